Background: an optimization exercise with open tools, aiming at small area, a short achievable clock period and few clock cycles. Do not read the settings as production practice.
At most, simulation tests tie the RTL to the original design; equivalence was not proved.
Runs are listed by start time; runs that overlapped did not see each other's results, and the first one shown may already differ from the original design.
Not every run is shown, and edits may drop behaviour that the tests do not exercise.
No functional check of the RTL was part of runs 2 to 8, 11, 18, 19, 21, 26 and 27.
Power figures rest on the tool's default switching activity, not on a simulated workload.

**run.sh**
```bash
#!/bin/bash
# synth_recipe.tcl (not shown) runs the flow's synth.tcl, then flattens the netlist and writes it again
# the make line also repeats each setting of config.mk as NAME=value (left out here)
make -C /OpenROAD-flow-scripts/flow DESIGN_CONFIG=/design/flow/config.mk WORK_HOME=/design/flow/orfs CLKGATE_MAP_FILE= SYNTH_SCRIPT=/design/flow/synth_recipe.tcl finish
```
**config.mk**
```make
export PLATFORM = sky130hd
export DESIGN_NAME = mul
export DESIGN_NICKNAME = mul
export VERILOG_FILES = /design/flow/design.v
export SDC_FILE = /design/flow/constraint.sdc
export NUM_CORES = 4
export LEC_CHECK = 0
export CAP_MARGIN = 20
export CORE_MARGIN = 2
export CORE_UTILIZATION = 40
export SLEW_MARGIN = 20
```
**constraint.sdc**
```tcl
create_clock -name core_clock -period 12.0 [get_ports {clk}]
set_input_delay 2.4000 -clock core_clock [delete_from_list [all_inputs] [get_ports {clk}]]
set_output_delay 2.4000 -clock core_clock [all_outputs]
set_load 0.01 [all_outputs]
```
**design.v**
```verilog
module mul
(
	input clk,
	input rst,
	input  [31:0] a,
	input  [31:0] b,
	input start,
	output [31:0] res_mul,
	output logic vld
);
logic znak;
logic [63:0] ab;
assign res_mul = ab[31:0];
assign znak = a[31] ^ b[31];
logic [31:0] a_abs;
logic [31:0] b_abs;
logic [31:0] a_norm;
logic [31:0] b_norm;
assign a_abs = (a[31]) ? (~a + 1) : a;
assign b_abs = (b[31]) ? (~b + 1) : b;
logic [63:0] ab_abs;
logic [4:0] cnt;
logic [31:0] max_abs;
logic [31:0] min_abs;
assign max_abs = (a_abs > b_abs) ? a_abs : b_abs;
assign min_abs = (a_abs > b_abs) ? b_abs : a_abs;
assign vld = (cnt == 5'd31);
assign ab = (znak) ? (~(ab_abs) + 1) : ab_abs;
always_ff @(posedge clk) begin
	if (rst || (~start)&&(cnt == 5'd0)) begin
		ab_abs <= '0;
		cnt <= '0;
	end
	else begin
		if (cnt == 5'd31) begin 
			cnt <= '0;
			ab_abs <= '0;
		end
		else begin
			ab_abs <= ab_abs + ((max_abs & {32{min_abs [cnt]}}) << cnt);	
			cnt <= cnt + 1;
		end
	end
end
endmodule
```
==> results.toml, run 1 <==
[synth]
syn_inst = 1073
yosysTopAreaCellShare_pct = 10.8
synth_edf_count = 0
yosysSeqAreaShare_pct = 9.12
avgSynthCellArea_um2 = 7.57
yosys-top-cells-area = "mux4_2, ha_1, dfxtp_1"
yosys_register_bits = 37
ys.flop_type = "dfxtp_1"
synth_area_leader_cell = "mux4_2"
syn-num-nets = 1210
synthArstFlopShare_pct = 0
yosys_warnings = 1
netlist_area_um2 = 8120
yosysUniqueCellTypes = 75

[power_and_ir_drop]
p_per_area_nw_per_um2 = 156
power.leakage_nw = 4.02
ir_drop_uv = 59.8

[sta]
rsz0062_at_grt = "no"
fmax_mhz = 89.6
post-route-period-util_pct = 93.0
relSlewSlack_pct = 37.4
worstMarginPinSlew_ns = 0.937
report.final.slew_viol_count = 0
final.min_clock_period_ns = 11.16
finClkSkew_ns = 0.00966
hold_viol_final = 0
setup_tns_ns = 0
setup_violations = 0

[global_route]
grt_max_degree = 36
grt_pass1_vias = 7762
antenna_found_initial = 0
grt_overflow = 0
grtUsageTotal_pct = 23.0
grt_pass1_wl_um = 40300

[clock_network]
ctsHtreeMaxLevel = 2
cts.sinks = 37
path_clk_slew_ns = 0.06
cts_hold_buf = 0
clk_latency_ns = 0.29
clk_path_buf_depth = 2
cts_tree = "yes"
cts_root_buffer = "clkbuf_16"
cts_buffers = 5

[place]
hpwl_um = 20700
io_buffer_count = 99
place_congestion = 0.913
dpl-instance-area_um2 = 9410

[detailed_routing]
vias_per_cell = 5.80
drt_first_pass_iters = 7
post_drt_wl_per_cell_um = 17.5
vias = 8234
wl_met1_um = 11600
routed_wl_um = 24800
route.met2.wl_um = 11300
top_layer = "met4"
ant_nets = 0
drt_iter0_drc = 470
post-route-drc-count = 0
met3RoutedLength_um = 1090

[worst_setup_path]
slowest_stage = "or4_1"
crit_type = "in -> reg"
cp_max_fo = 14
max_stage_delay_ns = 0.61
cp_common_cell = "buf_4"
cp-start-kind = "primary input"
endpoint_kind = "flop"
crit_arrival_ns = 11.38
crit_required_ns = 12.22

[floorplan]
die_area_um2 = 21500
die_y_um = 147
core_area_um2 = 20100
die_x_um = 147
num_rows = 52
initial_core_util_pct = 40.4
ios = 100

[hold_path]
holdCritPathClass = "reg -> reg"

[layout]
layout_commonest_cell = "nor2_1"
final_nets = 1285
drive_above_1_share_pct = 8.79
fin_area_um2 = 9560
n_antenna_cell = 0
area_delta_synth_final_pct = 17.6
mostFrequentLayoutCells = "nor2_1, clkdlybuf4s50_1, nand2_1"
final_core_util_pct = 47.5

[flow_run]
maxCapViolCount = 0

[status]
status = "finished clean"
final cells by class:
class / instances / area, um^2
Clock inverter: 2 / 10.0
Clock buffer: 6 / 129
Fill cell: 2028 / 10500
Sequential cell: 37 / 741
Multi-Input combinational cell: 913 / 6920
Tap cell: 270 / 338
Timing Repair Buffer: 119 / 1150
Inverter: 72 / 270
cell families (layout without fill, tap and decap cells):
logic type,after synthesis,in the layout,share of synthesized area (%)
simple gates,365,365,21.9
mux,94,94,18.0
buf+inv,123,199,5.84
xor+xnor,112,112,12.1
flops,37,37,9.12
compound gates,272,272,22.2
fa+ha+maj,70,70,10.9
synth_stat cells (4+ instances only):
library cell / n
nor2_1: 129
nand2_1: 87
xor2_1: 72
a21oi_1: 70
ha_1: 69
inv_1: 69
o21ai_0: 60
mux2i_1: 43
xnor2_1: 40
mux4_2: 39
dfxtp_1: 37
clkbuf_1: 34
nor3_1: 28
o31ai_1: 19
nand4_1: 17
nand3_1: 15
o211ai_1: 15
o2111ai_1: 14
a211oi_1: 13
nand2b_1: 13
and2_1: 11
buf_1: 11
mux2_2: 11
o41ai_1: 10
a21o_1: 9
and3_1: 9
or4_1: 9
a31oi_1: 8
o21bai_1: 8
or3_1: 8
o221ai_1: 7
nor4_1: 6
or2_2: 6
o21a_1: 5
a211o_1: 4
buf_2: 4
nor4b_1: 4
final timing paths:
kind          start         end  slack [ns]  depth (start not counted)
max           a[20]  ab_abs[31]        0.84                         35
min          cnt[0]      cnt[0]        0.69                          2
max reg2reg  cnt[1]  ab_abs[28]        6.15                         26
min reg2reg  cnt[0]      cnt[0]        0.69                          2
metrics by stage:
step	worst slack (ns)	instances	total power, W	hold slack, ns
after floorplan	1.73	1073	0.000982	0.549
after global placement	0.624	1411	0.00135	0.668
after detailed placement	0.487	1411	0.00136	0.677
after CTS	0.754	1419	0.00149	0.695
after global routing	0.0441	1419	0.00163	0.732
final	0.837	1419	0.00149	0.688
registers in the layout, summed over array words and instances, names as in the netlist:
| name | flops |
|---|---|
| ab_abs | 32 |
| cnt | 5 |
where the power goes:
group | internal (W) | total, W | switching, W
clock | 0.0000763 | 0.000128 | 0.0000513
sequential | 0.000158 | 0.000206 | 0.0000475
combinational | 0.000552 | 0.00116 | 0.000607
total | 0.000787 | 0.00149 | 0.000706
critical path: cells and delay by family:
family | cells | cell delay, ns
AO/OA/AOI/OAI | 12 | 2.52
XOR/XNOR | 1 | 0.29
adder cells (fa/ha/maj) | 2 | 0.60
buffers and inverters | 5 | 1.25
multiplexers | 1 | 0.53
AND/OR/NAND/NOR | 14 | 3.79
what timing repair did:
item	CTS	global route
setup endpoints to repair	0	3
setup buffers	0	0
gates resized for setup	0	1
routing by layer:
layer	global-route usage, %	vias to the layer above
li1	-	4129
met1	31.4	3811
met2	38.2	255
met3	2.00	39
met4	7.96	0
met5	0	-
Testbench counts, summed over its fixed seeds: cycles 51,200.
==> run 2, diff against run 1 <==
==> design.v (replaced) <==
module mul
(
	input clk,
	input rst,
	input  [31:0] a,
	input  [31:0] b,
	input start,
	output [31:0] res_mul,
	output logic vld
);
logic bo0, bt0, bn0;
logic pp1;
logic pp2;
logic pp3;
logic pp4;
logic pp5;
logic pp6;
logic pp7;
logic pp8;
logic pp9;
logic pp10;
logic pp11;
logic pp12;
logic pp13;
logic pp14;
logic pp15;
logic pp16;
logic pp17;
logic pp18;
logic pp19;
logic pp20;
logic pp21;
logic pp22;
logic pp23;
logic pp24;
logic pp25;
logic pp26;
logic pp27;
logic pp28;
logic pp29;
logic pp30;
logic pp31;
logic pp32;
logic bo1, bt1, bn1;
logic pp33;
logic pp34;
logic pp35;
logic pp36;
logic pp37;
logic pp38;
logic pp39;
logic pp40;
logic pp41;
logic pp42;
logic pp43;
logic pp44;
logic pp45;
logic pp46;
logic pp47;
logic pp48;
logic pp49;
logic pp50;
logic pp51;
logic pp52;
logic pp53;
logic pp54;
logic pp55;
logic pp56;
logic pp57;
logic pp58;
logic pp59;
logic pp60;
logic pp61;
logic pp62;
logic bo2, bt2, bn2;
logic pp63;
logic pp64;
logic pp65;
logic pp66;
logic pp67;
logic pp68;
logic pp69;
logic pp70;
logic pp71;
logic pp72;
logic pp73;
logic pp74;
logic pp75;
logic pp76;
logic pp77;
logic pp78;
logic pp79;
logic pp80;
logic pp81;
logic pp82;
logic pp83;
logic pp84;
logic pp85;
logic pp86;
logic pp87;
logic pp88;
logic pp89;
logic pp90;
logic bo3, bt3, bn3;
logic pp91;
logic pp92;
logic pp93;
logic pp94;
logic pp95;
logic pp96;
logic pp97;
logic pp98;
logic pp99;
logic pp100;
logic pp101;
logic pp102;
logic pp103;
logic pp104;
logic pp105;
logic pp106;
logic pp107;
logic pp108;
logic pp109;
logic pp110;
logic pp111;
logic pp112;
logic pp113;
logic pp114;
logic pp115;
logic pp116;
logic bo4, bt4, bn4;
logic pp117;
logic pp118;
logic pp119;
logic pp120;
logic pp121;
logic pp122;
logic pp123;
logic pp124;
logic pp125;
logic pp126;
logic pp127;
logic pp128;
logic pp129;
logic pp130;
logic pp131;
logic pp132;
logic pp133;
logic pp134;
logic pp135;
logic pp136;
logic pp137;
logic pp138;
logic pp139;
logic pp140;
logic bo5, bt5, bn5;
logic pp141;
logic pp142;
logic pp143;
logic pp144;
logic pp145;
logic pp146;
logic pp147;
logic pp148;
logic pp149;
logic pp150;
logic pp151;
logic pp152;
logic pp153;
logic pp154;
logic pp155;
logic pp156;
logic pp157;
logic pp158;
logic pp159;
logic pp160;
logic pp161;
logic pp162;
logic bo6, bt6, bn6;
logic pp163;
logic pp164;
logic pp165;
logic pp166;
logic pp167;
logic pp168;
logic pp169;
logic pp170;
logic pp171;
logic pp172;
logic pp173;
logic pp174;
logic pp175;
logic pp176;
logic pp177;
logic pp178;
logic pp179;
logic pp180;
logic pp181;
logic pp182;
logic bo7, bt7, bn7;
logic pp183;
logic pp184;
logic pp185;
logic pp186;
logic pp187;
logic pp188;
logic pp189;
logic pp190;
logic pp191;
logic pp192;
logic pp193;
logic pp194;
logic pp195;
logic pp196;
logic pp197;
logic pp198;
logic pp199;
logic pp200;
logic bo8, bt8, bn8;
logic pp201;
logic pp202;
logic pp203;
logic pp204;
logic pp205;
logic pp206;
logic pp207;
logic pp208;
logic pp209;
logic pp210;
logic pp211;
logic pp212;
logic pp213;
logic pp214;
logic pp215;
logic pp216;
logic bo9, bt9, bn9;
logic pp217;
logic pp218;
logic pp219;
logic pp220;
logic pp221;
logic pp222;
logic pp223;
logic pp224;
logic pp225;
logic pp226;
logic pp227;
logic pp228;
logic pp229;
logic pp230;
logic bo10, bt10, bn10;
logic pp231;
logic pp232;
logic pp233;
logic pp234;
logic pp235;
logic pp236;
logic pp237;
logic pp238;
logic pp239;
logic pp240;
logic pp241;
logic pp242;
logic bo11, bt11, bn11;
logic pp243;
logic pp244;
logic pp245;
logic pp246;
logic pp247;
logic pp248;
logic pp249;
logic pp250;
logic pp251;
logic pp252;
logic bo12, bt12, bn12;
logic pp253;
logic pp254;
logic pp255;
logic pp256;
logic pp257;
logic pp258;
logic pp259;
logic pp260;
logic bo13, bt13, bn13;
logic pp261;
logic pp262;
logic pp263;
logic pp264;
logic pp265;
logic pp266;
logic bo14, bt14, bn14;
logic pp267;
logic pp268;
logic pp269;
logic pp270;
logic bo15, bt15, bn15;
logic pp271;
logic pp272;
logic s273;
logic c274;
logic s275;
logic c276;
logic s277;
logic c278;
logic s279;
logic c280;
logic s281;
logic c282;
logic s283;
logic c284;
logic s285;
logic c286;
logic s287;
logic c288;
logic s289;
logic c290;
logic s291;
logic c292;
logic s293;
logic c294;
logic s295;
logic c296;
logic s297;
logic c298;
logic s299;
logic c300;
logic s301;
logic c302;
logic s303;
logic c304;
logic s305;
logic c306;
logic s307;
logic c308;
logic s309;
logic c310;
logic s311;
logic c312;
logic s313;
logic c314;
logic s315;
logic c316;
logic s317;
logic c318;
logic s319;
logic c320;
logic s321;
logic c322;
logic s323;
logic c324;
logic s325;
logic c326;
logic s327;
logic c328;
logic s329;
logic c330;
logic s331;
logic c332;
logic s333;
logic c334;
logic s335;
logic c336;
logic s337;
logic c338;
logic s339;
logic c340;
logic s341;
logic c342;
logic s343;
logic c344;
logic s345;
logic c346;
logic s347;
logic c348;
logic s349;
logic c350;
logic s351;
logic c352;
logic s353;
logic c354;
logic s355;
logic c356;
logic s357;
logic c358;
logic s359;
logic c360;
logic s361;
logic c362;
logic s363;
logic c364;
logic s365;
logic c366;
logic s367;
logic c368;
logic s369;
logic c370;
logic s371;
logic c372;
logic s373;
logic c374;
logic s375;
logic c376;
logic s377;
logic c378;
logic s379;
logic c380;
logic s381;
logic c382;
logic s383;
logic c384;
logic s385;
logic c386;
logic s387;
logic c388;
logic s389;
logic c390;
logic s391;
logic c392;
logic s393;
logic c394;
logic s395;
logic c396;
logic s397;
logic c398;
logic s399;
logic c400;
logic s401;
logic c402;
logic s403;
logic c404;
logic s405;
logic c406;
logic s407;
logic c408;
logic s409;
logic c410;
logic s411;
logic c412;
logic s413;
logic c414;
logic s415;
logic c416;
logic s417;
logic c418;
logic s419;
logic c420;
logic s421;
logic c422;
logic s423;
logic c424;
logic s425;
logic c426;
logic s427;
logic c428;
logic s429;
logic c430;
logic s431;
logic c432;
logic s433;
logic c434;
logic s435;
logic c436;
logic s437;
logic c438;
logic s439;
logic c440;
logic s441;
logic c442;
logic s443;
logic c444;
logic s445;
logic c446;
logic s447;
logic c448;
logic s449;
logic c450;
logic s451;
logic c452;
logic s453;
logic c454;
logic s455;
logic c456;
logic s457;
logic c458;
logic s459;
logic c460;
logic s461;
logic c462;
logic s463;
logic c464;
logic s465;
logic c466;
logic s467;
logic c468;
logic s469;
logic c470;
logic s471;
logic c472;
logic s473;
logic c474;
logic s475;
logic c476;
logic s477;
logic c478;
logic s479;
logic c480;
logic s481;
logic c482;
logic s483;
logic c484;
logic s485;
logic c486;
logic s487;
logic c488;
logic s489;
logic c490;
logic s491;
logic c492;
logic s493;
logic c494;
logic s495;
logic c496;
logic s497;
logic c498;
logic s499;
logic c500;
logic s501;
logic c502;
logic s503;
logic c504;
logic s505;
logic c506;
logic s507;
logic c508;
logic s509;
logic c510;
logic s511;
logic c512;
logic s513;
logic c514;
logic s515;
logic c516;
logic s517;
logic c518;
logic s519;
logic c520;
logic s521;
logic c522;
logic s523;
logic c524;
logic s525;
logic c526;
logic s527;
logic c528;
logic s529;
logic c530;
logic s531;
logic c532;
logic s533;
logic c534;
logic s535;
logic c536;
logic s537;
logic c538;
logic s539;
logic c540;
logic s541;
logic c542;
logic s543;
logic c544;
logic s545;
logic c546;
logic s547;
logic c548;
logic s549;
logic c550;
logic s551;
logic c552;
logic s553;
logic c554;
logic s555;
logic c556;
logic s557;
logic c558;
logic s559;
logic c560;
logic s561;
logic c562;
logic s563;
logic c564;
logic s565;
logic c566;
logic s567;
logic c568;
logic s569;
logic c570;
logic s571;
logic c572;
logic s573;
logic c574;
logic s575;
logic c576;
logic s577;
logic c578;
logic s579;
logic c580;
logic s581;
logic c582;
logic s583;
logic c584;
logic s585;
logic c586;
logic s587;
logic c588;
logic s589;
logic c590;
logic s591;
logic c592;
logic s593;
logic c594;
logic s595;
logic c596;
logic s597;
logic c598;
logic s599;
logic c600;
logic s601;
logic c602;
logic s603;
logic c604;
logic s605;
logic c606;
logic s607;
logic c608;
logic s609;
logic c610;
logic s611;
logic c612;
logic s613;
logic c614;
logic s615;
logic c616;
logic s617;
logic c618;
logic s619;
logic c620;
logic s621;
logic c622;
logic s623;
logic c624;
logic s625;
logic c626;
logic s627;
logic c628;
logic s629;
logic c630;
logic s631;
logic c632;
logic s633;
logic c634;
logic s635;
logic c636;
logic s637;
logic c638;
logic s639;
logic c640;
logic s641;
logic c642;
logic s643;
logic c644;
logic s645;
logic c646;
logic s647;
logic c648;
logic s649;
logic c650;
logic s651;
logic c652;
logic s653;
logic c654;
logic s655;
logic c656;
logic s657;
logic c658;
logic s659;
logic c660;
logic s661;
logic c662;
logic s663;
logic c664;
logic s665;
logic c666;
logic s667;
logic c668;
logic s669;
logic c670;
logic s671;
logic c672;
logic s673;
logic c674;
logic s675;
logic c676;
logic s677;
logic c678;
logic s679;
logic c680;
logic s681;
logic c682;
logic s683;
logic c684;
logic s685;
logic c686;
logic s687;
logic c688;
logic s689;
logic c690;
logic s691;
logic c692;
logic s693;
logic c694;
logic s695;
logic c696;
logic s697;
logic c698;
logic s699;
logic c700;
logic s701;
logic c702;
logic s703;
logic c704;
logic s705;
logic c706;
logic s707;
logic c708;
logic s709;
logic c710;
logic s711;
logic c712;
logic s713;
logic c714;
logic s715;
logic c716;
logic s717;
logic c718;
logic s719;
logic c720;
logic s721;
logic c722;
logic x723;
logic x724;
logic x725;
logic x726;
logic x727;
logic x728;
logic x729;
logic x730;
logic x731;
logic x732;
logic x733;
logic x734;
logic x735;
logic x736;
logic x737;
assign bo0 = b[0] ^ 1'b0;
assign bt0 = (b[1] & ~b[0] & ~1'b0) | (~b[1] & b[0] & 1'b0);
assign bn0 = b[1] & ~(b[0] & 1'b0);
assign pp1 = ((bo0 & a[0]) | (bt0 & 1'b0)) ^ bn0;
assign pp2 = ((bo0 & a[1]) | (bt0 & a[0])) ^ bn0;
assign pp3 = ((bo0 & a[2]) | (bt0 & a[1])) ^ bn0;
assign pp4 = ((bo0 & a[3]) | (bt0 & a[2])) ^ bn0;
assign pp5 = ((bo0 & a[4]) | (bt0 & a[3])) ^ bn0;
assign pp6 = ((bo0 & a[5]) | (bt0 & a[4])) ^ bn0;
assign pp7 = ((bo0 & a[6]) | (bt0 & a[5])) ^ bn0;
assign pp8 = ((bo0 & a[7]) | (bt0 & a[6])) ^ bn0;
assign pp9 = ((bo0 & a[8]) | (bt0 & a[7])) ^ bn0;
assign pp10 = ((bo0 & a[9]) | (bt0 & a[8])) ^ bn0;
assign pp11 = ((bo0 & a[10]) | (bt0 & a[9])) ^ bn0;
assign pp12 = ((bo0 & a[11]) | (bt0 & a[10])) ^ bn0;
assign pp13 = ((bo0 & a[12]) | (bt0 & a[11])) ^ bn0;
assign pp14 = ((bo0 & a[13]) | (bt0 & a[12])) ^ bn0;
assign pp15 = ((bo0 & a[14]) | (bt0 & a[13])) ^ bn0;
assign pp16 = ((bo0 & a[15]) | (bt0 & a[14])) ^ bn0;
assign pp17 = ((bo0 & a[16]) | (bt0 & a[15])) ^ bn0;
assign pp18 = ((bo0 & a[17]) | (bt0 & a[16])) ^ bn0;
assign pp19 = ((bo0 & a[18]) | (bt0 & a[17])) ^ bn0;
assign pp20 = ((bo0 & a[19]) | (bt0 & a[18])) ^ bn0;
assign pp21 = ((bo0 & a[20]) | (bt0 & a[19])) ^ bn0;
assign pp22 = ((bo0 & a[21]) | (bt0 & a[20])) ^ bn0;
assign pp23 = ((bo0 & a[22]) | (bt0 & a[21])) ^ bn0;
assign pp24 = ((bo0 & a[23]) | (bt0 & a[22])) ^ bn0;
assign pp25 = ((bo0 & a[24]) | (bt0 & a[23])) ^ bn0;
assign pp26 = ((bo0 & a[25]) | (bt0 & a[24])) ^ bn0;
assign pp27 = ((bo0 & a[26]) | (bt0 & a[25])) ^ bn0;
assign pp28 = ((bo0 & a[27]) | (bt0 & a[26])) ^ bn0;
assign pp29 = ((bo0 & a[28]) | (bt0 & a[27])) ^ bn0;
assign pp30 = ((bo0 & a[29]) | (bt0 & a[28])) ^ bn0;
assign pp31 = ((bo0 & a[30]) | (bt0 & a[29])) ^ bn0;
assign pp32 = ((bo0 & a[31]) | (bt0 & a[30])) ^ bn0;
assign bo1 = b[2] ^ b[1];
assign bt1 = (b[3] & ~b[2] & ~b[1]) | (~b[3] & b[2] & b[1]);
assign bn1 = b[3] & ~(b[2] & b[1]);
assign pp33 = ((bo1 & a[0]) | (bt1 & 1'b0)) ^ bn1;
assign pp34 = ((bo1 & a[1]) | (bt1 & a[0])) ^ bn1;
assign pp35 = ((bo1 & a[2]) | (bt1 & a[1])) ^ bn1;
assign pp36 = ((bo1 & a[3]) | (bt1 & a[2])) ^ bn1;
assign pp37 = ((bo1 & a[4]) | (bt1 & a[3])) ^ bn1;
assign pp38 = ((bo1 & a[5]) | (bt1 & a[4])) ^ bn1;
assign pp39 = ((bo1 & a[6]) | (bt1 & a[5])) ^ bn1;
assign pp40 = ((bo1 & a[7]) | (bt1 & a[6])) ^ bn1;
assign pp41 = ((bo1 & a[8]) | (bt1 & a[7])) ^ bn1;
assign pp42 = ((bo1 & a[9]) | (bt1 & a[8])) ^ bn1;
assign pp43 = ((bo1 & a[10]) | (bt1 & a[9])) ^ bn1;
assign pp44 = ((bo1 & a[11]) | (bt1 & a[10])) ^ bn1;
assign pp45 = ((bo1 & a[12]) | (bt1 & a[11])) ^ bn1;
assign pp46 = ((bo1 & a[13]) | (bt1 & a[12])) ^ bn1;
assign pp47 = ((bo1 & a[14]) | (bt1 & a[13])) ^ bn1;
assign pp48 = ((bo1 & a[15]) | (bt1 & a[14])) ^ bn1;
assign pp49 = ((bo1 & a[16]) | (bt1 & a[15])) ^ bn1;
assign pp50 = ((bo1 & a[17]) | (bt1 & a[16])) ^ bn1;
assign pp51 = ((bo1 & a[18]) | (bt1 & a[17])) ^ bn1;
assign pp52 = ((bo1 & a[19]) | (bt1 & a[18])) ^ bn1;
assign pp53 = ((bo1 & a[20]) | (bt1 & a[19])) ^ bn1;
assign pp54 = ((bo1 & a[21]) | (bt1 & a[20])) ^ bn1;
assign pp55 = ((bo1 & a[22]) | (bt1 & a[21])) ^ bn1;
assign pp56 = ((bo1 & a[23]) | (bt1 & a[22])) ^ bn1;
assign pp57 = ((bo1 & a[24]) | (bt1 & a[23])) ^ bn1;
assign pp58 = ((bo1 & a[25]) | (bt1 & a[24])) ^ bn1;
assign pp59 = ((bo1 & a[26]) | (bt1 & a[25])) ^ bn1;
assign pp60 = ((bo1 & a[27]) | (bt1 & a[26])) ^ bn1;
assign pp61 = ((bo1 & a[28]) | (bt1 & a[27])) ^ bn1;
assign pp62 = ((bo1 & a[29]) | (bt1 & a[28])) ^ bn1;
assign bo2 = b[4] ^ b[3];
assign bt2 = (b[5] & ~b[4] & ~b[3]) | (~b[5] & b[4] & b[3]);
assign bn2 = b[5] & ~(b[4] & b[3]);
assign pp63 = ((bo2 & a[0]) | (bt2 & 1'b0)) ^ bn2;
assign pp64 = ((bo2 & a[1]) | (bt2 & a[0])) ^ bn2;
assign pp65 = ((bo2 & a[2]) | (bt2 & a[1])) ^ bn2;
assign pp66 = ((bo2 & a[3]) | (bt2 & a[2])) ^ bn2;
assign pp67 = ((bo2 & a[4]) | (bt2 & a[3])) ^ bn2;
assign pp68 = ((bo2 & a[5]) | (bt2 & a[4])) ^ bn2;
assign pp69 = ((bo2 & a[6]) | (bt2 & a[5])) ^ bn2;
assign pp70 = ((bo2 & a[7]) | (bt2 & a[6])) ^ bn2;
assign pp71 = ((bo2 & a[8]) | (bt2 & a[7])) ^ bn2;
assign pp72 = ((bo2 & a[9]) | (bt2 & a[8])) ^ bn2;
assign pp73 = ((bo2 & a[10]) | (bt2 & a[9])) ^ bn2;
assign pp74 = ((bo2 & a[11]) | (bt2 & a[10])) ^ bn2;
assign pp75 = ((bo2 & a[12]) | (bt2 & a[11])) ^ bn2;
assign pp76 = ((bo2 & a[13]) | (bt2 & a[12])) ^ bn2;
assign pp77 = ((bo2 & a[14]) | (bt2 & a[13])) ^ bn2;
assign pp78 = ((bo2 & a[15]) | (bt2 & a[14])) ^ bn2;
assign pp79 = ((bo2 & a[16]) | (bt2 & a[15])) ^ bn2;
assign pp80 = ((bo2 & a[17]) | (bt2 & a[16])) ^ bn2;
assign pp81 = ((bo2 & a[18]) | (bt2 & a[17])) ^ bn2;
assign pp82 = ((bo2 & a[19]) | (bt2 & a[18])) ^ bn2;
assign pp83 = ((bo2 & a[20]) | (bt2 & a[19])) ^ bn2;
assign pp84 = ((bo2 & a[21]) | (bt2 & a[20])) ^ bn2;
assign pp85 = ((bo2 & a[22]) | (bt2 & a[21])) ^ bn2;
assign pp86 = ((bo2 & a[23]) | (bt2 & a[22])) ^ bn2;
assign pp87 = ((bo2 & a[24]) | (bt2 & a[23])) ^ bn2;
assign pp88 = ((bo2 & a[25]) | (bt2 & a[24])) ^ bn2;
assign pp89 = ((bo2 & a[26]) | (bt2 & a[25])) ^ bn2;
assign pp90 = ((bo2 & a[27]) | (bt2 & a[26])) ^ bn2;
assign bo3 = b[6] ^ b[5];
assign bt3 = (b[7] & ~b[6] & ~b[5]) | (~b[7] & b[6] & b[5]);
assign bn3 = b[7] & ~(b[6] & b[5]);
assign pp91 = ((bo3 & a[0]) | (bt3 & 1'b0)) ^ bn3;
assign pp92 = ((bo3 & a[1]) | (bt3 & a[0])) ^ bn3;
assign pp93 = ((bo3 & a[2]) | (bt3 & a[1])) ^ bn3;
assign pp94 = ((bo3 & a[3]) | (bt3 & a[2])) ^ bn3;
assign pp95 = ((bo3 & a[4]) | (bt3 & a[3])) ^ bn3;
assign pp96 = ((bo3 & a[5]) | (bt3 & a[4])) ^ bn3;
assign pp97 = ((bo3 & a[6]) | (bt3 & a[5])) ^ bn3;
assign pp98 = ((bo3 & a[7]) | (bt3 & a[6])) ^ bn3;
assign pp99 = ((bo3 & a[8]) | (bt3 & a[7])) ^ bn3;
assign pp100 = ((bo3 & a[9]) | (bt3 & a[8])) ^ bn3;
assign pp101 = ((bo3 & a[10]) | (bt3 & a[9])) ^ bn3;
assign pp102 = ((bo3 & a[11]) | (bt3 & a[10])) ^ bn3;
assign pp103 = ((bo3 & a[12]) | (bt3 & a[11])) ^ bn3;
assign pp104 = ((bo3 & a[13]) | (bt3 & a[12])) ^ bn3;
assign pp105 = ((bo3 & a[14]) | (bt3 & a[13])) ^ bn3;
assign pp106 = ((bo3 & a[15]) | (bt3 & a[14])) ^ bn3;
assign pp107 = ((bo3 & a[16]) | (bt3 & a[15])) ^ bn3;
assign pp108 = ((bo3 & a[17]) | (bt3 & a[16])) ^ bn3;
assign pp109 = ((bo3 & a[18]) | (bt3 & a[17])) ^ bn3;
assign pp110 = ((bo3 & a[19]) | (bt3 & a[18])) ^ bn3;
assign pp111 = ((bo3 & a[20]) | (bt3 & a[19])) ^ bn3;
assign pp112 = ((bo3 & a[21]) | (bt3 & a[20])) ^ bn3;
assign pp113 = ((bo3 & a[22]) | (bt3 & a[21])) ^ bn3;
assign pp114 = ((bo3 & a[23]) | (bt3 & a[22])) ^ bn3;
assign pp115 = ((bo3 & a[24]) | (bt3 & a[23])) ^ bn3;
assign pp116 = ((bo3 & a[25]) | (bt3 & a[24])) ^ bn3;
assign bo4 = b[8] ^ b[7];
assign bt4 = (b[9] & ~b[8] & ~b[7]) | (~b[9] & b[8] & b[7]);
assign bn4 = b[9] & ~(b[8] & b[7]);
assign pp117 = ((bo4 & a[0]) | (bt4 & 1'b0)) ^ bn4;
assign pp118 = ((bo4 & a[1]) | (bt4 & a[0])) ^ bn4;
assign pp119 = ((bo4 & a[2]) | (bt4 & a[1])) ^ bn4;
assign pp120 = ((bo4 & a[3]) | (bt4 & a[2])) ^ bn4;
assign pp121 = ((bo4 & a[4]) | (bt4 & a[3])) ^ bn4;
assign pp122 = ((bo4 & a[5]) | (bt4 & a[4])) ^ bn4;
assign pp123 = ((bo4 & a[6]) | (bt4 & a[5])) ^ bn4;
assign pp124 = ((bo4 & a[7]) | (bt4 & a[6])) ^ bn4;
assign pp125 = ((bo4 & a[8]) | (bt4 & a[7])) ^ bn4;
assign pp126 = ((bo4 & a[9]) | (bt4 & a[8])) ^ bn4;
assign pp127 = ((bo4 & a[10]) | (bt4 & a[9])) ^ bn4;
assign pp128 = ((bo4 & a[11]) | (bt4 & a[10])) ^ bn4;
assign pp129 = ((bo4 & a[12]) | (bt4 & a[11])) ^ bn4;
assign pp130 = ((bo4 & a[13]) | (bt4 & a[12])) ^ bn4;
assign pp131 = ((bo4 & a[14]) | (bt4 & a[13])) ^ bn4;
assign pp132 = ((bo4 & a[15]) | (bt4 & a[14])) ^ bn4;
assign pp133 = ((bo4 & a[16]) | (bt4 & a[15])) ^ bn4;
assign pp134 = ((bo4 & a[17]) | (bt4 & a[16])) ^ bn4;
assign pp135 = ((bo4 & a[18]) | (bt4 & a[17])) ^ bn4;
assign pp136 = ((bo4 & a[19]) | (bt4 & a[18])) ^ bn4;
assign pp137 = ((bo4 & a[20]) | (bt4 & a[19])) ^ bn4;
assign pp138 = ((bo4 & a[21]) | (bt4 & a[20])) ^ bn4;
assign pp139 = ((bo4 & a[22]) | (bt4 & a[21])) ^ bn4;
assign pp140 = ((bo4 & a[23]) | (bt4 & a[22])) ^ bn4;
assign bo5 = b[10] ^ b[9];
assign bt5 = (b[11] & ~b[10] & ~b[9]) | (~b[11] & b[10] & b[9]);
assign bn5 = b[11] & ~(b[10] & b[9]);
assign pp141 = ((bo5 & a[0]) | (bt5 & 1'b0)) ^ bn5;
assign pp142 = ((bo5 & a[1]) | (bt5 & a[0])) ^ bn5;
assign pp143 = ((bo5 & a[2]) | (bt5 & a[1])) ^ bn5;
assign pp144 = ((bo5 & a[3]) | (bt5 & a[2])) ^ bn5;
assign pp145 = ((bo5 & a[4]) | (bt5 & a[3])) ^ bn5;
assign pp146 = ((bo5 & a[5]) | (bt5 & a[4])) ^ bn5;
assign pp147 = ((bo5 & a[6]) | (bt5 & a[5])) ^ bn5;
assign pp148 = ((bo5 & a[7]) | (bt5 & a[6])) ^ bn5;
assign pp149 = ((bo5 & a[8]) | (bt5 & a[7])) ^ bn5;
assign pp150 = ((bo5 & a[9]) | (bt5 & a[8])) ^ bn5;
assign pp151 = ((bo5 & a[10]) | (bt5 & a[9])) ^ bn5;
assign pp152 = ((bo5 & a[11]) | (bt5 & a[10])) ^ bn5;
assign pp153 = ((bo5 & a[12]) | (bt5 & a[11])) ^ bn5;
assign pp154 = ((bo5 & a[13]) | (bt5 & a[12])) ^ bn5;
assign pp155 = ((bo5 & a[14]) | (bt5 & a[13])) ^ bn5;
assign pp156 = ((bo5 & a[15]) | (bt5 & a[14])) ^ bn5;
assign pp157 = ((bo5 & a[16]) | (bt5 & a[15])) ^ bn5;
assign pp158 = ((bo5 & a[17]) | (bt5 & a[16])) ^ bn5;
assign pp159 = ((bo5 & a[18]) | (bt5 & a[17])) ^ bn5;
assign pp160 = ((bo5 & a[19]) | (bt5 & a[18])) ^ bn5;
assign pp161 = ((bo5 & a[20]) | (bt5 & a[19])) ^ bn5;
assign pp162 = ((bo5 & a[21]) | (bt5 & a[20])) ^ bn5;
assign bo6 = b[12] ^ b[11];
assign bt6 = (b[13] & ~b[12] & ~b[11]) | (~b[13] & b[12] & b[11]);
assign bn6 = b[13] & ~(b[12] & b[11]);
assign pp163 = ((bo6 & a[0]) | (bt6 & 1'b0)) ^ bn6;
assign pp164 = ((bo6 & a[1]) | (bt6 & a[0])) ^ bn6;
assign pp165 = ((bo6 & a[2]) | (bt6 & a[1])) ^ bn6;
assign pp166 = ((bo6 & a[3]) | (bt6 & a[2])) ^ bn6;
assign pp167 = ((bo6 & a[4]) | (bt6 & a[3])) ^ bn6;
assign pp168 = ((bo6 & a[5]) | (bt6 & a[4])) ^ bn6;
assign pp169 = ((bo6 & a[6]) | (bt6 & a[5])) ^ bn6;
assign pp170 = ((bo6 & a[7]) | (bt6 & a[6])) ^ bn6;
assign pp171 = ((bo6 & a[8]) | (bt6 & a[7])) ^ bn6;
assign pp172 = ((bo6 & a[9]) | (bt6 & a[8])) ^ bn6;
assign pp173 = ((bo6 & a[10]) | (bt6 & a[9])) ^ bn6;
assign pp174 = ((bo6 & a[11]) | (bt6 & a[10])) ^ bn6;
assign pp175 = ((bo6 & a[12]) | (bt6 & a[11])) ^ bn6;
assign pp176 = ((bo6 & a[13]) | (bt6 & a[12])) ^ bn6;
assign pp177 = ((bo6 & a[14]) | (bt6 & a[13])) ^ bn6;
assign pp178 = ((bo6 & a[15]) | (bt6 & a[14])) ^ bn6;
assign pp179 = ((bo6 & a[16]) | (bt6 & a[15])) ^ bn6;
assign pp180 = ((bo6 & a[17]) | (bt6 & a[16])) ^ bn6;
assign pp181 = ((bo6 & a[18]) | (bt6 & a[17])) ^ bn6;
assign pp182 = ((bo6 & a[19]) | (bt6 & a[18])) ^ bn6;
assign bo7 = b[14] ^ b[13];
assign bt7 = (b[15] & ~b[14] & ~b[13]) | (~b[15] & b[14] & b[13]);
assign bn7 = b[15] & ~(b[14] & b[13]);
assign pp183 = ((bo7 & a[0]) | (bt7 & 1'b0)) ^ bn7;
assign pp184 = ((bo7 & a[1]) | (bt7 & a[0])) ^ bn7;
assign pp185 = ((bo7 & a[2]) | (bt7 & a[1])) ^ bn7;
assign pp186 = ((bo7 & a[3]) | (bt7 & a[2])) ^ bn7;
assign pp187 = ((bo7 & a[4]) | (bt7 & a[3])) ^ bn7;
assign pp188 = ((bo7 & a[5]) | (bt7 & a[4])) ^ bn7;
assign pp189 = ((bo7 & a[6]) | (bt7 & a[5])) ^ bn7;
assign pp190 = ((bo7 & a[7]) | (bt7 & a[6])) ^ bn7;
assign pp191 = ((bo7 & a[8]) | (bt7 & a[7])) ^ bn7;
assign pp192 = ((bo7 & a[9]) | (bt7 & a[8])) ^ bn7;
assign pp193 = ((bo7 & a[10]) | (bt7 & a[9])) ^ bn7;
assign pp194 = ((bo7 & a[11]) | (bt7 & a[10])) ^ bn7;
assign pp195 = ((bo7 & a[12]) | (bt7 & a[11])) ^ bn7;
assign pp196 = ((bo7 & a[13]) | (bt7 & a[12])) ^ bn7;
assign pp197 = ((bo7 & a[14]) | (bt7 & a[13])) ^ bn7;
assign pp198 = ((bo7 & a[15]) | (bt7 & a[14])) ^ bn7;
assign pp199 = ((bo7 & a[16]) | (bt7 & a[15])) ^ bn7;
assign pp200 = ((bo7 & a[17]) | (bt7 & a[16])) ^ bn7;
assign bo8 = b[16] ^ b[15];
assign bt8 = (b[17] & ~b[16] & ~b[15]) | (~b[17] & b[16] & b[15]);
assign bn8 = b[17] & ~(b[16] & b[15]);
assign pp201 = ((bo8 & a[0]) | (bt8 & 1'b0)) ^ bn8;
assign pp202 = ((bo8 & a[1]) | (bt8 & a[0])) ^ bn8;
assign pp203 = ((bo8 & a[2]) | (bt8 & a[1])) ^ bn8;
assign pp204 = ((bo8 & a[3]) | (bt8 & a[2])) ^ bn8;
assign pp205 = ((bo8 & a[4]) | (bt8 & a[3])) ^ bn8;
assign pp206 = ((bo8 & a[5]) | (bt8 & a[4])) ^ bn8;
assign pp207 = ((bo8 & a[6]) | (bt8 & a[5])) ^ bn8;
assign pp208 = ((bo8 & a[7]) | (bt8 & a[6])) ^ bn8;
assign pp209 = ((bo8 & a[8]) | (bt8 & a[7])) ^ bn8;
assign pp210 = ((bo8 & a[9]) | (bt8 & a[8])) ^ bn8;
assign pp211 = ((bo8 & a[10]) | (bt8 & a[9])) ^ bn8;
assign pp212 = ((bo8 & a[11]) | (bt8 & a[10])) ^ bn8;
assign pp213 = ((bo8 & a[12]) | (bt8 & a[11])) ^ bn8;
assign pp214 = ((bo8 & a[13]) | (bt8 & a[12])) ^ bn8;
assign pp215 = ((bo8 & a[14]) | (bt8 & a[13])) ^ bn8;
assign pp216 = ((bo8 & a[15]) | (bt8 & a[14])) ^ bn8;
assign bo9 = b[18] ^ b[17];
assign bt9 = (b[19] & ~b[18] & ~b[17]) | (~b[19] & b[18] & b[17]);
assign bn9 = b[19] & ~(b[18] & b[17]);
assign pp217 = ((bo9 & a[0]) | (bt9 & 1'b0)) ^ bn9;
assign pp218 = ((bo9 & a[1]) | (bt9 & a[0])) ^ bn9;
assign pp219 = ((bo9 & a[2]) | (bt9 & a[1])) ^ bn9;
assign pp220 = ((bo9 & a[3]) | (bt9 & a[2])) ^ bn9;
assign pp221 = ((bo9 & a[4]) | (bt9 & a[3])) ^ bn9;
assign pp222 = ((bo9 & a[5]) | (bt9 & a[4])) ^ bn9;
assign pp223 = ((bo9 & a[6]) | (bt9 & a[5])) ^ bn9;
assign pp224 = ((bo9 & a[7]) | (bt9 & a[6])) ^ bn9;
assign pp225 = ((bo9 & a[8]) | (bt9 & a[7])) ^ bn9;
assign pp226 = ((bo9 & a[9]) | (bt9 & a[8])) ^ bn9;
assign pp227 = ((bo9 & a[10]) | (bt9 & a[9])) ^ bn9;
assign pp228 = ((bo9 & a[11]) | (bt9 & a[10])) ^ bn9;
assign pp229 = ((bo9 & a[12]) | (bt9 & a[11])) ^ bn9;
assign pp230 = ((bo9 & a[13]) | (bt9 & a[12])) ^ bn9;
assign bo10 = b[20] ^ b[19];
assign bt10 = (b[21] & ~b[20] & ~b[19]) | (~b[21] & b[20] & b[19]);
assign bn10 = b[21] & ~(b[20] & b[19]);
assign pp231 = ((bo10 & a[0]) | (bt10 & 1'b0)) ^ bn10;
assign pp232 = ((bo10 & a[1]) | (bt10 & a[0])) ^ bn10;
assign pp233 = ((bo10 & a[2]) | (bt10 & a[1])) ^ bn10;
assign pp234 = ((bo10 & a[3]) | (bt10 & a[2])) ^ bn10;
assign pp235 = ((bo10 & a[4]) | (bt10 & a[3])) ^ bn10;
assign pp236 = ((bo10 & a[5]) | (bt10 & a[4])) ^ bn10;
assign pp237 = ((bo10 & a[6]) | (bt10 & a[5])) ^ bn10;
assign pp238 = ((bo10 & a[7]) | (bt10 & a[6])) ^ bn10;
assign pp239 = ((bo10 & a[8]) | (bt10 & a[7])) ^ bn10;
assign pp240 = ((bo10 & a[9]) | (bt10 & a[8])) ^ bn10;
assign pp241 = ((bo10 & a[10]) | (bt10 & a[9])) ^ bn10;
assign pp242 = ((bo10 & a[11]) | (bt10 & a[10])) ^ bn10;
assign bo11 = b[22] ^ b[21];
assign bt11 = (b[23] & ~b[22] & ~b[21]) | (~b[23] & b[22] & b[21]);
assign bn11 = b[23] & ~(b[22] & b[21]);
assign pp243 = ((bo11 & a[0]) | (bt11 & 1'b0)) ^ bn11;
assign pp244 = ((bo11 & a[1]) | (bt11 & a[0])) ^ bn11;
assign pp245 = ((bo11 & a[2]) | (bt11 & a[1])) ^ bn11;
assign pp246 = ((bo11 & a[3]) | (bt11 & a[2])) ^ bn11;
assign pp247 = ((bo11 & a[4]) | (bt11 & a[3])) ^ bn11;
assign pp248 = ((bo11 & a[5]) | (bt11 & a[4])) ^ bn11;
assign pp249 = ((bo11 & a[6]) | (bt11 & a[5])) ^ bn11;
assign pp250 = ((bo11 & a[7]) | (bt11 & a[6])) ^ bn11;
assign pp251 = ((bo11 & a[8]) | (bt11 & a[7])) ^ bn11;
assign pp252 = ((bo11 & a[9]) | (bt11 & a[8])) ^ bn11;
assign bo12 = b[24] ^ b[23];
assign bt12 = (b[25] & ~b[24] & ~b[23]) | (~b[25] & b[24] & b[23]);
assign bn12 = b[25] & ~(b[24] & b[23]);
assign pp253 = ((bo12 & a[0]) | (bt12 & 1'b0)) ^ bn12;
assign pp254 = ((bo12 & a[1]) | (bt12 & a[0])) ^ bn12;
assign pp255 = ((bo12 & a[2]) | (bt12 & a[1])) ^ bn12;
assign pp256 = ((bo12 & a[3]) | (bt12 & a[2])) ^ bn12;
assign pp257 = ((bo12 & a[4]) | (bt12 & a[3])) ^ bn12;
assign pp258 = ((bo12 & a[5]) | (bt12 & a[4])) ^ bn12;
assign pp259 = ((bo12 & a[6]) | (bt12 & a[5])) ^ bn12;
assign pp260 = ((bo12 & a[7]) | (bt12 & a[6])) ^ bn12;
assign bo13 = b[26] ^ b[25];
assign bt13 = (b[27] & ~b[26] & ~b[25]) | (~b[27] & b[26] & b[25]);
assign bn13 = b[27] & ~(b[26] & b[25]);
assign pp261 = ((bo13 & a[0]) | (bt13 & 1'b0)) ^ bn13;
assign pp262 = ((bo13 & a[1]) | (bt13 & a[0])) ^ bn13;
assign pp263 = ((bo13 & a[2]) | (bt13 & a[1])) ^ bn13;
assign pp264 = ((bo13 & a[3]) | (bt13 & a[2])) ^ bn13;
assign pp265 = ((bo13 & a[4]) | (bt13 & a[3])) ^ bn13;
assign pp266 = ((bo13 & a[5]) | (bt13 & a[4])) ^ bn13;
assign bo14 = b[28] ^ b[27];
assign bt14 = (b[29] & ~b[28] & ~b[27]) | (~b[29] & b[28] & b[27]);
assign bn14 = b[29] & ~(b[28] & b[27]);
assign pp267 = ((bo14 & a[0]) | (bt14 & 1'b0)) ^ bn14;
assign pp268 = ((bo14 & a[1]) | (bt14 & a[0])) ^ bn14;
assign pp269 = ((bo14 & a[2]) | (bt14 & a[1])) ^ bn14;
assign pp270 = ((bo14 & a[3]) | (bt14 & a[2])) ^ bn14;
assign bo15 = b[30] ^ b[29];
assign bt15 = (b[31] & ~b[30] & ~b[29]) | (~b[31] & b[30] & b[29]);
assign bn15 = b[31] & ~(b[30] & b[29]);
assign pp271 = ((bo15 & a[0]) | (bt15 & 1'b0)) ^ bn15;
assign pp272 = ((bo15 & a[1]) | (bt15 & a[0])) ^ bn15;
assign s273 = bn1 ^ pp3;
assign c274 = bn1 & pp3;
assign s275 = pp4 ^ pp34;
assign c276 = pp4 & pp34;
assign s277 = bn2 ^ pp5 ^ pp35;
assign c278 = (bn2 & pp5) | (pp35 & (bn2 ^ pp5));
assign s279 = pp63 ^ c276;
assign c280 = pp63 & c276;
assign s281 = pp6 ^ pp36 ^ pp64;
assign c282 = (pp6 & pp36) | (pp64 & (pp6 ^ pp36));
assign s283 = c278 ^ c280;
assign c284 = c278 & c280;
assign s285 = bn3 ^ pp7 ^ pp37;
assign c286 = (bn3 & pp7) | (pp37 & (bn3 ^ pp7));
assign s287 = pp65 ^ pp91 ^ c282;
assign c288 = (pp65 & pp91) | (c282 & (pp65 ^ pp91));
assign s289 = s285 ^ c284;
assign c290 = s285 & c284;
assign s291 = pp8 ^ pp38 ^ pp66;
assign c292 = (pp8 & pp38) | (pp66 & (pp8 ^ pp38));
assign s293 = pp92 ^ c286 ^ s291;
assign c294 = (pp92 & c286) | (s291 & (pp92 ^ c286));
assign s295 = c288 ^ c290;
assign c296 = c288 & c290;
assign s297 = bn4 ^ pp9 ^ pp39;
assign c298 = (bn4 & pp9) | (pp39 & (bn4 ^ pp9));
assign s299 = pp67 ^ pp93 ^ pp117;
assign c300 = (pp67 & pp93) | (pp117 & (pp67 ^ pp93));
assign s301 = c292 ^ s297 ^ s299;
assign c302 = (c292 & s297) | (s299 & (c292 ^ s297));
assign s303 = c294 ^ s301;
assign c304 = c294 & s301;
assign s305 = pp10 ^ pp40 ^ pp68;
assign c306 = (pp10 & pp40) | (pp68 & (pp10 ^ pp40));
assign s307 = pp94 ^ pp118 ^ c298;
assign c308 = (pp94 & pp118) | (c298 & (pp94 ^ pp118));
assign s309 = c300 ^ s305 ^ c302;
assign c310 = (c300 & s305) | (c302 & (c300 ^ s305));
assign s311 = s307 ^ c304;
assign c312 = s307 & c304;
assign s313 = bn5 ^ pp11 ^ pp41;
assign c314 = (bn5 & pp11) | (pp41 & (bn5 ^ pp11));
assign s315 = pp69 ^ pp95 ^ pp119;
assign c316 = (pp69 & pp95) | (pp119 & (pp69 ^ pp95));
assign s317 = pp141 ^ c306 ^ s313;
assign c318 = (pp141 & c306) | (s313 & (pp141 ^ c306));
assign s319 = s315 ^ c308 ^ s317;
assign c320 = (s315 & c308) | (s317 & (s315 ^ c308));
assign s321 = c310 ^ c312;
assign c322 = c310 & c312;
assign s323 = pp12 ^ pp42 ^ pp70;
assign c324 = (pp12 & pp42) | (pp70 & (pp12 ^ pp42));
assign s325 = pp96 ^ pp120 ^ pp142;
assign c326 = (pp96 & pp120) | (pp142 & (pp96 ^ pp120));
assign s327 = c314 ^ c316 ^ s323;
assign c328 = (c314 & c316) | (s323 & (c314 ^ c316));
assign s329 = s325 ^ c318 ^ s327;
assign c330 = (s325 & c318) | (s327 & (s325 ^ c318));
assign s331 = c320 ^ s329;
assign c332 = c320 & s329;
assign s333 = bn6 ^ pp13 ^ pp43;
assign c334 = (bn6 & pp13) | (pp43 & (bn6 ^ pp13));
assign s335 = pp71 ^ pp97 ^ pp121;
assign c336 = (pp71 & pp97) | (pp121 & (pp71 ^ pp97));
assign s337 = pp143 ^ pp163 ^ c324;
assign c338 = (pp143 & pp163) | (c324 & (pp143 ^ pp163));
assign s339 = c326 ^ s333 ^ s335;
assign c340 = (c326 & s333) | (s335 & (c326 ^ s333));
assign s341 = c328 ^ s337 ^ s339;
assign c342 = (c328 & s337) | (s339 & (c328 ^ s337));
assign s343 = c330 ^ s341;
assign c344 = c330 & s341;
assign s345 = pp14 ^ pp44 ^ pp72;
assign c346 = (pp14 & pp44) | (pp72 & (pp14 ^ pp44));
assign s347 = pp98 ^ pp122 ^ pp144;
assign c348 = (pp98 & pp122) | (pp144 & (pp98 ^ pp122));
assign s349 = pp164 ^ c334 ^ c336;
assign c350 = (pp164 & c334) | (c336 & (pp164 ^ c334));
assign s351 = s345 ^ s347 ^ c338;
assign c352 = (s345 & s347) | (c338 & (s345 ^ s347));
assign s353 = c340 ^ s349 ^ s351;
assign c354 = (c340 & s349) | (s351 & (c340 ^ s349));
assign s355 = c342 ^ c344;
assign c356 = c342 & c344;
assign s357 = bn7 ^ pp15 ^ pp45;
assign c358 = (bn7 & pp15) | (pp45 & (bn7 ^ pp15));
assign s359 = pp73 ^ pp99 ^ pp123;
assign c360 = (pp73 & pp99) | (pp123 & (pp73 ^ pp99));
assign s361 = pp145 ^ pp165 ^ pp183;
assign c362 = (pp145 & pp165) | (pp183 & (pp145 ^ pp165));
assign s363 = c346 ^ c348 ^ s357;
assign c364 = (c346 & c348) | (s357 & (c346 ^ c348));
assign s365 = s359 ^ s361 ^ c350;
assign c366 = (s359 & s361) | (c350 & (s359 ^ s361));
assign s367 = s363 ^ c352 ^ s365;
assign c368 = (s363 & c352) | (s365 & (s363 ^ c352));
assign s369 = c354 ^ s367;
assign c370 = c354 & s367;
assign s371 = pp16 ^ pp46 ^ pp74;
assign c372 = (pp16 & pp46) | (pp74 & (pp16 ^ pp46));
assign s373 = pp100 ^ pp124 ^ pp146;
assign c374 = (pp100 & pp124) | (pp146 & (pp100 ^ pp124));
assign s375 = pp166 ^ pp184 ^ c358;
assign c376 = (pp166 & pp184) | (c358 & (pp166 ^ pp184));
assign s377 = c360 ^ c362 ^ s371;
assign c378 = (c360 & c362) | (s371 & (c360 ^ c362));
assign s379 = s373 ^ c364 ^ s375;
assign c380 = (s373 & c364) | (s375 & (s373 ^ c364));
assign s381 = s377 ^ c366 ^ s379;
assign c382 = (s377 & c366) | (s379 & (s377 ^ c366));
assign s383 = c368 ^ s381;
assign c384 = c368 & s381;
assign s385 = bn8 ^ pp17 ^ pp47;
assign c386 = (bn8 & pp17) | (pp47 & (bn8 ^ pp17));
assign s387 = pp75 ^ pp101 ^ pp125;
assign c388 = (pp75 & pp101) | (pp125 & (pp75 ^ pp101));
assign s389 = pp147 ^ pp167 ^ pp185;
assign c390 = (pp147 & pp167) | (pp185 & (pp147 ^ pp167));
assign s391 = pp201 ^ c372 ^ c374;
assign c392 = (pp201 & c372) | (c374 & (pp201 ^ c372));
assign s393 = s385 ^ s387 ^ s389;
assign c394 = (s385 & s387) | (s389 & (s385 ^ s387));
assign s395 = c376 ^ c378 ^ s391;
assign c396 = (c376 & c378) | (s391 & (c376 ^ c378));
assign s397 = s393 ^ c380 ^ s395;
assign c398 = (s393 & c380) | (s395 & (s393 ^ c380));
assign s399 = c382 ^ s397;
assign c400 = c382 & s397;
assign s401 = pp18 ^ pp48 ^ pp76;
assign c402 = (pp18 & pp48) | (pp76 & (pp18 ^ pp48));
assign s403 = pp102 ^ pp126 ^ pp148;
assign c404 = (pp102 & pp126) | (pp148 & (pp102 ^ pp126));
assign s405 = pp168 ^ pp186 ^ pp202;
assign c406 = (pp168 & pp186) | (pp202 & (pp168 ^ pp186));
assign s407 = c386 ^ c388 ^ c390;
assign c408 = (c386 & c388) | (c390 & (c386 ^ c388));
assign s409 = s401 ^ s403 ^ s405;
assign c410 = (s401 & s403) | (s405 & (s401 ^ s403));
assign s411 = c392 ^ c394 ^ s407;
assign c412 = (c392 & c394) | (s407 & (c392 ^ c394));
assign s413 = s409 ^ c396 ^ s411;
assign c414 = (s409 & c396) | (s411 & (s409 ^ c396));
assign s415 = c398 ^ s413;
assign c416 = c398 & s413;
assign s417 = bn9 ^ pp19 ^ pp49;
assign c418 = (bn9 & pp19) | (pp49 & (bn9 ^ pp19));
assign s419 = pp77 ^ pp103 ^ pp127;
assign c420 = (pp77 & pp103) | (pp127 & (pp77 ^ pp103));
assign s421 = pp149 ^ pp169 ^ pp187;
assign c422 = (pp149 & pp169) | (pp187 & (pp149 ^ pp169));
assign s423 = pp203 ^ pp217 ^ c402;
assign c424 = (pp203 & pp217) | (c402 & (pp203 ^ pp217));
assign s425 = c404 ^ c406 ^ s417;
assign c426 = (c404 & c406) | (s417 & (c404 ^ c406));
assign s427 = s419 ^ s421 ^ c408;
assign c428 = (s419 & s421) | (c408 & (s419 ^ s421));
assign s429 = c410 ^ s423 ^ s425;
assign c430 = (c410 & s423) | (s425 & (c410 ^ s423));
assign s431 = s427 ^ c412 ^ s429;
assign c432 = (s427 & c412) | (s429 & (s427 ^ c412));
assign s433 = c414 ^ s431;
assign c434 = c414 & s431;
assign s435 = pp20 ^ pp50 ^ pp78;
assign c436 = (pp20 & pp50) | (pp78 & (pp20 ^ pp50));
assign s437 = pp104 ^ pp128 ^ pp150;
assign c438 = (pp104 & pp128) | (pp150 & (pp104 ^ pp128));
assign s439 = pp170 ^ pp188 ^ pp204;
assign c440 = (pp170 & pp188) | (pp204 & (pp170 ^ pp188));
assign s441 = pp218 ^ c418 ^ c420;
assign c442 = (pp218 & c418) | (c420 & (pp218 ^ c418));
assign s443 = c422 ^ s435 ^ s437;
assign c444 = (c422 & s435) | (s437 & (c422 ^ s435));
assign s445 = s439 ^ c424 ^ c426;
assign c446 = (s439 & c424) | (c426 & (s439 ^ c424));
assign s447 = s441 ^ s443 ^ c428;
assign c448 = (s441 & s443) | (c428 & (s441 ^ s443));
assign s449 = s445 ^ c430 ^ s447;
assign c450 = (s445 & c430) | (s447 & (s445 ^ c430));
assign s451 = c432 ^ s449;
assign c452 = c432 & s449;
assign s453 = bn10 ^ pp21 ^ pp51;
assign c454 = (bn10 & pp21) | (pp51 & (bn10 ^ pp21));
assign s455 = pp79 ^ pp105 ^ pp129;
assign c456 = (pp79 & pp105) | (pp129 & (pp79 ^ pp105));
assign s457 = pp151 ^ pp171 ^ pp189;
assign c458 = (pp151 & pp171) | (pp189 & (pp151 ^ pp171));
assign s459 = pp205 ^ pp219 ^ pp231;
assign c460 = (pp205 & pp219) | (pp231 & (pp205 ^ pp219));
assign s461 = c436 ^ c438 ^ c440;
assign c462 = (c436 & c438) | (c440 & (c436 ^ c438));
assign s463 = s453 ^ s455 ^ s457;
assign c464 = (s453 & s455) | (s457 & (s453 ^ s455));
assign s465 = s459 ^ c442 ^ c444;
assign c466 = (s459 & c442) | (c444 & (s459 ^ c442));
assign s467 = s461 ^ s463 ^ c446;
assign c468 = (s461 & s463) | (c446 & (s461 ^ s463));
assign s469 = s465 ^ c448 ^ s467;
assign c470 = (s465 & c448) | (s467 & (s465 ^ c448));
assign s471 = c450 ^ s469;
assign c472 = c450 & s469;
assign s473 = pp22 ^ pp52 ^ pp80;
assign c474 = (pp22 & pp52) | (pp80 & (pp22 ^ pp52));
assign s475 = pp106 ^ pp130 ^ pp152;
assign c476 = (pp106 & pp130) | (pp152 & (pp106 ^ pp130));
assign s477 = pp172 ^ pp190 ^ pp206;
assign c478 = (pp172 & pp190) | (pp206 & (pp172 ^ pp190));
assign s479 = pp220 ^ pp232 ^ c454;
assign c480 = (pp220 & pp232) | (c454 & (pp220 ^ pp232));
assign s481 = c456 ^ c458 ^ c460;
assign c482 = (c456 & c458) | (c460 & (c456 ^ c458));
assign s483 = s473 ^ s475 ^ s477;
assign c484 = (s473 & s475) | (s477 & (s473 ^ s475));
assign s485 = c462 ^ c464 ^ s479;
assign c486 = (c462 & c464) | (s479 & (c462 ^ c464));
assign s487 = s481 ^ s483 ^ c466;
assign c488 = (s481 & s483) | (c466 & (s481 ^ s483));
assign s489 = s485 ^ c468 ^ s487;
assign c490 = (s485 & c468) | (s487 & (s485 ^ c468));
assign s491 = c470 ^ s489;
assign c492 = c470 & s489;
assign s493 = bn11 ^ pp23 ^ pp53;
assign c494 = (bn11 & pp23) | (pp53 & (bn11 ^ pp23));
assign s495 = pp81 ^ pp107 ^ pp131;
assign c496 = (pp81 & pp107) | (pp131 & (pp81 ^ pp107));
assign s497 = pp153 ^ pp173 ^ pp191;
assign c498 = (pp153 & pp173) | (pp191 & (pp153 ^ pp173));
assign s499 = pp207 ^ pp221 ^ pp233;
assign c500 = (pp207 & pp221) | (pp233 & (pp207 ^ pp221));
assign s501 = pp243 ^ c474 ^ c476;
assign c502 = (pp243 & c474) | (c476 & (pp243 ^ c474));
assign s503 = c478 ^ s493 ^ s495;
assign c504 = (c478 & s493) | (s495 & (c478 ^ s493));
assign s505 = s497 ^ s499 ^ c480;
assign c506 = (s497 & s499) | (c480 & (s497 ^ s499));
assign s507 = c482 ^ c484 ^ s501;
assign c508 = (c482 & c484) | (s501 & (c482 ^ c484));
assign s509 = s503 ^ s505 ^ c486;
assign c510 = (s503 & s505) | (c486 & (s503 ^ s505));
assign s511 = s507 ^ c488 ^ s509;
assign c512 = (s507 & c488) | (s509 & (s507 ^ c488));
assign s513 = c490 ^ s511;
assign c514 = c490 & s511;
assign s515 = pp24 ^ pp54 ^ pp82;
assign c516 = (pp24 & pp54) | (pp82 & (pp24 ^ pp54));
assign s517 = pp108 ^ pp132 ^ pp154;
assign c518 = (pp108 & pp132) | (pp154 & (pp108 ^ pp132));
assign s519 = pp174 ^ pp192 ^ pp208;
assign c520 = (pp174 & pp192) | (pp208 & (pp174 ^ pp192));
assign s521 = pp222 ^ pp234 ^ pp244;
assign c522 = (pp222 & pp234) | (pp244 & (pp222 ^ pp234));
assign s523 = c494 ^ c496 ^ c498;
assign c524 = (c494 & c496) | (c498 & (c494 ^ c496));
assign s525 = c500 ^ s515 ^ s517;
assign c526 = (c500 & s515) | (s517 & (c500 ^ s515));
assign s527 = s519 ^ s521 ^ c502;
assign c528 = (s519 & s521) | (c502 & (s519 ^ s521));
assign s529 = c504 ^ s523 ^ s525;
assign c530 = (c504 & s523) | (s525 & (c504 ^ s523));
assign s531 = c506 ^ s527 ^ c508;
assign c532 = (c506 & s527) | (c508 & (c506 ^ s527));
assign s533 = s529 ^ c510 ^ s531;
assign c534 = (s529 & c510) | (s531 & (s529 ^ c510));
assign s535 = c512 ^ s533;
assign c536 = c512 & s533;
assign s537 = bn12 ^ pp25 ^ pp55;
assign c538 = (bn12 & pp25) | (pp55 & (bn12 ^ pp25));
assign s539 = pp83 ^ pp109 ^ pp133;
assign c540 = (pp83 & pp109) | (pp133 & (pp83 ^ pp109));
assign s541 = pp155 ^ pp175 ^ pp193;
assign c542 = (pp155 & pp175) | (pp193 & (pp155 ^ pp175));
assign s543 = pp209 ^ pp223 ^ pp235;
assign c544 = (pp209 & pp223) | (pp235 & (pp209 ^ pp223));
assign s545 = pp245 ^ pp253 ^ c516;
assign c546 = (pp245 & pp253) | (c516 & (pp245 ^ pp253));
assign s547 = c518 ^ c520 ^ c522;
assign c548 = (c518 & c520) | (c522 & (c518 ^ c520));
assign s549 = s537 ^ s539 ^ s541;
assign c550 = (s537 & s539) | (s541 & (s537 ^ s539));
assign s551 = s543 ^ c524 ^ c526;
assign c552 = (s543 & c524) | (c526 & (s543 ^ c524));
assign s553 = s545 ^ s547 ^ s549;
assign c554 = (s545 & s547) | (s549 & (s545 ^ s547));
assign s555 = c528 ^ s551 ^ c530;
assign c556 = (c528 & s551) | (c530 & (c528 ^ s551));
assign s557 = s553 ^ c532 ^ s555;
assign c558 = (s553 & c532) | (s555 & (s553 ^ c532));
assign s559 = c534 ^ s557;
assign c560 = c534 & s557;
assign s561 = pp26 ^ pp56 ^ pp84;
assign c562 = (pp26 & pp56) | (pp84 & (pp26 ^ pp56));
assign s563 = pp110 ^ pp134 ^ pp156;
assign c564 = (pp110 & pp134) | (pp156 & (pp110 ^ pp134));
assign s565 = pp176 ^ pp194 ^ pp210;
assign c566 = (pp176 & pp194) | (pp210 & (pp176 ^ pp194));
assign s567 = pp224 ^ pp236 ^ pp246;
assign c568 = (pp224 & pp236) | (pp246 & (pp224 ^ pp236));
assign s569 = pp254 ^ c538 ^ c540;
assign c570 = (pp254 & c538) | (c540 & (pp254 ^ c538));
assign s571 = c542 ^ c544 ^ s561;
assign c572 = (c542 & c544) | (s561 & (c542 ^ c544));
assign s573 = s563 ^ s565 ^ s567;
assign c574 = (s563 & s565) | (s567 & (s563 ^ s565));
assign s575 = c546 ^ c548 ^ c550;
assign c576 = (c546 & c548) | (c550 & (c546 ^ c548));
assign s577 = s569 ^ s571 ^ s573;
assign c578 = (s569 & s571) | (s573 & (s569 ^ s571));
assign s579 = c552 ^ s575 ^ c554;
assign c580 = (c552 & s575) | (c554 & (c552 ^ s575));
assign s581 = s577 ^ c556 ^ s579;
assign c582 = (s577 & c556) | (s579 & (s577 ^ c556));
assign s583 = c558 ^ s581;
assign c584 = c558 & s581;
assign s585 = bn13 ^ pp27 ^ pp57;
assign c586 = (bn13 & pp27) | (pp57 & (bn13 ^ pp27));
assign s587 = pp85 ^ pp111 ^ pp135;
assign c588 = (pp85 & pp111) | (pp135 & (pp85 ^ pp111));
assign s589 = pp157 ^ pp177 ^ pp195;
assign c590 = (pp157 & pp177) | (pp195 & (pp157 ^ pp177));
assign s591 = pp211 ^ pp225 ^ pp237;
assign c592 = (pp211 & pp225) | (pp237 & (pp211 ^ pp225));
assign s593 = pp247 ^ pp255 ^ pp261;
assign c594 = (pp247 & pp255) | (pp261 & (pp247 ^ pp255));
assign s595 = c562 ^ c564 ^ c566;
assign c596 = (c562 & c564) | (c566 & (c562 ^ c564));
assign s597 = c568 ^ s585 ^ s587;
assign c598 = (c568 & s585) | (s587 & (c568 ^ s585));
assign s599 = s589 ^ s591 ^ s593;
assign c600 = (s589 & s591) | (s593 & (s589 ^ s591));
assign s601 = c570 ^ c572 ^ c574;
assign c602 = (c570 & c572) | (c574 & (c570 ^ c572));
assign s603 = s595 ^ s597 ^ s599;
assign c604 = (s595 & s597) | (s599 & (s595 ^ s597));
assign s605 = c576 ^ s601 ^ c578;
assign c606 = (c576 & s601) | (c578 & (c576 ^ s601));
assign s607 = s603 ^ c580 ^ s605;
assign c608 = (s603 & c580) | (s605 & (s603 ^ c580));
assign s609 = c582 ^ s607;
assign c610 = c582 & s607;
assign s611 = pp28 ^ pp58 ^ pp86;
assign c612 = (pp28 & pp58) | (pp86 & (pp28 ^ pp58));
assign s613 = pp112 ^ pp136 ^ pp158;
assign c614 = (pp112 & pp136) | (pp158 & (pp112 ^ pp136));
assign s615 = pp178 ^ pp196 ^ pp212;
assign c616 = (pp178 & pp196) | (pp212 & (pp178 ^ pp196));
assign s617 = pp226 ^ pp238 ^ pp248;
assign c618 = (pp226 & pp238) | (pp248 & (pp226 ^ pp238));
assign s619 = pp256 ^ pp262 ^ c586;
assign c620 = (pp256 & pp262) | (c586 & (pp256 ^ pp262));
assign s621 = c588 ^ c590 ^ c592;
assign c622 = (c588 & c590) | (c592 & (c588 ^ c590));
assign s623 = c594 ^ s611 ^ s613;
assign c624 = (c594 & s611) | (s613 & (c594 ^ s611));
assign s625 = s615 ^ s617 ^ c596;
assign c626 = (s615 & s617) | (c596 & (s615 ^ s617));
assign s627 = c598 ^ c600 ^ s619;
assign c628 = (c598 & c600) | (s619 & (c598 ^ c600));
assign s629 = s621 ^ s623 ^ s625;
assign c630 = (s621 & s623) | (s625 & (s621 ^ s623));
assign s631 = c602 ^ s627 ^ c604;
assign c632 = (c602 & s627) | (c604 & (c602 ^ s627));
assign s633 = s629 ^ c606 ^ s631;
assign c634 = (s629 & c606) | (s631 & (s629 ^ c606));
assign s635 = c608 ^ s633;
assign c636 = c608 & s633;
assign s637 = bn14 ^ pp29 ^ pp59;
assign c638 = (bn14 & pp29) | (pp59 & (bn14 ^ pp29));
assign s639 = pp87 ^ pp113 ^ pp137;
assign c640 = (pp87 & pp113) | (pp137 & (pp87 ^ pp113));
assign s641 = pp159 ^ pp179 ^ pp197;
assign c642 = (pp159 & pp179) | (pp197 & (pp159 ^ pp179));
assign s643 = pp213 ^ pp227 ^ pp239;
assign c644 = (pp213 & pp227) | (pp239 & (pp213 ^ pp227));
assign s645 = pp249 ^ pp257 ^ pp263;
assign c646 = (pp249 & pp257) | (pp263 & (pp249 ^ pp257));
assign s647 = pp267 ^ c612 ^ c614;
assign c648 = (pp267 & c612) | (c614 & (pp267 ^ c612));
assign s649 = c616 ^ c618 ^ s637;
assign c650 = (c616 & c618) | (s637 & (c616 ^ c618));
assign s651 = s639 ^ s641 ^ s643;
assign c652 = (s639 & s641) | (s643 & (s639 ^ s641));
assign s653 = s645 ^ c620 ^ c622;
assign c654 = (s645 & c620) | (c622 & (s645 ^ c620));
assign s655 = c624 ^ s647 ^ s649;
assign c656 = (c624 & s647) | (s649 & (c624 ^ s647));
assign s657 = s651 ^ c626 ^ s653;
assign c658 = (s651 & c626) | (s653 & (s651 ^ c626));
assign s659 = c628 ^ s655 ^ c630;
assign c660 = (c628 & s655) | (c630 & (c628 ^ s655));
assign s661 = s657 ^ c632 ^ s659;
assign c662 = (s657 & c632) | (s659 & (s657 ^ c632));
assign s663 = c634 ^ c636;
assign c664 = c634 & c636;
assign s665 = pp30 ^ pp60 ^ pp88;
assign c666 = (pp30 & pp60) | (pp88 & (pp30 ^ pp60));
assign s667 = pp114 ^ pp138 ^ pp160;
assign c668 = (pp114 & pp138) | (pp160 & (pp114 ^ pp138));
assign s669 = pp180 ^ pp198 ^ pp214;
assign c670 = (pp180 & pp198) | (pp214 & (pp180 ^ pp198));
assign s671 = pp228 ^ pp240 ^ pp250;
assign c672 = (pp228 & pp240) | (pp250 & (pp228 ^ pp240));
assign s673 = pp258 ^ pp264 ^ pp268;
assign c674 = (pp258 & pp264) | (pp268 & (pp258 ^ pp264));
assign s675 = c638 ^ c640 ^ c642;
assign c676 = (c638 & c640) | (c642 & (c638 ^ c640));
assign s677 = c644 ^ c646 ^ s665;
assign c678 = (c644 & c646) | (s665 & (c644 ^ c646));
assign s679 = s667 ^ s669 ^ s671;
assign c680 = (s667 & s669) | (s671 & (s667 ^ s669));
assign s681 = s673 ^ c648 ^ c650;
assign c682 = (s673 & c648) | (c650 & (s673 ^ c648));
assign s683 = c652 ^ s675 ^ s677;
assign c684 = (c652 & s675) | (s677 & (c652 ^ s675));
assign s685 = s679 ^ c654 ^ s681;
assign c686 = (s679 & c654) | (s681 & (s679 ^ c654));
assign s687 = c656 ^ s683 ^ c658;
assign c688 = (c656 & s683) | (c658 & (c656 ^ s683));
assign s689 = s685 ^ c660 ^ s687;
assign c690 = (s685 & c660) | (s687 & (s685 ^ c660));
assign s691 = c662 ^ s689;
assign c692 = c662 & s689;
assign s693 = bn15 ^ pp31 ^ pp61;
assign c694 = (bn15 & pp31) | (pp61 & (bn15 ^ pp31));
assign s695 = pp89 ^ pp115 ^ pp139;
assign c696 = (pp89 & pp115) | (pp139 & (pp89 ^ pp115));
assign s697 = pp161 ^ pp181 ^ pp199;
assign c698 = (pp161 & pp181) | (pp199 & (pp161 ^ pp181));
assign s699 = pp215 ^ pp229 ^ pp241;
assign c700 = (pp215 & pp229) | (pp241 & (pp215 ^ pp229));
assign s701 = pp251 ^ pp259 ^ pp265;
assign c702 = (pp251 & pp259) | (pp265 & (pp251 ^ pp259));
assign s703 = pp269 ^ pp271 ^ c666;
assign c704 = (pp269 & pp271) | (c666 & (pp269 ^ pp271));
assign s705 = c668 ^ c670 ^ c672;
assign c706 = (c668 & c670) | (c672 & (c668 ^ c670));
assign s707 = c674 ^ s693 ^ s695;
assign c708 = (c674 & s693) | (s695 & (c674 ^ s693));
assign s709 = s697 ^ s699 ^ s701;
assign c710 = (s697 & s699) | (s701 & (s697 ^ s699));
assign s711 = c676 ^ c678 ^ c680;
assign c712 = (c676 & c678) | (c680 & (c676 ^ c678));
assign s713 = s703 ^ s705 ^ s707;
assign c714 = (s703 & s705) | (s707 & (s703 ^ s705));
assign s715 = s709 ^ c682 ^ s711;
assign c716 = (s709 & c682) | (s711 & (s709 ^ c682));
assign s717 = c684 ^ s713 ^ c686;
assign c718 = (c684 & s713) | (c686 & (c684 ^ s713));
assign s719 = s715 ^ c688 ^ s717;
assign c720 = (s715 & c688) | (s717 & (s715 ^ c688));
assign s721 = c690 ^ s719;
assign c722 = c690 & s719;
assign x723 = pp32 ^ pp62 ^ pp90;
assign x724 = pp116 ^ pp140 ^ pp162;
assign x725 = pp182 ^ pp200 ^ pp216;
assign x726 = pp230 ^ pp242 ^ pp252;
assign x727 = pp260 ^ pp266 ^ pp270;
assign x728 = pp272 ^ x723 ^ x724;
assign x729 = x725 ^ x726 ^ x727;
assign x730 = c694 ^ c696 ^ c698;
assign x731 = c700 ^ c702 ^ x728;
assign x732 = x729 ^ x730 ^ c704;
assign x733 = c706 ^ c708 ^ c710;
assign x734 = x731 ^ x732 ^ x733;
assign x735 = c712 ^ c714 ^ x734;
assign x736 = c716 ^ x735 ^ c718;
assign x737 = x736 ^ c720 ^ c722;
logic [31:0] r0, r1;
assign r0 = {x737, c692, c664, s661, c610, c584, c560, c536, c514, c492, c472, c452, c434, c416, c400, c384, c370, c356, s353, c332, c322, s319, s309, c296, s293, s287, s281, s277, c274, pp33, pp2, pp1};
assign r1 = {1'b0, s721, s691, s663, s635, s609, s583, s559, s535, s513, s491, s471, s451, s433, s415, s399, s383, s369, s355, s343, s331, s321, s311, s303, s295, s289, s283, s279, s275, s273, 1'b0, bn0};
logic [31:0] s_q, c_q;
always_ff @(posedge clk) begin
	s_q <= r0;
	c_q <= r1;
	vld <= start & ~rst;
end
assign res_mul = s_q + c_q;
endmodule
==> results.toml, run 2 <==
[layout]
mostFrequentLayoutCells = "a22oi_1, xor2_1, fa_1"
area_delta_synth_final_pct = 12.7
largest_reg_flops = 32
fin_area_um2 = 14800
multiInputGateArea_um2 = 11000
reg_top3 = "s_q x32, c_q x30, vld x1"
drive_above_1_share_pct = 5.23
final_nets = 1747
register_area_um2 = 1260
largest-register = "s_q"
layout_commonest_cell = "a22oi_1"
fillers = 3073
n_antenna_cell = 0

[detailed_routing]
drt_first_pass_iters = 6
vias = 10500
drt_iter0_drc = 895
vias_per_cell = 5.66
post-route-drc-count = 0
routed_wl_um = 38200
ant_nets = 0
post_drt_wl_per_cell_um = 20.6

[clock_network]
clk_path_buf_depth = 2
ctsHtreeMaxLevel = 3
path_clk_slew_ns = 0.07
cts_buffers = 9
cts.sinks = 63
cts_tree = "yes"
cts_hold_buf = 0
cts_root_buffer = "clkbuf_16"
cts-resized-gates = 0
postCtsSetupBuffers = 0

[floorplan]
num_rows = 66
ios = 100
die_area_um2 = 34300
die_x_um = 185
initial_core_util_pct = 40.5
die_y_um = 185
core_area_um2 = 32500

[synth]
ys.flop_type = "dfxtp_1"
yosysSeqAreaShare_pct = 9.60
synth_edf_count = 0
synth_area_leader_cell = "fa_1"
avgSynthCellArea_um2 = 9.42
ys_top_cells_by_count = "a22oi_1, xor2_1, fa_1, xnor2_1, clkbuf_1"
yosys-top-cells-area = "fa_1, xor2_1, a22oi_1"
netlist_area_um2 = 13100
syn-num-nets = 1733
yosysUniqueCellTypes = 47
yosys_warnings = 1
synth_most_common_cell = "a22oi_1"
synthArstFlopShare_pct = 0
syn_inst = 1395
yosysTopAreaCellShare_pct = 29.9
yosys_register_bits = 63

[sta]
hold_viol_final = 0
setup_slack_ns = 4.02
rsz0062_at_grt = "no"
report.final.slew_viol_count = 0
relSlewSlack_pct = 26.8
post-route-period-util_pct = 66.5
whs_ns = 2.58
setup_violations = 0
final.min_clock_period_ns = 7.98
fmax_mhz = 125
worstMarginPinSlew_ns = 1.09
setup_tns_ns = 0

[worst_setup_path]
crit_arrival_ns = 8.26
cp-start-kind = "primary input"
endpoint_kind = "flop"
cp_max_fo = 24
crit_path_start = "b[3]"
crit_required_ns = 12.28
crit_type = "in -> reg"

[global_route]
grtUsageTotal_pct = 22.9
grt_pass1_wl_um = 60200
grt_max_degree = 62
grt_overflow = 0
grt_pass1_vias = 10400
antenna_found_initial = 0

[power_and_ir_drop]
power.leakage_nw = 5.97
ir_drop_uv = 285
totalPowerFinal_w = 0.00484
p_per_area_nw_per_um2 = 327

[place]
hpwl_um = 28000
dpl-instance-area_um2 = 14500
place_congestion = 0.891
dp_worst_setup_slack_ns = 3.65
io_buffer_count = 99

[hold_path]
holdCritPathClass = "in -> reg"
worstHoldStart = "rst"

[status]
status = "finished clean"

[flow_run]
maxCapViolCount = 0
==> run 2: final cells by class <==
class | instances | area share [%]
multi-input cells | 1095 | 74.4
repair buffers | 137 | 8.55
flip-flops and latches | 63 | 8.51
well taps | 442 | 3.73
inverters | 103 | 2.61
clock buffers | 9 | 1.52
clock inverters | 7 | 0.710
==> run 2: cell families (layout without fill, tap and decap cells) <==
group	Yosys count	after routing	share of synthesized area, %
AOI/OAI and AO/OA	355	355	18.8
xor gates and xnor gates	331	331	22.1
adders and majority gates	271	271	37.0
buffers and inverters	237	256	6.81
DFF	63	63	9.60
and+or+nand+nor	138	138	5.73
==> run 2: per-stage QoR <==
step	cells	util, %
3_3_place_gp	1840	44.6
6_report	1856	45.6
5_1_grt	1856	45.6
4_1_cts	1856	45.6
2_1_floorplan	1395	-
3_5_place_dp	1840	44.6
==> run 2: metal layers <==
| layer | GRT usage (%) | share of wire (%) | vias to the layer above |
|---|---|---|---|
| li1 | - | - | 4723 |
| met1 | 32.0 | 44 | 5257 |
| met2 | 36.8 | 47 | 470 |
| met3 | 3.68 | 6.9 | 55 |
| met4 | 5.90 | 2.1 | 0 |
| met5 | 0 | 0 | - |
==> run 2: critical path, cell delays in order <==
cell             delay [ns]
clkdlybuf4s50_1        0.49
ha_1                   0.23
nor2b_1                0.49
inv_2                  0.46
xnor2_1                0.28
fa_1                   0.48
fa_1                   0.46
fa_1                   0.40
fa_1                   0.42
fa_1                   0.46
fa_1                   0.49
inv_1                  0.04
ha_1                   0.18
xor2_1                 0.15
xnor2_1                0.21
xnor2_1                0.15
xnor2_1                0.15
xnor2_1                0.15
xnor2_1                0.13
==> run 2: worst paths after layout <==
kind | end | depth (start not counted)
worst max-delay path | s_q[31] | 19
worst min-delay path | vld | 2
==> run 2: power by group <==
| part | leakage (nW) | internal [W] | switching [W] |
|---|---|---|---|
| Clock | 0.158 | 0.000185 | 0.000121 |
| Sequential | 0.528 | 0.000391 | 0.0000265 |
| Combinational | 5.29 | 0.00198 | 0.00214 |
==> run 3, diff against run 2 <==
--- a/config.mk
+++ b/config.mk
@@ -7,5 +7,6 @@
 export LEC_CHECK = 0
 export CAP_MARGIN = 20
 export CORE_MARGIN = 2
-export CORE_UTILIZATION = 40
+export CORE_UTILIZATION = 60
+export SETUP_SLACK_MARGIN = 5
 export SLEW_MARGIN = 20
==> results.toml, run 3 <==
[status]
status = "finished clean"

[sta]
rsz0062_at_grt = "no"
setup_violations = 0
setup_slack_ns = 5.16
worstMarginPinSlew_ns = 0.646
hold_viol_final = 0
setup_tns_ns = 0
final.min_clock_period_ns = 6.84
fmax_mhz = 146
report.final.slew_viol_count = 0
relSlewSlack_pct = 56.9
post-route-period-util_pct = 57.0

[detailed_routing]
drt_iter0_drc = 1430
routed_wl_um = 41200
drt_first_pass_iters = 6
vias_per_cell = 6.35
post_drt_wl_per_cell_um = 23.5
vias = 11100
post-route-drc-count = 0
ant_nets = 0

[clock_network]
cts.sinks = 63
cts_tree = "yes"
cts_buffers = 9
ctsHtreeMaxLevel = 3
clk_path_buf_depth = 2
path_clk_slew_ns = 0.07
cts_root_buffer = "clkbuf_16"

[place]
dp_worst_setup_slack_ns = 3.75
place_congestion = 0.911
io_buffer_count = 99
dpl-instance-area_um2 = 14300
hpwl_um = 27000

[layout]
largest-register = "s_q"
drive_above_1_share_pct = 15.5
n_antenna_cell = 0
final_core_util_pct = 73.3
area_delta_synth_final_pct = 21.0
largest_reg_flops = 32
layout_commonest_cell = "a22oi_1"
mostFrequentLayoutCells = "a22oi_1, xor2_1, fa_1"
final_nets = 1806
reg_top3 = "s_q x32, c_q x30, vld x1"
fin_area_um2 = 15900

[power_and_ir_drop]
power_frac_comb_pct = 85.1
ir_drop_uv = 376
p_switching_w = 0.00235
p_per_area_nw_per_um2 = 315
totalPowerFinal_w = 0.00500
power.leakage_nw = 6.65
seqPwrFrac_pct = 8.3
p_sw_share_pct = 47.0
clock_power_share_pct = 6.6
p_int_w = 0.00265

[floorplan]
ios = 100
die_y_um = 152
num_rows = 54
die_x_um = 152
core_area_um2 = 21700
die_area_um2 = 23100
initial_core_util_pct = 60.6

[global_route]
met3_usage_pct = 8.39
grt_overflow = 0
grtUsageTotal_pct = 35.1
grt_pass1_wl_um = 63500
top_usage_layer = "met2"
grt_max_degree = 62
met2_usage_pct = 55.5
grt_use_met1_pct = 47.8
antenna_found_initial = 1
grt_pass1_vias = 11100

[worst_setup_path]
slowest_stage = "clkdlybuf4s18_2"
endpoint_kind = "flop"
max_stage_delay_ns = 0.57
crit_type = "in -> reg"
crit_required_ns = 12.26
cp-start-kind = "primary input"
cp_common_cell = "xnor2_1"
cp_max_fo = 21
cp_top_family = "adder cells"
crit_chain = "clkdlybuf4s18_2 -> a22oi_1 -> xor2_1 -> fa_2 -> fa_2 -> fa_1 -> fa_2 -> fa_1 -> fa_1 -> inv_1 -> ha_1 -> xor2_1 -> xnor2_1 -> xnor2_1 -> xnor2_1 -> xnor2_1 -> xnor2_1"
crit_arrival_ns = 7.10
crit_buf_inv = 2

[synth]
syn_inst = 1395
netlist_area_um2 = 13100
ys_top_cells_by_count = "a22oi_1, xor2_1, fa_1, xnor2_1, clkbuf_1"
yosys_warnings = 1
ys.flop_type = "dfxtp_1"
synth_area_leader_cell = "fa_1"
yosys-top-cells-area = "fa_1, xor2_1, a22oi_1"
yosys_register_bits = 63
synth_edf_count = 0
synthArstFlopShare_pct = 0
yosysSeqAreaShare_pct = 9.60
synth_most_common_cell = "a22oi_1"
yosysUniqueCellTypes = 47
syn-num-nets = 1733
avgSynthCellArea_um2 = 9.42
yosysTopAreaCellShare_pct = 29.9

[hold_path]
worstHoldStart = "b[1]"
holdPathStages = 2
holdCritPathClass = "in -> reg"
holdPathEnd = "c_q[0]"

[flow_run]
maxCapViolCount = 0
==> run 3: power groups by stage <==
stage	Clock (W)	Combinational (W)	Sequential (W)
2_1_floorplan	0	0.00287	0.000415
3_3_place_gp	0	0.00409	0.000421
3_5_place_dp	0	0.00417	0.000422
4_1_cts	0.000332	0.00425	0.000417
5_1_grt	0.000338	0.00483	0.000423
6_report	0.000328	0.00426	0.000416
==> run 3: area by class of cell <==
type                       count  area [um^2]
fill                        1621         5790
clock inverter                 7          128
sequential                    63         1260
inverter                     103          393
tap                          280          350
multi-input combinational   1096        11500
timing repair buffer         195         2080
clock buffer                   9          225
==> run 3: through the flow <==
step,hold WS [ns],std cells
finish,2.56,1753
global route,2.56,1753
CTS,2.59,1735
detailed placement,2.95,1674
global placement,2.94,1674
floorplan,2.43,1395
==> run 3: worst max-delay path by stage <==
stage,startpoint,end,depth (start not counted)
5_1_grt,b[14],s_q[31],21
4_1_cts,b[1],s_q[31],18
6_report,a[11],s_q[31],17
2_1_floorplan,b[1],s_q[31],22
3_3_place_gp,b[3],s_q[31],19
3_5_place_dp,b[3],s_q[31],19
==> run 3: kinds of logic (layout without fill, tap and decap cells) <==
group                    count (synthesis)  after routing  synth area share [%]
AND/OR/NAND/NOR                        138            138                  5.73
flip-flops                              63             63                  9.60
XOR/XNOR                               331            331                  22.1
adder cells (fa/ha/maj)                271            271                  37.0
AO/OA/AOI/OAI                          355            356                  18.8
buffers and inverters                  237            314                  6.81
==> run 3: routing by layer <==
| metal | wire, um | up-vias |
|---|---|---|
| li1 | - | 4855 |
| met1 | 16300 | 5454 |
| met2 | 19100 | 692 |
| met3 | 4210 | 128 |
| met4 | 1520 | 2 |
| met5 | 13 | - |
==> run 3: what timing repair did <==
action | 4_1_cts | 5_1_grt
resized for setup | 145 | 118
pin swaps | 16 | 28
buffers inserted | 39 | 12
endpoints found under the setup margin | 12 | 1
gates cloned | 6 | 6
hold buffers | 0 | 0
--- run 4: outline of the changes from run 3 ---
design.v: 1559 -> 940 lines; modules unchanged: 0
  mul: edited, 1559 -> 940 lines, shown in part
==> module mul as of run 4, first 43 of 940 lines <==
module mul
(
	input clk,
	input rst,
	input  [31:0] a,
	input  [31:0] b,
	input start,
	output [31:0] res_mul,
	output logic vld
);
logic bo0, bt0, bn0;
assign bo0 = b[0] ^ 1'b0;
assign bt0 = (b[1] & ~b[0] & ~1'b0) | (~b[1] & b[0] & 1'b0);
assign bn0 = b[1] & ~(b[0] & 1'b0);
assign pp1 = ((bo0 & a[0]) | (bt0 & 1'b0)) ^ bn0;
assign pp2 = ((bo0 & a[1]) | (bt0 & a[0])) ^ bn0;
assign pp3 = ((bo0 & a[2]) | (bt0 & a[1])) ^ bn0;
assign pp4 = ((bo0 & a[3]) | (bt0 & a[2])) ^ bn0;
assign pp5 = ((bo0 & a[4]) | (bt0 & a[3])) ^ bn0;
assign pp6 = ((bo0 & a[5]) | (bt0 & a[4])) ^ bn0;
assign pp7 = ((bo0 & a[6]) | (bt0 & a[5])) ^ bn0;
assign pp8 = ((bo0 & a[7]) | (bt0 & a[6])) ^ bn0;
assign pp9 = ((bo0 & a[8]) | (bt0 & a[7])) ^ bn0;
assign pp10 = ((bo0 & a[9]) | (bt0 & a[8])) ^ bn0;
assign pp11 = ((bo0 & a[10]) | (bt0 & a[9])) ^ bn0;
assign pp12 = ((bo0 & a[11]) | (bt0 & a[10])) ^ bn0;
assign pp13 = ((bo0 & a[12]) | (bt0 & a[11])) ^ bn0;
assign pp14 = ((bo0 & a[13]) | (bt0 & a[12])) ^ bn0;
assign pp15 = ((bo0 & a[14]) | (bt0 & a[13])) ^ bn0;
assign pp16 = ((bo0 & a[15]) | (bt0 & a[14])) ^ bn0;
assign pp17 = ((bo0 & a[16]) | (bt0 & a[15])) ^ bn0;
assign pp18 = ((bo0 & a[17]) | (bt0 & a[16])) ^ bn0;
assign pp19 = ((bo0 & a[18]) | (bt0 & a[17])) ^ bn0;
assign pp20 = ((bo0 & a[19]) | (bt0 & a[18])) ^ bn0;
assign pp21 = ((bo0 & a[20]) | (bt0 & a[19])) ^ bn0;
assign pp22 = ((bo0 & a[21]) | (bt0 & a[20])) ^ bn0;
assign pp23 = ((bo0 & a[22]) | (bt0 & a[21])) ^ bn0;
assign pp24 = ((bo0 & a[23]) | (bt0 & a[22])) ^ bn0;
assign pp25 = ((bo0 & a[24]) | (bt0 & a[23])) ^ bn0;
assign pp26 = ((bo0 & a[25]) | (bt0 & a[24])) ^ bn0;
assign pp27 = ((bo0 & a[26]) | (bt0 & a[25])) ^ bn0;
assign pp28 = ((bo0 & a[27]) | (bt0 & a[26])) ^ bn0;
assign pp29 = ((bo0 & a[28]) | (bt0 & a[27])) ^ bn0;
--- a/config.mk
+++ b/config.mk
@@ -7,6 +7,5 @@
 export LEC_CHECK = 0
 export CAP_MARGIN = 20
 export CORE_MARGIN = 2
-export CORE_UTILIZATION = 60
-export SETUP_SLACK_MARGIN = 5
+export CORE_UTILIZATION = 40
 export SLEW_MARGIN = 20
==> results.toml, run 4 <==
[status]
status = "finished clean"

[global_route]
grt_max_degree = 68
antenna_found_initial = 0
grt_pass1_wl_um = 64400
grt_overflow = 0
grt_pass1_vias = 11400
grtUsageTotal_pct = 23.6

[flow_run]
maxCapViolCount = 0

[layout]
fin_area_um2 = 15200
layout_commonest_cell = "a22oi_1"
n_antenna_cell = 0
drive_above_1_share_pct = 5.36
final_nets = 1845
fin_cells = 1960
mostFrequentLayoutCells = "a22oi_1, fa_1, xnor2_1"
area_delta_synth_final_pct = 12.0

[synth]
ys_top_cells_by_count = "a22oi_1, fa_1, xnor2_1, inv_1, xor2_1"
synthArstFlopShare_pct = 0
synth_edf_count = 0
yosysUniqueCellTypes = 56
yosys-top-cells-area = "fa_1, a22oi_1, xnor2_1"
yosysTopAreaCellShare_pct = 28.9
yosys_register_bits = 70
yosys_warnings = 1
syn_inst = 1488
synth_area_leader_cell = "fa_1"
avgSynthCellArea_um2 = 9.14
yosysSeqAreaShare_pct = 10.3
synth_most_common_cell = "a22oi_1"
ys.flop_type = "dfxtp_1"
netlist_area_um2 = 13600
syn-num-nets = 1826

[power_and_ir_drop]
ir_drop_uv = 157
totalPowerFinal_w = 0.00429
power.leakage_nw = 6.34
p_per_area_nw_per_um2 = 282

[detailed_routing]
drt_first_pass_iters = 6
post_drt_wl_per_cell_um = 20.9
vias = 11100
post-route-drc-count = 0
routed_wl_um = 41000
drt_iter0_drc = 1094
vias_per_cell = 5.68
ant_nets = 0

[clock_network]
clk_path_buf_depth = 2
cts.sinks = 70
postCtsSetupBuffers = 0
cts_root_buffer = "clkbuf_16"
cts_buffers = 9
path_clk_slew_ns = 0.06
cts_tree = "yes"
cts_hold_buf = 0
ctsHtreeMaxLevel = 3
cts-resized-gates = 0

[worst_setup_path]
cp_max_fo = 22
crit_arrival_ns = 7.18
crit_required_ns = 12.25
cp-start-kind = "primary input"
crit_type = "in -> reg"
endpoint_kind = "flop"

[hold_path]
holdCritPathClass = "in -> reg"

[place]
dp_cells = 1944
dpl-instance-area_um2 = 15000
place_congestion = 0.868
io_buffer_count = 99
dp_worst_setup_slack_ns = 4.64
hpwl_um = 29300

[sta]
post-route-period-util_pct = 57.7
hold_viol_final = 0
final.min_clock_period_ns = 6.93
relSlewSlack_pct = 30.0
fmax_mhz = 144
rsz0062_at_grt = "no"
worstMarginPinSlew_ns = 1.05
setup_violations = 0
setup_tns_ns = 0
setup_slack_ns = 5.07
report.final.slew_viol_count = 0

[floorplan]
die_x_um = 188
die_y_um = 188
initial_core_util_pct = 40.5
ios = 100
num_rows = 67
core_area_um2 = 33500
die_area_um2 = 35500
## run 4: changes by cell type in the layout (fill, tap and decap cells not counted), moves of 18 or more
cell | previous run | this run
xor2_1 | 206 | 136
inv_1 | 101 | 152
nand2_1 | 35 | 68
nand3_1 | 4 | 22
nand2b_1 | 9 | 30
fa_1 | 174 | 196
clkdlybuf4s50_1 | 50 | 97
fa_2 | 22 | 0
a21oi_1 | 62 | 36
xnor2_1 | 124 | 163
## run 4: logic make-up after synthesis
group | after synthesis | synth area share (%)
AOI/OAI and AO/OA | 351 | 18.3
muxes | 16 | 1.18
and+or+nand+nor | 191 | 6.95
buffers and inverters | 290 | 8.21
xor gates and xnor gates | 299 | 19.3
adders and majority gates | 271 | 35.8
DFF | 70 | 10.3
## run 4: critical path, stage by stage
cell	delay, ns
clkdlybuf4s50_1	0.49
ha_1	0.24
nor2b_1	0.62
clkinv_1	0.15
buf_4	0.30
xnor2_1	0.21
fa_1	0.48
fa_1	0.54
inv_1	0.05
fa_1	0.48
fa_1	0.49
ha_1	0.21
ha_1	0.20
ha_1	0.28
## run 4: metrics by stage
stage | hold slack, ns | util [%]
floorplan | 2.43 | -
finish | 2.56 | 45.4
global route | 2.58 | 45.4
detailed placement | 2.94 | 44.6
global placement | 2.93 | 44.6
CTS | 2.55 | 45.4
## run 4: final cells by class
type | count | area, um^2
Timing Repair Buffer | 141 | 1300
Inverter | 157 | 589
Fill cell | 3287 | 18300
Multi-Input combinational cell | 1128 | 11100
Clock buffer | 9 | 225
Sequential cell | 70 | 1400
Tap cell | 448 | 561
Clock inverter | 7 | 47.5
## run 4: report_power, final
part	switching (W)	internal, W	total, W
combinational	0.00191	0.00169	0.00360
sequential	0.0000339	0.000404	0.000438
clock	0.000115	0.000140	0.000255
total	0.00206	0.00223	0.00429
## run 4: metal layers
metal,wire [um],global-route usage [%],vias up
met5,0,0.412,-
met1,17300,31.1,5518
met4,1350,10.1,0
met2,19300,38.0,532
li1,-,-,4980
met3,3120,4.10,95
## run 4: final timing paths
path / endpoint / startpoint / cells after the start / slack [ns]
max: s471_q / b[3] / 14 / 5.07
min: vld / rst / 2 / 2.56
==> run 5, diff against run 4 <==
==> flow/run.sh (new file) <==
#!/bin/bash
# The standard ORFS layout, with the port buffers that ORFS inserts before
# global placement made of sky130_fd_sc_hd__buf_4 instead of the delay
# buffer that buffer_ports picks by default.
set -euo pipefail
cd "$(dirname "$0")/.."
export BUFFER_PORTS_ARGS="-buffer_cell sky130_fd_sc_hd__buf_4"
bash standard.sh finish > standard.log 2>&1
==> standard.sh (new file) <==
#!/bin/bash
# synth_recipe.tcl (not shown) runs the flow's synth.tcl, then flattens the netlist and writes it again
# the make line also repeats each setting of config.mk as NAME=value (left out here)
make -C /OpenROAD-flow-scripts/flow DESIGN_CONFIG=/design/flow/config.mk WORK_HOME=/design/flow/orfs CLKGATE_MAP_FILE= SYNTH_SCRIPT=/design/flow/synth_recipe.tcl "${@:-finish}"
removed: run.sh
==> results.toml, run 5 <==
[status]
status = "finished clean"

[synth]
syn-num-nets = 1826
avgSynthCellArea_um2 = 9.14
yosys-top-cells-area = "fa_1, a22oi_1, xnor2_1"
synth_most_common_cell = "a22oi_1"
ys_top_cells_by_count = "a22oi_1, fa_1, xnor2_1, inv_1, xor2_1"
synth_edf_count = 0
yosys_register_bits = 70
yosys_warnings = 1
ys.flop_type = "dfxtp_1"
yosysSeqAreaShare_pct = 10.3
synth_area_leader_cell = "fa_1"
netlist_area_um2 = 13600
synthArstFlopShare_pct = 0
yosysTopAreaCellShare_pct = 28.9
syn_inst = 1488
yosysUniqueCellTypes = 56

[place]
io_buffer_count = 99
hpwl_um = 29100
place_congestion = 0.872
dp_worst_setup_slack_ns = 5.05

[sta]
setup_slack_ns = 5.41
relSlewSlack_pct = 42.9
final.min_clock_period_ns = 6.59
post-route-period-util_pct = 54.9
rsz0062_at_grt = "no"
worstMarginPinSlew_ns = 0.854
setup_violations = 0
report.final.slew_viol_count = 0
fmax_mhz = 152
hold_viol_final = 0
setup_tns_ns = 0

[layout]
mostFrequentLayoutCells = "a22oi_1, fa_1, xnor2_1"
area_delta_synth_final_pct = 9.42
final_core_util_pct = 44.4
layout_commonest_cell = "a22oi_1"
drive_above_1_share_pct = 10.9
n_antenna_cell = 0
final_nets = 1830

[worst_setup_path]
crit_arrival_ns = 6.84
cp-start-kind = "primary input"
cp_common_cell = "fa_1"
cp_max_fo = 22
crit_chain = "buf_4 -> ha_1 -> nor2b_1 -> clkinv_1 -> buf_4 -> xnor2_1 -> fa_1 -> fa_1 -> fa_1 -> fa_1 -> fa_1 -> inv_1 -> ha_1"
crit_type = "in -> reg"
crit_buf_inv = 4
max_stage_delay_ns = 0.66
endpoint_kind = "flop"
crit_required_ns = 12.24
slowest_stage = "nor2b_1"
cp_top_family = "adder cells"

[global_route]
grt_pass1_vias = 11300
antenna_found_initial = 0
grt_pass1_wl_um = 64900
grt_max_degree = 68
grt_overflow = 0
grtUsageTotal_pct = 23.6

[detailed_routing]
routed_wl_um = 40800
ant_nets = 0
vias_per_cell = 5.64
vias = 11000
post-route-drc-count = 0
post_drt_wl_per_cell_um = 21.0
drt_first_pass_iters = 8
drt_iter0_drc = 1043

[clock_network]
path_clk_slew_ns = 0.06
cts_hold_buf = 0
clk_path_buf_depth = 2
cts-resized-gates = 0
cts_buffers = 9
ctsHtreeMaxLevel = 3
postCtsSetupBuffers = 0
cts_tree = "yes"
cts_root_buffer = "clkbuf_16"
cts.sinks = 70

[floorplan]
initial_core_util_pct = 40.5
die_x_um = 188
die_area_um2 = 35500
num_rows = 67
core_area_um2 = 33500
die_y_um = 188
ios = 100

[hold_path]
worstHoldStart = "rst"
holdCritPathClass = "in -> reg"
holdPathEnd = "vld"
holdPathStages = 2

[power_and_ir_drop]
ir_drop_uv = 121
power.leakage_nw = 6.36
p_per_area_nw_per_um2 = 282
totalPowerFinal_w = 0.00419

[flow_run]
maxCapViolCount = 0
==> run 5: cell counts after synthesis <==
No cell type changed its count.
==> run 5: logic make-up (layout without fill, tap and decap cells) <==
group / after synthesis / count (layout) / share of synthesized area (%)
AO/OA/AOI/OAI: 351 / 351 / 18.3
XOR/XNOR: 299 / 299 / 19.3
buffers and inverters: 290 / 299 / 8.21
adder cells (fa/ha/maj): 271 / 271 / 35.8
AND/OR/NAND/NOR: 191 / 191 / 6.95
flip-flops: 70 / 70 / 10.3
multiplexers: 16 / 16 / 1.18
==> run 5: worst max path at each step <==
stage             end  cells after the start  from
6_report       s513_q                     13  b[3]
4_1_cts        s513_q                     13  b[3]
5_1_grt        s513_q                     13  b[3]
3_5_place_dp   s513_q                     13  b[3]
2_1_floorplan  s471_q                     15  b[1]
3_3_place_gp   s513_q                     13  b[3]
==> run 5: area by class of cell <==
| type | count | area, um^2 |
|---|---|---|
| fillers | 3307 | 18700 |
| multi-input cells | 1128 | 11100 |
| flip-flops and latches | 70 | 1400 |
| repair buffers | 126 | 946 |
| inverters | 157 | 589 |
| well taps | 448 | 561 |
| clock buffers | 9 | 225 |
| clock inverters | 7 | 50.0 |
==> run 5: per-layer routing <==
metal / vias up / track usage (%) / wire length [um]
li1: 4947 / - / -
met1: 5388 / 31.5 / 17100
met2: 528 / 38.8 / 19300
met3: 99 / 3.43 / 2940
met4: 0 / 9.19 / 1460
met5: - / 0 / 0
==> run 5: power breakdown <==
| part | internal [W] | total, W | leakage (nW) | switching [W] |
|---|---|---|---|---|
| clock | 0.000140 | 0.000256 | 0.128 | 0.000116 |
| sequential | 0.000404 | 0.000439 | 0.588 | 0.0000351 |
| combinational | 0.00159 | 0.00350 | 5.64 | 0.00191 |
| total | 0.00213 | 0.00419 | 6.36 | 0.00206 |
==> run 5: metrics by stage <==
step,instance area [um^2],instances,hold WS (ns)
after detailed placement,14600,1929,2.56
final,14900,1945,2.18
after CTS,14900,1945,2.17
after floorplan,13600,1488,2.43
after global routing,14900,1945,2.19
after global placement,14600,1929,2.56
==> run 6, diff against run 5 <==
--- a/design.v
+++ b/design.v
@@ -372,23 +372,21 @@
 logic s401, c402, s403, c404, s405, c406, s407, c408, s409, c410, s411, c412, s413, c414, s415, c416;
 logic s417, c418, s419, c420, s421, c422, s423, c424, s425, c426, s427, c428, s429, c430, s431, c432;
 logic s433, c434, s435, c436, s437, c438, s439, c440, s441, c442, s443, c444, s445, c446, s447, c448;
-logic s449, c450, s451, c452, s453, c454, s455, c456, s457, c458, s459, c460, s461, c462, s463, c464;
-logic s465, c466, s467, c468, s469, c470, s471, c472, s473, c474, s475, c476, s477, c478, s479, c480;
-logic s481, c482, s483, c484, s485, c486, s487, c488, s489, c490, s491, c492, s493, c494, s495, c496;
-logic s497, c498, s499, c500, s501, c502, s503, c504, s505, c506, s507, c508, s509, c510, s511, c512;
-logic s513, c514, s515, c516, s517, c518, s519, c520, s521, c522, s523, c524, s525, c526, s527, c528;
-logic s529, c530, s531, c532, s533, c534, s535, c536, s537, c538, s539, c540, s541, c542, s543, c544;
-logic s545, c546, s547, c548, s549, c550, s551, c552, s553, c554, s555, c556, s557, c558, s561, c562;
-logic s563, c564, s565, c566, s567, c568, s569, c570, s571, c572, s573, c574, s575, c576, s577, c578;
-logic s579, c580, s581, c582, s585, c586, s587, c588, s589, c590, s591, c592, s593, c594, s595, c596;
-logic s597, c598, s599, c600, s601, c602, s603, c604, s605, c606, s607, c608, s611, c612, s613, c614;
-logic s615, c616, s617, c618, s619, c620, s621, c622, s623, c624, s625, c626, s627, c628, s629, c630;
-logic s631, c632, s633, c634, s637, c638, s639, c640, s641, c642, s643, c644, s645, c646, s647, c648;
-logic s649, c650, s651, c652, s653, c654, s655, c656, s657, c658, s659, c660, s665, c666, s667, c668;
-logic s669, c670, s671, c672, s673, c674, s675, c676, s677, c678, s679, c680, s681, c682, s683, c684;
-logic s685, c686, s687, c688, s693, c694, s695, c696, s697, c698, s699, c700, s701, c702, s703, c704;
-logic s705, c706, s707, c708, s709, c710, s711, c712, s713, c714, s715, c716, s717, c718, s723, s724;
-logic s725, s726, s727, s728, s729, s730, s731, s732, s733, s734, s735;
+logic s453, c454, s455, c456, s457, c458, s459, c460, s461, c462, s463, c464, s465, c466, s467, c468;
+logic s473, c474, s475, c476, s477, c478, s479, c480, s481, c482, s483, c484, s485, c486, s487, c488;
+logic s493, c494, s495, c496, s497, c498, s499, c500, s501, c502, s503, c504, s505, c506, s507, c508;
+logic s509, c510, s515, c516, s517, c518, s519, c520, s521, c522, s523, c524, s525, c526, s527, c528;
+logic s529, c530, s531, c532, s537, c538, s539, c540, s541, c542, s543, c544, s545, c546, s547, c548;
+logic s549, c550, s551, c552, s553, c554, s555, c556, s561, c562, s563, c564, s565, c566, s567, c568;
+logic s569, c570, s571, c572, s573, c574, s575, c576, s577, c578, s579, c580, s585, c586, s587, c588;
+logic s589, c590, s591, c592, s593, c594, s595, c596, s597, c598, s599, c600, s601, c602, s603, c604;
+logic s605, c606, s611, c612, s613, c614, s615, c616, s617, c618, s619, c620, s621, c622, s623, c624;
+logic s625, c626, s627, c628, s629, c630, s631, c632, s637, c638, s639, c640, s641, c642, s643, c644;
+logic s645, c646, s647, c648, s649, c650, s651, c652, s653, c654, s655, c656, s657, c658, s665, c666;
+logic s667, c668, s669, c670, s671, c672, s673, c674, s675, c676, s677, c678, s679, c680, s681, c682;
+logic s683, c684, s685, c686, s693, c694, s695, c696, s697, c698, s699, c700, s701, c702, s703, c704;
+logic s705, c706, s707, c708, s709, c710, s711, c712, s713, c714, s715, c716, s723, s724, s725, s726;
+logic s727, s728, s729, s730, s731, s732, s733, s734, s735;
 assign s273 = bn1 ^ pp3;
 assign c274 = bn1 & pp3;
 assign s275 = pp4 ^ pp34;
@@ -565,10 +563,6 @@
 assign c446 = (s439 & c424) | (c426 & (s439 ^ c424));
 assign s447 = s441 ^ s443 ^ c428;
 assign c448 = (s441 & s443) | (c428 & (s441 ^ s443));
-assign s449 = s445 ^ c430 ^ s447;
-assign c450 = (s445 & c430) | (s447 & (s445 ^ c430));
-assign s451 = c432 ^ c434;
-assign c452 = c432 & c434;
 assign s453 = bn10 ^ pp21 ^ pp51;
 assign c454 = (bn10 & pp21) | (pp51 & (bn10 ^ pp21));
 assign s455 = pp79 ^ pp105 ^ pp129;
@@ -585,10 +579,6 @@
 assign c466 = (s459 & c442) | (c444 & (s459 ^ c442));
 assign s467 = s461 ^ s463 ^ c446;
 assign c468 = (s461 & s463) | (c446 & (s461 ^ s463));
-assign s469 = s465 ^ c448 ^ s467;
-assign c470 = (s465 & c448) | (s467 & (s465 ^ c448));
-assign s471 = c450 ^ c452;
-assign c472 = c450 & c452;
 assign s473 = pp22 ^ pp52 ^ pp80;
 assign c474 = (pp22 & pp52) | (pp80 & (pp22 ^ pp52));
 assign s475 = pp106 ^ pp130 ^ pp152;
@@ -605,10 +595,6 @@
 assign c486 = (c462 & c464) | (s479 & (c462 ^ c464));
 assign s487 = s481 ^ s483 ^ c466;
 assign c488 = (s481 & s483) | (c466 & (s481 ^ s483));
-assign s489 = s485 ^ c468 ^ s487;
-assign c490 = (s485 & c468) | (s487 & (s485 ^ c468));
-assign s491 = c470 ^ s489;
-assign c492 = c470 & s489;
 assign s493 = bn11 ^ pp23 ^ pp53;
 assign c494 = (bn11 & pp23) | (pp53 & (bn11 ^ pp23));
 assign s495 = pp81 ^ pp107 ^ pp131;
@@ -627,10 +613,6 @@
 assign c508 = (c482 & c484) | (s501 & (c482 ^ c484));
 assign s509 = s503 ^ c486 ^ s505;
 assign c510 = (s503 & c486) | (s505 & (s503 ^ c486));
-assign s511 = s507 ^ c488 ^ s509;
-assign c512 = (s507 & c488) | (s509 & (s507 ^ c488));
-assign s513 = c490 ^ s511;
-assign c514 = c490 & s511;
 assign s515 = pp24 ^ pp54 ^ pp82;
 assign c516 = (pp24 & pp54) | (pp82 & (pp24 ^ pp54));
 assign s517 = pp108 ^ pp132 ^ pp154;
@@ -649,10 +631,6 @@
 assign c530 = (c504 & s523) | (s525 & (c504 ^ s523));
 assign s531 = c506 ^ c508 ^ s527;
 assign c532 = (c506 & c508) | (s527 & (c506 ^ c508));
-assign s533 = s529 ^ c510 ^ s531;
-assign c534 = (s529 & c510) | (s531 & (s529 ^ c510));
-assign s535 = c512 ^ s533;
-assign c536 = c512 & s533;
 assign s537 = bn12 ^ pp25 ^ pp55;
 assign c538 = (bn12 & pp25) | (pp55 & (bn12 ^ pp25));
 assign s539 = pp83 ^ pp109 ^ pp133;
@@ -673,8 +651,6 @@
 assign c554 = (s545 & s547) | (s549 & (s545 ^ s547));
 assign s555 = c528 ^ s551 ^ c530;
 assign c556 = (c528 & s551) | (c530 & (c528 ^ s551));
-assign s557 = s553 ^ c532 ^ s555;
-assign c558 = (s553 & c532) | (s555 & (s553 ^ c532));
 assign s561 = pp26 ^ pp56 ^ pp84;
 assign c562 = (pp26 & pp56) | (pp84 & (pp26 ^ pp56));
 assign s563 = pp110 ^ pp134 ^ pp156;
@@ -695,8 +671,6 @@
 assign c578 = (s569 & s571) | (s573 & (s569 ^ s571));
 assign s579 = c552 ^ s575 ^ c554;
 assign c580 = (c552 & s575) | (c554 & (c552 ^ s575));
-assign s581 = s577 ^ c556 ^ s579;
-assign c582 = (s577 & c556) | (s579 & (s577 ^ c556));
 assign s585 = bn13 ^ pp27 ^ pp57;
 assign c586 = (bn13 & pp27) | (pp57 & (bn13 ^ pp27));
 assign s587 = pp85 ^ pp111 ^ pp135;
@@ -719,8 +693,6 @@
 assign c604 = (s595 & s597) | (s599 & (s595 ^ s597));
 assign s605 = c576 ^ s601 ^ c578;
 assign c606 = (c576 & s601) | (c578 & (c576 ^ s601));
-assign s607 = s603 ^ c580 ^ s605;
-assign c608 = (s603 & c580) | (s605 & (s603 ^ c580));
 assign s611 = pp28 ^ pp58 ^ pp86;
 assign c612 = (pp28 & pp58) | (pp86 & (pp28 ^ pp58));
 assign s613 = pp112 ^ pp136 ^ pp158;
@@ -743,8 +715,6 @@
 assign c630 = (s621 & s623) | (c602 & (s621 ^ s623));
 assign s631 = s625 ^ s627 ^ c604;
 assign c632 = (s625 & s627) | (c604 & (s625 ^ s627));
-assign s633 = s629 ^ c606 ^ s631;
-assign c634 = (s629 & c606) | (s631 & (s629 ^ c606));
 assign s637 = bn14 ^ pp29 ^ pp59;
 assign c638 = (bn14 & pp29) | (pp59 & (bn14 ^ pp29));
 assign s639 = pp87 ^ pp113 ^ pp137;
@@ -767,8 +737,6 @@
 assign c656 = (c624 & s647) | (s649 & (c624 ^ s647));
 assign s657 = s651 ^ c626 ^ c628;
 assign c658 = (s651 & c626) | (c628 & (s651 ^ c626));
-assign s659 = s653 ^ s655 ^ c630;
-assign c660 = (s653 & s655) | (c630 & (s653 ^ s655));
 assign s665 = pp30 ^ pp60 ^ pp88;
 assign c666 = (pp30 & pp60) | (pp88 & (pp30 ^ pp60));
 assign s667 = pp114 ^ pp138 ^ pp160;
@@ -791,8 +759,6 @@
 assign c684 = (c652 & s675) | (s677 & (c652 ^ s675));
 assign s685 = s679 ^ c654 ^ s681;
 assign c686 = (s679 & c654) | (s681 & (s679 ^ c654));
-assign s687 = c656 ^ s683 ^ c658;
-assign c688 = (c656 & s683) | (c658 & (c656 ^ s683));
 assign s693 = bn15 ^ pp31 ^ pp61;
 assign c694 = (bn15 & pp31) | (pp61 & (bn15 ^ pp31));
 assign s695 = pp89 ^ pp115 ^ pp139;
@@ -817,8 +783,6 @@
 assign c714 = (s703 & s705) | (s707 & (s703 ^ s705));
 assign s715 = s709 ^ c682 ^ s711;
 assign c716 = (s709 & c682) | (s711 & (s709 ^ c682));
-assign s717 = c684 ^ s713 ^ c686;
-assign c718 = (c684 & s713) | (c686 & (c684 ^ s713));
 assign s723 = pp32 ^ pp62 ^ pp90;
 assign s724 = pp116 ^ pp140 ^ pp162;
 assign s725 = pp182 ^ pp200 ^ pp216;
@@ -832,34 +796,58 @@
 assign s733 = c706 ^ s731 ^ c708;
 assign s734 = c710 ^ s732 ^ s733;
 assign s735 = c712 ^ c714 ^ s734;
-logic c534_q, s557_q, c558_q, s581_q, c582_q, s607_q, c608_q, s633_q, s657_q, c632_q, s659_q, c634_q, s685_q, c660_q, s687_q, s715_q;
-logic c688_q, s717_q, s735_q, c716_q, c718_q, pp1_q, pp2_q, pp33_q, c274_q, s277_q, s281_q, s287_q, s293_q, c296_q, s309_q, s319_q;
-logic c322_q, c332_q, s353_q, s367_q, c370_q, c384_q, c400_q, c416_q, s449_q, s469_q, c472_q, c492_q, c514_q, c536_q, bn0_q, s273_q;
-logic s275_q, s279_q, s283_q, s289_q, s295_q, s303_q, s311_q, s321_q, s331_q, s343_q, s355_q, s369_q, s383_q, s399_q, s415_q, s433_q;
-logic s451_q, s471_q, s491_q, s513_q, s535_q;
+logic s445_q, c430_q, s447_q, c432_q, c434_q, s465_q, c448_q, s467_q, s485_q, c468_q, s487_q, s507_q, c488_q, s509_q, s529_q, c510_q;
+logic s531_q, s553_q, c532_q, s555_q, s577_q, c556_q, s579_q, s603_q, c580_q, s605_q, s629_q, c606_q, s631_q, s653_q, s655_q, c630_q;
+logic s657_q, c632_q, c656_q, s683_q, c658_q, s685_q, c684_q, s713_q, c686_q, s715_q, s735_q, c716_q, pp1_q, pp2_q, pp33_q, c274_q;
+logic s277_q, s281_q, s287_q, s293_q, c296_q, s309_q, s319_q, c322_q, c332_q, s353_q, s367_q, c370_q, c384_q, c400_q, c416_q, bn0_q;
+logic s273_q, s275_q, s279_q, s283_q, s289_q, s295_q, s303_q, s311_q, s321_q, s331_q, s343_q, s355_q, s369_q, s383_q, s399_q, s415_q;
+logic s433_q;
 always_ff @(posedge clk) begin
 	vld <= start & ~rst;
-	c534_q <= c534;
-	s557_q <= s557;
-	c558_q <= c558;
-	s581_q <= s581;
-	c582_q <= c582;
-	s607_q <= s607;
-	c608_q <= c608;
-	s633_q <= s633;
+	s445_q <= s445;
+	c430_q <= c430;
+	s447_q <= s447;
+	c432_q <= c432;
+	c434_q <= c434;
+	s465_q <= s465;
+	c448_q <= c448;
+	s467_q <= s467;
+	s485_q <= s485;
+	c468_q <= c468;
+	s487_q <= s487;
+	s507_q <= s507;
+	c488_q <= c488;
+	s509_q <= s509;
+	s529_q <= s529;
+	c510_q <= c510;
+	s531_q <= s531;
+	s553_q <= s553;
+	c532_q <= c532;
+	s555_q <= s555;
+	s577_q <= s577;
+	c556_q <= c556;
+	s579_q <= s579;
+	s603_q <= s603;
+	c580_q <= c580;
+	s605_q <= s605;
+	s629_q <= s629;
+	c606_q <= c606;
+	s631_q <= s631;
+	s653_q <= s653;
+	s655_q <= s655;
+	c630_q <= c630;
 	s657_q <= s657;
 	c632_q <= c632;
-	s659_q <= s659;
-	c634_q <= c634;
+	c656_q <= c656;
+	s683_q <= s683;
+	c658_q <= c658;
 	s685_q <= s685;
-	c660_q <= c660;
-	s687_q <= s687;
+	c684_q <= c684;
+	s713_q <= s713;
+	c686_q <= c686;
 	s715_q <= s715;
-	c688_q <= c688;
-	s717_q <= s717;
 	s735_q <= s735;
 	c716_q <= c716;
-	c718_q <= c718;
 	pp1_q <= pp1;
 	pp2_q <= pp2;
 	pp33_q <= pp33;
@@ -879,12 +867,6 @@
 	c384_q <= c384;
 	c400_q <= c400;
 	c416_q <= c416;
-	s449_q <= s449;
-	s469_q <= s469;
-	c472_q <= c472;
-	c492_q <= c492;
-	c514_q <= c514;
-	c536_q <= c536;
 	bn0_q <= bn0;
 	s273_q <= s273;
 	s275_q <= s275;
@@ -903,38 +885,69 @@
 	s399_q <= s399;
 	s415_q <= s415;
 	s433_q <= s433;
-	s451_q <= s451;
-	s471_q <= s471;
-	s491_q <= s491;
-	s513_q <= s513;
-	s535_q <= s535;
 end
-logic s559, c560, s583, c584, s609, c610, s635, c636, s661, c662, s663, c664, s689, c690, s691, c692;
-logic s719, c720, s721, c722, s736, s737;
-assign s559 = c534_q ^ s557_q;
-assign c560 = c534_q & s557_q;
-assign s583 = c558_q ^ s581_q;
-assign c584 = c558_q & s581_q;
-assign s609 = c582_q ^ s607_q;
-assign c610 = c582_q & s607_q;
-assign s635 = c608_q ^ s633_q;
-assign c636 = c608_q & s633_q;
-assign s661 = s657_q ^ c632_q ^ s659_q;
-assign c662 = (s657_q & c632_q) | (s659_q & (s657_q ^ c632_q));
-assign s663 = c634_q ^ c636;
-assign c664 = c634_q & c636;
-assign s689 = s685_q ^ c660_q ^ s687_q;
-assign c690 = (s685_q & c660_q) | (s687_q & (s685_q ^ c660_q));
+logic s449, c450, s451, c452, s469, c470, s471, c472, s489, c490, s491, c492, s511, c512, s513, c514;
+logic s533, c534, s535, c536, s557, c558, s559, c560, s581, c582, s583, c584, s607, c608, s609, c610;
+logic s633, c634, s635, c636, s659, c660, s661, c662, s663, c664, s687, c688, s689, c690, s691, c692;
+logic s717, c718, s719, c720, s721, c722, s736, s737;
+assign s449 = s445_q ^ c430_q ^ s447_q;
+assign c450 = (s445_q & c430_q) | (s447_q & (s445_q ^ c430_q));
+assign s451 = c432_q ^ c434_q;
+assign c452 = c432_q & c434_q;
+assign s469 = s465_q ^ c448_q ^ s467_q;
+assign c470 = (s465_q & c448_q) | (s467_q & (s465_q ^ c448_q));
+assign s471 = c450 ^ c452;
+assign c472 = c450 & c452;
+assign s489 = s485_q ^ c468_q ^ s487_q;
+assign c490 = (s485_q & c468_q) | (s487_q & (s485_q ^ c468_q));
+assign s491 = c470 ^ s489;
+assign c492 = c470 & s489;
+assign s511 = s507_q ^ c488_q ^ s509_q;
+assign c512 = (s507_q & c488_q) | (s509_q & (s507_q ^ c488_q));
+assign s513 = c490 ^ s511;
+assign c514 = c490 & s511;
+assign s533 = s529_q ^ c510_q ^ s531_q;
+assign c534 = (s529_q & c510_q) | (s531_q & (s529_q ^ c510_q));
+assign s535 = c512 ^ s533;
+assign c536 = c512 & s533;
+assign s557 = s553_q ^ c532_q ^ s555_q;
+assign c558 = (s553_q & c532_q) | (s555_q & (s553_q ^ c532_q));
+assign s559 = c534 ^ s557;
+assign c560 = c534 & s557;
+assign s581 = s577_q ^ c556_q ^ s579_q;
+assign c582 = (s577_q & c556_q) | (s579_q & (s577_q ^ c556_q));
+assign s583 = c558 ^ s581;
+assign c584 = c558 & s581;
+assign s607 = s603_q ^ c580_q ^ s605_q;
+assign c608 = (s603_q & c580_q) | (s605_q & (s603_q ^ c580_q));
+assign s609 = c582 ^ s607;
+assign c610 = c582 & s607;
+assign s633 = s629_q ^ c606_q ^ s631_q;
+assign c634 = (s629_q & c606_q) | (s631_q & (s629_q ^ c606_q));
+assign s635 = c608 ^ s633;
+assign c636 = c608 & s633;
+assign s659 = s653_q ^ s655_q ^ c630_q;
+assign c660 = (s653_q & s655_q) | (c630_q & (s653_q ^ s655_q));
+assign s661 = s657_q ^ c632_q ^ s659;
+assign c662 = (s657_q & c632_q) | (s659 & (s657_q ^ c632_q));
+assign s663 = c634 ^ c636;
+assign c664 = c634 & c636;
+assign s687 = c656_q ^ s683_q ^ c658_q;
+assign c688 = (c656_q & s683_q) | (c658_q & (c656_q ^ s683_q));
+assign s689 = s685_q ^ c660 ^ s687;
+assign c690 = (s685_q & c660) | (s687 & (s685_q ^ c660));
 assign s691 = c662 ^ c664;
 assign c692 = c662 & c664;
-assign s719 = s715_q ^ c688_q ^ s717_q;
-assign c720 = (s715_q & c688_q) | (s717_q & (s715_q ^ c688_q));
+assign s717 = c684_q ^ s713_q ^ c686_q;
+assign c718 = (c684_q & s713_q) | (c686_q & (c684_q ^ s713_q));
+assign s719 = s715_q ^ c688 ^ s717;
+assign c720 = (s715_q & c688) | (s717 & (s715_q ^ c688));
 assign s721 = c690 ^ s719;
 assign c722 = c690 & s719;
-assign s736 = s735_q ^ c716_q ^ c718_q;
+assign s736 = s735_q ^ c716_q ^ c718;
 assign s737 = s736 ^ c720;
 logic [31:0] r0, r1;
-assign r0 = {c722, c692, s689, s661, c610, c584, c560, c536_q, c514_q, c492_q, c472_q, s469_q, s449_q, c416_q, c400_q, c384_q, c370_q, s367_q, s353_q, c332_q, c322_q, s319_q, s309_q, c296_q, s293_q, s287_q, s281_q, s277_q, c274_q, pp33_q, pp2_q, pp1_q};
-assign r1 = {s737, s721, s691, s663, s635, s609, s583, s559, s535_q, s513_q, s491_q, s471_q, s451_q, s433_q, s415_q, s399_q, s383_q, s369_q, s355_q, s343_q, s331_q, s321_q, s311_q, s303_q, s295_q, s289_q, s283_q, s279_q, s275_q, s273_q, 1'b0, bn0_q};
+assign r0 = {c722, c692, s689, s661, c610, c584, c560, c536, c514, c492, c472, s469, s449, c416_q, c400_q, c384_q, c370_q, s367_q, s353_q, c332_q, c322_q, s319_q, s309_q, c296_q, s293_q, s287_q, s281_q, s277_q, c274_q, pp33_q, pp2_q, pp1_q};
+assign r1 = {s737, s721, s691, s663, s635, s609, s583, s559, s535, s513, s491, s471, s451, s433_q, s415_q, s399_q, s383_q, s369_q, s355_q, s343_q, s331_q, s321_q, s311_q, s303_q, s295_q, s289_q, s283_q, s279_q, s275_q, s273_q, 1'b0, bn0_q};
 assign res_mul = r0 + r1;
 endmodule
--- a/config.mk
+++ b/config.mk
@@ -8,4 +8,5 @@
 export CAP_MARGIN = 20
 export CORE_MARGIN = 2
 export CORE_UTILIZATION = 40
+export SETUP_SLACK_MARGIN = 5
 export SLEW_MARGIN = 20
==> results.toml, run 6 <==
[floorplan]
die_x_um = 191
initial_core_util_pct = 40.7
core_area_um2 = 34500
ios = 100
die_y_um = 191
die_area_um2 = 36600
num_rows = 68

[layout]
area_delta_synth_final_pct = 9.27
n_antenna_cell = 0
layout_commonest_cell = "a22oi_1"
final_nets = 1899
mostFrequentLayoutCells = "a22oi_1, inv_1, fa_1"
final_core_util_pct = 44.5
drive_above_1_share_pct = 9.96

[detailed_routing]
vias_per_cell = 5.57
routed_wl_um = 40700
drt_first_pass_iters = 8
ant_nets = 0
vias = 11300
post-route-drc-count = 0
drt_iter0_drc = 992
post_drt_wl_per_cell_um = 20.1

[clock_network]
path_clk_slew_ns = 0.07
cts-resized-gates = 0
cts_buffers = 9
ctsHtreeMaxLevel = 3
cts_root_buffer = "clkbuf_16"
cts.sinks = 82
clk_path_buf_depth = 2
cts_tree = "yes"
postCtsSetupBuffers = 0
cts_hold_buf = 0

[worst_setup_path]
crit_arrival_ns = 6.65
crit_type = "in -> reg"
crit_required_ns = 12.26
cp-endpoint = "s735_q"
crit_path_start = "b[3]"
cp-start-kind = "primary input"
cp_max_fo = 24
endpoint_kind = "flop"

[sta]
rsz0062_at_grt = "no"
relSlewSlack_pct = 44.0
hold_viol_final = 0
worstMarginPinSlew_ns = 0.838
report.final.slew_viol_count = 0
setup_violations = 0
post-route-period-util_pct = 53.3
final.min_clock_period_ns = 6.39
setup_tns_ns = 0
setup_slack_ns = 5.61
fmax_mhz = 156

[global_route]
grt_pass1_wl_um = 64000
grt_overflow = 0
grt_use_met1_pct = 29.3
grt_max_degree = 68
met3_usage_pct = 4.66
grt_pass1_vias = 11400
top_usage_layer = "met2"
met2_usage_pct = 37.3
grtUsageTotal_pct = 22.9
antenna_found_initial = 0

[synth]
synthArstFlopShare_pct = 0
yosysTopAreaCellShare_pct = 27.9
syn_inst = 1563
synth_most_common_cell = "a22oi_1"
yosys_warnings = 1
yosysSeqAreaShare_pct = 11.7
synth_area_leader_cell = "fa_1"
ys.flop_type = "dfxtp_1"
netlist_area_um2 = 14100
synth_edf_count = 0
syn-num-nets = 1901
yosys-top-cells-area = "fa_1, a22oi_1, dfxtp_1"
ys_top_cells_by_count = "a22oi_1, inv_1, fa_1, xor2_1, xnor2_1"
avgSynthCellArea_um2 = 8.99
yosys_register_bits = 82
yosysUniqueCellTypes = 53

[hold_path]
holdCritPathClass = "in -> reg"

[place]
dp_worst_setup_slack_ns = 5.27
place_congestion = 0.876
io_buffer_count = 99
hpwl_um = 29900

[power_and_ir_drop]
ir_drop_uv = 411
p_per_area_nw_per_um2 = 323
power.leakage_nw = 6.80

[status]
status = "finished clean"

[flow_run]
maxCapViolCount = 0
[run 6: cell count changes in the layout (fill, tap and decap cells not counted), sizes merged, moves of 4 or more]
cell / before / now
and2b: 6 / 0
dfxtp: 70 / 82
inv: 156 / 206
nand2: 68 / 64
nand3: 22 / 26
nor2b: 10 / 16
o22ai: 1 / 5
xnor2: 163 / 141
xor2: 136 / 148
[run 6: cell families after synthesis]
kind of cell               Yosys count  synth area share, %
muxes                               15                 1.07
DFF                                 82                 11.7
xor gates and xnor gates           291                 18.3
adders and majority gates          271                 34.6
AOI/OAI and AO/OA                  362                 18.1
and+or+nand+nor                    202                 7.10
buffers and inverters              340                 9.15
[run 6: critical path, stage by stage]
cell and delay (ns):
buf_4 0.13, ha_1 0.19, nor2b_1 0.51, inv_2 0.48, xnor2_1 0.40, fa_1 0.49, fa_1 0.51, inv_1 0.05
fa_1 0.39, xor2_1 0.18, xnor2_1 0.19, xnor2_1 0.16, xnor2_1 0.16, xnor2_1 0.16, xnor3_1 0.23
[run 6: how the worst min path moves through the flow]
stage / from / end / slack [ns] / cells past startpoint
CTS: rst / vld / 2.16 / 2
floorplan: b[1] / bn0_q / 2.43 / 0
detailed placement: rst / vld / 2.56 / 2
global route: rst / vld / 2.16 / 2
global placement: rst / vld / 2.56 / 2
finish: rst / vld / 2.18 / 2
[run 6: metrics by stage]
stage / total power (W) / std cells / hold WS [ns] / instance area (um^2)
2_1_floorplan: 0.00328 / 1563 / 2.43 / 14100
3_3_place_gp: 0.00468 / 2005 / 2.56 / 15100
3_5_place_dp: 0.00476 / 2005 / 2.56 / 15100
4_1_cts: 0.00505 / 2021 / 2.16 / 15400
5_1_grt: 0.00554 / 2021 / 2.16 / 15400
6_report: 0.00496 / 2021 / 2.18 / 15400
[run 6: final cells by class]
type | instances | area, um^2
clock buffer | 9 | 225
multi-input combinational | 1141 | 11200
sequential | 82 | 1640
inverter | 202 | 758
fill | 3440 | 19200
timing repair buffer | 125 | 938
clock inverter | 7 | 60.1
tap | 455 | 569
[run 6: layer usage]
layer | routed length (um) | vias to the layer above
met5 | 0 | -
met4 | 1640 | 0
met3 | 3010 | 104
met2 | 19400 | 494
met1 | 16600 | 5510
li1 | - | 5154
[run 6: power breakdown]
group	internal (W)	switching, W	total, W
Combinational	0.00192	0.00228	0.00420
Clock	0.000144	0.000125	0.000269
Sequential	0.000445	0.0000463	0.000491
==> run 7, diff against run 6 <==
--- a/design.v
+++ b/design.v
@@ -435,8 +435,8 @@
 assign c318 = (pp141 & c306) | (s313 & (pp141 ^ c306));
 assign s319 = s315 ^ c308 ^ s317;
 assign c320 = (s315 & c308) | (s317 & (s315 ^ c308));
-assign s321 = c312 ^ c310;
-assign c322 = c312 & c310;
+assign s321 = c310 ^ c312;
+assign c322 = c310 & c312;
 assign s323 = pp12 ^ pp42 ^ pp70;
 assign c324 = (pp12 & pp42) | (pp70 & (pp12 ^ pp42));
 assign s325 = pp96 ^ pp120 ^ pp142;
@@ -649,8 +649,8 @@
 assign c552 = (s543 & c524) | (c526 & (s543 ^ c524));
 assign s553 = s545 ^ s547 ^ s549;
 assign c554 = (s545 & s547) | (s549 & (s545 ^ s547));
-assign s555 = c528 ^ s551 ^ c530;
-assign c556 = (c528 & s551) | (c530 & (c528 ^ s551));
+assign s555 = c528 ^ c530 ^ s551;
+assign c556 = (c528 & c530) | (s551 & (c528 ^ c530));
 assign s561 = pp26 ^ pp56 ^ pp84;
 assign c562 = (pp26 & pp56) | (pp84 & (pp26 ^ pp56));
 assign s563 = pp110 ^ pp134 ^ pp156;
@@ -669,8 +669,8 @@
 assign c576 = (c546 & c548) | (c550 & (c546 ^ c548));
 assign s577 = s569 ^ s571 ^ s573;
 assign c578 = (s569 & s571) | (s573 & (s569 ^ s571));
-assign s579 = c552 ^ s575 ^ c554;
-assign c580 = (c552 & s575) | (c554 & (c552 ^ s575));
+assign s579 = c552 ^ c554 ^ s575;
+assign c580 = (c552 & c554) | (s575 & (c552 ^ c554));
 assign s585 = bn13 ^ pp27 ^ pp57;
 assign c586 = (bn13 & pp27) | (pp57 & (bn13 ^ pp27));
 assign s587 = pp85 ^ pp111 ^ pp135;
@@ -691,8 +691,8 @@
 assign c602 = (c570 & c572) | (c574 & (c570 ^ c572));
 assign s603 = s595 ^ s597 ^ s599;
 assign c604 = (s595 & s597) | (s599 & (s595 ^ s597));
-assign s605 = c576 ^ s601 ^ c578;
-assign c606 = (c576 & s601) | (c578 & (c576 ^ s601));
+assign s605 = c576 ^ c578 ^ s601;
+assign c606 = (c576 & c578) | (s601 & (c576 ^ c578));
 assign s611 = pp28 ^ pp58 ^ pp86;
 assign c612 = (pp28 & pp58) | (pp86 & (pp28 ^ pp58));
 assign s613 = pp112 ^ pp136 ^ pp158;
@@ -713,8 +713,8 @@
 assign c628 = (c598 & c600) | (s619 & (c598 ^ c600));
 assign s629 = s621 ^ s623 ^ c602;
 assign c630 = (s621 & s623) | (c602 & (s621 ^ s623));
-assign s631 = s625 ^ s627 ^ c604;
-assign c632 = (s625 & s627) | (c604 & (s625 ^ s627));
+assign s631 = s625 ^ c604 ^ s627;
+assign c632 = (s625 & c604) | (s627 & (s625 ^ c604));
 assign s637 = bn14 ^ pp29 ^ pp59;
 assign c638 = (bn14 & pp29) | (pp59 & (bn14 ^ pp29));
 assign s639 = pp87 ^ pp113 ^ pp137;
@@ -757,8 +757,8 @@
 assign c682 = (s673 & c648) | (c650 & (s673 ^ c648));
 assign s683 = c652 ^ s675 ^ s677;
 assign c684 = (c652 & s675) | (s677 & (c652 ^ s675));
-assign s685 = s679 ^ c654 ^ s681;
-assign c686 = (s679 & c654) | (s681 & (s679 ^ c654));
+assign s685 = s679 ^ c654 ^ c656;
+assign c686 = (s679 & c654) | (c656 & (s679 ^ c654));
 assign s693 = bn15 ^ pp31 ^ pp61;
 assign c694 = (bn15 & pp31) | (pp61 & (bn15 ^ pp31));
 assign s695 = pp89 ^ pp115 ^ pp139;
@@ -781,8 +781,8 @@
 assign c712 = (c676 & c678) | (c680 & (c676 ^ c678));
 assign s713 = s703 ^ s705 ^ s707;
 assign c714 = (s703 & s705) | (s707 & (s703 ^ s705));
-assign s715 = s709 ^ c682 ^ s711;
-assign c716 = (s709 & c682) | (s711 & (s709 ^ c682));
+assign s715 = s709 ^ c682 ^ c684;
+assign c716 = (s709 & c682) | (c684 & (s709 ^ c682));
 assign s723 = pp32 ^ pp62 ^ pp90;
 assign s724 = pp116 ^ pp140 ^ pp162;
 assign s725 = pp182 ^ pp200 ^ pp216;
@@ -793,19 +793,19 @@
 assign s730 = c694 ^ c696 ^ c698;
 assign s731 = c700 ^ c702 ^ s728;
 assign s732 = s729 ^ s730 ^ c704;
-assign s733 = c706 ^ s731 ^ c708;
-assign s734 = c710 ^ s732 ^ s733;
+assign s733 = c706 ^ c708 ^ c710;
+assign s734 = s731 ^ s732 ^ s733;
 assign s735 = c712 ^ c714 ^ s734;
-logic s445_q, c430_q, s447_q, c432_q, c434_q, s465_q, c448_q, s467_q, s485_q, c468_q, s487_q, s507_q, c488_q, s509_q, s529_q, c510_q;
-logic s531_q, s553_q, c532_q, s555_q, s577_q, c556_q, s579_q, s603_q, c580_q, s605_q, s629_q, c606_q, s631_q, s653_q, s655_q, c630_q;
-logic s657_q, c632_q, c656_q, s683_q, c658_q, s685_q, c684_q, s713_q, c686_q, s715_q, s735_q, c716_q, pp1_q, pp2_q, pp33_q, c274_q;
+logic c430_q, s445_q, s447_q, c432_q, c434_q, s465_q, c448_q, s467_q, s485_q, c468_q, s487_q, s507_q, c488_q, s509_q, s529_q, c510_q;
+logic s531_q, s553_q, c532_q, s555_q, s577_q, c556_q, s579_q, s603_q, c580_q, s605_q, c606_q, s629_q, s631_q, s653_q, s655_q, c630_q;
+logic c632_q, s657_q, s681_q, s683_q, c658_q, s685_q, s711_q, s713_q, c686_q, s715_q, c716_q, s735_q, pp1_q, pp2_q, pp33_q, c274_q;
 logic s277_q, s281_q, s287_q, s293_q, c296_q, s309_q, s319_q, c322_q, c332_q, s353_q, s367_q, c370_q, c384_q, c400_q, c416_q, bn0_q;
 logic s273_q, s275_q, s279_q, s283_q, s289_q, s295_q, s303_q, s311_q, s321_q, s331_q, s343_q, s355_q, s369_q, s383_q, s399_q, s415_q;
 logic s433_q;
 always_ff @(posedge clk) begin
 	vld <= start & ~rst;
-	s445_q <= s445;
 	c430_q <= c430;
+	s445_q <= s445;
 	s447_q <= s447;
 	c432_q <= c432;
 	c434_q <= c434;
@@ -830,24 +830,24 @@
 	s603_q <= s603;
 	c580_q <= c580;
 	s605_q <= s605;
-	s629_q <= s629;
 	c606_q <= c606;
+	s629_q <= s629;
 	s631_q <= s631;
 	s653_q <= s653;
 	s655_q <= s655;
 	c630_q <= c630;
-	s657_q <= s657;
 	c632_q <= c632;
-	c656_q <= c656;
+	s657_q <= s657;
+	s681_q <= s681;
 	s683_q <= s683;
 	c658_q <= c658;
 	s685_q <= s685;
-	c684_q <= c684;
+	s711_q <= s711;
 	s713_q <= s713;
 	c686_q <= c686;
 	s715_q <= s715;
-	s735_q <= s735;
 	c716_q <= c716;
+	s735_q <= s735;
 	pp1_q <= pp1;
 	pp2_q <= pp2;
 	pp33_q <= pp33;
@@ -890,8 +890,8 @@
 logic s533, c534, s535, c536, s557, c558, s559, c560, s581, c582, s583, c584, s607, c608, s609, c610;
 logic s633, c634, s635, c636, s659, c660, s661, c662, s663, c664, s687, c688, s689, c690, s691, c692;
 logic s717, c718, s719, c720, s721, c722, s736, s737;
-assign s449 = s445_q ^ c430_q ^ s447_q;
-assign c450 = (s445_q & c430_q) | (s447_q & (s445_q ^ c430_q));
+assign s449 = c430_q ^ s445_q ^ s447_q;
+assign c450 = (c430_q & s445_q) | (s447_q & (c430_q ^ s445_q));
 assign s451 = c432_q ^ c434_q;
 assign c452 = c432_q & c434_q;
 assign s469 = s465_q ^ c448_q ^ s467_q;
@@ -922,29 +922,29 @@
 assign c608 = (s603_q & c580_q) | (s605_q & (s603_q ^ c580_q));
 assign s609 = c582 ^ s607;
 assign c610 = c582 & s607;
-assign s633 = s629_q ^ c606_q ^ s631_q;
-assign c634 = (s629_q & c606_q) | (s631_q & (s629_q ^ c606_q));
+assign s633 = c606_q ^ s629_q ^ s631_q;
+assign c634 = (c606_q & s629_q) | (s631_q & (c606_q ^ s629_q));
 assign s635 = c608 ^ s633;
 assign c636 = c608 & s633;
 assign s659 = s653_q ^ s655_q ^ c630_q;
 assign c660 = (s653_q & s655_q) | (c630_q & (s653_q ^ s655_q));
-assign s661 = s657_q ^ c632_q ^ s659;
-assign c662 = (s657_q & c632_q) | (s659 & (s657_q ^ c632_q));
+assign s661 = c632_q ^ s657_q ^ s659;
+assign c662 = (c632_q & s657_q) | (s659 & (c632_q ^ s657_q));
 assign s663 = c634 ^ c636;
 assign c664 = c634 & c636;
-assign s687 = c656_q ^ s683_q ^ c658_q;
-assign c688 = (c656_q & s683_q) | (c658_q & (c656_q ^ s683_q));
+assign s687 = s681_q ^ s683_q ^ c658_q;
+assign c688 = (s681_q & s683_q) | (c658_q & (s681_q ^ s683_q));
 assign s689 = s685_q ^ c660 ^ s687;
 assign c690 = (s685_q & c660) | (s687 & (s685_q ^ c660));
 assign s691 = c662 ^ c664;
 assign c692 = c662 & c664;
-assign s717 = c684_q ^ s713_q ^ c686_q;
-assign c718 = (c684_q & s713_q) | (c686_q & (c684_q ^ s713_q));
+assign s717 = s711_q ^ s713_q ^ c686_q;
+assign c718 = (s711_q & s713_q) | (c686_q & (s711_q ^ s713_q));
 assign s719 = s715_q ^ c688 ^ s717;
 assign c720 = (s715_q & c688) | (s717 & (s715_q ^ c688));
 assign s721 = c690 ^ s719;
 assign c722 = c690 & s719;
-assign s736 = s735_q ^ c716_q ^ c718;
+assign s736 = c716_q ^ s735_q ^ c718;
 assign s737 = s736 ^ c720;
 logic [31:0] r0, r1;
 assign r0 = {c722, c692, s689, s661, c610, c584, c560, c536, c514, c492, c472, s469, s449, c416_q, c400_q, c384_q, c370_q, s367_q, s353_q, c332_q, c322_q, s319_q, s309_q, c296_q, s293_q, s287_q, s281_q, s277_q, c274_q, pp33_q, pp2_q, pp1_q};
==> flow/run.sh (replaced) <==
#!/bin/bash
# The standard ORFS layout with three changes to how it is made:
#  - synthesis skips the generic ABC pass inside Yosys's synth command
#    (SYNTH_ARGS=-noabc), so extract_fa sees the adders as written and maps
#    them to full-adder cells without inverters between them; registers and
#    their names are the standard synthesis's;
#  - the port buffers are sky130_fd_sc_hd__buf_4 instead of a delay buffer;
#  - repair_timing aims for a larger setup margin.
set -euo pipefail
cd "$(dirname "$0")/.."
export SYNTH_ARGS="-noabc"
export BUFFER_PORTS_ARGS="-buffer_cell sky130_fd_sc_hd__buf_4"
export SETUP_SLACK_MARGIN=6.5
bash standard.sh finish > standard.log 2>&1
--- a/config.mk
+++ b/config.mk
@@ -7,6 +7,5 @@
 export LEC_CHECK = 0
 export CAP_MARGIN = 20
 export CORE_MARGIN = 2
-export CORE_UTILIZATION = 40
-export SETUP_SLACK_MARGIN = 5
+export CORE_UTILIZATION = 55
 export SLEW_MARGIN = 20
==> results.toml, run 7 <==
[sta]
post-route-period-util_pct = 47.0
setup_violations = 0
rsz0062_at_grt = "yes"
report.final.slew_viol_count = 0
whs_ns = 2.19
relSlewSlack_pct = 54.6
worstMarginPinSlew_ns = 0.676
setup_slack_ns = 6.36
hold_viol_final = 0
fmax_mhz = 177
final.min_clock_period_ns = 5.64
setup_tns_ns = 0

[layout]
final_nets = 1807
drive_above_1_share_pct = 25.8
layout_commonest_cell = "xnor2_1"
n_antenna_cell = 0
mostFrequentLayoutCells = "xnor2_1, a22oi_1, fa_1"
final_core_util_pct = 69.3
area_delta_synth_final_pct = 25.1

[detailed_routing]
drt_iter0_drc = 1411
drt_first_pass_iters = 7
vias_per_cell = 6.49
ant_nets = 0
post-route-drc-count = 0
vias = 11700
routed_wl_um = 47900
post_drt_wl_per_cell_um = 26.6

[synth]
synthAdderAreaFrac_pct = 36.4
yosysTopAreaCellShare_pct = 29.4
yosys_warnings = 1
netlist_area_um2 = 13400
avgSynthCellArea_um2 = 9.85
syn_inst = 1356
synthMuxAreaShare_pct = 0
yosys_register_bits = 82
yosysUniqueCellTypes = 59
synthArstFlopShare_pct = 0
yosys-top-cells-area = "fa_1, xnor2_1, a22oi_1"
syn-num-nets = 1694
ys_top_cells_by_count = "xnor2_1, a22oi_1, fa_1, clkbuf_1, dfxtp_1"
synth_xor_area_share_pct = 21.6
synthSimpleGateAreaFrac_pct = 4.42
ys.flop_type = "dfxtp_1"
synth_most_common_cell = "xnor2_1"
synth_area_leader_cell = "fa_1"
synth_edf_count = 0
synth_top_family_by_area = "adder cells"
synth_compound_area_share_pct = 20.4
yosysSeqAreaShare_pct = 12.3

[power_and_ir_drop]
p_int_w = 0.00317
power.leakage_nw = 6.50
totalPowerFinal_w = 0.00594
ir_drop_uv = 545
p_per_area_nw_per_um2 = 355
clock_power_share_pct = 5.6
p_sw_share_pct = 46.7
power_frac_comb_pct = 85.9
p_switching_w = 0.00277
seqPwrFrac_pct = 8.5

[worst_setup_path]
cp_max_fo = 4
crit_required_ns = 9.60
crit_type = "reg -> out"
cp-start-kind = "flop"
endpoint_kind = "output port"
crit_arrival_ns = 3.24

[clock_network]
cts_root_buffer = "clkbuf_16"
ctsHtreeMaxLevel = 3
clk_path_buf_depth = 2
cts.sinks = 82
cts_tree = "yes"
cts_buffers = 9
path_clk_slew_ns = 0.07

[hold_path]
holdPathStages = 2
holdPathEnd = "vld"
worstHoldStart = "rst"
holdCritPathClass = "in -> reg"

[place]
io_buffer_count = 99
dp_worst_setup_slack_ns = 5.21
hpwl_um = 29500
place_congestion = 0.882

[global_route]
antenna_found_initial = 0
grt_pass1_vias = 11400
grt_max_degree = 60
grtUsageTotal_pct = 36.8
grt_pass1_wl_um = 70600
grt_overflow = 0

[floorplan]
die_y_um = 160
num_rows = 57
initial_core_util_pct = 55.4
die_area_um2 = 25500
ios = 100
core_area_um2 = 24100
die_x_um = 160

[flow_run]
maxCapViolCount = 0

[status]
status = "finished clean"
==> run 7: cell count changes in the layout (fill, tap and decap cells not counted), sizes merged, moves of 9 or more <==
cell    delta
nand3b     -9
a21oi     +33
o21ai     -16
mux2i     -15
nand3     -20
xnor2    +146
buf       +91
inv      -168
nor2      -24
xor2     -108
nor2b     -13
==> run 7: layer usage <==
layer,track usage [%],vias up,wire length [um]
met3,9.06,203,5550
met5,0,-,0
met1,50.4,5676,18800
met4,14.2,0,2570
met2,56.6,852,21000
li1,-,4924,-
==> run 7: cell type report <==
type	count	area [um^2]
inverter	45	294
fill	1852	7400
timing repair inverter	2	17.5
clock inverter	5	104
timing repair buffer	222	2120
clock buffer	10	229
sequential	82	1650
tap	324	405
multi-input combinational	1107	11900
==> run 7: worst max path at each step <==
stage	slack, ns	cells after the start	startpoint	endpoint
final	6.36	13	c430_q	res_mul[27]
after global routing	6.25	13	c430_q	res_mul[27]
after CTS	6.34	11	s507_q	res_mul[29]
after detailed placement	5.21	11	b[1]	s433_q
after global placement	5.29	11	b[1]	s383_q
after floorplan	6.33	15	b[3]	s735_q
==> run 7: critical path: stages, from the launching register on <==
cell      delay [ns]
dfxtp_2         0.32
fa_2            0.41
ha_4            0.24
ha_4            0.29
nand4_1         0.11
buf_4           0.18
nor2_4          0.08
nand4_1         0.15
a211oi_4        0.35
nor3_4          0.07
or2_4           0.27
buf_4           0.14
xnor2_2         0.12
buf_4           0.15
==> run 7: repair_timing <==
| item | in CTS | in global routing |
|---|---|---|
| endpoints found under the setup margin | 64 | 27 |
| gates resized for setup | 142 | 94 |
| pin swaps | 52 | 75 |
| hold buffers | 0 | 0 |
| cloned | 7 | 3 |
| buffers inserted | 57 | 44 |
==> run 7: per-stage QoR <==
step                      cells  cell area [um^2]
after floorplan            1356             13500
after CTS                  1750             15800
after global placement     1671             14200
after detailed placement   1671             14200
final                      1797             16700
after global routing       1797             16700
==> run 7: power groups by stage <==
stage / registers (W) / logic, W / clock network (W)
3_5_place_dp: 0.000508 / 0.00425 / 0
4_1_cts: 0.000505 / 0.00472 / 0.000339
3_3_place_gp: 0.000505 / 0.00419 / 0
2_1_floorplan: 0.000495 / 0.00281 / 0
5_1_grt: 0.000519 / 0.00556 / 0.000348
6_report: 0.000505 / 0.00510 / 0.000333
==> run 7: kinds of logic after synthesis <==
kind of cell             after synthesis
buffers and inverters                167
AO/OA/AOI/OAI                        385
flip-flops                            82
XOR/XNOR                             328
AND/OR/NAND/NOR                      123
adder cells (fa/ha/maj)              271
==> run 8, diff against run 7 <==
--- a/design.v
+++ b/design.v
@@ -372,21 +372,23 @@
 logic s401, c402, s403, c404, s405, c406, s407, c408, s409, c410, s411, c412, s413, c414, s415, c416;
 logic s417, c418, s419, c420, s421, c422, s423, c424, s425, c426, s427, c428, s429, c430, s431, c432;
 logic s433, c434, s435, c436, s437, c438, s439, c440, s441, c442, s443, c444, s445, c446, s447, c448;
-logic s453, c454, s455, c456, s457, c458, s459, c460, s461, c462, s463, c464, s465, c466, s467, c468;
-logic s473, c474, s475, c476, s477, c478, s479, c480, s481, c482, s483, c484, s485, c486, s487, c488;
-logic s493, c494, s495, c496, s497, c498, s499, c500, s501, c502, s503, c504, s505, c506, s507, c508;
-logic s509, c510, s515, c516, s517, c518, s519, c520, s521, c522, s523, c524, s525, c526, s527, c528;
-logic s529, c530, s531, c532, s537, c538, s539, c540, s541, c542, s543, c544, s545, c546, s547, c548;
-logic s549, c550, s551, c552, s553, c554, s555, c556, s561, c562, s563, c564, s565, c566, s567, c568;
-logic s569, c570, s571, c572, s573, c574, s575, c576, s577, c578, s579, c580, s585, c586, s587, c588;
+logic s449, c450, s451, c452, s453, c454, s455, c456, s457, c458, s459, c460, s461, c462, s463, c464;
+logic s465, c466, s467, c468, s469, c470, s473, c474, s475, c476, s477, c478, s479, c480, s481, c482;
+logic s483, c484, s485, c486, s487, c488, s489, c490, s493, c494, s495, c496, s497, c498, s499, c500;
+logic s501, c502, s503, c504, s505, c506, s507, c508, s509, c510, s511, c512, s515, c516, s517, c518;
+logic s519, c520, s521, c522, s523, c524, s525, c526, s527, c528, s529, c530, s531, c532, s533, c534;
+logic s537, c538, s539, c540, s541, c542, s543, c544, s545, c546, s547, c548, s549, c550, s551, c552;
+logic s553, c554, s555, c556, s557, c558, s561, c562, s563, c564, s565, c566, s567, c568, s569, c570;
+logic s571, c572, s573, c574, s575, c576, s577, c578, s579, c580, s581, c582, s585, c586, s587, c588;
 logic s589, c590, s591, c592, s593, c594, s595, c596, s597, c598, s599, c600, s601, c602, s603, c604;
-logic s605, c606, s611, c612, s613, c614, s615, c616, s617, c618, s619, c620, s621, c622, s623, c624;
-logic s625, c626, s627, c628, s629, c630, s631, c632, s637, c638, s639, c640, s641, c642, s643, c644;
-logic s645, c646, s647, c648, s649, c650, s651, c652, s653, c654, s655, c656, s657, c658, s665, c666;
-logic s667, c668, s669, c670, s671, c672, s673, c674, s675, c676, s677, c678, s679, c680, s681, c682;
-logic s683, c684, s685, c686, s693, c694, s695, c696, s697, c698, s699, c700, s701, c702, s703, c704;
-logic s705, c706, s707, c708, s709, c710, s711, c712, s713, c714, s715, c716, s723, s724, s725, s726;
-logic s727, s728, s729, s730, s731, s732, s733, s734, s735;
+logic s605, c606, s607, c608, s611, c612, s613, c614, s615, c616, s617, c618, s619, c620, s621, c622;
+logic s623, c624, s625, c626, s627, c628, s629, c630, s631, c632, s633, c634, s637, c638, s639, c640;
+logic s641, c642, s643, c644, s645, c646, s647, c648, s649, c650, s651, c652, s653, c654, s655, c656;
+logic s657, c658, s659, c660, s665, c666, s667, c668, s669, c670, s671, c672, s673, c674, s675, c676;
+logic s677, c678, s679, c680, s681, c682, s683, c684, s685, c686, s687, c688, s693, c694, s695, c696;
+logic s697, c698, s699, c700, s701, c702, s703, c704, s705, c706, s707, c708, s709, c710, s711, c712;
+logic s713, c714, s715, c716, s717, c718, s723, s724, s725, s726, s727, s728, s729, s730, s731, s732;
+logic s733, s734, s735;
 assign s273 = bn1 ^ pp3;
 assign c274 = bn1 & pp3;
 assign s275 = pp4 ^ pp34;
@@ -563,6 +565,10 @@
 assign c446 = (s439 & c424) | (c426 & (s439 ^ c424));
 assign s447 = s441 ^ s443 ^ c428;
 assign c448 = (s441 & s443) | (c428 & (s441 ^ s443));
+assign s449 = c430 ^ s445 ^ s447;
+assign c450 = (c430 & s445) | (s447 & (c430 ^ s445));
+assign s451 = c432 ^ c434;
+assign c452 = c432 & c434;
 assign s453 = bn10 ^ pp21 ^ pp51;
 assign c454 = (bn10 & pp21) | (pp51 & (bn10 ^ pp21));
 assign s455 = pp79 ^ pp105 ^ pp129;
@@ -579,6 +585,8 @@
 assign c466 = (s459 & c442) | (c444 & (s459 ^ c442));
 assign s467 = s461 ^ s463 ^ c446;
 assign c468 = (s461 & s463) | (c446 & (s461 ^ s463));
+assign s469 = s465 ^ c448 ^ s467;
+assign c470 = (s465 & c448) | (s467 & (s465 ^ c448));
 assign s473 = pp22 ^ pp52 ^ pp80;
 assign c474 = (pp22 & pp52) | (pp80 & (pp22 ^ pp52));
 assign s475 = pp106 ^ pp130 ^ pp152;
@@ -595,6 +603,8 @@
 assign c486 = (c462 & c464) | (s479 & (c462 ^ c464));
 assign s487 = s481 ^ s483 ^ c466;
 assign c488 = (s481 & s483) | (c466 & (s481 ^ s483));
+assign s489 = s485 ^ c468 ^ s487;
+assign c490 = (s485 & c468) | (s487 & (s485 ^ c468));
 assign s493 = bn11 ^ pp23 ^ pp53;
 assign c494 = (bn11 & pp23) | (pp53 & (bn11 ^ pp23));
 assign s495 = pp81 ^ pp107 ^ pp131;
@@ -613,6 +623,8 @@
 assign c508 = (c482 & c484) | (s501 & (c482 ^ c484));
 assign s509 = s503 ^ c486 ^ s505;
 assign c510 = (s503 & c486) | (s505 & (s503 ^ c486));
+assign s511 = s507 ^ c488 ^ s509;
+assign c512 = (s507 & c488) | (s509 & (s507 ^ c488));
 assign s515 = pp24 ^ pp54 ^ pp82;
 assign c516 = (pp24 & pp54) | (pp82 & (pp24 ^ pp54));
 assign s517 = pp108 ^ pp132 ^ pp154;
@@ -631,6 +643,8 @@
 assign c530 = (c504 & s523) | (s525 & (c504 ^ s523));
 assign s531 = c506 ^ c508 ^ s527;
 assign c532 = (c506 & c508) | (s527 & (c506 ^ c508));
+assign s533 = s529 ^ c510 ^ s531;
+assign c534 = (s529 & c510) | (s531 & (s529 ^ c510));
 assign s537 = bn12 ^ pp25 ^ pp55;
 assign c538 = (bn12 & pp25) | (pp55 & (bn12 ^ pp25));
 assign s539 = pp83 ^ pp109 ^ pp133;
@@ -651,6 +665,8 @@
 assign c554 = (s545 & s547) | (s549 & (s545 ^ s547));
 assign s555 = c528 ^ c530 ^ s551;
 assign c556 = (c528 & c530) | (s551 & (c528 ^ c530));
+assign s557 = s553 ^ c532 ^ s555;
+assign c558 = (s553 & c532) | (s555 & (s553 ^ c532));
 assign s561 = pp26 ^ pp56 ^ pp84;
 assign c562 = (pp26 & pp56) | (pp84 & (pp26 ^ pp56));
 assign s563 = pp110 ^ pp134 ^ pp156;
@@ -671,6 +687,8 @@
 assign c578 = (s569 & s571) | (s573 & (s569 ^ s571));
 assign s579 = c552 ^ c554 ^ s575;
 assign c580 = (c552 & c554) | (s575 & (c552 ^ c554));
+assign s581 = s577 ^ c556 ^ s579;
+assign c582 = (s577 & c556) | (s579 & (s577 ^ c556));
 assign s585 = bn13 ^ pp27 ^ pp57;
 assign c586 = (bn13 & pp27) | (pp57 & (bn13 ^ pp27));
 assign s587 = pp85 ^ pp111 ^ pp135;
@@ -693,6 +711,8 @@
 assign c604 = (s595 & s597) | (s599 & (s595 ^ s597));
 assign s605 = c576 ^ c578 ^ s601;
 assign c606 = (c576 & c578) | (s601 & (c576 ^ c578));
+assign s607 = s603 ^ c580 ^ s605;
+assign c608 = (s603 & c580) | (s605 & (s603 ^ c580));
 assign s611 = pp28 ^ pp58 ^ pp86;
 assign c612 = (pp28 & pp58) | (pp86 & (pp28 ^ pp58));
 assign s613 = pp112 ^ pp136 ^ pp158;
@@ -715,6 +735,8 @@
 assign c630 = (s621 & s623) | (c602 & (s621 ^ s623));
 assign s631 = s625 ^ c604 ^ s627;
 assign c632 = (s625 & c604) | (s627 & (s625 ^ c604));
+assign s633 = c606 ^ s629 ^ s631;
+assign c634 = (c606 & s629) | (s631 & (c606 ^ s629));
 assign s637 = bn14 ^ pp29 ^ pp59;
 assign c638 = (bn14 & pp29) | (pp59 & (bn14 ^ pp29));
 assign s639 = pp87 ^ pp113 ^ pp137;
@@ -737,6 +759,8 @@
 assign c656 = (c624 & s647) | (s649 & (c624 ^ s647));
 assign s657 = s651 ^ c626 ^ c628;
 assign c658 = (s651 & c626) | (c628 & (s651 ^ c626));
+assign s659 = s653 ^ s655 ^ c630;
+assign c660 = (s653 & s655) | (c630 & (s653 ^ s655));
 assign s665 = pp30 ^ pp60 ^ pp88;
 assign c666 = (pp30 & pp60) | (pp88 & (pp30 ^ pp60));
 assign s667 = pp114 ^ pp138 ^ pp160;
@@ -759,6 +783,8 @@
 assign c684 = (c652 & s675) | (s677 & (c652 ^ s675));
 assign s685 = s679 ^ c654 ^ c656;
 assign c686 = (s679 & c654) | (c656 & (s679 ^ c654));
+assign s687 = s681 ^ s683 ^ c658;
+assign c688 = (s681 & s683) | (c658 & (s681 ^ s683));
 assign s693 = bn15 ^ pp31 ^ pp61;
 assign c694 = (bn15 & pp31) | (pp61 & (bn15 ^ pp31));
 assign s695 = pp89 ^ pp115 ^ pp139;
@@ -783,6 +809,8 @@
 assign c714 = (s703 & s705) | (s707 & (s703 ^ s705));
 assign s715 = s709 ^ c682 ^ c684;
 assign c716 = (s709 & c682) | (c684 & (s709 ^ c682));
+assign s717 = s711 ^ s713 ^ c686;
+assign c718 = (s711 & s713) | (c686 & (s711 ^ s713));
 assign s723 = pp32 ^ pp62 ^ pp90;
 assign s724 = pp116 ^ pp140 ^ pp162;
 assign s725 = pp182 ^ pp200 ^ pp216;
@@ -796,58 +824,42 @@
 assign s733 = c706 ^ c708 ^ c710;
 assign s734 = s731 ^ s732 ^ s733;
 assign s735 = c712 ^ c714 ^ s734;
-logic c430_q, s445_q, s447_q, c432_q, c434_q, s465_q, c448_q, s467_q, s485_q, c468_q, s487_q, s507_q, c488_q, s509_q, s529_q, c510_q;
-logic s531_q, s553_q, c532_q, s555_q, s577_q, c556_q, s579_q, s603_q, c580_q, s605_q, c606_q, s629_q, s631_q, s653_q, s655_q, c630_q;
-logic c632_q, s657_q, s681_q, s683_q, c658_q, s685_q, s711_q, s713_q, c686_q, s715_q, c716_q, s735_q, pp1_q, pp2_q, pp33_q, c274_q;
-logic s277_q, s281_q, s287_q, s293_q, c296_q, s309_q, s319_q, c322_q, c332_q, s353_q, s367_q, c370_q, c384_q, c400_q, c416_q, bn0_q;
-logic s273_q, s275_q, s279_q, s283_q, s289_q, s295_q, s303_q, s311_q, s321_q, s331_q, s343_q, s355_q, s369_q, s383_q, s399_q, s415_q;
-logic s433_q;
+logic c450_q, c452_q, c470_q, s489_q, c490_q, s511_q, c512_q, s533_q, c534_q, s557_q, c558_q, s581_q, c582_q, s607_q, c608_q, s633_q;
+logic c632_q, s657_q, s659_q, c634_q, s685_q, c660_q, s687_q, s715_q, c688_q, s717_q, c716_q, s735_q, c718_q, pp1_q, pp2_q, pp33_q;
+logic c274_q, s277_q, s281_q, s287_q, s293_q, c296_q, s309_q, s319_q, c322_q, c332_q, s353_q, s367_q, c370_q, c384_q, c400_q, c416_q;
+logic s449_q, s469_q, bn0_q, s273_q, s275_q, s279_q, s283_q, s289_q, s295_q, s303_q, s311_q, s321_q, s331_q, s343_q, s355_q, s369_q;
+logic s383_q, s399_q, s415_q, s433_q, s451_q;
 always_ff @(posedge clk) begin
 	vld <= start & ~rst;
-	c430_q <= c430;
-	s445_q <= s445;
-	s447_q <= s447;
-	c432_q <= c432;
-	c434_q <= c434;
-	s465_q <= s465;
-	c448_q <= c448;
-	s467_q <= s467;
-	s485_q <= s485;
-	c468_q <= c468;
-	s487_q <= s487;
-	s507_q <= s507;
-	c488_q <= c488;
-	s509_q <= s509;
-	s529_q <= s529;
-	c510_q <= c510;
-	s531_q <= s531;
-	s553_q <= s553;
-	c532_q <= c532;
-	s555_q <= s555;
-	s577_q <= s577;
-	c556_q <= c556;
-	s579_q <= s579;
-	s603_q <= s603;
-	c580_q <= c580;
-	s605_q <= s605;
-	c606_q <= c606;
-	s629_q <= s629;
-	s631_q <= s631;
-	s653_q <= s653;
-	s655_q <= s655;
-	c630_q <= c630;
+	c450_q <= c450;
+	c452_q <= c452;
+	c470_q <= c470;
+	s489_q <= s489;
+	c490_q <= c490;
+	s511_q <= s511;
+	c512_q <= c512;
+	s533_q <= s533;
+	c534_q <= c534;
+	s557_q <= s557;
+	c558_q <= c558;
+	s581_q <= s581;
+	c582_q <= c582;
+	s607_q <= s607;
+	c608_q <= c608;
+	s633_q <= s633;
 	c632_q <= c632;
 	s657_q <= s657;
-	s681_q <= s681;
-	s683_q <= s683;
-	c658_q <= c658;
+	s659_q <= s659;
+	c634_q <= c634;
 	s685_q <= s685;
-	s711_q <= s711;
-	s713_q <= s713;
-	c686_q <= c686;
+	c660_q <= c660;
+	s687_q <= s687;
 	s715_q <= s715;
+	c688_q <= c688;
+	s717_q <= s717;
 	c716_q <= c716;
 	s735_q <= s735;
+	c718_q <= c718;
 	pp1_q <= pp1;
 	pp2_q <= pp2;
 	pp33_q <= pp33;
@@ -867,6 +879,8 @@
 	c384_q <= c384;
 	c400_q <= c400;
 	c416_q <= c416;
+	s449_q <= s449;
+	s469_q <= s469;
 	bn0_q <= bn0;
 	s273_q <= s273;
 	s275_q <= s275;
@@ -885,69 +899,42 @@
 	s399_q <= s399;
 	s415_q <= s415;
 	s433_q <= s433;
+	s451_q <= s451;
 end
-logic s449, c450, s451, c452, s469, c470, s471, c472, s489, c490, s491, c492, s511, c512, s513, c514;
-logic s533, c534, s535, c536, s557, c558, s559, c560, s581, c582, s583, c584, s607, c608, s609, c610;
-logic s633, c634, s635, c636, s659, c660, s661, c662, s663, c664, s687, c688, s689, c690, s691, c692;
-logic s717, c718, s719, c720, s721, c722, s736, s737;
-assign s449 = c430_q ^ s445_q ^ s447_q;
-assign c450 = (c430_q & s445_q) | (s447_q & (c430_q ^ s445_q));
-assign s451 = c432_q ^ c434_q;
-assign c452 = c432_q & c434_q;
-assign s469 = s465_q ^ c448_q ^ s467_q;
-assign c470 = (s465_q & c448_q) | (s467_q & (s465_q ^ c448_q));
-assign s471 = c450 ^ c452;
-assign c472 = c450 & c452;
-assign s489 = s485_q ^ c468_q ^ s487_q;
-assign c490 = (s485_q & c468_q) | (s487_q & (s485_q ^ c468_q));
-assign s491 = c470 ^ s489;
-assign c492 = c470 & s489;
-assign s511 = s507_q ^ c488_q ^ s509_q;
-assign c512 = (s507_q & c488_q) | (s509_q & (s507_q ^ c488_q));
-assign s513 = c490 ^ s511;
-assign c514 = c490 & s511;
-assign s533 = s529_q ^ c510_q ^ s531_q;
-assign c534 = (s529_q & c510_q) | (s531_q & (s529_q ^ c510_q));
-assign s535 = c512 ^ s533;
-assign c536 = c512 & s533;
-assign s557 = s553_q ^ c532_q ^ s555_q;
-assign c558 = (s553_q & c532_q) | (s555_q & (s553_q ^ c532_q));
-assign s559 = c534 ^ s557;
-assign c560 = c534 & s557;
-assign s581 = s577_q ^ c556_q ^ s579_q;
-assign c582 = (s577_q & c556_q) | (s579_q & (s577_q ^ c556_q));
-assign s583 = c558 ^ s581;
-assign c584 = c558 & s581;
-assign s607 = s603_q ^ c580_q ^ s605_q;
-assign c608 = (s603_q & c580_q) | (s605_q & (s603_q ^ c580_q));
-assign s609 = c582 ^ s607;
-assign c610 = c582 & s607;
-assign s633 = c606_q ^ s629_q ^ s631_q;
-assign c634 = (c606_q & s629_q) | (s631_q & (c606_q ^ s629_q));
-assign s635 = c608 ^ s633;
-assign c636 = c608 & s633;
-assign s659 = s653_q ^ s655_q ^ c630_q;
-assign c660 = (s653_q & s655_q) | (c630_q & (s653_q ^ s655_q));
-assign s661 = c632_q ^ s657_q ^ s659;
-assign c662 = (c632_q & s657_q) | (s659 & (c632_q ^ s657_q));
-assign s663 = c634 ^ c636;
-assign c664 = c634 & c636;
-assign s687 = s681_q ^ s683_q ^ c658_q;
-assign c688 = (s681_q & s683_q) | (c658_q & (s681_q ^ s683_q));
-assign s689 = s685_q ^ c660 ^ s687;
-assign c690 = (s685_q & c660) | (s687 & (s685_q ^ c660));
+logic s471, c472, s491, c492, s513, c514, s535, c536, s559, c560, s583, c584, s609, c610, s635, c636;
+logic s661, c662, s663, c664, s689, c690, s691, c692, s719, c720, s721, c722, s736, s737;
+assign s471 = c450_q ^ c452_q;
+assign c472 = c450_q & c452_q;
+assign s491 = c470_q ^ s489_q;
+assign c492 = c470_q & s489_q;
+assign s513 = c490_q ^ s511_q;
+assign c514 = c490_q & s511_q;
+assign s535 = c512_q ^ s533_q;
+assign c536 = c512_q & s533_q;
+assign s559 = c534_q ^ s557_q;
+assign c560 = c534_q & s557_q;
+assign s583 = c558_q ^ s581_q;
+assign c584 = c558_q & s581_q;
+assign s609 = c582_q ^ s607_q;
+assign c610 = c582_q & s607_q;
+assign s635 = c608_q ^ s633_q;
+assign c636 = c608_q & s633_q;
+assign s661 = c632_q ^ s657_q ^ s659_q;
+assign c662 = (c632_q & s657_q) | (s659_q & (c632_q ^ s657_q));
+assign s663 = c634_q ^ c636;
+assign c664 = c634_q & c636;
+assign s689 = s685_q ^ c660_q ^ s687_q;
+assign c690 = (s685_q & c660_q) | (s687_q & (s685_q ^ c660_q));
 assign s691 = c662 ^ c664;
 assign c692 = c662 & c664;
-assign s717 = s711_q ^ s713_q ^ c686_q;
-assign c718 = (s711_q & s713_q) | (c686_q & (s711_q ^ s713_q));
-assign s719 = s715_q ^ c688 ^ s717;
-assign c720 = (s715_q & c688) | (s717 & (s715_q ^ c688));
+assign s719 = s715_q ^ c688_q ^ s717_q;
+assign c720 = (s715_q & c688_q) | (s717_q & (s715_q ^ c688_q));
 assign s721 = c690 ^ s719;
 assign c722 = c690 & s719;
-assign s736 = c716_q ^ s735_q ^ c718;
+assign s736 = c716_q ^ s735_q ^ c718_q;
 assign s737 = s736 ^ c720;
 logic [31:0] r0, r1;
-assign r0 = {c722, c692, s689, s661, c610, c584, c560, c536, c514, c492, c472, s469, s449, c416_q, c400_q, c384_q, c370_q, s367_q, s353_q, c332_q, c322_q, s319_q, s309_q, c296_q, s293_q, s287_q, s281_q, s277_q, c274_q, pp33_q, pp2_q, pp1_q};
-assign r1 = {s737, s721, s691, s663, s635, s609, s583, s559, s535, s513, s491, s471, s451, s433_q, s415_q, s399_q, s383_q, s369_q, s355_q, s343_q, s331_q, s321_q, s311_q, s303_q, s295_q, s289_q, s283_q, s279_q, s275_q, s273_q, 1'b0, bn0_q};
+assign r0 = {c722, c692, s689, s661, c610, c584, c560, c536, c514, c492, c472, s469_q, s449_q, c416_q, c400_q, c384_q, c370_q, s367_q, s353_q, c332_q, c322_q, s319_q, s309_q, c296_q, s293_q, s287_q, s281_q, s277_q, c274_q, pp33_q, pp2_q, pp1_q};
+assign r1 = {s737, s721, s691, s663, s635, s609, s583, s559, s535, s513, s491, s471, s451_q, s433_q, s415_q, s399_q, s383_q, s369_q, s355_q, s343_q, s331_q, s321_q, s311_q, s303_q, s295_q, s289_q, s283_q, s279_q, s275_q, s273_q, 1'b0, bn0_q};
 assign res_mul = r0 + r1;
 endmodule
==> results.toml, run 8 <==
[synth]
synthSimpleGateAreaFrac_pct = 5.24
synthAdderAreaFrac_pct = 37.1
yosys-top-cells-area = "fa_1, xnor2_1, a22oi_1"
synthArstFlopShare_pct = 0
yosysSeqAreaShare_pct = 10.7
ys_top_cells_by_count = "xnor2_1, a22oi_1, fa_1, clkbuf_1, ha_1"
synth_edf_count = 0
yosysUniqueCellTypes = 53
synth_area_leader_cell = "fa_1"
yosys_warnings = 1
synth_top_family_by_area = "adder cells"
synthMuxAreaShare_pct = 0
syn-num-nets = 1690
ys.flop_type = "dfxtp_1"
syn_inst = 1352
synth_xor_area_share_pct = 22.0
netlist_area_um2 = 13100
synth_compound_area_share_pct = 20.1
yosys_register_bits = 70
synth_most_common_cell = "xnor2_1"
avgSynthCellArea_um2 = 9.68
yosysTopAreaCellShare_pct = 30.0

[sta]
setup_slack_ns = 6.46
final.min_clock_period_ns = 5.54
post-route-period-util_pct = 46.2
rsz0062_at_grt = "yes"
worstMarginPinSlew_ns = 0.629
hold_viol_final = 0
setup_violations = 0
report.final.slew_viol_count = 0
setup_tns_ns = 0
relSlewSlack_pct = 58.1
fmax_mhz = 180

[worst_setup_path]
cp.depth = 12
crit_arrival_ns = 5.77
cp-endpoint = "s607_q"
crit_required_ns = 12.23
max_stage_delay_ns = 0.55
slowest_stage = "fa_2"
crit_chain = "buf_8 -> nand2b_4 -> o22ai_4 -> buf_12 -> buf_12 -> a22oi_2 -> xnor2_2 -> fa_2 -> fa_2 -> fa_2 -> fa_2 -> fa_1"
cp_top_family = "adder cells"
crit_buf_inv = 3
endpoint_kind = "flop"
cp-start-kind = "primary input"
crit_type = "in -> reg"
cp_max_fo = 6
cp_common_cell = "fa_2"
crit_path_start = "b[2]"

[power_and_ir_drop]
seqPwrFrac_pct = 10.1
p_sw_share_pct = 47.0
p_int_w = 0.00231
ir_drop_uv = 269
p_per_area_nw_per_um2 = 264
power_frac_comb_pct = 83.8
clock_power_share_pct = 6.1
p_switching_w = 0.00205
power.leakage_nw = 6.28

[floorplan]
core_area_um2 = 23400
die_x_um = 158
num_rows = 56
die_area_um2 = 25100
ios = 100
die_y_um = 158
initial_core_util_pct = 55.9

[global_route]
grt_pass1_wl_um = 66400
grtUsageTotal_pct = 36.0
grt_pass1_vias = 11200
antenna_found_initial = 1
grt_overflow = 0
grt_max_degree = 60

[clock_network]
cts.sinks = 70
clk_path_buf_depth = 2
cts_hold_buf = 0
cts_root_buffer = "clkbuf_16"
cts_tree = "yes"
ctsHtreeMaxLevel = 3
cts_buffers = 9
path_clk_slew_ns = 0.07

[detailed_routing]
drt_iter0_drc = 1440
drt_first_pass_iters = 7
routed_wl_um = 46200
ant_nets = 0
vias_per_cell = 6.47
post_drt_wl_per_cell_um = 26.0
post-route-drc-count = 0
vias = 11500

[layout]
fillers = 1840
final_nets = 1790
area_delta_synth_final_pct = 26.0
register_area_um2 = 1400
drive_above_1_share_pct = 28.3
multiInputGateArea_um2 = 12000
mostFrequentLayoutCells = "xnor2_1, a22oi_1, buf_4"
layout_commonest_cell = "xnor2_1"

[place]
hpwl_um = 28000
io_buffer_count = 99
dp_worst_setup_slack_ns = 5.37
place_congestion = 0.904

[status]
status = "finished clean"

[hold_path]
holdCritPathClass = "in -> reg"

[flow_run]
maxCapViolCount = 0
run 8: cells by family (layout without fill, tap and decap cells):
kind of cell / after synthesis / after routing
buffers and inverters: 168 / 272
AOI/OAI and AO/OA: 378 / 379
other: 0 / 1
adders and majority gates: 271 / 271
and+or+nand+nor: 138 / 138
DFF: 70 / 70
xor gates and xnor gates: 327 / 327
run 8: how the worst min path moves through the flow:
stage               start  cells after the start     to
finish                rst                      2    vld
detailed placement    rst                      2    vld
global route          rst                      2    vld
global placement      rst                      2    vld
floorplan            b[1]                      0  bn0_q
CTS                   rst                      2    vld
run 8: layout make-up:
type,instances,share of cell area [%]
Tap cell,319,2.42
Inverter,46,1.83
Timing Repair inverter,5,0.228
Clock buffer,9,1.37
Clock inverter,7,0.341
Multi-Input combinational cell,1115,72.7
Timing Repair Buffer,205,12.6
Antenna cell,1,0.0152
Sequential cell,70,8.50
run 8: layer usage:
metal | vias to the layer above | share of wire, % | track usage [%] | wire length, um
met5 | - | 0.026 | 0 | 12
met4 | 2 | 4.8 | 14.9 | 2230
met3 | 192 | 11 | 9.20 | 5220
met2 | 758 | 45 | 56.0 | 20700
met1 | 5665 | 39 | 48.1 | 18000
li1 | 4878 | - | - | -
run 8: timing repair:
action                                  4_1_cts  5_1_grt
resized for setup                            96       75
pin swaps                                    31       73
endpoints found under the setup margin       54       40
buffers inserted                             53       41
cloned                                        8        5
hold endpoints to repair                      0        0
run 8: power by group through the flow:
stage / registers (W) / clock network [W] / logic (W)
4_1_cts: 0.000439 / 0.000271 / 0.00353
3_5_place_dp: 0.000444 / 0 / 0.00344
5_1_grt: 0.000449 / 0.000280 / 0.00413
2_1_floorplan: 0.000432 / 0 / 0.00241
6_report: 0.000440 / 0.000266 / 0.00366
3_3_place_gp: 0.000443 / 0 / 0.00337
run 8: per-stage QoR:
stage	cells	util, %	area [um^2]	power, W	hold WS (ns)
after floorplan	1352	-	13900	0.00284	2.43
after global routing	1776	70.5	16500	0.00486	2.18
after global placement	1653	60.9	14300	0.00381	2.56
after detailed placement	1653	60.9	14300	0.00388	2.56
after CTS	1730	67.0	15700	0.00424	2.18
final	1777	70.5	16500	0.00436	2.19
==> run 9, diff against run 8 <==
--- a/design.v
+++ b/design.v
@@ -372,23 +372,24 @@
 logic s401, c402, s403, c404, s405, c406, s407, c408, s409, c410, s411, c412, s413, c414, s415, c416;
 logic s417, c418, s419, c420, s421, c422, s423, c424, s425, c426, s427, c428, s429, c430, s431, c432;
 logic s433, c434, s435, c436, s437, c438, s439, c440, s441, c442, s443, c444, s445, c446, s447, c448;
-logic s449, c450, s451, c452, s453, c454, s455, c456, s457, c458, s459, c460, s461, c462, s463, c464;
-logic s465, c466, s467, c468, s469, c470, s473, c474, s475, c476, s477, c478, s479, c480, s481, c482;
-logic s483, c484, s485, c486, s487, c488, s489, c490, s493, c494, s495, c496, s497, c498, s499, c500;
-logic s501, c502, s503, c504, s505, c506, s507, c508, s509, c510, s511, c512, s515, c516, s517, c518;
-logic s519, c520, s521, c522, s523, c524, s525, c526, s527, c528, s529, c530, s531, c532, s533, c534;
-logic s537, c538, s539, c540, s541, c542, s543, c544, s545, c546, s547, c548, s549, c550, s551, c552;
-logic s553, c554, s555, c556, s557, c558, s561, c562, s563, c564, s565, c566, s567, c568, s569, c570;
-logic s571, c572, s573, c574, s575, c576, s577, c578, s579, c580, s581, c582, s585, c586, s587, c588;
-logic s589, c590, s591, c592, s593, c594, s595, c596, s597, c598, s599, c600, s601, c602, s603, c604;
-logic s605, c606, s607, c608, s611, c612, s613, c614, s615, c616, s617, c618, s619, c620, s621, c622;
-logic s623, c624, s625, c626, s627, c628, s629, c630, s631, c632, s633, c634, s637, c638, s639, c640;
-logic s641, c642, s643, c644, s645, c646, s647, c648, s649, c650, s651, c652, s653, c654, s655, c656;
-logic s657, c658, s659, c660, s665, c666, s667, c668, s669, c670, s671, c672, s673, c674, s675, c676;
-logic s677, c678, s679, c680, s681, c682, s683, c684, s685, c686, s687, c688, s693, c694, s695, c696;
-logic s697, c698, s699, c700, s701, c702, s703, c704, s705, c706, s707, c708, s709, c710, s711, c712;
-logic s713, c714, s715, c716, s717, c718, s723, s724, s725, s726, s727, s728, s729, s730, s731, s732;
-logic s733, s734, s735;
+logic s449, c450, s453, c454, s455, c456, s457, c458, s459, c460, s461, c462, s463, c464, s465, c466;
+logic s467, c468, s469, c470, s473, c474, s475, c476, s477, c478, s479, c480, s481, c482, s483, c484;
+logic s485, c486, s487, c488, s489, c490, s493, c494, s495, c496, s497, c498, s499, c500, s501, c502;
+logic s503, c504, s505, c506, s507, c508, s509, c510, s511, c512, s515, c516, s517, c518, s519, c520;
+logic s521, c522, s523, c524, s525, c526, s527, c528, s529, c530, s531, c532, s533, c534, s537, c538;
+logic s539, c540, s541, c542, s543, c544, s545, c546, s547, c548, s549, c550, s551, c552, s553, c554;
+logic s555, c556, s561, c562, s563, c564, s565, c566, s567, c568, s569, c570, s571, c572, s573, c574;
+logic s575, c576, s577, c578, s579, c580, s585, c586, s587, c588, s589, c590, s591, c592, s593, c594;
+logic s595, c596, s597, c598, s599, c600, s601, c602, s603, c604, s605, c606, s611, c612, s613, c614;
+logic s615, c616, s617, c618, s619, c620, s621, c622, s623, c624, s625, c626, s627, c628, s629, c630;
+logic s631, c632, s637, c638, s639, c640, s641, c642, s643, c644, s645, c646, s647, c648, s649, c650;
+logic s651, c652, s653, c654, s655, c656, s657, c658, s659, c660, s665, c666, s667, c668, s669, c670;
+logic s671, c672, s673, c674, s675, c676, s677, c678, s679, c680, s681, c682, s683, c684, s685, c686;
+logic s687, c688, s693, c694, s695, c696, s697, c698, s699, c700, s701, c702, s703, c704, s705, c706;
+logic s707, c708, s709, c710, s711, c712, s713, c714, s715, c716, s717, c718, s723, s724, s725, s726;
+logic s727, s728, s729, s730, s731, s732, s733, s734, s735, s736, s737, s738, s739, s740, s741, s742;
+logic s743, s744, s745, s746, s747, s748, s749, s752, c753, s754, c755, s756, c757, s758, c759, s760;
+logic c761, s762, c763;
 assign s273 = bn1 ^ pp3;
 assign c274 = bn1 & pp3;
 assign s275 = pp4 ^ pp34;
@@ -485,8 +486,8 @@
 assign c366 = (s359 & s361) | (c350 & (s359 ^ s361));
 assign s367 = s363 ^ c352 ^ s365;
 assign c368 = (s363 & c352) | (s365 & (s363 ^ c352));
-assign s369 = c354 ^ c356;
-assign c370 = c354 & c356;
+assign s369 = c354 ^ s367;
+assign c370 = c354 & s367;
 assign s371 = pp16 ^ pp46 ^ pp74;
 assign c372 = (pp16 & pp46) | (pp74 & (pp16 ^ pp46));
 assign s373 = pp100 ^ pp124 ^ pp146;
@@ -567,8 +568,6 @@
 assign c448 = (s441 & s443) | (c428 & (s441 ^ s443));
 assign s449 = c430 ^ s445 ^ s447;
 assign c450 = (c430 & s445) | (s447 & (c430 ^ s445));
-assign s451 = c432 ^ c434;
-assign c452 = c432 & c434;
 assign s453 = bn10 ^ pp21 ^ pp51;
 assign c454 = (bn10 & pp21) | (pp51 & (bn10 ^ pp21));
 assign s455 = pp79 ^ pp105 ^ pp129;
@@ -665,8 +664,6 @@
 assign c554 = (s545 & s547) | (s549 & (s545 ^ s547));
 assign s555 = c528 ^ c530 ^ s551;
 assign c556 = (c528 & c530) | (s551 & (c528 ^ c530));
-assign s557 = s553 ^ c532 ^ s555;
-assign c558 = (s553 & c532) | (s555 & (s553 ^ c532));
 assign s561 = pp26 ^ pp56 ^ pp84;
 assign c562 = (pp26 & pp56) | (pp84 & (pp26 ^ pp56));
 assign s563 = pp110 ^ pp134 ^ pp156;
@@ -687,8 +684,6 @@
 assign c578 = (s569 & s571) | (s573 & (s569 ^ s571));
 assign s579 = c552 ^ c554 ^ s575;
 assign c580 = (c552 & c554) | (s575 & (c552 ^ c554));
-assign s581 = s577 ^ c556 ^ s579;
-assign c582 = (s577 & c556) | (s579 & (s577 ^ c556));
 assign s585 = bn13 ^ pp27 ^ pp57;
 assign c586 = (bn13 & pp27) | (pp57 & (bn13 ^ pp27));
 assign s587 = pp85 ^ pp111 ^ pp135;
@@ -711,8 +706,6 @@
 assign c604 = (s595 & s597) | (s599 & (s595 ^ s597));
 assign s605 = c576 ^ c578 ^ s601;
 assign c606 = (c576 & c578) | (s601 & (c576 ^ c578));
-assign s607 = s603 ^ c580 ^ s605;
-assign c608 = (s603 & c580) | (s605 & (s603 ^ c580));
 assign s611 = pp28 ^ pp58 ^ pp86;
 assign c612 = (pp28 & pp58) | (pp86 & (pp28 ^ pp58));
 assign s613 = pp112 ^ pp136 ^ pp158;
@@ -735,8 +728,6 @@
 assign c630 = (s621 & s623) | (c602 & (s621 ^ s623));
 assign s631 = s625 ^ c604 ^ s627;
 assign c632 = (s625 & c604) | (s627 & (s625 ^ c604));
-assign s633 = c606 ^ s629 ^ s631;
-assign c634 = (c606 & s629) | (s631 & (c606 ^ s629));
 assign s637 = bn14 ^ pp29 ^ pp59;
 assign c638 = (bn14 & pp29) | (pp59 & (bn14 ^ pp29));
 assign s639 = pp87 ^ pp113 ^ pp137;
@@ -811,61 +802,92 @@
 assign c716 = (s709 & c682) | (c684 & (s709 ^ c682));
 assign s717 = s711 ^ s713 ^ c686;
 assign c718 = (s711 & s713) | (c686 & (s711 ^ s713));
-assign s723 = pp32 ^ pp62 ^ pp90;
-assign s724 = pp116 ^ pp140 ^ pp162;
-assign s725 = pp182 ^ pp200 ^ pp216;
-assign s726 = pp230 ^ pp242 ^ pp252;
-assign s727 = pp260 ^ pp266 ^ pp270;
-assign s728 = pp272 ^ s723 ^ s724;
-assign s729 = s725 ^ s726 ^ s727;
-assign s730 = c694 ^ c696 ^ c698;
-assign s731 = c700 ^ c702 ^ s728;
-assign s732 = s729 ^ s730 ^ c704;
-assign s733 = c706 ^ c708 ^ c710;
-assign s734 = s731 ^ s732 ^ s733;
-assign s735 = c712 ^ c714 ^ s734;
-logic c450_q, c452_q, c470_q, s489_q, c490_q, s511_q, c512_q, s533_q, c534_q, s557_q, c558_q, s581_q, c582_q, s607_q, c608_q, s633_q;
-logic c632_q, s657_q, s659_q, c634_q, s685_q, c660_q, s687_q, s715_q, c688_q, s717_q, c716_q, s735_q, c718_q, pp1_q, pp2_q, pp33_q;
-logic c274_q, s277_q, s281_q, s287_q, s293_q, c296_q, s309_q, s319_q, c322_q, c332_q, s353_q, s367_q, c370_q, c384_q, c400_q, c416_q;
-logic s449_q, s469_q, bn0_q, s273_q, s275_q, s279_q, s283_q, s289_q, s295_q, s303_q, s311_q, s321_q, s331_q, s343_q, s355_q, s369_q;
-logic s383_q, s399_q, s415_q, s433_q, s451_q;
+assign s723 = pp32 ^ pp62;
+assign s724 = pp90 ^ pp116;
+assign s725 = pp140 ^ pp162;
+assign s726 = pp182 ^ pp200;
+assign s727 = pp216 ^ pp230;
+assign s728 = pp242 ^ pp252;
+assign s729 = pp260 ^ pp266;
+assign s730 = pp270 ^ pp272;
+assign s731 = s723 ^ s724;
+assign s732 = s725 ^ s726;
+assign s733 = s727 ^ s728;
+assign s734 = s729 ^ s730;
+assign s735 = s731 ^ s732;
+assign s736 = s733 ^ s734;
+assign s737 = c694 ^ c696;
+assign s738 = c698 ^ c700;
+assign s739 = c702 ^ s735;
+assign s740 = s736 ^ s737;
+assign s741 = s738 ^ s739;
+assign s742 = s740 ^ c704;
+assign s743 = c706 ^ c708;
+assign s744 = c710 ^ s741;
+assign s745 = s742 ^ s743;
+assign s746 = s744 ^ s745;
+assign s747 = c712 ^ c714;
+assign s748 = s746 ^ s747;
+assign s749 = s748 ^ c716;
+assign s752 = pp1 ^ bn0;
+assign c753 = pp1 & bn0;
+assign s754 = pp2 ^ c753;
+assign c755 = pp2 & c753;
+assign s756 = pp33 ^ s273 ^ c755;
+assign c757 = (pp33 & s273) | (c755 & (pp33 ^ s273));
+assign s758 = c274 ^ s275 ^ c757;
+assign c759 = (c274 & s275) | (c757 & (c274 ^ s275));
+assign s760 = s277 ^ s279 ^ c759;
+assign c761 = (s277 & s279) | (c759 & (s277 ^ s279));
+assign s762 = s281 ^ s283 ^ c761;
+assign c763 = (s281 & s283) | (c761 & (s281 ^ s283));
+logic c432_q, c434_q, c450_q, s469_q, c470_q, s489_q, c490_q, s511_q, c512_q, s533_q, s553_q, c532_q, s555_q, c534_q, s577_q, c556_q;
+logic s579_q, s603_q, c580_q, s605_q, c606_q, s629_q, s631_q, c632_q, s657_q, s659_q, s685_q, c660_q, s687_q, s715_q, c688_q, s717_q;
+logic s749_q, c718_q, s752_q, s754_q, s756_q, s758_q, s760_q, s762_q, s287_q, s293_q, c296_q, s309_q, s319_q, c322_q, c332_q, s353_q;
+logic c356_q, c370_q, c384_q, c400_q, c416_q, s449_q, s289_q, s295_q, s303_q, s311_q, s321_q, s331_q, s343_q, s355_q, s369_q, s383_q;
+logic s399_q, s415_q, s433_q, c763_q;
 always_ff @(posedge clk) begin
 	vld <= start & ~rst;
+	c432_q <= c432;
+	c434_q <= c434;
 	c450_q <= c450;
-	c452_q <= c452;
+	s469_q <= s469;
 	c470_q <= c470;
 	s489_q <= s489;
 	c490_q <= c490;
 	s511_q <= s511;
 	c512_q <= c512;
 	s533_q <= s533;
+	s553_q <= s553;
+	c532_q <= c532;
+	s555_q <= s555;
 	c534_q <= c534;
-	s557_q <= s557;
-	c558_q <= c558;
-	s581_q <= s581;
-	c582_q <= c582;
-	s607_q <= s607;
-	c608_q <= c608;
-	s633_q <= s633;
+	s577_q <= s577;
+	c556_q <= c556;
+	s579_q <= s579;
+	s603_q <= s603;
+	c580_q <= c580;
+	s605_q <= s605;
+	c606_q <= c606;
+	s629_q <= s629;
+	s631_q <= s631;
 	c632_q <= c632;
 	s657_q <= s657;
 	s659_q <= s659;
-	c634_q <= c634;
 	s685_q <= s685;
 	c660_q <= c660;
 	s687_q <= s687;
 	s715_q <= s715;
 	c688_q <= c688;
 	s717_q <= s717;
-	c716_q <= c716;
-	s735_q <= s735;
+	s749_q <= s749;
 	c718_q <= c718;
-	pp1_q <= pp1;
-	pp2_q <= pp2;
-	pp33_q <= pp33;
-	c274_q <= c274;
-	s277_q <= s277;
-	s281_q <= s281;
+	s752_q <= s752;
+	s754_q <= s754;
+	s756_q <= s756;
+	s758_q <= s758;
+	s760_q <= s760;
+	s762_q <= s762;
 	s287_q <= s287;
 	s293_q <= s293;
 	c296_q <= c296;
@@ -874,18 +896,12 @@
 	c322_q <= c322;
 	c332_q <= c332;
 	s353_q <= s353;
-	s367_q <= s367;
+	c356_q <= c356;
 	c370_q <= c370;
 	c384_q <= c384;
 	c400_q <= c400;
 	c416_q <= c416;
 	s449_q <= s449;
-	s469_q <= s469;
-	bn0_q <= bn0;
-	s273_q <= s273;
-	s275_q <= s275;
-	s279_q <= s279;
-	s283_q <= s283;
 	s289_q <= s289;
 	s295_q <= s295;
 	s303_q <= s303;
@@ -899,42 +915,54 @@
 	s399_q <= s399;
 	s415_q <= s415;
 	s433_q <= s433;
-	s451_q <= s451;
+	c763_q <= c763;
 end
-logic s471, c472, s491, c492, s513, c514, s535, c536, s559, c560, s583, c584, s609, c610, s635, c636;
-logic s661, c662, s663, c664, s689, c690, s691, c692, s719, c720, s721, c722, s736, s737;
-assign s471 = c450_q ^ c452_q;
-assign c472 = c450_q & c452_q;
+logic s451, c452, s471, c472, s491, c492, s513, c514, s535, c536, s557, c558, s559, c560, s581, c582;
+logic s583, c584, s607, c608, s609, c610, s633, c634, s635, c636, s661, c662, s663, c664, s689, c690;
+logic s691, c692, s719, c720, s721, c722, s750, s751;
+assign s451 = c432_q ^ c434_q;
+assign c452 = c432_q & c434_q;
+assign s471 = c450_q ^ s469_q;
+assign c472 = c450_q & s469_q;
 assign s491 = c470_q ^ s489_q;
 assign c492 = c470_q & s489_q;
 assign s513 = c490_q ^ s511_q;
 assign c514 = c490_q & s511_q;
 assign s535 = c512_q ^ s533_q;
 assign c536 = c512_q & s533_q;
-assign s559 = c534_q ^ s557_q;
-assign c560 = c534_q & s557_q;
-assign s583 = c558_q ^ s581_q;
-assign c584 = c558_q & s581_q;
-assign s609 = c582_q ^ s607_q;
-assign c610 = c582_q & s607_q;
-assign s635 = c608_q ^ s633_q;
-assign c636 = c608_q & s633_q;
+assign s557 = s553_q ^ c532_q ^ s555_q;
+assign c558 = (s553_q & c532_q) | (s555_q & (s553_q ^ c532_q));
+assign s559 = c534_q ^ s557;
+assign c560 = c534_q & s557;
+assign s581 = s577_q ^ c556_q ^ s579_q;
+assign c582 = (s577_q & c556_q) | (s579_q & (s577_q ^ c556_q));
+assign s583 = c558 ^ s581;
+assign c584 = c558 & s581;
+assign s607 = s603_q ^ c580_q ^ s605_q;
+assign c608 = (s603_q & c580_q) | (s605_q & (s603_q ^ c580_q));
+assign s609 = c582 ^ s607;
+assign c610 = c582 & s607;
+assign s633 = c606_q ^ s629_q ^ s631_q;
+assign c634 = (c606_q & s629_q) | (s631_q & (c606_q ^ s629_q));
+assign s635 = c608 ^ s633;
+assign c636 = c608 & s633;
 assign s661 = c632_q ^ s657_q ^ s659_q;
 assign c662 = (c632_q & s657_q) | (s659_q & (c632_q ^ s657_q));
-assign s663 = c634_q ^ c636;
-assign c664 = c634_q & c636;
+assign s663 = c634 ^ c636;
+assign c664 = c634 & c636;
 assign s689 = s685_q ^ c660_q ^ s687_q;
 assign c690 = (s685_q & c660_q) | (s687_q & (s685_q ^ c660_q));
-assign s691 = c662 ^ c664;
-assign c692 = c662 & c664;
+assign s691 = c662 ^ s689;
+assign c692 = c662 & s689;
 assign s719 = s715_q ^ c688_q ^ s717_q;
 assign c720 = (s715_q & c688_q) | (s717_q & (s715_q ^ c688_q));
 assign s721 = c690 ^ s719;
 assign c722 = c690 & s719;
-assign s736 = c716_q ^ s735_q ^ c718_q;
-assign s737 = s736 ^ c720;
-logic [31:0] r0, r1;
-assign r0 = {c722, c692, s689, s661, c610, c584, c560, c536, c514, c492, c472, s469_q, s449_q, c416_q, c400_q, c384_q, c370_q, s367_q, s353_q, c332_q, c322_q, s319_q, s309_q, c296_q, s293_q, s287_q, s281_q, s277_q, c274_q, pp33_q, pp2_q, pp1_q};
-assign r1 = {s737, s721, s691, s663, s635, s609, s583, s559, s535, s513, s491, s471, s451_q, s433_q, s415_q, s399_q, s383_q, s369_q, s355_q, s343_q, s331_q, s321_q, s311_q, s303_q, s295_q, s289_q, s283_q, s279_q, s275_q, s273_q, 1'b0, bn0_q};
-assign res_mul = r0 + r1;
+assign s750 = s749_q ^ c718_q;
+assign s751 = s750 ^ c720;
+logic [25:0] r0, r1;
+assign r0 = {c722, c692, c664, s661, c610, c584, c560, c536, c514, c492, c472, c452, s449_q, c416_q, c400_q, c384_q, c370_q, c356_q, s353_q, c332_q, c322_q, s319_q, s309_q, c296_q, s293_q, s287_q};
+assign r1 = {s751, s721, s691, s663, s635, s609, s583, s559, s535, s513, s491, s471, s451, s433_q, s415_q, s399_q, s383_q, s369_q, s355_q, s343_q, s331_q, s321_q, s311_q, s303_q, s295_q, s289_q};
+assign res_mul[31:6] = r0 + r1 + {25'b0, c763_q};
+assign res_mul[5:0] = {s762_q, s760_q, s758_q, s756_q, s754_q, s752_q};
 endmodule
==> results.toml, run 9 <==
[status]
status = "finished clean"

[synth]
ys.flop_type = "dfxtp_1"
synth_area_leader_cell = "fa_1"
avgSynthCellArea_um2 = 9.81
syn_inst = 1321
yosys_warnings = 1
synth_edf_count = 0
ys_top_cells_by_count = "xnor2_1, a22oi_1, fa_1, clkbuf_1, a21oi_1"
netlist_area_um2 = 13000
yosys_register_bits = 69
yosys-top-cells-area = "fa_1, xnor2_1, a22oi_1"
syn-num-nets = 1661
synthArstFlopShare_pct = 0
synth_most_common_cell = "xnor2_1"
yosysTopAreaCellShare_pct = 31.2
yosysUniqueCellTypes = 51
yosysSeqAreaShare_pct = 10.7

[floorplan]
die_area_um2 = 24800
ios = 100
initial_core_util_pct = 55.7
die_x_um = 157
core_area_um2 = 23300
die_y_um = 157
num_rows = 56

[sta]
fmax_mhz = 179
worstMarginPinSlew_ns = 0.753
rsz0062_at_grt = "yes"
final.min_clock_period_ns = 5.58
setup_tns_ns = 0
post-route-period-util_pct = 46.5
hold_viol_final = 0
relSlewSlack_pct = 49.3
report.final.slew_viol_count = 0
setup_violations = 0

[layout]
area_delta_synth_final_pct = 28.1
final_nets = 1782
layout_commonest_cell = "xnor2_1"
register_area_um2 = 1380
final_core_util_pct = 71.3
drive_above_1_share_pct = 32.2
fillers = 1722
mostFrequentLayoutCells = "xnor2_1, a22oi_1, buf_4"
n_antenna_cell = 0
multiInputGateArea_um2 = 11900

[global_route]
grt_pass1_wl_um = 68900
grt_max_degree = 64
antenna_found_initial = 0
grtUsageTotal_pct = 37.8
grt_overflow = 0
grt_pass1_vias = 11400

[clock_network]
cts_root_buffer = "clkbuf_16"
clk_path_buf_depth = 2
cts_buffers = 9
ctsHtreeMaxLevel = 3
cts_hold_buf = 0
cts_tree = "yes"
path_clk_slew_ns = 0.07
cts.sinks = 69

[worst_setup_path]
cp_top_family = "adder cells"
cp_common_cell = "fa_2"
endpoint_kind = "flop"
slowest_stage = "fa_1"
crit_required_ns = 12.24
max_stage_delay_ns = 0.47
crit_type = "in -> reg"
crit_chain = "buf_6 -> nand2b_4 -> o21ai_4 -> buf_4 -> buf_4 -> bufbuf_16 -> a22oi_2 -> xnor2_2 -> fa_1 -> fa_2 -> fa_2 -> fa_2 -> fa_1"
crit_arrival_ns = 5.82
cp_max_fo = 13
crit_buf_inv = 4
cp-start-kind = "primary input"

[hold_path]
worstHoldStart = "rst"
holdPathEnd = "vld"
holdCritPathClass = "in -> reg"
holdPathStages = 2

[detailed_routing]
post_drt_wl_per_cell_um = 26.0
drt_iter0_drc = 1365
vias_per_cell = 6.43
drt_first_pass_iters = 6
vias = 11300
ant_nets = 0
routed_wl_um = 46000
post-route-drc-count = 0

[power_and_ir_drop]
p_per_area_nw_per_um2 = 284
totalPowerFinal_w = 0.00471
power.leakage_nw = 6.43
ir_drop_uv = 358

[place]
place_congestion = 0.915
io_buffer_count = 99
hpwl_um = 28800

[flow_run]
maxCapViolCount = 0
[run 9: cell types whose count changed in the layout (fill, tap and decap cells not counted), moves of 9 or more]
cell / change
nand2_1: -17
fa_2: +9
buf_6: +13
o21ai_0: -13
buf_4: +27
xnor2_2: +11
nor2_1: -11
xor2_1: -11
xnor2_1: -9
[run 9: kinds of logic after synthesis]
family | share of synthesized area [%]
AOI/OAI and AO/OA | 19.3
xor gates and xnor gates | 21.8
adders and majority gates | 38.1
buffers and inverters | 5.60
DFF | 10.7
and+or+nand+nor | 4.58
[run 9: stage by stage]
step | cell area (um^2) | hold slack, ns | setup WS (ns) | cells
global route | 16600 | 2.20 | 6.31 | 1766
floorplan | 13500 | 2.47 | 6.25 | 1321
detailed placement | 14000 | 2.56 | 5.15 | 1622
finish | 16600 | 2.19 | 6.42 | 1766
global placement | 14000 | 2.56 | 5.27 | 1622
CTS | 16100 | 2.18 | 6.45 | 1740
[run 9: power breakdown]
group          switching [W]  internal (W)  total (W)
logic                0.00203       0.00195    0.00398
clock network       0.000118      0.000161   0.000279
registers          0.0000464      0.000399   0.000445
[run 9: timing repair]
| action | in CTS | in global routing |
|---|---|---|
| pin swaps | 66 | 77 |
| setup endpoints to repair | 68 | 26 |
| buffers inserted | 94 | 26 |
| gates resized for setup | 165 | 84 |
| cloned | 8 | 0 |
| endpoints found under the hold margin | 0 | 0 |
[run 9: metal layers]
layer / wire length (um) / GRT usage, % / up-vias
li1: - / - / 4782
met2: 21000 / 60.9 / 799
met1: 17500 / 48.6 / 5578
met5: 0 / 0 / -
met4: 2820 / 19.9 / 0
met3: 4690 / 6.75 / 189
[run 9: worst max path at each step]
| stage | from | to | cells after the start | slack, ns |
|---|---|---|---|---|
| CTS | b[6] | s489_q | 12 | 6.45 |
| floorplan | b[1] | s749_q | 16 | 6.25 |
| global placement | b[1] | s489_q | 11 | 5.27 |
| finish | b[4] | s687_q | 13 | 6.42 |
| detailed placement | b[1] | s489_q | 11 | 5.15 |
| global route | b[25] | s749_q | 15 | 6.31 |
[run 9: area by class of cell]
type	count	area share, %
clock buffer	10	1.38
clock inverter	6	0.385
inverter	52	1.89
multi-input combinational	1070	71.7
sequential	69	8.34
tap	319	2.41
timing repair buffer	237	13.7
timing repair inverter	3	0.158
Testbench counts for the RTL of run 9, summed over its fixed seeds: cycles 3,200.
==> run 10, diff against run 9 <==
--- a/flow/run.sh
+++ b/flow/run.sh
@@ -10,5 +10,5 @@
 cd "$(dirname "$0")/.."
 export SYNTH_ARGS="-noabc"
 export BUFFER_PORTS_ARGS="-buffer_cell sky130_fd_sc_hd__buf_4"
-export SETUP_SLACK_MARGIN=6.5
+export SETUP_SLACK_MARGIN=6.0
 bash standard.sh finish > standard.log 2>&1
==> results.toml, run 10 <==
[sta]
hold_viol_final = 0
setup_tns_ns = 0
worstMarginPinSlew_ns = 0.690
report.final.slew_viol_count = 0
setup_slack_ns = 6.00
fmax_mhz = 167
final.min_clock_period_ns = 6.00
whs_ns = 2.19
rsz0062_at_grt = "yes"
post-route-period-util_pct = 50.0
relSlewSlack_pct = 53.7
setup_violations = 0

[synth]
syn-num-nets = 1661
synth_edf_count = 0
netlist_area_um2 = 13000
synth_area_leader_cell = "fa_1"
yosysSeqAreaShare_pct = 10.7
ys_top_cells_by_count = "xnor2_1, a22oi_1, fa_1, clkbuf_1, a21oi_1"
yosys_warnings = 1
avgSynthCellArea_um2 = 9.81
synthArstFlopShare_pct = 0
yosys_register_bits = 69
synth_most_common_cell = "xnor2_1"
yosysUniqueCellTypes = 51
ys.flop_type = "dfxtp_1"
syn_inst = 1321
yosys-top-cells-area = "fa_1, xnor2_1, a22oi_1"
yosysTopAreaCellShare_pct = 31.2

[hold_path]
holdPathStages = 2
worstHoldStart = "rst"
holdPathEnd = "vld"
holdCritPathClass = "in -> reg"

[clock_network]
cts.sinks = 69
clk_path_buf_depth = 2
cts_buffers = 9
path_clk_slew_ns = 0.07
cts_tree = "yes"
cts_root_buffer = "clkbuf_16"
ctsHtreeMaxLevel = 3

[detailed_routing]
drt_iter0_drc = 880
post-route-drc-count = 0
ant_nets = 0
vias = 10100
post_drt_wl_per_cell_um = 23.9
vias_per_cell = 6.13
drt_first_pass_iters = 5
routed_wl_um = 39500

[power_and_ir_drop]
totalPowerFinal_w = 0.00433
ir_drop_uv = 346
power.leakage_nw = 5.51
p_per_area_nw_per_um2 = 303

[worst_setup_path]
crit_chain = "buf_4 -> ha_1 -> buf_4 -> a22oi_1 -> xnor2_1 -> fa_1 -> fa_1 -> fa_1 -> fa_1 -> xnor2_1 -> xnor2_1 -> xnor2_1 -> xnor2_1 -> xnor2_1"
cp-start-kind = "primary input"
slowest_stage = "fa_1"
crit_type = "in -> reg"
cp_max_fo = 26
endpoint_kind = "flop"
crit_arrival_ns = 6.28
cp_common_cell = "xnor2_1"
max_stage_delay_ns = 0.49
crit_required_ns = 12.29

[global_route]
top_usage_layer = "met2"
grt_overflow = 0
grt_max_degree = 68
grt_pass1_wl_um = 60800
grt_use_met1_pct = 44.4
grt_pass1_vias = 10300
grtUsageTotal_pct = 32.9
met2_usage_pct = 53.1
met3_usage_pct = 6.06
antenna_found_initial = 0

[place]
io_buffer_count = 99
dp_worst_setup_slack_ns = 4.98
dp_cells = 1623
hpwl_um = 28300
place_congestion = 0.917

[layout]
fillers = 2031
final_nets = 1671
fin_cells = 1655
drive_above_1_share_pct = 13.3
multiInputGateArea_um2 = 11000
register_area_um2 = 1380
area_delta_synth_final_pct = 10.4
mostFrequentLayoutCells = "xnor2_1, a22oi_1, fa_1"
layout_commonest_cell = "xnor2_1"
n_antenna_cell = 0

[status]
status = "finished clean"

[floorplan]
die_area_um2 = 24800
ios = 100
die_y_um = 157
die_x_um = 157
core_area_um2 = 23300
initial_core_util_pct = 55.7
num_rows = 56

[flow_run]
maxCapViolCount = 0
## run 10: cell count changes in the layout (fill, tap and decap cells not counted), sizes merged
cell    change
bufbuf      -4
clkinv      +1
buf       -105
inv         -1
bufinv      -2
## run 10: cell families (layout without fill, tap and decap cells)
| family | Yosys count | in the layout | synth area share (%) |
|---|---|---|---|
| compound gates | 362 | 362 | 19.3 |
| xor+xnor | 320 | 320 | 21.8 |
| fa+ha+maj | 273 | 273 | 38.1 |
| buf+inv | 182 | 197 | 5.60 |
| simple gates | 115 | 115 | 4.58 |
| flops | 69 | 69 | 10.7 |
## run 10: critical path, delay by kind of cell
family / cells / cell delay (ns)
AO/OA/AOI/OAI: 1 / 0.18
buffers and inverters: 2 / 0.52
XOR/XNOR: 6 / 1.00
adder cells (fa/ha/maj): 5 / 2.15
## run 10: per-stage QoR
| step | instance area (um^2) | utilization, % |
|---|---|---|
| finish | 14300 | 61.5 |
| global route | 14300 | 61.5 |
| CTS | 14200 | 61.0 |
| detailed placement | 13700 | 58.9 |
| global placement | 13700 | 58.9 |
| floorplan | 13000 | - |
## run 10: worst max path at each step
stage,from,end,cells after the start
2_1_floorplan,b[11],s469_q,10
3_3_place_gp,b[1],s511_q,11
3_5_place_dp,b[1],s511_q,11
4_1_cts,b[9],s749_q,15
5_1_grt,b[5],s749_q,14
6_report,b[5],s749_q,14
## run 10: repair_timing
item,in CTS,in global routing
setup endpoints to repair,32,13
pin swaps,3,2
hold buffers,0,0
gates cloned,0,1
setup buffers,8,7
gates resized for setup,32,8
## run 10: final cells by class
class / count / share of cell area (%)
timing repair buffer: 129 / 7.15
inverter: 52 / 1.72
clock buffer: 9 / 1.58
sequential: 69 / 9.66
tap: 319 / 2.79
multi-input combinational: 1070 / 76.7
clock inverter: 7 / 0.359
## run 10: routing by layer
| layer | share of wire, % | up-vias |
|---|---|---|
| met5 | 0 | - |
| met4 | 3.7 | 0 |
| met3 | 7.5 | 94 |
| met2 | 46 | 471 |
| met1 | 42 | 5031 |
| li1 | - | 4547 |
## run 10: power by group
part | switching (W) | internal [W] | total (W)
sequential | 0.0000455 | 0.000398 | 0.000444
combinational | 0.00189 | 0.00173 | 0.00362
clock | 0.000123 | 0.000141 | 0.000264
==> run 11, diff against run 10 <==
--- a/design.v
+++ b/design.v
@@ -372,24 +372,24 @@
 logic s401, c402, s403, c404, s405, c406, s407, c408, s409, c410, s411, c412, s413, c414, s415, c416;
 logic s417, c418, s419, c420, s421, c422, s423, c424, s425, c426, s427, c428, s429, c430, s431, c432;
 logic s433, c434, s435, c436, s437, c438, s439, c440, s441, c442, s443, c444, s445, c446, s447, c448;
-logic s449, c450, s453, c454, s455, c456, s457, c458, s459, c460, s461, c462, s463, c464, s465, c466;
-logic s467, c468, s469, c470, s473, c474, s475, c476, s477, c478, s479, c480, s481, c482, s483, c484;
-logic s485, c486, s487, c488, s489, c490, s493, c494, s495, c496, s497, c498, s499, c500, s501, c502;
-logic s503, c504, s505, c506, s507, c508, s509, c510, s511, c512, s515, c516, s517, c518, s519, c520;
-logic s521, c522, s523, c524, s525, c526, s527, c528, s529, c530, s531, c532, s533, c534, s537, c538;
-logic s539, c540, s541, c542, s543, c544, s545, c546, s547, c548, s549, c550, s551, c552, s553, c554;
-logic s555, c556, s561, c562, s563, c564, s565, c566, s567, c568, s569, c570, s571, c572, s573, c574;
-logic s575, c576, s577, c578, s579, c580, s585, c586, s587, c588, s589, c590, s591, c592, s593, c594;
-logic s595, c596, s597, c598, s599, c600, s601, c602, s603, c604, s605, c606, s611, c612, s613, c614;
-logic s615, c616, s617, c618, s619, c620, s621, c622, s623, c624, s625, c626, s627, c628, s629, c630;
-logic s631, c632, s637, c638, s639, c640, s641, c642, s643, c644, s645, c646, s647, c648, s649, c650;
-logic s651, c652, s653, c654, s655, c656, s657, c658, s659, c660, s665, c666, s667, c668, s669, c670;
-logic s671, c672, s673, c674, s675, c676, s677, c678, s679, c680, s681, c682, s683, c684, s685, c686;
-logic s687, c688, s693, c694, s695, c696, s697, c698, s699, c700, s701, c702, s703, c704, s705, c706;
-logic s707, c708, s709, c710, s711, c712, s713, c714, s715, c716, s717, c718, s723, s724, s725, s726;
-logic s727, s728, s729, s730, s731, s732, s733, s734, s735, s736, s737, s738, s739, s740, s741, s742;
-logic s743, s744, s745, s746, s747, s748, s749, s752, c753, s754, c755, s756, c757, s758, c759, s760;
-logic c761, s762, c763;
+logic s449, c450, s451, c452, s453, c454, s455, c456, s457, c458, s459, c460, s461, c462, s463, c464;
+logic s465, c466, s467, c468, s469, c470, s473, c474, s475, c476, s477, c478, s479, c480, s481, c482;
+logic s483, c484, s485, c486, s487, c488, s489, c490, s493, c494, s495, c496, s497, c498, s499, c500;
+logic s501, c502, s503, c504, s505, c506, s507, c508, s509, c510, s511, c512, s515, c516, s517, c518;
+logic s519, c520, s521, c522, s523, c524, s525, c526, s527, c528, s529, c530, s531, c532, s533, c534;
+logic s537, c538, s539, c540, s541, c542, s543, c544, s545, c546, s547, c548, s549, c550, s551, c552;
+logic s553, c554, s555, c556, s557, c558, s561, c562, s563, c564, s565, c566, s567, c568, s569, c570;
+logic s571, c572, s573, c574, s575, c576, s577, c578, s579, c580, s581, c582, s585, c586, s587, c588;
+logic s589, c590, s591, c592, s593, c594, s595, c596, s597, c598, s599, c600, s601, c602, s603, c604;
+logic s605, c606, s607, c608, s611, c612, s613, c614, s615, c616, s617, c618, s619, c620, s621, c622;
+logic s623, c624, s625, c626, s627, c628, s629, c630, s631, c632, s633, c634, s637, c638, s639, c640;
+logic s641, c642, s643, c644, s645, c646, s647, c648, s649, c650, s651, c652, s653, c654, s655, c656;
+logic s657, c658, s659, c660, s665, c666, s667, c668, s669, c670, s671, c672, s673, c674, s675, c676;
+logic s677, c678, s679, c680, s681, c682, s683, c684, s685, c686, s687, c688, s693, c694, s695, c696;
+logic s697, c698, s699, c700, s701, c702, s703, c704, s705, c706, s707, c708, s709, c710, s711, c712;
+logic s713, c714, s715, c716, s717, c718, s723, s724, s725, s726, s727, s728, s729, s730, s731, s732;
+logic s733, s734, s735, s736, s737, s738, s739, s740, s741, s742, s743, s744, s745, s746, s747, s748;
+logic s749, s752, c753, s754, c755, s756, c757, s758, c759, s760, c761, s762, c763;
 assign s273 = bn1 ^ pp3;
 assign c274 = bn1 & pp3;
 assign s275 = pp4 ^ pp34;
@@ -400,8 +400,8 @@
 assign c280 = pp63 & c276;
 assign s281 = pp6 ^ pp36 ^ pp64;
 assign c282 = (pp6 & pp36) | (pp64 & (pp6 ^ pp36));
-assign s283 = c280 ^ c278;
-assign c284 = c280 & c278;
+assign s283 = c278 ^ s281;
+assign c284 = c278 & s281;
 assign s285 = bn3 ^ pp7 ^ pp37;
 assign c286 = (bn3 & pp7) | (pp37 & (bn3 ^ pp7));
 assign s287 = pp65 ^ pp91 ^ c282;
@@ -412,8 +412,8 @@
 assign c292 = (pp8 & pp38) | (pp66 & (pp8 ^ pp38));
 assign s293 = pp92 ^ c286 ^ s291;
 assign c294 = (pp92 & c286) | (s291 & (pp92 ^ c286));
-assign s295 = c290 ^ c288;
-assign c296 = c290 & c288;
+assign s295 = c288 ^ s293;
+assign c296 = c288 & s293;
 assign s297 = bn4 ^ pp9 ^ pp39;
 assign c298 = (bn4 & pp9) | (pp39 & (bn4 ^ pp9));
 assign s299 = pp67 ^ pp93 ^ pp117;
@@ -438,8 +438,8 @@
 assign c318 = (pp141 & c306) | (s313 & (pp141 ^ c306));
 assign s319 = s315 ^ c308 ^ s317;
 assign c320 = (s315 & c308) | (s317 & (s315 ^ c308));
-assign s321 = c310 ^ c312;
-assign c322 = c310 & c312;
+assign s321 = c310 ^ s319;
+assign c322 = c310 & s319;
 assign s323 = pp12 ^ pp42 ^ pp70;
 assign c324 = (pp12 & pp42) | (pp70 & (pp12 ^ pp42));
 assign s325 = pp96 ^ pp120 ^ pp142;
@@ -568,6 +568,8 @@
 assign c448 = (s441 & s443) | (c428 & (s441 ^ s443));
 assign s449 = c430 ^ s445 ^ s447;
 assign c450 = (c430 & s445) | (s447 & (c430 ^ s445));
+assign s451 = c432 ^ c434;
+assign c452 = c432 & c434;
 assign s453 = bn10 ^ pp21 ^ pp51;
 assign c454 = (bn10 & pp21) | (pp51 & (bn10 ^ pp21));
 assign s455 = pp79 ^ pp105 ^ pp129;
@@ -664,6 +666,8 @@
 assign c554 = (s545 & s547) | (s549 & (s545 ^ s547));
 assign s555 = c528 ^ c530 ^ s551;
 assign c556 = (c528 & c530) | (s551 & (c528 ^ c530));
+assign s557 = s553 ^ c532 ^ s555;
+assign c558 = (s553 & c532) | (s555 & (s553 ^ c532));
 assign s561 = pp26 ^ pp56 ^ pp84;
 assign c562 = (pp26 & pp56) | (pp84 & (pp26 ^ pp56));
 assign s563 = pp110 ^ pp134 ^ pp156;
@@ -684,6 +688,8 @@
 assign c578 = (s569 & s571) | (s573 & (s569 ^ s571));
 assign s579 = c552 ^ c554 ^ s575;
 assign c580 = (c552 & c554) | (s575 & (c552 ^ c554));
+assign s581 = s577 ^ c556 ^ s579;
+assign c582 = (s577 & c556) | (s579 & (s577 ^ c556));
 assign s585 = bn13 ^ pp27 ^ pp57;
 assign c586 = (bn13 & pp27) | (pp57 & (bn13 ^ pp27));
 assign s587 = pp85 ^ pp111 ^ pp135;
@@ -706,6 +712,8 @@
 assign c604 = (s595 & s597) | (s599 & (s595 ^ s597));
 assign s605 = c576 ^ c578 ^ s601;
 assign c606 = (c576 & c578) | (s601 & (c576 ^ c578));
+assign s607 = s603 ^ c580 ^ s605;
+assign c608 = (s603 & c580) | (s605 & (s603 ^ c580));
 assign s611 = pp28 ^ pp58 ^ pp86;
 assign c612 = (pp28 & pp58) | (pp86 & (pp28 ^ pp58));
 assign s613 = pp112 ^ pp136 ^ pp158;
@@ -728,6 +736,8 @@
 assign c630 = (s621 & s623) | (c602 & (s621 ^ s623));
 assign s631 = s625 ^ c604 ^ s627;
 assign c632 = (s625 & c604) | (s627 & (s625 ^ c604));
+assign s633 = c606 ^ s629 ^ s631;
+assign c634 = (c606 & s629) | (s631 & (c606 ^ s629));
 assign s637 = bn14 ^ pp29 ^ pp59;
 assign c638 = (bn14 & pp29) | (pp59 & (bn14 ^ pp29));
 assign s639 = pp87 ^ pp113 ^ pp137;
@@ -821,9 +831,9 @@
 assign s739 = c702 ^ s735;
 assign s740 = s736 ^ s737;
 assign s741 = s738 ^ s739;
-assign s742 = s740 ^ c704;
-assign s743 = c706 ^ c708;
-assign s744 = c710 ^ s741;
+assign s742 = s740 ^ s741;
+assign s743 = c704 ^ c706;
+assign s744 = c708 ^ c710;
 assign s745 = s742 ^ s743;
 assign s746 = s744 ^ s745;
 assign s747 = c712 ^ c714;
@@ -839,17 +849,14 @@
 assign c759 = (c274 & s275) | (c757 & (c274 ^ s275));
 assign s760 = s277 ^ s279 ^ c759;
 assign c761 = (s277 & s279) | (c759 & (s277 ^ s279));
-assign s762 = s281 ^ s283 ^ c761;
-assign c763 = (s281 & s283) | (c761 & (s281 ^ s283));
-logic c432_q, c434_q, c450_q, s469_q, c470_q, s489_q, c490_q, s511_q, c512_q, s533_q, s553_q, c532_q, s555_q, c534_q, s577_q, c556_q;
-logic s579_q, s603_q, c580_q, s605_q, c606_q, s629_q, s631_q, c632_q, s657_q, s659_q, s685_q, c660_q, s687_q, s715_q, c688_q, s717_q;
-logic s749_q, c718_q, s752_q, s754_q, s756_q, s758_q, s760_q, s762_q, s287_q, s293_q, c296_q, s309_q, s319_q, c322_q, c332_q, s353_q;
-logic c356_q, c370_q, c384_q, c400_q, c416_q, s449_q, s289_q, s295_q, s303_q, s311_q, s321_q, s331_q, s343_q, s355_q, s369_q, s383_q;
-logic s399_q, s415_q, s433_q, c763_q;
+assign s762 = c280 ^ s283 ^ c761;
+assign c763 = (c280 & s283) | (c761 & (c280 ^ s283));
+logic c450_q, s469_q, c470_q, s489_q, c490_q, s511_q, c512_q, s533_q, c534_q, s557_q, c558_q, s581_q, c582_q, s607_q, c608_q, s633_q;
+logic c632_q, s657_q, s659_q, c634_q, s685_q, c660_q, s687_q, s715_q, c688_q, s717_q, s749_q, c718_q, s752_q, s754_q, s756_q, s758_q;
+logic s760_q, s762_q, s287_q, c290_q, c296_q, s309_q, c312_q, c322_q, c332_q, s353_q, c356_q, c370_q, c384_q, c400_q, c416_q, s449_q;
+logic c452_q, s289_q, s295_q, s303_q, s311_q, s321_q, s331_q, s343_q, s355_q, s369_q, s383_q, s399_q, s415_q, s433_q, s451_q, c763_q;
 always_ff @(posedge clk) begin
 	vld <= start & ~rst;
-	c432_q <= c432;
-	c434_q <= c434;
 	c450_q <= c450;
 	s469_q <= s469;
 	c470_q <= c470;
@@ -858,22 +865,18 @@
 	s511_q <= s511;
 	c512_q <= c512;
 	s533_q <= s533;
-	s553_q <= s553;
-	c532_q <= c532;
-	s555_q <= s555;
 	c534_q <= c534;
-	s577_q <= s577;
-	c556_q <= c556;
-	s579_q <= s579;
-	s603_q <= s603;
-	c580_q <= c580;
-	s605_q <= s605;
-	c606_q <= c606;
-	s629_q <= s629;
-	s631_q <= s631;
+	s557_q <= s557;
+	c558_q <= c558;
+	s581_q <= s581;
+	c582_q <= c582;
+	s607_q <= s607;
+	c608_q <= c608;
+	s633_q <= s633;
 	c632_q <= c632;
 	s657_q <= s657;
 	s659_q <= s659;
+	c634_q <= c634;
 	s685_q <= s685;
 	c660_q <= c660;
 	s687_q <= s687;
@@ -889,10 +892,10 @@
 	s760_q <= s760;
 	s762_q <= s762;
 	s287_q <= s287;
-	s293_q <= s293;
+	c290_q <= c290;
 	c296_q <= c296;
 	s309_q <= s309;
-	s319_q <= s319;
+	c312_q <= c312;
 	c322_q <= c322;
 	c332_q <= c332;
 	s353_q <= s353;
@@ -902,6 +905,7 @@
 	c400_q <= c400;
 	c416_q <= c416;
 	s449_q <= s449;
+	c452_q <= c452;
 	s289_q <= s289;
 	s295_q <= s295;
 	s303_q <= s303;
@@ -915,13 +919,11 @@
 	s399_q <= s399;
 	s415_q <= s415;
 	s433_q <= s433;
+	s451_q <= s451;
 	c763_q <= c763;
 end
-logic s451, c452, s471, c472, s491, c492, s513, c514, s535, c536, s557, c558, s559, c560, s581, c582;
-logic s583, c584, s607, c608, s609, c610, s633, c634, s635, c636, s661, c662, s663, c664, s689, c690;
-logic s691, c692, s719, c720, s721, c722, s750, s751;
-assign s451 = c432_q ^ c434_q;
-assign c452 = c432_q & c434_q;
+logic s471, c472, s491, c492, s513, c514, s535, c536, s559, c560, s583, c584, s609, c610, s635, c636;
+logic s661, c662, s663, c664, s689, c690, s691, c692, s719, c720, s721, c722, s750, s751;
 assign s471 = c450_q ^ s469_q;
 assign c472 = c450_q & s469_q;
 assign s491 = c470_q ^ s489_q;
@@ -930,26 +932,18 @@
 assign c514 = c490_q & s511_q;
 assign s535 = c512_q ^ s533_q;
 assign c536 = c512_q & s533_q;
-assign s557 = s553_q ^ c532_q ^ s555_q;
-assign c558 = (s553_q & c532_q) | (s555_q & (s553_q ^ c532_q));
-assign s559 = c534_q ^ s557;
-assign c560 = c534_q & s557;
-assign s581 = s577_q ^ c556_q ^ s579_q;
-assign c582 = (s577_q & c556_q) | (s579_q & (s577_q ^ c556_q));
-assign s583 = c558 ^ s581;
-assign c584 = c558 & s581;
-assign s607 = s603_q ^ c580_q ^ s605_q;
-assign c608 = (s603_q & c580_q) | (s605_q & (s603_q ^ c580_q));
-assign s609 = c582 ^ s607;
-assign c610 = c582 & s607;
-assign s633 = c606_q ^ s629_q ^ s631_q;
-assign c634 = (c606_q & s629_q) | (s631_q & (c606_q ^ s629_q));
-assign s635 = c608 ^ s633;
-assign c636 = c608 & s633;
+assign s559 = c534_q ^ s557_q;
+assign c560 = c534_q & s557_q;
+assign s583 = c558_q ^ s581_q;
+assign c584 = c558_q & s581_q;
+assign s609 = c582_q ^ s607_q;
+assign c610 = c582_q & s607_q;
+assign s635 = c608_q ^ s633_q;
+assign c636 = c608_q & s633_q;
 assign s661 = c632_q ^ s657_q ^ s659_q;
 assign c662 = (c632_q & s657_q) | (s659_q & (c632_q ^ s657_q));
-assign s663 = c634 ^ c636;
-assign c664 = c634 & c636;
+assign s663 = c634_q ^ c636;
+assign c664 = c634_q & c636;
 assign s689 = s685_q ^ c660_q ^ s687_q;
 assign c690 = (s685_q & c660_q) | (s687_q & (s685_q ^ c660_q));
 assign s691 = c662 ^ s689;
@@ -961,8 +955,8 @@
 assign s750 = s749_q ^ c718_q;
 assign s751 = s750 ^ c720;
 logic [25:0] r0, r1;
-assign r0 = {c722, c692, c664, s661, c610, c584, c560, c536, c514, c492, c472, c452, s449_q, c416_q, c400_q, c384_q, c370_q, c356_q, s353_q, c332_q, c322_q, s319_q, s309_q, c296_q, s293_q, s287_q};
-assign r1 = {s751, s721, s691, s663, s635, s609, s583, s559, s535, s513, s491, s471, s451, s433_q, s415_q, s399_q, s383_q, s369_q, s355_q, s343_q, s331_q, s321_q, s311_q, s303_q, s295_q, s289_q};
+assign r0 = {c722, c692, c664, s661, c610, c584, c560, c536, c514, c492, c472, c452_q, s449_q, c416_q, c400_q, c384_q, c370_q, c356_q, s353_q, c332_q, c322_q, c312_q, s309_q, c296_q, c290_q, s287_q};
+assign r1 = {s751, s721, s691, s663, s635, s609, s583, s559, s535, s513, s491, s471, s451_q, s433_q, s415_q, s399_q, s383_q, s369_q, s355_q, s343_q, s331_q, s321_q, s311_q, s303_q, s295_q, s289_q};
 assign res_mul[31:6] = r0 + r1 + {25'b0, c763_q};
 assign res_mul[5:0] = {s762_q, s760_q, s758_q, s756_q, s754_q, s752_q};
 endmodule
==> results.toml, run 11 <==
[place]
dp_worst_setup_slack_ns = 4.98
io_buffer_count = 99
hpwl_um = 28400
place_congestion = 0.917
dp_cells = 1639

[power_and_ir_drop]
p_sw_share_pct = 47.2
p_int_w = 0.00223
totalPowerFinal_w = 0.00423
p_per_area_nw_per_um2 = 288
p_switching_w = 0.00199
ir_drop_uv = 264
seqPwrFrac_pct = 10.1
power_frac_comb_pct = 83.1
power.leakage_nw = 5.63
clock_power_share_pct = 6.8

[layout]
n_antenna_cell = 0
fin_cells = 1686
area_delta_synth_final_pct = 13.6
final_nets = 1702
drive_above_1_share_pct = 15.9
layout_commonest_cell = "xnor2_1"
mostFrequentLayoutCells = "xnor2_1, a22oi_1, fa_1"

[synth]
yosys_register_bits = 65
netlist_area_um2 = 12900
synth_area_leader_cell = "fa_1"
yosys-top-cells-area = "fa_1, xnor2_1, a22oi_1"
synth_edf_count = 0
avgSynthCellArea_um2 = 9.69
synth_most_common_cell = "xnor2_1"
yosysUniqueCellTypes = 51
synthArstFlopShare_pct = 0
syn-num-nets = 1674
ys.flop_type = "dfxtp_1"
yosysTopAreaCellShare_pct = 31.3
ys_top_cells_by_count = "xnor2_1, a22oi_1, fa_1, clkbuf_1, a21oi_1"
yosysSeqAreaShare_pct = 10.1
syn_inst = 1334
yosys_warnings = 1

[floorplan]
ios = 100
num_rows = 56
initial_core_util_pct = 55.6
die_area_um2 = 24700
die_y_um = 157
die_x_um = 157
core_area_um2 = 23300

[sta]
report.final.slew_viol_count = 0
worstMarginPinSlew_ns = 0.710
hold_viol_final = 0
post-route-period-util_pct = 50.1
fmax_mhz = 166
setup_slack_ns = 5.99
rsz0062_at_grt = "yes"
whs_ns = 2.20
setup_tns_ns = 0
setup_violations = 0
final.min_clock_period_ns = 6.01
relSlewSlack_pct = 52.2

[clock_network]
cts_buffers = 9
cts_tree = "yes"
ctsHtreeMaxLevel = 3
cts_root_buffer = "clkbuf_16"
cts.sinks = 65
path_clk_slew_ns = 0.07
cts_hold_buf = 0
clk_path_buf_depth = 2

[flow_run]
maxCapViolCount = 0

[detailed_routing]
drt_iter0_drc = 1092
vias = 10500
ant_nets = 0
post-route-drc-count = 0
vias_per_cell = 6.21
post_drt_wl_per_cell_um = 24.4
routed_wl_um = 41200
drt_first_pass_iters = 5

[global_route]
grt_max_degree = 64
grtUsageTotal_pct = 33.4
antenna_found_initial = 0
grt_pass1_wl_um = 61300
grt_pass1_vias = 10200
grt_overflow = 0

[worst_setup_path]
endpoint_kind = "flop"
crit_type = "in -> reg"
cp_max_fo = 10
crit_required_ns = 12.23
cp-start-kind = "primary input"
crit_arrival_ns = 6.24

[status]
status = "finished clean"

[hold_path]
holdCritPathClass = "in -> reg"
holdPathStages = 2
## run 11: logic make-up after synthesis
group	share of synthesized area, %
buffers and inverters	5.50
flip-flops	10.1
XOR/XNOR	21.7
adder cells (fa/ha/maj)	38.2
AO/OA/AOI/OAI	20.0
AND/OR/NAND/NOR	4.56
## run 11: layout make-up
type / count / area, um^2
multi-input combinational: 1088 / 11200
fill: 2045 / 8590
sequential: 65 / 1300
timing repair buffer: 148 / 1250
tap: 319 / 399
inverter: 50 / 269
clock buffer: 9 / 225
clock inverter: 7 / 77.6
## run 11: path summary, 6_finish.rpt
path	start	slack, ns	endpoint
hold / removal	rst	2.20	vld
setup / recovery	b[9]	5.99	s749_q
## run 11: repair_timing
item                                    4_1_cts  5_1_grt
resized for setup                            41       45
endpoints found under the setup margin       39       14
pin swaps                                     2        8
cloned                                        1        0
setup buffers                                 3       27
hold endpoints to repair                      0        0
## run 11: metrics by stage
stage               cell area (um^2)  util [%]
CTS                            14300      61.4
global route                   14700      63.1
finish                         14700      63.1
global placement               13700      59.1
detailed placement             13700      59.1
floorplan                      13100         -
## run 11: power by group through the flow
| stage | Combinational (W) | Sequential (W) | Clock, W |
|---|---|---|---|
| 6_report | 0.00351 | 0.000428 | 0.000286 |
| 5_1_grt | 0.00395 | 0.000438 | 0.000303 |
| 4_1_cts | 0.00349 | 0.000429 | 0.000293 |
| 3_5_place_dp | 0.00346 | 0.000433 | 0 |
| 3_3_place_gp | 0.00337 | 0.000431 | 0 |
| 2_1_floorplan | 0.00241 | 0.000421 | 0 |
## run 11: layer usage
layer	part of all wire, %	global-route usage, %
met5	0	0
met4	2.2	9.00
met3	8.7	6.53
met2	47	54.6
met1	42	45.5
## run 11: critical path, stage by stage
cell      delay (ns)
buf_4           0.14
nand2b_1        0.18
o22ai_4         0.38
a22oi_1         0.17
xnor2_1         0.19
fa_1            0.47
fa_1            0.49
fa_2            0.38
fa_2            0.36
xnor2_2         0.15
xnor2_1         0.13
xnor2_1         0.25
xnor2_1         0.17
xnor2_1         0.15
xnor3_1         0.22
==> run 12, diff against run 11 <==
--- a/design.v
+++ b/design.v
@@ -388,8 +388,8 @@
 logic s677, c678, s679, c680, s681, c682, s683, c684, s685, c686, s687, c688, s693, c694, s695, c696;
 logic s697, c698, s699, c700, s701, c702, s703, c704, s705, c706, s707, c708, s709, c710, s711, c712;
 logic s713, c714, s715, c716, s717, c718, s723, s724, s725, s726, s727, s728, s729, s730, s731, s732;
-logic s733, s734, s735, s736, s737, s738, s739, s740, s741, s742, s743, s744, s745, s746, s747, s748;
-logic s749, s752, c753, s754, c755, s756, c757, s758, c759, s760, c761, s762, c763;
+logic s733, s734, s735, s736, s737, s738, s739, s740, s741, s742, s743, s744, s745, s752, c753, s754;
+logic c755, s756, c757, s758, c759, s760, c761, s762, c763;
 assign s273 = bn1 ^ pp3;
 assign c274 = bn1 & pp3;
 assign s275 = pp4 ^ pp34;
@@ -835,10 +835,6 @@
 assign s743 = c704 ^ c706;
 assign s744 = c708 ^ c710;
 assign s745 = s742 ^ s743;
-assign s746 = s744 ^ s745;
-assign s747 = c712 ^ c714;
-assign s748 = s746 ^ s747;
-assign s749 = s748 ^ c716;
 assign s752 = pp1 ^ bn0;
 assign c753 = pp1 & bn0;
 assign s754 = pp2 ^ c753;
@@ -852,9 +848,10 @@
 assign s762 = c280 ^ s283 ^ c761;
 assign c763 = (c280 & s283) | (c761 & (c280 ^ s283));
 logic c450_q, s469_q, c470_q, s489_q, c490_q, s511_q, c512_q, s533_q, c534_q, s557_q, c558_q, s581_q, c582_q, s607_q, c608_q, s633_q;
-logic c632_q, s657_q, s659_q, c634_q, s685_q, c660_q, s687_q, s715_q, c688_q, s717_q, s749_q, c718_q, s752_q, s754_q, s756_q, s758_q;
-logic s760_q, s762_q, s287_q, c290_q, c296_q, s309_q, c312_q, c322_q, c332_q, s353_q, c356_q, c370_q, c384_q, c400_q, c416_q, s449_q;
-logic c452_q, s289_q, s295_q, s303_q, s311_q, s321_q, s331_q, s343_q, s355_q, s369_q, s383_q, s399_q, s415_q, s433_q, s451_q, c763_q;
+logic c632_q, s657_q, s659_q, c634_q, s685_q, c660_q, s687_q, s715_q, c688_q, s717_q, s744_q, s745_q, c712_q, c714_q, c716_q, c718_q;
+logic s752_q, s754_q, s756_q, s758_q, s760_q, s762_q, s287_q, c290_q, c296_q, s309_q, c312_q, c322_q, c332_q, s353_q, c356_q, c370_q;
+logic c384_q, c400_q, c416_q, s449_q, c452_q, s289_q, s295_q, s303_q, s311_q, s321_q, s331_q, s343_q, s355_q, s369_q, s383_q, s399_q;
+logic s415_q, s433_q, s451_q, c763_q;
 always_ff @(posedge clk) begin
 	vld <= start & ~rst;
 	c450_q <= c450;
@@ -883,7 +880,11 @@
 	s715_q <= s715;
 	c688_q <= c688;
 	s717_q <= s717;
-	s749_q <= s749;
+	s744_q <= s744;
+	s745_q <= s745;
+	c712_q <= c712;
+	c714_q <= c714;
+	c716_q <= c716;
 	c718_q <= c718;
 	s752_q <= s752;
 	s754_q <= s754;
@@ -923,7 +924,8 @@
 	c763_q <= c763;
 end
 logic s471, c472, s491, c492, s513, c514, s535, c536, s559, c560, s583, c584, s609, c610, s635, c636;
-logic s661, c662, s663, c664, s689, c690, s691, c692, s719, c720, s721, c722, s750, s751;
+logic s661, c662, s663, c664, s689, c690, s691, c692, s719, c720, s721, c722, s746, s747, s748, s749;
+logic s750, s751;
 assign s471 = c450_q ^ s469_q;
 assign c472 = c450_q & s469_q;
 assign s491 = c470_q ^ s489_q;
@@ -952,7 +954,11 @@
 assign c720 = (s715_q & c688_q) | (s717_q & (s715_q ^ c688_q));
 assign s721 = c690 ^ s719;
 assign c722 = c690 & s719;
-assign s750 = s749_q ^ c718_q;
+assign s746 = s744_q ^ s745_q;
+assign s747 = c712_q ^ c714_q;
+assign s748 = s746 ^ s747;
+assign s749 = s748 ^ c716_q;
+assign s750 = s749 ^ c718_q;
 assign s751 = s750 ^ c720;
 logic [25:0] r0, r1;
 assign r0 = {c722, c692, c664, s661, c610, c584, c560, c536, c514, c492, c472, c452_q, s449_q, c416_q, c400_q, c384_q, c370_q, c356_q, s353_q, c332_q, c322_q, c312_q, s309_q, c296_q, c290_q, s287_q};
==> flow/run.sh (replaced) <==
#!/bin/bash
# The standard ORFS layout with three changes to how it is made:
#  - synthesis skips the generic ABC pass inside Yosys's synth command
#    (SYNTH_ARGS=-noabc), so extract_fa sees the adders as written and maps
#    them to full-adder cells without inverters between them; registers and
#    their names are the standard synthesis's;
#  - the port buffers are sky130_fd_sc_hd__buf_2 instead of a delay buffer;
#  - repair_timing aims for a larger setup margin.
set -euo pipefail
cd "$(dirname "$0")/.."
export SYNTH_ARGS="-noabc"
export BUFFER_PORTS_ARGS="-buffer_cell sky130_fd_sc_hd__buf_2"
export SETUP_SLACK_MARGIN=6.0
bash standard.sh finish > standard.log 2>&1
==> results.toml, run 12 <==
[status]
status = "finished clean"

[sta]
whs_ns = 2.20
fmax_mhz = 169
setup_violations = 0
rsz0062_at_grt = "yes"
hold_viol_final = 0
post-route-period-util_pct = 49.2
setup_tns_ns = 0
relSlewSlack_pct = 50.2
final.min_clock_period_ns = 5.91
worstMarginPinSlew_ns = 0.745
report.final.slew_viol_count = 0

[layout]
final_nets = 1673
layout_commonest_cell = "xnor2_1"
area_delta_synth_final_pct = 10.2
fin_cells = 1657
n_antenna_cell = 0
drive_above_1_share_pct = 14.6
mostFrequentLayoutCells = "xnor2_1, a22oi_1, fa_1"

[power_and_ir_drop]
p_int_w = 0.00206
p_switching_w = 0.00190
power_frac_comb_pct = 81.3
ir_drop_uv = 196
power.leakage_nw = 5.46
clock_power_share_pct = 7.3
p_sw_share_pct = 48.0
seqPwrFrac_pct = 11.3
p_per_area_nw_per_um2 = 279

[place]
dp_cells = 1618
hpwl_um = 27800
io_buffer_count = 99
place_congestion = 0.868

[synth]
synthMuxAreaShare_pct = 0
synthSimpleGateAreaFrac_pct = 4.09
synth_compound_area_share_pct = 19.8
yosysUniqueCellTypes = 47
synthAdderAreaFrac_pct = 38.2
syn-num-nets = 1653
synth_most_common_cell = "xnor2_1"
synth_area_leader_cell = "fa_1"
yosysTopAreaCellShare_pct = 31.3
yosysSeqAreaShare_pct = 10.7
yosys_register_bits = 69
ys_top_cells_by_count = "xnor2_1, a22oi_1, fa_1, clkbuf_1, a21oi_1"
yosys-top-cells-area = "fa_1, xnor2_1, a22oi_1"
synth_edf_count = 0
synth_top_family_by_area = "adder cells"
syn_inst = 1313
yosys_warnings = 1
synthArstFlopShare_pct = 0
synth_xor_area_share_pct = 21.8
ys.flop_type = "dfxtp_1"
avgSynthCellArea_um2 = 9.83
netlist_area_um2 = 12900

[clock_network]
cts.sinks = 69
path_clk_slew_ns = 0.06
cts_buffers = 9
cts_hold_buf = 0
clk_path_buf_depth = 2
ctsHtreeMaxLevel = 3
cts_tree = "yes"
cts_root_buffer = "clkbuf_16"

[hold_path]
holdCritPathClass = "in -> reg"

[worst_setup_path]
crit_arrival_ns = 6.12
crit_required_ns = 12.22
endpoint_kind = "flop"
cp-start-kind = "primary input"
cp_max_fo = 34
crit_type = "in -> reg"

[detailed_routing]
vias_per_cell = 6.17
post_drt_wl_per_cell_um = 23.7
post-route-drc-count = 0
ant_nets = 0
drt_first_pass_iters = 6
vias = 10200
routed_wl_um = 39300
drt_iter0_drc = 1020

[floorplan]
ios = 100
num_rows = 56
die_area_um2 = 24700
die_x_um = 157
initial_core_util_pct = 55.5
die_y_um = 157
core_area_um2 = 23300

[flow_run]
maxCapViolCount = 0

[global_route]
antenna_found_initial = 0
grt_pass1_vias = 10400
grtUsageTotal_pct = 32.9
grt_max_degree = 64
grt_pass1_wl_um = 60800
grt_overflow = 0
## run 12: cell types whose count changed in the layout (fill, tap and decap cells not counted), moves of 5 or more
| cell | previous run | this run |
|---|---|---|
| buf_2 | 0 | 99 |
| buf_4 | 133 | 28 |
| buf_6 | 7 | 1 |
| clkinv_4 | 5 | 0 |
| fa_1 | 195 | 200 |
| fa_2 | 7 | 2 |
| ha_4 | 7 | 1 |
| nand2_1 | 48 | 38 |
| nand2b_1 | 22 | 28 |
| nor2_1 | 22 | 17 |
| o21a_1 | 1 | 7 |
| o21ai_0 | 20 | 8 |
| xor2_1 | 20 | 26 |
## run 12: power groups by stage
stage	clock network [W]	logic, W	registers, W
2_1_floorplan	0	0.00228	0.000443
3_3_place_gp	0	0.00311	0.000452
3_5_place_dp	0	0.00318	0.000454
4_1_cts	0.000298	0.00322	0.000449
5_1_grt	0.000309	0.00369	0.000461
6_report	0.000291	0.00323	0.000449
## run 12: worst paths after layout
check / from / endpoint / slack, ns / cells after the start
setup / recovery: b[1] / s607_q / 6.09 / 11
hold / removal: rst / vld / 2.20 / 2
## run 12: final cells by class
| cell class | count | area (um^2) |
|---|---|---|
| tap | 319 | 399 |
| timing repair buffer | 136 | 880 |
| multi-input combinational | 1068 | 11000 |
| clock buffer | 10 | 239 |
| clock inverter | 6 | 70.1 |
| fill | 2041 | 9050 |
| sequential | 69 | 1380 |
| inverter | 49 | 210 |
## run 12: repair_timing
action	4_1_cts	5_1_grt
resized for setup	23	36
setup endpoints to repair	42	30
setup buffers	8	13
pin swaps	2	10
cloned	1	1
## run 12: kinds of logic after synthesis
family                     count (synthesis)
AOI/OAI and AO/OA                        366
xor gates and xnor gates                 321
and+or+nand+nor                          107
DFF                                       69
adders and majority gates                273
buffers and inverters                    177
## run 12: metal layers
layer / vias to the layer above / wire length, um / track usage (%)
met5: - / 0 / 0
met4: 0 / 1730 / 13.6
met3: 100 / 2900 / 5.81
met2: 487 / 17900 / 51.7
met1: 5086 / 16800 / 45.3
li1: 4549 / - / -
## run 12: stage by stage
stage                     worst slack (ns)  util, %  instance area (um^2)  total power, W
after global placement                5.14     57.7                 13400         0.00357
after global routing                  5.98     61.1                 14200         0.00446
after CTS                             6.00     60.0                 14000         0.00397
after floorplan                       6.01        -                 12900         0.00273
final                                 6.09     61.1                 14200         0.00397
after detailed placement              5.03     57.7                 13400         0.00363
## run 12: worst max-delay path: stages
cell and delay [ns]:
buf_2 0.13, buf_12 0.17, ha_1 0.37, buf_12 0.21
a22oi_1 0.12, xnor2_1 0.33, fa_1 0.49, fa_1 0.48
fa_1 0.43, fa_1 0.54, fa_1 0.43
Testbench counts for the RTL of run 12, summed over its fixed seeds: cycles 3,200.
==> run 13, diff against run 12 <==
==> flow/run.sh (replaced) <==
#!/bin/bash
# The standard ORFS layout with three changes to how it is made:
#  - synthesis skips the generic ABC pass inside Yosys's synth command
#    (SYNTH_ARGS=-noabc), so extract_fa sees the adders as written and maps
#    them to full-adder cells without inverters between them; registers and
#    their names are the standard synthesis's;
#  - the port buffers are sky130_fd_sc_hd__buf_4 instead of a delay buffer;
#  - repair_timing aims for a larger setup margin.
set -euo pipefail
cd "$(dirname "$0")/.."
export SYNTH_ARGS="-noabc"
export BUFFER_PORTS_ARGS="-buffer_cell sky130_fd_sc_hd__buf_4"
export SETUP_SLACK_MARGIN=6.0
bash standard.sh finish > standard.log 2>&1
==> results.toml, run 13 <==
[detailed_routing]
post_drt_wl_per_cell_um = 23.2
post-route-drc-count = 0
vias = 10000
routed_wl_um = 38200
drt_iter0_drc = 919
ant_nets = 0
vias_per_cell = 6.10
drt_first_pass_iters = 6

[sta]
rsz0062_at_grt = "no"
final.min_clock_period_ns = 5.89
report.final.slew_viol_count = 0
worstMarginPinSlew_ns = 0.693
setup_violations = 0
fmax_mhz = 170
post-route-period-util_pct = 49.1
setup_tns_ns = 0
hold_viol_final = 0
whs_ns = 2.19
relSlewSlack_pct = 53.7

[synth]
avgSynthCellArea_um2 = 9.83
netlist_area_um2 = 12900
yosysSeqAreaShare_pct = 10.7
syn-num-nets = 1653
yosysUniqueCellTypes = 47
yosysTopAreaCellShare_pct = 31.3
synth_most_common_cell = "xnor2_1"
synth_edf_count = 0
ys_top_cells_by_count = "xnor2_1, a22oi_1, fa_1, clkbuf_1, a21oi_1"
synthArstFlopShare_pct = 0
ys.flop_type = "dfxtp_1"
yosys-top-cells-area = "fa_1, xnor2_1, a22oi_1"
yosys_warnings = 1
yosys_register_bits = 69
synth_area_leader_cell = "fa_1"
syn_inst = 1313

[flow_run]
maxCapViolCount = 0

[layout]
n_antenna_cell = 0
fin_cells = 1645
mostFrequentLayoutCells = "xnor2_1, a22oi_1, fa_1"
final_core_util_pct = 61.0
layout_commonest_cell = "xnor2_1"
fillers = 2060
drive_above_1_share_pct = 12.8
area_delta_synth_final_pct = 9.95
final_nets = 1661

[power_and_ir_drop]
power_frac_comb_pct = 81.7
p_sw_share_pct = 46.5
power.leakage_nw = 5.43
ir_drop_uv = 298
seqPwrFrac_pct = 10.9
clock_power_share_pct = 7.4
p_int_w = 0.00220
p_switching_w = 0.00191
totalPowerFinal_w = 0.00411
p_per_area_nw_per_um2 = 290

[worst_setup_path]
endpoint_kind = "flop"
crit_required_ns = 12.23
crit_type = "in -> reg"
crit_arrival_ns = 6.12
cp_max_fo = 11
cp-start-kind = "primary input"

[global_route]
grt_pass1_vias = 9943
grt_max_degree = 64
antenna_found_initial = 0
grt_pass1_wl_um = 58700
grt_overflow = 0
grtUsageTotal_pct = 31.8

[hold_path]
worstHoldStart = "rst"
holdCritPathClass = "in -> reg"
holdPathStages = 2
holdPathEnd = "vld"

[clock_network]
cts_tree = "yes"
path_clk_slew_ns = 0.07
cts_buffers = 9
ctsHtreeMaxLevel = 3
cts_root_buffer = "clkbuf_16"
cts.sinks = 69
clk_path_buf_depth = 2
cts_hold_buf = 0

[floorplan]
die_area_um2 = 24700
num_rows = 56
ios = 100
core_area_um2 = 23300
initial_core_util_pct = 55.5
die_y_um = 157
die_x_um = 157

[status]
status = "finished clean"

[place]
hpwl_um = 27300
io_buffer_count = 99
dp_cells = 1617
place_congestion = 0.877
-- run 13: cell counts after synthesis --
No cell type changed its count.
-- run 13: cell type report --
| cell class | count | area [um^2] | area share, % |
|---|---|---|---|
| clock inverters | 7 | 98.8 | 0.697 |
| multi-input cells | 1067 | 10900 | 76.9 |
| repair buffers | 125 | 967 | 6.82 |
| clock buffers | 9 | 225 | 1.59 |
| well taps | 319 | 399 | 2.81 |
| flip-flops and latches | 69 | 1380 | 9.74 |
| inverters | 49 | 204 | 1.44 |
-- run 13: cell families (layout without fill, tap and decap cells) --
family          Yosys count  after routing  share of synthesized area [%]
flops                    69             69                           10.7
fa+ha+maj               273            273                           38.2
compound gates          366            366                           19.8
buf+inv                 177            190                           5.39
xor+xnor                321            321                           21.8
simple gates            107            107                           4.09
-- run 13: timing repair --
item,4_1_cts,5_1_grt
pin swaps,2,3
setup endpoints to repair,34,20
resized for setup,12,11
buffers inserted,5,7
-- run 13: how the worst max path moves through the flow --
stage / cells after the start / start / end / slack (ns)
2_1_floorplan: 10 / b[4] / s633_q / 6.01
3_3_place_gp: 12 / b[1] / s451_q / 5.44
3_5_place_dp: 12 / b[1] / s451_q / 5.37
4_1_cts: 12 / s287_q / res_mul[28] / 5.99
5_1_grt: 12 / s287_q / res_mul[30] / 5.99
6_report: 11 / b[13] / s633_q / 6.11
-- run 13: power by group through the flow --
stage	Combinational, W	Clock, W	Sequential, W
2_1_floorplan	0.00228	0	0.000443
6_report	0.00336	0.000306	0.000449
5_1_grt	0.00379	0.000324	0.000461
4_1_cts	0.00336	0.000312	0.000450
3_3_place_gp	0.00327	0	0.000452
3_5_place_dp	0.00332	0	0.000454
-- run 13: through the flow --
step / setup slack, ns / area [um^2]
6_report: 6.11 / 14200
5_1_grt: 5.99 / 14200
4_1_cts: 5.99 / 14100
3_5_place_dp: 5.37 / 13700
3_3_place_gp: 5.44 / 13700
2_1_floorplan: 6.01 / 12900
-- run 13: worst max-delay path, stage by stage --
cell and delay [ns]:
buf_4 0.15, nand2b_1 0.16, o22ai_2 0.46, buf_4 0.25, a22oi_1 0.08, xnor2_1 0.25
fa_1 0.48, fa_1 0.51, fa_1 0.41, fa_1 0.56, fa_1 0.41
-- run 13: layer usage --
metal  track usage, %  up-vias  share of wire [%]
met5                0        -                  0
li1                 -     4516                  -
met1             44.2     4989                 42
met4             9.91        0                2.9
met2             50.3      467                 46
met3             5.97       68                8.3
==> run 14, diff against run 13 <==
--- a/config.mk
+++ b/config.mk
@@ -7,5 +7,5 @@
 export LEC_CHECK = 0
 export CAP_MARGIN = 20
 export CORE_MARGIN = 2
-export CORE_UTILIZATION = 55
+export CORE_UTILIZATION = 70
 export SLEW_MARGIN = 20
==> results.toml, run 14 <==
[status]
status = "finished clean"

[power_and_ir_drop]
totalPowerFinal_w = 0.00416
p_int_w = 0.00220
p_per_area_nw_per_um2 = 293
power_frac_comb_pct = 82.3
ir_drop_uv = 493
power.leakage_nw = 5.46
clock_power_share_pct = 6.9
seqPwrFrac_pct = 10.8
p_sw_share_pct = 47.2
p_switching_w = 0.00196

[sta]
post-route-period-util_pct = 49.6
fmax_mhz = 168
worstMarginPinSlew_ns = 0.675
final.min_clock_period_ns = 5.95
relSlewSlack_pct = 54.9
rsz0062_at_grt = "no"
setup_violations = 0
report.final.slew_viol_count = 0
hold_viol_final = 0
setup_tns_ns = 0
whs_ns = 2.19

[worst_setup_path]
crit_required_ns = 12.23
cp_top_family = "adder cells"
crit_buf_inv = 2
cp.depth = 10
slowest_stage = "fa_1"
max_stage_delay_ns = 0.55
cp_common_cell = "fa_1"
endpoint_kind = "flop"
cp_max_fo = 34
crit_type = "in -> reg"
cp-start-kind = "primary input"
crit_arrival_ns = 6.17
crit_chain = "buf_16 -> ha_1 -> buf_4 -> a22oi_1 -> xnor2_1 -> fa_1 -> fa_1 -> fa_1 -> fa_1 -> fa_1"

[floorplan]
die_y_um = 140
die_x_um = 140
num_rows = 49
initial_core_util_pct = 71.6
ios = 100
die_area_um2 = 19500
core_area_um2 = 18000

[synth]
netlist_area_um2 = 12900
ys.flop_type = "dfxtp_1"
yosys_register_bits = 69
syn_inst = 1313
avgSynthCellArea_um2 = 9.83
yosysSeqAreaShare_pct = 10.7
synth_most_common_cell = "xnor2_1"
yosys_warnings = 1
yosysUniqueCellTypes = 47
synth_area_leader_cell = "fa_1"
yosys-top-cells-area = "fa_1, xnor2_1, a22oi_1"
synthArstFlopShare_pct = 0
ys_top_cells_by_count = "xnor2_1, a22oi_1, fa_1, clkbuf_1, a21oi_1"
syn-num-nets = 1653
yosysTopAreaCellShare_pct = 31.3
synth_edf_count = 0

[clock_network]
cts_hold_buf = 0
cts_root_buffer = "clkbuf_16"
cts_tree = "yes"
path_clk_slew_ns = 0.07
ctsHtreeMaxLevel = 3
cts_buffers = 9
clk_path_buf_depth = 2
cts.sinks = 69

[detailed_routing]
post_drt_wl_per_cell_um = 24.5
vias_per_cell = 6.85
drt_first_pass_iters = 6
ant_nets = 0
vias = 10700
drt_iter0_drc = 1139
routed_wl_um = 38300
post-route-drc-count = 0

[place]
dpl-instance-area_um2 = 13500
hpwl_um = 27000
place_congestion = 0.931
io_buffer_count = 99

[layout]
layout_commonest_cell = "xnor2_1"
area_delta_synth_final_pct = 9.86
register_area_um2 = 1380
mostFrequentLayoutCells = "xnor2_1, a22oi_1, fa_1"
drive_above_1_share_pct = 13.4
n_antenna_cell = 0
final_nets = 1667
final_core_util_pct = 78.6
fillers = 1262
fin_area_um2 = 14200
multiInputGateArea_um2 = 11000

[global_route]
grt_pass1_vias = 10800
grt_max_degree = 68
antenna_found_initial = 0
grt_pass1_wl_um = 59700
grtUsageTotal_pct = 39.4
grt_overflow = 0

[flow_run]
maxCapViolCount = 0

[hold_path]
holdPathStages = 2
holdCritPathClass = "in -> reg"
[run 14: cell counts after synthesis]
Identical to the previous run, type by type.
[run 14: path summary, 6_finish.rpt]
check | startpoint | end
setup / recovery | b[1] | s533_q
hold / removal | rst | vld
[run 14: area by class of cell]
type                            instances  share of cell area (%)
Clock inverter                          7                   0.565
Sequential cell                        69                    9.74
Timing Repair Buffer                  131                    7.34
Multi-Input combinational cell       1067                    77.3
Tap cell                              229                    2.02
Inverter                               49                    1.44
Clock buffer                            9                    1.59
[run 14: kinds of logic (layout without fill, tap and decap cells)]
family / after synthesis / count (layout) / share of synthesized area (%)
xor+xnor: 321 / 321 / 21.8
buf+inv: 177 / 196 / 5.39
fa+ha+maj: 273 / 273 / 38.2
simple gates: 107 / 107 / 4.09
flops: 69 / 69 / 10.7
compound gates: 366 / 366 / 19.8
[run 14: repair_timing]
action | CTS | global route
gates resized for setup | 19 | 15
gates cloned | 0 | 1
endpoints found under the setup margin | 39 | 27
buffers inserted | 6 | 11
pin swaps | 1 | 5
[run 14: power by group through the flow]
| stage | clock, W | sequential, W | combinational, W |
|---|---|---|---|
| after floorplan | 0 | 0.000443 | 0.00228 |
| after global placement | 0 | 0.000451 | 0.00320 |
| after detailed placement | 0 | 0.000456 | 0.00335 |
| after CTS | 0.000290 | 0.000451 | 0.00340 |
| after global routing | 0.000297 | 0.000459 | 0.00380 |
| final | 0.000286 | 0.000450 | 0.00342 |
[run 14: metal layers]
layer | global-route usage [%] | routed length, um | up-vias
met5 | 0 | 0 | -
li1 | - | - | 4531
met2 | 60.9 | 17400 | 818
met4 | 19.5 | 1980 | 0
met3 | 8.26 | 4320 | 154
met1 | 53.1 | 14600 | 5191
[run 14: metrics by stage]
stage	worst slack, ns	cells
floorplan	6.01	1313
detailed placement	5.11	1527
global route	6.00	1561
global placement	5.27	1527
finish	6.05	1561
CTS	5.99	1549
==> run 15, diff against run 14 <==
--- a/flow/run.sh
+++ b/flow/run.sh
@@ -10,5 +10,5 @@
 cd "$(dirname "$0")/.."
 export SYNTH_ARGS="-noabc"
 export BUFFER_PORTS_ARGS="-buffer_cell sky130_fd_sc_hd__buf_4"
-export SETUP_SLACK_MARGIN=6.0
+export SETUP_SLACK_MARGIN=6.2
 bash standard.sh finish > standard.log 2>&1
--- a/config.mk
+++ b/config.mk
@@ -7,5 +7,5 @@
 export LEC_CHECK = 0
 export CAP_MARGIN = 20
 export CORE_MARGIN = 2
-export CORE_UTILIZATION = 70
+export CORE_UTILIZATION = 55
 export SLEW_MARGIN = 20
==> results.toml, run 15 <==
[layout]
multiInputGateArea_um2 = 11000
drive_above_1_share_pct = 15.4
final_core_util_pct = 62.8
register_area_um2 = 1380
fin_cells = 1659
fillers = 2004
layout_commonest_cell = "xnor2_1"
mostFrequentLayoutCells = "xnor2_1, a22oi_1, fa_1"
final_nets = 1675
area_delta_synth_final_pct = 13.2
n_antenna_cell = 0

[clock_network]
cts_buffers = 9
clk_path_buf_depth = 2
cts.sinks = 69
path_clk_slew_ns = 0.07
cts_root_buffer = "clkbuf_16"
ctsHtreeMaxLevel = 3
cts_tree = "yes"
cts_hold_buf = 0

[synth]
syn-num-nets = 1653
syn_inst = 1313
netlist_area_um2 = 12900
avgSynthCellArea_um2 = 9.83
yosysTopAreaCellShare_pct = 31.3
yosys_warnings = 1
yosys-top-cells-area = "fa_1, xnor2_1, a22oi_1"
synthArstFlopShare_pct = 0
ys.flop_type = "dfxtp_1"
ys_top_cells_by_count = "xnor2_1, a22oi_1, fa_1, clkbuf_1, a21oi_1"
synth_area_leader_cell = "fa_1"
yosys_register_bits = 69
yosysSeqAreaShare_pct = 10.7
synth_most_common_cell = "xnor2_1"
synth_edf_count = 0
yosysUniqueCellTypes = 47

[worst_setup_path]
crit_required_ns = 9.60
endpoint_kind = "output port"
cp-start-kind = "flop"
cp_max_fo = 5
crit_type = "reg -> out"
crit_arrival_ns = 3.35
crit_path_start = "s287_q"

[detailed_routing]
drt_first_pass_iters = 8
vias = 10300
ant_nets = 0
post-route-drc-count = 0
post_drt_wl_per_cell_um = 24.1
routed_wl_um = 39900
vias_per_cell = 6.18
drt_iter0_drc = 933

[floorplan]
die_area_um2 = 24700
num_rows = 56
initial_core_util_pct = 55.5
die_x_um = 157
core_area_um2 = 23300
ios = 100
die_y_um = 157

[sta]
hold_viol_final = 0
setup_violations = 0
worstMarginPinSlew_ns = 0.687
fmax_mhz = 174
whs_ns = 2.19
post-route-period-util_pct = 47.9
setup_tns_ns = 0
rsz0062_at_grt = "yes"
relSlewSlack_pct = 54.1
final.min_clock_period_ns = 5.75
report.final.slew_viol_count = 0

[place]
io_buffer_count = 99
dp_cells = 1617
place_congestion = 0.870
hpwl_um = 27300

[power_and_ir_drop]
p_per_area_nw_per_um2 = 287
totalPowerFinal_w = 0.00420
p_switching_w = 0.00193
power_frac_comb_pct = 81.3
clock_power_share_pct = 7.9
seqPwrFrac_pct = 10.8
p_sw_share_pct = 46.0
power.leakage_nw = 5.57
p_int_w = 0.00227
ir_drop_uv = 238

[hold_path]
holdCritPathClass = "in -> reg"
holdPathStages = 2
worstHoldStart = "rst"
holdPathEnd = "vld"

[flow_run]
maxCapViolCount = 0

[global_route]
grt_pass1_wl_um = 60000
grt_overflow = 0
grt_pass1_vias = 10200
grtUsageTotal_pct = 32.6
antenna_found_initial = 0
grt_max_degree = 67

[status]
status = "finished clean"
## run 15: cell counts after synthesis
Identical to the previous run, type by type.
## run 15: power by group through the flow
stage	logic (W)	registers, W	clock network (W)
after floorplan	0.00230	0.000443	0
after global placement	0.00325	0.000455	0
after detailed placement	0.00333	0.000456	0
after CTS	0.00338	0.000452	0.000339
after global routing	0.00386	0.000461	0.000349
final	0.00341	0.000452	0.000333
## run 15: worst max-delay path by stage
| stage | end | slack (ns) |
|---|---|---|
| floorplan | s451_q | 6.18 |
| global placement | s533_q | 5.43 |
| detailed placement | s557_q | 5.39 |
| CTS | s451_q | 6.20 |
| global route | res_mul[30] | 6.05 |
| finish | res_mul[30] | 6.25 |
## run 15: what timing repair did
action                                  in CTS  in global routing
resized for setup                           26                 34
pin swaps                                    5                 17
buffers inserted                             5                 17
cloned                                       0                  4
endpoints found under the setup margin      40                 30
## run 15: final cells by class
type,count,share of cell area [%]
clock inverters,5,0.728
multi-input cells,1067,75.5
well taps,319,2.73
clock buffers,11,1.73
repair buffers,139,8.24
flip-flops and latches,69,9.47
inverters,49,1.61
## run 15: kinds of logic after synthesis
family / count (synthesis) / synth area share (%)
AO/OA/AOI/OAI: 366 / 19.8
XOR/XNOR: 321 / 21.8
adder cells (fa/ha/maj): 273 / 38.2
buffers and inverters: 177 / 5.39
AND/OR/NAND/NOR: 107 / 4.09
flip-flops: 69 / 10.7
## run 15: per-stage QoR
stage | cell area, um^2 | setup slack, ns
floorplan | 13000 | 6.18
global placement | 13700 | 5.43
detailed placement | 13700 | 5.39
CTS | 14200 | 6.20
global route | 14600 | 6.05
finish | 14600 | 6.25
## run 15: metal layers
layer / global-route usage (%) / share of wire (%) / up-vias
li1: - / - / 4548
met1: 44.0 / 42 / 5175
met2: 53.5 / 48 / 458
met3: 4.90 / 7.3 / 72
met4: 11.5 / 2.7 / 0
met5: 0 / 0 / -
## run 15: worst max-delay path, cell delays in order (launching register included)
cell      delay [ns]
dfxtp_2         0.33
fa_2            0.40
fa_2            0.37
a21o_1          0.23
a21oi_4         0.17
o21ai_2         0.09
a221oi_2        0.23
buf_4           0.17
a31oi_4         0.12
a221oi_4        0.41
o21a_1          0.18
o311ai_0        0.12
buf_4           0.17
==> run 16, diff against run 15 <==
--- a/flow/run.sh
+++ b/flow/run.sh
@@ -10,5 +10,5 @@
 cd "$(dirname "$0")/.."
 export SYNTH_ARGS="-noabc"
 export BUFFER_PORTS_ARGS="-buffer_cell sky130_fd_sc_hd__buf_4"
-export SETUP_SLACK_MARGIN=6.2
+export SETUP_SLACK_MARGIN=5.8
 bash standard.sh finish > standard.log 2>&1
==> results.toml, run 16 <==
[status]
status = "finished clean"

[layout]
layout_commonest_cell = "xnor2_1"
fillers = 2038
mostFrequentLayoutCells = "xnor2_1, a22oi_1, fa_1"
drive_above_1_share_pct = 11.8
final_nets = 1654
fin_cells = 1638
n_antenna_cell = 0
area_delta_synth_final_pct = 9.26

[sta]
worstMarginPinSlew_ns = 1.01
fmax_mhz = 165
setup_violations = 0
rsz0062_at_grt = "yes"
final.min_clock_period_ns = 6.06
post-route-period-util_pct = 50.5
hold_viol_final = 0
report.final.slew_viol_count = 0
relSlewSlack_pct = 32.9
setup_slack_ns = 5.94
setup_tns_ns = 0

[synth]
avgSynthCellArea_um2 = 9.83
ys.flop_type = "dfxtp_1"
synth_edf_count = 0
yosysSeqAreaShare_pct = 10.7
synth_most_common_cell = "xnor2_1"
yosysTopAreaCellShare_pct = 31.3
syn_inst = 1313
yosys_register_bits = 69
yosysUniqueCellTypes = 47
yosys_warnings = 1
ys_top_cells_by_count = "xnor2_1, a22oi_1, fa_1, clkbuf_1, a21oi_1"
synth_area_leader_cell = "fa_1"
synthArstFlopShare_pct = 0
syn-num-nets = 1653
netlist_area_um2 = 12900
yosys-top-cells-area = "fa_1, xnor2_1, a22oi_1"

[place]
io_buffer_count = 99
dp_cells = 1617
dp_worst_setup_slack_ns = 5.08
hpwl_um = 27500
place_congestion = 0.909

[power_and_ir_drop]
ir_drop_uv = 326
clock_power_share_pct = 7.9
seqPwrFrac_pct = 10.8
power.leakage_nw = 5.41
p_switching_w = 0.00192
p_per_area_nw_per_um2 = 293
power_frac_comb_pct = 81.3
p_int_w = 0.00221
p_sw_share_pct = 46.4

[detailed_routing]
drt_first_pass_iters = 6
drt_iter0_drc = 986
routed_wl_um = 38600
ant_nets = 0
vias_per_cell = 6.14
vias = 10100
post-route-drc-count = 0
post_drt_wl_per_cell_um = 23.6

[floorplan]
ios = 100
die_area_um2 = 24700
die_x_um = 157
die_y_um = 157
num_rows = 56
core_area_um2 = 23300
initial_core_util_pct = 55.5

[clock_network]
cts_root_buffer = "clkbuf_16"
cts_tree = "yes"
ctsHtreeMaxLevel = 3
path_clk_slew_ns = 0.06
cts.sinks = 69
clk_path_buf_depth = 2
cts_buffers = 9
cts_hold_buf = 0

[global_route]
grt_max_degree = 68
grt_pass1_wl_um = 59800
grt_pass1_vias = 10000
grt_overflow = 0
antenna_found_initial = 0
grtUsageTotal_pct = 32.4

[worst_setup_path]
cp-start-kind = "primary input"
crit_type = "in -> reg"
endpoint_kind = "flop"
crit_required_ns = 12.23
cp_max_fo = 25
crit_arrival_ns = 6.29

[hold_path]
holdCritPathClass = "in -> reg"

[flow_run]
maxCapViolCount = 0
==> run 16: area by class of cell <==
| class | count | area (um^2) | area share [%] |
|---|---|---|---|
| multi-input cells | 1067 | 10900 | 77.1 |
| flip-flops and latches | 69 | 1380 | 9.80 |
| clock inverters | 7 | 121 | 0.861 |
| clock buffers | 9 | 225 | 1.60 |
| well taps | 319 | 399 | 2.83 |
| inverters | 49 | 198 | 1.40 |
| repair buffers | 118 | 898 | 6.37 |
==> run 16: what timing repair did <==
| action | CTS | global route |
|---|---|---|
| pin swaps | 1 | 2 |
| cloned | 0 | 0 |
| endpoints found under the setup margin | 29 | 23 |
| buffers inserted | 2 | 3 |
| gates resized for setup | 5 | 7 |
==> run 16: kinds of logic after synthesis <==
| logic type | share of synthesized area [%] |
|---|---|
| flip-flops | 10.7 |
| buffers and inverters | 5.39 |
| AO/OA/AOI/OAI | 19.8 |
| adder cells (fa/ha/maj) | 38.2 |
| XOR/XNOR | 21.8 |
| AND/OR/NAND/NOR | 4.09 |
==> run 16: worst max-delay path, stage by stage <==
cell and delay [ns]:
buf_4 0.14, ha_1 0.18, nand2b_1 0.22, inv_2 0.68, xnor2_1 0.22, fa_1 0.61
fa_1 0.44, fa_1 0.42, fa_1 0.55, fa_1 0.41
==> run 16: routing by layer <==
metal / up-vias / part of all wire [%] / global-route usage (%)
met5: - / 0 / 0
met4: 0 / 2.7 / 10.0
met3: 67 / 7.7 / 6.17
met2: 478 / 47 / 51.9
met1: 5009 / 43 / 44.8
li1: 4503 / - / -
==> run 16: worst paths after layout <==
| path | end | from | cells past startpoint |
|---|---|---|---|
| max | s557_q | b[5] | 10 |
| min | vld | rst | 2 |
==> run 16: per-stage QoR <==
stage	power, W	area [um^2]	hold slack (ns)	utilization, %
after floorplan	0.00272	12900	2.47	-
after global placement	0.00373	13700	2.56	58.7
after detailed placement	0.00380	13700	2.56	58.7
after CTS	0.00416	14000	2.19	60.4
after global routing	0.00461	14100	2.20	60.6
final	0.00413	14100	2.19	60.6
==> run 16: power by group through the flow <==
stage | Clock [W] | Sequential, W | Combinational, W
after floorplan | 0 | 0.000443 | 0.00228
after CTS | 0.000331 | 0.000450 | 0.00338
after detailed placement | 0 | 0.000454 | 0.00334
final | 0.000326 | 0.000448 | 0.00336
after global routing | 0.000342 | 0.000460 | 0.00381
after global placement | 0 | 0.000452 | 0.00327
==> run 17, diff against run 16 <==
--- a/design.v
+++ b/design.v
@@ -362,58 +362,55 @@
 logic pp241, pp242, pp243, pp244, pp245, pp246, pp247, pp248, pp249, pp250, pp251, pp252, pp253, pp254, pp255, pp256;
 logic pp257, pp258, pp259, pp260, pp261, pp262, pp263, pp264, pp265, pp266, pp267, pp268, pp269, pp270, pp271, pp272;
 logic s273, c274, s275, c276, s277, c278, s279, c280, s281, c282, s283, c284, s285, c286, s287, c288;
-logic s289, c290, s291, c292, s293, c294, s295, c296, s297, c298, s299, c300, s301, c302, s303, c304;
-logic s305, c306, s307, c308, s309, c310, s311, c312, s313, c314, s315, c316, s317, c318, s319, c320;
-logic s321, c322, s323, c324, s325, c326, s327, c328, s329, c330, s331, c332, s333, c334, s335, c336;
-logic s337, c338, s339, c340, s341, c342, s343, c344, s345, c346, s347, c348, s349, c350, s351, c352;
-logic s353, c354, s355, c356, s357, c358, s359, c360, s361, c362, s363, c364, s365, c366, s367, c368;
-logic s369, c370, s371, c372, s373, c374, s375, c376, s377, c378, s379, c380, s381, c382, s383, c384;
-logic s385, c386, s387, c388, s389, c390, s391, c392, s393, c394, s395, c396, s397, c398, s399, c400;
-logic s401, c402, s403, c404, s405, c406, s407, c408, s409, c410, s411, c412, s413, c414, s415, c416;
-logic s417, c418, s419, c420, s421, c422, s423, c424, s425, c426, s427, c428, s429, c430, s431, c432;
-logic s433, c434, s435, c436, s437, c438, s439, c440, s441, c442, s443, c444, s445, c446, s447, c448;
-logic s449, c450, s451, c452, s453, c454, s455, c456, s457, c458, s459, c460, s461, c462, s463, c464;
-logic s465, c466, s467, c468, s469, c470, s473, c474, s475, c476, s477, c478, s479, c480, s481, c482;
-logic s483, c484, s485, c486, s487, c488, s489, c490, s493, c494, s495, c496, s497, c498, s499, c500;
-logic s501, c502, s503, c504, s505, c506, s507, c508, s509, c510, s511, c512, s515, c516, s517, c518;
-logic s519, c520, s521, c522, s523, c524, s525, c526, s527, c528, s529, c530, s531, c532, s533, c534;
-logic s537, c538, s539, c540, s541, c542, s543, c544, s545, c546, s547, c548, s549, c550, s551, c552;
-logic s553, c554, s555, c556, s557, c558, s561, c562, s563, c564, s565, c566, s567, c568, s569, c570;
-logic s571, c572, s573, c574, s575, c576, s577, c578, s579, c580, s581, c582, s585, c586, s587, c588;
-logic s589, c590, s591, c592, s593, c594, s595, c596, s597, c598, s599, c600, s601, c602, s603, c604;
-logic s605, c606, s607, c608, s611, c612, s613, c614, s615, c616, s617, c618, s619, c620, s621, c622;
-logic s623, c624, s625, c626, s627, c628, s629, c630, s631, c632, s633, c634, s637, c638, s639, c640;
-logic s641, c642, s643, c644, s645, c646, s647, c648, s649, c650, s651, c652, s653, c654, s655, c656;
-logic s657, c658, s659, c660, s665, c666, s667, c668, s669, c670, s671, c672, s673, c674, s675, c676;
-logic s677, c678, s679, c680, s681, c682, s683, c684, s685, c686, s687, c688, s693, c694, s695, c696;
-logic s697, c698, s699, c700, s701, c702, s703, c704, s705, c706, s707, c708, s709, c710, s711, c712;
-logic s713, c714, s715, c716, s717, c718, s723, s724, s725, s726, s727, s728, s729, s730, s731, s732;
-logic s733, s734, s735, s736, s737, s738, s739, s740, s741, s742, s743, s744, s745, s752, c753, s754;
-logic c755, s756, c757, s758, c759, s760, c761, s762, c763;
-assign s273 = bn1 ^ pp3;
-assign c274 = bn1 & pp3;
-assign s275 = pp4 ^ pp34;
-assign c276 = pp4 & pp34;
+logic s289, c290, s291, c292, s293, c294, s297, c298, s299, c300, s301, c302, s303, c304, s305, c306;
+logic s307, c308, s309, c310, s311, c312, s313, c314, s315, c316, s317, c318, s319, c320, s321, c322;
+logic s323, c324, s325, c326, s327, c328, s329, c330, s333, c334, s335, c336, s337, c338, s339, c340;
+logic s341, c342, s343, c344, s345, c346, s347, c348, s349, c350, s351, c352, s353, c354, s355, c356;
+logic s357, c358, s359, c360, s361, c362, s363, c364, s365, c366, s367, c368, s371, c372, s373, c374;
+logic s375, c376, s377, c378, s379, c380, s381, c382, s383, c384, s385, c386, s387, c388, s389, c390;
+logic s391, c392, s393, c394, s395, c396, s397, c398, s401, c402, s403, c404, s405, c406, s407, c408;
+logic s409, c410, s411, c412, s413, c414, s417, c418, s419, c420, s421, c422, s423, c424, s425, c426;
+logic s427, c428, s429, c430, s431, c432, s433, c434, s435, c436, s437, c438, s439, c440, s441, c442;
+logic s443, c444, s445, c446, s447, c448, s449, c450, s453, c454, s455, c456, s457, c458, s459, c460;
+logic s461, c462, s463, c464, s465, c466, s467, c468, s469, c470, s473, c474, s475, c476, s477, c478;
+logic s479, c480, s481, c482, s483, c484, s485, c486, s487, c488, s489, c490, s493, c494, s495, c496;
+logic s497, c498, s499, c500, s501, c502, s503, c504, s505, c506, s507, c508, s509, c510, s511, c512;
+logic s515, c516, s517, c518, s519, c520, s521, c522, s523, c524, s525, c526, s527, c528, s529, c530;
+logic s531, c532, s533, c534, s537, c538, s539, c540, s541, c542, s543, c544, s545, c546, s547, c548;
+logic s549, c550, s551, c552, s553, c554, s555, c556, s557, c558, s561, c562, s563, c564, s565, c566;
+logic s567, c568, s569, c570, s571, c572, s573, c574, s575, c576, s577, c578, s579, c580, s581, c582;
+logic s585, c586, s587, c588, s589, c590, s591, c592, s593, c594, s595, c596, s597, c598, s599, c600;
+logic s601, c602, s603, c604, s605, c606, s607, c608, s611, c612, s613, c614, s615, c616, s617, c618;
+logic s619, c620, s621, c622, s623, c624, s625, c626, s627, c628, s629, c630, s631, c632, s633, c634;
+logic s637, c638, s639, c640, s641, c642, s643, c644, s645, c646, s647, c648, s649, c650, s651, c652;
+logic s653, c654, s655, c656, s657, c658, s659, c660, s665, c666, s667, c668, s669, c670, s671, c672;
+logic s673, c674, s675, c676, s677, c678, s679, c680, s681, c682, s683, c684, s685, c686, s687, c688;
+logic s693, c694, s695, c696, s697, c698, s699, c700, s701, c702, s703, c704, s705, c706, s707, c708;
+logic s709, c710, s711, c712, s713, c714, s715, c716, s717, c718, s723, s724, s725, s726, s727, s728;
+logic s729, s730, s731, s732, s733, s734, s735, s736, s737, s738, s739, s740, s741, s742, s743, s744;
+logic s745, s752, c753, s754, c755, s756, c757, s758, c759, s760, c761, s762, c763;
+assign s273 = bn1 ^ pp3 ^ pp33;
+assign c274 = (bn1 & pp3) | (pp33 & (bn1 ^ pp3));
+assign s275 = pp4 ^ pp34 ^ c274;
+assign c276 = (pp4 & pp34) | (c274 & (pp4 ^ pp34));
 assign s277 = bn2 ^ pp5 ^ pp35;
 assign c278 = (bn2 & pp5) | (pp35 & (bn2 ^ pp5));
-assign s279 = pp63 ^ c276;
-assign c280 = pp63 & c276;
+assign s279 = pp63 ^ s277 ^ c276;
+assign c280 = (pp63 & s277) | (c276 & (pp63 ^ s277));
 assign s281 = pp6 ^ pp36 ^ pp64;
 assign c282 = (pp6 & pp36) | (pp64 & (pp6 ^ pp36));
-assign s283 = c278 ^ s281;
-assign c284 = c278 & s281;
+assign s283 = c278 ^ s281 ^ c280;
+assign c284 = (c278 & s281) | (c280 & (c278 ^ s281));
 assign s285 = bn3 ^ pp7 ^ pp37;
 assign c286 = (bn3 & pp7) | (pp37 & (bn3 ^ pp7));
 assign s287 = pp65 ^ pp91 ^ c282;
 assign c288 = (pp65 & pp91) | (c282 & (pp65 ^ pp91));
-assign s289 = s285 ^ c284;
-assign c290 = s285 & c284;
+assign s289 = s285 ^ s287 ^ c284;
+assign c290 = (s285 & s287) | (c284 & (s285 ^ s287));
 assign s291 = pp8 ^ pp38 ^ pp66;
 assign c292 = (pp8 & pp38) | (pp66 & (pp8 ^ pp38));
 assign s293 = pp92 ^ c286 ^ s291;
 assign c294 = (pp92 & c286) | (s291 & (pp92 ^ c286));
-assign s295 = c288 ^ s293;
-assign c296 = c288 & s293;
 assign s297 = bn4 ^ pp9 ^ pp39;
 assign c298 = (bn4 & pp9) | (pp39 & (bn4 ^ pp9));
 assign s299 = pp67 ^ pp93 ^ pp117;
@@ -428,8 +425,8 @@
 assign c308 = (pp94 & pp118) | (c298 & (pp94 ^ pp118));
 assign s309 = c300 ^ s305 ^ c302;
 assign c310 = (c300 & s305) | (c302 & (c300 ^ s305));
-assign s311 = s307 ^ c304;
-assign c312 = s307 & c304;
+assign s311 = s307 ^ c304 ^ s309;
+assign c312 = (s307 & c304) | (s309 & (s307 ^ c304));
 assign s313 = bn5 ^ pp11 ^ pp41;
 assign c314 = (bn5 & pp11) | (pp41 & (bn5 ^ pp11));
 assign s315 = pp69 ^ pp95 ^ pp119;
@@ -438,8 +435,8 @@
 assign c318 = (pp141 & c306) | (s313 & (pp141 ^ c306));
 assign s319 = s315 ^ c308 ^ s317;
 assign c320 = (s315 & c308) | (s317 & (s315 ^ c308));
-assign s321 = c310 ^ s319;
-assign c322 = c310 & s319;
+assign s321 = c310 ^ s319 ^ c312;
+assign c322 = (c310 & s319) | (c312 & (c310 ^ s319));
 assign s323 = pp12 ^ pp42 ^ pp70;
 assign c324 = (pp12 & pp42) | (pp70 & (pp12 ^ pp42));
 assign s325 = pp96 ^ pp120 ^ pp142;
@@ -448,8 +445,6 @@
 assign c328 = (c314 & c316) | (s323 & (c314 ^ c316));
 assign s329 = s325 ^ c318 ^ s327;
 assign c330 = (s325 & c318) | (s327 & (s325 ^ c318));
-assign s331 = c320 ^ s329;
-assign c332 = c320 & s329;
 assign s333 = bn6 ^ pp13 ^ pp43;
 assign c334 = (bn6 & pp13) | (pp43 & (bn6 ^ pp13));
 assign s335 = pp71 ^ pp97 ^ pp121;
@@ -472,8 +467,8 @@
 assign c352 = (s345 & s347) | (c338 & (s345 ^ s347));
 assign s353 = c340 ^ s349 ^ s351;
 assign c354 = (c340 & s349) | (s351 & (c340 ^ s349));
-assign s355 = c342 ^ c344;
-assign c356 = c342 & c344;
+assign s355 = c342 ^ c344 ^ s353;
+assign c356 = (c342 & c344) | (s353 & (c342 ^ c344));
 assign s357 = bn7 ^ pp15 ^ pp45;
 assign c358 = (bn7 & pp15) | (pp45 & (bn7 ^ pp15));
 assign s359 = pp73 ^ pp99 ^ pp123;
@@ -486,8 +481,6 @@
 assign c366 = (s359 & s361) | (c350 & (s359 ^ s361));
 assign s367 = s363 ^ c352 ^ s365;
 assign c368 = (s363 & c352) | (s365 & (s363 ^ c352));
-assign s369 = c354 ^ s367;
-assign c370 = c354 & s367;
 assign s371 = pp16 ^ pp46 ^ pp74;
 assign c372 = (pp16 & pp46) | (pp74 & (pp16 ^ pp46));
 assign s373 = pp100 ^ pp124 ^ pp146;
@@ -516,8 +509,6 @@
 assign c396 = (c376 & c378) | (s391 & (c376 ^ c378));
 assign s397 = s393 ^ c380 ^ s395;
 assign c398 = (s393 & c380) | (s395 & (s393 ^ c380));
-assign s399 = c382 ^ s397;
-assign c400 = c382 & s397;
 assign s401 = pp18 ^ pp48 ^ pp76;
 assign c402 = (pp18 & pp48) | (pp76 & (pp18 ^ pp48));
 assign s403 = pp102 ^ pp126 ^ pp148;
@@ -532,8 +523,6 @@
 assign c412 = (c392 & c394) | (s407 & (c392 ^ c394));
 assign s413 = s409 ^ c396 ^ s411;
 assign c414 = (s409 & c396) | (s411 & (s409 ^ c396));
-assign s415 = c398 ^ s413;
-assign c416 = c398 & s413;
 assign s417 = bn9 ^ pp19 ^ pp49;
 assign c418 = (bn9 & pp19) | (pp49 & (bn9 ^ pp19));
 assign s419 = pp77 ^ pp103 ^ pp127;
@@ -568,8 +557,6 @@
 assign c448 = (s441 & s443) | (c428 & (s441 ^ s443));
 assign s449 = c430 ^ s445 ^ s447;
 assign c450 = (c430 & s445) | (s447 & (c430 ^ s445));
-assign s451 = c432 ^ c434;
-assign c452 = c432 & c434;
 assign s453 = bn10 ^ pp21 ^ pp51;
 assign c454 = (bn10 & pp21) | (pp51 & (bn10 ^ pp21));
 assign s455 = pp79 ^ pp105 ^ pp129;
@@ -839,21 +826,37 @@
 assign c753 = pp1 & bn0;
 assign s754 = pp2 ^ c753;
 assign c755 = pp2 & c753;
-assign s756 = pp33 ^ s273 ^ c755;
-assign c757 = (pp33 & s273) | (c755 & (pp33 ^ s273));
-assign s758 = c274 ^ s275 ^ c757;
-assign c759 = (c274 & s275) | (c757 & (c274 ^ s275));
-assign s760 = s277 ^ s279 ^ c759;
-assign c761 = (s277 & s279) | (c759 & (s277 ^ s279));
-assign s762 = c280 ^ s283 ^ c761;
-assign c763 = (c280 & s283) | (c761 & (c280 ^ s283));
-logic c450_q, s469_q, c470_q, s489_q, c490_q, s511_q, c512_q, s533_q, c534_q, s557_q, c558_q, s581_q, c582_q, s607_q, c608_q, s633_q;
-logic c632_q, s657_q, s659_q, c634_q, s685_q, c660_q, s687_q, s715_q, c688_q, s717_q, s744_q, s745_q, c712_q, c714_q, c716_q, c718_q;
-logic s752_q, s754_q, s756_q, s758_q, s760_q, s762_q, s287_q, c290_q, c296_q, s309_q, c312_q, c322_q, c332_q, s353_q, c356_q, c370_q;
-logic c384_q, c400_q, c416_q, s449_q, c452_q, s289_q, s295_q, s303_q, s311_q, s321_q, s331_q, s343_q, s355_q, s369_q, s383_q, s399_q;
-logic s415_q, s433_q, s451_q, c763_q;
+assign s756 = s273 ^ c755;
+assign c757 = s273 & c755;
+assign s758 = s275 ^ c757;
+assign c759 = s275 & c757;
+assign s760 = s279 ^ c759;
+assign c761 = s279 & c759;
+assign s762 = s283 ^ c761;
+assign c763 = s283 & c761;
+logic c288_q, s293_q, c290_q, c320_q, s329_q, c322_q, c354_q, s367_q, c356_q, c382_q, s397_q, c384_q, c398_q, s413_q, c432_q, c434_q;
+logic s449_q, c450_q, s469_q, c470_q, s489_q, c490_q, s511_q, c512_q, s533_q, c534_q, s557_q, c558_q, s581_q, c582_q, s607_q, c608_q;
+logic s633_q, c632_q, s657_q, s659_q, c634_q, s685_q, c660_q, s687_q, s715_q, c688_q, s717_q, s744_q, s745_q, c712_q, c714_q, c716_q;
+logic c718_q, s752_q, s754_q, s756_q, s758_q, s760_q, s762_q, s289_q, s311_q, s321_q, s355_q, s303_q, s343_q, s383_q, s433_q, c763_q;
 always_ff @(posedge clk) begin
 	vld <= start & ~rst;
+	c288_q <= c288;
+	s293_q <= s293;
+	c290_q <= c290;
+	c320_q <= c320;
+	s329_q <= s329;
+	c322_q <= c322;
+	c354_q <= c354;
+	s367_q <= s367;
+	c356_q <= c356;
+	c382_q <= c382;
+	s397_q <= s397;
+	c384_q <= c384;
+	c398_q <= c398;
+	s413_q <= s413;
+	c432_q <= c432;
+	c434_q <= c434;
+	s449_q <= s449;
 	c450_q <= c450;
 	s469_q <= s469;
 	c470_q <= c470;
@@ -892,60 +895,51 @@
 	s758_q <= s758;
 	s760_q <= s760;
 	s762_q <= s762;
-	s287_q <= s287;
-	c290_q <= c290;
-	c296_q <= c296;
-	s309_q <= s309;
-	c312_q <= c312;
-	c322_q <= c322;
-	c332_q <= c332;
-	s353_q <= s353;
-	c356_q <= c356;
-	c370_q <= c370;
-	c384_q <= c384;
-	c400_q <= c400;
-	c416_q <= c416;
-	s449_q <= s449;
-	c452_q <= c452;
 	s289_q <= s289;
-	s295_q <= s295;
-	s303_q <= s303;
 	s311_q <= s311;
 	s321_q <= s321;
-	s331_q <= s331;
-	s343_q <= s343;
 	s355_q <= s355;
-	s369_q <= s369;
+	s303_q <= s303;
+	s343_q <= s343;
 	s383_q <= s383;
-	s399_q <= s399;
-	s415_q <= s415;
 	s433_q <= s433;
-	s451_q <= s451;
 	c763_q <= c763;
 end
-logic s471, c472, s491, c492, s513, c514, s535, c536, s559, c560, s583, c584, s609, c610, s635, c636;
-logic s661, c662, s663, c664, s689, c690, s691, c692, s719, c720, s721, c722, s746, s747, s748, s749;
-logic s750, s751;
+logic s295, c296, s331, c332, s369, c370, s399, c400, s415, c416, s451, c452, s471, c472, s491, c492;
+logic s513, c514, s535, c536, s559, c560, s583, c584, s609, c610, s635, c636, s661, c662, s663, c664;
+logic s689, c690, s691, c692, s719, c720, s721, c722, s746, s747, s748, s749, s750, s751;
+assign s295 = c288_q ^ s293_q ^ c290_q;
+assign c296 = (c288_q & s293_q) | (c290_q & (c288_q ^ s293_q));
+assign s331 = c320_q ^ s329_q ^ c322_q;
+assign c332 = (c320_q & s329_q) | (c322_q & (c320_q ^ s329_q));
+assign s369 = c354_q ^ s367_q ^ c356_q;
+assign c370 = (c354_q & s367_q) | (c356_q & (c354_q ^ s367_q));
+assign s399 = c382_q ^ s397_q ^ c384_q;
+assign c400 = (c382_q & s397_q) | (c384_q & (c382_q ^ s397_q));
+assign s415 = c398_q ^ s413_q ^ c400;
+assign c416 = (c398_q & s413_q) | (c400 & (c398_q ^ s413_q));
+assign s451 = c432_q ^ c434_q ^ s449_q;
+assign c452 = (c432_q & c434_q) | (s449_q & (c432_q ^ c434_q));
 assign s471 = c450_q ^ s469_q;
 assign c472 = c450_q & s469_q;
-assign s491 = c470_q ^ s489_q;
-assign c492 = c470_q & s489_q;
+assign s491 = c470_q ^ s489_q ^ c472;
+assign c492 = (c470_q & s489_q) | (c472 & (c470_q ^ s489_q));
 assign s513 = c490_q ^ s511_q;
 assign c514 = c490_q & s511_q;
-assign s535 = c512_q ^ s533_q;
-assign c536 = c512_q & s533_q;
+assign s535 = c512_q ^ s533_q ^ c514;
+assign c536 = (c512_q & s533_q) | (c514 & (c512_q ^ s533_q));
 assign s559 = c534_q ^ s557_q;
 assign c560 = c534_q & s557_q;
-assign s583 = c558_q ^ s581_q;
-assign c584 = c558_q & s581_q;
+assign s583 = c558_q ^ s581_q ^ c560;
+assign c584 = (c558_q & s581_q) | (c560 & (c558_q ^ s581_q));
 assign s609 = c582_q ^ s607_q;
 assign c610 = c582_q & s607_q;
-assign s635 = c608_q ^ s633_q;
-assign c636 = c608_q & s633_q;
+assign s635 = c608_q ^ s633_q ^ c610;
+assign c636 = (c608_q & s633_q) | (c610 & (c608_q ^ s633_q));
 assign s661 = c632_q ^ s657_q ^ s659_q;
 assign c662 = (c632_q & s657_q) | (s659_q & (c632_q ^ s657_q));
-assign s663 = c634_q ^ c636;
-assign c664 = c634_q & c636;
+assign s663 = c634_q ^ s661;
+assign c664 = c634_q & s661;
 assign s689 = s685_q ^ c660_q ^ s687_q;
 assign c690 = (s685_q & c660_q) | (s687_q & (s685_q ^ c660_q));
 assign s691 = c662 ^ s689;
@@ -961,8 +955,8 @@
 assign s750 = s749 ^ c718_q;
 assign s751 = s750 ^ c720;
 logic [25:0] r0, r1;
-assign r0 = {c722, c692, c664, s661, c610, c584, c560, c536, c514, c492, c472, c452_q, s449_q, c416_q, c400_q, c384_q, c370_q, c356_q, s353_q, c332_q, c322_q, c312_q, s309_q, c296_q, c290_q, s287_q};
-assign r1 = {s751, s721, s691, s663, s635, s609, s583, s559, s535, s513, s491, s471, s451_q, s433_q, s415_q, s399_q, s383_q, s369_q, s355_q, s343_q, s331_q, s321_q, s311_q, s303_q, s295_q, s289_q};
+assign r0 = {c722, c692, c664, c636, s635, c584, s583, c536, s535, c492, s491, c452, s451, c416, s415, s399, c370, s369, s355_q, c332, s331, s321_q, s311_q, c296, s295, s289_q};
+assign r1 = {s751, s721, s691, s663, 1'b0, s609, 1'b0, s559, 1'b0, s513, 1'b0, s471, 1'b0, s433_q, 1'b0, 1'b0, s383_q, 1'b0, 1'b0, s343_q, 1'b0, 1'b0, 1'b0, s303_q, 1'b0, 1'b0};
 assign res_mul[31:6] = r0 + r1 + {25'b0, c763_q};
 assign res_mul[5:0] = {s762_q, s760_q, s758_q, s756_q, s754_q, s752_q};
 endmodule
--- a/flow/run.sh
+++ b/flow/run.sh
@@ -10,5 +10,5 @@
 cd "$(dirname "$0")/.."
 export SYNTH_ARGS="-noabc"
 export BUFFER_PORTS_ARGS="-buffer_cell sky130_fd_sc_hd__buf_4"
-export SETUP_SLACK_MARGIN=5.8
+export SETUP_SLACK_MARGIN=6.0
 bash standard.sh finish > standard.log 2>&1
==> results.toml, run 17 <==
[power_and_ir_drop]
power.leakage_nw = 5.15
ir_drop_uv = 404
totalPowerFinal_w = 0.00382
p_per_area_nw_per_um2 = 279

[sta]
rsz0062_at_grt = "yes"
setup_tns_ns = 0
report.final.slew_viol_count = 0
final.min_clock_period_ns = 5.90
fmax_mhz = 170
hold_viol_final = 0
post-route-period-util_pct = 49.1
setup_slack_ns = 6.10
worstMarginPinSlew_ns = 0.666
relSlewSlack_pct = 55.1
setup_violations = 0

[detailed_routing]
ant_nets = 0
drt_first_pass_iters = 7
post_drt_wl_per_cell_um = 25.0
vias_per_cell = 6.32
vias = 9655
drt_iter0_drc = 912
routed_wl_um = 38200
post-route-drc-count = 0

[worst_setup_path]
crit_chain = "buf_4 -> ha_1 -> nand2b_1 -> inv_6 -> buf_6 -> xnor2_1 -> fa_1 -> fa_1 -> fa_1 -> fa_1 -> fa_1"
max_stage_delay_ns = 0.57
cp-start-kind = "primary input"
cp_top_family = "adder cells"
cp_max_fo = 15
crit_type = "in -> reg"
slowest_stage = "fa_1"
crit_arrival_ns = 6.12
crit_required_ns = 12.22
endpoint_kind = "flop"
cp_common_cell = "fa_1"
crit_buf_inv = 3

[clock_network]
cts_hold_buf = 0
cts_buffers = 9
clk_path_buf_depth = 2
ctsHtreeMaxLevel = 3
path_clk_slew_ns = 0.06
cts.sinks = 65
cts_root_buffer = "clkbuf_16"
cts_tree = "yes"

[floorplan]
die_x_um = 154
die_y_um = 154
num_rows = 55
ios = 100
die_area_um2 = 23900
core_area_um2 = 22400
initial_core_util_pct = 55.5

[layout]
fillers = 1969
register_area_um2 = 1300
mostFrequentLayoutCells = "xnor2_1, a22oi_1, fa_1"
multiInputGateArea_um2 = 10700
final_nets = 1567
area_delta_synth_final_pct = 9.84
n_antenna_cell = 0
final_core_util_pct = 61.0
drive_above_1_share_pct = 14.3
layout_commonest_cell = "xnor2_1"

[synth]
yosys_register_bits = 65
synth_edf_count = 0
yosysUniqueCellTypes = 51
yosysTopAreaCellShare_pct = 34.4
syn-num-nets = 1553
ys.flop_type = "dfxtp_1"
ys_top_cells_by_count = "xnor2_1, a22oi_1, fa_1, clkbuf_1, dfxtp_1"
synthArstFlopShare_pct = 0
yosysSeqAreaShare_pct = 10.5
yosys_warnings = 1
netlist_area_um2 = 12400
synth_area_leader_cell = "fa_1"
synth_most_common_cell = "xnor2_1"
syn_inst = 1226
yosys-top-cells-area = "fa_1, xnor2_1, a22oi_1"
avgSynthCellArea_um2 = 10.2

[hold_path]
worstHoldStart = "rst"
holdCritPathClass = "in -> reg"
holdPathStages = 2
holdPathEnd = "vld"

[place]
place_congestion = 0.838
hpwl_um = 26900
dp_worst_setup_slack_ns = 5.16
io_buffer_count = 99

[status]
status = "finished clean"

[global_route]
grt_overflow = 0
grt_pass1_vias = 9846
antenna_found_initial = 0
grt_pass1_wl_um = 59200
grt_max_degree = 63
grtUsageTotal_pct = 33.0

[flow_run]
maxCapViolCount = 0
-- run 17: changes by cell type in the layout (fill, tap and decap cells not counted), moves of 24 or more --
cell / change
a21oi_1: -73
ha_1: -26
inv_1: -35
nand2_1: +26
nand2b_1: +24
xnor2_1: -37
-- run 17: worst max-delay path by stage --
stage,startpoint,end,slack (ns),cells past startpoint
finish,b[3],s581_q,6.10,11
global placement,b[1],s511_q,5.22,11
detailed placement,b[1],s511_q,5.16,11
global route,b[3],s581_q,5.98,11
CTS,b[3],s633_q,6.01,11
floorplan,b[17],s633_q,6.02,10
-- run 17: power breakdown --
part	internal, W	leakage, nW	switching [W]
Combinational	0.00152	4.48	0.00160
Clock	0.000137	0.124	0.000114
Sequential	0.000386	0.548	0.0000542
Total	0.00205	5.15	0.00177
-- run 17: area by class of cell --
class	count	share of cell area, %
multi-input cells	1023	78.2
clock buffers	10	1.67
well taps	285	2.61
clock inverters	4	0.165
flip-flops and latches	65	9.52
inverters	15	0.595
repair buffers	126	7.27
-- run 17: cells by family (layout without fill, tap and decap cells) --
kind of cell    Yosys count  in the layout  synth area share, %
compound gates          296            297                 17.4
xor+xnor                290            290                 21.2
fa+ha+maj               260            260                 39.0
buf+inv                 139            155                 4.44
flops                    65             65                 10.5
mux                       6              6                0.482
simple gates            170            170                 7.03
-- run 17: timing repair --
action	4_1_cts	5_1_grt
endpoints found under the setup margin	35	26
setup buffers	4	7
pin swaps	1	1
cloned	1	0
gates resized for setup	9	18
-- run 17: metal layers --
metal / wire length, um / GRT usage (%)
met5: 0 / 0.621
met4: 1090 / 11.4
met3: 3240 / 5.88
met2: 18000 / 52.2
met1: 15900 / 46.0
-- run 17: stage by stage --
stage          instances  hold WS, ns  cell area, um^2
2_1_floorplan       1226         2.47            12500
3_3_place_gp        1502         2.56            13200
3_5_place_dp        1502         2.56            13200
4_1_cts             1521         2.19            13500
5_1_grt             1528         2.20            13700
6_report            1528         2.20            13700
Testbench counts for the RTL of run 17, summed over its fixed seeds: cycles 3,200.
==> run 18, diff against run 17 <==
--- a/design.v
+++ b/design.v
@@ -957,6 +957,170 @@
 logic [25:0] r0, r1;
 assign r0 = {c722, c692, c664, c636, s635, c584, s583, c536, s535, c492, s491, c452, s451, c416, s415, s399, c370, s369, s355_q, c332, s331, s321_q, s311_q, c296, s295, s289_q};
 assign r1 = {s751, s721, s691, s663, 1'b0, s609, 1'b0, s559, 1'b0, s513, 1'b0, s471, 1'b0, s433_q, 1'b0, 1'b0, s383_q, 1'b0, 1'b0, s343_q, 1'b0, 1'b0, 1'b0, s303_q, 1'b0, 1'b0};
-assign res_mul[31:6] = r0 + r1 + {25'b0, c763_q};
+logic [25:0] gp, pp_, hs;
+assign gp = r0 & r1;
+assign pp_ = r0 ^ r1;
+logic cin_; assign cin_ = c763_q;
+logic bg0_1, bp0_1;
+assign bg0_1 = gp[0] | (pp_[0] & cin_);
+assign bp0_1 = pp_[0] & 1'b0;
+logic bg0_3, bp0_3;
+assign bg0_3 = gp[2] | (pp_[2] & gp[1]);
+assign bp0_3 = pp_[2] & pp_[1];
+logic bg0_5, bp0_5;
+assign bg0_5 = gp[4] | (pp_[4] & gp[3]);
+assign bp0_5 = pp_[4] & pp_[3];
+logic bg0_7, bp0_7;
+assign bg0_7 = gp[6] | (pp_[6] & gp[5]);
+assign bp0_7 = pp_[6] & pp_[5];
+logic bg0_9, bp0_9;
+assign bg0_9 = gp[8] | (pp_[8] & gp[7]);
+assign bp0_9 = pp_[8] & pp_[7];
+logic bg0_11, bp0_11;
+assign bg0_11 = gp[10] | (pp_[10] & gp[9]);
+assign bp0_11 = pp_[10] & pp_[9];
+logic bg0_13, bp0_13;
+assign bg0_13 = gp[12] | (pp_[12] & gp[11]);
+assign bp0_13 = pp_[12] & pp_[11];
+logic bg0_15, bp0_15;
+assign bg0_15 = gp[14] | (pp_[14] & gp[13]);
+assign bp0_15 = pp_[14] & pp_[13];
+logic bg0_17, bp0_17;
+assign bg0_17 = gp[16] | (pp_[16] & gp[15]);
+assign bp0_17 = pp_[16] & pp_[15];
+logic bg0_19, bp0_19;
+assign bg0_19 = gp[18] | (pp_[18] & gp[17]);
+assign bp0_19 = pp_[18] & pp_[17];
+logic bg0_21, bp0_21;
+assign bg0_21 = gp[20] | (pp_[20] & gp[19]);
+assign bp0_21 = pp_[20] & pp_[19];
+logic bg0_23, bp0_23;
+assign bg0_23 = gp[22] | (pp_[22] & gp[21]);
+assign bp0_23 = pp_[22] & pp_[21];
+logic bg0_25, bp0_25;
+assign bg0_25 = gp[24] | (pp_[24] & gp[23]);
+assign bp0_25 = pp_[24] & pp_[23];
+logic bg1_3, bp1_3;
+assign bg1_3 = bg0_3 | (bp0_3 & bg0_1);
+assign bp1_3 = bp0_3 & bp0_1;
+logic bg1_7, bp1_7;
+assign bg1_7 = bg0_7 | (bp0_7 & bg0_5);
+assign bp1_7 = bp0_7 & bp0_5;
+logic bg1_11, bp1_11;
+assign bg1_11 = bg0_11 | (bp0_11 & bg0_9);
+assign bp1_11 = bp0_11 & bp0_9;
+logic bg1_15, bp1_15;
+assign bg1_15 = bg0_15 | (bp0_15 & bg0_13);
+assign bp1_15 = bp0_15 & bp0_13;
+logic bg1_19, bp1_19;
+assign bg1_19 = bg0_19 | (bp0_19 & bg0_17);
+assign bp1_19 = bp0_19 & bp0_17;
+logic bg1_23, bp1_23;
+assign bg1_23 = bg0_23 | (bp0_23 & bg0_21);
+assign bp1_23 = bp0_23 & bp0_21;
+logic bg2_7, bp2_7;
+assign bg2_7 = bg1_7 | (bp1_7 & bg1_3);
+assign bp2_7 = bp1_7 & bp1_3;
+logic bg2_15, bp2_15;
+assign bg2_15 = bg1_15 | (bp1_15 & bg1_11);
+assign bp2_15 = bp1_15 & bp1_11;
+logic bg2_23, bp2_23;
+assign bg2_23 = bg1_23 | (bp1_23 & bg1_19);
+assign bp2_23 = bp1_23 & bp1_19;
+logic bg3_15, bp3_15;
+assign bg3_15 = bg2_15 | (bp2_15 & bg2_7);
+assign bp3_15 = bp2_15 & bp2_7;
+logic bg6_23, bp6_23;
+assign bg6_23 = bg2_23 | (bp2_23 & bg3_15);
+assign bp6_23 = bp2_23 & bp3_15;
+logic bg7_11, bp7_11;
+assign bg7_11 = bg1_11 | (bp1_11 & bg2_7);
+assign bp7_11 = bp1_11 & bp2_7;
+logic bg7_19, bp7_19;
+assign bg7_19 = bg1_19 | (bp1_19 & bg3_15);
+assign bp7_19 = bp1_19 & bp3_15;
+logic bg8_5, bp8_5;
+assign bg8_5 = bg0_5 | (bp0_5 & bg1_3);
+assign bp8_5 = bp0_5 & bp1_3;
+logic bg8_9, bp8_9;
+assign bg8_9 = bg0_9 | (bp0_9 & bg2_7);
+assign bp8_9 = bp0_9 & bp2_7;
+logic bg8_13, bp8_13;
+assign bg8_13 = bg0_13 | (bp0_13 & bg7_11);
+assign bp8_13 = bp0_13 & bp7_11;
+logic bg8_17, bp8_17;
+assign bg8_17 = bg0_17 | (bp0_17 & bg3_15);
+assign bp8_17 = bp0_17 & bp3_15;
+logic bg8_21, bp8_21;
+assign bg8_21 = bg0_21 | (bp0_21 & bg7_19);
+assign bp8_21 = bp0_21 & bp7_19;
+logic bg8_25, bp8_25;
+assign bg8_25 = bg0_25 | (bp0_25 & bg6_23);
+assign bp8_25 = bp0_25 & bp6_23;
+logic bg9_2, bp9_2;
+assign bg9_2 = gp[1] | (pp_[1] & bg0_1);
+assign bp9_2 = pp_[1] & bp0_1;
+logic bg9_4, bp9_4;
+assign bg9_4 = gp[3] | (pp_[3] & bg1_3);
+assign bp9_4 = pp_[3] & bp1_3;
+logic bg9_6, bp9_6;
+assign bg9_6 = gp[5] | (pp_[5] & bg8_5);
+assign bp9_6 = pp_[5] & bp8_5;
+logic bg9_8, bp9_8;
+assign bg9_8 = gp[7] | (pp_[7] & bg2_7);
+assign bp9_8 = pp_[7] & bp2_7;
+logic bg9_10, bp9_10;
+assign bg9_10 = gp[9] | (pp_[9] & bg8_9);
+assign bp9_10 = pp_[9] & bp8_9;
+logic bg9_12, bp9_12;
+assign bg9_12 = gp[11] | (pp_[11] & bg7_11);
+assign bp9_12 = pp_[11] & bp7_11;
+logic bg9_14, bp9_14;
+assign bg9_14 = gp[13] | (pp_[13] & bg8_13);
+assign bp9_14 = pp_[13] & bp8_13;
+logic bg9_16, bp9_16;
+assign bg9_16 = gp[15] | (pp_[15] & bg3_15);
+assign bp9_16 = pp_[15] & bp3_15;
+logic bg9_18, bp9_18;
+assign bg9_18 = gp[17] | (pp_[17] & bg8_17);
+assign bp9_18 = pp_[17] & bp8_17;
+logic bg9_20, bp9_20;
+assign bg9_20 = gp[19] | (pp_[19] & bg7_19);
+assign bp9_20 = pp_[19] & bp7_19;
+logic bg9_22, bp9_22;
+assign bg9_22 = gp[21] | (pp_[21] & bg8_21);
+assign bp9_22 = pp_[21] & bp8_21;
+logic bg9_24, bp9_24;
+assign bg9_24 = gp[23] | (pp_[23] & bg6_23);
+assign bp9_24 = pp_[23] & bp6_23;
+logic bg9_26, bp9_26;
+assign bg9_26 = gp[25] | (pp_[25] & bg8_25);
+assign bp9_26 = pp_[25] & bp8_25;
+assign res_mul[6] = pp_[0] ^ cin_;
+assign res_mul[7] = pp_[1] ^ bg0_1;
+assign res_mul[8] = pp_[2] ^ bg9_2;
+assign res_mul[9] = pp_[3] ^ bg1_3;
+assign res_mul[10] = pp_[4] ^ bg9_4;
+assign res_mul[11] = pp_[5] ^ bg8_5;
+assign res_mul[12] = pp_[6] ^ bg9_6;
+assign res_mul[13] = pp_[7] ^ bg2_7;
+assign res_mul[14] = pp_[8] ^ bg9_8;
+assign res_mul[15] = pp_[9] ^ bg8_9;
+assign res_mul[16] = pp_[10] ^ bg9_10;
+assign res_mul[17] = pp_[11] ^ bg7_11;
+assign res_mul[18] = pp_[12] ^ bg9_12;
+assign res_mul[19] = pp_[13] ^ bg8_13;
+assign res_mul[20] = pp_[14] ^ bg9_14;
+assign res_mul[21] = pp_[15] ^ bg3_15;
+assign res_mul[22] = pp_[16] ^ bg9_16;
+assign res_mul[23] = pp_[17] ^ bg8_17;
+assign res_mul[24] = pp_[18] ^ bg9_18;
+assign res_mul[25] = pp_[19] ^ bg7_19;
+assign res_mul[26] = pp_[20] ^ bg9_20;
+assign res_mul[27] = pp_[21] ^ bg8_21;
+assign res_mul[28] = pp_[22] ^ bg9_22;
+assign res_mul[29] = pp_[23] ^ bg6_23;
+assign res_mul[30] = pp_[24] ^ bg9_24;
+assign res_mul[31] = pp_[25] ^ bg8_25;
 assign res_mul[5:0] = {s762_q, s760_q, s758_q, s756_q, s754_q, s752_q};
 endmodule
--- a/flow/run.sh
+++ b/flow/run.sh
@@ -10,5 +10,5 @@
 cd "$(dirname "$0")/.."
 export SYNTH_ARGS="-noabc"
 export BUFFER_PORTS_ARGS="-buffer_cell sky130_fd_sc_hd__buf_4"
-export SETUP_SLACK_MARGIN=6.0
+export SETUP_SLACK_MARGIN=6.3
 bash standard.sh finish > standard.log 2>&1
==> results.toml, run 18 <==
[status]
status = "finished clean"

[power_and_ir_drop]
power_frac_comb_pct = 82.2
power.leakage_nw = 5.50
clock_power_share_pct = 6.4
p_int_w = 0.00208
seqPwrFrac_pct = 11.4
p_per_area_nw_per_um2 = 269
p_sw_share_pct = 46.3
p_switching_w = 0.00180
totalPowerFinal_w = 0.00388
ir_drop_uv = 176

[synth]
avgSynthCellArea_um2 = 10.2
ys_top_cells_by_count = "xnor2_1, a22oi_1, fa_1, clkbuf_1, dfxtp_1"
ys.flop_type = "dfxtp_1"
yosys-top-cells-area = "fa_1, xnor2_1, a22oi_1"
netlist_area_um2 = 12500
yosysTopAreaCellShare_pct = 34.6
synth_most_common_cell = "xnor2_1"
synthArstFlopShare_pct = 0
synth_area_leader_cell = "fa_1"
yosys_warnings = 1
yosysSeqAreaShare_pct = 10.4
yosysUniqueCellTypes = 46
synth_edf_count = 0
syn-num-nets = 1558
yosys_register_bits = 65
syn_inst = 1220

[floorplan]
ios = 100
die_x_um = 155
die_y_um = 155
num_rows = 55
core_area_um2 = 22400
initial_core_util_pct = 55.6
die_area_um2 = 23900

[clock_network]
ctsHtreeMaxLevel = 3
cts_hold_buf = 0
path_clk_slew_ns = 0.06
cts_tree = "yes"
clk_path_buf_depth = 2
cts.sinks = 65
cts_root_buffer = "clkbuf_16"
cts_buffers = 9

[detailed_routing]
vias_per_cell = 6.40
vias = 9897
route.met2.wl_um = 18500
drt_first_pass_iters = 6
top_layer = "met4"
ant_nets = 0
wl_met1_um = 15800
drt_iter0_drc = 1108
post_drt_wl_per_cell_um = 25.3
routed_wl_um = 39100
met3RoutedLength_um = 3450
post-route-drc-count = 0

[hold_path]
holdPathEnd = "vld"
holdCritPathClass = "in -> reg"
holdPathStages = 2
worstHoldStart = "rst"

[layout]
drive_above_1_share_pct = 19.7
layout_commonest_cell = "xnor2_1"
area_delta_synth_final_pct = 15.6
fillers = 1845
final_core_util_pct = 64.3
n_antenna_cell = 0
final_nets = 1594
mostFrequentLayoutCells = "xnor2_1, a22oi_1, fa_1"

[sta]
report.final.slew_viol_count = 0
hold_viol_final = 0
worstMarginPinSlew_ns = 0.666
post-route-period-util_pct = 47.4
setup_tns_ns = 0
setup_violations = 0
relSlewSlack_pct = 55.3
whs_ns = 2.20
rsz0062_at_grt = "yes"
fmax_mhz = 176
final.min_clock_period_ns = 5.69

[worst_setup_path]
crit_arrival_ns = 5.90
crit_required_ns = 12.21
cp-start-kind = "primary input"
crit_type = "in -> reg"
cp_max_fo = 12
endpoint_kind = "flop"

[global_route]
grt_pass1_vias = 10100
grt_pass1_wl_um = 60000
grt_max_degree = 56
grtUsageTotal_pct = 33.4
antenna_found_initial = 0
grt_overflow = 0

[place]
hpwl_um = 26800
io_buffer_count = 99
place_congestion = 0.882

[flow_run]
maxCapViolCount = 0
-- run 18: cell count changes after synthesis, sizes merged, moves of 9 or more --
cell	change
ha	+9
o21ai	-17
inv	+21
a21oi	+38
xor2	+15
nand2b	-30
nand3	-26
nand2	-13
-- run 18: layer usage --
layer,track usage [%],up-vias
li1,-,4245
met4,11.7,0
met2,53.3,565
met5,0,-
met1,46.1,5000
met3,5.72,87
-- run 18: per-stage QoR --
step / setup slack, ns / instances / instance area [um^2]
2_1_floorplan: 6.27 / 1220 / 12800
3_3_place_gp: 5.15 / 1486 / 13300
3_5_place_dp: 5.08 / 1486 / 13300
4_1_cts: 6.30 / 1533 / 14200
5_1_grt: 6.24 / 1546 / 14400
6_report: 6.31 / 1546 / 14400
-- run 18: timing repair --
item                                    CTS  global route
setup buffers                            27            11
pin swaps                                 6             6
endpoints found under the setup margin   56            28
hold endpoints to repair                  0             0
gates cloned                              4             2
resized for setup                        59            40
-- run 18: worst max path at each step --
| stage | to | cells after the start | start | slack, ns |
|---|---|---|---|---|
| 2_1_floorplan | s511_q | 10 | b[5] | 6.27 |
| 5_1_grt | s633_q | 10 | b[13] | 6.24 |
| 3_3_place_gp | s511_q | 9 | b[1] | 5.15 |
| 6_report | c634_q | 10 | b[13] | 6.31 |
| 3_5_place_dp | s511_q | 9 | b[1] | 5.08 |
| 4_1_cts | res_mul[28] | 11 | c382_q | 6.30 |
-- run 18: final cells by class --
type	instances	area, um^2	share of cell area, %
Clock buffer	12	236	1.64
Clock inverter	4	20.0	0.139
Timing Repair inverter	2	17.5	0.121
Timing Repair Buffer	146	1280	8.85
Multi-Input combinational cell	996	11000	76.0
Sequential cell	65	1300	9.02
Inverter	36	259	1.79
Tap cell	285	357	2.47
-- run 18: power by group through the flow --
stage	registers (W)	logic [W]	clock network, W
2_1_floorplan	0.000434	0.00208	0
3_3_place_gp	0.000446	0.00305	0
3_5_place_dp	0.000449	0.00312	0
4_1_cts	0.000445	0.00319	0.000256
5_1_grt	0.000456	0.00359	0.000263
6_report	0.000443	0.00319	0.000249
-- run 18: logic make-up after synthesis --
logic type / count (synthesis) / share of synthesized area (%)
AO/OA/AOI/OAI: 307 / 17.6
XOR/XNOR: 307 / 22.2
adder cells (fa/ha/maj): 271 / 40.2
buffers and inverters: 161 / 5.14
AND/OR/NAND/NOR: 109 / 4.48
flip-flops: 65 / 10.4
-- run 18: critical path: stages --
cell	delay (ns)
buf_4	0.18
ha_4	0.17
nand2b_2	0.25
bufinv_8	0.31
xnor2_1	0.12
fa_1	0.54
fa_1	0.47
fa_1	0.54
fa_1	0.45
fa_1	0.45
==> run 19, diff against run 18 <==
--- a/flow/run.sh
+++ b/flow/run.sh
@@ -10,5 +10,5 @@
 cd "$(dirname "$0")/.."
 export SYNTH_ARGS="-noabc"
 export BUFFER_PORTS_ARGS="-buffer_cell sky130_fd_sc_hd__buf_4"
-export SETUP_SLACK_MARGIN=6.3
+export SETUP_SLACK_MARGIN=6.1
 bash standard.sh finish > standard.log 2>&1
==> results.toml, run 19 <==
[detailed_routing]
drt_first_pass_iters = 7
vias = 9711
post-route-drc-count = 0
ant_nets = 0
vias_per_cell = 6.38
routed_wl_um = 39700
drt_iter0_drc = 1035
post_drt_wl_per_cell_um = 26.1

[sta]
whs_ns = 2.20
worstMarginPinSlew_ns = 0.689
hold_viol_final = 0
final.min_clock_period_ns = 5.84
setup_slack_ns = 6.16
rsz0062_at_grt = "no"
setup_violations = 0
post-route-period-util_pct = 48.6
setup_tns_ns = 0
fmax_mhz = 171
relSlewSlack_pct = 54.1
report.final.slew_viol_count = 0

[synth]
synth_edf_count = 0
netlist_area_um2 = 12500
synth_area_leader_cell = "fa_1"
yosysTopAreaCellShare_pct = 34.6
yosys_warnings = 1
avgSynthCellArea_um2 = 10.2
ys_top_cells_by_count = "xnor2_1, a22oi_1, fa_1, clkbuf_1, dfxtp_1"
synthArstFlopShare_pct = 0
yosys-top-cells-area = "fa_1, xnor2_1, a22oi_1"
ys.flop_type = "dfxtp_1"
synth_most_common_cell = "xnor2_1"
yosys_register_bits = 65
syn-num-nets = 1558
yosysUniqueCellTypes = 46
syn_inst = 1220
yosysSeqAreaShare_pct = 10.4

[worst_setup_path]
crit_buf_inv = 1
crit_type = "in -> reg"
endpoint_kind = "flop"
cp_top_family = "adder cells"
cp_max_fo = 20
cp-start-kind = "primary input"
crit_required_ns = 12.23
crit_arrival_ns = 6.06
crit_chain = "buf_4 -> ha_2 -> a22oi_1 -> xnor2_1 -> fa_1 -> fa_1 -> fa_1 -> fa_1 -> fa_1"
max_stage_delay_ns = 0.66
slowest_stage = "ha_2"
cp_common_cell = "fa_1"

[clock_network]
cts_tree = "yes"
path_clk_slew_ns = 0.06
cts_hold_buf = 0
cts_root_buffer = "clkbuf_16"
clk_path_buf_depth = 2
ctsHtreeMaxLevel = 3
cts_buffers = 9
cts.sinks = 65

[place]
hpwl_um = 27400
dp_worst_setup_slack_ns = 4.97
place_congestion = 0.856
io_buffer_count = 99

[global_route]
grtUsageTotal_pct = 34.0
grt_pass1_wl_um = 60400
antenna_found_initial = 0
grt_max_degree = 61
grt_pass1_vias = 9898
grt_overflow = 0

[layout]
area_delta_synth_final_pct = 11.2
final_nets = 1569
drive_above_1_share_pct = 14.9
n_antenna_cell = 0
layout_commonest_cell = "xnor2_1"
mostFrequentLayoutCells = "xnor2_1, a22oi_1, fa_1"
final_core_util_pct = 61.9

[power_and_ir_drop]
power.leakage_nw = 5.32
p_per_area_nw_per_um2 = 276
ir_drop_uv = 188

[status]
status = "finished clean"

[floorplan]
die_area_um2 = 23900
die_y_um = 155
ios = 100
initial_core_util_pct = 55.6
die_x_um = 155
core_area_um2 = 22400
num_rows = 55

[hold_path]
holdCritPathClass = "in -> reg"

[flow_run]
maxCapViolCount = 0
## run 19: cell types whose count changed in the layout (fill, tap and decap cells not counted), moves of 5 or more
cell     change
fa_1        +17
fa_2        -17
a22oi_1     +10
a22oi_2     -10
buf_4       -10
buf_12       -5
buf_6        -5
## run 19: report_power, final
| group | switching (W) | internal (W) |
|---|---|---|
| clock | 0.000115 | 0.000193 |
| combinational | 0.00159 | 0.00149 |
| sequential | 0.0000562 | 0.000387 |
## run 19: cells by family (layout without fill, tap and decap cells)
family / after synthesis / in the layout / share of synthesized area (%)
AO/OA/AOI/OAI: 307 / 308 / 17.6
XOR/XNOR: 307 / 307 / 22.2
adder cells (fa/ha/maj): 271 / 271 / 40.2
buffers and inverters: 161 / 176 / 5.14
AND/OR/NAND/NOR: 109 / 109 / 4.48
flip-flops: 65 / 65 / 10.4
## run 19: path summary, 6_finish.rpt
path   from     end  depth (start not counted)
max   b[11]  s633_q                          9
min     rst     vld                          2
## run 19: area by class of cell
| class | instances | area (um^2) |
|---|---|---|
| fillers | 1921 | 8560 |
| flip-flops and latches | 65 | 1300 |
| well taps | 285 | 357 |
| repair buffers | 124 | 1020 |
| clock inverters | 5 | 77.6 |
| multi-input cells | 995 | 10700 |
| inverters | 36 | 179 |
| clock buffers | 11 | 253 |
## run 19: timing repair
item | in CTS | in global routing
gates resized for setup | 21 | 28
setup buffers | 6 | 2
endpoints found under the setup margin | 51 | 28
endpoints found under the hold margin | 0 | 0
gates cloned | 1 | 1
pin swaps | 1 | 1
## run 19: metal layers
metal,vias to the layer above,GRT usage (%),share of wire (%)
met5,-,0,0
met4,0,13.0,3.7
met3,87,6.86,9.4
met2,582,52.6,46
met1,4850,47.3,41
li1,4192,-,-
## run 19: through the flow
stage	power [W]	instance area, um^2	cells
floorplan	0.00249	12500	1220
global placement	0.00343	13200	1495
detailed placement	0.00351	13200	1495
CTS	0.00385	13700	1518
global route	0.00426	13900	1521
finish	0.00383	13900	1521
==> run 20, diff against run 19 <==
==> design.v: back to that of run 17 <==
--- a/flow/run.sh
+++ b/flow/run.sh
@@ -10,5 +10,5 @@
 cd "$(dirname "$0")/.."
 export SYNTH_ARGS="-noabc"
 export BUFFER_PORTS_ARGS="-buffer_cell sky130_fd_sc_hd__buf_4"
-export SETUP_SLACK_MARGIN=6.1
+export SETUP_SLACK_MARGIN=6.2
 bash standard.sh finish > standard.log 2>&1
==> results.toml, run 20 <==
[layout]
register_area_um2 = 1300
final_nets = 1574
multiInputGateArea_um2 = 10700
n_antenna_cell = 0
area_delta_synth_final_pct = 11.6
fillers = 1929
layout_commonest_cell = "xnor2_1"
mostFrequentLayoutCells = "xnor2_1, a22oi_1, fa_1"
drive_above_1_share_pct = 15.7

[floorplan]
die_area_um2 = 23900
ios = 100
die_x_um = 154
die_y_um = 154
core_area_um2 = 22400
num_rows = 55
initial_core_util_pct = 55.5

[synth]
synth_most_common_cell = "xnor2_1"
yosys_register_bits = 65
synth_edf_count = 0
yosysUniqueCellTypes = 51
yosysSeqAreaShare_pct = 10.5
yosys-top-cells-area = "fa_1, xnor2_1, a22oi_1"
synthArstFlopShare_pct = 0
netlist_area_um2 = 12400
ys_top_cells_by_count = "xnor2_1, a22oi_1, fa_1, clkbuf_1, dfxtp_1"
synth_area_leader_cell = "fa_1"
syn_inst = 1226
yosysTopAreaCellShare_pct = 34.4
avgSynthCellArea_um2 = 10.2
syn-num-nets = 1553
yosys_warnings = 1
ys.flop_type = "dfxtp_1"

[sta]
final.min_clock_period_ns = 5.76
report.final.slew_viol_count = 0
setup_tns_ns = 0
setup_violations = 0
relSlewSlack_pct = 54.3
worstMarginPinSlew_ns = 0.679
rsz0062_at_grt = "yes"
hold_viol_final = 0
post-route-period-util_pct = 48.0
whs_ns = 2.20
fmax_mhz = 174

[worst_setup_path]
crit_type = "in -> reg"
max_stage_delay_ns = 0.56
crit_arrival_ns = 5.98
cp-start-kind = "primary input"
crit_buf_inv = 1
slowest_stage = "fa_1"
crit_required_ns = 12.22
cp_common_cell = "fa_1"
cp_max_fo = 11
crit_chain = "buf_4 -> nand2b_1 -> o22ai_2 -> a22oi_1 -> xnor2_1 -> fa_1 -> fa_1 -> fa_1 -> fa_1 -> fa_1"
cp_top_family = "adder cells"
endpoint_kind = "flop"

[power_and_ir_drop]
power.leakage_nw = 5.24
ir_drop_uv = 419
p_per_area_nw_per_um2 = 276

[detailed_routing]
ant_nets = 0
drt_iter0_drc = 965
post_drt_wl_per_cell_um = 25.1
vias_per_cell = 6.28
vias = 9646
post-route-drc-count = 0
routed_wl_um = 38600
drt_first_pass_iters = 6

[flow_run]
maxCapViolCount = 0

[clock_network]
cts_buffers = 9
cts_root_buffer = "clkbuf_16"
ctsHtreeMaxLevel = 3
cts_hold_buf = 0
clk_path_buf_depth = 2
path_clk_slew_ns = 0.06
cts.sinks = 65
cts_tree = "yes"

[hold_path]
holdPathStages = 2
holdCritPathClass = "in -> reg"
holdPathEnd = "vld"
worstHoldStart = "rst"

[status]
status = "finished clean"

[place]
hpwl_um = 26700
io_buffer_count = 99
place_congestion = 0.874

[global_route]
antenna_found_initial = 0
grt_max_degree = 63
grtUsageTotal_pct = 33.4
grt_pass1_wl_um = 60000
grt_pass1_vias = 10000
grt_overflow = 0
## run 20: cell families after synthesis
family                     Yosys count  synth area share (%)
DFF                                 65                  10.5
xor gates and xnor gates           290                  21.2
AOI/OAI and AO/OA                  296                  17.4
buffers and inverters              139                  4.44
and+or+nand+nor                    170                  7.03
adders and majority gates          260                  39.0
muxes                                6                 0.482
## run 20: how the worst max path moves through the flow
stage / start / to / depth (start not counted)
2_1_floorplan: b[3] / s633_q / 10
3_3_place_gp: b[1] / s633_q / 11
3_5_place_dp: b[1] / s511_q / 11
4_1_cts: b[19] / s633_q / 10
5_1_grt: b[3] / s633_q / 10
6_report: b[19] / s633_q / 10
## run 20: timing repair
action | 4_1_cts | 5_1_grt
cloned | 1 | 1
resized for setup | 24 | 32
setup endpoints to repair | 52 | 31
setup buffers | 6 | 11
pin swaps | 4 | 3
## run 20: per-layer routing
| metal | global-route usage (%) | routed length, um | part of all wire [%] | up-vias |
|---|---|---|---|---|
| li1 | - | - | - | 4245 |
| met1 | 46.0 | 16000 | 41 | 4818 |
| met5 | 0 | 0 | 0 | - |
| met4 | 11.6 | 1210 | 3.1 | 0 |
| met3 | 4.93 | 3010 | 7.8 | 87 |
| met2 | 54.2 | 18400 | 48 | 496 |
## run 20: cell type report
class / instances / share of cell area, %
Sequential cell: 65 / 9.36
Tap cell: 285 / 2.57
Clock inverter: 4 / 0.324
Clock buffer: 10 / 1.72
Inverter: 15 / 0.819
Timing Repair Buffer: 133 / 7.90
Multi-Input combinational cell: 1023 / 77.3
## run 20: where the power goes
group          switching (W)  total, W  leakage, nW  internal [W]
Sequential         0.0000552  0.000441        0.548      0.000386
Combinational        0.00160   0.00313         4.54       0.00153
Clock               0.000108  0.000272        0.144      0.000163
Total                0.00176   0.00384         5.24       0.00208
## run 20: per-stage QoR
stage          cell area [um^2]  util, %  total power [W]  std cells  setup WS (ns)
6_report                  13900     61.9          0.00384       1535           6.24
5_1_grt                   13900     61.9          0.00430       1535           6.16
4_1_cts                   13700     61.0          0.00387       1523           6.14
3_5_place_dp              13200     58.8          0.00355       1502           5.10
3_3_place_gp              13200     58.8          0.00349       1502           5.17
2_1_floorplan             12500        -          0.00255       1226           6.20
Testbench counts for the RTL of run 20, summed over its fixed seeds: cycles 3,200.
==> run 21, diff against run 20 <==
--- a/design.v
+++ b/design.v
@@ -362,33 +362,31 @@
 logic pp241, pp242, pp243, pp244, pp245, pp246, pp247, pp248, pp249, pp250, pp251, pp252, pp253, pp254, pp255, pp256;
 logic pp257, pp258, pp259, pp260, pp261, pp262, pp263, pp264, pp265, pp266, pp267, pp268, pp269, pp270, pp271, pp272;
 logic s273, c274, s275, c276, s277, c278, s279, c280, s281, c282, s283, c284, s285, c286, s287, c288;
-logic s289, c290, s291, c292, s293, c294, s297, c298, s299, c300, s301, c302, s303, c304, s305, c306;
-logic s307, c308, s309, c310, s311, c312, s313, c314, s315, c316, s317, c318, s319, c320, s321, c322;
-logic s323, c324, s325, c326, s327, c328, s329, c330, s333, c334, s335, c336, s337, c338, s339, c340;
-logic s341, c342, s343, c344, s345, c346, s347, c348, s349, c350, s351, c352, s353, c354, s355, c356;
-logic s357, c358, s359, c360, s361, c362, s363, c364, s365, c366, s367, c368, s371, c372, s373, c374;
-logic s375, c376, s377, c378, s379, c380, s381, c382, s383, c384, s385, c386, s387, c388, s389, c390;
-logic s391, c392, s393, c394, s395, c396, s397, c398, s401, c402, s403, c404, s405, c406, s407, c408;
-logic s409, c410, s411, c412, s413, c414, s417, c418, s419, c420, s421, c422, s423, c424, s425, c426;
-logic s427, c428, s429, c430, s431, c432, s433, c434, s435, c436, s437, c438, s439, c440, s441, c442;
-logic s443, c444, s445, c446, s447, c448, s449, c450, s453, c454, s455, c456, s457, c458, s459, c460;
-logic s461, c462, s463, c464, s465, c466, s467, c468, s469, c470, s473, c474, s475, c476, s477, c478;
-logic s479, c480, s481, c482, s483, c484, s485, c486, s487, c488, s489, c490, s493, c494, s495, c496;
-logic s497, c498, s499, c500, s501, c502, s503, c504, s505, c506, s507, c508, s509, c510, s511, c512;
-logic s515, c516, s517, c518, s519, c520, s521, c522, s523, c524, s525, c526, s527, c528, s529, c530;
-logic s531, c532, s533, c534, s537, c538, s539, c540, s541, c542, s543, c544, s545, c546, s547, c548;
-logic s549, c550, s551, c552, s553, c554, s555, c556, s557, c558, s561, c562, s563, c564, s565, c566;
-logic s567, c568, s569, c570, s571, c572, s573, c574, s575, c576, s577, c578, s579, c580, s581, c582;
-logic s585, c586, s587, c588, s589, c590, s591, c592, s593, c594, s595, c596, s597, c598, s599, c600;
-logic s601, c602, s603, c604, s605, c606, s607, c608, s611, c612, s613, c614, s615, c616, s617, c618;
-logic s619, c620, s621, c622, s623, c624, s625, c626, s627, c628, s629, c630, s631, c632, s633, c634;
-logic s637, c638, s639, c640, s641, c642, s643, c644, s645, c646, s647, c648, s649, c650, s651, c652;
-logic s653, c654, s655, c656, s657, c658, s659, c660, s665, c666, s667, c668, s669, c670, s671, c672;
-logic s673, c674, s675, c676, s677, c678, s679, c680, s681, c682, s683, c684, s685, c686, s687, c688;
-logic s693, c694, s695, c696, s697, c698, s699, c700, s701, c702, s703, c704, s705, c706, s707, c708;
-logic s709, c710, s711, c712, s713, c714, s715, c716, s717, c718, s723, s724, s725, s726, s727, s728;
-logic s729, s730, s731, s732, s733, s734, s735, s736, s737, s738, s739, s740, s741, s742, s743, s744;
-logic s745, s752, c753, s754, c755, s756, c757, s758, c759, s760, c761, s762, c763;
+logic s291, c292, s293, c294, s297, c298, s299, c300, s301, c302, s303, c304, s305, c306, s307, c308;
+logic s309, c310, s311, c312, s313, c314, s315, c316, s317, c318, s319, c320, s323, c324, s325, c326;
+logic s327, c328, s329, c330, s333, c334, s335, c336, s337, c338, s339, c340, s341, c342, s343, c344;
+logic s345, c346, s347, c348, s349, c350, s351, c352, s353, c354, s357, c358, s359, c360, s361, c362;
+logic s363, c364, s365, c366, s367, c368, s371, c372, s373, c374, s375, c376, s377, c378, s379, c380;
+logic s381, c382, s383, c384, s385, c386, s387, c388, s389, c390, s391, c392, s393, c394, s395, c396;
+logic s397, c398, s401, c402, s403, c404, s405, c406, s407, c408, s409, c410, s411, c412, s413, c414;
+logic s417, c418, s419, c420, s421, c422, s423, c424, s425, c426, s427, c428, s429, c430, s431, c432;
+logic s433, c434, s435, c436, s437, c438, s439, c440, s441, c442, s443, c444, s445, c446, s447, c448;
+logic s453, c454, s455, c456, s457, c458, s459, c460, s461, c462, s463, c464, s465, c466, s467, c468;
+logic s473, c474, s475, c476, s477, c478, s479, c480, s481, c482, s483, c484, s485, c486, s487, c488;
+logic s493, c494, s495, c496, s497, c498, s499, c500, s501, c502, s503, c504, s505, c506, s507, c508;
+logic s509, c510, s515, c516, s517, c518, s519, c520, s521, c522, s523, c524, s525, c526, s527, c528;
+logic s529, c530, s531, c532, s537, c538, s539, c540, s541, c542, s543, c544, s545, c546, s547, c548;
+logic s549, c550, s551, c552, s553, c554, s555, c556, s561, c562, s563, c564, s565, c566, s567, c568;
+logic s569, c570, s571, c572, s573, c574, s575, c576, s577, c578, s579, c580, s585, c586, s587, c588;
+logic s589, c590, s591, c592, s593, c594, s595, c596, s597, c598, s599, c600, s601, c602, s603, c604;
+logic s605, c606, s611, c612, s613, c614, s615, c616, s617, c618, s619, c620, s621, c622, s623, c624;
+logic s625, c626, s627, c628, s629, c630, s631, c632, s637, c638, s639, c640, s641, c642, s643, c644;
+logic s645, c646, s647, c648, s649, c650, s651, c652, s653, c654, s655, c656, s657, c658, s665, c666;
+logic s667, c668, s669, c670, s671, c672, s673, c674, s675, c676, s677, c678, s679, c680, s681, c682;
+logic s683, c684, s685, c686, s693, c694, s695, c696, s697, c698, s699, c700, s701, c702, s703, c704;
+logic s705, c706, s707, c708, s709, c710, s711, c712, s713, c714, s715, c716, s723, s724, s725, s726;
+logic s727, s728, s729, s730, s731, s732, s733, s734, s735, s736, s737, s738, s739, s740, s741, s742;
+logic s743, s744, s745, s752, c753, s754, c755, s756, c757, s758, c759, s760, c761, s762, c763;
 assign s273 = bn1 ^ pp3 ^ pp33;
 assign c274 = (bn1 & pp3) | (pp33 & (bn1 ^ pp3));
 assign s275 = pp4 ^ pp34 ^ c274;
@@ -405,8 +403,6 @@
 assign c286 = (bn3 & pp7) | (pp37 & (bn3 ^ pp7));
 assign s287 = pp65 ^ pp91 ^ c282;
 assign c288 = (pp65 & pp91) | (c282 & (pp65 ^ pp91));
-assign s289 = s285 ^ s287 ^ c284;
-assign c290 = (s285 & s287) | (c284 & (s285 ^ s287));
 assign s291 = pp8 ^ pp38 ^ pp66;
 assign c292 = (pp8 & pp38) | (pp66 & (pp8 ^ pp38));
 assign s293 = pp92 ^ c286 ^ s291;
@@ -435,8 +431,6 @@
 assign c318 = (pp141 & c306) | (s313 & (pp141 ^ c306));
 assign s319 = s315 ^ c308 ^ s317;
 assign c320 = (s315 & c308) | (s317 & (s315 ^ c308));
-assign s321 = c310 ^ s319 ^ c312;
-assign c322 = (c310 & s319) | (c312 & (c310 ^ s319));
 assign s323 = pp12 ^ pp42 ^ pp70;
 assign c324 = (pp12 & pp42) | (pp70 & (pp12 ^ pp42));
 assign s325 = pp96 ^ pp120 ^ pp142;
@@ -467,8 +461,6 @@
 assign c352 = (s345 & s347) | (c338 & (s345 ^ s347));
 assign s353 = c340 ^ s349 ^ s351;
 assign c354 = (c340 & s349) | (s351 & (c340 ^ s349));
-assign s355 = c342 ^ c344 ^ s353;
-assign c356 = (c342 & c344) | (s353 & (c342 ^ c344));
 assign s357 = bn7 ^ pp15 ^ pp45;
 assign c358 = (bn7 & pp15) | (pp45 & (bn7 ^ pp15));
 assign s359 = pp73 ^ pp99 ^ pp123;
@@ -555,8 +547,6 @@
 assign c446 = (s439 & c424) | (c426 & (s439 ^ c424));
 assign s447 = s441 ^ s443 ^ c428;
 assign c448 = (s441 & s443) | (c428 & (s441 ^ s443));
-assign s449 = c430 ^ s445 ^ s447;
-assign c450 = (c430 & s445) | (s447 & (c430 ^ s445));
 assign s453 = bn10 ^ pp21 ^ pp51;
 assign c454 = (bn10 & pp21) | (pp51 & (bn10 ^ pp21));
 assign s455 = pp79 ^ pp105 ^ pp129;
@@ -573,8 +563,6 @@
 assign c466 = (s459 & c442) | (c444 & (s459 ^ c442));
 assign s467 = s461 ^ s463 ^ c446;
 assign c468 = (s461 & s463) | (c446 & (s461 ^ s463));
-assign s469 = s465 ^ c448 ^ s467;
-assign c470 = (s465 & c448) | (s467 & (s465 ^ c448));
 assign s473 = pp22 ^ pp52 ^ pp80;
 assign c474 = (pp22 & pp52) | (pp80 & (pp22 ^ pp52));
 assign s475 = pp106 ^ pp130 ^ pp152;
@@ -591,8 +579,6 @@
 assign c486 = (c462 & c464) | (s479 & (c462 ^ c464));
 assign s487 = s481 ^ s483 ^ c466;
 assign c488 = (s481 & s483) | (c466 & (s481 ^ s483));
-assign s489 = s485 ^ c468 ^ s487;
-assign c490 = (s485 & c468) | (s487 & (s485 ^ c468));
 assign s493 = bn11 ^ pp23 ^ pp53;
 assign c494 = (bn11 & pp23) | (pp53 & (bn11 ^ pp23));
 assign s495 = pp81 ^ pp107 ^ pp131;
@@ -611,8 +597,6 @@
 assign c508 = (c482 & c484) | (s501 & (c482 ^ c484));
 assign s509 = s503 ^ c486 ^ s505;
 assign c510 = (s503 & c486) | (s505 & (s503 ^ c486));
-assign s511 = s507 ^ c488 ^ s509;
-assign c512 = (s507 & c488) | (s509 & (s507 ^ c488));
 assign s515 = pp24 ^ pp54 ^ pp82;
 assign c516 = (pp24 & pp54) | (pp82 & (pp24 ^ pp54));
 assign s517 = pp108 ^ pp132 ^ pp154;
@@ -631,8 +615,6 @@
 assign c530 = (c504 & s523) | (s525 & (c504 ^ s523));
 assign s531 = c506 ^ c508 ^ s527;
 assign c532 = (c506 & c508) | (s527 & (c506 ^ c508));
-assign s533 = s529 ^ c510 ^ s531;
-assign c534 = (s529 & c510) | (s531 & (s529 ^ c510));
 assign s537 = bn12 ^ pp25 ^ pp55;
 assign c538 = (bn12 & pp25) | (pp55 & (bn12 ^ pp25));
 assign s539 = pp83 ^ pp109 ^ pp133;
@@ -653,8 +635,6 @@
 assign c554 = (s545 & s547) | (s549 & (s545 ^ s547));
 assign s555 = c528 ^ c530 ^ s551;
 assign c556 = (c528 & c530) | (s551 & (c528 ^ c530));
-assign s557 = s553 ^ c532 ^ s555;
-assign c558 = (s553 & c532) | (s555 & (s553 ^ c532));
 assign s561 = pp26 ^ pp56 ^ pp84;
 assign c562 = (pp26 & pp56) | (pp84 & (pp26 ^ pp56));
 assign s563 = pp110 ^ pp134 ^ pp156;
@@ -675,8 +655,6 @@
 assign c578 = (s569 & s571) | (s573 & (s569 ^ s571));
 assign s579 = c552 ^ c554 ^ s575;
 assign c580 = (c552 & c554) | (s575 & (c552 ^ c554));
-assign s581 = s577 ^ c556 ^ s579;
-assign c582 = (s577 & c556) | (s579 & (s577 ^ c556));
 assign s585 = bn13 ^ pp27 ^ pp57;
 assign c586 = (bn13 & pp27) | (pp57 & (bn13 ^ pp27));
 assign s587 = pp85 ^ pp111 ^ pp135;
@@ -699,8 +677,6 @@
 assign c604 = (s595 & s597) | (s599 & (s595 ^ s597));
 assign s605 = c576 ^ c578 ^ s601;
 assign c606 = (c576 & c578) | (s601 & (c576 ^ c578));
-assign s607 = s603 ^ c580 ^ s605;
-assign c608 = (s603 & c580) | (s605 & (s603 ^ c580));
 assign s611 = pp28 ^ pp58 ^ pp86;
 assign c612 = (pp28 & pp58) | (pp86 & (pp28 ^ pp58));
 assign s613 = pp112 ^ pp136 ^ pp158;
@@ -723,8 +699,6 @@
 assign c630 = (s621 & s623) | (c602 & (s621 ^ s623));
 assign s631 = s625 ^ c604 ^ s627;
 assign c632 = (s625 & c604) | (s627 & (s625 ^ c604));
-assign s633 = c606 ^ s629 ^ s631;
-assign c634 = (c606 & s629) | (s631 & (c606 ^ s629));
 assign s637 = bn14 ^ pp29 ^ pp59;
 assign c638 = (bn14 & pp29) | (pp59 & (bn14 ^ pp29));
 assign s639 = pp87 ^ pp113 ^ pp137;
@@ -747,8 +721,6 @@
 assign c656 = (c624 & s647) | (s649 & (c624 ^ s647));
 assign s657 = s651 ^ c626 ^ c628;
 assign c658 = (s651 & c626) | (c628 & (s651 ^ c626));
-assign s659 = s653 ^ s655 ^ c630;
-assign c660 = (s653 & s655) | (c630 & (s653 ^ s655));
 assign s665 = pp30 ^ pp60 ^ pp88;
 assign c666 = (pp30 & pp60) | (pp88 & (pp30 ^ pp60));
 assign s667 = pp114 ^ pp138 ^ pp160;
@@ -771,8 +743,6 @@
 assign c684 = (c652 & s675) | (s677 & (c652 ^ s675));
 assign s685 = s679 ^ c654 ^ c656;
 assign c686 = (s679 & c654) | (c656 & (s679 ^ c654));
-assign s687 = s681 ^ s683 ^ c658;
-assign c688 = (s681 & s683) | (c658 & (s681 ^ s683));
 assign s693 = bn15 ^ pp31 ^ pp61;
 assign c694 = (bn15 & pp31) | (pp61 & (bn15 ^ pp31));
 assign s695 = pp89 ^ pp115 ^ pp139;
@@ -797,8 +767,6 @@
 assign c714 = (s703 & s705) | (s707 & (s703 ^ s705));
 assign s715 = s709 ^ c682 ^ c684;
 assign c716 = (s709 & c682) | (c684 & (s709 ^ c682));
-assign s717 = s711 ^ s713 ^ c686;
-assign c718 = (s711 & s713) | (c686 & (s711 ^ s713));
 assign s723 = pp32 ^ pp62;
 assign s724 = pp90 ^ pp116;
 assign s725 = pp140 ^ pp162;
@@ -834,128 +802,176 @@
 assign c761 = s279 & c759;
 assign s762 = s283 ^ c761;
 assign c763 = s283 & c761;
-logic c288_q, s293_q, c290_q, c320_q, s329_q, c322_q, c354_q, s367_q, c356_q, c382_q, s397_q, c384_q, c398_q, s413_q, c432_q, c434_q;
-logic s449_q, c450_q, s469_q, c470_q, s489_q, c490_q, s511_q, c512_q, s533_q, c534_q, s557_q, c558_q, s581_q, c582_q, s607_q, c608_q;
-logic s633_q, c632_q, s657_q, s659_q, c634_q, s685_q, c660_q, s687_q, s715_q, c688_q, s717_q, s744_q, s745_q, c712_q, c714_q, c716_q;
-logic c718_q, s752_q, s754_q, s756_q, s758_q, s760_q, s762_q, s289_q, s311_q, s321_q, s355_q, s303_q, s343_q, s383_q, s433_q, c763_q;
+logic s285_q, s287_q, c284_q, c288_q, s293_q, c310_q, s319_q, c312_q, c320_q, s329_q, c342_q, c344_q, s353_q, c354_q, s367_q, c382_q;
+logic s397_q, c384_q, c398_q, s413_q, c430_q, s445_q, s447_q, c432_q, c434_q, s465_q, c448_q, s467_q, s485_q, c468_q, s487_q, s507_q;
+logic c488_q, s509_q, s529_q, c510_q, s531_q, s553_q, c532_q, s555_q, s577_q, c556_q, s579_q, s603_q, c580_q, s605_q, c606_q, s629_q;
+logic s631_q, s653_q, s655_q, c630_q, c632_q, s657_q, s681_q, s683_q, c658_q, s685_q, s711_q, s713_q, c686_q, s715_q, s744_q, s745_q;
+logic c712_q, c714_q, c716_q, s752_q, s754_q, s756_q, s758_q, s760_q, s762_q, s311_q, s303_q, s343_q, s383_q, s433_q, c763_q;
 always_ff @(posedge clk) begin
 	vld <= start & ~rst;
+	s285_q <= s285;
+	s287_q <= s287;
+	c284_q <= c284;
 	c288_q <= c288;
 	s293_q <= s293;
-	c290_q <= c290;
+	c310_q <= c310;
+	s319_q <= s319;
+	c312_q <= c312;
 	c320_q <= c320;
 	s329_q <= s329;
-	c322_q <= c322;
+	c342_q <= c342;
+	c344_q <= c344;
+	s353_q <= s353;
 	c354_q <= c354;
 	s367_q <= s367;
-	c356_q <= c356;
 	c382_q <= c382;
 	s397_q <= s397;
 	c384_q <= c384;
 	c398_q <= c398;
 	s413_q <= s413;
+	c430_q <= c430;
+	s445_q <= s445;
+	s447_q <= s447;
 	c432_q <= c432;
 	c434_q <= c434;
-	s449_q <= s449;
-	c450_q <= c450;
-	s469_q <= s469;
-	c470_q <= c470;
-	s489_q <= s489;
-	c490_q <= c490;
-	s511_q <= s511;
-	c512_q <= c512;
-	s533_q <= s533;
-	c534_q <= c534;
-	s557_q <= s557;
-	c558_q <= c558;
-	s581_q <= s581;
-	c582_q <= c582;
-	s607_q <= s607;
-	c608_q <= c608;
-	s633_q <= s633;
+	s465_q <= s465;
+	c448_q <= c448;
+	s467_q <= s467;
+	s485_q <= s485;
+	c468_q <= c468;
+	s487_q <= s487;
+	s507_q <= s507;
+	c488_q <= c488;
+	s509_q <= s509;
+	s529_q <= s529;
+	c510_q <= c510;
+	s531_q <= s531;
+	s553_q <= s553;
+	c532_q <= c532;
+	s555_q <= s555;
+	s577_q <= s577;
+	c556_q <= c556;
+	s579_q <= s579;
+	s603_q <= s603;
+	c580_q <= c580;
+	s605_q <= s605;
+	c606_q <= c606;
+	s629_q <= s629;
+	s631_q <= s631;
+	s653_q <= s653;
+	s655_q <= s655;
+	c630_q <= c630;
 	c632_q <= c632;
 	s657_q <= s657;
-	s659_q <= s659;
-	c634_q <= c634;
+	s681_q <= s681;
+	s683_q <= s683;
+	c658_q <= c658;
 	s685_q <= s685;
-	c660_q <= c660;
-	s687_q <= s687;
+	s711_q <= s711;
+	s713_q <= s713;
+	c686_q <= c686;
 	s715_q <= s715;
-	c688_q <= c688;
-	s717_q <= s717;
 	s744_q <= s744;
 	s745_q <= s745;
 	c712_q <= c712;
 	c714_q <= c714;
 	c716_q <= c716;
-	c718_q <= c718;
 	s752_q <= s752;
 	s754_q <= s754;
 	s756_q <= s756;
 	s758_q <= s758;
 	s760_q <= s760;
 	s762_q <= s762;
-	s289_q <= s289;
 	s311_q <= s311;
-	s321_q <= s321;
-	s355_q <= s355;
 	s303_q <= s303;
 	s343_q <= s343;
 	s383_q <= s383;
 	s433_q <= s433;
 	c763_q <= c763;
 end
-logic s295, c296, s331, c332, s369, c370, s399, c400, s415, c416, s451, c452, s471, c472, s491, c492;
-logic s513, c514, s535, c536, s559, c560, s583, c584, s609, c610, s635, c636, s661, c662, s663, c664;
-logic s689, c690, s691, c692, s719, c720, s721, c722, s746, s747, s748, s749, s750, s751;
-assign s295 = c288_q ^ s293_q ^ c290_q;
-assign c296 = (c288_q & s293_q) | (c290_q & (c288_q ^ s293_q));
-assign s331 = c320_q ^ s329_q ^ c322_q;
-assign c332 = (c320_q & s329_q) | (c322_q & (c320_q ^ s329_q));
-assign s369 = c354_q ^ s367_q ^ c356_q;
-assign c370 = (c354_q & s367_q) | (c356_q & (c354_q ^ s367_q));
+logic s289, c290, s295, c296, s321, c322, s331, c332, s355, c356, s369, c370, s399, c400, s415, c416;
+logic s449, c450, s451, c452, s469, c470, s471, c472, s489, c490, s491, c492, s511, c512, s513, c514;
+logic s533, c534, s535, c536, s557, c558, s559, c560, s581, c582, s583, c584, s607, c608, s609, c610;
+logic s633, c634, s635, c636, s659, c660, s661, c662, s663, c664, s687, c688, s689, c690, s691, c692;
+logic s717, c718, s719, c720, s721, c722, s746, s747, s748, s749, s750, s751;
+assign s289 = s285_q ^ s287_q ^ c284_q;
+assign c290 = (s285_q & s287_q) | (c284_q & (s285_q ^ s287_q));
+assign s295 = c288_q ^ s293_q ^ c290;
+assign c296 = (c288_q & s293_q) | (c290 & (c288_q ^ s293_q));
+assign s321 = c310_q ^ s319_q ^ c312_q;
+assign c322 = (c310_q & s319_q) | (c312_q & (c310_q ^ s319_q));
+assign s331 = c320_q ^ s329_q ^ c322;
+assign c332 = (c320_q & s329_q) | (c322 & (c320_q ^ s329_q));
+assign s355 = c342_q ^ c344_q ^ s353_q;
+assign c356 = (c342_q & c344_q) | (s353_q & (c342_q ^ c344_q));
+assign s369 = c354_q ^ s367_q ^ c356;
+assign c370 = (c354_q & s367_q) | (c356 & (c354_q ^ s367_q));
 assign s399 = c382_q ^ s397_q ^ c384_q;
 assign c400 = (c382_q & s397_q) | (c384_q & (c382_q ^ s397_q));
 assign s415 = c398_q ^ s413_q ^ c400;
 assign c416 = (c398_q & s413_q) | (c400 & (c398_q ^ s413_q));
-assign s451 = c432_q ^ c434_q ^ s449_q;
-assign c452 = (c432_q & c434_q) | (s449_q & (c432_q ^ c434_q));
-assign s471 = c450_q ^ s469_q;
-assign c472 = c450_q & s469_q;
-assign s491 = c470_q ^ s489_q ^ c472;
-assign c492 = (c470_q & s489_q) | (c472 & (c470_q ^ s489_q));
-assign s513 = c490_q ^ s511_q;
-assign c514 = c490_q & s511_q;
-assign s535 = c512_q ^ s533_q ^ c514;
-assign c536 = (c512_q & s533_q) | (c514 & (c512_q ^ s533_q));
-assign s559 = c534_q ^ s557_q;
-assign c560 = c534_q & s557_q;
-assign s583 = c558_q ^ s581_q ^ c560;
-assign c584 = (c558_q & s581_q) | (c560 & (c558_q ^ s581_q));
-assign s609 = c582_q ^ s607_q;
-assign c610 = c582_q & s607_q;
-assign s635 = c608_q ^ s633_q ^ c610;
-assign c636 = (c608_q & s633_q) | (c610 & (c608_q ^ s633_q));
-assign s661 = c632_q ^ s657_q ^ s659_q;
-assign c662 = (c632_q & s657_q) | (s659_q & (c632_q ^ s657_q));
-assign s663 = c634_q ^ s661;
-assign c664 = c634_q & s661;
-assign s689 = s685_q ^ c660_q ^ s687_q;
-assign c690 = (s685_q & c660_q) | (s687_q & (s685_q ^ c660_q));
+assign s449 = c430_q ^ s445_q ^ s447_q;
+assign c450 = (c430_q & s445_q) | (s447_q & (c430_q ^ s445_q));
+assign s451 = c432_q ^ c434_q ^ s449;
+assign c452 = (c432_q & c434_q) | (s449 & (c432_q ^ c434_q));
+assign s469 = s465_q ^ c448_q ^ s467_q;
+assign c470 = (s465_q & c448_q) | (s467_q & (s465_q ^ c448_q));
+assign s471 = c450 ^ s469;
+assign c472 = c450 & s469;
+assign s489 = s485_q ^ c468_q ^ s487_q;
+assign c490 = (s485_q & c468_q) | (s487_q & (s485_q ^ c468_q));
+assign s491 = c470 ^ s489 ^ c472;
+assign c492 = (c470 & s489) | (c472 & (c470 ^ s489));
+assign s511 = s507_q ^ c488_q ^ s509_q;
+assign c512 = (s507_q & c488_q) | (s509_q & (s507_q ^ c488_q));
+assign s513 = c490 ^ s511;
+assign c514 = c490 & s511;
+assign s533 = s529_q ^ c510_q ^ s531_q;
+assign c534 = (s529_q & c510_q) | (s531_q & (s529_q ^ c510_q));
+assign s535 = c512 ^ s533 ^ c514;
+assign c536 = (c512 & s533) | (c514 & (c512 ^ s533));
+assign s557 = s553_q ^ c532_q ^ s555_q;
+assign c558 = (s553_q & c532_q) | (s555_q & (s553_q ^ c532_q));
+assign s559 = c534 ^ s557;
+assign c560 = c534 & s557;
+assign s581 = s577_q ^ c556_q ^ s579_q;
+assign c582 = (s577_q & c556_q) | (s579_q & (s577_q ^ c556_q));
+assign s583 = c558 ^ s581 ^ c560;
+assign c584 = (c558 & s581) | (c560 & (c558 ^ s581));
+assign s607 = s603_q ^ c580_q ^ s605_q;
+assign c608 = (s603_q & c580_q) | (s605_q & (s603_q ^ c580_q));
+assign s609 = c582 ^ s607;
+assign c610 = c582 & s607;
+assign s633 = c606_q ^ s629_q ^ s631_q;
+assign c634 = (c606_q & s629_q) | (s631_q & (c606_q ^ s629_q));
+assign s635 = c608 ^ s633 ^ c610;
+assign c636 = (c608 & s633) | (c610 & (c608 ^ s633));
+assign s659 = s653_q ^ s655_q ^ c630_q;
+assign c660 = (s653_q & s655_q) | (c630_q & (s653_q ^ s655_q));
+assign s661 = c632_q ^ s657_q ^ s659;
+assign c662 = (c632_q & s657_q) | (s659 & (c632_q ^ s657_q));
+assign s663 = c634 ^ s661;
+assign c664 = c634 & s661;
+assign s687 = s681_q ^ s683_q ^ c658_q;
+assign c688 = (s681_q & s683_q) | (c658_q & (s681_q ^ s683_q));
+assign s689 = s685_q ^ c660 ^ s687;
+assign c690 = (s685_q & c660) | (s687 & (s685_q ^ c660));
 assign s691 = c662 ^ s689;
 assign c692 = c662 & s689;
-assign s719 = s715_q ^ c688_q ^ s717_q;
-assign c720 = (s715_q & c688_q) | (s717_q & (s715_q ^ c688_q));
+assign s717 = s711_q ^ s713_q ^ c686_q;
+assign c718 = (s711_q & s713_q) | (c686_q & (s711_q ^ s713_q));
+assign s719 = s715_q ^ c688 ^ s717;
+assign c720 = (s715_q & c688) | (s717 & (s715_q ^ c688));
 assign s721 = c690 ^ s719;
 assign c722 = c690 & s719;
 assign s746 = s744_q ^ s745_q;
 assign s747 = c712_q ^ c714_q;
 assign s748 = s746 ^ s747;
 assign s749 = s748 ^ c716_q;
-assign s750 = s749 ^ c718_q;
+assign s750 = s749 ^ c718;
 assign s751 = s750 ^ c720;
 logic [25:0] r0, r1;
-assign r0 = {c722, c692, c664, c636, s635, c584, s583, c536, s535, c492, s491, c452, s451, c416, s415, s399, c370, s369, s355_q, c332, s331, s321_q, s311_q, c296, s295, s289_q};
+assign r0 = {c722, c692, c664, c636, s635, c584, s583, c536, s535, c492, s491, c452, s451, c416, s415, s399, c370, s369, s355, c332, s331, s321, s311_q, c296, s295, s289};
 assign r1 = {s751, s721, s691, s663, 1'b0, s609, 1'b0, s559, 1'b0, s513, 1'b0, s471, 1'b0, s433_q, 1'b0, 1'b0, s383_q, 1'b0, 1'b0, s343_q, 1'b0, 1'b0, 1'b0, s303_q, 1'b0, 1'b0};
 assign res_mul[31:6] = r0 + r1 + {25'b0, c763_q};
 assign res_mul[5:0] = {s762_q, s760_q, s758_q, s756_q, s754_q, s752_q};
--- a/config.mk
+++ b/config.mk
@@ -8,4 +8,6 @@
 export CAP_MARGIN = 20
 export CORE_MARGIN = 2
 export CORE_UTILIZATION = 55
+export CTS_BUF_LIST = sky130_fd_sc_hd__clkbuf_4 sky130_fd_sc_hd__clkbuf_8
+export CTS_CLUSTER_SIZE = 40
 export SLEW_MARGIN = 20
==> results.toml, run 21 <==
[power_and_ir_drop]
seqPwrFrac_pct = 10.2
p_sw_share_pct = 46.5
p_switching_w = 0.00236
p_int_w = 0.00272
clock_power_share_pct = 5.1
ir_drop_uv = 394
power_frac_comb_pct = 84.7
p_per_area_nw_per_um2 = 357
power.leakage_nw = 5.31

[worst_setup_path]
cp-start-kind = "primary input"
endpoint_kind = "flop"
crit_arrival_ns = 6.04
crit_type = "in -> reg"
crit_required_ns = 12.26
cp_max_fo = 18

[detailed_routing]
vias_per_cell = 6.53
ant_nets = 0
post_drt_wl_per_cell_um = 26.4
post-route-drc-count = 0
routed_wl_um = 41100
drt_first_pass_iters = 7
vias = 10200
drt_iter0_drc = 1118

[floorplan]
initial_core_util_pct = 56.3
die_x_um = 157
die_area_um2 = 24500
core_area_um2 = 22700
ios = 100
num_rows = 55
die_y_um = 157

[synth]
synth_edf_count = 0
yosysSeqAreaShare_pct = 12.5
synthArstFlopShare_pct = 0
yosysTopAreaCellShare_pct = 33.5
ys.flop_type = "dfxtp_1"
ys_top_cells_by_count = "xnor2_1, a22oi_1, fa_1, clkbuf_1, dfxtp_1"
syn_inst = 1254
avgSynthCellArea_um2 = 10.2
synth_area_leader_cell = "fa_1"
syn-num-nets = 1581
yosys-top-cells-area = "fa_1, xnor2_1, a22oi_1"
netlist_area_um2 = 12800
synth_most_common_cell = "xnor2_1"
yosys_register_bits = 80
yosys_warnings = 1
yosysUniqueCellTypes = 55

[clock_network]
cts_root_buffer = "clkbuf_8"
cts_tree = "yes"
clk_path_buf_depth = 2
cts_hold_buf = 0
cts.sinks = 80
ctsHtreeMaxLevel = 3
cts_buffers = 9
path_clk_slew_ns = 0.09

[sta]
fmax_mhz = 173
worstMarginPinSlew_ns = 0.830
setup_slack_ns = 6.22
relSlewSlack_pct = 44.7
setup_violations = 0
whs_ns = 2.16
report.final.slew_viol_count = 0
post-route-period-util_pct = 48.2
hold_viol_final = 0
setup_tns_ns = 0
rsz0062_at_grt = "yes"
final.min_clock_period_ns = 5.78

[place]
dp_worst_setup_slack_ns = 5.28
place_congestion = 0.898
hpwl_um = 27700
dp_cells = 1531
dpl-instance-area_um2 = 13600
io_buffer_count = 99

[layout]
mostFrequentLayoutCells = "xnor2_1, a22oi_1, fa_1"
register_area_um2 = 1600
fin_cells = 1559
fillers = 1928
fin_area_um2 = 14300
multiInputGateArea_um2 = 11000
n_antenna_cell = 0
final_nets = 1597
area_delta_synth_final_pct = 11.4
drive_above_1_share_pct = 16.8
layout_commonest_cell = "xnor2_1"

[status]
status = "finished clean"

[global_route]
grtUsageTotal_pct = 34.8
grt_overflow = 0
grt_max_degree = 65
grt_pass1_vias = 10500
grt_pass1_wl_um = 63000
antenna_found_initial = 0

[hold_path]
holdCritPathClass = "in -> reg"

[flow_run]
maxCapViolCount = 0
run 21: cell count changes after synthesis, sizes merged, moves of 3 or more:
cell,change
o21a,-3
inv,+4
a22o,-4
nor2b,+3
a21oi,+4
nand4,-4
xor2,+5
buf,-3
nand3,+5
o21bai,+3
dfxtp,+15
run 21: worst paths after layout:
path	start	end	slack (ns)	depth (start not counted)
max	b[13]	s433_q	6.22	9
min	rst	vld	2.16	2
run 21: timing repair:
action                     CTS  global route
buffers inserted             3             9
pin swaps                    6            14
gates resized for setup     26            30
setup endpoints to repair   46            15
cloned                       1             0
run 21: cell families after synthesis:
group	synth area share, %
AOI/OAI and AO/OA	17.6
xor gates and xnor gates	20.2
adders and majority gates	38.0
buffers and inverters	4.37
DFF	12.5
muxes	0.313
and+or+nand+nor	6.98
run 21: routing by layer:
metal  vias to the layer above  GRT usage (%)  routed length, um
met3                       107           8.78               4450
met1                      5073           45.9              16200
li1                       4331              -                  -
met2                       676           55.1              19000
met5                         -              0                  0
met4                         0           13.8               1500
run 21: power by group through the flow:
stage	Sequential (W)	Clock [W]	Combinational, W
after floorplan	0.000506	0	0.00254
after global placement	0.000521	0	0.00382
after detailed placement	0.000524	0	0.00385
after CTS	0.000520	0.000266	0.00406
after global routing	0.000536	0.000276	0.00474
final	0.000519	0.000260	0.00431
run 21: final cells by class:
cell class | count | share of cell area [%]
inverters | 19 | 0.623
clock inverters | 3 | 0.632
multi-input cells | 1033 | 77.0
clock buffers | 12 | 1.07
repair buffers | 127 | 6.93
flip-flops and latches | 80 | 11.2
well taps | 285 | 2.50
run 21: critical path, cell delays in order:
cell     delay [ns]
buf_4          0.13
ha_1           0.83
a22oi_1        0.22
xnor2_1        0.23
fa_1           0.50
fa_1           0.43
fa_1           0.58
fa_1           0.42
ha_1           0.28
run 21: per-stage QoR:
stage                     util, %  power, W
after global placement       59.7   0.00434
after detailed placement     59.7   0.00438
after global routing         62.8   0.00556
after CTS                    61.6   0.00485
final                        62.8   0.00509
after floorplan                 -   0.00305
==> run 22, diff against run 21 <==
==> design.v: back to that of run 17 <==
--- a/config.mk
+++ b/config.mk
@@ -10,4 +10,5 @@
 export CORE_UTILIZATION = 55
 export CTS_BUF_LIST = sky130_fd_sc_hd__clkbuf_4 sky130_fd_sc_hd__clkbuf_8
 export CTS_CLUSTER_SIZE = 40
+export GPL_ROUTABILITY_DRIVEN = 0
 export SLEW_MARGIN = 20
==> results.toml, run 22 <==
[layout]
multiInputGateArea_um2 = 10700
drive_above_1_share_pct = 15.3
fin_area_um2 = 13700
mostFrequentLayoutCells = "xnor2_1, a22oi_1, fa_1"
layout_commonest_cell = "xnor2_1"
fillers = 1940
final_core_util_pct = 61.3
register_area_um2 = 1300
n_antenna_cell = 0
final_nets = 1572
area_delta_synth_final_pct = 10.4

[synth]
ys.flop_type = "dfxtp_1"
yosys-top-cells-area = "fa_1, xnor2_1, a22oi_1"
synth_area_leader_cell = "fa_1"
yosys_register_bits = 65
yosysTopAreaCellShare_pct = 34.4
synth_edf_count = 0
netlist_area_um2 = 12400
syn-num-nets = 1553
synth_compound_area_share_pct = 17.4
yosys_warnings = 1
synthArstFlopShare_pct = 0
synth_top_family_by_area = "adder cells"
synthMuxAreaShare_pct = 0.482
avgSynthCellArea_um2 = 10.2
synthSimpleGateAreaFrac_pct = 7.03
yosysUniqueCellTypes = 51
yosysSeqAreaShare_pct = 10.5
synthAdderAreaFrac_pct = 39.0
ys_top_cells_by_count = "xnor2_1, a22oi_1, fa_1, clkbuf_1, dfxtp_1"
syn_inst = 1226
synth_xor_area_share_pct = 21.2
synth_most_common_cell = "xnor2_1"

[power_and_ir_drop]
seqPwrFrac_pct = 11.7
p_int_w = 0.00202
ir_drop_uv = 419
power.leakage_nw = 5.17
clock_power_share_pct = 5.3
p_sw_share_pct = 46.6
p_switching_w = 0.00176
power_frac_comb_pct = 83.1
p_per_area_nw_per_um2 = 275

[status]
status = "finished clean"

[clock_network]
cts_buffers = 9
cts.sinks = 65
cts_hold_buf = 0
ctsHtreeMaxLevel = 3
cts_root_buffer = "clkbuf_8"
path_clk_slew_ns = 0.08
cts_tree = "yes"
clk_path_buf_depth = 2

[detailed_routing]
vias_per_cell = 6.29
ant_nets = 0
post-route-drc-count = 0
vias = 9645
routed_wl_um = 38100
drt_first_pass_iters = 6
drt_iter0_drc = 810
post_drt_wl_per_cell_um = 24.9

[sta]
report.final.slew_viol_count = 0
relSlewSlack_pct = 53.7
post-route-period-util_pct = 47.8
fmax_mhz = 174
rsz0062_at_grt = "yes"
hold_viol_final = 0
setup_slack_ns = 6.26
worstMarginPinSlew_ns = 0.687
setup_violations = 0
final.min_clock_period_ns = 5.74
setup_tns_ns = 0

[worst_setup_path]
crit_arrival_ns = 5.99
cp_common_cell = "fa_1"
cp-start-kind = "primary input"
cp_top_family = "adder cells"
slowest_stage = "ha_1"
max_stage_delay_ns = 0.58
crit_chain = "buf_4 -> ha_1 -> a22oi_1 -> xnor2_1 -> fa_1 -> fa_1 -> fa_1 -> fa_1 -> fa_1"
cp_max_fo = 14
crit_buf_inv = 1
endpoint_kind = "flop"
crit_type = "in -> reg"
crit_required_ns = 12.25

[floorplan]
die_x_um = 154
ios = 100
initial_core_util_pct = 55.5
die_y_um = 154
die_area_um2 = 23900
core_area_um2 = 22400
num_rows = 55

[place]
dp_worst_setup_slack_ns = 5.10
dpl-instance-area_um2 = 13200
io_buffer_count = 99
hpwl_um = 26700

[global_route]
grt_pass1_wl_um = 59900
grt_pass1_vias = 10000
grt_max_degree = 63
antenna_found_initial = 0
grtUsageTotal_pct = 33.3
grt_overflow = 0

[flow_run]
maxCapViolCount = 0

[hold_path]
holdCritPathClass = "in -> reg"
==> run 22: changes by cell type in the layout (fill, tap and decap cells not counted), sizes merged, moves of 4 or more <==
cell | before | now
nand3 | 31 | 26
a21oi | 9 | 5
nand4 | 1 | 5
inv | 15 | 9
dfxtp | 80 | 65
a22o | 4 | 8
buf | 126 | 131
xor2 | 30 | 25
==> run 22: cell families (layout without fill, tap and decap cells) <==
group                    Yosys count  after routing
AND/OR/NAND/NOR                  170            170
flip-flops                        65             65
XOR/XNOR                         290            290
buffers and inverters            139            160
multiplexers                       6              6
AO/OA/AOI/OAI                    296            297
adder cells (fa/ha/maj)          260            260
==> run 22: stage by stage <==
| stage | cells | hold slack [ns] | power, W |
|---|---|---|---|
| floorplan | 1226 | 2.47 | 0.00255 |
| global placement | 1502 | 2.56 | 0.00349 |
| detailed placement | 1502 | 2.56 | 0.00355 |
| CTS | 1523 | 2.16 | 0.00380 |
| global route | 1533 | 2.16 | 0.00422 |
| finish | 1533 | 2.17 | 0.00378 |
==> run 22: cell type report <==
type	count	share of cell area, %
Clock buffer	10	1.00
Sequential cell	65	9.47
Clock inverter	4	0.328
Multi-Input combinational cell	1023	78.1
Timing Repair Buffer	131	7.65
Inverter	15	0.819
Tap cell	285	2.59
==> run 22: path summary, 6_finish.rpt <==
check / start / to / slack [ns] / depth (start not counted)
worst min-delay path: rst / vld / 2.17 / 2
worst max-delay path: b[17] / s633_q / 6.26 / 9
==> run 22: timing repair <==
action	in CTS	in global routing
gates resized for setup	22	27
pin swaps	3	3
endpoints found under the setup margin	49	27
cloned	1	0
setup buffers	6	10
==> run 22: power groups by stage <==
stage          sequential [W]  clock (W)  combinational [W]
3_5_place_dp         0.000445          0            0.00310
4_1_cts              0.000442   0.000204            0.00316
5_1_grt              0.000453   0.000213            0.00356
6_report             0.000441   0.000198            0.00314
2_1_floorplan        0.000433          0            0.00212
3_3_place_gp         0.000445          0            0.00304
==> run 22: routing by layer <==
layer / track usage [%] / part of all wire, % / up-vias
met5: 0 / 0 / -
met4: 11.4 / 3.1 / 0
met3: 5.21 / 7.9 / 87
met2: 53.8 / 47 / 498
met1: 46.0 / 42 / 4815
li1: - / - / 4245
Testbench counts for the RTL of run 22, summed over its fixed seeds: cycles 3,200.
==> run 23, diff against run 22 <==
--- a/config.mk
+++ b/config.mk
@@ -10,5 +10,4 @@
 export CORE_UTILIZATION = 55
 export CTS_BUF_LIST = sky130_fd_sc_hd__clkbuf_4 sky130_fd_sc_hd__clkbuf_8
 export CTS_CLUSTER_SIZE = 40
-export GPL_ROUTABILITY_DRIVEN = 0
 export SLEW_MARGIN = 20
==> results.toml, run 23 <==
[status]
status = "finished clean"

[global_route]
antenna_found_initial = 0
grtUsageTotal_pct = 33.3
grt_pass1_wl_um = 59900
grt_max_degree = 63
grt_pass1_vias = 10000
grt_overflow = 0

[worst_setup_path]
cp_max_fo = 14
crit_required_ns = 12.25
crit_arrival_ns = 5.99
cp_common_cell = "fa_1"
endpoint_kind = "flop"
cp_top_family = "adder cells"
cp-start-kind = "primary input"
crit_chain = "buf_4 -> ha_1 -> a22oi_1 -> xnor2_1 -> fa_1 -> fa_1 -> fa_1 -> fa_1 -> fa_1"
crit_type = "in -> reg"
max_stage_delay_ns = 0.58
crit_path_start = "b[17]"
crit_buf_inv = 1
slowest_stage = "ha_1"

[sta]
hold_viol_final = 0
report.final.slew_viol_count = 0
relSlewSlack_pct = 53.7
fmax_mhz = 174
post-route-period-util_pct = 47.8
setup_slack_ns = 6.26
worstMarginPinSlew_ns = 0.687
setup_violations = 0
final.min_clock_period_ns = 5.74
rsz0062_at_grt = "yes"
setup_tns_ns = 0

[floorplan]
initial_core_util_pct = 55.5
ios = 100
die_x_um = 154
die_y_um = 154
die_area_um2 = 23900
core_area_um2 = 22400
num_rows = 55

[detailed_routing]
routed_wl_um = 38100
post_drt_wl_per_cell_um = 24.9
ant_nets = 0
post-route-drc-count = 0
drt_iter0_drc = 810
drt_first_pass_iters = 6
vias = 9645
vias_per_cell = 6.29

[clock_network]
path_clk_slew_ns = 0.08
cts_buffers = 9
ctsHtreeMaxLevel = 3
cts_tree = "yes"
clk_path_buf_depth = 2
cts_root_buffer = "clkbuf_8"
cts_hold_buf = 0
cts.sinks = 65

[layout]
layout_commonest_cell = "xnor2_1"
drive_above_1_share_pct = 15.3
area_delta_synth_final_pct = 10.4
final_nets = 1572
mostFrequentLayoutCells = "xnor2_1, a22oi_1, fa_1"
n_antenna_cell = 0

[synth]
yosysTopAreaCellShare_pct = 34.4
synthArstFlopShare_pct = 0
yosys_warnings = 1
synth_edf_count = 0
netlist_area_um2 = 12400
syn-num-nets = 1553
synth_area_leader_cell = "fa_1"
yosysUniqueCellTypes = 51
yosysSeqAreaShare_pct = 10.5
yosys_register_bits = 65
yosys-top-cells-area = "fa_1, xnor2_1, a22oi_1"
ys.flop_type = "dfxtp_1"
syn_inst = 1226
ys_top_cells_by_count = "xnor2_1, a22oi_1, fa_1, clkbuf_1, dfxtp_1"
synth_most_common_cell = "xnor2_1"
avgSynthCellArea_um2 = 10.2

[place]
io_buffer_count = 99
place_congestion = 0.874
dp_worst_setup_slack_ns = 5.10
hpwl_um = 26700

[power_and_ir_drop]
power.leakage_nw = 5.17
p_per_area_nw_per_um2 = 275
ir_drop_uv = 419

[hold_path]
holdCritPathClass = "in -> reg"
holdPathEnd = "vld"
worstHoldStart = "rst"
holdPathStages = 2

[flow_run]
maxCapViolCount = 0
## run 23: cell type report
type                            instances  area (um^2)
Clock inverter                          4         45.0
Sequential cell                        65         1300
Tap cell                              285          357
Inverter                               15          113
Multi-Input combinational cell       1023        10700
Fill cell                            1940         8690
Clock buffer                           10          138
Timing Repair Buffer                  131         1050
## run 23: cell families after synthesis
logic type      after synthesis  share of synthesized area [%]
compound gates              296                           17.4
xor+xnor                    290                           21.2
fa+ha+maj                   260                           39.0
buf+inv                     139                           4.44
flops                        65                           10.5
mux                           6                          0.482
simple gates                170                           7.03
## run 23: worst max path at each step
stage | endpoint | slack, ns | cells after the start
6_report | s633_q | 6.26 | 9
5_1_grt | s633_q | 6.17 | 11
4_1_cts | s633_q | 6.15 | 10
3_5_place_dp | s511_q | 5.10 | 11
3_3_place_gp | s633_q | 5.17 | 11
2_1_floorplan | s633_q | 6.20 | 10
## run 23: repair_timing
action                     in CTS  in global routing
buffers inserted                6                 10
setup endpoints to repair      49                 27
gates cloned                    1                  0
gates resized for setup        22                 27
pin swaps                       3                  3
## run 23: per-layer routing
metal | global-route usage [%] | share of wire, %
met2 | 53.8 | 47
met3 | 5.21 | 7.9
met1 | 46.0 | 42
met4 | 11.4 | 3.1
met5 | 0 | 0
## run 23: where the power goes
part	internal [W]	switching, W	total [W]	leakage (nW)
clock network	0.0000984	0.0000999	0.000198	0.0978
logic	0.00153	0.00161	0.00314	4.52
registers	0.000385	0.0000550	0.000441	0.548
total	0.00202	0.00176	0.00378	5.17
## run 23: stage by stage
| stage | utilization, % | power [W] | std cells | hold WS, ns | instance area (um^2) |
|---|---|---|---|---|---|
| detailed placement | 58.8 | 0.00355 | 1502 | 2.56 | 13200 |
| floorplan | - | 0.00255 | 1226 | 2.47 | 12500 |
| finish | 61.3 | 0.00378 | 1533 | 2.17 | 13700 |
| global route | 61.3 | 0.00422 | 1533 | 2.16 | 13700 |
| global placement | 58.8 | 0.00349 | 1502 | 2.56 | 13200 |
| CTS | 60.5 | 0.00380 | 1523 | 2.16 | 13600 |
==> run 24, diff against run 23 <==
--- a/flow/run.sh
+++ b/flow/run.sh
@@ -10,5 +10,5 @@
 cd "$(dirname "$0")/.."
 export SYNTH_ARGS="-noabc"
 export BUFFER_PORTS_ARGS="-buffer_cell sky130_fd_sc_hd__buf_4"
-export SETUP_SLACK_MARGIN=6.2
+export SETUP_SLACK_MARGIN=6.4
 bash standard.sh finish > standard.log 2>&1
==> results.toml, run 24 <==
[place]
hpwl_um = 26000
io_buffer_count = 99
place_congestion = 0.836

[global_route]
grtUsageTotal_pct = 33.3
grt_overflow = 0
grt_pass1_wl_um = 59800
antenna_found_initial = 0
grt_pass1_vias = 10200
grt_max_degree = 63

[clock_network]
cts_hold_buf = 0
clk_path_buf_depth = 2
cts_root_buffer = "clkbuf_8"
cts_tree = "yes"
ctsHtreeMaxLevel = 3
path_clk_slew_ns = 0.09
cts.sinks = 65
cts_buffers = 9

[sta]
fmax_mhz = 177
rsz0062_at_grt = "yes"
relSlewSlack_pct = 60.6
setup_tns_ns = 0
final.min_clock_period_ns = 5.64
setup_violations = 0
worstMarginPinSlew_ns = 0.589
report.final.slew_viol_count = 0
post-route-period-util_pct = 47.0
hold_viol_final = 0

[synth]
synth_edf_count = 0
yosysUniqueCellTypes = 51
synth_area_leader_cell = "fa_1"
yosysTopAreaCellShare_pct = 34.4
ys.flop_type = "dfxtp_1"
yosys-top-cells-area = "fa_1, xnor2_1, a22oi_1"
ys_top_cells_by_count = "xnor2_1, a22oi_1, fa_1, clkbuf_1, dfxtp_1"
yosys_register_bits = 65
yosys_warnings = 1
synth_most_common_cell = "xnor2_1"
yosysSeqAreaShare_pct = 10.5
syn-num-nets = 1553
netlist_area_um2 = 12400
avgSynthCellArea_um2 = 10.2
syn_inst = 1226
synthArstFlopShare_pct = 0

[hold_path]
holdCritPathClass = "in -> reg"
worstHoldStart = "rst"

[layout]
final_nets = 1614
area_delta_synth_final_pct = 19.3
mostFrequentLayoutCells = "xnor2_1, a22oi_1, fa_1"
layout_commonest_cell = "xnor2_1"
n_antenna_cell = 0
final_core_util_pct = 66.2
drive_above_1_share_pct = 24.5

[floorplan]
die_area_um2 = 23900
die_y_um = 154
num_rows = 55
initial_core_util_pct = 55.5
ios = 100
core_area_um2 = 22400
die_x_um = 154

[status]
status = "finished clean"

[worst_setup_path]
crit_required_ns = 9.60
crit_arrival_ns = 3.24
crit_chain = "fa_2 -> fa_2 -> ha_4 -> nand4_1 -> buf_6 -> or4_4 -> nand3_4 -> a21oi_4 -> o21ai_2 -> xnor2_1 -> buf_4"
crit_type = "reg -> out"
endpoint_kind = "output port"
cp_max_fo = 3
crit_path_start = "c384_q"
cp-start-kind = "flop"
max_stage_delay_ns = 0.52
slowest_stage = "or4_4"
cp_top_family = "adder cells"
cp_common_cell = "fa_2"
crit_buf_inv = 2

[detailed_routing]
drt_iter0_drc = 1005
vias = 10100
post_drt_wl_per_cell_um = 25.6
vias_per_cell = 6.39
post-route-drc-count = 0
ant_nets = 0
drt_first_pass_iters = 7
routed_wl_um = 40300

[power_and_ir_drop]
p_per_area_nw_per_um2 = 266
power_frac_comb_pct = 83.6
power.leakage_nw = 5.51
ir_drop_uv = 416
seqPwrFrac_pct = 11.1
totalPowerFinal_w = 0.00394
clock_power_share_pct = 5.3
p_switching_w = 0.00182
p_sw_share_pct = 46.3
p_int_w = 0.00212

[flow_run]
maxCapViolCount = 0
run 24: metrics by stage:
stage	area (um^2)	cells	setup slack [ns]	hold slack, ns
floorplan	13000	1226	6.37	2.47
global placement	13400	1493	5.66	2.56
detailed placement	13400	1493	5.56	2.56
CTS	14100	1532	6.32	2.14
global route	14800	1577	6.22	2.14
finish	14800	1577	6.36	2.14
run 24: timing repair:
action,CTS,global route
cloned,3,4
pin swaps,7,22
gates resized for setup,45,62
buffers inserted,20,41
setup endpoints to repair,43,30
run 24: cell type report:
cell class / instances / area, um^2
inverters: 15 / 169
repair buffers: 171 / 1600
fillers: 1813 / 7580
multi-input cells: 1024 / 11200
well taps: 285 / 357
clock buffers: 9 / 124
flip-flops and latches: 65 / 1300
repair inverters: 1 / 8.76
clock inverters: 7 / 71.3
run 24: final timing paths:
kind / to / slack (ns) / cells past startpoint
max: res_mul[31] / 6.36 / 11
min: vld / 2.14 / 2
run 24: power groups by stage:
stage	combinational [W]	sequential, W	clock [W]
floorplan	0.00218	0.000433	0
global placement	0.00309	0.000442	0
detailed placement	0.00317	0.000444	0
CTS	0.00325	0.000441	0.000212
global route	0.00371	0.000451	0.000221
finish	0.00330	0.000439	0.000208
run 24: layer usage:
layer,part of all wire [%],global-route usage [%]
met2,48,55.4
met4,3.3,11.2
met3,9.0,5.74
met5,0,0
met1,40,44.5
run 24: cell families (layout without fill, tap and decap cells):
group,Yosys count,after routing,share of synthesized area (%)
AO/OA/AOI/OAI,296,298,17.4
XOR/XNOR,290,290,21.2
adder cells (fa/ha/maj),260,260,39.0
buffers and inverters,139,203,4.44
flip-flops,65,65,10.5
multiplexers,6,6,0.482
AND/OR/NAND/NOR,170,170,7.03
==> run 25, diff against run 24 <==
--- a/flow/run.sh
+++ b/flow/run.sh
@@ -10,5 +10,5 @@
 cd "$(dirname "$0")/.."
 export SYNTH_ARGS="-noabc"
 export BUFFER_PORTS_ARGS="-buffer_cell sky130_fd_sc_hd__buf_4"
-export SETUP_SLACK_MARGIN=6.4
-bash standard.sh finish > standard.log 2>&1
+export SETUP_SLACK_MARGIN=6.2
+bash standard.sh MATCH_CELL_FOOTPRINT=0 finish > standard.log 2>&1
==> results.toml, run 25 <==
[worst_setup_path]
crit_type = "in -> reg"
endpoint_kind = "flop"
crit_arrival_ns = 6.00
cp-start-kind = "primary input"
cp_max_fo = 17
crit_required_ns = 12.27

[place]
place_congestion = 0.864
io_buffer_count = 99
dp_cells = 1502
hpwl_um = 26900

[clock_network]
cts_root_buffer = "clkbuf_8"
path_clk_slew_ns = 0.09
clk_path_buf_depth = 2
cts.sinks = 65
cts_buffers = 9
ctsHtreeMaxLevel = 3
cts_hold_buf = 0
cts_tree = "yes"

[floorplan]
die_area_um2 = 23900
num_rows = 55
ios = 100
initial_core_util_pct = 55.5
die_x_um = 154
core_area_um2 = 22400
die_y_um = 154

[detailed_routing]
post_drt_wl_per_cell_um = 25.2
vias = 9728
routed_wl_um = 38700
drt_first_pass_iters = 7
ant_nets = 0
drt_iter0_drc = 983
vias_per_cell = 6.34
post-route-drc-count = 0

[sta]
final.min_clock_period_ns = 5.73
report.final.slew_viol_count = 0
setup_tns_ns = 0
rsz0062_at_grt = "yes"
hold_viol_final = 0
fmax_mhz = 175
relSlewSlack_pct = 57.8
post-route-period-util_pct = 47.7
setup_violations = 0
worstMarginPinSlew_ns = 0.627

[power_and_ir_drop]
p_per_area_nw_per_um2 = 275
ir_drop_uv = 522
power.leakage_nw = 5.18

[synth]
synth_most_common_cell = "xnor2_1"
yosys_warnings = 1
synthArstFlopShare_pct = 0
yosysSeqAreaShare_pct = 10.5
syn-num-nets = 1553
yosysTopAreaCellShare_pct = 34.4
synth_edf_count = 0
avgSynthCellArea_um2 = 10.2
ys_top_cells_by_count = "xnor2_1, a22oi_1, fa_1, clkbuf_1, dfxtp_1"
netlist_area_um2 = 12400
synth_area_leader_cell = "fa_1"
yosys_register_bits = 65
yosys-top-cells-area = "fa_1, xnor2_1, a22oi_1"
yosysUniqueCellTypes = 51
ys.flop_type = "dfxtp_1"
syn_inst = 1226

[layout]
register_area_um2 = 1300
layout_commonest_cell = "xnor2_1"
mostFrequentLayoutCells = "xnor2_1, a22oi_1, fa_1"
n_antenna_cell = 0
final_nets = 1573
fin_cells = 1534
drive_above_1_share_pct = 15.9
multiInputGateArea_um2 = 10800
area_delta_synth_final_pct = 10.5
fillers = 1965

[status]
status = "finished clean"

[global_route]
grtUsageTotal_pct = 33.3
grt_max_degree = 63
grt_overflow = 0
antenna_found_initial = 0
grt_pass1_vias = 9879
grt_pass1_wl_um = 59900

[flow_run]
maxCapViolCount = 0

[hold_path]
holdCritPathClass = "in -> reg"
[run 25: changes by cell type in the layout (fill, tap and decap cells not counted), moves of 8 or more]
cell	change
fa_2	-36
a22oi_2	-18
ha_4	-11
a22oi_1	+18
fa_1	+36
buf_4	-19
buf_12	-15
o22ai_4	-8
ha_1	+10
[run 25: what timing repair did]
item	CTS	global route
cloned	1	0
setup buffers	6	11
setup endpoints to repair	46	31
resized for setup	25	27
pin swaps	2	2
[run 25: area by class of cell]
type                            count  area share [%]
Clock buffer                       10            1.00
Clock inverter                      4           0.327
Inverter                           15           0.682
Multi-Input combinational cell   1023            78.2
Sequential cell                    65            9.46
Tap cell                          285            2.59
Timing Repair Buffer              132            7.69
[run 25: final timing paths]
| check | start | end | slack, ns | depth (start not counted) |
|---|---|---|---|---|
| max | b[13] | s633_q | 6.27 | 10 |
| min | rst | vld | 2.16 | 2 |
[run 25: report_power, final]
group	switching [W]	internal [W]
clock	0.000103	0.0000984
sequential	0.0000541	0.000385
combinational	0.00162	0.00153
total	0.00177	0.00202
[run 25: cell families (layout without fill, tap and decap cells)]
group	Yosys count	after routing	share of synthesized area, %
buf+inv	139	161	4.44
mux	6	6	0.482
xor+xnor	290	290	21.2
fa+ha+maj	260	260	39.0
compound gates	296	297	17.4
flops	65	65	10.5
simple gates	170	170	7.03
[run 25: stage by stage]
step / power (W) / utilization [%] / setup WS (ns) / cell area (um^2) / hold WS [ns]
2_1_floorplan: 0.00256 / - / 6.20 / 12500 / 2.47
3_3_place_gp: 0.00349 / 58.9 / 5.18 / 13200 / 2.56
3_5_place_dp: 0.00357 / 58.9 / 5.07 / 13200 / 2.56
4_1_cts: 0.00381 / 60.4 / 6.15 / 13600 / 2.16
5_1_grt: 0.00425 / 61.3 / 6.13 / 13800 / 2.16
6_report: 0.00379 / 61.3 / 6.27 / 13800 / 2.16
[run 25: worst max-delay path, cell delays in order]
cell	delay [ns]
buf_4	0.14
ha_2	0.17
nand2b_1	0.24
inv_2	0.44
xnor2_1	0.20
fa_1	0.48
fa_1	0.48
fa_1	0.48
fa_1	0.53
fa_1	0.42
[run 25: layer usage]
metal | routed length (um) | global-route usage (%)
met5 | 0 | 0
met4 | 1050 | 10.9
met3 | 2970 | 4.96
met2 | 18600 | 54.4
met1 | 16000 | 45.9
==> run 26, diff against run 25 <==
--- a/design.v
+++ b/design.v
@@ -362,33 +362,32 @@
 logic pp241, pp242, pp243, pp244, pp245, pp246, pp247, pp248, pp249, pp250, pp251, pp252, pp253, pp254, pp255, pp256;
 logic pp257, pp258, pp259, pp260, pp261, pp262, pp263, pp264, pp265, pp266, pp267, pp268, pp269, pp270, pp271, pp272;
 logic s273, c274, s275, c276, s277, c278, s279, c280, s281, c282, s283, c284, s285, c286, s287, c288;
-logic s289, c290, s291, c292, s293, c294, s297, c298, s299, c300, s301, c302, s303, c304, s305, c306;
-logic s307, c308, s309, c310, s311, c312, s313, c314, s315, c316, s317, c318, s319, c320, s321, c322;
-logic s323, c324, s325, c326, s327, c328, s329, c330, s333, c334, s335, c336, s337, c338, s339, c340;
-logic s341, c342, s343, c344, s345, c346, s347, c348, s349, c350, s351, c352, s353, c354, s355, c356;
-logic s357, c358, s359, c360, s361, c362, s363, c364, s365, c366, s367, c368, s371, c372, s373, c374;
-logic s375, c376, s377, c378, s379, c380, s381, c382, s383, c384, s385, c386, s387, c388, s389, c390;
-logic s391, c392, s393, c394, s395, c396, s397, c398, s401, c402, s403, c404, s405, c406, s407, c408;
-logic s409, c410, s411, c412, s413, c414, s417, c418, s419, c420, s421, c422, s423, c424, s425, c426;
-logic s427, c428, s429, c430, s431, c432, s433, c434, s435, c436, s437, c438, s439, c440, s441, c442;
-logic s443, c444, s445, c446, s447, c448, s449, c450, s453, c454, s455, c456, s457, c458, s459, c460;
-logic s461, c462, s463, c464, s465, c466, s467, c468, s469, c470, s473, c474, s475, c476, s477, c478;
-logic s479, c480, s481, c482, s483, c484, s485, c486, s487, c488, s489, c490, s493, c494, s495, c496;
-logic s497, c498, s499, c500, s501, c502, s503, c504, s505, c506, s507, c508, s509, c510, s511, c512;
-logic s515, c516, s517, c518, s519, c520, s521, c522, s523, c524, s525, c526, s527, c528, s529, c530;
-logic s531, c532, s533, c534, s537, c538, s539, c540, s541, c542, s543, c544, s545, c546, s547, c548;
-logic s549, c550, s551, c552, s553, c554, s555, c556, s557, c558, s561, c562, s563, c564, s565, c566;
-logic s567, c568, s569, c570, s571, c572, s573, c574, s575, c576, s577, c578, s579, c580, s581, c582;
-logic s585, c586, s587, c588, s589, c590, s591, c592, s593, c594, s595, c596, s597, c598, s599, c600;
-logic s601, c602, s603, c604, s605, c606, s607, c608, s611, c612, s613, c614, s615, c616, s617, c618;
-logic s619, c620, s621, c622, s623, c624, s625, c626, s627, c628, s629, c630, s631, c632, s633, c634;
-logic s637, c638, s639, c640, s641, c642, s643, c644, s645, c646, s647, c648, s649, c650, s651, c652;
-logic s653, c654, s655, c656, s657, c658, s659, c660, s665, c666, s667, c668, s669, c670, s671, c672;
-logic s673, c674, s675, c676, s677, c678, s679, c680, s681, c682, s683, c684, s685, c686, s687, c688;
-logic s693, c694, s695, c696, s697, c698, s699, c700, s701, c702, s703, c704, s705, c706, s707, c708;
-logic s709, c710, s711, c712, s713, c714, s715, c716, s717, c718, s723, s724, s725, s726, s727, s728;
-logic s729, s730, s731, s732, s733, s734, s735, s736, s737, s738, s739, s740, s741, s742, s743, s744;
-logic s745, s752, c753, s754, c755, s756, c757, s758, c759, s760, c761, s762, c763;
+logic s289, c290, s291, c292, s293, c294, s297, c298, s299, c300, s301, c302, s305, c306, s307, c308;
+logic s309, c310, s311, c312, s313, c314, s315, c316, s317, c318, s319, c320, s321, c322, s323, c324;
+logic s325, c326, s327, c328, s329, c330, s333, c334, s335, c336, s337, c338, s339, c340, s341, c342;
+logic s345, c346, s347, c348, s349, c350, s351, c352, s353, c354, s355, c356, s357, c358, s359, c360;
+logic s361, c362, s363, c364, s365, c366, s367, c368, s371, c372, s373, c374, s375, c376, s377, c378;
+logic s379, c380, s381, c382, s385, c386, s387, c388, s389, c390, s391, c392, s393, c394, s395, c396;
+logic s397, c398, s399, c400, s401, c402, s403, c404, s405, c406, s407, c408, s409, c410, s411, c412;
+logic s413, c414, s417, c418, s419, c420, s421, c422, s423, c424, s425, c426, s427, c428, s429, c430;
+logic s431, c432, s435, c436, s437, c438, s439, c440, s441, c442, s443, c444, s445, c446, s447, c448;
+logic s449, c450, s453, c454, s455, c456, s457, c458, s459, c460, s461, c462, s463, c464, s465, c466;
+logic s467, c468, s469, c470, s473, c474, s475, c476, s477, c478, s479, c480, s481, c482, s483, c484;
+logic s485, c486, s487, c488, s489, c490, s493, c494, s495, c496, s497, c498, s499, c500, s501, c502;
+logic s503, c504, s505, c506, s507, c508, s509, c510, s511, c512, s515, c516, s517, c518, s519, c520;
+logic s521, c522, s523, c524, s525, c526, s527, c528, s529, c530, s531, c532, s533, c534, s537, c538;
+logic s539, c540, s541, c542, s543, c544, s545, c546, s547, c548, s549, c550, s551, c552, s553, c554;
+logic s555, c556, s561, c562, s563, c564, s565, c566, s567, c568, s569, c570, s571, c572, s573, c574;
+logic s575, c576, s577, c578, s579, c580, s585, c586, s587, c588, s589, c590, s591, c592, s593, c594;
+logic s595, c596, s597, c598, s599, c600, s601, c602, s603, c604, s605, c606, s611, c612, s613, c614;
+logic s615, c616, s617, c618, s619, c620, s621, c622, s623, c624, s625, c626, s627, c628, s629, c630;
+logic s631, c632, s637, c638, s639, c640, s641, c642, s643, c644, s645, c646, s647, c648, s649, c650;
+logic s651, c652, s653, c654, s655, c656, s657, c658, s659, c660, s665, c666, s667, c668, s669, c670;
+logic s671, c672, s673, c674, s675, c676, s677, c678, s679, c680, s681, c682, s683, c684, s685, c686;
+logic s687, c688, s693, c694, s695, c696, s697, c698, s699, c700, s701, c702, s703, c704, s705, c706;
+logic s707, c708, s709, c710, s711, c712, s713, c714, s715, c716, s717, c718, s723, s724, s725, s726;
+logic s727, s728, s729, s730, s731, s732, s733, s734, s735, s736, s737, s738, s739, s740, s741, s742;
+logic s743, s744, s745, s746, s752, c753, s754, c755, s756, c757, s758, c759, s760, c761, s762, c763;
 assign s273 = bn1 ^ pp3 ^ pp33;
 assign c274 = (bn1 & pp3) | (pp33 & (bn1 ^ pp3));
 assign s275 = pp4 ^ pp34 ^ c274;
@@ -417,16 +416,14 @@
 assign c300 = (pp67 & pp93) | (pp117 & (pp67 ^ pp93));
 assign s301 = c292 ^ s297 ^ s299;
 assign c302 = (c292 & s297) | (s299 & (c292 ^ s297));
-assign s303 = c294 ^ s301;
-assign c304 = c294 & s301;
 assign s305 = pp10 ^ pp40 ^ pp68;
 assign c306 = (pp10 & pp40) | (pp68 & (pp10 ^ pp40));
 assign s307 = pp94 ^ pp118 ^ c298;
 assign c308 = (pp94 & pp118) | (c298 & (pp94 ^ pp118));
 assign s309 = c300 ^ s305 ^ c302;
 assign c310 = (c300 & s305) | (c302 & (c300 ^ s305));
-assign s311 = s307 ^ c304 ^ s309;
-assign c312 = (s307 & c304) | (s309 & (s307 ^ c304));
+assign s311 = s307 ^ s309;
+assign c312 = s307 & s309;
 assign s313 = bn5 ^ pp11 ^ pp41;
 assign c314 = (bn5 & pp11) | (pp41 & (bn5 ^ pp11));
 assign s315 = pp69 ^ pp95 ^ pp119;
@@ -455,8 +452,6 @@
 assign c340 = (c326 & s333) | (s335 & (c326 ^ s333));
 assign s341 = c328 ^ s337 ^ s339;
 assign c342 = (c328 & s337) | (s339 & (c328 ^ s337));
-assign s343 = c330 ^ s341;
-assign c344 = c330 & s341;
 assign s345 = pp14 ^ pp44 ^ pp72;
 assign c346 = (pp14 & pp44) | (pp72 & (pp14 ^ pp44));
 assign s347 = pp98 ^ pp122 ^ pp144;
@@ -467,8 +462,8 @@
 assign c352 = (s345 & s347) | (c338 & (s345 ^ s347));
 assign s353 = c340 ^ s349 ^ s351;
 assign c354 = (c340 & s349) | (s351 & (c340 ^ s349));
-assign s355 = c342 ^ c344 ^ s353;
-assign c356 = (c342 & c344) | (s353 & (c342 ^ c344));
+assign s355 = c342 ^ s353;
+assign c356 = c342 & s353;
 assign s357 = bn7 ^ pp15 ^ pp45;
 assign c358 = (bn7 & pp15) | (pp45 & (bn7 ^ pp15));
 assign s359 = pp73 ^ pp99 ^ pp123;
@@ -493,8 +488,6 @@
 assign c380 = (s373 & c364) | (s375 & (s373 ^ c364));
 assign s381 = s377 ^ c366 ^ s379;
 assign c382 = (s377 & c366) | (s379 & (s377 ^ c366));
-assign s383 = c368 ^ s381;
-assign c384 = c368 & s381;
 assign s385 = bn8 ^ pp17 ^ pp47;
 assign c386 = (bn8 & pp17) | (pp47 & (bn8 ^ pp17));
 assign s387 = pp75 ^ pp101 ^ pp125;
@@ -509,6 +502,8 @@
 assign c396 = (c376 & c378) | (s391 & (c376 ^ c378));
 assign s397 = s393 ^ c380 ^ s395;
 assign c398 = (s393 & c380) | (s395 & (s393 ^ c380));
+assign s399 = c382 ^ s397;
+assign c400 = c382 & s397;
 assign s401 = pp18 ^ pp48 ^ pp76;
 assign c402 = (pp18 & pp48) | (pp76 & (pp18 ^ pp48));
 assign s403 = pp102 ^ pp126 ^ pp148;
@@ -539,8 +534,6 @@
 assign c430 = (c410 & s423) | (s425 & (c410 ^ s423));
 assign s431 = c412 ^ s427 ^ s429;
 assign c432 = (c412 & s427) | (s429 & (c412 ^ s427));
-assign s433 = c414 ^ s431;
-assign c434 = c414 & s431;
 assign s435 = pp20 ^ pp50 ^ pp78;
 assign c436 = (pp20 & pp50) | (pp78 & (pp20 ^ pp50));
 assign s437 = pp104 ^ pp128 ^ pp150;
@@ -653,8 +646,6 @@
 assign c554 = (s545 & s547) | (s549 & (s545 ^ s547));
 assign s555 = c528 ^ c530 ^ s551;
 assign c556 = (c528 & c530) | (s551 & (c528 ^ c530));
-assign s557 = s553 ^ c532 ^ s555;
-assign c558 = (s553 & c532) | (s555 & (s553 ^ c532));
 assign s561 = pp26 ^ pp56 ^ pp84;
 assign c562 = (pp26 & pp56) | (pp84 & (pp26 ^ pp56));
 assign s563 = pp110 ^ pp134 ^ pp156;
@@ -675,8 +666,6 @@
 assign c578 = (s569 & s571) | (s573 & (s569 ^ s571));
 assign s579 = c552 ^ c554 ^ s575;
 assign c580 = (c552 & c554) | (s575 & (c552 ^ c554));
-assign s581 = s577 ^ c556 ^ s579;
-assign c582 = (s577 & c556) | (s579 & (s577 ^ c556));
 assign s585 = bn13 ^ pp27 ^ pp57;
 assign c586 = (bn13 & pp27) | (pp57 & (bn13 ^ pp27));
 assign s587 = pp85 ^ pp111 ^ pp135;
@@ -699,8 +688,6 @@
 assign c604 = (s595 & s597) | (s599 & (s595 ^ s597));
 assign s605 = c576 ^ c578 ^ s601;
 assign c606 = (c576 & c578) | (s601 & (c576 ^ c578));
-assign s607 = s603 ^ c580 ^ s605;
-assign c608 = (s603 & c580) | (s605 & (s603 ^ c580));
 assign s611 = pp28 ^ pp58 ^ pp86;
 assign c612 = (pp28 & pp58) | (pp86 & (pp28 ^ pp58));
 assign s613 = pp112 ^ pp136 ^ pp158;
@@ -723,8 +710,6 @@
 assign c630 = (s621 & s623) | (c602 & (s621 ^ s623));
 assign s631 = s625 ^ c604 ^ s627;
 assign c632 = (s625 & c604) | (s627 & (s625 ^ c604));
-assign s633 = c606 ^ s629 ^ s631;
-assign c634 = (c606 & s629) | (s631 & (c606 ^ s629));
 assign s637 = bn14 ^ pp29 ^ pp59;
 assign c638 = (bn14 & pp29) | (pp59 & (bn14 ^ pp29));
 assign s639 = pp87 ^ pp113 ^ pp137;
@@ -818,10 +803,11 @@
 assign s739 = c702 ^ s735;
 assign s740 = s736 ^ s737;
 assign s741 = s738 ^ s739;
-assign s742 = s740 ^ s741;
-assign s743 = c704 ^ c706;
+assign s742 = s740 ^ c704;
+assign s743 = c706 ^ s741;
 assign s744 = c708 ^ c710;
 assign s745 = s742 ^ s743;
+assign s746 = s744 ^ s745;
 assign s752 = pp1 ^ bn0;
 assign c753 = pp1 & bn0;
 assign s754 = pp2 ^ c753;
@@ -834,28 +820,34 @@
 assign c761 = s279 & c759;
 assign s762 = s283 ^ c761;
 assign c763 = s283 & c761;
-logic c288_q, s293_q, c290_q, c320_q, s329_q, c322_q, c354_q, s367_q, c356_q, c382_q, s397_q, c384_q, c398_q, s413_q, c432_q, c434_q;
-logic s449_q, c450_q, s469_q, c470_q, s489_q, c490_q, s511_q, c512_q, s533_q, c534_q, s557_q, c558_q, s581_q, c582_q, s607_q, c608_q;
-logic s633_q, c632_q, s657_q, s659_q, c634_q, s685_q, c660_q, s687_q, s715_q, c688_q, s717_q, s744_q, s745_q, c712_q, c714_q, c716_q;
-logic c718_q, s752_q, s754_q, s756_q, s758_q, s760_q, s762_q, s289_q, s311_q, s321_q, s355_q, s303_q, s343_q, s383_q, s433_q, c763_q;
+logic c288_q, s293_q, c290_q, c294_q, s301_q, c320_q, s329_q, c322_q, c330_q, s341_q, c354_q, s367_q, c356_q, c368_q, s381_q, c398_q;
+logic s413_q, c400_q, c414_q, s431_q, c432_q, s449_q, c450_q, s469_q, c470_q, s489_q, c490_q, s511_q, c512_q, s533_q, s553_q, c532_q;
+logic s555_q, c534_q, s577_q, c556_q, s579_q, s603_q, c580_q, s605_q, c606_q, s629_q, s631_q, c632_q, s657_q, s659_q, s685_q, c660_q;
+logic s687_q, s715_q, c688_q, s717_q, c712_q, s746_q, c714_q, c716_q, c718_q, s752_q, s754_q, s756_q, s758_q, s760_q, s762_q, s289_q;
+logic s321_q, s311_q, s355_q, s399_q, c763_q;
 always_ff @(posedge clk) begin
 	vld <= start & ~rst;
 	c288_q <= c288;
 	s293_q <= s293;
 	c290_q <= c290;
+	c294_q <= c294;
+	s301_q <= s301;
 	c320_q <= c320;
 	s329_q <= s329;
 	c322_q <= c322;
+	c330_q <= c330;
+	s341_q <= s341;
 	c354_q <= c354;
 	s367_q <= s367;
 	c356_q <= c356;
-	c382_q <= c382;
-	s397_q <= s397;
-	c384_q <= c384;
+	c368_q <= c368;
+	s381_q <= s381;
 	c398_q <= c398;
 	s413_q <= s413;
+	c400_q <= c400;
+	c414_q <= c414;
+	s431_q <= s431;
 	c432_q <= c432;
-	c434_q <= c434;
 	s449_q <= s449;
 	c450_q <= c450;
 	s469_q <= s469;
@@ -865,27 +857,30 @@
 	s511_q <= s511;
 	c512_q <= c512;
 	s533_q <= s533;
+	s553_q <= s553;
+	c532_q <= c532;
+	s555_q <= s555;
 	c534_q <= c534;
-	s557_q <= s557;
-	c558_q <= c558;
-	s581_q <= s581;
-	c582_q <= c582;
-	s607_q <= s607;
-	c608_q <= c608;
-	s633_q <= s633;
+	s577_q <= s577;
+	c556_q <= c556;
+	s579_q <= s579;
+	s603_q <= s603;
+	c580_q <= c580;
+	s605_q <= s605;
+	c606_q <= c606;
+	s629_q <= s629;
+	s631_q <= s631;
 	c632_q <= c632;
 	s657_q <= s657;
 	s659_q <= s659;
-	c634_q <= c634;
 	s685_q <= s685;
 	c660_q <= c660;
 	s687_q <= s687;
 	s715_q <= s715;
 	c688_q <= c688;
 	s717_q <= s717;
-	s744_q <= s744;
-	s745_q <= s745;
 	c712_q <= c712;
+	s746_q <= s746;
 	c714_q <= c714;
 	c716_q <= c716;
 	c718_q <= c718;
@@ -896,50 +891,62 @@
 	s760_q <= s760;
 	s762_q <= s762;
 	s289_q <= s289;
-	s311_q <= s311;
 	s321_q <= s321;
+	s311_q <= s311;
 	s355_q <= s355;
-	s303_q <= s303;
-	s343_q <= s343;
-	s383_q <= s383;
-	s433_q <= s433;
+	s399_q <= s399;
 	c763_q <= c763;
 end
-logic s295, c296, s331, c332, s369, c370, s399, c400, s415, c416, s451, c452, s471, c472, s491, c492;
-logic s513, c514, s535, c536, s559, c560, s583, c584, s609, c610, s635, c636, s661, c662, s663, c664;
-logic s689, c690, s691, c692, s719, c720, s721, c722, s746, s747, s748, s749, s750, s751;
+logic s295, c296, s303, c304, s331, c332, s343, c344, s369, c370, s383, c384, s415, c416, s433, c434;
+logic s451, c452, s471, c472, s491, c492, s513, c514, s535, c536, s557, c558, s559, c560, s581, c582;
+logic s583, c584, s607, c608, s609, c610, s633, c634, s635, c636, s661, c662, s663, c664, s689, c690;
+logic s691, c692, s719, c720, s721, c722, s747, s748, s749, s750, s751;
 assign s295 = c288_q ^ s293_q ^ c290_q;
 assign c296 = (c288_q & s293_q) | (c290_q & (c288_q ^ s293_q));
+assign s303 = c294_q ^ s301_q ^ c296;
+assign c304 = (c294_q & s301_q) | (c296 & (c294_q ^ s301_q));
 assign s331 = c320_q ^ s329_q ^ c322_q;
 assign c332 = (c320_q & s329_q) | (c322_q & (c320_q ^ s329_q));
+assign s343 = c330_q ^ s341_q ^ c332;
+assign c344 = (c330_q & s341_q) | (c332 & (c330_q ^ s341_q));
 assign s369 = c354_q ^ s367_q ^ c356_q;
 assign c370 = (c354_q & s367_q) | (c356_q & (c354_q ^ s367_q));
-assign s399 = c382_q ^ s397_q ^ c384_q;
-assign c400 = (c382_q & s397_q) | (c384_q & (c382_q ^ s397_q));
-assign s415 = c398_q ^ s413_q ^ c400;
-assign c416 = (c398_q & s413_q) | (c400 & (c398_q ^ s413_q));
-assign s451 = c432_q ^ c434_q ^ s449_q;
-assign c452 = (c432_q & c434_q) | (s449_q & (c432_q ^ c434_q));
-assign s471 = c450_q ^ s469_q;
-assign c472 = c450_q & s469_q;
-assign s491 = c470_q ^ s489_q ^ c472;
-assign c492 = (c470_q & s489_q) | (c472 & (c470_q ^ s489_q));
-assign s513 = c490_q ^ s511_q;
-assign c514 = c490_q & s511_q;
-assign s535 = c512_q ^ s533_q ^ c514;
-assign c536 = (c512_q & s533_q) | (c514 & (c512_q ^ s533_q));
-assign s559 = c534_q ^ s557_q;
-assign c560 = c534_q & s557_q;
-assign s583 = c558_q ^ s581_q ^ c560;
-assign c584 = (c558_q & s581_q) | (c560 & (c558_q ^ s581_q));
-assign s609 = c582_q ^ s607_q;
-assign c610 = c582_q & s607_q;
-assign s635 = c608_q ^ s633_q ^ c610;
-assign c636 = (c608_q & s633_q) | (c610 & (c608_q ^ s633_q));
+assign s383 = c368_q ^ s381_q ^ c370;
+assign c384 = (c368_q & s381_q) | (c370 & (c368_q ^ s381_q));
+assign s415 = c398_q ^ s413_q ^ c400_q;
+assign c416 = (c398_q & s413_q) | (c400_q & (c398_q ^ s413_q));
+assign s433 = c414_q ^ s431_q ^ c416;
+assign c434 = (c414_q & s431_q) | (c416 & (c414_q ^ s431_q));
+assign s451 = c432_q ^ s449_q;
+assign c452 = c432_q & s449_q;
+assign s471 = c450_q ^ s469_q ^ c452;
+assign c472 = (c450_q & s469_q) | (c452 & (c450_q ^ s469_q));
+assign s491 = c470_q ^ s489_q;
+assign c492 = c470_q & s489_q;
+assign s513 = c490_q ^ s511_q ^ c492;
+assign c514 = (c490_q & s511_q) | (c492 & (c490_q ^ s511_q));
+assign s535 = c512_q ^ s533_q;
+assign c536 = c512_q & s533_q;
+assign s557 = s553_q ^ c532_q ^ s555_q;
+assign c558 = (s553_q & c532_q) | (s555_q & (s553_q ^ c532_q));
+assign s559 = c534_q ^ s557 ^ c536;
+assign c560 = (c534_q & s557) | (c536 & (c534_q ^ s557));
+assign s581 = s577_q ^ c556_q ^ s579_q;
+assign c582 = (s577_q & c556_q) | (s579_q & (s577_q ^ c556_q));
+assign s583 = c558 ^ s581;
+assign c584 = c558 & s581;
+assign s607 = s603_q ^ c580_q ^ s605_q;
+assign c608 = (s603_q & c580_q) | (s605_q & (s603_q ^ c580_q));
+assign s609 = c582 ^ s607 ^ c584;
+assign c610 = (c582 & s607) | (c584 & (c582 ^ s607));
+assign s633 = c606_q ^ s629_q ^ s631_q;
+assign c634 = (c606_q & s629_q) | (s631_q & (c606_q ^ s629_q));
+assign s635 = c608 ^ s633;
+assign c636 = c608 & s633;
 assign s661 = c632_q ^ s657_q ^ s659_q;
 assign c662 = (c632_q & s657_q) | (s659_q & (c632_q ^ s657_q));
-assign s663 = c634_q ^ s661;
-assign c664 = c634_q & s661;
+assign s663 = c634 ^ c636;
+assign c664 = c634 & c636;
 assign s689 = s685_q ^ c660_q ^ s687_q;
 assign c690 = (s685_q & c660_q) | (s687_q & (s685_q ^ c660_q));
 assign s691 = c662 ^ s689;
@@ -948,15 +955,14 @@
 assign c720 = (s715_q & c688_q) | (s717_q & (s715_q ^ c688_q));
 assign s721 = c690 ^ s719;
 assign c722 = c690 & s719;
-assign s746 = s744_q ^ s745_q;
-assign s747 = c712_q ^ c714_q;
-assign s748 = s746 ^ s747;
+assign s747 = c712_q ^ s746_q;
+assign s748 = c714_q ^ s747;
 assign s749 = s748 ^ c716_q;
 assign s750 = s749 ^ c718_q;
 assign s751 = s750 ^ c720;
 logic [25:0] r0, r1;
-assign r0 = {c722, c692, c664, c636, s635, c584, s583, c536, s535, c492, s491, c452, s451, c416, s415, s399, c370, s369, s355_q, c332, s331, s321_q, s311_q, c296, s295, s289_q};
-assign r1 = {s751, s721, s691, s663, 1'b0, s609, 1'b0, s559, 1'b0, s513, 1'b0, s471, 1'b0, s433_q, 1'b0, 1'b0, s383_q, 1'b0, 1'b0, s343_q, 1'b0, 1'b0, 1'b0, s303_q, 1'b0, 1'b0};
+assign r0 = {c722, c692, c664, s661, c610, s609, c560, s559, c514, s513, c472, s471, c434, s433, s415, c384, s383, s369, c344, s343, s331, s321_q, c304, s303, s295, s289_q};
+assign r1 = {s751, s721, s691, s663, s635, 1'b0, s583, 1'b0, s535, 1'b0, s491, 1'b0, s451, 1'b0, 1'b0, s399_q, 1'b0, 1'b0, s355_q, 1'b0, 1'b0, 1'b0, s311_q, 1'b0, 1'b0, 1'b0};
 assign res_mul[31:6] = r0 + r1 + {25'b0, c763_q};
 assign res_mul[5:0] = {s762_q, s760_q, s758_q, s756_q, s754_q, s752_q};
 endmodule
--- a/flow/run.sh
+++ b/flow/run.sh
@@ -11,4 +11,4 @@
 export SYNTH_ARGS="-noabc"
 export BUFFER_PORTS_ARGS="-buffer_cell sky130_fd_sc_hd__buf_4"
 export SETUP_SLACK_MARGIN=6.2
-bash standard.sh MATCH_CELL_FOOTPRINT=0 finish > standard.log 2>&1
+bash standard.sh finish > standard.log 2>&1
==> results.toml, run 26 <==
[synth]
netlist_area_um2 = 12500
synth_compound_area_share_pct = 17.3
synth_edf_count = 0
synth_area_leader_cell = "fa_1"
yosys_register_bits = 70
ys_top_cells_by_count = "xnor2_1, a22oi_1, fa_1, clkbuf_1, dfxtp_1"
synthArstFlopShare_pct = 0
syn-num-nets = 1560
synthAdderAreaFrac_pct = 38.9
yosys-top-cells-area = "fa_1, xnor2_1, a22oi_1"
avgSynthCellArea_um2 = 10.1
yosys_warnings = 1
synth_most_common_cell = "xnor2_1"
synthMuxAreaShare_pct = 0.321
yosysUniqueCellTypes = 46
synth_xor_area_share_pct = 20.8
synthSimpleGateAreaFrac_pct = 6.97
synth_top_family_by_area = "adder cells"
syn_inst = 1233
yosysTopAreaCellShare_pct = 34.3
yosysSeqAreaShare_pct = 11.2
ys.flop_type = "dfxtp_1"

[global_route]
grt_overflow = 0
grtUsageTotal_pct = 33.2
grt_pass1_wl_um = 59600
antenna_found_initial = 0
grt_max_degree = 65
grt_pass1_vias = 10100

[worst_setup_path]
cp_top_family = "compound AO/OA/AOI/OAI gates"
cp_max_fo = 4
endpoint_kind = "output port"
crit_arrival_ns = 3.39
crit_type = "reg -> out"
crit_buf_inv = 2
max_stage_delay_ns = 0.38
crit_chain = "fa_2 -> fa_2 -> ha_4 -> a41o_4 -> a31o_4 -> a41o_4 -> a21oi_4 -> buf_12 -> o311ai_4 -> a21oi_2 -> xnor2_1 -> buf_4"
crit_required_ns = 9.60
cp-start-kind = "flop"
slowest_stage = "fa_2"
crit_path_start = "c288_q"

[sta]
worstMarginPinSlew_ns = 0.614
fmax_mhz = 173
setup_tns_ns = 0
setup_violations = 0
final.min_clock_period_ns = 5.79
hold_viol_final = 0
post-route-period-util_pct = 48.3
relSlewSlack_pct = 59.1
report.final.slew_viol_count = 0
rsz0062_at_grt = "yes"

[clock_network]
cts_tree = "yes"
cts.sinks = 70
cts_root_buffer = "clkbuf_8"
clk_path_buf_depth = 2
path_clk_slew_ns = 0.09
cts_hold_buf = 0
ctsHtreeMaxLevel = 3
cts_buffers = 9

[floorplan]
die_area_um2 = 23900
core_area_um2 = 22400
ios = 100
die_y_um = 155
num_rows = 55
initial_core_util_pct = 55.7
die_x_um = 155

[detailed_routing]
vias_per_cell = 6.37
drt_first_pass_iters = 6
ant_nets = 0
post_drt_wl_per_cell_um = 25.0
post-route-drc-count = 0
vias = 9822
routed_wl_um = 38600
drt_iter0_drc = 982

[power_and_ir_drop]
ir_drop_uv = 363
p_per_area_nw_per_um2 = 302
power.leakage_nw = 5.27
totalPowerFinal_w = 0.00422

[layout]
final_nets = 1580
area_delta_synth_final_pct = 12.0
layout_commonest_cell = "xnor2_1"
fin_area_um2 = 14000
mostFrequentLayoutCells = "xnor2_1, a22oi_1, fa_1"
n_antenna_cell = 0
drive_above_1_share_pct = 15.8

[place]
io_buffer_count = 99
place_congestion = 0.862
dpl-instance-area_um2 = 13200
hpwl_um = 26600

[status]
status = "finished clean"

[hold_path]
holdCritPathClass = "in -> reg"
worstHoldStart = "rst"

[flow_run]
maxCapViolCount = 0
-- run 26: cell types whose count changed after synthesis, moves of 3 or more --
cell and change:
clkbuf_1 +5, dfxtp_1 +5, nand3_1 +4, xor2_1 +6, nand4_1 -4, o21bai_1 +3
buf_1 -7, nor2_1 +4, o21ai_1 -4, o21a_1 -3
-- run 26: area by class of cell --
cell class / instances / area, um^2
Sequential cell: 70 / 1400
Multi-Input combinational cell: 1023 / 10800
Clock inverter: 5 / 129
Clock buffer: 11 / 151
Inverter: 16 / 92.6
Fill cell: 1922 / 8450
Tap cell: 285 / 357
Timing Repair Buffer: 133 / 1070
-- run 26: through the flow --
stage	instances	hold slack [ns]	setup slack, ns	util (%)
CTS	1532	2.15	6.20	61.4
global route	1543	2.16	6.12	62.3
floorplan	1233	2.47	6.20	-
global placement	1506	2.56	5.29	58.9
detailed placement	1506	2.56	5.21	58.9
finish	1543	2.16	6.21	62.3
-- run 26: path summary, 6_finish.rpt --
check / to / slack [ns] / cells past startpoint
min: vld / 2.16 / 2
max: res_mul[31] / 6.21 / 12
-- run 26: kinds of logic after synthesis --
kind of cell / count (synthesis)
mux: 4
flops: 70
compound gates: 294
simple gates: 174
xor+xnor: 291
fa+ha+maj: 260
buf+inv: 140
-- run 26: what timing repair did --
| action | 4_1_cts | 5_1_grt |
|---|---|---|
| setup buffers | 10 | 11 |
| gates resized for setup | 40 | 19 |
| hold endpoints to repair | 0 | 0 |
| pin swaps | 10 | 5 |
| setup endpoints to repair | 39 | 21 |
-- run 26: routing by layer --
metal	vias to the layer above	GRT usage (%)	part of all wire (%)
met4	0	12.3	3.4
met3	87	6.50	9.6
met2	547	52.6	47
met5	-	0	0
met1	4918	45.6	40
li1	4270	-	-
-- run 26: report_power, final --
part / internal [W] / total [W] / leakage, nW / switching, W
logic: 0.00172 / 0.00348 / 4.54 / 0.00176
registers: 0.000402 / 0.000462 / 0.590 / 0.0000599
clock network: 0.000171 / 0.000276 / 0.140 / 0.000105
total: 0.00229 / 0.00422 / 5.27 / 0.00193
==> run 27, diff against run 26 <==
--- a/design.v
+++ b/design.v
@@ -377,17 +377,18 @@
 logic s503, c504, s505, c506, s507, c508, s509, c510, s511, c512, s515, c516, s517, c518, s519, c520;
 logic s521, c522, s523, c524, s525, c526, s527, c528, s529, c530, s531, c532, s533, c534, s537, c538;
 logic s539, c540, s541, c542, s543, c544, s545, c546, s547, c548, s549, c550, s551, c552, s553, c554;
-logic s555, c556, s561, c562, s563, c564, s565, c566, s567, c568, s569, c570, s571, c572, s573, c574;
-logic s575, c576, s577, c578, s579, c580, s585, c586, s587, c588, s589, c590, s591, c592, s593, c594;
-logic s595, c596, s597, c598, s599, c600, s601, c602, s603, c604, s605, c606, s611, c612, s613, c614;
-logic s615, c616, s617, c618, s619, c620, s621, c622, s623, c624, s625, c626, s627, c628, s629, c630;
-logic s631, c632, s637, c638, s639, c640, s641, c642, s643, c644, s645, c646, s647, c648, s649, c650;
-logic s651, c652, s653, c654, s655, c656, s657, c658, s659, c660, s665, c666, s667, c668, s669, c670;
-logic s671, c672, s673, c674, s675, c676, s677, c678, s679, c680, s681, c682, s683, c684, s685, c686;
-logic s687, c688, s693, c694, s695, c696, s697, c698, s699, c700, s701, c702, s703, c704, s705, c706;
-logic s707, c708, s709, c710, s711, c712, s713, c714, s715, c716, s717, c718, s723, s724, s725, s726;
-logic s727, s728, s729, s730, s731, s732, s733, s734, s735, s736, s737, s738, s739, s740, s741, s742;
-logic s743, s744, s745, s746, s752, c753, s754, c755, s756, c757, s758, c759, s760, c761, s762, c763;
+logic s555, c556, s557, c558, s561, c562, s563, c564, s565, c566, s567, c568, s569, c570, s571, c572;
+logic s573, c574, s575, c576, s577, c578, s579, c580, s581, c582, s585, c586, s587, c588, s589, c590;
+logic s591, c592, s593, c594, s595, c596, s597, c598, s599, c600, s601, c602, s603, c604, s605, c606;
+logic s607, c608, s611, c612, s613, c614, s615, c616, s617, c618, s619, c620, s621, c622, s623, c624;
+logic s625, c626, s627, c628, s629, c630, s631, c632, s633, c634, s637, c638, s639, c640, s641, c642;
+logic s643, c644, s645, c646, s647, c648, s649, c650, s651, c652, s653, c654, s655, c656, s657, c658;
+logic s659, c660, s665, c666, s667, c668, s669, c670, s671, c672, s673, c674, s675, c676, s677, c678;
+logic s679, c680, s681, c682, s683, c684, s685, c686, s687, c688, s693, c694, s695, c696, s697, c698;
+logic s699, c700, s701, c702, s703, c704, s705, c706, s707, c708, s709, c710, s711, c712, s713, c714;
+logic s715, c716, s717, c718, s723, s724, s725, s726, s727, s728, s729, s730, s731, s732, s733, s734;
+logic s735, s736, s737, s738, s739, s740, s741, s742, s743, s744, s745, s746, s752, c753, s754, c755;
+logic s756, c757, s758, c759, s760, c761, s762, c763, s764, c765;
 assign s273 = bn1 ^ pp3 ^ pp33;
 assign c274 = (bn1 & pp3) | (pp33 & (bn1 ^ pp3));
 assign s275 = pp4 ^ pp34 ^ c274;
@@ -646,6 +647,8 @@
 assign c554 = (s545 & s547) | (s549 & (s545 ^ s547));
 assign s555 = c528 ^ c530 ^ s551;
 assign c556 = (c528 & c530) | (s551 & (c528 ^ c530));
+assign s557 = s553 ^ c532 ^ s555;
+assign c558 = (s553 & c532) | (s555 & (s553 ^ c532));
 assign s561 = pp26 ^ pp56 ^ pp84;
 assign c562 = (pp26 & pp56) | (pp84 & (pp26 ^ pp56));
 assign s563 = pp110 ^ pp134 ^ pp156;
@@ -666,6 +669,8 @@
 assign c578 = (s569 & s571) | (s573 & (s569 ^ s571));
 assign s579 = c552 ^ c554 ^ s575;
 assign c580 = (c552 & c554) | (s575 & (c552 ^ c554));
+assign s581 = s577 ^ c556 ^ s579;
+assign c582 = (s577 & c556) | (s579 & (s577 ^ c556));
 assign s585 = bn13 ^ pp27 ^ pp57;
 assign c586 = (bn13 & pp27) | (pp57 & (bn13 ^ pp27));
 assign s587 = pp85 ^ pp111 ^ pp135;
@@ -688,6 +693,8 @@
 assign c604 = (s595 & s597) | (s599 & (s595 ^ s597));
 assign s605 = c576 ^ c578 ^ s601;
 assign c606 = (c576 & c578) | (s601 & (c576 ^ c578));
+assign s607 = s603 ^ c580 ^ s605;
+assign c608 = (s603 & c580) | (s605 & (s603 ^ c580));
 assign s611 = pp28 ^ pp58 ^ pp86;
 assign c612 = (pp28 & pp58) | (pp86 & (pp28 ^ pp58));
 assign s613 = pp112 ^ pp136 ^ pp158;
@@ -710,6 +717,8 @@
 assign c630 = (s621 & s623) | (c602 & (s621 ^ s623));
 assign s631 = s625 ^ c604 ^ s627;
 assign c632 = (s625 & c604) | (s627 & (s625 ^ c604));
+assign s633 = c606 ^ s629 ^ s631;
+assign c634 = (c606 & s629) | (s631 & (c606 ^ s629));
 assign s637 = bn14 ^ pp29 ^ pp59;
 assign c638 = (bn14 & pp29) | (pp59 & (bn14 ^ pp29));
 assign s639 = pp87 ^ pp113 ^ pp137;
@@ -820,11 +829,13 @@
 assign c761 = s279 & c759;
 assign s762 = s283 ^ c761;
 assign c763 = s283 & c761;
+assign s764 = s289 ^ c763;
+assign c765 = s289 & c763;
 logic c288_q, s293_q, c290_q, c294_q, s301_q, c320_q, s329_q, c322_q, c330_q, s341_q, c354_q, s367_q, c356_q, c368_q, s381_q, c398_q;
-logic s413_q, c400_q, c414_q, s431_q, c432_q, s449_q, c450_q, s469_q, c470_q, s489_q, c490_q, s511_q, c512_q, s533_q, s553_q, c532_q;
-logic s555_q, c534_q, s577_q, c556_q, s579_q, s603_q, c580_q, s605_q, c606_q, s629_q, s631_q, c632_q, s657_q, s659_q, s685_q, c660_q;
-logic s687_q, s715_q, c688_q, s717_q, c712_q, s746_q, c714_q, c716_q, c718_q, s752_q, s754_q, s756_q, s758_q, s760_q, s762_q, s289_q;
-logic s321_q, s311_q, s355_q, s399_q, c763_q;
+logic s413_q, c400_q, c414_q, s431_q, c432_q, s449_q, c450_q, s469_q, c470_q, s489_q, c490_q, s511_q, c512_q, s533_q, c534_q, s557_q;
+logic c558_q, s581_q, c582_q, s607_q, c608_q, s633_q, c632_q, s657_q, s659_q, c634_q, s685_q, c660_q, s687_q, s715_q, c688_q, s717_q;
+logic c712_q, s746_q, c714_q, c716_q, c718_q, s752_q, s754_q, s756_q, s758_q, s760_q, s762_q, s764_q, s321_q, s311_q, s355_q, s399_q;
+logic c765_q;
 always_ff @(posedge clk) begin
 	vld <= start & ~rst;
 	c288_q <= c288;
@@ -857,22 +868,18 @@
 	s511_q <= s511;
 	c512_q <= c512;
 	s533_q <= s533;
-	s553_q <= s553;
-	c532_q <= c532;
-	s555_q <= s555;
 	c534_q <= c534;
-	s577_q <= s577;
-	c556_q <= c556;
-	s579_q <= s579;
-	s603_q <= s603;
-	c580_q <= c580;
-	s605_q <= s605;
-	c606_q <= c606;
-	s629_q <= s629;
-	s631_q <= s631;
+	s557_q <= s557;
+	c558_q <= c558;
+	s581_q <= s581;
+	c582_q <= c582;
+	s607_q <= s607;
+	c608_q <= c608;
+	s633_q <= s633;
 	c632_q <= c632;
 	s657_q <= s657;
 	s659_q <= s659;
+	c634_q <= c634;
 	s685_q <= s685;
 	c660_q <= c660;
 	s687_q <= s687;
@@ -890,17 +897,17 @@
 	s758_q <= s758;
 	s760_q <= s760;
 	s762_q <= s762;
-	s289_q <= s289;
+	s764_q <= s764;
 	s321_q <= s321;
 	s311_q <= s311;
 	s355_q <= s355;
 	s399_q <= s399;
-	c763_q <= c763;
+	c765_q <= c765;
 end
 logic s295, c296, s303, c304, s331, c332, s343, c344, s369, c370, s383, c384, s415, c416, s433, c434;
-logic s451, c452, s471, c472, s491, c492, s513, c514, s535, c536, s557, c558, s559, c560, s581, c582;
-logic s583, c584, s607, c608, s609, c610, s633, c634, s635, c636, s661, c662, s663, c664, s689, c690;
-logic s691, c692, s719, c720, s721, c722, s747, s748, s749, s750, s751;
+logic s451, c452, s471, c472, s491, c492, s513, c514, s535, c536, s559, c560, s583, c584, s609, c610;
+logic s635, c636, s661, c662, s663, c664, s689, c690, s691, c692, s719, c720, s721, c722, s747, s748;
+logic s749, s750, s751;
 assign s295 = c288_q ^ s293_q ^ c290_q;
 assign c296 = (c288_q & s293_q) | (c290_q & (c288_q ^ s293_q));
 assign s303 = c294_q ^ s301_q ^ c296;
@@ -927,26 +934,18 @@
 assign c514 = (c490_q & s511_q) | (c492 & (c490_q ^ s511_q));
 assign s535 = c512_q ^ s533_q;
 assign c536 = c512_q & s533_q;
-assign s557 = s553_q ^ c532_q ^ s555_q;
-assign c558 = (s553_q & c532_q) | (s555_q & (s553_q ^ c532_q));
-assign s559 = c534_q ^ s557 ^ c536;
-assign c560 = (c534_q & s557) | (c536 & (c534_q ^ s557));
-assign s581 = s577_q ^ c556_q ^ s579_q;
-assign c582 = (s577_q & c556_q) | (s579_q & (s577_q ^ c556_q));
-assign s583 = c558 ^ s581;
-assign c584 = c558 & s581;
-assign s607 = s603_q ^ c580_q ^ s605_q;
-assign c608 = (s603_q & c580_q) | (s605_q & (s603_q ^ c580_q));
-assign s609 = c582 ^ s607 ^ c584;
-assign c610 = (c582 & s607) | (c584 & (c582 ^ s607));
-assign s633 = c606_q ^ s629_q ^ s631_q;
-assign c634 = (c606_q & s629_q) | (s631_q & (c606_q ^ s629_q));
-assign s635 = c608 ^ s633;
-assign c636 = c608 & s633;
+assign s559 = c534_q ^ s557_q ^ c536;
+assign c560 = (c534_q & s557_q) | (c536 & (c534_q ^ s557_q));
+assign s583 = c558_q ^ s581_q;
+assign c584 = c558_q & s581_q;
+assign s609 = c582_q ^ s607_q ^ c584;
+assign c610 = (c582_q & s607_q) | (c584 & (c582_q ^ s607_q));
+assign s635 = c608_q ^ s633_q;
+assign c636 = c608_q & s633_q;
 assign s661 = c632_q ^ s657_q ^ s659_q;
 assign c662 = (c632_q & s657_q) | (s659_q & (c632_q ^ s657_q));
-assign s663 = c634 ^ c636;
-assign c664 = c634 & c636;
+assign s663 = c634_q ^ c636;
+assign c664 = c634_q & c636;
 assign s689 = s685_q ^ c660_q ^ s687_q;
 assign c690 = (s685_q & c660_q) | (s687_q & (s685_q ^ c660_q));
 assign s691 = c662 ^ s689;
@@ -960,9 +959,9 @@
 assign s749 = s748 ^ c716_q;
 assign s750 = s749 ^ c718_q;
 assign s751 = s750 ^ c720;
-logic [25:0] r0, r1;
-assign r0 = {c722, c692, c664, s661, c610, s609, c560, s559, c514, s513, c472, s471, c434, s433, s415, c384, s383, s369, c344, s343, s331, s321_q, c304, s303, s295, s289_q};
-assign r1 = {s751, s721, s691, s663, s635, 1'b0, s583, 1'b0, s535, 1'b0, s491, 1'b0, s451, 1'b0, 1'b0, s399_q, 1'b0, 1'b0, s355_q, 1'b0, 1'b0, 1'b0, s311_q, 1'b0, 1'b0, 1'b0};
-assign res_mul[31:6] = r0 + r1 + {25'b0, c763_q};
-assign res_mul[5:0] = {s762_q, s760_q, s758_q, s756_q, s754_q, s752_q};
+logic [24:0] r0, r1;
+assign r0 = {c722, c692, c664, s661, c610, s609, c560, s559, c514, s513, c472, s471, c434, s433, s415, c384, s383, s369, c344, s343, s331, s321_q, c304, s303, s295};
+assign r1 = {s751, s721, s691, s663, s635, 1'b0, s583, 1'b0, s535, 1'b0, s491, 1'b0, s451, 1'b0, 1'b0, s399_q, 1'b0, 1'b0, s355_q, 1'b0, 1'b0, 1'b0, s311_q, 1'b0, 1'b0};
+assign res_mul[31:7] = r0 + r1 + {24'b0, c765_q};
+assign res_mul[6:0] = {s764_q, s762_q, s760_q, s758_q, s756_q, s754_q, s752_q};
 endmodule
==> results.toml, run 27 <==
[layout]
layout_commonest_cell = "xnor2_1"
drive_above_1_share_pct = 16.6
n_antenna_cell = 0
mostFrequentLayoutCells = "xnor2_1, a22oi_1, fa_1"
final_core_util_pct = 62.5
area_delta_synth_final_pct = 12.3
final_nets = 1585
fin_cells = 1547
fin_area_um2 = 14000

[worst_setup_path]
crit_arrival_ns = 3.51
slowest_stage = "fa_2"
crit_required_ns = 9.60
cp_top_family = "adder cells"
max_stage_delay_ns = 0.60
cp-start-kind = "flop"
cp_max_fo = 2
crit_buf_inv = 2
endpoint_kind = "output port"
crit_chain = "fa_2 -> fa_2 -> ha_4 -> a21oi_4 -> o31ai_4 -> a41oi_4 -> o21a_1 -> o31ai_4 -> buf_6 -> mux2i_1 -> nand4_1 -> buf_4"
crit_type = "reg -> out"

[sta]
setup_tns_ns = 0
rsz0062_at_grt = "yes"
fmax_mhz = 169
report.final.slew_viol_count = 0
relSlewSlack_pct = 59.7
setup_violations = 0
post-route-period-util_pct = 49.3
hold_viol_final = 0
worstMarginPinSlew_ns = 0.605
final.min_clock_period_ns = 5.91

[synth]
synth_area_leader_cell = "fa_1"
ys_top_cells_by_count = "xnor2_1, a22oi_1, fa_1, clkbuf_1, dfxtp_1"
yosys_warnings = 1
synth_edf_count = 0
avgSynthCellArea_um2 = 10.1
yosysUniqueCellTypes = 44
netlist_area_um2 = 12500
synth_most_common_cell = "xnor2_1"
yosys_register_bits = 66
yosys-top-cells-area = "fa_1, xnor2_1, a22oi_1"
synthArstFlopShare_pct = 0
yosysTopAreaCellShare_pct = 34.3
syn_inst = 1239
syn-num-nets = 1567
ys.flop_type = "dfxtp_1"
yosysSeqAreaShare_pct = 10.6

[clock_network]
path_clk_slew_ns = 0.09
cts.sinks = 66
ctsHtreeMaxLevel = 3
cts_tree = "yes"
cts_hold_buf = 0
clk_path_buf_depth = 2
cts_buffers = 9
cts_root_buffer = "clkbuf_8"

[place]
dp_cells = 1510
dpl-instance-area_um2 = 13200
hpwl_um = 26800
place_congestion = 0.903
io_buffer_count = 99

[power_and_ir_drop]
power.leakage_nw = 5.21
seqPwrFrac_pct = 11.0
power_frac_comb_pct = 83.7
p_sw_share_pct = 46.9
p_switching_w = 0.00191
ir_drop_uv = 447
p_per_area_nw_per_um2 = 290
p_int_w = 0.00216
clock_power_share_pct = 5.3

[global_route]
antenna_found_initial = 0
grt_pass1_wl_um = 60100
grt_max_degree = 57
grtUsageTotal_pct = 33.4
met2_usage_pct = 54.7
grt_overflow = 0
grt_pass1_vias = 10100
top_usage_layer = "met2"
grt_use_met1_pct = 46.6
met3_usage_pct = 5.02

[detailed_routing]
post_drt_wl_per_cell_um = 25.1
drt_first_pass_iters = 6
post-route-drc-count = 0
ant_nets = 0
vias_per_cell = 6.32
drt_iter0_drc = 939
routed_wl_um = 38800
vias = 9775

[floorplan]
num_rows = 55
initial_core_util_pct = 55.6
die_y_um = 155
die_area_um2 = 23900
ios = 100
die_x_um = 155
core_area_um2 = 22400

[status]
status = "finished clean"

[hold_path]
holdCritPathClass = "in -> reg"

[flow_run]
maxCapViolCount = 0
==> run 27: cell types whose count changed after synthesis, moves of 5 or more <==
cell,delta
nand2b_1,-22
xor2_1,+5
xnor2_1,+24
nor2_1,+6
a21oi_1,+42
o21ai_0,-14
nand2_1,-19
clkbuf_1,-5
nand3_1,-26
inv_1,+21
buf_1,+9
==> run 27: cell families after synthesis <==
family	count (synthesis)	share of synthesized area (%)
AOI/OAI and AO/OA	316	17.9
xor gates and xnor gates	320	22.8
adders and majority gates	261	39.0
buffers and inverters	164	5.21
DFF	66	10.6
muxes	1	0.0802
and+or+nand+nor	111	4.30
==> run 27: power groups by stage <==
stage               clock network, W  registers [W]  logic, W
finish                      0.000216       0.000446   0.00340
CTS                         0.000222       0.000447   0.00338
global placement                   0       0.000446   0.00315
global route                0.000234       0.000460   0.00383
floorplan                          0       0.000436   0.00218
detailed placement                 0       0.000448   0.00319
==> run 27: layout make-up <==
cell class	count	area, um^2
Tap cell	285	357
Timing Repair Buffer	134	1110
Fill cell	1916	8420
Sequential cell	66	1320
Clock buffer	12	159
Clock inverter	4	50.0
Inverter	37	194
Multi-Input combinational cell	1009	10800
==> run 27: path summary, 6_finish.rpt <==
kind | cells after the start | slack (ns) | endpoint | start
worst min-delay path | 2 | 2.16 | vld | rst
worst max-delay path | 12 | 6.09 | res_mul[31] | s293_q
==> run 27: what timing repair did <==
item                                    4_1_cts  5_1_grt
pin swaps                                    11       11
buffers inserted                             11        9
cloned                                        1        0
endpoints found under the setup margin       55       27
resized for setup                            50       31
==> run 27: stage by stage <==
step | hold slack (ns) | setup slack, ns | total power, W
floorplan | 2.47 | 6.21 | 0.00261
CTS | 2.15 | 6.09 | 0.00405
global route | 2.15 | 6.01 | 0.00452
detailed placement | 2.56 | 5.10 | 0.00364
global placement | 2.56 | 5.19 | 0.00359
finish | 2.16 | 6.09 | 0.00406
==> run 27: metal layers <==
metal | vias to the layer above | share of wire, %
li1 | 4247 | -
met1 | 4943 | 42
met2 | 533 | 48
met3 | 52 | 8.1
met4 | 0 | 2.1
met5 | - | 0
==> run 28, diff against run 27 <==
==> design.v: back to that of run 17 <==
--- a/flow/run.sh
+++ b/flow/run.sh
@@ -10,5 +10,5 @@
 cd "$(dirname "$0")/.."
 export SYNTH_ARGS="-noabc"
 export BUFFER_PORTS_ARGS="-buffer_cell sky130_fd_sc_hd__buf_4"
-export SETUP_SLACK_MARGIN=6.2
+export SETUP_SLACK_MARGIN=6.1
 bash standard.sh finish > standard.log 2>&1
==> results.toml, run 28 <==
[sta]
whs_ns = 2.16
hold_viol_final = 0
setup_tns_ns = 0
relSlewSlack_pct = 56.5
fmax_mhz = 172
rsz0062_at_grt = "yes"
final.min_clock_period_ns = 5.82
post-route-period-util_pct = 48.5
setup_violations = 0
report.final.slew_viol_count = 0
worstMarginPinSlew_ns = 0.646

[clock_network]
path_clk_slew_ns = 0.08
clk_path_buf_depth = 2
cts_tree = "yes"
cts.sinks = 65
cts_buffers = 9
cts_hold_buf = 0
ctsHtreeMaxLevel = 3
cts_root_buffer = "clkbuf_8"

[synth]
synth_edf_count = 0
yosysSeqAreaShare_pct = 10.5
yosys_warnings = 1
syn-num-nets = 1553
yosysTopAreaCellShare_pct = 34.4
synth_area_leader_cell = "fa_1"
yosysUniqueCellTypes = 51
ys_top_cells_by_count = "xnor2_1, a22oi_1, fa_1, clkbuf_1, dfxtp_1"
yosys_register_bits = 65
netlist_area_um2 = 12400
ys.flop_type = "dfxtp_1"
avgSynthCellArea_um2 = 10.2
yosys-top-cells-area = "fa_1, xnor2_1, a22oi_1"
syn_inst = 1226
synthArstFlopShare_pct = 0
synth_most_common_cell = "xnor2_1"

[global_route]
grt_max_degree = 63
grt_pass1_wl_um = 59800
grt_overflow = 0
antenna_found_initial = 0
grt_pass1_vias = 9868
grtUsageTotal_pct = 33.0

[worst_setup_path]
endpoint_kind = "flop"
crit_type = "in -> reg"
crit_required_ns = 12.26
crit_arrival_ns = 6.08
cp_max_fo = 16
cp-start-kind = "primary input"

[place]
io_buffer_count = 99
place_congestion = 0.880
hpwl_um = 26700
dp_cells = 1503

[floorplan]
core_area_um2 = 22400
die_x_um = 154
die_area_um2 = 23900
num_rows = 55
initial_core_util_pct = 55.5
ios = 100
die_y_um = 154

[flow_run]
maxCapViolCount = 0

[power_and_ir_drop]
p_int_w = 0.00204
clock_power_share_pct = 6.4
ir_drop_uv = 335
p_per_area_nw_per_um2 = 278
p_switching_w = 0.00175
p_sw_share_pct = 46.1
seqPwrFrac_pct = 11.6
power_frac_comb_pct = 82.0
power.leakage_nw = 5.12

[layout]
multiInputGateArea_um2 = 10700
drive_above_1_share_pct = 14.6
mostFrequentLayoutCells = "xnor2_1, a22oi_1, fa_1"
register_area_um2 = 1300
layout_commonest_cell = "xnor2_1"
fillers = 1956
fin_cells = 1527
final_core_util_pct = 60.8
final_nets = 1565
area_delta_synth_final_pct = 9.48
n_antenna_cell = 0

[detailed_routing]
ant_nets = 0
vias_per_cell = 6.29
drt_first_pass_iters = 6
post-route-drc-count = 0
vias = 9598
routed_wl_um = 37700
drt_iter0_drc = 1005
post_drt_wl_per_cell_um = 24.7

[hold_path]
holdCritPathClass = "in -> reg"

[status]
status = "finished clean"
## run 28: cell types whose count changed in the layout (fill, tap and decap cells not counted), moves of 9 or more
cell,before,now
nand2b_1,31,53
inv_1,24,2
nor2_1,14,5
a21oi_1,48,5
o21ai_0,10,28
xor2_1,35,24
nand3_1,3,25
nand2_1,47,64
xnor2_1,279,259
## run 28: timing repair
action	CTS	global route
resized for setup	12	16
setup endpoints to repair	44	27
pin swaps	0	2
setup buffers	3	6
## run 28: final cells by class
cell class                      count  share of cell area [%]
Multi-Input combinational cell   1022                    78.5
Sequential cell                    65                    9.55
Timing Repair Buffer              125                    7.06
Tap cell                          285                    2.62
Clock buffer                       13                    1.27
Inverter                           15                   0.597
Clock inverter                      2                   0.441
## run 28: metal layers
metal | vias up | global-route usage [%] | share of wire [%]
met3 | 66 | 5.30 | 8.1
met1 | 4800 | 46.2 | 42
met4 | 0 | 9.83 | 2.6
li1 | 4227 | - | -
met5 | - | 0 | 0
met2 | 505 | 53.1 | 47
## run 28: stage by stage
stage,setup WS (ns),total power [W],instance area (um^2)
CTS,6.06,0.00382,13500
global route,6.06,0.00425,13600
floorplan,6.10,0.00255,12500
finish,6.18,0.00378,13600
detailed placement,5.06,0.00355,13200
global placement,5.14,0.00348,13200
## run 28: cells by family (layout without fill, tap and decap cells)
family | count (synthesis) | count (layout) | synth area share [%]
compound gates | 296 | 296 | 17.4
xor+xnor | 290 | 290 | 21.2
fa+ha+maj | 260 | 260 | 39.0
buf+inv | 139 | 155 | 4.44
flops | 65 | 65 | 10.5
mux | 6 | 6 | 0.482
simple gates | 170 | 170 | 7.03
## run 28: power by group through the flow
| stage | clock (W) | combinational (W) | sequential [W] |
|---|---|---|---|
| 6_report | 0.000242 | 0.00310 | 0.000440 |
| 4_1_cts | 0.000246 | 0.00313 | 0.000441 |
| 5_1_grt | 0.000254 | 0.00354 | 0.000454 |
| 3_5_place_dp | 0 | 0.00311 | 0.000446 |
| 2_1_floorplan | 0 | 0.00212 | 0.000433 |
| 3_3_place_gp | 0 | 0.00303 | 0.000445 |
## run 28: worst max-delay path: stages
cell and delay, ns:
buf_4 0.14, ha_1 0.66, a22oi_1 0.20, xnor2_1 0.19, fa_1 0.64, fa_1 0.46
fa_1 0.41, fa_1 0.57, fa_1 0.41
## run 28: path summary, 6_finish.rpt
check | to | startpoint | slack [ns] | cells after the start
hold / removal | vld | rst | 2.16 | 2
setup / recovery | s633_q | b[15] | 6.18 | 9
Testbench counts for the RTL of run 28, summed over its fixed seeds: cycles 3,200.
==> run 29, diff against run 28 <==
--- a/flow/run.sh
+++ b/flow/run.sh
@@ -10,5 +10,5 @@
 cd "$(dirname "$0")/.."
 export SYNTH_ARGS="-noabc"
 export BUFFER_PORTS_ARGS="-buffer_cell sky130_fd_sc_hd__buf_4"
-export SETUP_SLACK_MARGIN=6.1
+export SETUP_SLACK_MARGIN=6.2
 bash standard.sh finish > standard.log 2>&1
--- a/config.mk
+++ b/config.mk
@@ -7,7 +7,7 @@
 export LEC_CHECK = 0
 export CAP_MARGIN = 20
 export CORE_MARGIN = 2
-export CORE_UTILIZATION = 55
+export CORE_UTILIZATION = 45
 export CTS_BUF_LIST = sky130_fd_sc_hd__clkbuf_4 sky130_fd_sc_hd__clkbuf_8
 export CTS_CLUSTER_SIZE = 40
 export SLEW_MARGIN = 20
==> results.toml, run 29 <==
[synth]
yosysTopAreaCellShare_pct = 34.4
ys_top_cells_by_count = "xnor2_1, a22oi_1, fa_1, clkbuf_1, dfxtp_1"
yosys_register_bits = 65
netlist_area_um2 = 12400
yosys_warnings = 1
synth_edf_count = 0
ys.flop_type = "dfxtp_1"
syn-num-nets = 1553
yosys-top-cells-area = "fa_1, xnor2_1, a22oi_1"
yosysUniqueCellTypes = 51
synthArstFlopShare_pct = 0
syn_inst = 1226
synth_area_leader_cell = "fa_1"
yosysSeqAreaShare_pct = 10.5
synth_most_common_cell = "xnor2_1"
avgSynthCellArea_um2 = 10.2

[floorplan]
initial_core_util_pct = 46.1
ios = 100
num_rows = 60
core_area_um2 = 27000
die_area_um2 = 29000
die_y_um = 170
die_x_um = 170

[sta]
final.min_clock_period_ns = 5.69
rsz0062_at_grt = "no"
post-route-period-util_pct = 47.4
hold_viol_final = 0
worstMarginPinSlew_ns = 0.629
relSlewSlack_pct = 57.6
setup_tns_ns = 0
report.final.slew_viol_count = 0
setup_violations = 0
fmax_mhz = 176

[worst_setup_path]
slowest_stage = "fa_1"
cp_max_fo = 62
crit_buf_inv = 2
crit_type = "in -> reg"
crit_path_start = "b[1]"
crit_arrival_ns = 5.95
cp_common_cell = "fa_1"
crit_chain = "buf_16 -> ha_1 -> buf_6 -> a22oi_1 -> xnor2_2 -> fa_1 -> fa_1 -> fa_1 -> fa_1 -> fa_1"
cp-start-kind = "primary input"
cp_top_family = "adder cells"
endpoint_kind = "flop"
max_stage_delay_ns = 0.56
cp.depth = 10
crit_required_ns = 12.26

[global_route]
grtUsageTotal_pct = 27.3
grt_pass1_vias = 9910
grt_overflow = 0
grt_max_degree = 63
antenna_found_initial = 0
grt_pass1_wl_um = 59200

[status]
status = "finished clean"

[place]
io_buffer_count = 99
hpwl_um = 26900
place_congestion = 0.874

[layout]
area_delta_synth_final_pct = 11.9
final_core_util_pct = 51.6
final_nets = 1566
fillers = 2480
mostFrequentLayoutCells = "xnor2_1, a22oi_1, fa_1"
n_antenna_cell = 0
layout_commonest_cell = "xnor2_1"
drive_above_1_share_pct = 16.1

[flow_run]
maxCapViolCount = 0

[power_and_ir_drop]
power.leakage_nw = 5.20
ir_drop_uv = 147
p_per_area_nw_per_um2 = 278

[detailed_routing]
vias_per_cell = 6.10
ant_nets = 0
post_drt_wl_per_cell_um = 24.1
vias = 9673
drt_iter0_drc = 877
post-route-drc-count = 0
drt_first_pass_iters = 6
routed_wl_um = 38200

[clock_network]
path_clk_slew_ns = 0.08
ctsHtreeMaxLevel = 3
cts_root_buffer = "clkbuf_8"
cts_buffers = 9
clk_path_buf_depth = 2
cts.sinks = 65
cts_tree = "yes"

[hold_path]
holdPathStages = 2
worstHoldStart = "rst"
holdCritPathClass = "in -> reg"
[run 29: cell count changes in the layout (fill, tap and decap cells not counted), sizes merged]
cell and delta:
buf +1, bufinv +1, clkbuf -3, clkinv +2, clkinvlp +1
[run 29: logic make-up after synthesis]
group           synth area share [%]
fa+ha+maj                       39.0
xor+xnor                        21.2
simple gates                    7.03
buf+inv                         4.44
mux                            0.482
compound gates                  17.4
flops                           10.5
[run 29: final timing paths]
kind,end,slack (ns)
max,s581_q,6.31
min,vld,2.16
[run 29: repair_timing]
item                       CTS  global route
pin swaps                    3             6
resized for setup           26            48
setup endpoints to repair   43            28
hold buffers                 0             0
setup buffers                2            11
[run 29: routing by layer]
metal | up-vias | global-route usage, % | part of all wire (%)
met3 | 84 | 3.93 | 8.1
met5 | - | 0 | 0
met2 | 520 | 44.3 | 47
met4 | 0 | 10.9 | 3.7
li1 | 4235 | - | -
met1 | 4834 | 36.8 | 41
[run 29: area by class of cell]
cell class / instances / area, um^2 / area share, %
clock buffer: 10 / 138 / 0.988
clock inverter: 6 / 91.3 / 0.655
inverter: 15 / 120 / 0.862
multi-input combinational: 1022 / 10800 / 77.7
sequential: 65 / 1300 / 9.34
tap: 341 / 427 / 3.06
timing repair buffer: 126 / 1030 / 7.41
[run 29: where the power goes]
part	switching [W]	total (W)	internal [W]
Clock	0.000108	0.000231	0.000123
Sequential	0.0000556	0.000441	0.000385
Combinational	0.00164	0.00320	0.00156
Total	0.00180	0.00387	0.00207
[run 29: through the flow]
stage	cells	cell area [um^2]	setup WS, ns	power (W)	hold WS (ns)
6_report	1585	13900	6.31	0.00387	2.16
2_1_floorplan	1226	12500	6.20	0.00255	2.47
3_3_place_gp	1556	13300	5.33	0.00351	2.56
5_1_grt	1585	13900	6.20	0.00429	2.15
4_1_cts	1574	13600	6.22	0.00389	2.14
3_5_place_dp	1556	13300	5.26	0.00360	2.56

[port drivers added, routing unchanged]
The flow's constraints put no driver on any port. The routed layouts listed below were extracted and timed again, unchanged, in two steps.
Step 1, drivers: a clkbuf_16 drives clk and a buf_2 each remaining input, both assumed.
Step 2 times the ports against the registers' clock, not the clock port: input delays grow and output delays shrink by t, the midpoint of the rising clock arrivals with the driver on.
a / b / c = ideal ports / drivers / drivers and shift; a / b = the first two.
run | t (ns) | setup WS [ns] | worst setup path after step 2 | clock arrival spread, ns | pins driven straight from the clock port
run 1 | 0.324 | 0.837 / 0.855 / 0.531 | input to register | 0.009 / 0.010 | 1
run 2 | 0.396 | 4.025 / 4.055 / 3.659 | input to register | 0.016 / 0.017 | 1
run 3 | 0.404 | 5.156 / 5.180 / 4.776 | input to register | 0.017 / 0.016 | 1
run 4 | 0.407 | 5.071 / 5.101 / 4.694 | input to register | 0.010 / 0.010 | 1
run 5 | 0.409 | 5.409 / 5.435 / 5.026 | input to register | 0.013 / 0.014 | 1
run 6 | 0.416 | 5.610 / 5.635 / 5.218 | input to register | 0.011 / 0.011 | 1
run 7 | 0.405 | 6.358 / 6.310 / 5.972 | input to register | 0.026 / 0.027 | 1
run 8 | 0.405 | 6.457 / 6.380 / 5.975 | input to register | 0.015 / 0.014 | 1
run 9 | 0.400 | 6.417 / 6.336 / 5.935 | input to register | 0.017 / 0.017 | 1
run 10 | 0.402 | 6.005 / 6.035 / 5.633 | input to register | 0.016 / 0.016 | 1
run 11 | 0.396 | 5.993 / 5.960 / 5.565 | input to register | 0.011 / 0.011 | 1
run 12 | 0.401 | 6.094 / 6.127 / 5.726 | input to register | 0.013 / 0.014 | 1
run 13 | 0.399 | 6.106 / 6.079 / 5.733 | input to register | 0.012 / 0.012 | 1
run 14 | 0.405 | 6.051 / 5.989 / 5.583 | input to register | 0.020 / 0.021 | 1
run 15 | 0.407 | 6.247 / 6.196 / 5.913 | input to register | 0.018 / 0.017 | 1
run 16 | 0.403 | 5.944 / 5.959 / 5.570 | input to register | 0.010 / 0.010 | 1
run 17 | 0.399 | 6.105 / 6.130 / 5.731 | input to register | 0.015 / 0.016 | 1
run 18 | 0.392 | 6.307 / 6.330 / 5.938 | input to register | 0.010 / 0.010 | 1
run 19 | 0.395 | 6.164 / 6.114 / 5.719 | input to register | 0.013 / 0.012 | 1
run 20 | 0.396 | 6.245 / 6.273 / 5.877 | input to register | 0.010 / 0.010 | 1
run 21 | 0.422 | 6.217 / 6.237 / 5.815 | input to register | 0.023 / 0.023 | 1
run 22 | 0.420 | 6.262 / 6.273 / 5.853 | input to register | 0.016 / 0.016 | 1
run 23 | 0.420 | 6.262 / 6.273 / 5.853 | input to register | 0.016 / 0.016 | 1
run 24 | 0.438 | 6.359 / 6.314 / 5.929 | input to register | 0.015 / 0.015 | 1
run 25 | 0.428 | 6.272 / 6.268 / 5.840 | input to register | 0.014 / 0.014 | 1
run 26 | 0.417 | 6.208 / 6.163 / 5.814 | input to register | 0.017 / 0.017 | 1
run 27 | 0.423 | 6.089 / 6.042 / 5.769 | input to register | 0.013 / 0.013 | 1
run 28 | 0.418 | 6.181 / 6.184 / 5.775 | input to register | 0.012 / 0.012 | 1
run 29 | 0.422 | 6.310 / 6.280 / 5.858 | input to register | 0.016 / 0.016 | 1
After both steps setup and hold are still met in every run listed.
